This is an optimization exercise on Yosys and OpenROAD, whose aim is small area, not a production implementation. RTL that was checked went through simulation tests only; none was proved equivalent to the original. The runs stand in the order in which they began. Some may have run side by side, so a run need not build on the results above it, and the first need not be the original design. Some runs may be left out. An edit can pass the tests and still lose a function that they never use. No functional check of the RTL was part of runs 2 to 15, 18, 19, 24, 28 and 33. The clock cells of runs 18 to 41 come from the design's own scripts or RTL, not from TritonCTS. The flow treats the clock pin as an ideal source. Dropping or thinning the clock tree relies on that and would not hold on a real chip.

===== flow/design.v =====
`timescale 1ns / 1ps
module BCD_SEG(
    input wire [3:0] BCD, 
    output reg [7:0] s
);
    always @(*) begin
        case(BCD)
            0: s = 8'b0000_0011; 
            1: s = 8'b1001_1111;
            2: s = 8'b0010_0101;
            3: s = 8'b0000_1101;
            4: s = 8'b1001_1001;
            5: s = 8'b0100_1001;
            6: s = 8'b0100_0001;
            7: s = 8'b0001_1111;
            8: s = 8'b0000_0001;
            9: s = 8'b0000_1001;
            default s = 8'b0000_0000;
        endcase
end
endmodule
`timescale 1ns / 1ps
`default_nettype none
module Multi_Driver(
    input wire clk, 
    input wire reset, 
    input wire [15:0] sw,
    output reg [3:0] an,
    output reg [7:0] seg
    );
    wire [7:0] segValues [3:0]; 
    genvar i;
    generate 
        for(i = 0; i < 4; i = i + 1) begin
            BCD_SEG x(sw[3 + 4 * i:4 * i], segValues[i]); 
        end
    endgenerate
    parameter DELAY = 4095; 
    reg [11:0] count;  
    always @(posedge clk) begin
        if(count < (DELAY / 4)) begin
            an <= 4'b1110;
            seg <= segValues[0];
        end
        else if (count < (DELAY / 2)) begin
            an <= 4'b1101;
            seg <= segValues[1];
        end
        else if (count < ((3 * DELAY) / 4)) begin
            an <= 4'b1011;
            seg <= segValues[2];
        end
        else begin
            an <= 4'b0111;
            seg <= segValues[3];
        end
    end
    always @(posedge clk or posedge reset) begin
        if(reset) count <= 0;
        else count <= count + 1;
    end
endmodule
`timescale 1ns / 1ps
module COUNT_BCD(
    input wire clk,  
    input wire reset, 
    input wire en,  
    input wire [15:0] count, 
    output reg [19:0] BCD,
    output reg rdy
    );
    parameter IDLE = 0; 
    parameter SHIFT = 1;
    parameter ADD = 2;
    reg [15:0] count_p;  
    reg [4:0] shift_idx;  
    reg [1:0] state;  
    reg [19:0] BCD_temp;  
    always @(posedge clk or posedge reset) begin
        if(reset) begin
            BCD <= 0;
            rdy <= 0; 
            shift_idx <= 0; 
            count_p <= 0; 
            state <= IDLE;
        end
        else begin
            case(state)
                IDLE : begin  
                    if((count_p != count) && en) begin  
                        rdy <= 0;
                        BCD <= 0;  
                        count_p <= count;  
                        shift_idx <= 0;  
                        state <= SHIFT;  
                    end 
                    else state <= IDLE;  
                    rdy <= 0;  
                end
                SHIFT : begin  
                    BCD <= {BCD[18:0], count_p[15 - shift_idx]};  
                    shift_idx <= shift_idx + 1;  
                    state <= ADD;  
                    rdy <= 0;  
                end
                ADD : begin  
                    if(shift_idx == 16) begin
                        rdy <= 1;     
                        state <= IDLE;   
                    end
                    else begin  
                        BCD <= {(BCD[15:12] >= 5) ? BCD[15:12] + 4'd3 : BCD[15:12], 
                            (BCD[11:8] >= 5) ? BCD[11:8] + 4'd3 : BCD[11:8],
                            (BCD[7:4] >= 5) ? BCD[7:4] + 4'd3 : BCD[7:4],
                            (BCD[3:0] >= 5) ? BCD[3:0] + 4'd3 : BCD[3:0]}; 
                        state <= SHIFT;  
                        rdy <= 0;  
                    end
                end
            endcase             
        end
    end
endmodule
`timescale 1ns / 1ps
module Seq_Mult(
        input wire [7:0] A,
        input wire [7:0] B,
        input wire clk,
        input wire rst,
        input wire enable,
        output reg [15:0] res,
        output reg ready
    );
    parameter idle = 2'b00;
    parameter multiplying = 2'b01;
    parameter done = 2'b10;
    reg [1:0] state;
    reg [2:0] ns;
    reg [2:0] count;
    reg [15:0] temp_output;
    reg [15:0] Multiplier;
    reg [7:0] Multiplicand;
    always@(posedge clk) begin
        if(rst == 1) begin
            count <= 0;
            temp_output <= 0;
            res <= 0;
            ready <= 0;
            ns <= 0;
            Multiplier <= 0;
            Multiplicand <= 0;
        end
        else begin
        case(state)
            idle: begin
                count <= 0;
                temp_output <= 0;
                if(!enable)
                    ns <= idle;
                else 
                    ns <= multiplying;
                Multiplier[7:0] <= A;
                Multiplicand <= B;
                res <= res; 
                end
            multiplying: begin
                ready <= 0;
                if(Multiplicand[0])
                    temp_output = temp_output + Multiplier;
                Multiplier <= Multiplier << 1;
                Multiplicand <= {1'b0, Multiplicand[7:1]};
                if(count == 3'b111)
                    ns<=done;
                else begin
                    count <= count + 1;
                    ns <= multiplying;
                end
                end
            done: begin
                res <= temp_output;
                ready <= 1;
                count <= 0;
                temp_output <= 0;
                ns <= idle;
                Multiplier <= 0;
                Multiplicand <= 0;
                end
            default begin
                count <= 0;
                temp_output <= 0;
                res <= 0;
                ready <= 0;
                ns <= 0;
                Multiplier <= 0;
                Multiplicand <= 0;
            end
        endcase
        end
    end
    always@(negedge clk) begin
        if(rst) state <= 0; 
        else state <= ns;
    end
endmodule
`timescale 1ns / 1ps
module MultTop_seq(input wire clk, input wire reset, input wire m_enable, input wire [7:0] a, input wire [7:0] b, 
               output wire [3:0] an, output wire [7:0] seg);
    wire rdy;
    reg [15:0] latched_BCD;  
    wire [15:0] mult_out; 
    wire convert_en; 
    Seq_Mult SeqMultiplier(.A(a), .B(b), .rst(reset), .clk(clk), .enable(m_enable), .res(mult_out), .ready(convert_en));
    wire [19:0] BCD_out; 
    COUNT_BCD converter(.clk(clk), .en(convert_en), .reset(reset), .count(mult_out), .BCD(BCD_out), .rdy(rdy));
    always @(posedge clk or posedge reset) begin
        if(reset) begin
            latched_BCD <= 0;
        end
        else if(rdy) begin
            latched_BCD <= BCD_out[15:0]; 
        end
    end
    wire [3:0] md_an; wire [7:0] md_seg; 
    Multi_Driver MD(.clk(clk), .reset(reset), .sw(latched_BCD), .an(md_an), .seg(md_seg));
    assign an = md_an;
    assign seg = md_seg;
endmodule

===== flow/run.sh =====
#!/bin/bash
# synth_recipe.tcl (not shown) runs the flow's synth.tcl, then flattens the netlist and writes it again
# the make line also repeats each setting of config.mk as NAME=value (left out here)
make -C /OpenROAD-flow-scripts/flow DESIGN_CONFIG=/design/flow/config.mk WORK_HOME=/design/flow/orfs CLKGATE_MAP_FILE= SYNTH_SCRIPT=/design/flow/synth_recipe.tcl finish

===== flow/config.mk =====
export PLATFORM = sky130hd
export DESIGN_NAME = MultTop_seq
export DESIGN_NICKNAME = MultTop_seq
export VERILOG_FILES = /design/flow/design.v
export SDC_FILE = /design/flow/constraint.sdc
export NUM_CORES = 4
export LEC_CHECK = 0
export CAP_MARGIN = 20
export CORE_MARGIN = 2
export CORE_UTILIZATION = 40
export SLEW_MARGIN = 20

===== flow/constraint.sdc =====
create_clock -name core_clock -period 10.0 [get_ports {clk}]
set_input_delay 2.0000 -clock core_clock [delete_from_list [all_inputs] [get_ports {clk}]]
set_output_delay 2.0000 -clock core_clock [all_outputs]
set_load 0.01 [all_outputs]

==> results of run 1 <==
state kept, by name (all words and copies together), names as in the netlist, 12 cells and up:
name and flops:
MD.count 12, SeqMultiplier.Multiplier 16, latched_BCD 16, converter.count_p 16
SeqMultiplier.res 16, SeqMultiplier.temp_output 16, converter.BCD 16
metal layers:
metal | vias up | wire length (um)
met4 | 0 | 169
met2 | 83 | 6690
met5 | - | 0
met3 | 12 | 406
li1 | 2879 | -
met1 | 2695 | 7620
cells in the final DEF, fill, tap and decap left out, types with 7 or more instances in the layout:
cell | netlist | routed
sky130_fd_sc_hd__nand3b_1 | 19 | 19
sky130_fd_sc_hd__dfrtp_1 | 68 | 68
sky130_fd_sc_hd__clkdlybuf4s50_1 | 0 | 30
sky130_fd_sc_hd__a22oi_1 | 8 | 8
sky130_fd_sc_hd__mux2i_1 | 18 | 18
sky130_fd_sc_hd__or3_1 | 7 | 7
sky130_fd_sc_hd__clkbuf_16 | 0 | 19
sky130_fd_sc_hd__xnor2_1 | 18 | 18
sky130_fd_sc_hd__o21ai_0 | 57 | 57
sky130_fd_sc_hd__nor2_1 | 39 | 39
sky130_fd_sc_hd__nor3_1 | 8 | 7
sky130_fd_sc_hd__ha_1 | 52 | 52
sky130_fd_sc_hd__o22ai_1 | 7 | 7
sky130_fd_sc_hd__xor2_1 | 25 | 25
sky130_fd_sc_hd__dfxtp_1 | 76 | 76
sky130_fd_sc_hd__nand2b_1 | 18 | 18
sky130_fd_sc_hd__a21oi_1 | 49 | 49
sky130_fd_sc_hd__a22o_1 | 25 | 25
sky130_fd_sc_hd__nand3_1 | 23 | 23
sky130_fd_sc_hd__a31oi_1 | 8 | 8
sky130_fd_sc_hd__nand2_1 | 69 | 69
sky130_fd_sc_hd__inv_1 | 38 | 38
sky130_fd_sc_hd__mux2_2 | 26 | 26
cells by family after synthesis:
group	count (synthesis)	share of synthesized area, %
simple gates	230	16.2
compound gates	202	17.2
xor+xnor	43	4.88
mux	48	7.19
fa+ha+maj	53	8.69
flops	144	41.7
buf+inv	75	4.05
layout make-up:
type / count / area [um^2] / share of cell area, %
well taps: 260 / 325 / 3.69
repair buffers: 33 / 323 / 3.66
clock inverters: 14 / 141 / 1.60
clock buffers: 20 / 479 / 5.43
inverters: 37 / 139 / 1.57
flip-flops and latches: 144 / 3220 / 36.5
multi-input cells: 576 / 4190 / 47.5
worst max path at each step:
stage                             end  slack, ns  depth (start not counted)
6_report       SeqMultiplier.state[1]       2.23                          2
5_1_grt        SeqMultiplier.state[0]       2.17                          2
4_1_cts        SeqMultiplier.state[0]       2.23                          2
3_5_place_dp   SeqMultiplier.state[1]       1.76                          2
3_3_place_gp   SeqMultiplier.state[0]       1.76                          2
2_1_floorplan  SeqMultiplier.state[0]       2.56                          2
per-stage QoR:
stage               setup WS, ns  std cells  cell area (um^2)  hold slack, ns
CTS                         2.23       1084              8820           0.452
finish                      2.23       1084              8820           0.449
global route                2.17       1084              8820           0.466
global placement            1.76       1051              8200           0.430
detailed placement          1.76       1051              8200           0.435
floorplan                   2.56        795              7720           0.426
==> impl_metrics.csv, run 1 <==
group,metric,value,unit
status,status,"no timing/DRC/antenna violations",
detailed_routing,first_pass_iters,4,
floorplanning,initial_utilization,41.0,%
sta,setup-tns-final,0,ns
cells_and_area,final_core_occ,46.8,%
flow_run,cap_violations,0,
yosys,ys.warnings.count,5,
sta,finalSetupViolations,0,
placed_design,globalplace.congestion,0.818,
grt,first_pass_grt_wire_length,25.6,mm
clocking,cts_buffer_depth,2,
yosys,syn-cell-area,7720,um^2
sta,timing.max_slew.rel_slack,36.3,%
clocking,cts.root.buffer_cell,"sky130_fd_sc_hd__clkbuf_16",
detailed_routing,route.detailed.vias_per_inst,5.23,
detailed_routing,drt_iter0_drc,260,
detailed_routing,avgRoutedWirePerCell,13.7,um
grt,grt_pass1_vias,5267,
floorplanning,floorplan.die_area,20400,um^2
yosys,synthTopCellsByCount,"sky130_fd_sc_hd__dfxtp_1 (76), sky130_fd_sc_hd__nand2_1 (69), sky130_fd_sc_hd__dfrtp_1 (68), sky130_fd_sc_hd__o21ai_0 (57), sky130_fd_sc_hd__ha_1 (52)",
clocking,holdBufCountCts,0,
yosys,synth.top_cell.area_share,22.0,%
min_path,whs_path_depth,1,
yosys,postSynthNetCount,867,
floorplanning,fp.dieH,143,um
yosys,post_synth.cell_area_avg,9.71,um^2
min_path,hold_path_end,"SeqMultiplier.Multiplicand[0]",
worst_setup_path,critPathMaxFanout,22,
grt,globalRouteTotalUtil,15.6,%
worst_setup_path,start_point_of_the_critical_path,"reset",
grt,grt_antenna_before_repair,0,
floorplanning,placeableCoreArea,18800,um^2
floorplanning,io_pins,31,
cells_and_area,area_growth,14.2,%
clocking,clkTransAtPathRegs,0.07,ns
worst_setup_path,worst_r2r_endpoint,"SeqMultiplier.temp_output[15]",
grt,gr-max-usage-layer,"met2",
worst_setup_path,startpoint_to_endpoint_class_of_the_critical_path,"input port to register",
floorplanning,floorplan.die.width,143,um
yosys,synthArstFlopShare,47.2,%
worst_setup_path,critPathBufInv,1,
yosys,synthDistinctLibCells,71,
cells_and_area,antenna_cells_inserted,0,
placed_design,dp_hpwl,10.3,mm
grt,gr-usage-met3,3.72,%
sta,hold_violations,0,
cells_and_area,fin_nets,883,
clocking,count_of_buffers_added_by_post_cts_timing_repair_for_setup,0,
yosys,yosys.cell_count.top_type,"sky130_fd_sc_hd__dfxtp_1",
worst_setup_path,timing.critical_path.max_delay_family,"buffers and inverters",
placed_design,port_buffers,30,
grt,maximum_number_of_pins_on_one_net_before_global_route_repair,69,
clocking,cts_htree_levels,4,
grt,globalRouteMet1Util,21.4,%
clocking,clock_sinks,144,
clocking,cts_tree,"yes",
worst_setup_path,data_required_time_of_the_critical_path,5.31,ns
yosys,postSynthCellCount,795,
clocking,cts_inserted_buffers,17,
worst_setup_path,worst_setup_path_end_kind,"register",
min_path,hold_class,"register to register",
clocking,cts_repair_resize_count,0,
cells_and_area,layout.filler_cells,1778,
detailed_routing,dr_total_vias,5669,
worst_setup_path,reg2reg_slack,2.70,ns
grt,global_route_congestion_overflow_total,0,
yosys,synth.ff_latch_count,144,
sta,timing_worst_slew_pin_value,0.955,ns
yosys,ys_seq_area_share,41.7,%
clocking,clk_latency,0.45,ns
detailed_routing,drc,0,
yosys,yosys-top-cells-area,"sky130_fd_sc_hd__dfrtp_1 (22%), sky130_fd_sc_hd__dfxtp_1 (20%), sky130_fd_sc_hd__ha_1 (8.4%)",
worst_setup_path,slowest_delay,0.98,ns
worst_setup_path,critical_path.slowest_cell,"sky130_fd_sc_hd__clkdlybuf4s50_1",
worst_setup_path,worst-endpoint-arrival,3.08,ns
detailed_routing,drt.antenna.violating_nets,0,
yosys,number_of_enable_type_register_cells_in_the_synthesized_netlist,0,
sta,worst_clock_skew,0.0297,ns
worst_setup_path,critical_path_cell_sequence,"clkdlybuf4s50_1, nor2b_1",
min_path,hp-start,"SeqMultiplier.Multiplicand[1]",
yosys,ys_dominant_reg_cell,"sky130_fd_sc_hd__dfxtp_1",
worst_setup_path,reg2reg_from,"SeqMultiplier.state[1]",
detailed_routing,drt_wl_total,14.9,mm
worst_setup_path,start_kind,"input port",
worst_setup_path,worst-r2r-cell-count,5,
sta,maxSlewViolCount,0,
sta,setup_repair_after_global_routing_missed_its_margin,"false",
cells_and_area,share_of_layout_cells_above_drive_strength_1,11.7,%
yosys,synth_top_area_cell,"sky130_fd_sc_hd__dfrtp_1",
floorplanning,std_cell_rows,50,
grt,use_met2,24.0,%
Power of run 1 is not shown: the default activity estimate is doubtful for this run.
==> run 2: changes to the inputs <==
==> flow/design.v (replaced) <==
`timescale 1ns / 1ps
module MultTop_seq(input wire clk, input wire reset, input wire m_enable,
                   input wire [7:0] a, input wire [7:0] b,
                   output wire [3:0] an, output wire [7:0] seg);
    reg  [3:0]  mc;
    reg         rv;       
    reg  [7:0]  ar;       
    reg  [15:0] p;        
    wire m_idle = (mc == 4'd0);
    wire m_done = (mc == 4'd9);
    wire m_first = (mc == 4'd1);
    wire [8:0] sum = {1'b0, p[15:8]} + (p[0] ? ar : 8'd0);
    reg  [5:0]  cnt;
    reg  [15:0] cp;       
    reg  [15:0] w;        
    reg         pl;       
    reg  [15:0] ld;       
    wire c_idle = (cnt == 6'd0) | (cnt == 6'd33);
    wire diff = (p != cp);
    wire cp_load = m_idle & rv & diff & (c_idle | (m_enable & (cnt == 6'd32)));
    wire start = c_idle & rv & (m_first | diff);
    wire step = (cnt[5:4] == 2'b01);
    wire first_step = step & (cnt[3:0] == 4'd0);
    wire sbit = cp[~cnt[3:0]];
    wire [15:0] wi = first_step ? 16'd0 : w;
    function [3:0] add3(input [3:0] d);
        add3 = (d >= 4'd5) ? d + 4'd3 : d;
    endfunction
    wire [15:0] wa = {add3(wi[15:12]), add3(wi[11:8]), add3(wi[7:4]), add3(wi[3:0])};
    always @(posedge clk) begin
        if (reset) mc <= 4'd0;
        else if (m_idle) mc <= {3'd0, m_enable};
        else if (m_done) mc <= 4'd0;
        else mc <= mc + 4'd1;
    end
    always @(posedge clk) begin
        if (reset) rv <= 1'b0;
        else if (m_done) rv <= 1'b1;
        else if (m_first) rv <= 1'b0;
        else if (m_idle & m_enable) rv <= rv & diff & (cnt == 6'd32);
    end
    always @(posedge clk) begin
        if (m_idle) begin
            ar <= a;
            if (m_enable) p <= {8'd0, b};
        end else if (!m_done) begin
            p <= {sum, p[7:1]};
        end
    end
    always @(posedge clk or posedge reset) begin
        if (reset) cnt <= 6'd0;
        else if (c_idle) cnt <= {5'd0, start};
        else cnt <= cnt + 6'd1;
    end
    always @(posedge clk or posedge reset) begin
        if (reset) cp <= 16'd0;
        else if (cp_load) cp <= p;
    end
    always @(posedge clk) begin
        if (step) w <= {wa[14:0], sbit};
    end
    always @(posedge clk) begin
        if (reset) pl <= 1'b0;
        else pl <= (cnt == 6'd33);
    end
    always @(posedge clk) begin
        if (reset) ld <= 16'd0;
        else if (pl) ld <= w;
    end
    reg [11:0] dc;        
    reg [1:0]  sel;       
    always @(posedge clk or posedge reset) begin
        if (reset) dc <= 12'd0;
        else dc <= dc + 12'd1;
    end
    wire wrap = &dc[9:0];
    always @(posedge clk) begin
        sel <= dc[11:10] + {1'b0, wrap & ~(&dc[11:10])};
    end
    reg [3:0] digit;
    always @(*) begin
        case (sel)
            2'd0: digit = ld[3:0];
            2'd1: digit = ld[7:4];
            2'd2: digit = ld[11:8];
            default: digit = ld[15:12];
        endcase
    end
    reg [7:0] s;
    always @(*) begin
        case (digit)
            4'd0: s = 8'b0000_0011;
            4'd1: s = 8'b1001_1111;
            4'd2: s = 8'b0010_0101;
            4'd3: s = 8'b0000_1101;
            4'd4: s = 8'b1001_1001;
            4'd5: s = 8'b0100_1001;
            4'd6: s = 8'b0100_0001;
            4'd7: s = 8'b0001_1111;
            4'd8: s = 8'b0000_0001;
            4'd9: s = 8'b0000_1001;
            default: s = 8'b0000_0000;
        endcase
    end
    assign seg = s;
    assign an = ~(4'd1 << sel);
endmodule
==> impl_metrics.csv, run 2 <==
group,metric,value,unit
status,status,"no timing/DRC/antenna violations",
floorplanning,std_cell_rows,42,
worst_setup_path,startpoint_to_endpoint_class_of_the_critical_path,"register to primary output",
detailed_routing,dr_total_vias,3431,
clocking,clkTransAtPathRegs,0.07,ns
sta,maxSlewViolCount,0,
detailed_routing,drc,0,
placed_design,globalplace.congestion,0.764,
cells_and_area,area_growth,13.7,%
detailed_routing,drt.antenna.violating_nets,0,
yosys,post_synth.cell_area_avg,11.3,um^2
grt,first_pass_grt_wire_length,16.0,mm
yosys,number_of_enable_type_register_cells_in_the_synthesized_netlist,40,
sta,finalSetupViolations,0,
sta,worst_clock_skew,0.00474,ns
sta,tcrit_tclk_final,46.8,%
floorplanning,floorplan.die_area,14200,um^2
grt,global_route_congestion_overflow_total,0,
flow_run,cap_violations,0,
yosys,synthTopCellsByCount,"sky130_fd_sc_hd__nor2_1 (47), sky130_fd_sc_hd__edfxtp_1 (40), sky130_fd_sc_hd__dfrtp_1 (34), sky130_fd_sc_hd__nand2_1 (34), sky130_fd_sc_hd__a21oi_1 (28)",
grt,grt_pass1_vias,3298,
worst_setup_path,worst_setup_path_end_kind,"primary output",
yosys,synth.top_cell.area_share,22.7,%
yosys,synthArstFlopShare,34.7,%
cells_and_area,antenna_cells_inserted,0,
yosys,postSynthNetCount,513,
clocking,cts_inserted_buffers,9,
placed_design,post-place-cells,659,
sta,clock.fmax,214,MHz
sta,timing.max_slew.rel_slack,37.4,%
floorplanning,placeableCoreArea,13100,um^2
sta,timing.hold.ws,0.470,ns
yosys,postSynthCellCount,469,
cells_and_area,share_of_layout_cells_above_drive_strength_1,13.2,%
yosys,synth_top_area_cell,"sky130_fd_sc_hd__edfxtp_1",
cells_and_area,final-instance-count-excl-fill,675,
worst_setup_path,worst-endpoint-arrival,2.68,ns
floorplanning,initial_utilization,40.4,%
detailed_routing,drt_wl_total,9.49,mm
cells_and_area,fin_nets,538,
cells_and_area,layout.cells.most_common,"sky130_fd_sc_hd__nor2_1",
clocking,cts_repair_resize_count,0,
placed_design,port_buffers,30,
yosys,yosys-top-cells-area,"sky130_fd_sc_hd__edfxtp_1 (23%), sky130_fd_sc_hd__dfrtp_1 (16%), sky130_fd_sc_hd__dfxtp_1 (9.1%)",
clocking,cts_tree,"yes",
detailed_routing,route.detailed.vias_per_inst,5.08,
yosys,ys_dominant_reg_cell,"sky130_fd_sc_hd__edfxtp_1",
grt,maximum_number_of_pins_on_one_net_before_global_route_repair,36,
floorplanning,floorplan.die.width,119,um
sta,period_minus_slack,4.68,ns
sta,timing_worst_slew_pin_value,0.938,ns
yosys,synth.ff_latch_count,98,
clocking,cts_buffer_depth,2,
yosys,synthDistinctLibCells,51,
sta,setup_repair_after_global_routing_missed_its_margin,"false",
cells_and_area,layout_common_cells,"sky130_fd_sc_hd__nor2_1 (47), sky130_fd_sc_hd__edfxtp_1 (40), sky130_fd_sc_hd__nand2_1 (34), sky130_fd_sc_hd__dfrtp_1 (34), sky130_fd_sc_hd__clkdlybuf4s50_1 (30)",
yosys,syn-cell-area,5290,um^2
clocking,clock_sinks,98,
worst_setup_path,start_kind,"register",
clocking,cts_htree_levels,3,
yosys,yosys.cell_count.top_type,"sky130_fd_sc_hd__nor2_1",
yosys,ys.warnings.count,1,
detailed_routing,avgRoutedWirePerCell,14.1,um
min_path,hold_class,"register to register",
placed_design,dp_hpwl,6.84,mm
detailed_routing,drt_iter0_drc,213,
yosys,ys_seq_area_share,47.9,%
grt,globalRouteTotalUtil,14.1,%
floorplanning,fp.dieH,119,um
clocking,cts.root.buffer_cell,"sky130_fd_sc_hd__clkbuf_16",
clocking,count_of_buffers_added_by_post_cts_timing_repair_for_setup,0,
detailed_routing,first_pass_iters,4,
clocking,clk_latency,0.35,ns
sta,setup-tns-final,0,ns
clocking,holdBufCountCts,0,
sta,hold_violations,0,
floorplanning,io_pins,31,
worst_setup_path,critPathMaxFanout,9,
grt,grt_antenna_before_repair,0,
cells_and_area,final_core_occ,45.9,%
worst_setup_path,data_required_time_of_the_critical_path,8.00,ns
-- run 2: cell types whose count changed in the layout (fill, tap and decap cells not counted), moves of 25 or more --
| cell | before | now |
|---|---|---|
| sky130_fd_sc_hd__a22o_1 | 25 | 0 |
| sky130_fd_sc_hd__dfrtp_1 | 68 | 34 |
| sky130_fd_sc_hd__dfxtp_1 | 76 | 24 |
| sky130_fd_sc_hd__edfxtp_1 | 0 | 40 |
| sky130_fd_sc_hd__ha_1 | 52 | 24 |
| sky130_fd_sc_hd__nand2_1 | 69 | 34 |
| sky130_fd_sc_hd__o21ai_0 | 57 | 14 |
-- run 2: final cells by class --
cell class	instances	area [um^2]
Clock inverter	5	62.6
Inverter	15	56.3
Tap cell	176	220
Multi-Input combinational cell	337	2580
Timing Repair Buffer	33	323
Sequential cell	98	2530
Clock buffer	11	233
Fill cell	1197	7070
-- run 2: critical path: stages, from the launching register on --
cell and delay [ns]:
sky130_fd_sc_hd__dfxtp_1 0.56, sky130_fd_sc_hd__mux4_2 0.62, sky130_fd_sc_hd__ha_1 0.31, sky130_fd_sc_hd__nand2b_1 0.14
sky130_fd_sc_hd__a21oi_1 0.15, sky130_fd_sc_hd__clkdlybuf4s50_1 0.55
-- run 2: path summary, 6_finish.rpt --
| check | from | to | slack [ns] | cells after the start |
|---|---|---|---|---|
| worst max-delay path | sel[0] | seg[4] | 5.32 | 5 |
| worst min-delay path | dc[7] | dc[7] | 0.47 | 1 |
| worst max register to register | cnt[0] | w[6] | 7.45 | 9 |
| worst min register to register | dc[7] | dc[7] | 0.47 | 1 |
| max in group asynchronous | reset | cp[6] | 7.37 | 4 |
| min in group asynchronous | reset | cp[14] | 2.31 | 4 |
-- run 2: cell families (layout without fill, tap and decap cells) --
| kind of cell | Yosys count | count (layout) | share of synthesized area, % |
|---|---|---|---|
| AND/OR/NAND/NOR | 154 | 154 | 15.1 |
| flip-flops | 98 | 98 | 47.9 |
| AO/OA/AOI/OAI | 69 | 69 | 8.00 |
| multiplexers | 54 | 54 | 13.9 |
| XOR/XNOR | 35 | 35 | 5.80 |
| buffers and inverters | 34 | 64 | 3.22 |
| adder cells (fa/ha/maj) | 25 | 25 | 6.06 |
-- run 2: metrics by stage --
step                      cell area, um^2  worst slack [ns]
after floorplan                      5290              6.31
after global routing                 6010              5.14
final                                6010              5.32
after detailed placement             5720              5.66
after CTS                            6010              5.28
after global placement               5720              5.72
-- run 2: per-layer routing --
layer  part of all wire [%]  vias to the layer above  track usage [%]
met5                      0                        -                0
met4                    2.2                        0             5.65
met3                    2.7                       18             3.16
met2                     45                       53             21.8
met1                     50                     1644             19.2
li1                       -                     1716                -
Power of run 2 is not shown: the default activity estimate is doubtful for this run.
==> run 3: changes to the inputs <==
--- a/flow/config.mk
+++ b/flow/config.mk
@@ -6,4 +6,5 @@
 export NUM_CORES = 4
 export LEC_CHECK = 0
+export ABC_AREA = 1
 export CAP_MARGIN = 20
 export CORE_MARGIN = 2
==> impl_metrics.csv, run 3 <==
group,metric,value,unit
yosys,synth-xor-area-share,2.79,%
grt,global_route_congestion_overflow_total,0,
sta,hold_violations,0,
cells_and_area,layout.filler_cells,1285,
placed_design,post-place-cells,814,
floorplanning,floorplan.die_area,14300,um^2
min_path,hold_class,"register to register",
worst_setup_path,critical_path_cell_sequence,"inv_1, nand2_1, o22ai_1, a21oi_1, nand2_1, inv_1, ha_1, a21oi_1, a211oi_1, clkdlybuf4s50_1",
clocking,count_of_buffers_added_by_post_cts_timing_repair_for_setup,0,
yosys,synth.top_cell.area_share,22.5,%
worst_setup_path,start_kind,"register",
yosys,synth.ff_latch_count,98,
yosys,synthTopCellsByCount,"sky130_fd_sc_hd__nand2_1 (137), sky130_fd_sc_hd__inv_1 (92), sky130_fd_sc_hd__nor2_1 (54), sky130_fd_sc_hd__o21ai_0 (41), sky130_fd_sc_hd__edfxtp_1 (40)",
worst_setup_path,logic_depth_of_the_worst_path_buffers_included,10,
clocking,cts_repair_resize_count,0,
cells_and_area,fin_nets,693,
clocking,cts_inserted_buffers,9,
worst_setup_path,worst_r2r_endpoint,"w[14]",
worst_setup_path,critPathMaxFanout,6,
yosys,postSynthCellCount,623,
detailed_routing,drt_wl_total,10.1,mm
worst_setup_path,slowest_delay,0.56,ns
sta,setup-tns-final,0,ns
cells_and_area,layout_common_cells,"sky130_fd_sc_hd__nand2_1 (137), sky130_fd_sc_hd__inv_1 (92), sky130_fd_sc_hd__nor2_1 (54), sky130_fd_sc_hd__o21ai_0 (40), sky130_fd_sc_hd__edfxtp_1 (40)",
min_path,hold_path_end,"dc[0]",
cells_and_area,share_of_layout_cells_above_drive_strength_1,8.87,%
cells_and_area,final-instance-count-excl-fill,830,
sta,finalSetupViolations,0,
worst_setup_path,worst_setup_path_end_kind,"primary output",
detailed_routing,drt.antenna.violating_nets,0,
grt,maximum_number_of_pins_on_one_net_before_global_route_repair,52,
cells_and_area,layout.cells.most_common,"sky130_fd_sc_hd__nand2_1",
floorplanning,std_cell_rows,42,
worst_setup_path,reg2reg_from,"cnt[0]",
yosys,synth_top_area_cell,"sky130_fd_sc_hd__edfxtp_1",
yosys,yosys.cell_count.top_type,"sky130_fd_sc_hd__nand2_1",
clocking,cts_buffer_depth,2,
clocking,clkTransAtPathRegs,0.07,ns
worst_setup_path,timing.critical_path.max_delay_family,"buffers and inverters",
yosys,synth_compound_area_share,14.1,%
sta,clock.fmax,224,MHz
sta,tcrit_tclk_final,44.7,%
placed_design,globalplace.congestion,0.827,
clocking,clock_sinks,98,
clocking,cts_htree_levels,3,
worst_setup_path,critical_path.slowest_cell,"sky130_fd_sc_hd__clkdlybuf4s50_1",
clocking,cts.root.buffer_cell,"sky130_fd_sc_hd__clkbuf_16",
sta,worst_slack,5.53,ns
sta,worst_clock_skew,0.00782,ns
worst_setup_path,data_required_time_of_the_critical_path,8.00,ns
yosys,number_of_enable_type_register_cells_in_the_synthesized_netlist,40,
yosys,synthDistinctLibCells,46,
yosys,ys_seq_area_share,47.4,%
status,status,"no timing/DRC/antenna violations",
grt,grt_pass1_vias,3912,
floorplanning,floorplan.die.width,120,um
sta,period_minus_slack,4.47,ns
yosys,muxShareOfSynthArea,0,%
sta,timing.hold.ws,0.460,ns
yosys,yosys-top-cells-area,"sky130_fd_sc_hd__edfxtp_1 (22%), sky130_fd_sc_hd__dfrtp_1 (16%), sky130_fd_sc_hd__nand2_1 (9.6%)",
sta,timing.max_slew.rel_slack,35.8,%
grt,first_pass_grt_wire_length,17.5,mm
clocking,holdBufCountCts,0,
detailed_routing,drt_iter0_drc,276,
yosys,synth_simple_gate_area_share,20.5,%
floorplanning,placeableCoreArea,13100,um^2
placed_design,dp_hpwl,7.20,mm
yosys,postSynthNetCount,667,
worst_setup_path,critPathBufInv,3,
yosys,ys.warnings.count,1,
yosys,main_combinational_cell_family_by_area_after_synthesis,"simple AND/OR/NAND/NOR gates",
yosys,syn-cell-area,5340,um^2
min_path,hp-start,"dc[0]",
min_path,whs_path_depth,1,
sta,setup_repair_after_global_routing_missed_its_margin,"false",
floorplanning,fp.dieH,120,um
worst_setup_path,reg2reg_slack,7.10,ns
yosys,synthAdderAreaFrac,5.99,%
detailed_routing,route.detailed.vias_per_inst,4.87,
sta,maxSlewViolCount,0,
cells_and_area,antenna_cells_inserted,0,
placed_design,pre_cts_ws,5.91,ns
grt,globalRouteTotalUtil,15.2,%
clocking,clk_latency,0.35,ns
floorplanning,io_pins,31,
placed_design,port_buffers,30,
worst_setup_path,worst-r2r-cell-count,11,
detailed_routing,drc,0,
worst_setup_path,startpoint_to_endpoint_class_of_the_critical_path,"register to primary output",
grt,grt_antenna_before_repair,0,
yosys,ys_dominant_reg_cell,"sky130_fd_sc_hd__edfxtp_1",
worst_setup_path,worst-endpoint-arrival,2.47,ns
cells_and_area,area_growth,12.9,%
detailed_routing,avgRoutedWirePerCell,12.2,um
detailed_routing,dr_total_vias,4043,
flow_run,cap_violations,0,
clocking,cts_tree,"yes",
yosys,synthArstFlopShare,34.7,%
detailed_routing,first_pass_iters,6,
sta,timing_worst_slew_pin_value,0.962,ns
floorplanning,initial_utilization,40.7,%
yosys,post_synth.cell_area_avg,8.58,um^2
==> run 3: cell count changes after synthesis, moves of 14 or more <==
cell,delta
sky130_fd_sc_hd__o21ai_0,+27
sky130_fd_sc_hd__inv_1,+78
sky130_fd_sc_hd__nand2_1,+103
sky130_fd_sc_hd__nand2b_1,-16
sky130_fd_sc_hd__mux2i_1,-20
sky130_fd_sc_hd__mux2_2,-14
sky130_fd_sc_hd__o21ai_2,+18
==> run 3: worst max path at each step <==
stage	start	end	slack, ns
2_1_floorplan	reset	ld[10]	6.29
3_3_place_gp	sel[0]	seg[3]	5.99
3_5_place_dp	sel[1]	seg[3]	5.91
4_1_cts	sel[1]	seg[3]	5.53
6_report	sel[1]	seg[3]	5.53
5_1_grt	sel[0]	seg[6]	5.36
==> run 3: cells by family after synthesis <==
logic type | count (synthesis)
AO/OA/AOI/OAI | 127
AND/OR/NAND/NOR | 244
buffers and inverters | 112
adder cells (fa/ha/maj) | 25
flip-flops | 98
XOR/XNOR | 17
==> run 3: cell type report <==
cell class	count	area, um^2	share of cell area [%]
sequential	98	2530	42.0
multi-input combinational	413	2320	38.4
timing repair buffer	31	308	5.10
clock inverter	5	37.5	0.622
clock buffer	11	254	4.21
tap	176	220	3.65
inverter	96	362	5.99
==> run 3: worst register-to-register path, cell delays in order (launching register included) <==
cell	delay, ns
sky130_fd_sc_hd__dfrtp_1	0.74
sky130_fd_sc_hd__inv_1	0.16
sky130_fd_sc_hd__ha_1	0.27
sky130_fd_sc_hd__nand3_2	0.47
sky130_fd_sc_hd__nand2_1	0.22
sky130_fd_sc_hd__ha_1	0.27
sky130_fd_sc_hd__o21ai_1	0.08
sky130_fd_sc_hd__nand2_1	0.06
sky130_fd_sc_hd__nand2_1	0.07
sky130_fd_sc_hd__nand2_1	0.08
sky130_fd_sc_hd__nand3_1	0.11
sky130_fd_sc_hd__o21ai_0	0.11
==> run 3: metal layers <==
| layer | global-route usage, % | vias up | wire length (um) |
|---|---|---|---|
| met2 | 25.6 | 71 | 4890 |
| li1 | - | 2091 | - |
| met5 | 0 | - | 0 |
| met4 | 6.25 | 0 | 152 |
| met3 | 3.80 | 10 | 345 |
| met1 | 18.6 | 1871 | 4720 |
==> run 3: stage by stage <==
stage	area, um^2	util (%)
6_report	6030	45.9
5_1_grt	6030	45.9
4_1_cts	6030	45.9
3_5_place_dp	5740	43.7
3_3_place_gp	5740	43.7
2_1_floorplan	5340	-
Power of run 3 is not shown: the default activity estimate is doubtful for this run.
==> run 4: changes to the inputs <==
--- a/flow/config.mk
+++ b/flow/config.mk
@@ -6,7 +6,8 @@
 export NUM_CORES = 4
 export LEC_CHECK = 0
-export ABC_AREA = 1
 export CAP_MARGIN = 20
 export CORE_MARGIN = 2
 export CORE_UTILIZATION = 40
+export CTS_BUF_LIST = sky130_fd_sc_hd__clkbuf_4 sky130_fd_sc_hd__clkbuf_8
+export CTS_CLUSTER_SIZE = 10
 export SLEW_MARGIN = 20
==> impl_metrics.csv, run 4 <==
group,metric,value,unit
status,status,"no timing/DRC/antenna violations",
worst_setup_path,timing.critical_path.max_delay_family,"multiplexers",
floorplanning,placeableCoreArea,13100,um^2
flow_run,cap_violations,0,
clocking,cts.root.buffer_cell,"sky130_fd_sc_hd__clkbuf_8",
worst_setup_path,data_required_time_of_the_critical_path,8.00,ns
sta,finalSetupViolations,0,
yosys,ys_dominant_reg_cell,"sky130_fd_sc_hd__edfxtp_1",
worst_setup_path,critical_path_cell_sequence,"mux4_2, ha_1, nand2b_1, a21oi_1, clkdlybuf4s50_1",
worst_setup_path,reg2reg_slack,7.45,ns
yosys,synth_top_area_cell,"sky130_fd_sc_hd__edfxtp_1",
yosys,postSynthCellCount,469,
placed_design,dp_hpwl,6.84,mm
worst_setup_path,worst-endpoint-arrival,2.71,ns
cells_and_area,layout_common_cells,"sky130_fd_sc_hd__nor2_1 (47), sky130_fd_sc_hd__edfxtp_1 (40), sky130_fd_sc_hd__nand2_1 (34), sky130_fd_sc_hd__dfrtp_1 (34), sky130_fd_sc_hd__clkdlybuf4s50_1 (30)",
min_path,hold_class,"register to register",
detailed_routing,drc,0,
yosys,postSynthNetCount,513,
worst_setup_path,logic_depth_of_the_worst_path_buffers_included,5,
worst_setup_path,critical_path.slowest_cell,"sky130_fd_sc_hd__mux4_2",
detailed_routing,drt_wl_total,9.43,mm
yosys,synthArstFlopShare,34.7,%
detailed_routing,met3RoutedLength,247,um
sta,hold_violations,0,
grt,grt_pass1_vias,3282,
grt,grt_antenna_before_repair,0,
sta,maxSlewViolCount,0,
floorplanning,floorplan.die.width,119,um
clocking,holdBufCountCts,0,
detailed_routing,first_pass_iters,4,
sta,tcrit_tclk_final,47.1,%
yosys,ys_seq_area_share,47.9,%
yosys,post_synth.cell_area_avg,11.3,um^2
clocking,cts_tree,"yes",
worst_setup_path,worst_r2r_endpoint,"w[6]",
cells_and_area,layout.filler_cells,1208,
clocking,clk_latency,0.37,ns
cells_and_area,multi_input_area,2580,um^2
sta,timing_worst_slew_pin_value,0.937,ns
detailed_routing,dr_total_vias,3418,
clocking,count_of_buffers_added_by_post_cts_timing_repair_for_setup,0,
floorplanning,floorplan.die_area,14200,um^2
floorplanning,io_pins,31,
yosys,syn-cell-area,5290,um^2
clocking,cts_inserted_buffers,9,
clocking,clock_sinks,98,
yosys,yosys.cell_count.top_type,"sky130_fd_sc_hd__nor2_1",
grt,globalRouteTotalUtil,14.0,%
sta,period_minus_slack,4.71,ns
cells_and_area,final_core_occ,45.2,%
detailed_routing,route.detailed.vias_per_inst,5.06,
yosys,synth.ff_latch_count,98,
detailed_routing,avgRoutedWirePerCell,14.0,um
grt,maximum_number_of_pins_on_one_net_before_global_route_repair,36,
yosys,synth.top_cell.area_share,22.7,%
placed_design,globalplace.congestion,0.764,
worst_setup_path,slowest_delay,0.62,ns
sta,clock.fmax,212,MHz
detailed_routing,drt_iter0_drc,143,
floorplanning,fp.dieH,119,um
cells_and_area,layout.cells.most_common,"sky130_fd_sc_hd__nor2_1",
sta,timing.max_slew.rel_slack,37.4,%
grt,first_pass_grt_wire_length,15.9,mm
cells_and_area,antenna_cells_inserted,0,
worst_setup_path,start_kind,"register",
clocking,cts_buffer_depth,2,
worst_setup_path,critPathMaxFanout,9,
cells_and_area,area.sequential,2530,um^2
detailed_routing,wl_met2,4.32,mm
clocking,cts_htree_levels,3,
yosys,yosys-top-cells-area,"sky130_fd_sc_hd__edfxtp_1 (23%), sky130_fd_sc_hd__dfrtp_1 (16%), sky130_fd_sc_hd__dfxtp_1 (9.1%)",
worst_setup_path,worst_setup_path_end_kind,"primary output",
sta,setup_repair_after_global_routing_missed_its_margin,"false",
yosys,number_of_enable_type_register_cells_in_the_synthesized_netlist,40,
worst_setup_path,setup.worst_path.end,"seg[4]",
floorplanning,std_cell_rows,42,
cells_and_area,area_growth,11.9,%
detailed_routing,routedLengthMet1,4.68,mm
placed_design,port_buffers,30,
worst_setup_path,startpoint_to_endpoint_class_of_the_critical_path,"register to primary output",
cells_and_area,share_of_layout_cells_above_drive_strength_1,13.6,%
worst_setup_path,critPathBufInv,1,
sta,setup-tns-final,0,ns
sta,worst_clock_skew,0.00740,ns
yosys,synthTopCellsByCount,"sky130_fd_sc_hd__nor2_1 (47), sky130_fd_sc_hd__edfxtp_1 (40), sky130_fd_sc_hd__dfrtp_1 (34), sky130_fd_sc_hd__nand2_1 (34), sky130_fd_sc_hd__a21oi_1 (28)",
detailed_routing,topRoutingLayerUsed,"met4",
yosys,ys.warnings.count,1,
worst_setup_path,worst-r2r-cell-count,9,
detailed_routing,drt.antenna.violating_nets,0,
worst_setup_path,reg2reg_from,"cnt[0]",
grt,global_route_congestion_overflow_total,0,
floorplanning,initial_utilization,40.4,%
worst_setup_path,start_point_of_the_critical_path,"sel[0]",
clocking,cts_repair_resize_count,0,
yosys,synthDistinctLibCells,51,
clocking,clkTransAtPathRegs,0.10,ns
cells_and_area,fin_nets,538,
-- run 4: changes by cell type after synthesis, moves of 14 or more --
cell / before / now
sky130_fd_sc_hd__o21ai_2: 18 / 0
sky130_fd_sc_hd__nand2_1: 137 / 34
sky130_fd_sc_hd__mux2_2: 0 / 14
sky130_fd_sc_hd__nand2b_1: 0 / 16
sky130_fd_sc_hd__mux2i_1: 0 / 20
sky130_fd_sc_hd__o21ai_0: 41 / 14
sky130_fd_sc_hd__inv_1: 92 / 14
-- run 4: logic make-up after synthesis --
group,after synthesis,synth area share [%]
buffers and inverters,34,3.22
AO/OA/AOI/OAI,69,8.00
XOR/XNOR,35,5.80
AND/OR/NAND/NOR,154,15.1
flip-flops,98,47.9
multiplexers,54,13.9
adder cells (fa/ha/maj),25,6.06
-- run 4: worst min path at each step --
stage	from	to	slack, ns	cells after the start
3_5_place_dp	dc[7]	dc[7]	0.46	1
3_3_place_gp	dc[7]	dc[7]	0.46	1
5_1_grt	dc[7]	dc[7]	0.48	1
2_1_floorplan	dc[7]	dc[7]	0.44	1
6_report	dc[7]	dc[7]	0.47	1
4_1_cts	dc[7]	dc[7]	0.48	1
-- run 4: layout make-up --
cell class | instances | share of cell area, %
Timing Repair Buffer | 33 | 5.46
Inverter | 15 | 0.952
Clock inverter | 5 | 1.06
Multi-Input combinational cell | 337 | 43.7
Tap cell | 176 | 3.72
Sequential cell | 98 | 42.8
Clock buffer | 11 | 2.35
-- run 4: stage by stage --
step / cells / setup WS (ns) / area [um^2] / hold WS, ns
6_report: 675 / 5.29 / 5920 / 0.473
5_1_grt: 675 / 5.09 / 5920 / 0.481
4_1_cts: 675 / 5.23 / 5920 / 0.475
3_5_place_dp: 659 / 5.66 / 5720 / 0.461
3_3_place_gp: 659 / 5.72 / 5720 / 0.460
2_1_floorplan: 469 / 6.31 / 5290 / 0.441
-- run 4: per-layer routing --
| metal | global-route usage, % | up-vias |
|---|---|---|
| met5 | 0 | - |
| met2 | 22.2 | 47 |
| met1 | 18.9 | 1641 |
| met4 | 6.03 | 0 |
| met3 | 2.44 | 14 |
| li1 | - | 1716 |
Power of run 4 is not shown: the default activity estimate is doubtful for this run.
==> run 5: changes to the inputs <==
--- a/flow/config.mk
+++ b/flow/config.mk
@@ -9,5 +9,4 @@
 export CORE_MARGIN = 2
 export CORE_UTILIZATION = 40
-export CTS_BUF_LIST = sky130_fd_sc_hd__clkbuf_4 sky130_fd_sc_hd__clkbuf_8
-export CTS_CLUSTER_SIZE = 10
+export CTS_BUF_LIST = sky130_fd_sc_hd__clkbuf_8
 export SLEW_MARGIN = 20
==> impl_metrics.csv, run 5 <==
group,metric,value,unit
worst_setup_path,worst-endpoint-arrival,2.71,ns
clocking,cts_tree,"yes",
yosys,syn-cell-area,5290,um^2
clocking,count_of_buffers_added_by_post_cts_timing_repair_for_setup,0,
worst_setup_path,reg2reg_slack,7.45,ns
worst_setup_path,data_required_time_of_the_critical_path,8.00,ns
sta,worst_slack,5.29,ns
clocking,clock_sinks,98,
cells_and_area,layout.cells.most_common,"sky130_fd_sc_hd__nor2_1",
placed_design,pre_cts_ws,5.66,ns
detailed_routing,drc,0,
clocking,holdBufCountCts,0,
detailed_routing,drt_iter0_drc,146,
flow_run,cap_violations,0,
grt,maximum_number_of_pins_on_one_net_before_global_route_repair,36,
clocking,clk_latency,0.37,ns
placed_design,dp_hpwl,6.84,mm
worst_setup_path,startpoint_to_endpoint_class_of_the_critical_path,"register to primary output",
yosys,post_synth.cell_area_avg,11.3,um^2
min_path,hp-start,"dc[7]",
worst_setup_path,reg2reg_from,"cnt[0]",
yosys,synthDistinctLibCells,51,
sta,clock.fmax,212,MHz
yosys,postSynthNetCount,513,
floorplanning,initial_utilization,40.4,%
clocking,cts_repair_resize_count,0,
detailed_routing,drt.antenna.violating_nets,0,
grt,globalRouteTotalUtil,14.0,%
floorplanning,floorplan.die.width,119,um
yosys,postSynthCellCount,469,
cells_and_area,layout.filler_cells,1213,
grt,grt_pass1_vias,3279,
clocking,cts.root.buffer_cell,"sky130_fd_sc_hd__clkbuf_8",
cells_and_area,share_of_layout_cells_above_drive_strength_1,13.2,%
floorplanning,std_cell_rows,42,
sta,hold_violations,0,
floorplanning,fp.dieH,119,um
clocking,cts_inserted_buffers,9,
yosys,synthTopCellsByCount,"sky130_fd_sc_hd__nor2_1 (47), sky130_fd_sc_hd__edfxtp_1 (40), sky130_fd_sc_hd__dfrtp_1 (34), sky130_fd_sc_hd__nand2_1 (34), sky130_fd_sc_hd__a21oi_1 (28)",
sta,setup-tns-final,0,ns
sta,tcrit_tclk_final,47.1,%
min_path,whs_path_depth,1,
worst_setup_path,worst_r2r_endpoint,"w[6]",
placed_design,globalplace.congestion,0.764,
placed_design,port_buffers,30,
yosys,synth.top_cell.area_share,22.7,%
yosys,synth_top_area_cell,"sky130_fd_sc_hd__edfxtp_1",
yosys,ys_dominant_reg_cell,"sky130_fd_sc_hd__edfxtp_1",
worst_setup_path,critPathBufInv,1,
worst_setup_path,start_kind,"register",
worst_setup_path,timing.critical_path.max_delay_family,"multiplexers",
detailed_routing,route.detailed.vias_per_inst,5.08,
cells_and_area,fin_nets,538,
grt,global_route_congestion_overflow_total,0,
grt,grt_antenna_before_repair,0,
clocking,cts_htree_levels,3,
cells_and_area,antenna_cells_inserted,0,
sta,finalSetupViolations,0,
sta,period_minus_slack,4.71,ns
detailed_routing,avgRoutedWirePerCell,14.0,um
worst_setup_path,worst_setup_path_end_kind,"primary output",
detailed_routing,first_pass_iters,4,
clocking,clkTransAtPathRegs,0.10,ns
yosys,synth.ff_latch_count,98,
clocking,cts_buffer_depth,2,
cells_and_area,area_growth,11.8,%
grt,first_pass_grt_wire_length,15.9,mm
cells_and_area,postLayoutCellArea,5910,um^2
sta,maxSlewViolCount,0,
floorplanning,floorplan.die_area,14200,um^2
sta,timing_worst_slew_pin_value,0.938,ns
min_path,hold_path_end,"dc[7]",
yosys,synthArstFlopShare,34.7,%
sta,setup_repair_after_global_routing_missed_its_margin,"false",
status,status,"no timing/DRC/antenna violations",
sta,worst_clock_skew,0.00844,ns
sta,timing.max_slew.rel_slack,37.4,%
yosys,yosys.cell_count.top_type,"sky130_fd_sc_hd__nor2_1",
worst_setup_path,critPathMaxFanout,9,
detailed_routing,drt_wl_total,9.44,mm
yosys,ys_seq_area_share,47.9,%
worst_setup_path,critical_path.slowest_cell,"sky130_fd_sc_hd__mux4_2",
yosys,ys.warnings.count,1,
floorplanning,placeableCoreArea,13100,um^2
worst_setup_path,worst-r2r-cell-count,9,
floorplanning,io_pins,31,
placed_design,dpl_cell_area,5720,um^2
worst_setup_path,slowest_delay,0.62,ns
sta,timing.hold.ws,0.472,ns
min_path,hold_class,"register to register",
worst_setup_path,critical_path_cell_sequence,"mux4_2, ha_1, nand2b_1, a21oi_1, clkdlybuf4s50_1",
detailed_routing,dr_total_vias,3426,
yosys,yosys-top-cells-area,"sky130_fd_sc_hd__edfxtp_1 (23%), sky130_fd_sc_hd__dfrtp_1 (16%), sky130_fd_sc_hd__dfxtp_1 (9.1%)",
yosys,number_of_enable_type_register_cells_in_the_synthesized_netlist,40,
cells_and_area,layout_common_cells,"sky130_fd_sc_hd__nor2_1 (47), sky130_fd_sc_hd__edfxtp_1 (40), sky130_fd_sc_hd__nand2_1 (34), sky130_fd_sc_hd__dfrtp_1 (34), sky130_fd_sc_hd__clkdlybuf4s50_1 (30)",
[run 5: layout make-up]
class	count	area, um^2	share of cell area, %
multi-input combinational	337	2580	43.7
sequential	98	2530	42.9
timing repair buffer	33	323	5.46
tap	176	220	3.73
clock buffer	9	124	2.10
clock inverter	7	70.1	1.19
inverter	15	56.3	0.953
[run 5: how the worst max path moves through the flow]
stage	startpoint	endpoint	depth (start not counted)
after floorplan	sel[0]	seg[4]	5
after global placement	sel[0]	seg[4]	5
after detailed placement	sel[0]	seg[4]	5
after CTS	sel[0]	seg[4]	5
after global routing	sel[0]	seg[4]	5
final	sel[0]	seg[4]	5
[run 5: cell families (layout without fill, tap and decap cells)]
kind of cell    Yosys count  after routing  share of synthesized area [%]
fa+ha+maj                25             25                           6.06
flops                    98             98                           47.9
simple gates            154            154                           15.1
mux                      54             54                           13.9
xor+xnor                 35             35                           5.80
buf+inv                  34             64                           3.22
compound gates           69             69                           8.00
[run 5: through the flow]
step	utilization [%]	std cells
after floorplan	-	469
after global placement	43.7	659
after detailed placement	43.7	659
after CTS	45.2	675
after global routing	45.2	675
final	45.2	675
[run 5: routing by layer]
| layer | track usage [%] | routed length, um | vias to the layer above | share of wire [%] |
|---|---|---|---|---|
| met1 | 18.9 | 4700 | 1648 | 50 |
| met4 | 6.03 | 145 | 0 | 1.5 |
| met2 | 22.2 | 4320 | 48 | 46 |
| met3 | 2.44 | 279 | 11 | 3.0 |
| li1 | - | - | 1719 | - |
| met5 | 0 | 0 | - | 0 |
Power of run 5 is not shown: the default activity estimate is doubtful for this run.
==> run 6: changes to the inputs <==
--- a/flow/config.mk
+++ b/flow/config.mk
@@ -10,3 +10,5 @@
 export CORE_UTILIZATION = 40
 export CTS_BUF_LIST = sky130_fd_sc_hd__clkbuf_8
+export CTS_CLUSTER_DIAMETER = 200
+export CTS_CLUSTER_SIZE = 50
 export SLEW_MARGIN = 20
==> impl_metrics.csv, run 6 <==
group,metric,value,unit
worst_setup_path,reg2reg_slack,7.45,ns
clocking,cts_htree_levels,3,
clocking,holdBufCountCts,0,
worst_setup_path,critPathMaxFanout,9,
cells_and_area,antenna_cells_inserted,0,
worst_setup_path,worst_r2r_endpoint,"w[6]",
clocking,count_of_buffers_added_by_post_cts_timing_repair_for_setup,0,
yosys,ys.warnings.count,1,
min_path,hold_path_end,"dc[7]",
worst_setup_path,slowest_delay,0.62,ns
detailed_routing,first_pass_iters,4,
cells_and_area,area_growth,11.8,%
grt,globalRouteTotalUtil,14.0,%
yosys,yosys.cell_count.top_type,"sky130_fd_sc_hd__nor2_1",
worst_setup_path,data_required_time_of_the_critical_path,8.00,ns
yosys,synthArstFlopShare,34.7,%
yosys,synth.top_cell.area_share,22.7,%
cells_and_area,layout.cells.most_common,"sky130_fd_sc_hd__nor2_1",
sta,maxSlewViolCount,0,
grt,global_route_congestion_overflow_total,0,
worst_setup_path,critical_path_cell_sequence,"mux4_2, ha_1, nand2b_1, a21oi_1, clkdlybuf4s50_1",
worst_setup_path,critPathBufInv,1,
detailed_routing,drt_iter0_drc,146,
yosys,post_synth.cell_area_avg,11.3,um^2
yosys,yosys-top-cells-area,"sky130_fd_sc_hd__edfxtp_1 (23%), sky130_fd_sc_hd__dfrtp_1 (16%), sky130_fd_sc_hd__dfxtp_1 (9.1%)",
worst_setup_path,reg2reg_from,"cnt[0]",
detailed_routing,drt.antenna.violating_nets,0,
min_path,hold_class,"register to register",
yosys,postSynthNetCount,513,
floorplanning,fp.dieH,119,um
placed_design,dp_hpwl,6.84,mm
placed_design,dpl_cell_area,5720,um^2
detailed_routing,route.detailed.vias_per_inst,5.08,
grt,grt_pass1_vias,3279,
placed_design,globalplace.congestion,0.764,
sta,hold_violations,0,
sta,tcrit_tclk_final,47.1,%
floorplanning,floorplan.die_area,14200,um^2
clocking,cts_inserted_buffers,9,
sta,period_minus_slack,4.71,ns
yosys,synth_top_area_cell,"sky130_fd_sc_hd__edfxtp_1",
min_path,hp-start,"dc[7]",
worst_setup_path,logic_depth_of_the_worst_path_buffers_included,5,
worst_setup_path,worst-endpoint-arrival,2.71,ns
detailed_routing,dr_total_vias,3426,
detailed_routing,drc,0,
floorplanning,std_cell_rows,42,
worst_setup_path,start_kind,"register",
sta,finalSetupViolations,0,
sta,timing.max_slew.rel_slack,37.4,%
yosys,postSynthCellCount,469,
clocking,cts_repair_resize_count,0,
yosys,ys_dominant_reg_cell,"sky130_fd_sc_hd__edfxtp_1",
floorplanning,placeableCoreArea,13100,um^2
flow_run,cap_violations,0,
sta,worst_clock_skew,0.00844,ns
sta,clock.fmax,212,MHz
clocking,cts_tree,"yes",
clocking,clock_sinks,98,
clocking,cts.root.buffer_cell,"sky130_fd_sc_hd__clkbuf_8",
cells_and_area,fin_nets,538,
grt,first_pass_grt_wire_length,15.9,mm
cells_and_area,share_of_layout_cells_above_drive_strength_1,13.2,%
yosys,synth.ff_latch_count,98,
sta,timing_worst_slew_pin_value,0.938,ns
grt,maximum_number_of_pins_on_one_net_before_global_route_repair,36,
yosys,number_of_enable_type_register_cells_in_the_synthesized_netlist,40,
clocking,clk_latency,0.37,ns
yosys,synthTopCellsByCount,"sky130_fd_sc_hd__nor2_1 (47), sky130_fd_sc_hd__edfxtp_1 (40), sky130_fd_sc_hd__dfrtp_1 (34), sky130_fd_sc_hd__nand2_1 (34), sky130_fd_sc_hd__a21oi_1 (28)",
worst_setup_path,critical_path.slowest_cell,"sky130_fd_sc_hd__mux4_2",
detailed_routing,avgRoutedWirePerCell,14.0,um
yosys,syn-cell-area,5290,um^2
detailed_routing,drt_wl_total,9.44,mm
placed_design,port_buffers,30,
yosys,synthDistinctLibCells,51,
worst_setup_path,timing.critical_path.max_delay_family,"multiplexers",
sta,setup_repair_after_global_routing_missed_its_margin,"false",
sta,setup-tns-final,0,ns
cells_and_area,postLayoutCellArea,5910,um^2
yosys,ys_seq_area_share,47.9,%
cells_and_area,layout_common_cells,"sky130_fd_sc_hd__nor2_1 (47), sky130_fd_sc_hd__edfxtp_1 (40), sky130_fd_sc_hd__nand2_1 (34), sky130_fd_sc_hd__dfrtp_1 (34), sky130_fd_sc_hd__clkdlybuf4s50_1 (30)",
worst_setup_path,startpoint_to_endpoint_class_of_the_critical_path,"register to primary output",
floorplanning,io_pins,31,
worst_setup_path,worst-r2r-cell-count,9,
clocking,cts_buffer_depth,2,
status,status,"no timing/DRC/antenna violations",
grt,grt_antenna_before_repair,0,
min_path,whs_path_depth,1,
clocking,clkTransAtPathRegs,0.10,ns
floorplanning,floorplan.die.width,119,um
floorplanning,initial_utilization,40.4,%
worst_setup_path,worst_setup_path_end_kind,"primary output",
[run 6: cell counts in the layout (fill, tap and decap cells not counted)]
No cell type changed its count.
[run 6: how the worst max path moves through the flow]
stage,to,slack (ns),from
final,seg[4],5.29,sel[0]
after CTS,seg[4],5.23,sel[0]
after global routing,seg[4],5.09,sel[0]
after detailed placement,seg[4],5.66,sel[0]
after floorplan,seg[4],6.31,sel[0]
after global placement,seg[4],5.72,sel[0]
[run 6: cell type report]
cell class	instances	area (um^2)
fill	1213	7180
multi-input combinational	337	2580
sequential	98	2530
timing repair buffer	33	323
tap	176	220
clock buffer	9	124
clock inverter	7	70.1
inverter	15	56.3
[run 6: worst reg2reg max path, cell delays in order (launching register included)]
cell	delay, ns
sky130_fd_sc_hd__dfrtp_1	0.54
sky130_fd_sc_hd__inv_1	0.11
sky130_fd_sc_hd__ha_1	0.25
sky130_fd_sc_hd__nand3_1	0.44
sky130_fd_sc_hd__nand2_1	0.21
sky130_fd_sc_hd__ha_1	0.25
sky130_fd_sc_hd__nand2b_1	0.08
sky130_fd_sc_hd__a21oi_1	0.16
sky130_fd_sc_hd__nor2_1	0.07
sky130_fd_sc_hd__o211a_1	0.21
[run 6: routing by layer]
metal,global-route usage (%),routed length (um)
met3,2.44,279
met1,18.9,4700
met2,22.2,4320
met4,6.03,145
met5,0,0
[run 6: logic make-up (layout without fill, tap and decap cells)]
logic type      after synthesis  in the layout  share of synthesized area, %
compound gates               69             69                          8.00
xor+xnor                     35             35                          5.80
fa+ha+maj                    25             25                          6.06
buf+inv                      34             64                          3.22
flops                        98             98                          47.9
mux                          54             54                          13.9
simple gates                154            154                          15.1
[run 6: per-stage QoR]
step	hold WS, ns	utilization, %	cells	setup WS [ns]
after floorplan	0.441	-	469	6.31
final	0.472	45.2	675	5.29
after CTS	0.475	45.2	675	5.23
after global placement	0.460	43.7	659	5.72
after detailed placement	0.461	43.7	659	5.66
after global routing	0.481	45.2	675	5.09
Power of run 6 is not shown: the default activity estimate is doubtful for this run.
==> run 7: changes to the inputs <==
--- a/flow/config.mk
+++ b/flow/config.mk
@@ -9,6 +9,6 @@
 export CORE_MARGIN = 2
 export CORE_UTILIZATION = 40
-export CTS_BUF_LIST = sky130_fd_sc_hd__clkbuf_8
-export CTS_CLUSTER_DIAMETER = 200
-export CTS_CLUSTER_SIZE = 50
+export CTS_BUF_LIST = sky130_fd_sc_hd__clkbuf_16
+export CTS_CLUSTER_DIAMETER = 300
+export CTS_CLUSTER_SIZE = 100
 export SLEW_MARGIN = 20
==> impl_metrics.csv, run 7 <==
group,metric,value,unit
sta,finalSetupViolations,0,
clocking,cts.root.buffer_cell,"sky130_fd_sc_hd__clkbuf_16",
yosys,yosys-top-cells-area,"sky130_fd_sc_hd__edfxtp_1 (23%), sky130_fd_sc_hd__dfrtp_1 (16%), sky130_fd_sc_hd__dfxtp_1 (9.1%)",
yosys,synthTopCellsByCount,"sky130_fd_sc_hd__nor2_1 (47), sky130_fd_sc_hd__edfxtp_1 (40), sky130_fd_sc_hd__dfrtp_1 (34), sky130_fd_sc_hd__nand2_1 (34), sky130_fd_sc_hd__a21oi_1 (28)",
placed_design,dpl_cell_area,5720,um^2
yosys,post_synth.cell_area_avg,11.3,um^2
grt,maximum_number_of_pins_on_one_net_before_global_route_repair,36,
flow_run,cap_violations,0,
detailed_routing,drt_iter0_drc,221,
yosys,ys.warnings.count,1,
yosys,synthDistinctLibCells,51,
min_path,hold_class,"register to register",
clocking,clk_latency,0.35,ns
yosys,synth_top_area_cell,"sky130_fd_sc_hd__edfxtp_1",
clocking,cts_htree_levels,3,
sta,period_minus_slack,4.68,ns
yosys,synthArstFlopShare,34.7,%
clocking,cts_inserted_buffers,9,
detailed_routing,drt.antenna.violating_nets,0,
grt,global_route_congestion_overflow_total,0,
sta,hold_violations,0,
grt,grt_antenna_before_repair,0,
sta,worst_clock_skew,0.00491,ns
worst_setup_path,critPathMaxFanout,9,
cells_and_area,multi_input_area,2580,um^2
yosys,synth.top_cell.area_share,22.7,%
yosys,number_of_enable_type_register_cells_in_the_synthesized_netlist,40,
clocking,cts_buffer_depth,2,
detailed_routing,route.detailed.vias_per_inst,5.08,
placed_design,dp_hpwl,6.84,mm
yosys,yosys.cell_count.top_type,"sky130_fd_sc_hd__nor2_1",
floorplanning,initial_utilization,40.4,%
grt,first_pass_grt_wire_length,16.0,mm
placed_design,globalplace.congestion,0.764,
worst_setup_path,startpoint_to_endpoint_class_of_the_critical_path,"register to primary output",
yosys,synth.ff_latch_count,98,
floorplanning,floorplan.die.width,119,um
worst_setup_path,start_kind,"register",
grt,grt_pass1_vias,3298,
sta,clock.fmax,214,MHz
grt,globalRouteTotalUtil,14.1,%
detailed_routing,dr_total_vias,3429,
worst_setup_path,data_required_time_of_the_critical_path,8.00,ns
detailed_routing,avgRoutedWirePerCell,14.0,um
cells_and_area,area_growth,13.7,%
floorplanning,std_cell_rows,42,
sta,timing.max_slew.rel_slack,37.4,%
cells_and_area,area.sequential,2530,um^2
yosys,postSynthCellCount,469,
sta,timing.hold.ws,0.470,ns
yosys,ys_seq_area_share,47.9,%
floorplanning,io_pins,31,
detailed_routing,first_pass_iters,4,
sta,setup-tns-final,0,ns
sta,timing_worst_slew_pin_value,0.938,ns
sta,setup_repair_after_global_routing_missed_its_margin,"false",
sta,maxSlewViolCount,0,
worst_setup_path,worst_setup_path_end_kind,"primary output",
yosys,ys_dominant_reg_cell,"sky130_fd_sc_hd__edfxtp_1",
floorplanning,floorplan.die_area,14200,um^2
floorplanning,fp.dieH,119,um
cells_and_area,share_of_layout_cells_above_drive_strength_1,13.2,%
cells_and_area,postLayoutCellArea,6010,um^2
cells_and_area,layout.filler_cells,1197,
yosys,syn-cell-area,5290,um^2
cells_and_area,layout_common_cells,"sky130_fd_sc_hd__nor2_1 (47), sky130_fd_sc_hd__edfxtp_1 (40), sky130_fd_sc_hd__nand2_1 (34), sky130_fd_sc_hd__dfrtp_1 (34), sky130_fd_sc_hd__clkdlybuf4s50_1 (30)",
cells_and_area,antenna_cells_inserted,0,
placed_design,port_buffers,30,
detailed_routing,drc,0,
clocking,cts_repair_resize_count,0,
worst_setup_path,worst-endpoint-arrival,2.68,ns
cells_and_area,layout.cells.most_common,"sky130_fd_sc_hd__nor2_1",
clocking,holdBufCountCts,0,
clocking,count_of_buffers_added_by_post_cts_timing_repair_for_setup,0,
clocking,clkTransAtPathRegs,0.07,ns
sta,tcrit_tclk_final,46.8,%
yosys,postSynthNetCount,513,
clocking,clock_sinks,98,
status,status,"no timing/DRC/antenna violations",
detailed_routing,drt_wl_total,9.47,mm
floorplanning,placeableCoreArea,13100,um^2
cells_and_area,fin_nets,538,
clocking,cts_tree,"yes",
run 7: cell counts after synthesis:
Identical to the previous run, type by type.
run 7: logic make-up (layout without fill, tap and decap cells):
family                     after synthesis  in the layout  synth area share, %
AOI/OAI and AO/OA                       69             69                 8.00
xor gates and xnor gates                35             35                 5.80
adders and majority gates               25             25                 6.06
buffers and inverters                   34             64                 3.22
DFF                                     98             98                 47.9
muxes                                   54             54                 13.9
and+or+nand+nor                        154            154                 15.1
run 7: path summary, 6_finish.rpt:
kind	start	endpoint	slack (ns)	cells after the start
max in group asynchronous	reset	cp[6]	7.37	4
hold reg to reg	dc[7]	dc[7]	0.47	1
setup reg to reg	cnt[0]	w[6]	7.45	9
hold / removal	dc[7]	dc[7]	0.47	1
min in group asynchronous	reset	cp[14]	2.31	4
setup / recovery	sel[0]	seg[4]	5.32	5
run 7: routing by layer:
metal | up-vias | routed length (um) | track usage [%]
li1 | 1716 | - | -
met1 | 1640 | 4720 | 19.2
met2 | 55 | 4280 | 21.8
met3 | 18 | 266 | 3.16
met4 | 0 | 201 | 5.65
met5 | - | 0 | 0
run 7: metrics by stage:
stage	setup WS, ns	instances	util [%]
finish	5.32	675	45.9
global route	5.14	675	45.9
CTS	5.28	675	45.9
detailed placement	5.66	659	43.7
global placement	5.72	659	43.7
floorplan	6.31	469	-
run 7: layout make-up:
class | count | area share (%)
multi-input combinational | 337 | 43.0
sequential | 98 | 42.1
timing repair buffer | 33 | 5.37
clock buffer | 9 | 3.75
tap | 176 | 3.66
clock inverter | 7 | 1.17
inverter | 15 | 0.937
run 7: critical path, stage by stage, from the launching register on:
cell,delay [ns]
sky130_fd_sc_hd__dfxtp_1,0.56
sky130_fd_sc_hd__mux4_2,0.62
sky130_fd_sc_hd__ha_1,0.31
sky130_fd_sc_hd__nand2b_1,0.14
sky130_fd_sc_hd__a21oi_1,0.15
sky130_fd_sc_hd__clkdlybuf4s50_1,0.55
Power of run 7 is not shown: the default activity estimate is doubtful for this run.
==> run 8: changes to the inputs <==
--- a/flow/design.v
+++ b/flow/design.v
@@ -13,7 +13,5 @@
     reg  [5:0]  cnt;
     reg  [15:0] cp;       
-    reg  [15:0] w;        
-    reg         pl;       
-    reg  [15:0] ld;       
+    reg  [15:0] l;        
     wire c_idle = (cnt == 6'd0) | (cnt == 6'd33);
     wire diff = (p != cp);
@@ -21,11 +19,11 @@
     wire start = c_idle & rv & (m_first | diff);
     wire step = (cnt[5:4] == 2'b01);
-    wire first_step = step & (cnt[3:0] == 4'd0);
-    wire sbit = cp[~cnt[3:0]];
-    wire [15:0] wi = first_step ? 16'd0 : w;
+    wire clr = reset | (step & (cnt[3:0] == 4'd0));
+    wire sbit = cp[~cnt[3:0]] & ~reset;
+    wire [15:0] li = clr ? 16'd0 : l;
     function [3:0] add3(input [3:0] d);
         add3 = (d >= 4'd5) ? d + 4'd3 : d;
     endfunction
-    wire [15:0] wa = {add3(wi[15:12]), add3(wi[11:8]), add3(wi[7:4]), add3(wi[3:0])};
+    wire [15:0] la = {add3(li[15:12]), add3(li[11:8]), add3(li[7:4]), add3(li[3:0])};
     always @(posedge clk) begin
         if (reset) mc <= 4'd0;
@@ -58,36 +56,45 @@
     end
     always @(posedge clk) begin
-        if (step) w <= {wa[14:0], sbit};
+        if (step | reset) l <= {la[14:0], sbit};
+    end
+    reg [9:0] lo;
+    reg [1:0] sel;
+    reg       q;
+    wire z9 = ~|lo[8:0];
+    wire lend = lo[9] & z9;
+    always @(posedge clk or posedge reset) begin
+        if (reset) lo <= 10'd0;
+        else lo <= {lo[8:0], lo[9] ^ lo[6] ^ z9};
+    end
+    wire sw = q | (lend & ~(&sel));
+    wire [1:0] sel_n = reset ? 2'd0 : sel + {1'b0, sw};
+    always @(posedge clk) begin
+        sel <= sel_n;
+        q <= lend & (&sel);
+    end
+    reg [3:0] d;
+    reg [3:0] sv;
+    wire capm = (cnt >= 6'd2) & (cnt <= 6'd15);
+    wire holdm = (cnt >= 6'd16);
+    wire [1:0] idx = sel + {1'b0, sw | capm};
+    reg [3:0] mx;
+    always @(*) begin
+        case (idx)
+            2'd0: mx = l[3:0];
+            2'd1: mx = l[7:4];
+            2'd2: mx = l[11:8];
+            default: mx = l[15:12];
+        endcase
     end
     always @(posedge clk) begin
-        if (reset) pl <= 1'b0;
-        else pl <= (cnt == 6'd33);
-    end
-    always @(posedge clk) begin
-        if (reset) ld <= 16'd0;
-        else if (pl) ld <= w;
-    end
-    reg [11:0] dc;        
-    reg [1:0]  sel;       
-    always @(posedge clk or posedge reset) begin
-        if (reset) dc <= 12'd0;
-        else dc <= dc + 12'd1;
-    end
-    wire wrap = &dc[9:0];
-    always @(posedge clk) begin
-        sel <= dc[11:10] + {1'b0, wrap & ~(&dc[11:10])};
-    end
-    reg [3:0] digit;
-    always @(*) begin
-        case (sel)
-            2'd0: digit = ld[3:0];
-            2'd1: digit = ld[7:4];
-            2'd2: digit = ld[11:8];
-            default: digit = ld[15:12];
-        endcase
+        if (capm) sv <= mx;
+        if (reset) d <= 4'd0;
+        else if (holdm) begin
+            if (sw) d <= sv;
+        end else if (sw | ~capm) d <= mx;
     end
     reg [7:0] s;
     always @(*) begin
-        case (digit)
+        case (d)
             4'd0: s = 8'b0000_0011;
             4'd1: s = 8'b1001_1111;
--- a/flow/config.mk
+++ b/flow/config.mk
@@ -9,6 +9,3 @@
 export CORE_MARGIN = 2
 export CORE_UTILIZATION = 40
-export CTS_BUF_LIST = sky130_fd_sc_hd__clkbuf_16
-export CTS_CLUSTER_DIAMETER = 300
-export CTS_CLUSTER_SIZE = 100
 export SLEW_MARGIN = 20
==> impl_metrics.csv, run 8 <==
group,metric,value,unit
yosys,synthTopCellsByCount,"sky130_fd_sc_hd__edfxtp_1 (44), sky130_fd_sc_hd__nor2_1 (36), sky130_fd_sc_hd__dfrtp_1 (32), sky130_fd_sc_hd__ha_1 (30), sky130_fd_sc_hd__nand2_1 (30)",
clocking,clkTransAtPathRegs,0.07,ns
placed_design,globalplace.congestion,0.818,
worst_setup_path,critPathMaxFanout,11,
yosys,synth.ff_latch_count,96,
yosys,postSynthCellCount,423,
yosys,number_of_enable_type_register_cells_in_the_synthesized_netlist,44,
sta,timing.max_slew.rel_slack,42.1,%
yosys,syn-cell-area,4900,um^2
detailed_routing,first_pass_iters,6,
worst_setup_path,critical_path.slowest_cell,"sky130_fd_sc_hd__a311oi_1",
yosys,synthDistinctLibCells,53,
detailed_routing,drt.antenna.violating_nets,0,
flow_run,cap_violations,0,
sta,finalSetupViolations,0,
sta,clock.fmax,225,MHz
min_path,whs_path_depth,0,
yosys,synth_top_area_cell,"sky130_fd_sc_hd__edfxtp_1",
worst_setup_path,worst_setup_path_end_kind,"register",
yosys,post_synth.cell_area_avg,11.6,um^2
clocking,clock_sinks,96,
grt,gr-usage-met3,2.95,%
floorplanning,fp.dieH,115,um
worst_setup_path,start_kind,"register",
cells_and_area,layout_common_cells,"sky130_fd_sc_hd__edfxtp_1 (44), sky130_fd_sc_hd__nor2_1 (35), sky130_fd_sc_hd__dfrtp_1 (32)",
grt,globalRouteTotalUtil,15.0,%
detailed_routing,dr_total_vias,3196,
worst_setup_path,critical-path-top-cell-by-count,"sky130_fd_sc_hd__ha_1",
sta,worst_clock_skew,0.00866,ns
worst_setup_path,worst-endpoint-arrival,4.75,ns
grt,grt_antenna_before_repair,0,
placed_design,dp_hpwl,6.45,mm
sta,setup_repair_after_global_routing_missed_its_margin,"false",
worst_setup_path,reg2reg_slack,5.55,ns
grt,global_route_congestion_overflow_total,0,
worst_setup_path,slowest_delay,0.69,ns
grt,maximum_number_of_pins_on_one_net_before_global_route_repair,26,
yosys,ys.warnings.count,1,
clocking,holdBufCountCts,0,
worst_setup_path,critPathBufInv,2,
clocking,count_of_buffers_added_by_post_cts_timing_repair_for_setup,0,
sta,timing_worst_slew_pin_value,0.846,ns
grt,first_pass_grt_wire_length,15.3,mm
yosys,synthArstFlopShare,33.3,%
floorplanning,placeableCoreArea,12000,um^2
cells_and_area,final-instance-count-excl-fill,608,
floorplanning,initial_utilization,40.8,%
cells_and_area,antenna_cells_inserted,0,
yosys,synth.top_cell.area_share,26.9,%
floorplanning,floorplan.die.width,115,um
detailed_routing,avgRoutedWirePerCell,15.1,um
grt,globalRouteMet1Util,19.5,%
worst_setup_path,worst-r2r-cell-count,14,
clocking,cts_inserted_buffers,9,
detailed_routing,route.detailed.vias_per_inst,5.26,
yosys,yosys-top-cells-area,"sky130_fd_sc_hd__edfxtp_1 (27%), sky130_fd_sc_hd__dfrtp_1 (16%), sky130_fd_sc_hd__dfxtp_1 (8.2%)",
clocking,cts_htree_levels,3,
worst_setup_path,data_required_time_of_the_critical_path,10.30,ns
sta,hold_violations,0,
grt,gr-max-usage-layer,"met2",
cells_and_area,largest_registers,"cp: 16 flops, l: 16 flops, p: 16 flops",
clocking,clk_latency,0.36,ns
clocking,cts_tree,"yes",
cells_and_area,fin_nets,506,
placed_design,port_buffers,30,
placed_design,post-place-cells,592,
cells_and_area,layout.cells.most_common,"sky130_fd_sc_hd__edfxtp_1",
floorplanning,std_cell_rows,40,
cells_and_area,layout.filler_cells,1150,
clocking,cts_repair_resize_count,0,
grt,use_met2,23.9,%
cells_and_area,multi_input_area,2260,um^2
sta,tcrit_tclk_final,44.5,%
yosys,ys_seq_area_share,51.4,%
cells_and_area,area.sequential,2520,um^2
worst_setup_path,timing.critical_path.max_delay_family,"simple AND/OR/NAND/NOR gates",
worst_setup_path,logic_depth_of_the_worst_path_buffers_included,14,
floorplanning,io_pins,31,
sta,period_minus_slack,4.45,ns
cells_and_area,share_of_layout_cells_above_drive_strength_1,12.8,%
cells_and_area,area_growth,15.7,%
status,status,"no timing/DRC/antenna violations",
sta,setup-tns-final,0,ns
yosys,yosys.cell_count.top_type,"sky130_fd_sc_hd__edfxtp_1",
yosys,ys_dominant_reg_cell,"sky130_fd_sc_hd__edfxtp_1",
yosys,postSynthNetCount,473,
detailed_routing,drc,0,
clocking,cts_buffer_depth,2,
min_path,hold_class,"register to register",
clocking,cts.root.buffer_cell,"sky130_fd_sc_hd__clkbuf_16",
sta,maxSlewViolCount,0,
detailed_routing,drt_iter0_drc,138,
worst_setup_path,critical_path_cell_sequence,"inv_1, ha_1, nor2_1, a21boi_0, or3_1, ha_1, xnor2_2, mux4_1, nand2_1, a311oi_1, inv_1, ha_1, or4b_1, nand3_1",
floorplanning,floorplan.die_area,13200,um^2
grt,grt_pass1_vias,3100,
worst_setup_path,startpoint_to_endpoint_class_of_the_critical_path,"register to register",
detailed_routing,drt_wl_total,9.15,mm
-- run 8: path summary, 6_finish.rpt --
path                        start  endpoint
max                        cnt[0]    seg[3]
min                         lo[7]     lo[8]
max reg2reg                cnt[0]    seg[3]
min reg2reg                 lo[7]     lo[8]
max in group asynchronous   reset     cp[4]
min in group asynchronous   reset     lo[3]
-- run 8: per-layer routing --
layer | routed length, um | vias up
met5 | 0 | -
met4 | 211 | 0
met3 | 313 | 11
met2 | 4370 | 52
met1 | 4250 | 1550
li1 | - | 1583
-- run 8: logic make-up after synthesis --
kind of cell               Yosys count  share of synthesized area (%)
and+or+nand+nor                    132                           13.6
DFF                                 96                           51.4
AOI/OAI and AO/OA                   62                           7.83
muxes                               39                           10.8
xor gates and xnor gates            32                           5.87
buffers and inverters               31                           2.45
adders and majority gates           31                           8.06
-- run 8: metrics by stage --
step	instance area [um^2]	setup WS (ns)	utilization, %	hold slack (ns)
after floorplan	4900	5.87	-	0.346
after global placement	5370	5.51	44.7	0.358
after detailed placement	5370	5.43	44.7	0.359
after CTS	5670	5.55	47.2	0.380
after global routing	5670	5.21	47.2	0.391
final	5670	5.55	47.2	0.379
-- run 8: area by class of cell --
| class | instances | area share (%) |
|---|---|---|
| Timing Repair Buffer | 34 | 5.82 |
| Clock inverter | 3 | 0.331 |
| Multi-Input combinational cell | 296 | 39.9 |
| Clock buffer | 13 | 4.96 |
| Tap cell | 147 | 3.24 |
| Sequential cell | 96 | 44.5 |
| Inverter | 19 | 1.26 |
Power of run 8 is not shown: the default activity estimate is doubtful for this run.
==> run 9: changes to the inputs <==
--- a/flow/design.v
+++ b/flow/design.v
@@ -94,20 +94,13 @@
         end else if (sw | ~capm) d <= mx;
     end
-    reg [7:0] s;
-    always @(*) begin
-        case (d)
-            4'd0: s = 8'b0000_0011;
-            4'd1: s = 8'b1001_1111;
-            4'd2: s = 8'b0010_0101;
-            4'd3: s = 8'b0000_1101;
-            4'd4: s = 8'b1001_1001;
-            4'd5: s = 8'b0100_1001;
-            4'd6: s = 8'b0100_0001;
-            4'd7: s = 8'b0001_1111;
-            4'd8: s = 8'b0000_0001;
-            4'd9: s = 8'b0000_1001;
-            default: s = 8'b0000_0000;
-        endcase
-    end
+    wire [3:0] d_ = d;
+    wire b7 = ~d_[1] & ~d_[3] & (d_[2] ^ d_[0]);
+    wire b6 = d_[2] & (d_[1] ^ d_[0]);
+    wire b5 = d_[1] & ~d_[2] & ~d_[0];
+    wire b4 = b7 | (d_[2] & d_[1] & d_[0]);
+    wire b3 = d_[0] | (d_[2] & ~d_[1]);
+    wire b2 = ~d_[3] & ((d_[1] & d_[0]) | (~d_[2] & (d_[1] | d_[0])));
+    wire b1 = ~d_[3] & (d_[2] ? (d_[1] & d_[0]) : ~d_[1]);
+    wire [7:0] s = {b7, b6, b5, b4, b3, b2, b1, 1'b1};
     assign seg = s;
     assign an = ~(4'd1 << sel);
==> impl_metrics.csv, run 9 <==
group,metric,value,unit
placed_design,pre_cts_ws,5.37,ns
yosys,ys.warnings.count,1,
floorplanning,floorplan.die_area,12700,um^2
yosys,postSynthNetCount,451,
sta,setup-tns-final,0,ns
floorplanning,floorplan.die.width,113,um
yosys,muxShareOfSynthArea,11.1,%
yosys,synth_simple_gate_area_share,13.1,%
status,status,"no timing/DRC/antenna violations",
grt,grt_pass1_vias,2903,
sta,timing_worst_slew_pin_value,0.822,ns
yosys,postSynthCellCount,404,
detailed_routing,avgRoutedWirePerCell,14.0,um
worst_setup_path,worst_setup_path_end_kind,"register",
detailed_routing,first_pass_iters,4,
worst_setup_path,data_required_time_of_the_critical_path,10.08,ns
yosys,ys_seq_area_share,50.1,%
sta,period_minus_slack,4.24,ns
worst_setup_path,startpoint_to_endpoint_class_of_the_critical_path,"input port to register",
clocking,cts_htree_levels,3,
clocking,count_of_buffers_added_by_post_cts_timing_repair_for_setup,0,
yosys,synth.top_cell.area_share,28.0,%
sta,setup_repair_after_global_routing_missed_its_margin,"false",
yosys,yosys-top-cells-area,"sky130_fd_sc_hd__edfxtp_1 (28%), sky130_fd_sc_hd__dfrtp_1 (17%), sky130_fd_sc_hd__ha_1 (7.2%)",
cells_and_area,share_of_layout_cells_above_drive_strength_1,13.0,%
clocking,holdBufCountCts,0,
clocking,clock_sinks,88,
cells_and_area,final_core_occ,46.7,%
sta,worst_slack,5.76,ns
grt,gr-usage-met3,4.10,%
cells_and_area,layout.cells.most_common,"sky130_fd_sc_hd__edfxtp_1",
cells_and_area,layout_common_cells,"sky130_fd_sc_hd__edfxtp_1 (44), sky130_fd_sc_hd__nor2_1 (40), sky130_fd_sc_hd__dfrtp_1 (32), sky130_fd_sc_hd__nand2_1 (29), sky130_fd_sc_hd__clkdlybuf4s50_1 (29)",
yosys,main_combinational_cell_family_by_area_after_synthesis,"simple AND/OR/NAND/NOR gates",
placed_design,dp_hpwl,5.73,mm
detailed_routing,dr_total_vias,2952,
cells_and_area,antenna_cells_inserted,0,
detailed_routing,drt.antenna.violating_nets,0,
yosys,ys_dominant_reg_cell,"sky130_fd_sc_hd__edfxtp_1",
placed_design,globalplace.congestion,0.754,
cells_and_area,area_growth,13.6,%
sta,maxSlewViolCount,0,
worst_setup_path,start_kind,"input port",
clocking,cts.root.buffer_cell,"sky130_fd_sc_hd__clkbuf_16",
grt,maximum_number_of_pins_on_one_net_before_global_route_repair,39,
worst_setup_path,worst-endpoint-arrival,4.32,ns
yosys,synth_compound_area_share,7.43,%
yosys,synth_top_area_cell,"sky130_fd_sc_hd__edfxtp_1",
grt,gr-max-usage-layer,"met2",
clocking,cts_inserted_buffers,9,
detailed_routing,drt_wl_total,8.08,mm
detailed_routing,route.detailed.vias_per_inst,5.13,
worst_setup_path,critPathMaxFanout,8,
flow_run,cap_violations,0,
grt,globalRouteTotalUtil,13.9,%
sta,tcrit_tclk_final,42.4,%
placed_design,port_buffers,29,
yosys,synth.ff_latch_count,88,
clocking,cts_tree,"yes",
detailed_routing,drc,0,
yosys,yosys.cell_count.top_type,"sky130_fd_sc_hd__edfxtp_1",
sta,timing.max_slew.rel_slack,45.2,%
cells_and_area,fin_nets,474,
sta,hold_violations,0,
yosys,synthAdderAreaFrac,7.59,%
yosys,synthArstFlopShare,36.4,%
floorplanning,placeableCoreArea,11500,um^2
yosys,synthDistinctLibCells,54,
detailed_routing,drt_iter0_drc,142,
clocking,clk_latency,0.34,ns
yosys,post_synth.cell_area_avg,11.7,um^2
grt,use_met2,22.9,%
min_path,hold_class,"register to register",
grt,global_route_congestion_overflow_total,0,
sta,clock.fmax,236,MHz
sta,finalSetupViolations,0,
grt,first_pass_grt_wire_length,14.0,mm
clocking,cts_repair_resize_count,0,
sta,timing.hold.ws,0.373,ns
yosys,number_of_enable_type_register_cells_in_the_synthesized_netlist,44,
cells_and_area,largest_registers,"cp: 16 flops, l: 16 flops, p: 16 flops",
floorplanning,std_cell_rows,39,
yosys,synthTopCellsByCount,"sky130_fd_sc_hd__edfxtp_1 (44), sky130_fd_sc_hd__nor2_1 (40), sky130_fd_sc_hd__dfrtp_1 (32), sky130_fd_sc_hd__nand2_1 (29), sky130_fd_sc_hd__ha_1 (27)",
grt,grt_antenna_before_repair,0,
clocking,cts_buffer_depth,2,
floorplanning,fp.dieH,113,um
yosys,synth-xor-area-share,6.31,%
floorplanning,io_pins,31,
clocking,clkTransAtPathRegs,0.06,ns
grt,globalRouteMet1Util,17.4,%
floorplanning,initial_utilization,41.1,%
yosys,syn-cell-area,4720,um^2
sta,worst_clock_skew,0.00975,ns
[run 9: per-layer routing]
metal,routed length (um),share of wire [%]
met5,0,0
met4,112,1.4
met3,292,3.6
met2,3940,49
met1,3730,46
[run 9: logic make-up (layout without fill, tap and decap cells)]
family / after synthesis / after routing
flip-flops: 88 / 88
buffers and inverters: 37 / 65
AND/OR/NAND/NOR: 124 / 124
AO/OA/AOI/OAI: 55 / 55
XOR/XNOR: 34 / 34
adder cells (fa/ha/maj): 28 / 28
multiplexers: 37 / 37
other: 1 / 1
[run 9: area by class of cell]
type	instances	area, um^2
Timing Repair Buffer	31	305
Sequential cell	88	2360
Multi-Input combinational cell	279	2150
Fill cell	1026	6110
Tap cell	143	179
Clock buffer	16	292
Inverter	18	67.6
[run 9: worst paths after layout]
path | to | cells past startpoint | start | slack, ns
max | l[10] | 9 | reset | 5.76
min | lo[2] | 0 | lo[1] | 0.37
max reg2reg | d[0] | 10 | cnt[0] | 6.55
min reg2reg | lo[2] | 0 | lo[1] | 0.37
max in group asynchronous | lo[0] | 3 | reset | 7.35
min in group asynchronous | cnt[3] | 3 | reset | 2.31
[run 9: per-stage QoR]
| stage | cells | area (um^2) |
|---|---|---|
| after floorplan | 404 | 4720 |
| after global placement | 559 | 5060 |
| after detailed placement | 559 | 5060 |
| after CTS | 575 | 5360 |
| after global routing | 575 | 5360 |
| final | 575 | 5360 |
[run 9: critical path, cell delays in order]
cell	delay, ns
sky130_fd_sc_hd__clkdlybuf4s50_1	0.55
sky130_fd_sc_hd__a31oi_1	0.64
sky130_fd_sc_hd__nand2_1	0.18
sky130_fd_sc_hd__ha_1	0.23
sky130_fd_sc_hd__nand2b_1	0.14
sky130_fd_sc_hd__a21oi_1	0.29
sky130_fd_sc_hd__nor2_1	0.08
sky130_fd_sc_hd__a21oi_1	0.14
sky130_fd_sc_hd__nor2_1	0.06
Power of run 9 is not shown: the default activity estimate is doubtful for this run.
==> run 10: changes to the inputs <==
==> flow/flow/run.sh (new file) <==
#!/bin/bash
export BUFFER_PORTS_ARGS="-buffer_cell sky130_fd_sc_hd__buf_1"
export CTS_ARGS="-sink_clustering_enable -repair_clock_nets -buf_list sky130_fd_sc_hd__clkbuf_8 -dont_use_dummy_load"
bash standard.sh > standard.log 2>&1
==> flow/standard.sh (new file) <==
#!/bin/bash
# synth_recipe.tcl (not shown) runs the flow's synth.tcl, then flattens the netlist and writes it again
# the make line also repeats each setting of config.mk as NAME=value (left out here)
make -C /OpenROAD-flow-scripts/flow DESIGN_CONFIG=/design/flow/config.mk WORK_HOME=/design/flow/orfs CLKGATE_MAP_FILE= SYNTH_SCRIPT=/design/flow/synth_recipe.tcl "${@:-finish}"
removed: flow/run.sh
==> impl_metrics.csv, run 10 <==
group,metric,value,unit
status,status,"no timing/DRC/antenna violations",
floorplanning,floorplan.die_area,12700,um^2
cells_and_area,layout.filler_cells,1081,
floorplanning,io_pins,31,
floorplanning,fp.dieH,113,um
worst_setup_path,startpoint_to_endpoint_class_of_the_critical_path,"input port to register",
yosys,synth.ff_latch_count,88,
cells_and_area,layout_common_cells,"sky130_fd_sc_hd__edfxtp_1 (44), sky130_fd_sc_hd__nor2_1 (40), sky130_fd_sc_hd__dfrtp_1 (32), sky130_fd_sc_hd__nand2_1 (29), sky130_fd_sc_hd__buf_1 (29)",
placed_design,post-place-cells,559,
clocking,cts_repair_resize_count,0,
detailed_routing,drt_wl_total,8.04,mm
grt,grt_antenna_before_repair,0,
grt,global_route_congestion_overflow_total,0,
yosys,ys_seq_area_share,50.1,%
detailed_routing,drc,0,
yosys,synthArstFlopShare,36.4,%
placed_design,dp_hpwl,5.76,mm
clocking,cts_htree_levels,3,
floorplanning,initial_utilization,41.1,%
yosys,yosys.cell_count.top_type,"sky130_fd_sc_hd__edfxtp_1",
clocking,count_of_buffers_added_by_post_cts_timing_repair_for_setup,0,
worst_setup_path,critPathMaxFanout,8,
cells_and_area,share_of_layout_cells_above_drive_strength_1,12.2,%
grt,maximum_number_of_pins_on_one_net_before_global_route_repair,39,
worst_setup_path,data_required_time_of_the_critical_path,10.10,ns
cells_and_area,area_growth,6.18,%
worst_setup_path,worst-endpoint-arrival,3.90,ns
yosys,syn-cell-area,4720,um^2
floorplanning,placeableCoreArea,11500,um^2
yosys,postSynthNetCount,451,
sta,period_minus_slack,3.79,ns
sta,setup-tns-final,0,ns
cells_and_area,layout.cells.most_common,"sky130_fd_sc_hd__edfxtp_1",
sta,timing_worst_slew_pin_value,0.810,ns
grt,grt_pass1_vias,2979,
worst_setup_path,reg2reg_slack,6.53,ns
clocking,clock_sinks,88,
cells_and_area,largest_registers,"cp: 16 flops, l: 16 flops, p: 16 flops",
sta,clock.fmax,264,MHz
yosys,ys.warnings.count,1,
sta,maxSlewViolCount,0,
detailed_routing,route.detailed.vias_per_inst,5.15,
sta,timing.hold.ws,0.374,ns
sta,hold_violations,0,
clocking,clk_latency,0.37,ns
flow_run,cap_violations,0,
sta,finalSetupViolations,0,
yosys,synthTopCellsByCount,"sky130_fd_sc_hd__edfxtp_1 (44), sky130_fd_sc_hd__nor2_1 (40), sky130_fd_sc_hd__dfrtp_1 (32), sky130_fd_sc_hd__nand2_1 (29), sky130_fd_sc_hd__ha_1 (27)",
yosys,post_synth.cell_area_avg,11.7,um^2
grt,first_pass_grt_wire_length,14.1,mm
cells_and_area,final-instance-count-excl-fill,568,
placed_design,globalplace.congestion,0.742,
placed_design,port_buffers,29,
sta,worst_clock_skew,0.0210,ns
worst_setup_path,critical_path.slowest_cell,"sky130_fd_sc_hd__a31oi_1",
clocking,cts.root.buffer_cell,"sky130_fd_sc_hd__clkbuf_8",
cells_and_area,antenna_cells_inserted,0,
yosys,ys_dominant_reg_cell,"sky130_fd_sc_hd__edfxtp_1",
min_path,hold_class,"register to register",
clocking,cts_buffer_depth,2,
detailed_routing,avgRoutedWirePerCell,14.2,um
yosys,number_of_enable_type_register_cells_in_the_synthesized_netlist,44,
yosys,postSynthCellCount,404,
clocking,clkTransAtPathRegs,0.08,ns
sta,timing.max_slew.rel_slack,45.5,%
detailed_routing,dr_total_vias,2928,
worst_setup_path,worst_setup_path_end_kind,"register",
sta,setup_repair_after_global_routing_missed_its_margin,"false",
cells_and_area,fin_nets,474,
worst_setup_path,start_kind,"input port",
worst_setup_path,slowest_delay,0.57,ns
yosys,yosys-top-cells-area,"sky130_fd_sc_hd__edfxtp_1 (28%), sky130_fd_sc_hd__dfrtp_1 (17%), sky130_fd_sc_hd__ha_1 (7.2%)",
detailed_routing,drt.antenna.violating_nets,0,
yosys,synthDistinctLibCells,54,
clocking,cts_tree,"yes",
clocking,holdBufCountCts,0,
grt,globalRouteTotalUtil,14.0,%
yosys,synth_top_area_cell,"sky130_fd_sc_hd__edfxtp_1",
clocking,cts_inserted_buffers,9,
yosys,synth.top_cell.area_share,28.0,%
detailed_routing,drt_iter0_drc,82,
sta,tcrit_tclk_final,37.9,%
floorplanning,std_cell_rows,39,
detailed_routing,first_pass_iters,4,
worst_setup_path,critical_path_cell_sequence,"buf_1, a31oi_1, nand2_1, ha_1, nand2b_1, a21oi_1, nor2_1, a21oi_1, nor2_1",
floorplanning,floorplan.die.width,113,um
run 10: cell families (layout without fill, tap and decap cells):
logic type      after synthesis  in the layout  synth area share [%]
buf+inv                      37             58                  4.30
xor+xnor                     34             34                  6.31
other cells                   1              1                0.0795
mux                          37             37                  11.1
flops                        88             88                  50.1
fa+ha+maj                    28             28                  7.59
simple gates                124            124                  13.1
compound gates               55             55                  7.43
run 10: critical path, delay by kind of cell:
kind	cells	cell delay (ns)
buffers and inverters	1	0.18
AND/OR/NAND/NOR	4	0.46
AO/OA/AOI/OAI	3	1.03
adder cells (fa/ha/maj)	1	0.22
run 10: area by class of cell:
cell class                      instances  area (um^2)  area share, %
Clock buffer                            9          124           2.47
Inverter                               18         67.6           1.35
Multi-Input combinational cell        279         2150           43.0
Sequential cell                        88         2360           47.2
Tap cell                              143          179           3.57
Timing Repair Buffer                   31          124           2.47
run 10: path summary, 6_finish.rpt:
path,start,to,depth (start not counted)
min in group asynchronous,reset,cp[0],3
min,lo[0],lo[1],0
max in group asynchronous,reset,cp[5],3
max reg2reg,cnt[0],d[0],10
min reg2reg,lo[0],lo[1],0
max,reset,l[2],9
run 10: through the flow:
step                      cell area, um^2  setup WS, ns  util [%]
after detailed placement             4880          5.83      42.6
after global placement               4880          5.93      42.6
after global routing                 5010          5.96      43.7
after CTS                            5010          6.22      43.7
after floorplan                      4720          6.40         -
final                                5010          6.21      43.7
run 10: routing by layer:
layer | GRT usage, % | vias up | part of all wire [%]
met1 | 18.3 | 1412 | 48
li1 | - | 1463 | -
met4 | 6.42 | 0 | 2.3
met5 | 0 | - | 0
met2 | 22.2 | 40 | 46
met3 | 3.29 | 13 | 3.0
Power of run 10 is not shown: the default activity estimate is doubtful for this run.
==> run 11: changes to the inputs <==
==> flow/flow/run.sh (replaced) <==
#!/bin/bash
export BUFFER_PORTS_ARGS="-buffer_cell sky130_fd_sc_hd__buf_1"
export CTS_ARGS="-sink_clustering_enable -repair_clock_nets -buf_list sky130_fd_sc_hd__clkbuf_16 -dont_use_dummy_load -sink_clustering_size 100 -sink_clustering_max_diameter 1000"
bash standard.sh > standard.log 2>&1
==> impl_metrics.csv, run 11 <==
group,metric,value,unit
sta,hold_violations,0,
sta,finalSetupViolations,0,
cells_and_area,layout.filler_cells,1071,
cells_and_area,largest_registers,"cp: 16 flops, l: 16 flops, p: 16 flops",
floorplanning,placeableCoreArea,11500,um^2
sta,setup-tns-final,0,ns
detailed_routing,avgRoutedWirePerCell,14.2,um
floorplanning,io_pins,31,
worst_setup_path,critPathMaxFanout,8,
yosys,ys.warnings.count,1,
floorplanning,floorplan.die.width,113,um
detailed_routing,dr_total_vias,2951,
clocking,cts_tree,"yes",
detailed_routing,drt_wl_total,8.09,mm
clocking,cts_buffer_depth,2,
yosys,synthDistinctLibCells,54,
sta,period_minus_slack,3.85,ns
flow_run,cap_violations,0,
sta,clock.fmax,260,MHz
placed_design,dp_hpwl,5.76,mm
yosys,ys_dominant_reg_cell,"sky130_fd_sc_hd__edfxtp_1",
min_path,hold_class,"register to register",
yosys,synth.ff_latch_count,88,
floorplanning,floorplan.die_area,12700,um^2
worst_setup_path,start_kind,"input port",
yosys,yosys-top-cells-area,"sky130_fd_sc_hd__edfxtp_1 (28%), sky130_fd_sc_hd__dfrtp_1 (17%), sky130_fd_sc_hd__ha_1 (7.2%)",
sta,tcrit_tclk_final,38.5,%
cells_and_area,area_growth,8.33,%
grt,maximum_number_of_pins_on_one_net_before_global_route_repair,39,
yosys,number_of_enable_type_register_cells_in_the_synthesized_netlist,44,
detailed_routing,drt.antenna.violating_nets,0,
clocking,clk_latency,0.34,ns
detailed_routing,drc,0,
worst_setup_path,data_required_time_of_the_critical_path,10.07,ns
cells_and_area,postLayoutCellArea,5110,um^2
clocking,holdBufCountCts,0,
yosys,synth.top_cell.area_share,28.0,%
sta,timing_worst_slew_pin_value,0.809,ns
floorplanning,std_cell_rows,39,
cells_and_area,multi_input_area,2150,um^2
worst_setup_path,worst-endpoint-arrival,3.93,ns
yosys,yosys.cell_count.top_type,"sky130_fd_sc_hd__edfxtp_1",
grt,grt_antenna_before_repair,0,
yosys,postSynthNetCount,451,
grt,global_route_congestion_overflow_total,0,
yosys,synth_top_area_cell,"sky130_fd_sc_hd__edfxtp_1",
sta,maxSlewViolCount,0,
sta,worst_clock_skew,0.0116,ns
clocking,clock_sinks,88,
yosys,synthTopCellsByCount,"sky130_fd_sc_hd__edfxtp_1 (44), sky130_fd_sc_hd__nor2_1 (40), sky130_fd_sc_hd__dfrtp_1 (32), sky130_fd_sc_hd__nand2_1 (29), sky130_fd_sc_hd__ha_1 (27)",
detailed_routing,route.detailed.vias_per_inst,5.20,
sta,timing.hold.ws,0.368,ns
detailed_routing,drt_iter0_drc,87,
cells_and_area,area.sequential,2360,um^2
clocking,cts_htree_levels,3,
cells_and_area,share_of_layout_cells_above_drive_strength_1,12.2,%
placed_design,dpl_cell_area,4880,um^2
clocking,cts_inserted_buffers,9,
cells_and_area,fin_nets,474,
clocking,clkTransAtPathRegs,0.06,ns
clocking,count_of_buffers_added_by_post_cts_timing_repair_for_setup,0,
yosys,postSynthCellCount,404,
grt,grt_pass1_vias,3009,
placed_design,pre_cts_ws,5.83,ns
status,status,"no timing/DRC/antenna violations",
clocking,cts.root.buffer_cell,"sky130_fd_sc_hd__clkbuf_16",
worst_setup_path,startpoint_to_endpoint_class_of_the_critical_path,"input port to register",
sta,worst_slack,6.15,ns
floorplanning,fp.dieH,113,um
yosys,ys_seq_area_share,50.1,%
detailed_routing,first_pass_iters,4,
placed_design,port_buffers,29,
floorplanning,initial_utilization,41.1,%
yosys,syn-cell-area,4720,um^2
grt,first_pass_grt_wire_length,14.3,mm
yosys,post_synth.cell_area_avg,11.7,um^2
cells_and_area,antenna_cells_inserted,0,
yosys,synthArstFlopShare,36.4,%
worst_setup_path,worst_setup_path_end_kind,"register",
cells_and_area,layout_common_cells,"sky130_fd_sc_hd__edfxtp_1 (44), sky130_fd_sc_hd__nor2_1 (40), sky130_fd_sc_hd__dfrtp_1 (32), sky130_fd_sc_hd__nand2_1 (29), sky130_fd_sc_hd__buf_1 (29)",
placed_design,globalplace.congestion,0.742,
clocking,cts_repair_resize_count,0,
cells_and_area,layout.cells.most_common,"sky130_fd_sc_hd__edfxtp_1",
sta,timing.max_slew.rel_slack,45.5,%
grt,globalRouteTotalUtil,14.2,%
sta,setup_repair_after_global_routing_missed_its_margin,"false",
==> run 11: cell families after synthesis <==
group,count (synthesis),share of synthesized area (%)
muxes,37,11.1
xor gates and xnor gates,34,6.31
DFF,88,50.1
adders and majority gates,28,7.59
other,1,0.0795
AOI/OAI and AO/OA,55,7.43
and+or+nand+nor,124,13.1
buffers and inverters,37,4.30
==> run 11: critical path: stages <==
cell	delay [ns]
sky130_fd_sc_hd__buf_1	0.19
sky130_fd_sc_hd__a31oi_1	0.58
sky130_fd_sc_hd__nand2_1	0.18
sky130_fd_sc_hd__ha_1	0.22
sky130_fd_sc_hd__nand2b_1	0.14
sky130_fd_sc_hd__a21oi_1	0.35
sky130_fd_sc_hd__nor2_1	0.09
sky130_fd_sc_hd__a21oi_1	0.13
sky130_fd_sc_hd__nor2_1	0.05
==> run 11: cell type report <==
type,count,area share (%)
Multi-Input combinational cell,279,42.1
Inverter,18,1.32
Sequential cell,88,46.2
Timing Repair Buffer,31,2.42
Tap cell,143,3.50
Clock buffer,9,4.41
==> run 11: through the flow <==
step	std cells	util, %
floorplan	404	-
global placement	559	42.6
detailed placement	559	42.6
CTS	568	44.5
global route	568	44.5
finish	568	44.5
==> run 11: final timing paths <==
check / startpoint / endpoint / slack (ns) / depth (start not counted)
worst min-delay path: lo[0] / lo[1] / 0.37 / 0
worst max-delay path: reset / l[2] / 6.15 / 9
min in group asynchronous: reset / cp[0] / 1.94 / 3
worst max register to register: cnt[0] / d[0] / 6.53 / 10
worst min register to register: lo[0] / lo[1] / 0.37 / 0
max in group asynchronous: reset / cp[4] / 7.73 / 3
==> run 11: per-layer routing <==
metal,GRT usage (%),routed length [um]
met3,3.24,265
met2,22.6,3800
met4,6.34,159
met5,0,0
met1,18.7,3870
Power of run 11 is not shown: the default activity estimate is doubtful for this run.
==> run 12: changes to the inputs <==
==> flow/flow/run.sh (replaced) <==
#!/bin/bash
export BUFFER_PORTS_ARGS="-buffer_cell sky130_fd_sc_hd__buf_1"
export CTS_ARGS="-sink_clustering_enable -repair_clock_nets -buf_list sky130_fd_sc_hd__clkbuf_8 -dont_use_dummy_load -sink_clustering_size 30 -sink_clustering_max_diameter 400"
bash standard.sh > standard.log 2>&1
==> impl_metrics.csv, run 12 <==
group,metric,value,unit
floorplanning,fp.dieH,113,um
clocking,clock_sinks,88,
detailed_routing,avgRoutedWirePerCell,14.2,um
cells_and_area,largest_registers,"cp: 16 flops, l: 16 flops, p: 16 flops",
sta,tcrit_tclk_final,37.9,%
worst_setup_path,worst-r2r-cell-count,10,
yosys,syn-cell-area,4720,um^2
grt,globalRouteTotalUtil,14.0,%
placed_design,globalplace.congestion,0.742,
yosys,ys_dominant_reg_cell,"sky130_fd_sc_hd__edfxtp_1",
grt,global_route_congestion_overflow_total,0,
yosys,postSynthCellCount,404,
detailed_routing,drc,0,
yosys,yosys.cell_count.top_type,"sky130_fd_sc_hd__edfxtp_1",
cells_and_area,layout.cells.most_common,"sky130_fd_sc_hd__edfxtp_1",
placed_design,pre_cts_ws,5.83,ns
yosys,synthArstFlopShare,36.4,%
clocking,clk_latency,0.37,ns
yosys,synthTopCellsByCount,"sky130_fd_sc_hd__edfxtp_1 (44), sky130_fd_sc_hd__nor2_1 (40), sky130_fd_sc_hd__dfrtp_1 (32), sky130_fd_sc_hd__nand2_1 (29), sky130_fd_sc_hd__ha_1 (27)",
sta,timing.hold.ws,0.374,ns
worst_setup_path,worst_r2r_endpoint,"d[0]",
detailed_routing,topRoutingLayerUsed,"met4",
sta,worst_slack,6.21,ns
min_path,hp-start,"lo[0]",
floorplanning,floorplan.die_area,12700,um^2
grt,first_pass_grt_wire_length,14.1,mm
grt,grt_pass1_vias,2979,
cells_and_area,fin_nets,474,
status,status,"no timing/DRC/antenna violations",
yosys,ys_seq_area_share,50.1,%
yosys,postSynthNetCount,451,
sta,clock.fmax,264,MHz
worst_setup_path,worst_setup_path_end_kind,"register",
yosys,number_of_enable_type_register_cells_in_the_synthesized_netlist,44,
sta,period_minus_slack,3.79,ns
cells_and_area,layout_common_cells,"sky130_fd_sc_hd__edfxtp_1 (44), sky130_fd_sc_hd__nor2_1 (40), sky130_fd_sc_hd__dfrtp_1 (32), sky130_fd_sc_hd__nand2_1 (29), sky130_fd_sc_hd__buf_1 (29)",
floorplanning,io_pins,31,
clocking,cts_repair_resize_count,0,
grt,grt_antenna_before_repair,0,
cells_and_area,area_growth,6.18,%
floorplanning,std_cell_rows,39,
sta,setup-tns-final,0,ns
worst_setup_path,reg2reg_from,"cnt[0]",
clocking,clkTransAtPathRegs,0.08,ns
min_path,hold_path_end,"lo[1]",
floorplanning,initial_utilization,41.1,%
detailed_routing,drt.antenna.violating_nets,0,
detailed_routing,first_pass_iters,4,
flow_run,cap_violations,0,
sta,maxSlewViolCount,0,
detailed_routing,met3RoutedLength,241,um
clocking,cts_buffer_depth,2,
clocking,holdBufCountCts,0,
detailed_routing,route.detailed.vias_per_inst,5.15,
clocking,cts_inserted_buffers,9,
min_path,hold_class,"register to register",
sta,worst_clock_skew,0.0210,ns
worst_setup_path,reg2reg_slack,6.53,ns
detailed_routing,drt_wl_total,8.04,mm
detailed_routing,wl_met2,3.72,mm
detailed_routing,routedLengthMet1,3.90,mm
sta,timing_worst_slew_pin_value,0.810,ns
placed_design,port_buffers,29,
min_path,whs_path_depth,0,
cells_and_area,final_core_occ,43.7,%
grt,maximum_number_of_pins_on_one_net_before_global_route_repair,39,
sta,timing.max_slew.rel_slack,45.5,%
yosys,synth_top_area_cell,"sky130_fd_sc_hd__edfxtp_1",
worst_setup_path,startpoint_to_endpoint_class_of_the_critical_path,"input port to register",
worst_setup_path,critPathMaxFanout,8,
worst_setup_path,start_kind,"input port",
worst_setup_path,data_required_time_of_the_critical_path,10.10,ns
yosys,ys.warnings.count,1,
worst_setup_path,worst-endpoint-arrival,3.90,ns
yosys,synthDistinctLibCells,54,
yosys,yosys-top-cells-area,"sky130_fd_sc_hd__edfxtp_1 (28%), sky130_fd_sc_hd__dfrtp_1 (17%), sky130_fd_sc_hd__ha_1 (7.2%)",
sta,setup_repair_after_global_routing_missed_its_margin,"false",
cells_and_area,antenna_cells_inserted,0,
floorplanning,floorplan.die.width,113,um
cells_and_area,share_of_layout_cells_above_drive_strength_1,12.2,%
yosys,post_synth.cell_area_avg,11.7,um^2
clocking,cts_tree,"yes",
yosys,synth.top_cell.area_share,28.0,%
detailed_routing,dr_total_vias,2928,
placed_design,dp_hpwl,5.76,mm
clocking,count_of_buffers_added_by_post_cts_timing_repair_for_setup,0,
yosys,synth.ff_latch_count,88,
sta,hold_violations,0,
detailed_routing,drt_iter0_drc,82,
worst_setup_path,start_point_of_the_critical_path,"reset",
clocking,cts.root.buffer_cell,"sky130_fd_sc_hd__clkbuf_8",
sta,finalSetupViolations,0,
floorplanning,placeableCoreArea,11500,um^2
clocking,cts_htree_levels,3,
## run 12: layout make-up
cell class                      count  area, um^2
Fill cell                        1081        6460
Sequential cell                    88        2360
Multi-Input combinational cell    279        2150
Tap cell                          143         179
Clock buffer                        9         124
Timing Repair Buffer               31         124
Inverter                           18        67.6
## run 12: worst max path at each step
stage	endpoint	slack, ns	cells after the start
2_1_floorplan	l[6]	6.40	4
3_3_place_gp	l[2]	5.93	9
3_5_place_dp	l[2]	5.83	9
4_1_cts	l[2]	6.22	9
5_1_grt	l[2]	5.96	9
6_report	l[2]	6.21	9
## run 12: kinds of logic (layout without fill, tap and decap cells)
family | Yosys count | after routing | share of synthesized area [%]
xor+xnor | 34 | 34 | 6.31
buf+inv | 37 | 58 | 4.30
simple gates | 124 | 124 | 13.1
fa+ha+maj | 28 | 28 | 7.59
flops | 88 | 88 | 50.1
mux | 37 | 37 | 11.1
compound gates | 55 | 55 | 7.43
other cells | 1 | 1 | 0.0795
## run 12: metal layers
layer / GRT usage [%] / vias to the layer above
li1: - / 1463
met1: 18.3 / 1412
met2: 22.2 / 40
met3: 3.29 / 13
met4: 6.42 / 0
met5: 0 / -
## run 12: metrics by stage
| step | cells | instance area, um^2 |
|---|---|---|
| after floorplan | 404 | 4720 |
| after global placement | 559 | 4880 |
| after detailed placement | 559 | 4880 |
| after CTS | 568 | 5010 |
| after global routing | 568 | 5010 |
| final | 568 | 5010 |
## run 12: critical path, stage by stage
cell,delay [ns]
sky130_fd_sc_hd__buf_1,0.18
sky130_fd_sc_hd__a31oi_1,0.57
sky130_fd_sc_hd__nand2_1,0.18
sky130_fd_sc_hd__ha_1,0.22
sky130_fd_sc_hd__nand2b_1,0.14
sky130_fd_sc_hd__a21oi_1,0.33
sky130_fd_sc_hd__nor2_1,0.09
sky130_fd_sc_hd__a21oi_1,0.13
sky130_fd_sc_hd__nor2_1,0.05
Power of run 12 is not shown: the default activity estimate is doubtful for this run.
==> run 13: changes to the inputs <==
==> flow/flow/run.sh (replaced) <==
#!/bin/bash
export BUFFER_PORTS_ARGS="-buffer_cell sky130_fd_sc_hd__buf_1"
export CTS_ARGS="-sink_clustering_enable -sink_clustering_levels 1 -repair_clock_nets -buf_list sky130_fd_sc_hd__clkbuf_8 -dont_use_dummy_load -sink_clustering_size 30 -sink_clustering_max_diameter 400"
bash standard.sh > standard.log 2>&1
==> impl_metrics.csv, run 13 <==
group,metric,value,unit
yosys,synth_top_area_cell,"sky130_fd_sc_hd__edfxtp_1",
sta,finalSetupViolations,0,
yosys,synth-xor-area-share,6.31,%
cells_and_area,antenna_cells_inserted,0,
cells_and_area,fin_nets,474,
yosys,ys.warnings.count,1,
yosys,synthAdderAreaFrac,7.59,%
grt,globalRouteTotalUtil,14.0,%
sta,worst_clock_skew,0.0210,ns
sta,tcrit_tclk_final,37.9,%
worst_setup_path,slowest_delay,0.57,ns
sta,setup_repair_after_global_routing_missed_its_margin,"false",
yosys,yosys-top-cells-area,"sky130_fd_sc_hd__edfxtp_1 (28%), sky130_fd_sc_hd__dfrtp_1 (17%), sky130_fd_sc_hd__ha_1 (7.2%)",
detailed_routing,drc,0,
clocking,cts.root.buffer_cell,"sky130_fd_sc_hd__clkbuf_8",
floorplanning,placeableCoreArea,11500,um^2
sta,timing_worst_slew_pin_value,0.810,ns
worst_setup_path,worst_setup_path_end_kind,"register",
flow_run,cap_violations,0,
clocking,count_of_buffers_added_by_post_cts_timing_repair_for_setup,0,
sta,worst_slack,6.21,ns
worst_setup_path,critical_path.slowest_cell,"sky130_fd_sc_hd__a31oi_1",
detailed_routing,drt_wl_total,8.04,mm
grt,grt_pass1_vias,2979,
yosys,synth.top_cell.area_share,28.0,%
yosys,postSynthNetCount,451,
clocking,cts_htree_levels,3,
clocking,clk_latency,0.37,ns
sta,maxSlewViolCount,0,
yosys,postSynthCellCount,404,
detailed_routing,drt_iter0_drc,82,
yosys,muxShareOfSynthArea,11.1,%
grt,maximum_number_of_pins_on_one_net_before_global_route_repair,39,
yosys,synth.ff_latch_count,88,
yosys,synth_simple_gate_area_share,13.1,%
yosys,ys_dominant_reg_cell,"sky130_fd_sc_hd__edfxtp_1",
cells_and_area,area.sequential,2360,um^2
sta,clock.fmax,264,MHz
sta,hold_violations,0,
floorplanning,std_cell_rows,39,
clocking,clock_sinks,88,
worst_setup_path,data_required_time_of_the_critical_path,10.10,ns
cells_and_area,layout.cells.most_common,"sky130_fd_sc_hd__edfxtp_1",
clocking,cts_repair_resize_count,0,
grt,first_pass_grt_wire_length,14.1,mm
worst_setup_path,critPathMaxFanout,8,
cells_and_area,final_core_occ,43.7,%
status,status,"no timing/DRC/antenna violations",
worst_setup_path,start_kind,"input port",
grt,global_route_congestion_overflow_total,0,
placed_design,dp_hpwl,5.76,mm
floorplanning,io_pins,31,
placed_design,pre_cts_ws,5.83,ns
cells_and_area,layout_common_cells,"sky130_fd_sc_hd__edfxtp_1 (44), sky130_fd_sc_hd__nor2_1 (40), sky130_fd_sc_hd__dfrtp_1 (32), sky130_fd_sc_hd__nand2_1 (29), sky130_fd_sc_hd__buf_1 (29)",
detailed_routing,dr_total_vias,2928,
worst_setup_path,worst-endpoint-arrival,3.90,ns
detailed_routing,drt.antenna.violating_nets,0,
yosys,number_of_enable_type_register_cells_in_the_synthesized_netlist,44,
clocking,holdBufCountCts,0,
clocking,cts_inserted_buffers,9,
placed_design,port_buffers,29,
placed_design,globalplace.congestion,0.742,
worst_setup_path,startpoint_to_endpoint_class_of_the_critical_path,"input port to register",
min_path,hold_class,"register to register",
cells_and_area,area_growth,6.18,%
clocking,cts_tree,"yes",
sta,period_minus_slack,3.79,ns
yosys,syn-cell-area,4720,um^2
floorplanning,initial_utilization,41.1,%
sta,setup-tns-final,0,ns
floorplanning,floorplan.die_area,12700,um^2
detailed_routing,avgRoutedWirePerCell,14.2,um
yosys,yosys.cell_count.top_type,"sky130_fd_sc_hd__edfxtp_1",
floorplanning,fp.dieH,113,um
sta,timing.max_slew.rel_slack,45.5,%
clocking,cts_buffer_depth,2,
yosys,post_synth.cell_area_avg,11.7,um^2
detailed_routing,first_pass_iters,4,
cells_and_area,largest_registers,"cp: 16 flops, l: 16 flops, p: 16 flops",
yosys,ys_seq_area_share,50.1,%
cells_and_area,share_of_layout_cells_above_drive_strength_1,12.2,%
floorplanning,floorplan.die.width,113,um
clocking,clkTransAtPathRegs,0.08,ns
cells_and_area,layout.filler_cells,1081,
detailed_routing,route.detailed.vias_per_inst,5.15,
yosys,synthTopCellsByCount,"sky130_fd_sc_hd__edfxtp_1 (44), sky130_fd_sc_hd__nor2_1 (40), sky130_fd_sc_hd__dfrtp_1 (32), sky130_fd_sc_hd__nand2_1 (29), sky130_fd_sc_hd__ha_1 (27)",
yosys,synthDistinctLibCells,54,
cells_and_area,multi_input_area,2150,um^2
yosys,synthArstFlopShare,36.4,%
yosys,synth_compound_area_share,7.43,%
yosys,main_combinational_cell_family_by_area_after_synthesis,"simple AND/OR/NAND/NOR gates",
grt,grt_antenna_before_repair,0,
worst_setup_path,critical_path_cell_sequence,"buf_1, a31oi_1, nand2_1, ha_1, nand2b_1, a21oi_1, nor2_1, a21oi_1, nor2_1",
run 13: cell counts in the layout (fill, tap and decap cells not counted):
Identical to the previous run, type by type.
run 13: worst paths after layout:
path / start / to / slack (ns) / depth (start not counted)
max reg2reg: cnt[0] / d[0] / 6.53 / 10
min reg2reg: lo[0] / lo[1] / 0.37 / 0
min in group asynchronous: reset / cp[0] / 1.91 / 3
max: reset / l[2] / 6.21 / 9
max in group asynchronous: reset / cp[5] / 7.75 / 3
min: lo[0] / lo[1] / 0.37 / 0
run 13: routing by layer:
metal / track usage (%) / share of wire (%) / routed length (um)
met5: 0 / 0 / 0
met4: 6.42 / 2.3 / 182
met3: 3.29 / 3.0 / 241
met2: 22.2 / 46 / 3720
met1: 18.3 / 48 / 3900
run 13: layout make-up:
class | count | share of cell area (%)
multi-input combinational | 279 | 43.0
timing repair buffer | 31 | 2.47
inverter | 18 | 1.35
tap | 143 | 3.57
sequential | 88 | 47.2
clock buffer | 9 | 2.47
run 13: cell families (layout without fill, tap and decap cells):
logic type	count (synthesis)	after routing
DFF	88	88
AOI/OAI and AO/OA	55	55
and+or+nand+nor	124	124
other	1	1
xor gates and xnor gates	34	34
adders and majority gates	28	28
buffers and inverters	37	58
muxes	37	37
run 13: stage by stage:
| stage | instance area (um^2) | hold WS [ns] | instances |
|---|---|---|---|
| floorplan | 4720 | 0.346 | 404 |
| global placement | 4880 | 0.356 | 559 |
| detailed placement | 4880 | 0.358 | 559 |
| CTS | 5010 | 0.376 | 568 |
| global route | 5010 | 0.393 | 568 |
| finish | 5010 | 0.374 | 568 |
run 13: critical path, delay by kind of cell:
family	cells	cell delay, ns
AND/OR/NAND/NOR	4	0.46
buffers and inverters	1	0.18
adder cells (fa/ha/maj)	1	0.22
AO/OA/AOI/OAI	3	1.03
Power of run 13 is not shown: the default activity estimate is doubtful for this run.
==> run 14: changes to the inputs <==
==> flow/flow/run.sh (replaced) <==
#!/bin/bash
export BUFFER_PORTS_ARGS="-buffer_cell sky130_fd_sc_hd__buf_1"
export CTS_ARGS="-repair_clock_nets -buf_list sky130_fd_sc_hd__clkbuf_16 -dont_use_dummy_load"
bash standard.sh > standard.log 2>&1
==> impl_metrics.csv, run 14 <==
group,metric,value,unit
sta,timing_worst_slew_pin_value,0.809,ns
worst_setup_path,critical_path.slowest_cell,"sky130_fd_sc_hd__a31oi_1",
clocking,clk_latency,0.34,ns
sta,period_minus_slack,3.85,ns
floorplanning,floorplan.die.width,113,um
worst_setup_path,timing.critical_path.max_delay_family,"compound AO/OA/AOI/OAI gates",
yosys,yosys-top-cells-area,"sky130_fd_sc_hd__edfxtp_1 (28%), sky130_fd_sc_hd__dfrtp_1 (17%), sky130_fd_sc_hd__ha_1 (7.2%)",
sta,maxSlewViolCount,0,
detailed_routing,avgRoutedWirePerCell,14.2,um
cells_and_area,layout.filler_cells,1071,
min_path,hold_class,"register to register",
cells_and_area,share_of_layout_cells_above_drive_strength_1,12.2,%
floorplanning,placeableCoreArea,11500,um^2
cells_and_area,layout_common_cells,"sky130_fd_sc_hd__edfxtp_1 (44), sky130_fd_sc_hd__nor2_1 (40), sky130_fd_sc_hd__dfrtp_1 (32), sky130_fd_sc_hd__nand2_1 (29), sky130_fd_sc_hd__buf_1 (29)",
cells_and_area,largest_registers,"cp: 16 flops, l: 16 flops, p: 16 flops",
yosys,synthDistinctLibCells,54,
grt,grt_pass1_vias,3009,
worst_setup_path,worst_setup_path_end_kind,"register",
clocking,clock_sinks,88,
placed_design,globalplace.congestion,0.742,
yosys,synth_top_area_cell,"sky130_fd_sc_hd__edfxtp_1",
placed_design,port_buffers,29,
cells_and_area,layout.cells.most_common,"sky130_fd_sc_hd__edfxtp_1",
sta,setup-tns-final,0,ns
clocking,cts_repair_resize_count,0,
yosys,synth.ff_latch_count,88,
cells_and_area,area.sequential,2360,um^2
worst_setup_path,critical_path_cell_sequence,"buf_1, a31oi_1, nand2_1, ha_1, nand2b_1, a21oi_1, nor2_1, a21oi_1, nor2_1",
placed_design,post-place-cells,559,
clocking,count_of_buffers_added_by_post_cts_timing_repair_for_setup,0,
grt,first_pass_grt_wire_length,14.3,mm
worst_setup_path,data_required_time_of_the_critical_path,10.07,ns
yosys,syn-cell-area,4720,um^2
grt,grt_antenna_before_repair,0,
clocking,cts_tree,"yes",
grt,maximum_number_of_pins_on_one_net_before_global_route_repair,39,
worst_setup_path,critPathBufInv,1,
clocking,cts.root.buffer_cell,"sky130_fd_sc_hd__clkbuf_16",
floorplanning,io_pins,31,
worst_setup_path,worst-endpoint-arrival,3.93,ns
clocking,clkTransAtPathRegs,0.06,ns
sta,worst_clock_skew,0.0116,ns
yosys,synthTopCellsByCount,"sky130_fd_sc_hd__edfxtp_1 (44), sky130_fd_sc_hd__nor2_1 (40), sky130_fd_sc_hd__dfrtp_1 (32), sky130_fd_sc_hd__nand2_1 (29), sky130_fd_sc_hd__ha_1 (27)",
yosys,synth-xor-area-share,6.31,%
clocking,cts_inserted_buffers,9,
sta,timing.max_slew.rel_slack,45.5,%
placed_design,dp_hpwl,5.76,mm
floorplanning,initial_utilization,41.1,%
yosys,synthAdderAreaFrac,7.59,%
yosys,synth_simple_gate_area_share,13.1,%
cells_and_area,multi_input_area,2150,um^2
sta,clock.fmax,260,MHz
sta,hold_violations,0,
cells_and_area,fin_nets,474,
yosys,ys.warnings.count,1,
yosys,main_combinational_cell_family_by_area_after_synthesis,"simple AND/OR/NAND/NOR gates",
sta,tcrit_tclk_final,38.5,%
status,status,"no timing/DRC/antenna violations",
flow_run,cap_violations,0,
detailed_routing,dr_total_vias,2951,
worst_setup_path,slowest_delay,0.58,ns
yosys,ys_seq_area_share,50.1,%
cells_and_area,antenna_cells_inserted,0,
grt,global_route_congestion_overflow_total,0,
floorplanning,fp.dieH,113,um
detailed_routing,drt_wl_total,8.09,mm
worst_setup_path,start_kind,"input port",
detailed_routing,drt.antenna.violating_nets,0,
detailed_routing,drc,0,
floorplanning,std_cell_rows,39,
detailed_routing,route.detailed.vias_per_inst,5.20,
yosys,number_of_enable_type_register_cells_in_the_synthesized_netlist,44,
yosys,muxShareOfSynthArea,11.1,%
grt,globalRouteTotalUtil,14.2,%
yosys,postSynthCellCount,404,
clocking,cts_buffer_depth,2,
sta,finalSetupViolations,0,
yosys,ys_dominant_reg_cell,"sky130_fd_sc_hd__edfxtp_1",
placed_design,pre_cts_ws,5.83,ns
sta,timing.hold.ws,0.368,ns
sta,setup_repair_after_global_routing_missed_its_margin,"false",
worst_setup_path,startpoint_to_endpoint_class_of_the_critical_path,"input port to register",
detailed_routing,drt_iter0_drc,87,
worst_setup_path,critPathMaxFanout,8,
yosys,yosys.cell_count.top_type,"sky130_fd_sc_hd__edfxtp_1",
yosys,synth_compound_area_share,7.43,%
clocking,holdBufCountCts,0,
clocking,cts_htree_levels,3,
cells_and_area,final-instance-count-excl-fill,568,
yosys,postSynthNetCount,451,
yosys,synthArstFlopShare,36.4,%
cells_and_area,area_growth,8.33,%
yosys,synth.top_cell.area_share,28.0,%
yosys,post_synth.cell_area_avg,11.7,um^2
floorplanning,floorplan.die_area,12700,um^2
detailed_routing,first_pass_iters,4,
sta,worst_slack,6.15,ns
[run 14: cell families after synthesis]
logic type                 count (synthesis)
xor gates and xnor gates                  34
and+or+nand+nor                          124
AOI/OAI and AO/OA                         55
adders and majority gates                 28
buffers and inverters                     37
DFF                                       88
muxes                                     37
other                                      1
[run 14: final timing paths]
kind | end | slack, ns | from | cells after the start
min reg2reg | lo[1] | 0.37 | lo[0] | 0
max reg2reg | d[0] | 6.53 | cnt[0] | 10
max in group asynchronous | cp[4] | 7.73 | reset | 3
min in group asynchronous | cp[0] | 1.94 | reset | 3
min | lo[1] | 0.37 | lo[0] | 0
max | l[2] | 6.15 | reset | 9
[run 14: through the flow]
step	utilization (%)	cell area [um^2]
6_report	44.5	5110
5_1_grt	44.5	5110
4_1_cts	44.5	5110
3_5_place_dp	42.6	4880
3_3_place_gp	42.6	4880
2_1_floorplan	-	4720
[run 14: area by class of cell]
cell class                 instances  share of cell area (%)
sequential                        88                    46.2
multi-input combinational        279                    42.1
clock buffer                       9                    4.41
tap                              143                    3.50
timing repair buffer              31                    2.42
inverter                          18                    1.32
[run 14: worst register-to-register path, delay by kind of cell (launching register included)]
family                     cells  cell delay, ns
and+or+nand+nor                4            1.03
muxes                          1            0.68
AOI/OAI and AO/OA              1            0.08
buffers and inverters          1            0.12
DFF                            1            0.58
xor gates and xnor gates       1            0.47
adders and majority gates      2            0.40
[run 14: routing by layer]
| layer | vias to the layer above | global-route usage (%) | wire length [um] |
|---|---|---|---|
| met3 | 12 | 3.24 | 265 |
| met1 | 1433 | 18.7 | 3870 |
| li1 | 1462 | - | - |
| met2 | 44 | 22.6 | 3800 |
| met5 | - | 0 | 0 |
| met4 | 0 | 6.34 | 159 |
Power of run 14 is not shown: the default activity estimate is doubtful for this run.
==> run 15: changes to the inputs <==
--- a/flow/design.v
+++ b/flow/design.v
@@ -10,10 +10,20 @@
     wire m_done = (mc == 4'd9);
     wire m_first = (mc == 4'd1);
-    wire [8:0] sum = {1'b0, p[15:8]} + (p[0] ? ar : 8'd0);
+    wire [7:0] addend = ar & {8{p[0]}};
+    wire [8:0] cy;
+    wire [7:0] sm;
+    assign cy[0] = 1'b0;
+    genvar gi;
+    generate for (gi = 0; gi < 8; gi = gi + 1) begin : rca
+        assign sm[gi] = p[8+gi] ^ addend[gi] ^ cy[gi];
+        assign cy[gi+1] = (p[8+gi] & addend[gi]) | (cy[gi] & (p[8+gi] ^ addend[gi]));
+    end endgenerate
+    wire [8:0] sum = {cy[8], sm};
     reg  [5:0]  cnt;
     reg  [15:0] cp;       
     reg  [15:0] l;        
     wire c_idle = (cnt == 6'd0) | (cnt == 6'd33);
-    wire diff = (p != cp);
+    reg         cz;       
+    wire diff = cz ? (p != 16'd0) : (p != cp);
     wire cp_load = m_idle & rv & diff & (c_idle | (m_enable & (cnt == 6'd32)));
     wire start = c_idle & rv & (m_first | diff);
@@ -23,5 +33,8 @@
     wire [15:0] li = clr ? 16'd0 : l;
     function [3:0] add3(input [3:0] d);
-        add3 = (d >= 4'd5) ? d + 4'd3 : d;
+        add3 = {d[3] | (d[2] & (d[1] | d[0])),
+                (d[3] & d[0]) | (d[2] & ~d[1] & ~d[0]),
+                (d[3] & ~d[0]) | (~d[2] & d[1]) | (d[1] & d[0]),
+                (d[3] & ~d[0]) | (~d[3] & ~d[2] & d[0]) | (d[2] & d[1] & ~d[0])};
     endfunction
     wire [15:0] la = {add3(li[15:12]), add3(li[11:8]), add3(li[7:4]), add3(li[3:0])};
@@ -51,7 +64,8 @@
         else cnt <= cnt + 6'd1;
     end
-    always @(posedge clk or posedge reset) begin
-        if (reset) cp <= 16'd0;
-        else if (cp_load) cp <= p;
+    always @(posedge clk) begin
+        if (cp_load) cp <= p;
+        if (reset) cz <= 1'b1;
+        else if (cp_load) cz <= 1'b0;
     end
     always @(posedge clk) begin
==> flow/flow/run.sh (replaced) <==
#!/bin/bash
export BUFFER_PORTS_ARGS="-buffer_cell sky130_fd_sc_hd__buf_1"
export CTS_ARGS="-sink_clustering_enable -sink_clustering_size 44 -sink_clustering_max_diameter 400 -sink_buffer_max_cap_derate 1.0 -buf_list sky130_fd_sc_hd__clkbuf_8 -dont_use_dummy_load -repair_clock_nets"
bash standard.sh > standard.log 2>&1
==> impl_metrics.csv, run 15 <==
group,metric,value,unit
status,status,"no timing/DRC/antenna violations",
sta,maxSlewViolCount,0,
yosys,yosys-top-cells-area,"sky130_fd_sc_hd__edfxtp_1 (40%), sky130_fd_sc_hd__dfrtp_1 (9.0%), sky130_fd_sc_hd__dfxtp_1 (5.8%)",
floorplanning,floorplan.die_area,12000,um^2
worst_setup_path,reg2reg_from,"p[0]",
min_path,hp-start,"lo[3]",
worst_setup_path,reg2reg_slack,6.49,ns
detailed_routing,drt_iter0_drc,114,
yosys,syn-cell-area,4460,um^2
yosys,number_of_enable_type_register_cells_in_the_synthesized_netlist,60,
yosys,ys_dominant_reg_cell,"sky130_fd_sc_hd__edfxtp_1",
clocking,clock_sinks,89,
placed_design,dp_hpwl,5.50,mm
cells_and_area,fin_nets,431,
worst_setup_path,critical_path.slowest_cell,"sky130_fd_sc_hd__dfxtp_1",
worst_setup_path,startpoint_to_endpoint_class_of_the_critical_path,"register to primary output",
worst_setup_path,worst_r2r_endpoint,"p[14]",
worst_setup_path,worst-r2r-cell-count,15,
placed_design,port_buffers,29,
sta,timing.max_slew.rel_slack,44.3,%
clocking,cts_inserted_buffers,9,
worst_setup_path,slowest_delay,0.50,ns
cells_and_area,antenna_cells_inserted,0,
sta,setup-tns-final,0,ns
yosys,ys.warnings.count,1,
sta,period_minus_slack,3.61,ns
detailed_routing,route.detailed.vias_per_inst,5.11,
yosys,synth_top_area_cell,"sky130_fd_sc_hd__edfxtp_1",
detailed_routing,dr_total_vias,2716,
clocking,holdBufCountCts,0,
detailed_routing,drt.antenna.violating_nets,0,
floorplanning,std_cell_rows,38,
grt,maximum_number_of_pins_on_one_net_before_global_route_repair,26,
sta,worst_clock_skew,0.0244,ns
floorplanning,fp.dieH,110,um
yosys,yosys.cell_count.top_type,"sky130_fd_sc_hd__edfxtp_1",
sta,timing_worst_slew_pin_value,0.825,ns
detailed_routing,avgRoutedWirePerCell,14.2,um
yosys,synth.top_cell.area_share,40.4,%
clocking,cts_buffer_depth,2,
floorplanning,initial_utilization,41.2,%
floorplanning,placeableCoreArea,10800,um^2
grt,grt_antenna_before_repair,0,
cells_and_area,largest_registers,"cp: 16 flops, l: 16 flops, p: 16 flops",
sta,finalSetupViolations,0,
yosys,synthDistinctLibCells,51,
cells_and_area,area_growth,6.37,%
sta,clock.fmax,277,MHz
yosys,synthTopCellsByCount,"sky130_fd_sc_hd__edfxtp_1 (60), sky130_fd_sc_hd__nor2_1 (39), sky130_fd_sc_hd__inv_1 (25), sky130_fd_sc_hd__a21oi_1 (23), sky130_fd_sc_hd__nand2_1 (18)",
min_path,hold_class,"register to register",
placed_design,globalplace.congestion,0.832,
detailed_routing,first_pass_iters,4,
clocking,cts.root.buffer_cell,"sky130_fd_sc_hd__clkbuf_8",
clocking,count_of_buffers_added_by_post_cts_timing_repair_for_setup,0,
worst_setup_path,data_required_time_of_the_critical_path,8.00,ns
min_path,whs_path_depth,0,
yosys,postSynthCellCount,373,
floorplanning,floorplan.die.width,110,um
sta,hold_violations,0,
worst_setup_path,worst-endpoint-arrival,1.61,ns
clocking,cts_repair_resize_count,0,
worst_setup_path,critical_path_cell_sequence,"inv_1, or3_1, mux2i_1, buf_1",
worst_setup_path,timing.critical_path.max_delay_family,"flip-flops",
grt,grt_pass1_vias,2677,
cells_and_area,layout_common_cells,"sky130_fd_sc_hd__edfxtp_1 (60), sky130_fd_sc_hd__nor2_1 (37), sky130_fd_sc_hd__buf_1 (29), sky130_fd_sc_hd__inv_1 (25), sky130_fd_sc_hd__a21oi_1 (23)",
yosys,synth.ff_latch_count,89,
sta,tcrit_tclk_final,36.1,%
sta,setup_repair_after_global_routing_missed_its_margin,"false",
grt,first_pass_grt_wire_length,12.8,mm
min_path,hold_path_end,"lo[4]",
worst_setup_path,worst_setup_path_end_kind,"primary output",
yosys,synthArstFlopShare,18.0,%
grt,globalRouteTotalUtil,13.9,%
detailed_routing,drt_wl_total,7.53,mm
worst_setup_path,start_kind,"register",
floorplanning,io_pins,31,
grt,global_route_congestion_overflow_total,0,
cells_and_area,layout.cells.most_common,"sky130_fd_sc_hd__edfxtp_1",
clocking,clkTransAtPathRegs,0.09,ns
detailed_routing,drc,0,
yosys,post_synth.cell_area_avg,12.0,um^2
clocking,cts_tree,"yes",
cells_and_area,share_of_layout_cells_above_drive_strength_1,8.70,%
clocking,cts_htree_levels,3,
clocking,clk_latency,0.36,ns
worst_setup_path,critPathBufInv,2,
flow_run,cap_violations,0,
yosys,postSynthNetCount,411,
worst_setup_path,critPathMaxFanout,8,
yosys,ys_seq_area_share,55.2,%
run 15: cell types whose count changed in the layout (fill, tap and decap cells not counted), sizes merged, moves of 6 or more:
cell | previous run | this run
edfxtp | 44 | 60
xor2 | 21 | 13
mux2 | 24 | 8
ha | 27 | 12
inv | 18 | 25
nand2 | 29 | 18
dfrtp | 32 | 16
fa | 1 | 7
run 15: worst max-delay path by stage:
stage	slack [ns]	cells after the start	end	startpoint
6_report	6.39	4	seg[4]	d[0]
5_1_grt	6.09	10	d[2]	cnt[0]
4_1_cts	6.38	4	seg[4]	d[0]
3_5_place_dp	6.26	5	rv	reset
3_3_place_gp	6.18	5	cp[12]	m_enable
2_1_floorplan	6.58	16	p[14]	p[0]
run 15: cell families (layout without fill, tap and decap cells):
| group | count (synthesis) | after routing | synth area share [%] |
|---|---|---|---|
| buffers and inverters | 45 | 63 | 5.10 |
| AO/OA/AOI/OAI | 58 | 58 | 8.38 |
| AND/OR/NAND/NOR | 113 | 113 | 12.7 |
| XOR/XNOR | 27 | 27 | 5.30 |
| other | 1 | 1 | 0.0840 |
| multiplexers | 21 | 21 | 6.70 |
| flip-flops | 89 | 89 | 55.2 |
| adder cells (fa/ha/maj) | 19 | 19 | 6.51 |
run 15: layer usage:
| layer | up-vias | routed length, um | track usage (%) |
|---|---|---|---|
| met5 | - | 0 | 0 |
| met4 | 0 | 89 | 4.07 |
| met3 | 8 | 372 | 4.62 |
| met2 | 52 | 3670 | 23.4 |
| met1 | 1309 | 3400 | 17.0 |
| li1 | 1347 | - | - |
run 15: cell type report:
type | count | area (um^2)
clock buffer | 9 | 124
sequential | 89 | 2460
multi-input combinational | 239 | 1780
timing repair buffer | 29 | 109
inverter | 25 | 93.8
fill | 1034 | 6090
tap | 140 | 175
run 15: per-stage QoR:
step	util (%)	instances	hold slack, ns	setup slack, ns	instance area (um^2)
finish	43.8	531	0.350	6.39	4750
global route	43.8	531	0.355	6.09	4750
CTS	43.7	531	0.357	6.38	4740
detailed placement	42.6	522	0.363	6.26	4620
global placement	42.6	522	0.353	6.18	4610
floorplan	-	373	0.346	6.58	4460
Power of run 15 is not shown: the default activity estimate is doubtful for this run.
==> run 16: changes to the inputs <==
--- a/flow/design.v
+++ b/flow/design.v
@@ -59,5 +59,5 @@
         end
     end
-    always @(posedge clk or posedge reset) begin
+    always @(posedge clk) begin
         if (reset) cnt <= 6'd0;
         else if (c_idle) cnt <= {5'd0, start};
==> flow/flow/run.sh (replaced) <==
#!/bin/bash
export BUFFER_PORTS_ARGS="-buffer_cell sky130_fd_sc_hd__buf_1"
export CTS_ARGS="-sink_clustering_enable -repair_clock_nets -buf_list sky130_fd_sc_hd__clkbuf_8 -dont_use_dummy_load"
export PRE_CTS_TCL=$PWD/flow/pre_cts.tcl
export MY_NBUF=2
export MY_BUFCELL=sky130_fd_sc_hd__clkbuf_8
bash standard.sh > standard.log 2>&1
==> flow/flow/pre_cts.tcl (new file) <==
# Clock tree by hand: the clock port drives NBUF clock buffers, each driving
# the flip-flops of one vertical slice of the placement.
set nbuf $::env(MY_NBUF)
set bufcell $::env(MY_BUFCELL)
set block [ord::get_db_block]
set db [ord::get_db]
set clk_net [$block findNet clk]
set master [$db findMaster $bufcell]
set sinks {}
foreach it [$clk_net getITerms] {
  lappend sinks $it
}
# sort sinks by x
set keyed {}
foreach it $sinks {
  set inst [$it getInst]
  set loc [$inst getLocation]
  lappend keyed [list [lindex $loc 0] [lindex $loc 1] $it]
}
set keyed [lsort -integer -index 0 $keyed]
set n [llength $keyed]
set per [expr {int(ceil(double($n) / $nbuf))}]
for {set b 0} {$b < $nbuf} {incr b} {
  set grp [lrange $keyed [expr {$b * $per}] [expr {($b + 1) * $per - 1}]]
  if {[llength $grp] == 0} { continue }
  set inst [odb::dbInst_create $block $master "clkbuf_man_$b"]
  set net [odb::dbNet_create $block "clknet_man_$b"]
  $net setSigType CLOCK
  set sx 0; set sy 0
  foreach e $grp {
    set it [lindex $e 2]
    $it disconnect
    $it connect $net
    set sx [expr {$sx + [lindex $e 0]}]
    set sy [expr {$sy + [lindex $e 1]}]
  }
  set cx [expr {$sx / [llength $grp]}]
  set cy [expr {$sy / [llength $grp]}]
  [$inst findITerm A] connect $clk_net
  [$inst findITerm X] connect $net
  $inst setLocation $cx $cy
  $inst setPlacementStatus PLACED
  puts "manual clock buffer $b: [llength $grp] sinks at $cx $cy"
}
detailed_placement
==> impl_metrics.csv, run 16 <==
group,metric,value,unit
yosys,number_of_enable_type_register_cells_in_the_synthesized_netlist,60,
placed_design,port_buffers,29,
floorplanning,io_pins,31,
detailed_routing,avgRoutedWirePerCell,14.1,um
cells_and_area,layout_common_cells,"sky130_fd_sc_hd__edfxtp_1 (60), sky130_fd_sc_hd__nor2_1 (40), sky130_fd_sc_hd__buf_1 (29), sky130_fd_sc_hd__a21oi_1 (27), sky130_fd_sc_hd__inv_1 (26)",
clocking,holdBufCountCts,0,
sta,finalSetupViolations,0,
grt,globalRouteTotalUtil,13.8,%
worst_setup_path,worst-endpoint-arrival,1.75,ns
worst_setup_path,worst_setup_path_end_kind,"primary output",
clocking,count_of_buffers_added_by_post_cts_timing_repair_for_setup,0,
detailed_routing,drt_iter0_drc,218,
yosys,ys.warnings.count,1,
yosys,ys_seq_area_share,55.1,%
sta,setup-tns-final,0,ns
worst_setup_path,critical_path.slowest_cell,"sky130_fd_sc_hd__dfxtp_1",
worst_setup_path,data_required_time_of_the_critical_path,8.00,ns
grt,global_route_congestion_overflow_total,0,
floorplanning,fp.dieH,109,um
clocking,clkTransAtPathRegs,0.08,ns
worst_setup_path,startpoint_to_endpoint_class_of_the_critical_path,"register to primary output",
cells_and_area,antenna_cells_inserted,0,
min_path,hold_class,"register to register",
detailed_routing,drt.antenna.violating_nets,0,
worst_setup_path,reg2reg_slack,6.47,ns
clocking,cts_tree,"yes",
flow_run,cap_violations,0,
grt,first_pass_grt_wire_length,12.9,mm
sta,worst_clock_skew,0.0247,ns
grt,maximum_number_of_pins_on_one_net_before_global_route_repair,27,
status,status,"no timing/DRC/antenna violations",
floorplanning,floorplan.die_area,11900,um^2
sta,period_minus_slack,3.75,ns
detailed_routing,dr_total_vias,2745,
worst_setup_path,start_kind,"register",
placed_design,globalplace.congestion,0.772,
clocking,clk_latency,0.63,ns
worst_setup_path,critical_path_cell_sequence,"inv_1, ha_1, and2_1, buf_1",
yosys,synth.top_cell.area_share,40.8,%
detailed_routing,drt_wl_total,7.60,mm
sta,hold_violations,0,
detailed_routing,drc,0,
sta,timing_worst_slew_pin_value,0.717,ns
yosys,synthArstFlopShare,11.2,%
worst_setup_path,critPathMaxFanout,6,
yosys,postSynthCellCount,371,
cells_and_area,fin_nets,437,
yosys,synth.ff_latch_count,89,
sta,setup_repair_after_global_routing_missed_its_margin,"false",
yosys,yosys.cell_count.top_type,"sky130_fd_sc_hd__edfxtp_1",
sta,maxSlewViolCount,0,
grt,grt_pass1_vias,2624,
worst_setup_path,slowest_delay,0.44,ns
yosys,synthDistinctLibCells,46,
yosys,synthTopCellsByCount,"sky130_fd_sc_hd__edfxtp_1 (60), sky130_fd_sc_hd__nor2_1 (40), sky130_fd_sc_hd__a21oi_1 (27), sky130_fd_sc_hd__inv_1 (26), sky130_fd_sc_hd__dfxtp_1 (19)",
yosys,ys_dominant_reg_cell,"sky130_fd_sc_hd__edfxtp_1",
yosys,syn-cell-area,4410,um^2
floorplanning,floorplan.die.width,109,um
cells_and_area,area.sequential,2430,um^2
cells_and_area,multi_input_area,1780,um^2
cells_and_area,largest_registers,"cp: 16 flops, l: 16 flops, p: 16 flops",
detailed_routing,route.detailed.vias_per_inst,5.11,
sta,timing.max_slew.rel_slack,52.1,%
cells_and_area,layout.cells.most_common,"sky130_fd_sc_hd__edfxtp_1",
yosys,post_synth.cell_area_avg,11.9,um^2
yosys,yosys-top-cells-area,"sky130_fd_sc_hd__edfxtp_1 (41%), sky130_fd_sc_hd__dfxtp_1 (8.6%), sky130_fd_sc_hd__dfrtp_1 (5.7%)",
placed_design,dp_hpwl,5.41,mm
cells_and_area,area_growth,9.07,%
detailed_routing,first_pass_iters,4,
clocking,cts_repair_resize_count,0,
floorplanning,initial_utilization,40.9,%
floorplanning,std_cell_rows,38,
cells_and_area,layout.filler_cells,1029,
sta,tcrit_tclk_final,37.5,%
floorplanning,placeableCoreArea,10800,um^2
yosys,postSynthNetCount,409,
yosys,synth_top_area_cell,"sky130_fd_sc_hd__edfxtp_1",
sta,clock.fmax,266,MHz
cells_and_area,share_of_layout_cells_above_drive_strength_1,11.1,%
grt,grt_antenna_before_repair,0,
run 16: critical path: cells and delay by family (launching register included):
| kind | cells | cell delay, ns |
|---|---|---|
| AND/OR/NAND/NOR | 1 | 0.15 |
| flip-flops | 1 | 0.44 |
| buffers and inverters | 2 | 0.23 |
| adder cells (fa/ha/maj) | 1 | 0.30 |
run 16: cell type report, without the clock buffers:
class	instances	share of cell area (%)
Buffer	2	0.572
Inverter	26	2.03
Multi-Input combinational cell	236	36.9
Sequential cell	89	50.5
Tap cell	140	3.64
Timing Repair Buffer	31	2.57
run 16: final timing paths:
check / from / end / cells after the start
max in group asynchronous: reset / lo[5] / 2
min reg2reg: lo[1] / lo[2] / 0
min: lo[1] / lo[2] / 0
min in group asynchronous: reset / lo[9] / 2
max: d[0] / seg[6] / 4
max reg2reg: p[0] / p[14] / 15
run 16: cells by family after synthesis:
logic type               after synthesis  share of synthesized area [%]
flip-flops                            89                           55.1
XOR/XNOR                              26                           5.33
adder cells (fa/ha/maj)               19                           6.58
other                                  1                         0.0850
AND/OR/NAND/NOR                      110                           12.7
buffers and inverters                 46                           4.73
multiplexers                          22                           7.77
AO/OA/AOI/OAI                         58                           7.68
run 16: routing by layer:
layer  track usage (%)  vias to the layer above  wire, um
met1              19.5                     1319      3770
li1                  -                     1366         -
met5                 0                        -         0
met3              3.29                        6       287
met2              21.3                       54      3440
met4              4.12                        0        91
run 16: stage by stage:
step                      hold WS (ns)  cells  area, um^2  utilization (%)  worst slack (ns)
after floorplan                  0.346    371        4410                -              5.57
after global placement           0.348    522        4610             42.7              6.58
after detailed placement         0.353    522        4610             42.7              6.47
after CTS                        0.371    537        4810             44.6              6.22
after global routing             0.386    537        4810             44.6              6.09
final                            0.370    537        4810             44.6              6.25
Power of run 16 is not shown: the default activity estimate is doubtful for this run.
==> run 17: changes to the inputs <==
==> flow/flow/run.sh (replaced) <==
#!/bin/bash
export BUFFER_PORTS_ARGS="-buffer_cell sky130_fd_sc_hd__buf_1"
export CTS_ARGS="-sink_clustering_enable -repair_clock_nets -buf_list sky130_fd_sc_hd__clkbuf_8 -dont_use_dummy_load"
bash standard.sh > standard.log 2>&1
removed: flow/flow/pre_cts.tcl
==> impl_metrics.csv, run 17 <==
group,metric,value,unit
cells_and_area,layout_common_cells,"sky130_fd_sc_hd__edfxtp_1 (60), sky130_fd_sc_hd__nor2_1 (40), sky130_fd_sc_hd__buf_1 (29), sky130_fd_sc_hd__a21oi_1 (27), sky130_fd_sc_hd__inv_1 (26)",
detailed_routing,drc,0,
worst_setup_path,worst-endpoint-arrival,3.66,ns
grt,globalRouteTotalUtil,14.4,%
floorplanning,io_pins,31,
sta,hold_violations,0,
sta,timing.max_slew.rel_slack,52.3,%
yosys,synth_compound_area_share,7.68,%
floorplanning,initial_utilization,40.9,%
worst_setup_path,data_required_time_of_the_critical_path,10.12,ns
worst_setup_path,critPathBufInv,5,
yosys,postSynthNetCount,409,
detailed_routing,avgRoutedWirePerCell,14.3,um
detailed_routing,met3RoutedLength,302,um
cells_and_area,share_of_layout_cells_above_drive_strength_1,9.72,%
sta,worst_slack,6.46,ns
clocking,clk_latency,0.38,ns
detailed_routing,drt_wl_total,7.59,mm
yosys,yosys-top-cells-area,"sky130_fd_sc_hd__edfxtp_1 (41%), sky130_fd_sc_hd__dfxtp_1 (8.6%), sky130_fd_sc_hd__dfrtp_1 (5.7%)",
yosys,post_synth.cell_area_avg,11.9,um^2
cells_and_area,antenna_cells_inserted,0,
clocking,cts_repair_resize_count,0,
flow_run,cap_violations,0,
cells_and_area,final_core_occ,43.8,%
yosys,muxShareOfSynthArea,7.77,%
worst_setup_path,start_point_of_the_critical_path,"p[0]",
yosys,synth_simple_gate_area_share,12.7,%
grt,grt_antenna_before_repair,0,
detailed_routing,drt_iter0_drc,228,
detailed_routing,drt.antenna.violating_nets,0,
floorplanning,std_cell_rows,38,
grt,first_pass_grt_wire_length,12.9,mm
detailed_routing,route.detailed.vias_per_inst,5.15,
yosys,postSynthCellCount,371,
sta,setup-tns-final,0,ns
clocking,cts_htree_levels,3,
detailed_routing,wl_met2,3.39,mm
grt,global_route_congestion_overflow_total,0,
worst_setup_path,critical_path_cell_sequence,"and2_1, ha_1, inv_1, fa_1, fa_1, inv_1, fa_1, fa_1, inv_1, fa_1, inv_1, fa_1, inv_1, fa_1, nor2_1",
floorplanning,floorplan.die.width,109,um
worst_setup_path,critPathMaxFanout,11,
clocking,cts.root.buffer_cell,"sky130_fd_sc_hd__clkbuf_8",
worst_setup_path,slowest_delay,0.55,ns
status,status,"no timing/DRC/antenna violations",
detailed_routing,topRoutingLayerUsed,"met4",
yosys,ys_dominant_reg_cell,"sky130_fd_sc_hd__edfxtp_1",
worst_setup_path,critical-path-top-cell-by-count,"sky130_fd_sc_hd__fa_1",
clocking,cts_inserted_buffers,9,
sta,finalSetupViolations,0,
sta,tcrit_tclk_final,35.4,%
detailed_routing,routedLengthMet1,3.77,mm
yosys,synth.top_cell.area_share,40.8,%
sta,period_minus_slack,3.54,ns
yosys,synthDistinctLibCells,46,
yosys,ys_seq_area_share,55.1,%
sta,worst_clock_skew,0.0340,ns
yosys,ys.warnings.count,1,
grt,maximum_number_of_pins_on_one_net_before_global_route_repair,27,
yosys,synth-xor-area-share,5.33,%
yosys,yosys.cell_count.top_type,"sky130_fd_sc_hd__edfxtp_1",
clocking,count_of_buffers_added_by_post_cts_timing_repair_for_setup,0,
floorplanning,floorplan.die_area,11900,um^2
yosys,synthTopCellsByCount,"sky130_fd_sc_hd__edfxtp_1 (60), sky130_fd_sc_hd__nor2_1 (40), sky130_fd_sc_hd__a21oi_1 (27), sky130_fd_sc_hd__inv_1 (26), sky130_fd_sc_hd__dfxtp_1 (19)",
yosys,synthArstFlopShare,11.2,%
cells_and_area,largest_registers,"cp: 16 flops, l: 16 flops, p: 16 flops",
yosys,synth_top_area_cell,"sky130_fd_sc_hd__edfxtp_1",
sta,maxSlewViolCount,0,
clocking,holdBufCountCts,0,
yosys,synthAdderAreaFrac,6.58,%
floorplanning,placeableCoreArea,10800,um^2
floorplanning,fp.dieH,109,um
sta,timing_worst_slew_pin_value,0.715,ns
cells_and_area,layout.cells.most_common,"sky130_fd_sc_hd__edfxtp_1",
clocking,cts_buffer_depth,2,
worst_setup_path,startpoint_to_endpoint_class_of_the_critical_path,"register to register",
clocking,clock_sinks,89,
detailed_routing,dr_total_vias,2732,
worst_setup_path,start_kind,"register",
yosys,number_of_enable_type_register_cells_in_the_synthesized_netlist,60,
placed_design,dp_hpwl,5.41,mm
worst_setup_path,timing.critical_path.max_delay_family,"adder cells",
worst_setup_path,worst_setup_path_end_kind,"register",
clocking,clkTransAtPathRegs,0.10,ns
placed_design,pre_cts_ws,6.47,ns
worst_setup_path,critical_path.slowest_cell,"sky130_fd_sc_hd__edfxtp_1",
min_path,hold_class,"register to register",
placed_design,globalplace.congestion,0.772,
yosys,main_combinational_cell_family_by_area_after_synthesis,"simple AND/OR/NAND/NOR gates",
placed_design,port_buffers,29,
worst_setup_path,reg2reg_from,"p[0]",
cells_and_area,area_growth,7.20,%
clocking,cts_tree,"yes",
min_path,hp-start,"lo[1]",
sta,setup_repair_after_global_routing_missed_its_margin,"false",
grt,grt_pass1_vias,2571,
detailed_routing,first_pass_iters,4,
sta,clock.fmax,283,MHz
yosys,synth.ff_latch_count,89,
cells_and_area,fin_nets,431,
yosys,syn-cell-area,4410,um^2
[run 17: layout make-up]
class                   instances  area (um^2)
inverters                      26         97.6
clock buffers                   9          124
fillers                      1025         6060
repair buffers                 31          124
multi-input cells             236         1780
flip-flops and latches         89         2430
well taps                     140          175
[run 17: stage by stage]
| step | hold WS, ns | instances | instance area [um^2] |
|---|---|---|---|
| 4_1_cts | 0.371 | 531 | 4730 |
| 3_3_place_gp | 0.348 | 522 | 4610 |
| 6_report | 0.371 | 531 | 4730 |
| 3_5_place_dp | 0.353 | 522 | 4610 |
| 2_1_floorplan | 0.346 | 371 | 4410 |
| 5_1_grt | 0.382 | 531 | 4730 |
[run 17: worst register-to-register path, stage by stage, from the launching register on]
cell and delay (ns):
sky130_fd_sc_hd__edfxtp_1 0.55, sky130_fd_sc_hd__and2_1 0.18, sky130_fd_sc_hd__ha_1 0.13, sky130_fd_sc_hd__inv_1 0.05
sky130_fd_sc_hd__fa_1 0.39, sky130_fd_sc_hd__fa_1 0.37, sky130_fd_sc_hd__inv_1 0.07, sky130_fd_sc_hd__fa_1 0.18
sky130_fd_sc_hd__fa_1 0.16, sky130_fd_sc_hd__inv_1 0.05, sky130_fd_sc_hd__fa_1 0.35, sky130_fd_sc_hd__inv_1 0.08
sky130_fd_sc_hd__fa_1 0.16, sky130_fd_sc_hd__inv_1 0.05, sky130_fd_sc_hd__fa_1 0.47, sky130_fd_sc_hd__nor2_1 0.04
[run 17: cells by family (layout without fill, tap and decap cells)]
kind of cell / count (synthesis) / after routing
simple gates: 110 / 110
flops: 89 / 89
compound gates: 58 / 58
buf+inv: 46 / 66
xor+xnor: 26 / 26
mux: 22 / 22
fa+ha+maj: 19 / 19
other cells: 1 / 1
[run 17: worst paths after layout]
path / cells after the start / slack (ns) / to
max: 15 / 6.46 / p[14]
min: 0 / 0.37 / lo[2]
max reg2reg: 15 / 6.46 / p[14]
min reg2reg: 0 / 0.37 / lo[2]
max in group asynchronous: 2 / 7.68 / lo[5]
min in group asynchronous: 2 / 1.87 / lo[3]
[run 17: routing by layer]
| metal | track usage, % | up-vias |
|---|---|---|
| li1 | - | 1348 |
| met1 | 19.8 | 1323 |
| met2 | 21.5 | 51 |
| met3 | 4.48 | 10 |
| met4 | 5.49 | 0 |
| met5 | 0 | - |
Power of run 17 is not shown: the default activity estimate is doubtful for this run.
==> run 18: changes to the inputs <==
--- a/flow/design.v
+++ b/flow/design.v
@@ -20,15 +20,20 @@
     end endgenerate
     wire [8:0] sum = {cy[8], sm};
-    reg  [5:0]  cnt;
+    reg  [1:0]  ph;
+    reg  [3:0]  ix;
+    wire ph_a = (ph == 2'd1);
+    wire ph_s = (ph == 2'd3);
+    wire ix0 = (ix == 4'd0);
+    wire ix15 = (ix == 4'd15);
     reg  [15:0] cp;       
     reg  [15:0] l;        
-    wire c_idle = (cnt == 6'd0) | (cnt == 6'd33);
+    wire c_idle = ~ph[0];
     reg         cz;       
     wire diff = cz ? (p != 16'd0) : (p != cp);
-    wire cp_load = m_idle & rv & diff & (c_idle | (m_enable & (cnt == 6'd32)));
+    wire cp_load = m_idle & rv & diff & (c_idle | (m_enable & ph_s & ix15));
     wire start = c_idle & rv & (m_first | diff);
-    wire step = (cnt[5:4] == 2'b01);
-    wire clr = reset | (step & (cnt[3:0] == 4'd0));
-    wire sbit = cp[~cnt[3:0]] & ~reset;
+    wire step = ph_s;
+    wire clr = reset | (ph_s & ix0);
+    wire sbit = cp[~ix] & ~reset;
     wire [15:0] li = clr ? 16'd0 : l;
     function [3:0] add3(input [3:0] d);
@@ -49,5 +54,5 @@
         else if (m_done) rv <= 1'b1;
         else if (m_first) rv <= 1'b0;
-        else if (m_idle & m_enable) rv <= rv & diff & (cnt == 6'd32);
+        else if (m_idle & m_enable) rv <= rv & diff & ph_s & ix15;
     end
     always @(posedge clk) begin
@@ -60,7 +65,12 @@
     end
     always @(posedge clk) begin
-        if (reset) cnt <= 6'd0;
-        else if (c_idle) cnt <= {5'd0, start};
-        else cnt <= cnt + 6'd1;
+        if (reset) begin
+            ph <= 2'd0;
+            ix <= 4'd0;
+        end else begin
+            if (c_idle) ph <= {1'b0, start};
+            else if (ix15) ph <= {1'b1, ~ph[1]};
+            if (ph[0]) ix <= ix + 4'd1;
+        end
     end
     always @(posedge clk) begin
@@ -89,6 +99,6 @@
     reg [3:0] d;
     reg [3:0] sv;
-    wire capm = (cnt >= 6'd2) & (cnt <= 6'd15);
-    wire holdm = (cnt >= 6'd16);
+    wire capm = ph_a & ~ix0;
+    wire holdm = ph[1];
     wire [1:0] idx = sel + {1'b0, sw | capm};
     reg [3:0] mx;
@@ -108,14 +118,19 @@
         end else if (sw | ~capm) d <= mx;
     end
-    wire [3:0] d_ = d;
-    wire b7 = ~d_[1] & ~d_[3] & (d_[2] ^ d_[0]);
-    wire b6 = d_[2] & (d_[1] ^ d_[0]);
-    wire b5 = d_[1] & ~d_[2] & ~d_[0];
-    wire b4 = b7 | (d_[2] & d_[1] & d_[0]);
-    wire b3 = d_[0] | (d_[2] & ~d_[1]);
-    wire b2 = ~d_[3] & ((d_[1] & d_[0]) | (~d_[2] & (d_[1] | d_[0])));
-    wire b1 = ~d_[3] & (d_[2] ? (d_[1] & d_[0]) : ~d_[1]);
-    wire [7:0] s = {b7, b6, b5, b4, b3, b2, b1, 1'b1};
-    assign seg = s;
+    function [7:0] segdec(input [3:0] v);
+        reg p7;
+        begin
+            p7 = ~v[1] & ~v[3] & (v[2] ^ v[0]);
+            segdec = {p7,
+                      v[2] & (v[1] ^ v[0]),
+                      v[1] & ~v[2] & ~v[0],
+                      p7 | (v[2] & v[1] & v[0]),
+                      v[0] | (v[2] & ~v[1]),
+                      ~v[3] & ((v[1] & v[0]) | (~v[2] & (v[1] | v[0]))),
+                      ~v[3] & (v[2] ? (v[1] & v[0]) : ~v[1]),
+                      1'b1};
+        end
+    endfunction
+    assign seg = segdec(d);
     assign an = ~(4'd1 << sel);
 endmodule
==> flow/flow/run.sh (replaced) <==
#!/bin/bash
export BUFFER_PORTS_ARGS="-buffer_cell sky130_fd_sc_hd__buf_1"
export PRE_CTS_TCL=$PWD/flow/pre_cts.tcl
export MY_NBUF=4
export MY_BUFCELL=sky130_fd_sc_hd__clkbuf_16
bash standard.sh > standard.log 2>&1
==> flow/flow/pre_cts.tcl (new file) <==
# Clock tree by hand: the clock port drives MY_NBUF clock buffers (a power
# of two), each driving the flip-flops of one region of the placement,
# regions found by recursive bisection at the median.
set nbuf $::env(MY_NBUF)
set bufcell $::env(MY_BUFCELL)
set block [ord::get_db_block]
set db [ord::get_db]
set clk_net [$block findNet clk]
set master [$db findMaster $bufcell]
set items {}
foreach it [$clk_net getITerms] {
  set loc [[$it getInst] getLocation]
  lappend items [list [lindex $loc 0] [lindex $loc 1] $it]
}
proc bisect {items n} {
  if {$n <= 1} { return [list $items] }
  set xs [lsort -integer [lmap e $items {lindex $e 0}]]
  set ys [lsort -integer [lmap e $items {lindex $e 1}]]
  set dx [expr {[lindex $xs end] - [lindex $xs 0]}]
  set dy [expr {[lindex $ys end] - [lindex $ys 0]}]
  set idx [expr {$dx >= $dy ? 0 : 1}]
  set sorted [lsort -integer -index $idx $items]
  set half [expr {[llength $sorted] / 2}]
  set a [lrange $sorted 0 [expr {$half - 1}]]
  set b [lrange $sorted $half end]
  set m [expr {$n / 2}]
  return [concat [bisect $a $m] [bisect $b $m]]
}
set groups [bisect $items $nbuf]
set b 0
foreach grp $groups {
  set inst [odb::dbInst_create $block $master "clkbuf_man_$b"]
  set net [odb::dbNet_create $block "clknet_man_$b"]
  $net setSigType CLOCK
  set sx 0; set sy 0
  foreach e $grp {
    set it [lindex $e 2]
    $it disconnect
    $it connect $net
    set sx [expr {$sx + [lindex $e 0]}]
    set sy [expr {$sy + [lindex $e 1]}]
  }
  set cx [expr {$sx / [llength $grp]}]
  set cy [expr {$sy / [llength $grp]}]
  [$inst findITerm A] connect $clk_net
  [$inst findITerm X] connect $net
  $inst setLocation $cx $cy
  $inst setPlacementStatus PLACED
  puts "manual clock buffer $b: [llength $grp] sinks at $cx $cy"
  incr b
}
detailed_placement
# the tree is complete: make clock_tree_synthesis only propagate the clock
rename clock_tree_synthesis orig_clock_tree_synthesis
proc clock_tree_synthesis {args} {
  puts "clock tree built by hand"
  set_propagated_clock [all_clocks]
}
--- a/flow/config.mk
+++ b/flow/config.mk
@@ -8,4 +8,5 @@
 export CAP_MARGIN = 20
 export CORE_MARGIN = 2
-export CORE_UTILIZATION = 40
+export CORE_UTILIZATION = 70
+export PLACE_DENSITY = 0.85
 export SLEW_MARGIN = 20
==> impl_metrics.csv, run 18 <==
group,metric,value,unit
clocking,clk_latency,0.15,ns
cells_and_area,layout_common_cells,"sky130_fd_sc_hd__edfxtp_1 (60), sky130_fd_sc_hd__nor2_1 (37), sky130_fd_sc_hd__buf_1 (29), sky130_fd_sc_hd__inv_1 (27), sky130_fd_sc_hd__a21oi_1 (26)",
cells_and_area,area_growth,6.34,%
cells_and_area,layout.filler_cells,412,
yosys,number_of_enable_type_register_cells_in_the_synthesized_netlist,60,
min_path,hold_class,"register to register",
yosys,ys_dominant_reg_cell,"sky130_fd_sc_hd__edfxtp_1",
cells_and_area,fin_nets,413,
yosys,synth_top_area_cell,"sky130_fd_sc_hd__edfxtp_1",
floorplanning,floorplan.die_area,6760,um^2
placed_design,globalplace.congestion,0.840,
floorplanning,std_cell_rows,28,
detailed_routing,avgRoutedWirePerCell,17.0,um
grt,first_pass_grt_wire_length,12.4,mm
yosys,synthArstFlopShare,11.2,%
yosys,syn-cell-area,4280,um^2
floorplanning,fp.dieH,82.2,um
cells_and_area,layout.cells.most_common,"sky130_fd_sc_hd__edfxtp_1",
yosys,ys_seq_area_share,56.8,%
detailed_routing,dr_total_vias,2677,
detailed_routing,drt.antenna.violating_nets,0,
grt,global_route_congestion_overflow_total,0,
sta,maxSlewViolCount,0,
worst_setup_path,worst-endpoint-arrival,3.71,ns
yosys,yosys-top-cells-area,"sky130_fd_sc_hd__edfxtp_1 (42%), sky130_fd_sc_hd__dfxtp_1 (8.9%), sky130_fd_sc_hd__dfrtp_1 (5.8%)",
status,status,"no timing/DRC/antenna violations",
sta,worst_slack,6.17,ns
detailed_routing,first_pass_iters,4,
sta,worst_clock_skew,0.00617,ns
sta,setup_repair_after_global_routing_missed_its_margin,"false",
worst_setup_path,startpoint_to_endpoint_class_of_the_critical_path,"input port to register",
yosys,postSynthNetCount,387,
clocking,cts_repair_resize_count,0,
sta,timing.max_slew.rel_slack,31.3,%
sta,hold_violations,0,
cells_and_area,share_of_layout_cells_above_drive_strength_1,8.27,%
yosys,yosys.cell_count.top_type,"sky130_fd_sc_hd__edfxtp_1",
yosys,ys.warnings.count,1,
clocking,count_of_buffers_added_by_post_cts_timing_repair_for_setup,0,
worst_setup_path,worst_setup_path_end_kind,"register",
cells_and_area,antenna_cells_inserted,0,
clocking,holdBufCountCts,0,
sta,finalSetupViolations,0,
yosys,synthTopCellsByCount,"sky130_fd_sc_hd__edfxtp_1 (60), sky130_fd_sc_hd__nor2_1 (38), sky130_fd_sc_hd__inv_1 (27), sky130_fd_sc_hd__a21oi_1 (26)",
yosys,synth.ff_latch_count,89,
yosys,synth.top_cell.area_share,42.1,%
placed_design,pre_cts_ws,5.99,ns
floorplanning,floorplan.die.width,82.2,um
worst_setup_path,critPathMaxFanout,16,
placed_design,port_buffers,29,
grt,maximum_number_of_pins_on_one_net_before_global_route_repair,26,
sta,timing_worst_slew_pin_value,1.03,ns
sta,clock.fmax,261,MHz
clocking,clkTransAtPathRegs,0.09,ns
sta,period_minus_slack,3.83,ns
cells_and_area,largest_registers,"cp: 16 flops, l: 16 flops, p: 16 flops",
floorplanning,initial_utilization,72.3,%
flow_run,cap_violations,0,
sta,tcrit_tclk_final,38.3,%
detailed_routing,drt_wl_total,7.63,mm
grt,grt_pass1_vias,2564,
yosys,post_synth.cell_area_avg,12.2,um^2
worst_setup_path,start_kind,"input port",
floorplanning,placeableCoreArea,5920,um^2
detailed_routing,drt_iter0_drc,132,
yosys,postSynthCellCount,351,
detailed_routing,route.detailed.vias_per_inst,5.95,
worst_setup_path,data_required_time_of_the_critical_path,9.87,ns
grt,globalRouteTotalUtil,23.8,%
placed_design,dp_hpwl,5.48,mm
sta,setup-tns-final,0,ns
floorplanning,io_pins,31,
grt,grt_antenna_before_repair,0,
sta,timing.hold.ws,0.395,ns
detailed_routing,drc,0,
yosys,synthDistinctLibCells,45,
## run 18: cell types whose count changed in the layout (fill, tap and decap cells not counted), moves of 3 or more
cell                        previous run  this run
sky130_fd_sc_hd__nand2b_1              6        10
sky130_fd_sc_hd__clkbuf_8              9         0
sky130_fd_sc_hd__clkbuf_16             0         4
sky130_fd_sc_hd__a221oi_1              0         4
sky130_fd_sc_hd__a21o_1                3         0
sky130_fd_sc_hd__mux2i_1               5         1
sky130_fd_sc_hd__nor2_1               40        37
sky130_fd_sc_hd__nor3_1               12         8
## run 18: through the flow
step | instances | cell area (um^2) | util [%]
2_1_floorplan | 351 | 4280 | -
3_3_place_gp | 446 | 4450 | 75.1
3_5_place_dp | 446 | 4450 | 75.2
4_1_cts | 450 | 4550 | 76.9
5_1_grt | 450 | 4550 | 76.9
6_report | 450 | 4550 | 76.9
## run 18: cells by family (layout without fill, tap and decap cells)
logic type / Yosys count / in the layout / synth area share (%)
flops: 89 / 89 / 56.8
fa+ha+maj: 17 / 17 / 6.20
compound gates: 56 / 56 / 8.01
mux: 18 / 18 / 7.16
simple gates: 108 / 108 / 13.1
xor+xnor: 25 / 25 / 5.29
buf+inv: 37 / 61 / 3.33
other cells: 1 / 1 / 0.0876
## run 18: critical path, stage by stage
cell and delay [ns]:
sky130_fd_sc_hd__buf_1 0.48, sky130_fd_sc_hd__inv_1 0.45, sky130_fd_sc_hd__o21ai_1 0.65, sky130_fd_sc_hd__nor2_1 0.12
## run 18: area by class of cell
type	count	area [um^2]	share of cell area, %
Sequential cell	89	2430	53.4
Buffer	4	100	2.20
Timing Repair Buffer	30	116	2.56
Tap cell	75	93.8	2.06
Multi-Input combinational cell	225	1710	37.5
Inverter	27	101	2.23
## run 18: routing by layer
metal,global-route usage [%],part of all wire [%],vias up
li1,-,-,1296
met1,30.3,41,1304
met2,45.2,53,66
met3,1.20,3.8,11
met4,4.83,1.6,0
met5,0,0,-
## run 18: worst paths after layout
check                      slack, ns  cells past startpoint     to  start
hold reg to reg                 0.39                      0  lo[8]  lo[7]
min in group asynchronous       2.16                      2  lo[8]  reset
setup / recovery                6.17                      4  l[13]  reset
max in group asynchronous       7.50                      2  lo[3]  reset
setup reg to reg                6.33                     15  p[14]   p[0]
hold / removal                  0.39                      0  lo[8]  lo[7]
Power of run 18 is not shown: the default activity estimate is doubtful for this run.
==> run 19: changes to the inputs <==
==> flow/flow/run.sh (replaced) <==
#!/bin/bash
export BUFFER_PORTS_ARGS="-buffer_cell sky130_fd_sc_hd__buf_1"
export PRE_CTS_TCL=$PWD/flow/pre_cts.tcl
export MY_NBUF=8
export MY_BUFCELL=sky130_fd_sc_hd__clkbuf_4

export MY_ROOT=sky130_fd_sc_hd__clkbuf_8
bash standard.sh > standard.log 2>&1
--- a/flow/flow/pre_cts.tcl
+++ b/flow/flow/pre_cts.tcl
@@ -28,4 +28,17 @@
 }
 set groups [bisect $items $nbuf]
+# optional root buffer between the clock port and the leaf buffers
+set root_net $clk_net
+if {[info exists ::env(MY_ROOT)] && $::env(MY_ROOT) ne ""} {
+  set rinst [odb::dbInst_create $block [$db findMaster $::env(MY_ROOT)] "clkbuf_man_root"]
+  set root_net [odb::dbNet_create $block "clknet_man_root"]
+  $root_net setSigType CLOCK
+  [$rinst findITerm A] connect $clk_net
+  [$rinst findITerm X] connect $root_net
+  set rx 0; set ry 0
+  foreach e $items { set rx [expr {$rx + [lindex $e 0]}]; set ry [expr {$ry + [lindex $e 1]}] }
+  $rinst setLocation [expr {$rx / [llength $items]}] [expr {$ry / [llength $items]}]
+  $rinst setPlacementStatus PLACED
+}
 set b 0
 foreach grp $groups {
@@ -43,5 +56,5 @@
   set cx [expr {$sx / [llength $grp]}]
   set cy [expr {$sy / [llength $grp]}]
-  [$inst findITerm A] connect $clk_net
+  [$inst findITerm A] connect $root_net
   [$inst findITerm X] connect $net
   $inst setLocation $cx $cy
==> impl_metrics.csv, run 19 <==
group,metric,value,unit
sta,finalSetupViolations,0,
worst_setup_path,data_required_time_of_the_critical_path,10.09,ns
yosys,ys.warnings.count,1,
worst_setup_path,critPathMaxFanout,16,
yosys,postSynthNetCount,387,
placed_design,port_buffers,29,
placed_design,dp_hpwl,5.48,mm
detailed_routing,drt_iter0_drc,140,
floorplanning,std_cell_rows,28,
detailed_routing,drc,0,
yosys,synth.top_cell.area_share,42.1,%
worst_setup_path,startpoint_to_endpoint_class_of_the_critical_path,"input port to register",
sta,timing_worst_slew_pin_value,1.02,ns
clocking,clk_latency,0.36,ns
grt,globalRouteTotalUtil,23.2,%
yosys,synthTopCellsByCount,"sky130_fd_sc_hd__edfxtp_1 (60), sky130_fd_sc_hd__nor2_1 (38), sky130_fd_sc_hd__inv_1 (27), sky130_fd_sc_hd__a21oi_1 (26)",
yosys,synth_top_area_cell,"sky130_fd_sc_hd__edfxtp_1",
sta,worst_clock_skew,0.0109,ns
floorplanning,floorplan.die.width,82.2,um
yosys,synthDistinctLibCells,45,
cells_and_area,fin_nets,418,
sta,clock.fmax,276,MHz
sta,hold_violations,0,
cells_and_area,area_growth,5.73,%
sta,timing.max_slew.rel_slack,32.0,%
floorplanning,floorplan.die_area,6760,um^2
worst_setup_path,worst_setup_path_end_kind,"register",
yosys,yosys.cell_count.top_type,"sky130_fd_sc_hd__edfxtp_1",
cells_and_area,share_of_layout_cells_above_drive_strength_1,9.47,%
sta,timing.hold.ws,0.400,ns
cells_and_area,layout.filler_cells,417,
grt,maximum_number_of_pins_on_one_net_before_global_route_repair,26,
floorplanning,placeableCoreArea,5920,um^2
grt,first_pass_grt_wire_length,12.2,mm
clocking,clkTransAtPathRegs,0.11,ns
detailed_routing,first_pass_iters,4,
yosys,number_of_enable_type_register_cells_in_the_synthesized_netlist,60,
placed_design,pre_cts_ws,5.99,ns
clocking,holdBufCountCts,0,
floorplanning,initial_utilization,72.3,%
grt,grt_antenna_before_repair,0,
placed_design,globalplace.congestion,0.840,
grt,grt_pass1_vias,2569,
detailed_routing,dr_total_vias,2704,
yosys,syn-cell-area,4280,um^2
cells_and_area,largest_registers,"cp: 16 flops, l: 16 flops, p: 16 flops",
worst_setup_path,start_kind,"input port",
clocking,cts_repair_resize_count,0,
yosys,ys_dominant_reg_cell,"sky130_fd_sc_hd__edfxtp_1",
yosys,synthArstFlopShare,11.2,%
sta,period_minus_slack,3.62,ns
yosys,ys_seq_area_share,56.8,%
flow_run,cap_violations,0,
detailed_routing,route.detailed.vias_per_inst,5.94,
clocking,count_of_buffers_added_by_post_cts_timing_repair_for_setup,0,
detailed_routing,drt.antenna.violating_nets,0,
detailed_routing,drt_wl_total,7.49,mm
floorplanning,io_pins,31,
cells_and_area,final-instance-count-excl-fill,455,
min_path,hold_class,"register to register",
cells_and_area,layout_common_cells,"sky130_fd_sc_hd__edfxtp_1 (60), sky130_fd_sc_hd__nor2_1 (37), sky130_fd_sc_hd__buf_1 (29), sky130_fd_sc_hd__inv_1 (27), sky130_fd_sc_hd__a21oi_1 (26)",
status,status,"no timing/DRC/antenna violations",
floorplanning,fp.dieH,82.2,um
yosys,postSynthCellCount,351,
worst_setup_path,worst-endpoint-arrival,3.70,ns
placed_design,post-place-cells,446,
detailed_routing,avgRoutedWirePerCell,16.5,um
cells_and_area,layout.cells.most_common,"sky130_fd_sc_hd__edfxtp_1",
yosys,post_synth.cell_area_avg,12.2,um^2
sta,setup-tns-final,0,ns
yosys,synth.ff_latch_count,89,
grt,global_route_congestion_overflow_total,0,
yosys,yosys-top-cells-area,"sky130_fd_sc_hd__edfxtp_1 (42%), sky130_fd_sc_hd__dfxtp_1 (8.9%), sky130_fd_sc_hd__dfrtp_1 (5.8%)",
sta,worst_slack,6.38,ns
sta,maxSlewViolCount,0,
cells_and_area,antenna_cells_inserted,0,
sta,setup_repair_after_global_routing_missed_its_margin,"false",
sta,tcrit_tclk_final,36.2,%
-- run 19: cell counts after synthesis --
No cell type changed its count.
-- run 19: path summary, 6_finish.rpt --
check | startpoint | endpoint | slack, ns | cells after the start
min reg2reg | lo[7] | lo[8] | 0.40 | 0
max | reset | l[13] | 6.38 | 4
min | lo[7] | lo[8] | 0.40 | 0
max reg2reg | p[0] | p[14] | 6.40 | 15
min in group asynchronous | reset | lo[9] | 1.95 | 2
max in group asynchronous | reset | lo[2] | 7.70 | 2
-- run 19: routing by layer --
layer / up-vias / routed length [um] / GRT usage, %
met5: - / 0 / 0
met4: 0 / 146 / 5.83
met3: 16 / 256 / 2.39
met2: 60 / 3880 / 42.3
met1: 1320 / 3210 / 29.8
li1: 1308 / - / -
-- run 19: cell type report --
| type | count | area (um^2) | area share [%] |
|---|---|---|---|
| Tap cell | 75 | 93.8 | 2.07 |
| Timing Repair Buffer | 30 | 116 | 2.57 |
| Multi-Input combinational cell | 225 | 1710 | 37.7 |
| Buffer | 9 | 73.8 | 1.63 |
| Sequential cell | 89 | 2430 | 53.7 |
| Inverter | 27 | 101 | 2.24 |
-- run 19: cell families after synthesis --
group                      share of synthesized area, %
and+or+nand+nor                                    13.1
DFF                                                56.8
AOI/OAI and AO/OA                                  8.01
buffers and inverters                              3.33
xor gates and xnor gates                           5.29
muxes                                              7.16
adders and majority gates                          6.20
other                                            0.0876
-- run 19: metrics by stage --
stage	util, %	instance area [um^2]
2_1_floorplan	-	4280
3_3_place_gp	75.1	4450
3_5_place_dp	75.2	4450
4_1_cts	76.4	4530
5_1_grt	76.4	4530
6_report	76.4	4530
-- run 19: worst max-delay path, stage by stage --
cell and delay, ns:
sky130_fd_sc_hd__buf_1 0.48, sky130_fd_sc_hd__inv_1 0.45, sky130_fd_sc_hd__o21ai_1 0.64, sky130_fd_sc_hd__nor2_1 0.12
Power of run 19 is not shown: the default activity estimate is doubtful for this run.
==> run 20: changes to the inputs <==
--- a/flow/design.v
+++ b/flow/design.v
@@ -129,5 +129,5 @@
                       ~v[3] & ((v[1] & v[0]) | (~v[2] & (v[1] | v[0]))),
                       ~v[3] & (v[2] ? (v[1] & v[0]) : ~v[1]),
-                      1'b1};
+                      ~(v[3] & (v[2] | v[1]))};
         end
     endfunction
==> flow/flow/run.sh (replaced) <==
#!/bin/bash
set -euo pipefail
W=$PWD
{ head -n 1 synth_recipe.tcl; cat flow/abc_override.tcl; tail -n +2 synth_recipe.tcl; } > my_synth.tcl
sed "s#SYNTH_SCRIPT=[^ ]*#SYNTH_SCRIPT=$W/my_synth.tcl#" standard.sh > my_standard.sh
grep -q "SYNTH_SCRIPT=$W/my_synth.tcl" my_standard.sh
export MY_ABC_SCRIPT=$W/flow/area.abc
export BUFFER_PORTS_ARGS="-buffer_cell sky130_fd_sc_hd__buf_1"
export PRE_CTS_TCL=$W/flow/pre_cts.tcl
export MY_NBUF=8
export MY_BUFCELL=sky130_fd_sc_hd__clkbuf_4
export MY_ROOT=sky130_fd_sc_hd__clkbuf_8
bash my_standard.sh > standard.log 2>&1
==> flow/flow/abc_override.tcl (new file) <==
# Map the combinational logic with an area-oriented ABC script (flow/area.abc)
# instead of ORFS's speed script; the flip-flops are mapped before ABC runs
# and are not touched by it.
proc abc {args} {
  set i [lsearch -exact $args -script]
  if {$i >= 0} {
    set args [lreplace $args [expr {$i + 1}] [expr {$i + 1}] $::env(MY_ABC_SCRIPT)]
  }
  puts "abc with script $::env(MY_ABC_SCRIPT)"
  yosys abc {*}$args
}
==> flow/flow/area.abc (new file) <==
&get -n
&st
&dch -f
&nf -R 1000 -F 8 -A 4
&put
==> impl_metrics.csv, run 20 <==
group,metric,value,unit
status,status,"no timing/DRC/antenna violations",
sta,finalSetupViolations,0,
yosys,yosys.cell_count.top_type,"sky130_fd_sc_hd__nor2_1",
yosys,postSynthCellCount,360,
grt,global_route_congestion_overflow_total,0,
detailed_routing,drc,0,
min_path,hold_class,"register to register",
detailed_routing,dr_total_vias,2772,
yosys,ys_dominant_reg_cell,"sky130_fd_sc_hd__edfxtp_1",
min_path,whs_path_depth,0,
cells_and_area,layout.filler_cells,362,
yosys,number_of_enable_type_register_cells_in_the_synthesized_netlist,60,
yosys,ys.warnings.count,1,
worst_setup_path,critPathMaxFanout,20,
floorplanning,std_cell_rows,27,
grt,first_pass_grt_wire_length,12.2,mm
detailed_routing,avgRoutedWirePerCell,15.7,um
clocking,clk_latency,0.37,ns
worst_setup_path,critical-path-top-cell-by-count,"sky130_fd_sc_hd__nand2_1",
detailed_routing,route.detailed.vias_per_inst,5.87,
floorplanning,io_pins,31,
detailed_routing,first_pass_iters,4,
floorplanning,initial_utilization,73.6,%
yosys,syn-cell-area,4130,um^2
sta,worst_clock_skew,0.0104,ns
grt,grt_antenna_before_repair,0,
placed_design,globalplace.congestion,0.760,
detailed_routing,drt_wl_total,7.42,mm
yosys,synthTopCellsByCount,"sky130_fd_sc_hd__nor2_1 (64), sky130_fd_sc_hd__edfxtp_1 (60), sky130_fd_sc_hd__nand2_1 (41), sky130_fd_sc_hd__clkinv_1 (21)",
cells_and_area,multi_input_area,1620,um^2
worst_setup_path,reg2reg_from,"p[0]",
cells_and_area,antenna_cells_inserted,0,
clocking,clkTransAtPathRegs,0.11,ns
cells_and_area,area_growth,7.00,%
cells_and_area,area.sequential,2430,um^2
worst_setup_path,worst-endpoint-arrival,4.07,ns
yosys,synth_top_area_cell,"sky130_fd_sc_hd__edfxtp_1",
sta,timing_worst_slew_pin_value,0.739,ns
placed_design,dp_hpwl,5.42,mm
yosys,ys_seq_area_share,58.9,%
floorplanning,placeableCoreArea,5610,um^2
worst_setup_path,start_kind,"input port",
cells_and_area,layout_common_cells,"sky130_fd_sc_hd__nor2_1 (64), sky130_fd_sc_hd__edfxtp_1 (60), sky130_fd_sc_hd__nand2_1 (41), sky130_fd_sc_hd__buf_1 (30), sky130_fd_sc_hd__clkinv_1 (21)",
floorplanning,floorplan.die_area,6530,um^2
sta,setup_repair_after_global_routing_missed_its_margin,"false",
grt,grt_pass1_vias,2647,
yosys,postSynthNetCount,396,
grt,maximum_number_of_pins_on_one_net_before_global_route_repair,25,
cells_and_area,largest_registers,"cp: 16 flops, l: 16 flops, p: 16 flops",
min_path,hp-start,"lo[7]",
sta,period_minus_slack,3.96,ns
yosys,synthArstFlopShare,11.2,%
worst_setup_path,slowest_delay,0.62,ns
yosys,synthDistinctLibCells,34,
worst_setup_path,worst-r2r-cell-count,15,
detailed_routing,drt.antenna.violating_nets,0,
worst_setup_path,critical_path.slowest_cell,"sky130_fd_sc_hd__clkinv_1",
sta,timing.max_slew.rel_slack,50.2,%
worst_setup_path,startpoint_to_endpoint_class_of_the_critical_path,"input port to register",
sta,setup-tns-final,0,ns
worst_setup_path,worst_r2r_endpoint,"p[14]",
sta,tcrit_tclk_final,39.6,%
cells_and_area,layout.cells.most_common,"sky130_fd_sc_hd__nor2_1",
clocking,count_of_buffers_added_by_post_cts_timing_repair_for_setup,0,
flow_run,cap_violations,0,
clocking,cts_repair_resize_count,0,
cells_and_area,fin_nets,438,
sta,hold_violations,0,
floorplanning,fp.dieH,80.8,um
min_path,hold_path_end,"lo[8]",
cells_and_area,share_of_layout_cells_above_drive_strength_1,4.00,%
floorplanning,floorplan.die.width,80.8,um
worst_setup_path,reg2reg_slack,6.21,ns
worst_setup_path,worst_setup_path_end_kind,"register",
detailed_routing,drt_iter0_drc,167,
sta,clock.fmax,252,MHz
clocking,holdBufCountCts,0,
worst_setup_path,critical_path_cell_sequence,"buf_1, clkinv_1, o21a_1, nand2_1, nor2_1, nand2_1, o211ai_1",
yosys,synth.ff_latch_count,89,
yosys,post_synth.cell_area_avg,11.5,um^2
worst_setup_path,data_required_time_of_the_critical_path,10.11,ns
grt,globalRouteTotalUtil,23.6,%
yosys,synth.top_cell.area_share,43.6,%
placed_design,port_buffers,30,
sta,maxSlewViolCount,0,
yosys,yosys-top-cells-area,"sky130_fd_sc_hd__edfxtp_1 (44%), sky130_fd_sc_hd__dfxtp_1 (9.2%), sky130_fd_sc_hd__dfrtp_1 (6.1%)",
run 20: changes by cell type after synthesis, moves of 8 or more:
cell	delta
sky130_fd_sc_hd__nor2_1	+26
sky130_fd_sc_hd__mux2_2	-8
sky130_fd_sc_hd__a21oi_1	-18
sky130_fd_sc_hd__nand2b_1	-8
sky130_fd_sc_hd__clkinv_1	+21
sky130_fd_sc_hd__inv_1	-27
sky130_fd_sc_hd__and2_0	+11
sky130_fd_sc_hd__and2_1	-8
sky130_fd_sc_hd__nand2_1	+27
sky130_fd_sc_hd__clkbuf_1	-9
run 20: cell type report:
| type | count | share of cell area [%] |
|---|---|---|
| sequential | 89 | 55.1 |
| multi-input combinational | 250 | 36.7 |
| timing repair buffer | 31 | 2.72 |
| tap | 72 | 2.04 |
| buffer | 9 | 1.67 |
| inverter | 21 | 1.78 |
run 20: cells by family (layout without fill, tap and decap cells):
| kind of cell | Yosys count | count (layout) | share of synthesized area, % |
|---|---|---|---|
| flip-flops | 89 | 89 | 58.9 |
| AO/OA/AOI/OAI | 45 | 45 | 6.94 |
| buffers and inverters | 21 | 61 | 1.91 |
| multiplexers | 11 | 11 | 4.21 |
| XOR/XNOR | 25 | 25 | 5.30 |
| adder cells (fa/ha/maj) | 17 | 17 | 6.42 |
| AND/OR/NAND/NOR | 152 | 152 | 16.3 |
run 20: worst max-delay path, delay by kind of cell:
family | cells | cell delay, ns
buffers and inverters | 2 | 1.06
and+or+nand+nor | 3 | 0.40
AOI/OAI and AO/OA | 2 | 0.60
run 20: worst max-delay path by stage:
stage / startpoint / to / slack [ns]
after global routing: reset / l[1] / 5.82
after detailed placement: reset / l[5] / 5.68
after global placement: reset / l[1] / 5.83
final: reset / l[5] / 6.04
after floorplan: m_enable / cp[0] / 6.34
after CTS: reset / l[1] / 6.07
run 20: per-layer routing:
layer | track usage (%) | wire (um)
met3 | 1.56 | 309
met5 | 0 | 0
met4 | 4.24 | 144
met1 | 30.7 | 3130
met2 | 44.2 | 3840
run 20: metrics by stage:
stage / cells / util, % / hold slack [ns] / worst slack (ns) / cell area [um^2]
2_1_floorplan: 360 / - / 0.354 / 6.34 / 4130
3_3_place_gp: 463 / 77.5 / 0.359 / 5.83 / 4340
3_5_place_dp: 463 / 77.5 / 0.368 / 5.68 / 4340
4_1_cts: 472 / 78.8 / 0.393 / 6.07 / 4420
5_1_grt: 472 / 78.8 / 0.404 / 5.82 / 4420
6_report: 472 / 78.8 / 0.390 / 6.04 / 4420
Power of run 20 is not shown: the default activity estimate is doubtful for this run.
==> run 21: changes to the inputs <==
--- a/flow/design.v
+++ b/flow/design.v
@@ -8,5 +8,5 @@
     reg  [15:0] p;        
     wire m_idle = (mc == 4'd0);
-    wire m_done = (mc == 4'd9);
+    wire m_done = (mc == 4'd5);
     wire m_first = (mc == 4'd1);
     wire [7:0] addend = ar & {8{p[0]}};
@@ -48,5 +48,5 @@
         else if (m_idle) mc <= {3'd0, m_enable};
         else if (m_done) mc <= 4'd0;
-        else mc <= mc + 4'd1;
+        else mc <= {mc[2:0], mc[3] ^ mc[2] ^ ~|mc[2:0]};
     end
     always @(posedge clk) begin
==> impl_metrics.csv, run 21 <==
group,metric,value,unit
status,status,"no timing/DRC/antenna violations",
detailed_routing,route.detailed.vias_per_inst,5.88,
yosys,synth.ff_latch_count,89,
cells_and_area,layout.cells.most_common,"sky130_fd_sc_hd__nor2_1",
detailed_routing,dr_total_vias,2751,
detailed_routing,first_pass_iters,4,
yosys,synth.top_cell.area_share,44.0,%
sta,maxSlewViolCount,0,
worst_setup_path,reg2reg_from,"p[0]",
sta,finalSetupViolations,0,
sta,tcrit_tclk_final,40.0,%
worst_setup_path,critical-path-top-cell-by-count,"sky130_fd_sc_hd__nand2_1",
cells_and_area,antenna_cells_inserted,0,
worst_setup_path,critical_path_cell_sequence,"buf_1, clkinv_1, o21a_1, nand2_1, nor2_1, nand2_1, o211ai_1",
clocking,holdBufCountCts,0,
yosys,ys_seq_area_share,59.4,%
floorplanning,floorplan.die.width,80.5,um
placed_design,port_buffers,30,
yosys,main_combinational_cell_family_by_area_after_synthesis,"simple AND/OR/NAND/NOR gates",
floorplanning,floorplan.die_area,6480,um^2
yosys,postSynthNetCount,391,
clocking,clk_latency,0.35,ns
cells_and_area,layout_common_cells,"sky130_fd_sc_hd__nor2_1 (62), sky130_fd_sc_hd__edfxtp_1 (60), sky130_fd_sc_hd__nand2_1 (40), sky130_fd_sc_hd__buf_1 (30), sky130_fd_sc_hd__clkinv_1 (21)",
placed_design,dp_hpwl,5.14,mm
min_path,hold_class,"register to register",
yosys,synth-xor-area-share,4.70,%
floorplanning,placeableCoreArea,5570,um^2
detailed_routing,drt.antenna.violating_nets,0,
worst_setup_path,data_required_time_of_the_critical_path,10.10,ns
min_path,whs_path_depth,0,
floorplanning,std_cell_rows,27,
clocking,cts_repair_resize_count,0,
yosys,ys_dominant_reg_cell,"sky130_fd_sc_hd__edfxtp_1",
worst_setup_path,timing.critical_path.max_delay_family,"buffers and inverters",
worst_setup_path,start_kind,"input port",
clocking,clkTransAtPathRegs,0.11,ns
worst_setup_path,worst_r2r_endpoint,"p[14]",
yosys,post_synth.cell_area_avg,11.5,um^2
detailed_routing,avgRoutedWirePerCell,15.0,um
worst_setup_path,worst-r2r-cell-count,15,
sta,timing.hold.ws,0.388,ns
floorplanning,fp.dieH,80.5,um
grt,maximum_number_of_pins_on_one_net_before_global_route_repair,24,
grt,grt_pass1_vias,2625,
clocking,count_of_buffers_added_by_post_cts_timing_repair_for_setup,0,
cells_and_area,share_of_layout_cells_above_drive_strength_1,4.04,%
worst_setup_path,slowest_delay,0.62,ns
min_path,hp-start,"lo[4]",
worst_setup_path,worst-endpoint-arrival,4.10,ns
floorplanning,io_pins,31,
sta,clock.fmax,250,MHz
min_path,hold_path_end,"lo[5]",
cells_and_area,fin_nets,433,
placed_design,globalplace.congestion,0.801,
sta,setup_repair_after_global_routing_missed_its_margin,"false",
grt,globalRouteTotalUtil,22.9,%
yosys,synthAdderAreaFrac,6.17,%
grt,first_pass_grt_wire_length,11.7,mm
yosys,number_of_enable_type_register_cells_in_the_synthesized_netlist,60,
yosys,postSynthCellCount,356,
detailed_routing,drt_wl_total,7.00,mm
cells_and_area,largest_registers,"cp: 16 flops, l: 16 flops, p: 16 flops",
worst_setup_path,critPathBufInv,2,
sta,setup-tns-final,0,ns
yosys,muxShareOfSynthArea,4.00,%
yosys,syn-cell-area,4100,um^2
yosys,yosys.cell_count.top_type,"sky130_fd_sc_hd__nor2_1",
cells_and_area,area_growth,7.06,%
placed_design,dpl_cell_area,4310,um^2
grt,global_route_congestion_overflow_total,0,
worst_setup_path,critical_path.slowest_cell,"sky130_fd_sc_hd__clkinv_1",
sta,worst_clock_skew,0.0122,ns
cells_and_area,postLayoutCellArea,4390,um^2
flow_run,cap_violations,0,
yosys,yosys-top-cells-area,"sky130_fd_sc_hd__edfxtp_1 (44%), sky130_fd_sc_hd__dfxtp_1 (9.3%), sky130_fd_sc_hd__dfrtp_1 (6.1%)",
yosys,synthArstFlopShare,11.2,%
yosys,ys.warnings.count,1,
yosys,synth_compound_area_share,6.99,%
worst_setup_path,startpoint_to_endpoint_class_of_the_critical_path,"input port to register",
worst_setup_path,critPathMaxFanout,20,
sta,hold_violations,0,
sta,timing_worst_slew_pin_value,0.744,ns
sta,timing.max_slew.rel_slack,49.9,%
cells_and_area,layout.filler_cells,353,
yosys,synthTopCellsByCount,"sky130_fd_sc_hd__nor2_1 (62), sky130_fd_sc_hd__edfxtp_1 (60), sky130_fd_sc_hd__nand2_1 (40), sky130_fd_sc_hd__clkinv_1 (21)",
worst_setup_path,reg2reg_slack,6.36,ns
detailed_routing,drc,0,
floorplanning,initial_utilization,73.5,%
detailed_routing,drt_iter0_drc,249,
grt,grt_antenna_before_repair,0,
yosys,synth_top_area_cell,"sky130_fd_sc_hd__edfxtp_1",
sta,period_minus_slack,4.00,ns
worst_setup_path,worst_setup_path_end_kind,"register",
yosys,synth_simple_gate_area_share,16.8,%
yosys,synthDistinctLibCells,35,
## run 21: cell count changes after synthesis, moves of 2 or more
cell,previous run,this run
sky130_fd_sc_hd__nor2_1,64,62
sky130_fd_sc_hd__nor3_1,5,7
sky130_fd_sc_hd__xnor2_1,6,3
sky130_fd_sc_hd__a311oi_1,0,2
sky130_fd_sc_hd__a21oi_1,8,6
## run 21: area by class of cell
| type | instances | area (um^2) | area share [%] |
|---|---|---|---|
| repair buffers | 31 | 120 | 2.74 |
| well taps | 72 | 90.1 | 2.05 |
| plain buffers | 9 | 73.8 | 1.68 |
| multi-input cells | 246 | 1590 | 36.3 |
| inverters | 21 | 78.8 | 1.80 |
| flip-flops and latches | 89 | 2430 | 55.5 |
## run 21: worst max-delay path by stage
stage,startpoint,end,cells past startpoint
after floorplan,m_enable,cp[0],2
after global placement,reset,l[1],7
after detailed placement,reset,l[5],7
after CTS,reset,l[1],7
after global routing,reset,l[5],7
final,reset,l[5],7
## run 21: per-stage QoR
step           util (%)  setup slack (ns)  instances
4_1_cts            78.7              6.04        468
5_1_grt            78.7              5.72        468
3_3_place_gp       77.4              5.73        459
3_5_place_dp       77.4              5.65        459
2_1_floorplan         -              6.34        356
6_report           78.7              6.00        468
## run 21: logic make-up after synthesis
logic type,after synthesis
and+or+nand+nor,154
muxes,10
adders and majority gates,16
buffers and inverters,21
AOI/OAI and AO/OA,44
DFF,89
xor gates and xnor gates,22
## run 21: layer usage
layer / track usage [%] / wire [um] / up-vias
li1: - / - / 1360
met4: 5.25 / 128 / 0
met1: 29.3 / 3070 / 1305
met5: 0 / 0 / -
met2: 42.4 / 3540 / 75
met3: 2.02 / 256 / 11
## run 21: worst reg2reg max path, cell delays in order (launching register included)
cell                       delay (ns)
sky130_fd_sc_hd__edfxtp_1        0.57
sky130_fd_sc_hd__and2_0          0.19
sky130_fd_sc_hd__ha_1            0.14
sky130_fd_sc_hd__clkinv_1        0.08
sky130_fd_sc_hd__fa_1            0.39
sky130_fd_sc_hd__fa_1            0.37
sky130_fd_sc_hd__clkinv_1        0.06
sky130_fd_sc_hd__fa_1            0.16
sky130_fd_sc_hd__fa_1            0.16
sky130_fd_sc_hd__clkinv_1        0.07
sky130_fd_sc_hd__fa_1            0.36
sky130_fd_sc_hd__clkinv_1        0.06
sky130_fd_sc_hd__fa_1            0.16
sky130_fd_sc_hd__clkinv_1        0.07
sky130_fd_sc_hd__fa_1            0.49
sky130_fd_sc_hd__nor2_1          0.05
Power of run 21 is not shown: the default activity estimate is doubtful for this run.
==> run 22: changes to the inputs <==
--- a/flow/config.mk
+++ b/flow/config.mk
@@ -6,7 +6,7 @@
 export NUM_CORES = 4
 export LEC_CHECK = 0
-export CAP_MARGIN = 20
+export CAP_MARGIN = 0
 export CORE_MARGIN = 2
 export CORE_UTILIZATION = 70
 export PLACE_DENSITY = 0.85
-export SLEW_MARGIN = 20
+export SLEW_MARGIN = 0
==> impl_metrics.csv, run 22 <==
group,metric,value,unit
sta,hold_violations,0,
min_path,hold_class,"register to register",
clocking,holdBufCountCts,0,
floorplanning,initial_utilization,73.5,%
cells_and_area,layout.cells.most_common,"sky130_fd_sc_hd__nor2_1",
yosys,synthAdderAreaFrac,6.17,%
sta,tcrit_tclk_final,40.0,%
clocking,clk_latency,0.35,ns
yosys,postSynthCellCount,356,
yosys,yosys-top-cells-area,"sky130_fd_sc_hd__edfxtp_1 (44%), sky130_fd_sc_hd__dfxtp_1 (9.3%), sky130_fd_sc_hd__dfrtp_1 (6.1%)",
detailed_routing,drc,0,
placed_design,port_buffers,30,
worst_setup_path,critPathMaxFanout,20,
sta,setup-tns-final,0,ns
worst_setup_path,critical-path-top-cell-by-count,"sky130_fd_sc_hd__nand2_1",
cells_and_area,largest_registers,"cp: 16 flops, l: 16 flops, p: 16 flops",
cells_and_area,layout_common_cells,"sky130_fd_sc_hd__nor2_1 (62), sky130_fd_sc_hd__edfxtp_1 (60), sky130_fd_sc_hd__nand2_1 (40), sky130_fd_sc_hd__buf_1 (30), sky130_fd_sc_hd__clkinv_1 (21)",
clocking,clkTransAtPathRegs,0.11,ns
yosys,post_synth.cell_area_avg,11.5,um^2
yosys,main_combinational_cell_family_by_area_after_synthesis,"simple AND/OR/NAND/NOR gates",
detailed_routing,route.detailed.vias_per_inst,5.88,
grt,maximum_number_of_pins_on_one_net_before_global_route_repair,24,
placed_design,globalplace.congestion,0.801,
yosys,postSynthNetCount,391,
floorplanning,floorplan.die.width,80.5,um
sta,period_minus_slack,4.00,ns
floorplanning,placeableCoreArea,5570,um^2
yosys,synth-xor-area-share,4.70,%
worst_setup_path,start_kind,"input port",
sta,timing.max_slew.rel_slack,49.9,%
floorplanning,floorplan.die_area,6480,um^2
sta,timing_worst_slew_pin_value,0.744,ns
yosys,synth.ff_latch_count,89,
yosys,number_of_enable_type_register_cells_in_the_synthesized_netlist,60,
detailed_routing,drt_iter0_drc,249,
grt,grt_pass1_vias,2625,
worst_setup_path,slowest_delay,0.62,ns
yosys,synthDistinctLibCells,35,
floorplanning,std_cell_rows,27,
yosys,ys.warnings.count,1,
detailed_routing,first_pass_iters,4,
flow_run,cap_violations,0,
yosys,synthTopCellsByCount,"sky130_fd_sc_hd__nor2_1 (62), sky130_fd_sc_hd__edfxtp_1 (60), sky130_fd_sc_hd__nand2_1 (40), sky130_fd_sc_hd__clkinv_1 (21)",
cells_and_area,area_growth,7.06,%
worst_setup_path,critical_path.slowest_cell,"sky130_fd_sc_hd__clkinv_1",
grt,first_pass_grt_wire_length,11.7,mm
detailed_routing,drt_wl_total,7.00,mm
yosys,synth_top_area_cell,"sky130_fd_sc_hd__edfxtp_1",
worst_setup_path,critical_path_cell_sequence,"buf_1, clkinv_1, o21a_1, nand2_1, nor2_1, nand2_1, o211ai_1",
worst_setup_path,worst_setup_path_end_kind,"register",
worst_setup_path,timing.critical_path.max_delay_family,"buffers and inverters",
yosys,syn-cell-area,4100,um^2
yosys,ys_dominant_reg_cell,"sky130_fd_sc_hd__edfxtp_1",
clocking,cts_repair_resize_count,0,
grt,globalRouteTotalUtil,22.9,%
yosys,ys_seq_area_share,59.4,%
detailed_routing,dr_total_vias,2751,
yosys,synth.top_cell.area_share,44.0,%
cells_and_area,antenna_cells_inserted,0,
grt,grt_antenna_before_repair,0,
yosys,synthArstFlopShare,11.2,%
grt,global_route_congestion_overflow_total,0,
clocking,count_of_buffers_added_by_post_cts_timing_repair_for_setup,0,
sta,clock.fmax,250,MHz
yosys,synth_simple_gate_area_share,16.8,%
sta,finalSetupViolations,0,
worst_setup_path,startpoint_to_endpoint_class_of_the_critical_path,"input port to register",
worst_setup_path,critPathBufInv,2,
sta,maxSlewViolCount,0,
worst_setup_path,data_required_time_of_the_critical_path,10.10,ns
cells_and_area,fin_nets,433,
detailed_routing,drt.antenna.violating_nets,0,
placed_design,dp_hpwl,5.14,mm
yosys,yosys.cell_count.top_type,"sky130_fd_sc_hd__nor2_1",
sta,setup_repair_after_global_routing_missed_its_margin,"false",
cells_and_area,share_of_layout_cells_above_drive_strength_1,4.04,%
yosys,synth_compound_area_share,6.99,%
floorplanning,io_pins,31,
floorplanning,fp.dieH,80.5,um
status,status,"no timing/DRC/antenna violations",
detailed_routing,avgRoutedWirePerCell,15.0,um
yosys,muxShareOfSynthArea,4.00,%
sta,worst_clock_skew,0.0122,ns
worst_setup_path,worst-endpoint-arrival,4.10,ns
## run 22: area by class of cell
type,count,area (um^2)
tap,72,90.1
multi-input combinational,246,1590
fill,353,1190
buffer,9,73.8
timing repair buffer,31,120
sequential,89,2430
inverter,21,78.8
## run 22: worst paths after layout
kind	slack, ns	end	cells after the start	from
hold reg to reg	0.39	lo[5]	0	lo[4]
setup reg to reg	6.36	p[14]	15	p[0]
min in group asynchronous	1.90	lo[8]	2	reset
max in group asynchronous	7.84	lo[3]	2	reset
hold / removal	0.39	lo[5]	0	lo[4]
setup / recovery	6.00	l[5]	7	reset
## run 22: metal layers
| metal | wire, um | global-route usage (%) | part of all wire, % | vias up |
|---|---|---|---|---|
| li1 | - | - | - | 1360 |
| met1 | 3070 | 29.3 | 44 | 1305 |
| met4 | 128 | 5.25 | 1.8 | 0 |
| met3 | 256 | 2.02 | 3.7 | 11 |
| met2 | 3540 | 42.4 | 51 | 75 |
| met5 | 0 | 0 | 0 | - |
## run 22: per-stage QoR
step	cell area, um^2	cells	utilization [%]	worst slack (ns)	hold WS, ns
2_1_floorplan	4100	356	-	6.34	0.354
3_3_place_gp	4310	459	77.4	5.73	0.360
3_5_place_dp	4310	459	77.4	5.65	0.360
4_1_cts	4390	468	78.7	6.04	0.388
5_1_grt	4390	468	78.7	5.72	0.398
6_report	4390	468	78.7	6.00	0.388
## run 22: kinds of logic after synthesis
family | count (synthesis)
AO/OA/AOI/OAI | 44
XOR/XNOR | 22
adder cells (fa/ha/maj) | 16
buffers and inverters | 21
flip-flops | 89
multiplexers | 10
AND/OR/NAND/NOR | 154
Power of run 22 is not shown: the default activity estimate is doubtful for this run.
==> run 23: changes to the inputs <==
--- a/flow/flow/run.sh
+++ b/flow/flow/run.sh
@@ -10,4 +10,4 @@
 export MY_NBUF=8
 export MY_BUFCELL=sky130_fd_sc_hd__clkbuf_4
-export MY_ROOT=sky130_fd_sc_hd__clkbuf_8
+export MY_ROOT=sky130_fd_sc_hd__clkbuf_4
 bash my_standard.sh > standard.log 2>&1
==> impl_metrics.csv, run 23 <==
group,metric,value,unit
cells_and_area,share_of_layout_cells_above_drive_strength_1,4.04,%
placed_design,port_buffers,30,
worst_setup_path,data_required_time_of_the_critical_path,10.16,ns
floorplanning,fp.dieH,80.5,um
yosys,synthTopCellsByCount,"sky130_fd_sc_hd__nor2_1 (62), sky130_fd_sc_hd__edfxtp_1 (60), sky130_fd_sc_hd__nand2_1 (40), sky130_fd_sc_hd__clkinv_1 (21)",
grt,global_route_congestion_overflow_total,0,
worst_setup_path,slowest_delay,0.62,ns
status,status,"no timing/DRC/antenna violations",
cells_and_area,antenna_cells_inserted,0,
sta,finalSetupViolations,0,
cells_and_area,layout_common_cells,"sky130_fd_sc_hd__nor2_1 (62), sky130_fd_sc_hd__edfxtp_1 (60), sky130_fd_sc_hd__nand2_1 (40), sky130_fd_sc_hd__buf_1 (30), sky130_fd_sc_hd__clkinv_1 (21)",
flow_run,cap_violations,0,
detailed_routing,first_pass_iters,4,
cells_and_area,fin_nets,433,
worst_setup_path,start_kind,"input port",
placed_design,globalplace.congestion,0.801,
worst_setup_path,reg2reg_slack,6.37,ns
worst_setup_path,start_point_of_the_critical_path,"reset",
worst_setup_path,critical_path.slowest_cell,"sky130_fd_sc_hd__clkinv_1",
sta,setup_repair_after_global_routing_missed_its_margin,"false",
worst_setup_path,critPathBufInv,2,
worst_setup_path,worst-r2r-cell-count,15,
detailed_routing,drc,0,
yosys,ys_dominant_reg_cell,"sky130_fd_sc_hd__edfxtp_1",
sta,tcrit_tclk_final,39.3,%
sta,worst_clock_skew,0.0102,ns
grt,grt_pass1_vias,2612,
worst_setup_path,worst-endpoint-arrival,4.09,ns
grt,globalRouteTotalUtil,22.7,%
sta,setup-tns-final,0,ns
detailed_routing,drt.antenna.violating_nets,0,
cells_and_area,area_growth,6.90,%
detailed_routing,drt_wl_total,6.95,mm
cells_and_area,postLayoutCellArea,4380,um^2
worst_setup_path,logic_depth_of_the_worst_path_buffers_included,7,
yosys,synth.top_cell.area_share,44.0,%
yosys,yosys.cell_count.top_type,"sky130_fd_sc_hd__nor2_1",
floorplanning,floorplan.die.width,80.5,um
worst_setup_path,reg2reg_from,"p[0]",
yosys,postSynthCellCount,356,
placed_design,dp_hpwl,5.14,mm
worst_setup_path,worst_r2r_endpoint,"p[14]",
min_path,hold_class,"register to register",
yosys,number_of_enable_type_register_cells_in_the_synthesized_netlist,60,
floorplanning,io_pins,31,
yosys,synth.ff_latch_count,89,
sta,period_minus_slack,3.93,ns
detailed_routing,drt_iter0_drc,238,
grt,maximum_number_of_pins_on_one_net_before_global_route_repair,24,
cells_and_area,layout.cells.most_common,"sky130_fd_sc_hd__nor2_1",
clocking,count_of_buffers_added_by_post_cts_timing_repair_for_setup,0,
yosys,synthDistinctLibCells,35,
worst_setup_path,setup.worst_path.end,"l[5]",
yosys,synth_top_area_cell,"sky130_fd_sc_hd__edfxtp_1",
worst_setup_path,critPathMaxFanout,20,
yosys,syn-cell-area,4100,um^2
clocking,clkTransAtPathRegs,0.10,ns
worst_setup_path,worst_setup_path_end_kind,"register",
worst_setup_path,critical-path-top-cell-by-count,"sky130_fd_sc_hd__nand2_1",
grt,grt_antenna_before_repair,0,
sta,timing_worst_slew_pin_value,0.744,ns
worst_setup_path,critical_path_cell_sequence,"buf_1, clkinv_1, o21a_1, nand2_1, nor2_1, nand2_1, o211ai_1",
yosys,post_synth.cell_area_avg,11.5,um^2
worst_setup_path,startpoint_to_endpoint_class_of_the_critical_path,"input port to register",
sta,clock.fmax,254,MHz
floorplanning,std_cell_rows,27,
floorplanning,placeableCoreArea,5570,um^2
detailed_routing,route.detailed.vias_per_inst,5.85,
worst_setup_path,timing.critical_path.max_delay_family,"buffers and inverters",
clocking,cts_repair_resize_count,0,
clocking,holdBufCountCts,0,
detailed_routing,avgRoutedWirePerCell,14.9,um
cells_and_area,largest_registers,"cp: 16 flops, l: 16 flops, p: 16 flops",
yosys,yosys-top-cells-area,"sky130_fd_sc_hd__edfxtp_1 (44%), sky130_fd_sc_hd__dfxtp_1 (9.3%), sky130_fd_sc_hd__dfrtp_1 (6.1%)",
placed_design,pre_cts_ws,5.65,ns
sta,timing.max_slew.rel_slack,49.9,%
sta,worst_slack,6.07,ns
yosys,postSynthNetCount,391,
floorplanning,initial_utilization,73.5,%
yosys,ys_seq_area_share,59.4,%
detailed_routing,dr_total_vias,2739,
yosys,synthArstFlopShare,11.2,%
sta,maxSlewViolCount,0,
cells_and_area,layout.filler_cells,357,
floorplanning,floorplan.die_area,6480,um^2
grt,first_pass_grt_wire_length,11.6,mm
sta,hold_violations,0,
placed_design,dpl_cell_area,4310,um^2
clocking,clk_latency,0.41,ns
yosys,ys.warnings.count,1,
-- run 23: final cells by class --
cell class | instances | area (um^2) | share of cell area, %
flip-flops and latches | 89 | 2430 | 55.5
multi-input cells | 246 | 1590 | 36.3
repair buffers | 31 | 120 | 2.74
well taps | 72 | 90.1 | 2.06
inverters | 21 | 78.8 | 1.80
plain buffers | 9 | 67.6 | 1.54
-- run 23: kinds of logic after synthesis --
| family | after synthesis | share of synthesized area (%) |
|---|---|---|
| AND/OR/NAND/NOR | 154 | 16.8 |
| buffers and inverters | 21 | 1.92 |
| flip-flops | 89 | 59.4 |
| adder cells (fa/ha/maj) | 16 | 6.17 |
| XOR/XNOR | 22 | 4.70 |
| AO/OA/AOI/OAI | 44 | 6.99 |
| multiplexers | 10 | 4.00 |
-- run 23: stage by stage --
step | std cells | hold slack (ns) | utilization (%)
after floorplan | 356 | 0.354 | -
after global placement | 459 | 0.360 | 77.4
after detailed placement | 459 | 0.360 | 77.4
after CTS | 468 | 0.388 | 78.6
after global routing | 468 | 0.398 | 78.6
final | 468 | 0.388 | 78.6
-- run 23: how the worst min path moves through the flow --
stage | slack [ns] | depth (start not counted) | from | end
after floorplan | 0.35 | 0 | lo[5] | lo[6]
after global placement | 0.36 | 0 | lo[3] | lo[4]
after detailed placement | 0.36 | 0 | lo[5] | lo[6]
after CTS | 0.39 | 0 | lo[4] | lo[5]
after global routing | 0.40 | 0 | lo[5] | lo[6]
final | 0.39 | 0 | lo[4] | lo[5]
-- run 23: layer usage --
layer,track usage (%),vias to the layer above,share of wire (%)
li1,-,1360,-
met5,0,-,0
met1,29.2,1307,44
met2,42.2,61,51
met3,1.80,11,3.1
met4,4.92,0,2.0
Power of run 23 is not shown: the default activity estimate is doubtful for this run.
==> run 24: changes to the inputs <==
--- a/flow/design.v
+++ b/flow/design.v
@@ -31,5 +31,5 @@
     reg         cz;       
     wire diff = cz ? (p != 16'd0) : (p != cp);
-    wire cp_load = m_idle & rv & diff & (c_idle | (m_enable & ph_s & ix15));
+    wire cp_load = m_idle & rv & (c_idle | (m_enable & ph_s & ix15));
     wire start = c_idle & rv & (m_first | diff);
     wire step = ph_s;
==> impl_metrics.csv, run 24 <==
group,metric,value,unit
yosys,synth.top_cell.area_share,43.8,%
cells_and_area,share_of_layout_cells_above_drive_strength_1,4.75,%
detailed_routing,avgRoutedWirePerCell,16.7,um
detailed_routing,first_pass_iters,5,
grt,globalRouteTotalUtil,24.2,%
cells_and_area,area.sequential,2430,um^2
sta,maxSlewViolCount,0,
grt,maximum_number_of_pins_on_one_net_before_global_route_repair,28,
cells_and_area,postLayoutCellArea,4410,um^2
yosys,synthTopCellsByCount,"sky130_fd_sc_hd__edfxtp_1 (60), sky130_fd_sc_hd__nand2_1 (37), sky130_fd_sc_hd__nor2_1 (37), sky130_fd_sc_hd__clkinv_1 (19), sky130_fd_sc_hd__dfxtp_1 (19)",
yosys,postSynthCellCount,338,
sta,worst_clock_skew,0.0121,ns
yosys,ys_seq_area_share,59.1,%
sta,clock.fmax,250,MHz
grt,grt_pass1_vias,2678,
placed_design,globalplace.congestion,0.818,
sta,timing.hold.ws,0.391,ns
worst_setup_path,startpoint_to_endpoint_class_of_the_critical_path,"input port to register",
worst_setup_path,critPathMaxFanout,20,
sta,tcrit_tclk_final,40.0,%
cells_and_area,layout_common_cells,"sky130_fd_sc_hd__edfxtp_1 (60), sky130_fd_sc_hd__nand2_1 (37), sky130_fd_sc_hd__nor2_1 (37), sky130_fd_sc_hd__buf_1 (30)",
detailed_routing,drt.antenna.violating_nets,0,
yosys,postSynthNetCount,373,
placed_design,port_buffers,30,
floorplanning,std_cell_rows,27,
cells_and_area,layout.cells.most_common,"sky130_fd_sc_hd__edfxtp_1",
worst_setup_path,start_kind,"input port",
clocking,clk_latency,0.43,ns
yosys,yosys.cell_count.top_type,"sky130_fd_sc_hd__edfxtp_1",
worst_setup_path,critical_path.slowest_cell,"sky130_fd_sc_hd__clkinv_1",
floorplanning,initial_utilization,73.8,%
worst_setup_path,worst_setup_path_end_kind,"register",
clocking,cts_repair_resize_count,0,
min_path,hold_class,"register to register",
clocking,clkTransAtPathRegs,0.12,ns
sta,setup-tns-final,0,ns
placed_design,dpl_cell_area,4340,um^2
yosys,synthArstFlopShare,11.2,%
yosys,synth.ff_latch_count,89,
sta,setup_repair_after_global_routing_missed_its_margin,"false",
cells_and_area,largest_registers,"cp: 16 flops, l: 16 flops, p: 16 flops",
sta,finalSetupViolations,0,
placed_design,dp_hpwl,5.52,mm
sta,timing_worst_slew_pin_value,0.758,ns
cells_and_area,area_growth,7.18,%
clocking,count_of_buffers_added_by_post_cts_timing_repair_for_setup,0,
floorplanning,floorplan.die_area,6500,um^2
worst_setup_path,critical_path_cell_sequence,"buf_1, clkinv_1, o21a_1, nand2_1, nor2_1, nand2_1, o211ai_1",
sta,hold_violations,0,
clocking,holdBufCountCts,0,
yosys,synth_top_area_cell,"sky130_fd_sc_hd__edfxtp_1",
worst_setup_path,data_required_time_of_the_critical_path,10.17,ns
sta,period_minus_slack,4.00,ns
floorplanning,floorplan.die.width,80.7,um
detailed_routing,drc,0,
cells_and_area,multi_input_area,1620,um^2
detailed_routing,drt_wl_total,7.52,mm
yosys,ys_dominant_reg_cell,"sky130_fd_sc_hd__edfxtp_1",
grt,global_route_congestion_overflow_total,0,
floorplanning,placeableCoreArea,5570,um^2
yosys,number_of_enable_type_register_cells_in_the_synthesized_netlist,60,
worst_setup_path,slowest_delay,0.63,ns
worst_setup_path,critical-path-top-cell-by-count,"sky130_fd_sc_hd__nand2_1",
cells_and_area,layout.filler_cells,347,
grt,grt_antenna_before_repair,0,
yosys,post_synth.cell_area_avg,12.2,um^2
status,status,"no timing/DRC/antenna violations",
flow_run,cap_violations,0,
detailed_routing,route.detailed.vias_per_inst,6.17,
cells_and_area,antenna_cells_inserted,0,
yosys,ys.warnings.count,1,
floorplanning,io_pins,31,
floorplanning,fp.dieH,80.7,um
cells_and_area,final_core_occ,79.1,%
sta,timing.max_slew.rel_slack,48.9,%
yosys,synthDistinctLibCells,40,
grt,first_pass_grt_wire_length,12.3,mm
detailed_routing,drt_iter0_drc,123,
detailed_routing,dr_total_vias,2784,
yosys,yosys-top-cells-area,"sky130_fd_sc_hd__edfxtp_1 (44%), sky130_fd_sc_hd__dfxtp_1 (9.2%), sky130_fd_sc_hd__dfrtp_1 (6.1%)",
cells_and_area,fin_nets,416,
worst_setup_path,worst-endpoint-arrival,4.17,ns
yosys,syn-cell-area,4110,um^2
==> run 24: cell types whose count changed in the layout (fill, tap and decap cells not counted), moves of 3 or more <==
| cell | delta |
|---|---|
| sky130_fd_sc_hd__and2_0 | -3 |
| sky130_fd_sc_hd__mux2_1 | +8 |
| sky130_fd_sc_hd__nand2_1 | -3 |
| sky130_fd_sc_hd__nor2_1 | -25 |
==> run 24: worst max-delay path, delay by kind of cell <==
| kind | cells | cell delay [ns] |
|---|---|---|
| simple gates | 3 | 0.41 |
| buf+inv | 2 | 1.13 |
| compound gates | 2 | 0.61 |
==> run 24: cells by family after synthesis <==
kind of cell / share of synthesized area (%)
AOI/OAI and AO/OA: 7.06
DFF: 59.1
xor gates and xnor gates: 4.90
muxes: 5.93
and+or+nand+nor: 15.1
buffers and inverters: 1.73
adders and majority gates: 6.15
==> run 24: layout make-up <==
cell class	instances	share of cell area (%)
multi-input combinational	230	36.7
timing repair buffer	32	2.90
inverter	19	1.62
buffer	9	1.53
tap	72	2.04
sequential	89	55.2
==> run 24: worst paths after layout <==
kind                       start    end  slack (ns)  cells after the start
min                        lo[0]  lo[1]        0.39                      0
min in group asynchronous  reset  lo[2]        1.83                      2
min reg2reg                lo[0]  lo[1]        0.39                      0
max in group asynchronous  reset  lo[0]        7.92                      2
max                        reset   l[5]        6.00                      7
max reg2reg                 p[0]  p[14]        6.27                     15
==> run 24: metrics by stage <==
stage	instances	worst slack, ns
4_1_cts	451	6.02
3_5_place_dp	442	5.59
2_1_floorplan	338	5.86
5_1_grt	451	5.76
6_report	451	6.00
3_3_place_gp	442	5.74
==> run 24: routing by layer <==
layer	track usage [%]	wire, um	up-vias
met5	0	0	-
met4	6.27	197	0
met3	2.47	431	23
met2	41.8	3650	127
met1	33.3	3240	1316
li1	-	-	1318
Power of run 24 is not shown: the default activity estimate is doubtful for this run.
==> run 25: changes to the inputs <==
--- a/flow/design.v
+++ b/flow/design.v
@@ -31,5 +31,5 @@
     reg         cz;       
     wire diff = cz ? (p != 16'd0) : (p != cp);
-    wire cp_load = m_idle & rv & (c_idle | (m_enable & ph_s & ix15));
+    wire cp_load = m_idle & rv & diff & (c_idle | (m_enable & ph_s & ix15));
     wire start = c_idle & rv & (m_first | diff);
     wire step = ph_s;
==> impl_metrics.csv, run 25 <==
group,metric,value,unit
detailed_routing,topRoutingLayerUsed,"met4",
clocking,holdBufCountCts,0,
sta,setup_repair_after_global_routing_missed_its_margin,"false",
placed_design,dpl_cell_area,4310,um^2
cells_and_area,fin_nets,433,
clocking,clk_latency,0.41,ns
clocking,clkTransAtPathRegs,0.10,ns
grt,maximum_number_of_pins_on_one_net_before_global_route_repair,24,
cells_and_area,largest_registers,"cp: 16 flops, l: 16 flops, p: 16 flops",
clocking,count_of_buffers_added_by_post_cts_timing_repair_for_setup,0,
detailed_routing,dr_total_vias,2739,
worst_setup_path,worst_setup_path_end_kind,"register",
sta,tcrit_tclk_final,39.3,%
yosys,synth_top_area_cell,"sky130_fd_sc_hd__edfxtp_1",
yosys,synthDistinctLibCells,35,
worst_setup_path,reg2reg_slack,6.37,ns
detailed_routing,wl_met2,3.53,mm
detailed_routing,first_pass_iters,4,
floorplanning,fp.dieH,80.5,um
placed_design,dp_hpwl,5.14,mm
placed_design,globalplace.congestion,0.801,
sta,setup-tns-final,0,ns
yosys,ys.warnings.count,1,
min_path,hold_path_end,"lo[5]",
grt,global_route_congestion_overflow_total,0,
grt,grt_antenna_before_repair,0,
sta,worst_clock_skew,0.0102,ns
sta,clock.fmax,254,MHz
sta,timing_worst_slew_pin_value,0.744,ns
status,status,"no timing/DRC/antenna violations",
sta,maxSlewViolCount,0,
yosys,number_of_enable_type_register_cells_in_the_synthesized_netlist,60,
yosys,syn-cell-area,4100,um^2
clocking,cts_repair_resize_count,0,
floorplanning,placeableCoreArea,5570,um^2
detailed_routing,drt_iter0_drc,238,
yosys,postSynthCellCount,356,
cells_and_area,layout.filler_cells,357,
cells_and_area,layout.cells.most_common,"sky130_fd_sc_hd__nor2_1",
yosys,synthTopCellsByCount,"sky130_fd_sc_hd__nor2_1 (62), sky130_fd_sc_hd__edfxtp_1 (60), sky130_fd_sc_hd__nand2_1 (40), sky130_fd_sc_hd__clkinv_1 (21)",
floorplanning,floorplan.die.width,80.5,um
placed_design,port_buffers,30,
floorplanning,floorplan.die_area,6480,um^2
yosys,ys_seq_area_share,59.4,%
yosys,synth.top_cell.area_share,44.0,%
floorplanning,std_cell_rows,27,
grt,globalRouteTotalUtil,22.7,%
worst_setup_path,critPathMaxFanout,20,
detailed_routing,drc,0,
cells_and_area,antenna_cells_inserted,0,
detailed_routing,drt.antenna.violating_nets,0,
detailed_routing,avgRoutedWirePerCell,14.9,um
floorplanning,initial_utilization,73.5,%
cells_and_area,final_core_occ,78.6,%
sta,timing.max_slew.rel_slack,49.9,%
min_path,hold_class,"register to register",
yosys,yosys-top-cells-area,"sky130_fd_sc_hd__edfxtp_1 (44%), sky130_fd_sc_hd__dfxtp_1 (9.3%), sky130_fd_sc_hd__dfrtp_1 (6.1%)",
yosys,synthArstFlopShare,11.2,%
cells_and_area,postLayoutCellArea,4380,um^2
flow_run,cap_violations,0,
grt,first_pass_grt_wire_length,11.6,mm
worst_setup_path,start_kind,"input port",
worst_setup_path,startpoint_to_endpoint_class_of_the_critical_path,"input port to register",
sta,period_minus_slack,3.93,ns
yosys,ys_dominant_reg_cell,"sky130_fd_sc_hd__edfxtp_1",
detailed_routing,drt_wl_total,6.95,mm
detailed_routing,met3RoutedLength,215,um
min_path,whs_path_depth,0,
yosys,synth.ff_latch_count,89,
cells_and_area,layout_common_cells,"sky130_fd_sc_hd__nor2_1 (62), sky130_fd_sc_hd__edfxtp_1 (60), sky130_fd_sc_hd__nand2_1 (40), sky130_fd_sc_hd__buf_1 (30), sky130_fd_sc_hd__clkinv_1 (21)",
detailed_routing,route.detailed.vias_per_inst,5.85,
sta,hold_violations,0,
worst_setup_path,worst-r2r-cell-count,15,
sta,finalSetupViolations,0,
worst_setup_path,worst-endpoint-arrival,4.09,ns
worst_setup_path,start_point_of_the_critical_path,"reset",
placed_design,pre_cts_ws,5.65,ns
yosys,postSynthNetCount,391,
sta,worst_slack,6.07,ns
yosys,yosys.cell_count.top_type,"sky130_fd_sc_hd__nor2_1",
worst_setup_path,data_required_time_of_the_critical_path,10.16,ns
detailed_routing,routedLengthMet1,3.06,mm
min_path,hp-start,"lo[4]",
worst_setup_path,reg2reg_from,"p[0]",
worst_setup_path,worst_r2r_endpoint,"p[14]",
grt,grt_pass1_vias,2612,
yosys,post_synth.cell_area_avg,11.5,um^2
cells_and_area,area_growth,6.90,%
floorplanning,io_pins,31,
cells_and_area,share_of_layout_cells_above_drive_strength_1,4.04,%
## run 25: final cells by class
class                           count  area (um^2)  share of cell area [%]
Inverter                           21         78.8                    1.80
Buffer                              9         67.6                    1.54
Tap cell                           72         90.1                    2.06
Sequential cell                    89         2430                    55.5
Multi-Input combinational cell    246         1590                    36.3
Timing Repair Buffer               31          120                    2.74
## run 25: critical path: stages
cell	delay, ns
sky130_fd_sc_hd__buf_1	0.50
sky130_fd_sc_hd__clkinv_1	0.62
sky130_fd_sc_hd__o21a_1	0.49
sky130_fd_sc_hd__nand2_1	0.24
sky130_fd_sc_hd__nor2_1	0.07
sky130_fd_sc_hd__nand2_1	0.08
sky130_fd_sc_hd__o211ai_1	0.09
## run 25: worst max path at each step
stage,to
2_1_floorplan,cp[0]
3_3_place_gp,l[1]
3_5_place_dp,l[5]
4_1_cts,l[1]
5_1_grt,l[5]
6_report,l[5]
## run 25: kinds of logic (layout without fill, tap and decap cells)
family	Yosys count	count (layout)	share of synthesized area (%)
compound gates	44	44	6.99
fa+ha+maj	16	16	6.17
buf+inv	21	61	1.92
flops	89	89	59.4
xor+xnor	22	22	4.70
mux	10	10	4.00
simple gates	154	154	16.8
## run 25: through the flow
step | hold WS, ns | instances
floorplan | 0.354 | 356
global placement | 0.360 | 459
detailed placement | 0.360 | 459
CTS | 0.388 | 468
global route | 0.398 | 468
finish | 0.388 | 468
## run 25: layer usage
layer  up-vias  global-route usage (%)
met1      1307                    29.2
li1       1360                       -
met3        11                    1.80
met2        61                    42.2
met4         0                    4.92
met5         -                       0
Power of run 25 is not shown: the default activity estimate is doubtful for this run.
==> run 26: changes to the inputs <==
--- a/flow/config.mk
+++ b/flow/config.mk
@@ -6,7 +6,8 @@
 export NUM_CORES = 4
 export LEC_CHECK = 0
-export CAP_MARGIN = 0
+export CAP_MARGIN = 20
 export CORE_MARGIN = 2
 export CORE_UTILIZATION = 70
+export GPL_TIMING_DRIVEN = 0
 export PLACE_DENSITY = 0.85
-export SLEW_MARGIN = 0
+export SLEW_MARGIN = 20
==> impl_metrics.csv, run 26 <==
group,metric,value,unit
status,status,"no timing/DRC/antenna violations",
placed_design,port_buffers,30,
detailed_routing,route.detailed.vias_per_inst,5.88,
grt,maximum_number_of_pins_on_one_net_before_global_route_repair,24,
grt,global_route_congestion_overflow_total,0,
detailed_routing,first_pass_iters,4,
worst_setup_path,startpoint_to_endpoint_class_of_the_critical_path,"input port to register",
yosys,post_synth.cell_area_avg,11.5,um^2
worst_setup_path,critPathMaxFanout,20,
sta,maxSlewViolCount,0,
floorplanning,floorplan.die.width,80.5,um
yosys,number_of_enable_type_register_cells_in_the_synthesized_netlist,60,
clocking,cts_repair_resize_count,0,
detailed_routing,drt.antenna.violating_nets,0,
cells_and_area,final_core_occ,78.6,%
clocking,clk_latency,0.43,ns
detailed_routing,drt_wl_total,6.94,mm
yosys,synthTopCellsByCount,"sky130_fd_sc_hd__nor2_1 (62), sky130_fd_sc_hd__edfxtp_1 (60), sky130_fd_sc_hd__nand2_1 (40), sky130_fd_sc_hd__clkinv_1 (21)",
grt,first_pass_grt_wire_length,11.8,mm
sta,timing.max_slew.rel_slack,50.6,%
yosys,ys_seq_area_share,59.4,%
placed_design,globalplace.congestion,0.782,
grt,globalRouteTotalUtil,22.8,%
cells_and_area,layout.cells.most_common,"sky130_fd_sc_hd__nor2_1",
grt,grt_antenna_before_repair,0,
yosys,synth.ff_latch_count,89,
detailed_routing,drt_iter0_drc,164,
yosys,synth_top_area_cell,"sky130_fd_sc_hd__edfxtp_1",
cells_and_area,largest_registers,"cp: 16 flops, l: 16 flops, p: 16 flops",
yosys,postSynthCellCount,356,
floorplanning,fp.dieH,80.5,um
worst_setup_path,setup.worst_path.end,"l[5]",
yosys,synthArstFlopShare,11.2,%
floorplanning,placeableCoreArea,5570,um^2
clocking,clkTransAtPathRegs,0.12,ns
sta,timing_worst_slew_pin_value,0.733,ns
sta,worst_clock_skew,0.0165,ns
grt,grt_pass1_vias,2683,
floorplanning,std_cell_rows,27,
yosys,ys.warnings.count,1,
worst_setup_path,start_point_of_the_critical_path,"reset",
sta,hold_violations,0,
cells_and_area,share_of_layout_cells_above_drive_strength_1,4.04,%
worst_setup_path,worst-r2r-cell-count,15,
yosys,yosys.cell_count.top_type,"sky130_fd_sc_hd__nor2_1",
min_path,hold_class,"register to register",
cells_and_area,fin_nets,433,
worst_setup_path,worst-endpoint-arrival,4.21,ns
detailed_routing,avgRoutedWirePerCell,14.8,um
floorplanning,initial_utilization,73.5,%
sta,tcrit_tclk_final,40.4,%
detailed_routing,dr_total_vias,2752,
yosys,ys_dominant_reg_cell,"sky130_fd_sc_hd__edfxtp_1",
clocking,holdBufCountCts,0,
yosys,postSynthNetCount,391,
cells_and_area,antenna_cells_inserted,0,
cells_and_area,layout_common_cells,"sky130_fd_sc_hd__nor2_1 (62), sky130_fd_sc_hd__edfxtp_1 (60), sky130_fd_sc_hd__nand2_1 (40), sky130_fd_sc_hd__buf_1 (30), sky130_fd_sc_hd__clkinv_1 (21)",
worst_setup_path,start_kind,"input port",
sta,finalSetupViolations,0,
worst_setup_path,data_required_time_of_the_critical_path,10.17,ns
worst_setup_path,reg2reg_slack,6.25,ns
sta,period_minus_slack,4.04,ns
clocking,count_of_buffers_added_by_post_cts_timing_repair_for_setup,0,
sta,setup-tns-final,0,ns
yosys,syn-cell-area,4100,um^2
floorplanning,io_pins,31,
worst_setup_path,worst_r2r_endpoint,"p[14]",
placed_design,dp_hpwl,5.03,mm
flow_run,cap_violations,0,
detailed_routing,drc,0,
yosys,synthDistinctLibCells,35,
floorplanning,floorplan.die_area,6480,um^2
sta,setup_repair_after_global_routing_missed_its_margin,"false",
worst_setup_path,worst_setup_path_end_kind,"register",
sta,clock.fmax,248,MHz
yosys,yosys-top-cells-area,"sky130_fd_sc_hd__edfxtp_1 (44%), sky130_fd_sc_hd__dfxtp_1 (9.3%), sky130_fd_sc_hd__dfrtp_1 (6.1%)",
cells_and_area,area_growth,6.99,%
worst_setup_path,reg2reg_from,"p[0]",
yosys,synth.top_cell.area_share,44.0,%
## run 26: cell types whose count changed in the layout (fill, tap and decap cells not counted)
cell / previous run / this run
sky130_fd_sc_hd__buf_4: 1 / 0
sky130_fd_sc_hd__buf_6: 0 / 1
## run 26: metrics by stage
| step | setup WS [ns] | instance area, um^2 | hold WS (ns) | instances |
|---|---|---|---|---|
| after floorplan | 6.34 | 4100 | 0.354 | 356 |
| after global routing | 5.69 | 4380 | 0.388 | 468 |
| final | 5.96 | 4380 | 0.377 | 468 |
| after global placement | 5.55 | 4300 | 0.359 | 458 |
| after detailed placement | 5.43 | 4320 | 0.363 | 459 |
| after CTS | 5.88 | 4380 | 0.381 | 468 |
## run 26: layout make-up
class                   count  area (um^2)
fillers                   338         1190
multi-input cells         246         1590
plain buffers               9         67.6
well taps                  72         90.1
flip-flops and latches     89         2430
repair buffers             31          124
inverters                  21         78.8
## run 26: worst min-delay path by stage
stage           from     to  slack (ns)  cells past startpoint
6_report       lo[5]  lo[6]        0.38                      0
5_1_grt        lo[5]  lo[6]        0.39                      0
4_1_cts        lo[5]  lo[6]        0.38                      0
3_5_place_dp   lo[7]  lo[8]        0.36                      0
3_3_place_gp   lo[5]  lo[6]        0.36                      0
2_1_floorplan  lo[5]  lo[6]        0.35                      0
## run 26: critical path, stage by stage
cell and delay (ns):
sky130_fd_sc_hd__buf_1 0.54, sky130_fd_sc_hd__clkinv_1 0.63, sky130_fd_sc_hd__o21a_1 0.51, sky130_fd_sc_hd__nand2_1 0.24, sky130_fd_sc_hd__nor2_1 0.08, sky130_fd_sc_hd__nand2_1 0.09, sky130_fd_sc_hd__o211ai_1 0.12
## run 26: kinds of logic after synthesis
group / after synthesis / synth area share (%)
xor gates and xnor gates: 22 / 4.70
adders and majority gates: 16 / 6.17
DFF: 89 / 59.4
muxes: 10 / 4.00
buffers and inverters: 21 / 1.92
and+or+nand+nor: 154 / 16.8
AOI/OAI and AO/OA: 44 / 6.99
## run 26: layer usage
| layer | vias up | GRT usage, % | part of all wire, % |
|---|---|---|---|
| met3 | 11 | 1.80 | 4.1 |
| met5 | - | 0 | 0 |
| met4 | 0 | 4.75 | 1.7 |
| met1 | 1310 | 29.8 | 43 |
| li1 | 1355 | - | - |
| met2 | 76 | 41.8 | 51 |
Power of run 26 is not shown: the default activity estimate is doubtful for this run.
==> run 27: changes to the inputs <==
--- a/flow/config.mk
+++ b/flow/config.mk
@@ -8,6 +8,5 @@
 export CAP_MARGIN = 20
 export CORE_MARGIN = 2
-export CORE_UTILIZATION = 70
-export GPL_TIMING_DRIVEN = 0
-export PLACE_DENSITY = 0.85
+export CORE_UTILIZATION = 60
+export PLACE_DENSITY = 0.75
 export SLEW_MARGIN = 20
==> impl_metrics.csv, run 27 <==
group,metric,value,unit
sta,setup-tns-final,0,ns
sta,setup_repair_after_global_routing_missed_its_margin,"false",
clocking,holdBufCountCts,0,
yosys,synthDistinctLibCells,35,
grt,maximum_number_of_pins_on_one_net_before_global_route_repair,24,
worst_setup_path,worst_setup_path_end_kind,"register",
detailed_routing,dr_total_vias,2725,
clocking,count_of_buffers_added_by_post_cts_timing_repair_for_setup,0,
sta,worst_clock_skew,0.0184,ns
cells_and_area,final_core_occ,65.7,%
yosys,post_synth.cell_area_avg,11.5,um^2
sta,timing.max_slew.rel_slack,49.8,%
cells_and_area,layout_common_cells,"sky130_fd_sc_hd__nor2_1 (62), sky130_fd_sc_hd__edfxtp_1 (60), sky130_fd_sc_hd__nand2_1 (40), sky130_fd_sc_hd__buf_1 (30), sky130_fd_sc_hd__clkinv_1 (21)",
floorplanning,initial_utilization,61.3,%
grt,globalRouteMet1Util,24.9,%
cells_and_area,layout.cells.most_common,"sky130_fd_sc_hd__nor2_1",
cells_and_area,layout.filler_cells,522,
worst_setup_path,start_kind,"input port",
floorplanning,floorplan.die.width,86.6,um
detailed_routing,drt_iter0_drc,127,
placed_design,port_buffers,30,
yosys,synthTopCellsByCount,"sky130_fd_sc_hd__nor2_1 (62), sky130_fd_sc_hd__edfxtp_1 (60), sky130_fd_sc_hd__nand2_1 (40), sky130_fd_sc_hd__clkinv_1 (21)",
cells_and_area,largest_registers,"cp: 16 flops, l: 16 flops, p: 16 flops",
worst_setup_path,critical_path_cell_sequence,"buf_1, clkinv_1, o21a_1, nand2_1, nor2_1, nand2_1, o211ai_1",
detailed_routing,drc,0,
yosys,ys_dominant_reg_cell,"sky130_fd_sc_hd__edfxtp_1",
floorplanning,floorplan.die_area,7500,um^2
sta,period_minus_slack,4.04,ns
clocking,cts_repair_resize_count,0,
grt,gr-usage-met3,1.71,%
sta,finalSetupViolations,0,
grt,grt_pass1_vias,2528,
worst_setup_path,startpoint_to_endpoint_class_of_the_critical_path,"input port to register",
grt,globalRouteTotalUtil,19.5,%
yosys,yosys-top-cells-area,"sky130_fd_sc_hd__edfxtp_1 (44%), sky130_fd_sc_hd__dfxtp_1 (9.3%), sky130_fd_sc_hd__dfrtp_1 (6.1%)",
worst_setup_path,data_required_time_of_the_critical_path,10.15,ns
cells_and_area,area.sequential,2430,um^2
detailed_routing,route.detailed.vias_per_inst,5.72,
clocking,clk_latency,0.43,ns
grt,global_route_congestion_overflow_total,0,
sta,clock.fmax,247,MHz
placed_design,dp_hpwl,5.20,mm
sta,tcrit_tclk_final,40.4,%
sta,hold_violations,0,
grt,use_met2,36.5,%
placed_design,globalplace.congestion,0.783,
worst_setup_path,critical-path-top-cell-by-count,"sky130_fd_sc_hd__nand2_1",
yosys,yosys.cell_count.top_type,"sky130_fd_sc_hd__nor2_1",
cells_and_area,antenna_cells_inserted,0,
cells_and_area,multi_input_area,1590,um^2
clocking,clkTransAtPathRegs,0.12,ns
flow_run,cap_violations,0,
yosys,synth.top_cell.area_share,44.0,%
floorplanning,std_cell_rows,30,
yosys,ys.warnings.count,1,
grt,first_pass_grt_wire_length,11.8,mm
yosys,syn-cell-area,4100,um^2
cells_and_area,fin_nets,433,
worst_setup_path,slowest_delay,0.64,ns
detailed_routing,drt.antenna.violating_nets,0,
cells_and_area,area_growth,7.15,%
yosys,number_of_enable_type_register_cells_in_the_synthesized_netlist,60,
sta,timing_worst_slew_pin_value,0.745,ns
yosys,synth.ff_latch_count,89,
min_path,hp-start,"lo[5]",
detailed_routing,avgRoutedWirePerCell,15.0,um
grt,gr-max-usage-layer,"met2",
floorplanning,io_pins,31,
min_path,hold_class,"register to register",
floorplanning,fp.dieH,86.6,um
worst_setup_path,critical_path.slowest_cell,"sky130_fd_sc_hd__clkinv_1",
yosys,synthArstFlopShare,11.2,%
worst_setup_path,start_point_of_the_critical_path,"reset",
detailed_routing,drt_wl_total,7.12,mm
worst_setup_path,worst-endpoint-arrival,4.20,ns
grt,grt_antenna_before_repair,0,
yosys,ys_seq_area_share,59.4,%
floorplanning,placeableCoreArea,6680,um^2
worst_setup_path,reg2reg_from,"p[0]",
status,status,"no timing/DRC/antenna violations",
sta,maxSlewViolCount,0,
yosys,postSynthCellCount,356,
yosys,postSynthNetCount,391,
yosys,synth_top_area_cell,"sky130_fd_sc_hd__edfxtp_1",
worst_setup_path,critPathMaxFanout,20,
cells_and_area,share_of_layout_cells_above_drive_strength_1,4.04,%
detailed_routing,first_pass_iters,6,
[run 27: kinds of logic after synthesis]
kind of cell               share of synthesized area (%)
muxes                                               4.00
adders and majority gates                           6.17
buffers and inverters                               1.92
xor gates and xnor gates                            4.70
AOI/OAI and AO/OA                                   6.99
and+or+nand+nor                                     16.8
DFF                                                 59.4
[run 27: worst max-delay path: cells and delay by family]
| family | cells | cell delay [ns] |
|---|---|---|
| AND/OR/NAND/NOR | 3 | 0.40 |
| buffers and inverters | 2 | 1.18 |
| AO/OA/AOI/OAI | 2 | 0.60 |
[run 27: area by class of cell]
| cell class | instances | share of cell area, % |
|---|---|---|
| tap | 80 | 2.28 |
| inverter | 21 | 1.80 |
| buffer | 9 | 1.54 |
| sequential | 89 | 55.4 |
| timing repair buffer | 31 | 2.74 |
| multi-input combinational | 246 | 36.2 |
[run 27: per-layer routing]
metal / share of wire, % / vias to the layer above
li1: - / 1366
met1: 44 / 1292
met2: 51 / 60
met3: 3.9 / 7
met4: 1.3 / 0
met5: 0 / -
[run 27: worst paths after layout]
check,to,slack [ns],cells past startpoint
setup / recovery,l[1],5.96,7
hold / removal,lo[6],0.38,0
setup reg to reg,p[14],6.29,15
hold reg to reg,lo[6],0.38,0
max in group asynchronous,lo[9],7.86,2
min in group asynchronous,lo[7],1.87,2
[run 27: through the flow]
stage	cells	hold slack, ns	instance area [um^2]	setup slack, ns
after floorplan	356	0.354	4100	6.34
after global placement	467	0.361	4320	5.64
after detailed placement	467	0.363	4320	5.51
after CTS	476	0.385	4390	5.97
after global routing	476	0.394	4390	5.83
final	476	0.379	4390	5.96
Power of run 27 is not shown: the default activity estimate is doubtful for this run.
==> run 28: changes to the inputs <==
--- a/flow/design.v
+++ b/flow/design.v
@@ -16,6 +16,5 @@
     genvar gi;
     generate for (gi = 0; gi < 8; gi = gi + 1) begin : rca
-        assign sm[gi] = p[8+gi] ^ addend[gi] ^ cy[gi];
-        assign cy[gi+1] = (p[8+gi] & addend[gi]) | (cy[gi] & (p[8+gi] ^ addend[gi]));
+        assign {cy[gi+1], sm[gi]} = p[8+gi] + addend[gi] + cy[gi];
     end endgenerate
     wire [8:0] sum = {cy[8], sm};
--- a/flow/config.mk
+++ b/flow/config.mk
@@ -8,5 +8,5 @@
 export CAP_MARGIN = 20
 export CORE_MARGIN = 2
-export CORE_UTILIZATION = 60
-export PLACE_DENSITY = 0.75
+export CORE_UTILIZATION = 70
+export PLACE_DENSITY = 0.85
 export SLEW_MARGIN = 20
==> impl_metrics.csv, run 28 <==
group,metric,value,unit
status,status,"no timing/DRC/antenna violations",
floorplanning,initial_utilization,73.6,%
cells_and_area,layout_common_cells,"sky130_fd_sc_hd__edfxtp_1 (60), sky130_fd_sc_hd__nor2_1 (59), sky130_fd_sc_hd__nand2_1 (35), sky130_fd_sc_hd__buf_1 (30), sky130_fd_sc_hd__xor2_1 (20)",
worst_setup_path,worst_setup_path_end_kind,"register",
worst_setup_path,critPathMaxFanout,11,
cells_and_area,area_growth,6.90,%
sta,clock.fmax,234,MHz
sta,finalSetupViolations,0,
detailed_routing,drt.antenna.violating_nets,0,
grt,grt_pass1_vias,2614,
sta,setup-tns-final,0,ns
yosys,ys_dominant_reg_cell,"sky130_fd_sc_hd__edfxtp_1",
detailed_routing,avgRoutedWirePerCell,15.7,um
detailed_routing,first_pass_iters,5,
detailed_routing,route.detailed.vias_per_inst,5.95,
placed_design,globalplace.congestion,0.817,
sta,hold_violations,0,
worst_setup_path,worst-endpoint-arrival,4.54,ns
yosys,post_synth.cell_area_avg,11.7,um^2
sta,timing.max_slew.rel_slack,48.7,%
cells_and_area,postLayoutCellArea,4380,um^2
cells_and_area,fin_nets,427,
worst_setup_path,start_kind,"register",
placed_design,port_buffers,30,
yosys,synthTopCellsByCount,"sky130_fd_sc_hd__edfxtp_1 (60), sky130_fd_sc_hd__nor2_1 (59), sky130_fd_sc_hd__nand2_1 (35), sky130_fd_sc_hd__xor2_1 (20), sky130_fd_sc_hd__dfxtp_1 (19)",
placed_design,dpl_cell_area,4320,um^2
yosys,synthArstFlopShare,11.2,%
sta,setup_repair_after_global_routing_missed_its_margin,"false",
yosys,ys.warnings.count,1,
grt,grt_antenna_before_repair,0,
detailed_routing,drt_wl_total,7.25,mm
detailed_routing,dr_total_vias,2747,
yosys,yosys-top-cells-area,"sky130_fd_sc_hd__edfxtp_1 (44%), sky130_fd_sc_hd__dfxtp_1 (9.3%), sky130_fd_sc_hd__dfrtp_1 (6.1%)",
flow_run,cap_violations,0,
yosys,postSynthNetCount,385,
yosys,synth.top_cell.area_share,43.9,%
worst_setup_path,data_required_time_of_the_critical_path,10.26,ns
clocking,cts_repair_resize_count,0,
yosys,synth.ff_latch_count,89,
clocking,holdBufCountCts,0,
yosys,yosys.cell_count.top_type,"sky130_fd_sc_hd__edfxtp_1",
floorplanning,fp.dieH,80.5,um
grt,global_route_congestion_overflow_total,0,
sta,maxSlewViolCount,0,
cells_and_area,largest_registers,"cp: 16 flops, l: 16 flops, p: 16 flops",
grt,globalRouteTotalUtil,22.8,%
detailed_routing,drc,0,
min_path,hold_class,"register to register",
yosys,postSynthCellCount,350,
floorplanning,floorplan.die_area,6490,um^2
cells_and_area,share_of_layout_cells_above_drive_strength_1,4.10,%
cells_and_area,layout.cells.most_common,"sky130_fd_sc_hd__edfxtp_1",
yosys,number_of_enable_type_register_cells_in_the_synthesized_netlist,60,
yosys,ys_seq_area_share,59.3,%
sta,tcrit_tclk_final,42.8,%
clocking,clkTransAtPathRegs,0.11,ns
placed_design,dp_hpwl,5.18,mm
floorplanning,std_cell_rows,27,
sta,period_minus_slack,4.28,ns
floorplanning,placeableCoreArea,5570,um^2
worst_setup_path,startpoint_to_endpoint_class_of_the_critical_path,"register to register",
yosys,synth_top_area_cell,"sky130_fd_sc_hd__edfxtp_1",
yosys,syn-cell-area,4100,um^2
sta,worst_clock_skew,0.0119,ns
clocking,clk_latency,0.43,ns
cells_and_area,antenna_cells_inserted,0,
yosys,synthDistinctLibCells,34,
floorplanning,io_pins,31,
grt,first_pass_grt_wire_length,11.7,mm
floorplanning,floorplan.die.width,80.5,um
sta,timing_worst_slew_pin_value,0.762,ns
detailed_routing,drt_iter0_drc,201,
clocking,count_of_buffers_added_by_post_cts_timing_repair_for_setup,0,
grt,maximum_number_of_pins_on_one_net_before_global_route_repair,21,
## run 28: cell types whose count changed in the layout (fill, tap and decap cells not counted), moves of 3 or more
cell	previous run	this run
sky130_fd_sc_hd__and2_0	11	17
sky130_fd_sc_hd__clkinv_1	21	14
sky130_fd_sc_hd__nor2_1	62	59
sky130_fd_sc_hd__nand2_1	40	35
## run 28: metal layers
metal	up-vias	GRT usage, %	share of wire [%]
met5	-	0	0
met4	0	5.08	1.7
met3	12	1.91	4.2
met2	70	41.9	51
met1	1326	29.5	43
li1	1339	-	-
## run 28: final timing paths
path | from | slack, ns | cells after the start | to
max | p[0] | 5.72 | 11 | p[14]
min | lo[1] | 0.39 | 0 | lo[2]
max reg2reg | p[0] | 5.72 | 11 | p[14]
min reg2reg | lo[1] | 0.39 | 0 | lo[2]
max in group asynchronous | reset | 7.87 | 2 | lo[3]
min in group asynchronous | reset | 1.87 | 2 | lo[7]
## run 28: critical path: stages, from the launching register on
cell and delay, ns:
sky130_fd_sc_hd__edfxtp_1 0.55, sky130_fd_sc_hd__and2_0 0.22, sky130_fd_sc_hd__ha_1 0.20, sky130_fd_sc_hd__fa_1 0.41
sky130_fd_sc_hd__fa_1 0.42, sky130_fd_sc_hd__fa_1 0.43, sky130_fd_sc_hd__fa_1 0.43, sky130_fd_sc_hd__fa_1 0.42
sky130_fd_sc_hd__fa_1 0.42, sky130_fd_sc_hd__clkinv_1 0.08, sky130_fd_sc_hd__fa_1 0.41, sky130_fd_sc_hd__nor2_1 0.12
## run 28: final cells by class
class | instances | area [um^2]
plain buffers | 9 | 67.6
well taps | 72 | 90.1
repair buffers | 31 | 120
inverters | 14 | 52.6
flip-flops and latches | 89 | 2430
multi-input cells | 247 | 1620
fillers | 362 | 1190
## run 28: metrics by stage
step / setup WS [ns] / hold slack [ns] / instances / utilization, %
final: 5.72 / 0.389 / 462 / 78.6
after global routing: 5.53 / 0.399 / 462 / 78.6
after CTS: 5.68 / 0.390 / 462 / 78.6
after detailed placement: 5.49 / 0.366 / 453 / 77.4
after global placement: 5.64 / 0.357 / 453 / 77.4
after floorplan: 5.96 / 0.354 / 350 / -
## run 28: cell families (layout without fill, tap and decap cells)
group / Yosys count / count (layout) / share of synthesized area (%)
compound gates: 44 / 44 / 6.96
xor+xnor: 24 / 24 / 5.13
fa+ha+maj: 16 / 16 / 6.16
buf+inv: 14 / 54 / 1.28
flops: 89 / 89 / 59.3
mux: 10 / 10 / 4.00
simple gates: 153 / 153 / 17.1
Power of run 28 is not shown: the default activity estimate is doubtful for this run.
==> run 29: changes to the inputs <==
--- a/flow/design.v
+++ b/flow/design.v
@@ -16,5 +16,6 @@
     genvar gi;
     generate for (gi = 0; gi < 8; gi = gi + 1) begin : rca
-        assign {cy[gi+1], sm[gi]} = p[8+gi] + addend[gi] + cy[gi];
+        assign sm[gi] = p[8+gi] ^ addend[gi] ^ cy[gi];
+        assign cy[gi+1] = (p[8+gi] & addend[gi]) | (cy[gi] & (p[8+gi] ^ addend[gi]));
     end endgenerate
     wire [8:0] sum = {cy[8], sm};
==> flow/flow/area.abc (replaced) <==
&get -n
&st
&dch -f
&nf -R 1000 -F 20 -A 20 -C 32
&put
==> impl_metrics.csv, run 29 <==
group,metric,value,unit
yosys,synth_top_area_cell,"sky130_fd_sc_hd__edfxtp_1",
grt,grt_antenna_before_repair,0,
detailed_routing,dr_total_vias,2692,
detailed_routing,first_pass_iters,4,
grt,maximum_number_of_pins_on_one_net_before_global_route_repair,24,
worst_setup_path,reg2reg_slack,6.24,ns
detailed_routing,drt.antenna.violating_nets,0,
yosys,synthArstFlopShare,11.2,%
grt,grt_pass1_vias,2641,
status,status,"no timing/DRC/antenna violations",
cells_and_area,layout.filler_cells,354,
min_path,hp-start,"lo[5]",
sta,setup-tns-final,0,ns
sta,maxSlewViolCount,0,
yosys,syn-cell-area,4090,um^2
detailed_routing,avgRoutedWirePerCell,15.8,um
detailed_routing,routedLengthMet1,3.03,mm
sta,hold_violations,0,
flow_run,cap_violations,0,
clocking,cts_repair_resize_count,0,
worst_setup_path,worst-endpoint-arrival,4.15,ns
cells_and_area,area_growth,6.91,%
yosys,post_synth.cell_area_avg,12.0,um^2
min_path,hold_class,"register to register",
detailed_routing,topRoutingLayerUsed,"met4",
floorplanning,fp.dieH,80.5,um
min_path,whs_path_depth,0,
yosys,synth.top_cell.area_share,44.0,%
placed_design,port_buffers,30,
yosys,ys_seq_area_share,59.4,%
yosys,synth.ff_latch_count,89,
cells_and_area,fin_nets,419,
sta,period_minus_slack,3.96,ns
sta,tcrit_tclk_final,39.6,%
detailed_routing,route.detailed.vias_per_inst,5.93,
floorplanning,placeableCoreArea,5570,um^2
placed_design,globalplace.congestion,0.797,
worst_setup_path,start_kind,"input port",
sta,timing.max_slew.rel_slack,52.3,%
cells_and_area,antenna_cells_inserted,0,
grt,first_pass_grt_wire_length,11.8,mm
worst_setup_path,reg2reg_from,"p[0]",
worst_setup_path,data_required_time_of_the_critical_path,10.19,ns
worst_setup_path,worst_setup_path_end_kind,"register",
cells_and_area,share_of_layout_cells_above_drive_strength_1,5.24,%
cells_and_area,largest_registers,"cp: 16 flops, l: 16 flops, p: 16 flops",
yosys,synthTopCellsByCount,"sky130_fd_sc_hd__edfxtp_1 (60), sky130_fd_sc_hd__nor2_1 (60), sky130_fd_sc_hd__nand2_1 (34), sky130_fd_sc_hd__clkinv_1 (20)",
min_path,hold_path_end,"lo[6]",
detailed_routing,wl_met2,3.65,mm
worst_setup_path,worst-r2r-cell-count,15,
detailed_routing,drc,0,
detailed_routing,drt_wl_total,7.19,mm
yosys,number_of_enable_type_register_cells_in_the_synthesized_netlist,60,
detailed_routing,met3RoutedLength,301,um
yosys,yosys-top-cells-area,"sky130_fd_sc_hd__edfxtp_1 (44%), sky130_fd_sc_hd__dfxtp_1 (9.3%), sky130_fd_sc_hd__dfrtp_1 (6.1%)",
floorplanning,floorplan.die.width,80.5,um
clocking,count_of_buffers_added_by_post_cts_timing_repair_for_setup,0,
sta,worst_clock_skew,0.0104,ns
detailed_routing,drt_iter0_drc,224,
clocking,clkTransAtPathRegs,0.12,ns
sta,finalSetupViolations,0,
yosys,synthDistinctLibCells,36,
yosys,postSynthCellCount,342,
yosys,postSynthNetCount,377,
floorplanning,io_pins,31,
placed_design,dp_hpwl,5.31,mm
yosys,ys.warnings.count,1,
clocking,clk_latency,0.43,ns
floorplanning,std_cell_rows,27,
floorplanning,floorplan.die_area,6470,um^2
cells_and_area,layout_common_cells,"sky130_fd_sc_hd__nor2_1 (60), sky130_fd_sc_hd__edfxtp_1 (60), sky130_fd_sc_hd__nand2_1 (34), sky130_fd_sc_hd__buf_1 (30), sky130_fd_sc_hd__clkinv_1 (20)",
grt,global_route_congestion_overflow_total,0,
grt,globalRouteTotalUtil,23.5,%
sta,clock.fmax,253,MHz
floorplanning,initial_utilization,73.4,%
sta,setup_repair_after_global_routing_missed_its_margin,"false",
clocking,holdBufCountCts,0,
worst_setup_path,worst_r2r_endpoint,"p[14]",
worst_setup_path,startpoint_to_endpoint_class_of_the_critical_path,"input port to register",
sta,timing_worst_slew_pin_value,0.709,ns
yosys,ys_dominant_reg_cell,"sky130_fd_sc_hd__edfxtp_1",
worst_setup_path,critPathMaxFanout,17,
[run 29: cell count changes after synthesis, sizes merged, moves of 4 or more]
cell    previous run  this run
o211ai             4         0
xnor2              4        19
a222oi             4         0
mux4               5         9
xor2              20         3
clkinv            14        20
and2              17        10
nand3              8         4
[run 29: stage by stage]
step / worst slack (ns) / instance area (um^2) / cells / util (%) / hold WS (ns)
floorplan: 6.34 / 4090 / 342 / - / 0.354
global placement: 5.69 / 4310 / 445 / 77.3 / 0.361
detailed placement: 5.58 / 4310 / 445 / 77.3 / 0.361
CTS: 6.04 / 4380 / 454 / 78.5 / 0.390
global route: 5.76 / 4380 / 454 / 78.5 / 0.402
finish: 6.04 / 4380 / 454 / 78.5 / 0.390
[run 29: cell type report]
cell class              instances  area (um^2)  area share, %
flip-flops and latches         89         2430           55.6
multi-input cells             233         1590           36.3
repair buffers                 31          120           2.75
well taps                      72         90.1           2.06
inverters                      20         75.1           1.72
plain buffers                   9         67.6           1.54
[run 29: cell families (layout without fill, tap and decap cells)]
logic type | count (synthesis) | after routing | synth area share [%]
flip-flops | 89 | 89 | 59.4
AND/OR/NAND/NOR | 142 | 142 | 15.5
multiplexers | 14 | 14 | 6.21
adder cells (fa/ha/maj) | 16 | 16 | 6.18
buffers and inverters | 20 | 60 | 1.83
XOR/XNOR | 22 | 22 | 4.71
AO/OA/AOI/OAI | 39 | 39 | 6.11
[run 29: worst max-delay path by stage]
stage	startpoint	end	slack, ns	depth (start not counted)
5_1_grt	reset	l[1]	5.76	6
3_5_place_dp	reset	l[1]	5.58	6
4_1_cts	reset	l[1]	6.04	6
6_report	reset	l[1]	6.04	6
2_1_floorplan	m_enable	cp[0]	6.34	2
3_3_place_gp	reset	l[9]	5.69	6
[run 29: worst max-delay path: stages]
cell                       delay [ns]
sky130_fd_sc_hd__buf_1           0.50
sky130_fd_sc_hd__clkinv_1        0.62
sky130_fd_sc_hd__o21a_1          0.45
sky130_fd_sc_hd__nand2_1         0.20
sky130_fd_sc_hd__nor2_1          0.08
sky130_fd_sc_hd__a211o_1         0.29
[run 29: per-layer routing]
| metal | vias to the layer above | track usage [%] |
|---|---|---|
| met5 | - | 0 |
| met4 | 0 | 5.59 |
| met3 | 18 | 1.80 |
| met2 | 76 | 43.3 |
| met1 | 1286 | 30.3 |
| li1 | 1312 | - |
Power of run 29 is not shown: the default activity estimate is doubtful for this run.
==> run 30: changes to the inputs <==
--- a/flow/design.v
+++ b/flow/design.v
@@ -65,12 +65,8 @@
     end
     always @(posedge clk) begin
-        if (reset) begin
-            ph <= 2'd0;
-            ix <= 4'd0;
-        end else begin
-            if (c_idle) ph <= {1'b0, start};
-            else if (ix15) ph <= {1'b1, ~ph[1]};
-            if (ph[0]) ix <= ix + 4'd1;
-        end
+        if (reset) ph <= 2'd0;
+        else if (c_idle) ph <= {1'b0, start};
+        else if (ix15) ph <= {1'b1, ~ph[1]};
+        ix <= ph[0] ? ix + 4'd1 : 4'd0;
     end
     always @(posedge clk) begin
==> flow/flow/area.abc (replaced) <==
&get -n
&st
&dch -f
&nf -R 1000 -F 8 -A 4
&put
==> impl_metrics.csv, run 30 <==
group,metric,value,unit
floorplanning,io_pins,31,
sta,worst_slack,6.25,ns
min_path,hold_path_end,"lo[6]",
cells_and_area,layout_common_cells,"sky130_fd_sc_hd__nor2_1 (62), sky130_fd_sc_hd__edfxtp_1 (60), sky130_fd_sc_hd__nand2_1 (41), sky130_fd_sc_hd__buf_1 (30), sky130_fd_sc_hd__clkinv_1 (21)",
detailed_routing,avgRoutedWirePerCell,15.0,um
floorplanning,std_cell_rows,27,
grt,global_route_congestion_overflow_total,0,
grt,first_pass_grt_wire_length,11.5,mm
worst_setup_path,worst-endpoint-arrival,1.75,ns
detailed_routing,dr_total_vias,2720,
grt,grt_antenna_before_repair,0,
yosys,yosys.cell_count.top_type,"sky130_fd_sc_hd__nor2_1",
detailed_routing,first_pass_iters,4,
placed_design,port_buffers,30,
floorplanning,placeableCoreArea,5570,um^2
grt,globalRouteTotalUtil,22.6,%
worst_setup_path,slowest_delay,0.51,ns
cells_and_area,final-instance-count-excl-fill,466,
yosys,yosys-top-cells-area,"sky130_fd_sc_hd__edfxtp_1 (44%), sky130_fd_sc_hd__dfxtp_1 (9.3%), sky130_fd_sc_hd__dfrtp_1 (6.1%)",
sta,worst_clock_skew,0.0111,ns
worst_setup_path,timing.critical_path.max_delay_family,"flip-flops",
yosys,synthDistinctLibCells,35,
status,status,"no timing/DRC/antenna violations",
worst_setup_path,critPathMaxFanout,9,
detailed_routing,route.detailed.vias_per_inst,5.84,
sta,maxSlewViolCount,0,
min_path,whs_path_depth,0,
grt,maximum_number_of_pins_on_one_net_before_global_route_repair,24,
worst_setup_path,data_required_time_of_the_critical_path,8.00,ns
cells_and_area,share_of_layout_cells_above_drive_strength_1,4.06,%
detailed_routing,drt.antenna.violating_nets,0,
worst_setup_path,startpoint_to_endpoint_class_of_the_critical_path,"register to primary output",
worst_setup_path,worst_r2r_endpoint,"p[14]",
placed_design,pre_cts_ws,5.81,ns
worst_setup_path,critPathBufInv,1,
yosys,synthTopCellsByCount,"sky130_fd_sc_hd__nor2_1 (62), sky130_fd_sc_hd__edfxtp_1 (60), sky130_fd_sc_hd__nand2_1 (41), sky130_fd_sc_hd__clkinv_1 (21), sky130_fd_sc_hd__dfxtp_1 (19)",
cells_and_area,area_growth,6.93,%
yosys,ys.warnings.count,1,
cells_and_area,largest_registers,"cp: 16 flops, l: 16 flops, p: 16 flops",
sta,timing.max_slew.rel_slack,52.3,%
min_path,hp-start,"lo[5]",
floorplanning,floorplan.die.width,80.3,um
yosys,synth.top_cell.area_share,44.2,%
clocking,cts_repair_resize_count,0,
yosys,postSynthNetCount,389,
yosys,ys_seq_area_share,59.6,%
worst_setup_path,start_kind,"register",
sta,setup-tns-final,0,ns
placed_design,post-place-cells,457,
yosys,synthArstFlopShare,11.2,%
floorplanning,floorplan.die_area,6450,um^2
placed_design,dp_hpwl,5.22,mm
worst_setup_path,critical_path_cell_sequence,"nor2_1, or3_1, a21oi_1, a31o_1, buf_1",
floorplanning,fp.dieH,80.3,um
clocking,clk_latency,0.42,ns
yosys,synth.ff_latch_count,89,
clocking,count_of_buffers_added_by_post_cts_timing_repair_for_setup,0,
cells_and_area,fin_nets,431,
worst_setup_path,critical_path.slowest_cell,"sky130_fd_sc_hd__dfxtp_1",
flow_run,cap_violations,0,
detailed_routing,drt_wl_total,6.98,mm
placed_design,globalplace.congestion,0.818,
sta,tcrit_tclk_final,37.5,%
worst_setup_path,worst-r2r-cell-count,15,
sta,hold_violations,0,
worst_setup_path,reg2reg_from,"p[0]",
sta,finalSetupViolations,0,
floorplanning,initial_utilization,73.2,%
sta,clock.fmax,266,MHz
clocking,holdBufCountCts,0,
cells_and_area,layout.cells.most_common,"sky130_fd_sc_hd__nor2_1",
detailed_routing,drc,0,
worst_setup_path,reg2reg_slack,6.33,ns
yosys,number_of_enable_type_register_cells_in_the_synthesized_netlist,60,
yosys,synth_top_area_cell,"sky130_fd_sc_hd__edfxtp_1",
worst_setup_path,worst_setup_path_end_kind,"primary output",
cells_and_area,antenna_cells_inserted,0,
detailed_routing,drt_iter0_drc,113,
grt,grt_pass1_vias,2644,
sta,setup_repair_after_global_routing_missed_its_margin,"false",
clocking,clkTransAtPathRegs,0.12,ns
yosys,syn-cell-area,4080,um^2
yosys,postSynthCellCount,354,
yosys,ys_dominant_reg_cell,"sky130_fd_sc_hd__edfxtp_1",
sta,period_minus_slack,3.75,ns
yosys,post_synth.cell_area_avg,11.5,um^2
sta,timing_worst_slew_pin_value,0.708,ns
min_path,hold_class,"register to register",
sta,timing.hold.ws,0.386,ns
run 30: changes by cell type in the layout (fill, tap and decap cells not counted), moves of 4 or more:
cell / previous run / this run
sky130_fd_sc_hd__nand3_1: 4 / 8
sky130_fd_sc_hd__mux4_2: 9 / 5
sky130_fd_sc_hd__nand2_1: 34 / 41
sky130_fd_sc_hd__xor2_1: 3 / 18
sky130_fd_sc_hd__a222oi_1: 0 / 4
sky130_fd_sc_hd__nor3_1: 9 / 5
sky130_fd_sc_hd__xnor2_1: 19 / 3
run 30: cells by family after synthesis:
logic type,Yosys count,synth area share (%)
buffers and inverters,21,1.93
XOR/XNOR,21,4.51
flip-flops,89,59.6
AO/OA/AOI/OAI,43,6.93
AND/OR/NAND/NOR,155,17.0
multiplexers,9,3.77
adder cells (fa/ha/maj),16,6.20
run 30: worst reg2reg max path, cell delays in order (launching register included):
cell	delay, ns
sky130_fd_sc_hd__edfxtp_1	0.58
sky130_fd_sc_hd__and2_0	0.19
sky130_fd_sc_hd__ha_1	0.14
sky130_fd_sc_hd__clkinv_1	0.08
sky130_fd_sc_hd__fa_1	0.39
sky130_fd_sc_hd__fa_1	0.38
sky130_fd_sc_hd__clkinv_1	0.07
sky130_fd_sc_hd__fa_1	0.17
sky130_fd_sc_hd__fa_1	0.17
sky130_fd_sc_hd__clkinv_1	0.07
sky130_fd_sc_hd__fa_1	0.36
sky130_fd_sc_hd__clkinv_1	0.06
sky130_fd_sc_hd__fa_1	0.15
sky130_fd_sc_hd__clkinv_1	0.07
sky130_fd_sc_hd__fa_1	0.48
sky130_fd_sc_hd__nor2_1	0.05
run 30: per-layer routing:
| metal | part of all wire (%) | wire (um) | track usage (%) |
|---|---|---|---|
| met1 | 42 | 2920 | 27.5 |
| met2 | 53 | 3680 | 43.2 |
| met3 | 3.4 | 237 | 1.57 |
| met4 | 2.1 | 149 | 6.10 |
| met5 | 0 | 0 | 0 |
run 30: through the flow:
step                      instance area, um^2  util (%)
after global routing                     4360      78.2
final                                    4360      78.2
after global placement                   4290      77.0
after floorplan                          4080         -
after CTS                                4360      78.2
after detailed placement                 4290      77.0
run 30: worst max-delay path by stage:
stage,startpoint,endpoint,cells past startpoint
after floorplan,m_enable,cp[0],2
after global placement,reset,l[1],7
final,d[2],seg[4],5
after CTS,d[2],seg[4],5
after detailed placement,reset,l[1],7
after global routing,reset,l[5],7
run 30: final cells by class:
cell class / count / area (um^2)
flip-flops and latches: 89 / 2430
multi-input cells: 244 / 1570
fillers: 351 / 1210
plain buffers: 9 / 67.6
well taps: 72 / 90.1
repair buffers: 31 / 120
inverters: 21 / 78.8
Power of run 30 is not shown: the default activity estimate is doubtful for this run.
==> run 31: changes to the inputs <==
--- a/flow/flow/run.sh
+++ b/flow/flow/run.sh
@@ -9,5 +9,5 @@
 export PRE_CTS_TCL=$W/flow/pre_cts.tcl
 export MY_NBUF=8
-export MY_BUFCELL=sky130_fd_sc_hd__clkbuf_4
-export MY_ROOT=sky130_fd_sc_hd__clkbuf_4
+export MY_BUFCELL=sky130_fd_sc_hd__inv_4
+export MY_ROOT=sky130_fd_sc_hd__inv_2
 bash my_standard.sh > standard.log 2>&1
--- a/flow/flow/pre_cts.tcl
+++ b/flow/flow/pre_cts.tcl
@@ -8,4 +8,10 @@
 set clk_net [$block findNet clk]
 set master [$db findMaster $bufcell]
+# the output pin of a buffer or inverter cell
+proc out_pin {m} {
+  foreach mt [$m getMTerms] {
+    if {[$mt getIoType] eq "OUTPUT"} { return [$mt getName] }
+  }
+}
 set items {}
 foreach it [$clk_net getITerms] {
@@ -35,5 +41,5 @@
   $root_net setSigType CLOCK
   [$rinst findITerm A] connect $clk_net
-  [$rinst findITerm X] connect $root_net
+  [$rinst findITerm [out_pin [$db findMaster $::env(MY_ROOT)]]] connect $root_net
   set rx 0; set ry 0
   foreach e $items { set rx [expr {$rx + [lindex $e 0]}]; set ry [expr {$ry + [lindex $e 1]}] }
@@ -57,5 +63,5 @@
   set cy [expr {$sy / [llength $grp]}]
   [$inst findITerm A] connect $root_net
-  [$inst findITerm X] connect $net
+  [$inst findITerm [out_pin $master]] connect $net
   $inst setLocation $cx $cy
   $inst setPlacementStatus PLACED
@@ -70,2 +76,7 @@
   set_propagated_clock [all_clocks]
 }
+# the hand-built tree may use inverter pairs; keep them as built
+rename repair_clock_inverters orig_repair_clock_inverters
+proc repair_clock_inverters {args} {
+  puts "clock inverters kept as built"
+}
==> impl_metrics.csv, run 31 <==
group,metric,value,unit
grt,globalRouteTotalUtil,22.7,%
worst_setup_path,critPathMaxFanout,20,
yosys,ys.warnings.count,1,
yosys,synth_simple_gate_area_share,17.0,%
worst_setup_path,start_kind,"input port",
clocking,clkTransAtPathRegs,0.12,ns
yosys,yosys.cell_count.top_type,"sky130_fd_sc_hd__nor2_1",
yosys,synth.top_cell.area_share,44.2,%
yosys,yosys-top-cells-area,"sky130_fd_sc_hd__edfxtp_1 (44%), sky130_fd_sc_hd__dfxtp_1 (9.3%), sky130_fd_sc_hd__dfrtp_1 (6.1%)",
status,status,"no timing/DRC/antenna violations",
yosys,postSynthNetCount,389,
min_path,hold_class,"register to register",
placed_design,post-place-cells,457,
worst_setup_path,worst-r2r-cell-count,15,
sta,timing.max_slew.rel_slack,52.4,%
sta,setup_repair_after_global_routing_missed_its_margin,"false",
sta,timing_worst_slew_pin_value,0.707,ns
yosys,syn-cell-area,4080,um^2
cells_and_area,layout_common_cells,"sky130_fd_sc_hd__nor2_1 (62), sky130_fd_sc_hd__edfxtp_1 (60), sky130_fd_sc_hd__nand2_1 (41), sky130_fd_sc_hd__buf_1 (30), sky130_fd_sc_hd__clkinv_1 (21)",
yosys,ys_seq_area_share,59.6,%
grt,maximum_number_of_pins_on_one_net_before_global_route_repair,24,
sta,clock.fmax,262,MHz
placed_design,pre_cts_ws,5.81,ns
grt,grt_antenna_before_repair,0,
yosys,synth-xor-area-share,4.51,%
grt,first_pass_grt_wire_length,11.6,mm
floorplanning,placeableCoreArea,5570,um^2
worst_setup_path,worst-endpoint-arrival,3.92,ns
yosys,synth_compound_area_share,6.93,%
yosys,synth_top_area_cell,"sky130_fd_sc_hd__edfxtp_1",
grt,global_route_congestion_overflow_total,0,
worst_setup_path,setup.worst_path.end,"l[1]",
flow_run,cap_violations,0,
cells_and_area,final-instance-count-excl-fill,466,
worst_setup_path,reg2reg_slack,6.35,ns
sta,tcrit_tclk_final,38.2,%
yosys,number_of_enable_type_register_cells_in_the_synthesized_netlist,60,
worst_setup_path,worst_r2r_endpoint,"p[14]",
placed_design,globalplace.congestion,0.818,
yosys,synthAdderAreaFrac,6.20,%
floorplanning,floorplan.die_area,6450,um^2
worst_setup_path,reg2reg_from,"p[0]",
cells_and_area,multi_input_area,1570,um^2
cells_and_area,layout.cells.most_common,"sky130_fd_sc_hd__nor2_1",
sta,worst_clock_skew,0.00950,ns
worst_setup_path,worst_setup_path_end_kind,"register",
sta,timing.hold.ws,0.394,ns
grt,grt_pass1_vias,2656,
floorplanning,initial_utilization,73.2,%
placed_design,dp_hpwl,5.22,mm
cells_and_area,largest_registers,"cp: 16 flops, l: 16 flops, p: 16 flops",
cells_and_area,share_of_layout_cells_above_drive_strength_1,4.06,%
clocking,holdBufCountCts,0,
detailed_routing,drt_iter0_drc,137,
yosys,synth.ff_latch_count,89,
yosys,main_combinational_cell_family_by_area_after_synthesis,"simple AND/OR/NAND/NOR gates",
yosys,muxShareOfSynthArea,3.77,%
cells_and_area,fin_nets,431,
detailed_routing,avgRoutedWirePerCell,15.0,um
worst_setup_path,start_point_of_the_critical_path,"reset",
worst_setup_path,data_required_time_of_the_critical_path,10.09,ns
detailed_routing,drc,0,
floorplanning,std_cell_rows,27,
sta,maxSlewViolCount,0,
detailed_routing,dr_total_vias,2735,
detailed_routing,route.detailed.vias_per_inst,5.87,
floorplanning,floorplan.die.width,80.3,um
sta,setup-tns-final,0,ns
yosys,synthArstFlopShare,11.2,%
yosys,postSynthCellCount,354,
detailed_routing,first_pass_iters,4,
yosys,synthDistinctLibCells,35,
yosys,synthTopCellsByCount,"sky130_fd_sc_hd__nor2_1 (62), sky130_fd_sc_hd__edfxtp_1 (60), sky130_fd_sc_hd__nand2_1 (41), sky130_fd_sc_hd__clkinv_1 (21), sky130_fd_sc_hd__dfxtp_1 (19)",
yosys,ys_dominant_reg_cell,"sky130_fd_sc_hd__edfxtp_1",
detailed_routing,drt.antenna.violating_nets,0,
cells_and_area,area_growth,6.60,%
clocking,count_of_buffers_added_by_post_cts_timing_repair_for_setup,0,
cells_and_area,area.sequential,2430,um^2
sta,worst_slack,6.18,ns
sta,finalSetupViolations,0,
sta,hold_violations,0,
sta,period_minus_slack,3.82,ns
detailed_routing,drt_wl_total,7.01,mm
yosys,post_synth.cell_area_avg,11.5,um^2
cells_and_area,layout.filler_cells,360,
floorplanning,io_pins,31,
placed_design,port_buffers,30,
worst_setup_path,startpoint_to_endpoint_class_of_the_critical_path,"input port to register",
cells_and_area,antenna_cells_inserted,0,
clocking,cts_repair_resize_count,0,
floorplanning,fp.dieH,80.3,um
clocking,clk_latency,0.35,ns
[run 31: cell count changes in the layout (fill, tap and decap cells not counted)]
cell and delta:
sky130_fd_sc_hd__inv_2 +1, sky130_fd_sc_hd__clkbuf_4 -9, sky130_fd_sc_hd__inv_4 +8
[run 31: routing by layer]
metal / vias up / routed length (um) / track usage (%)
met3: 14 / 218 / 1.57
met1: 1316 / 2940 / 27.6
met2: 56 / 3670 / 43.3
met5: - / 0 / 0
li1: 1349 / - / -
met4: 0 / 182 / 6.44
[run 31: stage by stage]
step,utilization (%),instance area [um^2]
final,78.0,4350
after global routing,78.0,4350
after CTS,78.0,4350
after detailed placement,77.0,4290
after global placement,77.0,4290
after floorplan,-,4080
[run 31: critical path: stages]
cell                       delay [ns]
sky130_fd_sc_hd__buf_1           0.42
sky130_fd_sc_hd__clkinv_1        0.54
sky130_fd_sc_hd__o21a_1          0.47
sky130_fd_sc_hd__nand2_1         0.24
sky130_fd_sc_hd__nor2_1          0.08
sky130_fd_sc_hd__nand2_1         0.08
sky130_fd_sc_hd__o211ai_1        0.09
[run 31: final cells by class]
cell class / instances / share of cell area [%]
inverters: 30 / 3.05
repair buffers: 31 / 2.76
multi-input cells: 244 / 36.2
flip-flops and latches: 89 / 55.9
well taps: 72 / 2.07
[run 31: worst min-delay path by stage]
| stage | endpoint | slack (ns) | start | cells past startpoint |
|---|---|---|---|---|
| 2_1_floorplan | lo[6] | 0.35 | lo[5] | 0 |
| 5_1_grt | lo[2] | 0.40 | lo[1] | 0 |
| 3_5_place_dp | lo[6] | 0.37 | lo[5] | 0 |
| 3_3_place_gp | lo[4] | 0.36 | lo[3] | 0 |
| 6_report | lo[8] | 0.39 | lo[7] | 0 |
| 4_1_cts | lo[8] | 0.40 | lo[7] | 0 |
[run 31: cell families after synthesis]
kind of cell,after synthesis
fa+ha+maj,16
buf+inv,21
xor+xnor,21
mux,9
compound gates,43
flops,89
simple gates,155
Power of run 31 is not shown: the default activity estimate is doubtful for this run.
==> run 32: changes to the inputs <==
--- a/flow/flow/run.sh
+++ b/flow/flow/run.sh
@@ -8,6 +8,6 @@
 export BUFFER_PORTS_ARGS="-buffer_cell sky130_fd_sc_hd__buf_1"
 export PRE_CTS_TCL=$W/flow/pre_cts.tcl
-export MY_NBUF=8
-export MY_BUFCELL=sky130_fd_sc_hd__inv_4
+export MY_NBUF=4
+export MY_BUFCELL=sky130_fd_sc_hd__inv_8
 export MY_ROOT=sky130_fd_sc_hd__inv_2
 bash my_standard.sh > standard.log 2>&1
==> impl_metrics.csv, run 32 <==
group,metric,value,unit
sta,tcrit_tclk_final,38.4,%
worst_setup_path,slowest_delay,0.53,ns
yosys,postSynthNetCount,389,
sta,timing_worst_slew_pin_value,0.729,ns
yosys,synthTopCellsByCount,"sky130_fd_sc_hd__nor2_1 (62), sky130_fd_sc_hd__edfxtp_1 (60), sky130_fd_sc_hd__nand2_1 (41), sky130_fd_sc_hd__clkinv_1 (21), sky130_fd_sc_hd__dfxtp_1 (19)",
detailed_routing,drt.antenna.violating_nets,0,
placed_design,post-place-cells,457,
worst_setup_path,data_required_time_of_the_critical_path,10.07,ns
worst_setup_path,startpoint_to_endpoint_class_of_the_critical_path,"input port to register",
grt,first_pass_grt_wire_length,11.4,mm
worst_setup_path,critical_path.slowest_cell,"sky130_fd_sc_hd__clkinv_1",
grt,maximum_number_of_pins_on_one_net_before_global_route_repair,24,
sta,worst_slack,6.16,ns
sta,period_minus_slack,3.84,ns
cells_and_area,layout.filler_cells,368,
sta,worst_clock_skew,0.0141,ns
clocking,count_of_buffers_added_by_post_cts_timing_repair_for_setup,0,
floorplanning,fp.dieH,80.3,um
floorplanning,std_cell_rows,27,
yosys,synthDistinctLibCells,35,
yosys,synth_top_area_cell,"sky130_fd_sc_hd__edfxtp_1",
cells_and_area,fin_nets,427,
cells_and_area,layout_common_cells,"sky130_fd_sc_hd__nor2_1 (62), sky130_fd_sc_hd__edfxtp_1 (60), sky130_fd_sc_hd__nand2_1 (41), sky130_fd_sc_hd__buf_1 (30), sky130_fd_sc_hd__clkinv_1 (21)",
yosys,yosys.cell_count.top_type,"sky130_fd_sc_hd__nor2_1",
placed_design,port_buffers,30,
sta,setup-tns-final,0,ns
yosys,post_synth.cell_area_avg,11.5,um^2
worst_setup_path,critical_path_cell_sequence,"buf_1, clkinv_1, o21a_1, nand2_1, nor2_1, nand2_1, o211ai_1",
worst_setup_path,worst-endpoint-arrival,3.91,ns
detailed_routing,drc,0,
cells_and_area,area_growth,6.47,%
cells_and_area,largest_registers,"cp: 16 flops, l: 16 flops, p: 16 flops",
floorplanning,floorplan.die_area,6450,um^2
yosys,synth.top_cell.area_share,44.2,%
worst_setup_path,critPathMaxFanout,20,
floorplanning,io_pins,31,
yosys,synth.ff_latch_count,89,
worst_setup_path,critical-path-top-cell-by-count,"sky130_fd_sc_hd__nand2_1",
cells_and_area,share_of_layout_cells_above_drive_strength_1,3.08,%
yosys,syn-cell-area,4080,um^2
yosys,ys.warnings.count,1,
yosys,yosys-top-cells-area,"sky130_fd_sc_hd__edfxtp_1 (44%), sky130_fd_sc_hd__dfxtp_1 (9.3%), sky130_fd_sc_hd__dfrtp_1 (6.1%)",
sta,hold_violations,0,
yosys,ys_dominant_reg_cell,"sky130_fd_sc_hd__edfxtp_1",
floorplanning,floorplan.die.width,80.3,um
flow_run,cap_violations,0,
grt,grt_pass1_vias,2603,
sta,timing.max_slew.rel_slack,50.9,%
sta,setup_repair_after_global_routing_missed_its_margin,"false",
yosys,postSynthCellCount,354,
worst_setup_path,start_kind,"input port",
detailed_routing,drt_wl_total,6.94,mm
worst_setup_path,worst_setup_path_end_kind,"register",
floorplanning,placeableCoreArea,5570,um^2
cells_and_area,final-instance-count-excl-fill,462,
placed_design,pre_cts_ws,5.81,ns
detailed_routing,drt_iter0_drc,160,
detailed_routing,first_pass_iters,4,
grt,globalRouteTotalUtil,22.5,%
grt,grt_antenna_before_repair,0,
cells_and_area,antenna_cells_inserted,0,
sta,finalSetupViolations,0,
floorplanning,initial_utilization,73.2,%
sta,clock.fmax,261,MHz
cells_and_area,layout.cells.most_common,"sky130_fd_sc_hd__nor2_1",
placed_design,globalplace.congestion,0.818,
clocking,clk_latency,0.32,ns
clocking,holdBufCountCts,0,
yosys,number_of_enable_type_register_cells_in_the_synthesized_netlist,60,
sta,maxSlewViolCount,0,
detailed_routing,dr_total_vias,2740,
yosys,ys_seq_area_share,59.6,%
min_path,hold_class,"register to register",
detailed_routing,route.detailed.vias_per_inst,5.93,
placed_design,dp_hpwl,5.22,mm
detailed_routing,avgRoutedWirePerCell,15.0,um
yosys,synthArstFlopShare,11.2,%
grt,global_route_congestion_overflow_total,0,
clocking,clkTransAtPathRegs,0.12,ns
status,status,"no timing/DRC/antenna violations",
clocking,cts_repair_resize_count,0,
==> run 32: changes by cell type in the layout (fill, tap and decap cells not counted) <==
cell	before	now
sky130_fd_sc_hd__inv_4	8	0
sky130_fd_sc_hd__inv_8	0	4
==> run 32: layer usage <==
layer	share of wire (%)	vias to the layer above	GRT usage, %
met2	53	58	43.1
li1	-	1337	-
met3	2.9	14	1.24
met4	2.4	0	5.76
met1	41	1331	27.5
met5	0	-	0
==> run 32: final timing paths <==
check,from,to,slack [ns],cells past startpoint
worst max-delay path,reset,l[1],6.16,7
worst min-delay path,lo[5],lo[6],0.39,0
worst max register to register,p[0],p[14],6.34,15
worst min register to register,lo[5],lo[6],0.39,0
max in group asynchronous,reset,lo[4],7.92,2
min in group asynchronous,reset,lo[7],1.84,2
==> run 32: area by class of cell <==
| cell class | count | area (um^2) | share of cell area [%] |
|---|---|---|---|
| flip-flops and latches | 89 | 2430 | 56.0 |
| multi-input cells | 244 | 1570 | 36.2 |
| well taps | 72 | 90.1 | 2.07 |
| repair buffers | 31 | 120 | 2.77 |
| inverters | 26 | 128 | 2.94 |
==> run 32: stage by stage <==
stage	hold WS, ns	area, um^2	util, %
floorplan	0.354	4080	-
global placement	0.361	4290	77.0
detailed placement	0.367	4290	77.0
CTS	0.398	4340	77.9
global route	0.407	4340	77.9
finish	0.392	4340	77.9
==> run 32: cell families (layout without fill, tap and decap cells) <==
| logic type | count (synthesis) | after routing | synth area share (%) |
|---|---|---|---|
| compound gates | 43 | 43 | 6.93 |
| buf+inv | 21 | 57 | 1.93 |
| mux | 9 | 9 | 3.77 |
| xor+xnor | 21 | 21 | 4.51 |
| simple gates | 155 | 155 | 17.0 |
| flops | 89 | 89 | 59.6 |
| fa+ha+maj | 16 | 16 | 6.20 |
==> run 32: worst max-delay path, delay by kind of cell <==
family | cells | cell delay, ns
AOI/OAI and AO/OA | 2 | 0.56
buffers and inverters | 2 | 0.95
and+or+nand+nor | 3 | 0.40
Power of run 32 is not shown: the default activity estimate is doubtful for this run.
==> run 33: changes to the inputs <==
--- a/flow/design.v
+++ b/flow/design.v
@@ -31,5 +31,6 @@
     reg         cz;       
     wire diff = cz ? (p != 16'd0) : (p != cp);
-    wire cp_load = m_idle & rv & diff & (c_idle | (m_enable & ph_s & ix15));
+    wire cp_take = m_idle & rv & (c_idle | (m_enable & ph_s & ix15));
+    wire cp_load = cp_take & diff;
     wire start = c_idle & rv & (m_first | diff);
     wire step = ph_s;
@@ -71,5 +72,6 @@
     end
     always @(posedge clk) begin
-        if (cp_load) cp <= p;
+        if (cp_load) cp[15:8] <= p[15:8];
+        if (cp_take) cp[7:0] <= p[7:0];
         if (reset) cz <= 1'b1;
         else if (cp_load) cz <= 1'b0;
--- a/flow/flow/run.sh
+++ b/flow/flow/run.sh
@@ -8,6 +8,6 @@
 export BUFFER_PORTS_ARGS="-buffer_cell sky130_fd_sc_hd__buf_1"
 export PRE_CTS_TCL=$W/flow/pre_cts.tcl
-export MY_NBUF=4
-export MY_BUFCELL=sky130_fd_sc_hd__inv_8
+export MY_NBUF=8
+export MY_BUFCELL=sky130_fd_sc_hd__inv_4
 export MY_ROOT=sky130_fd_sc_hd__inv_2
 bash my_standard.sh > standard.log 2>&1
==> impl_metrics.csv, run 33 <==
group,metric,value,unit
grt,maximum_number_of_pins_on_one_net_before_global_route_repair,28,
worst_setup_path,reg2reg_slack,6.31,ns
floorplanning,initial_utilization,73.5,%
yosys,syn-cell-area,4100,um^2
min_path,hold_class,"register to register",
cells_and_area,layout.cells.most_common,"sky130_fd_sc_hd__edfxtp_1",
cells_and_area,postLayoutCellArea,4360,um^2
worst_setup_path,start_point_of_the_critical_path,"reset",
placed_design,post-place-cells,442,
cells_and_area,share_of_layout_cells_above_drive_strength_1,4.22,%
floorplanning,floorplan.die_area,6480,um^2
yosys,postSynthCellCount,339,
sta,tcrit_tclk_final,38.3,%
worst_setup_path,startpoint_to_endpoint_class_of_the_critical_path,"input port to register",
yosys,yosys.cell_count.top_type,"sky130_fd_sc_hd__edfxtp_1",
clocking,clk_latency,0.35,ns
worst_setup_path,critPathMaxFanout,20,
worst_setup_path,logic_depth_of_the_worst_path_buffers_included,7,
floorplanning,placeableCoreArea,5570,um^2
floorplanning,fp.dieH,80.5,um
yosys,yosys-top-cells-area,"sky130_fd_sc_hd__edfxtp_1 (44%), sky130_fd_sc_hd__dfxtp_1 (9.3%), sky130_fd_sc_hd__dfrtp_1 (6.1%)",
grt,grt_pass1_vias,2594,
yosys,postSynthNetCount,374,
placed_design,dpl_cell_area,4310,um^2
sta,period_minus_slack,3.83,ns
floorplanning,io_pins,31,
sta,timing_worst_slew_pin_value,0.892,ns
worst_setup_path,setup.worst_path.end,"l[5]",
clocking,cts_repair_resize_count,0,
flow_run,cap_violations,0,
sta,maxSlewViolCount,0,
yosys,synthDistinctLibCells,36,
sta,timing.hold.ws,0.392,ns
cells_and_area,largest_registers,"cp: 16 flops, l: 16 flops, p: 16 flops",
detailed_routing,dr_total_vias,2681,
clocking,count_of_buffers_added_by_post_cts_timing_repair_for_setup,0,
detailed_routing,drt.antenna.violating_nets,0,
yosys,synthTopCellsByCount,"sky130_fd_sc_hd__edfxtp_1 (60), sky130_fd_sc_hd__nand2_1 (43), sky130_fd_sc_hd__nor2_1 (36), sky130_fd_sc_hd__clkinv_1 (19), sky130_fd_sc_hd__dfxtp_1 (19)",
detailed_routing,drt_iter0_drc,145,
worst_setup_path,critPathBufInv,2,
grt,global_route_congestion_overflow_total,0,
grt,grt_antenna_before_repair,0,
sta,hold_violations,0,
worst_setup_path,critical_path_cell_sequence,"buf_1, clkinv_1, o21a_1, nand2_1, nor2_1, nand2_1, o211ai_1",
yosys,synth.top_cell.area_share,44.0,%
yosys,synthArstFlopShare,11.2,%
placed_design,dp_hpwl,5.05,mm
floorplanning,floorplan.die.width,80.5,um
worst_setup_path,critical_path.slowest_cell,"sky130_fd_sc_hd__clkinv_1",
grt,first_pass_grt_wire_length,11.4,mm
detailed_routing,first_pass_iters,4,
detailed_routing,avgRoutedWirePerCell,15.4,um
placed_design,globalplace.congestion,0.863,
worst_setup_path,start_kind,"input port",
worst_setup_path,reg2reg_from,"p[0]",
detailed_routing,route.detailed.vias_per_inst,5.94,
yosys,post_synth.cell_area_avg,12.1,um^2
cells_and_area,area_growth,6.57,%
cells_and_area,fin_nets,416,
status,status,"no timing/DRC/antenna violations",
sta,clock.fmax,261,MHz
worst_setup_path,data_required_time_of_the_critical_path,10.10,ns
worst_setup_path,worst_r2r_endpoint,"p[14]",
worst_setup_path,worst_setup_path_end_kind,"register",
sta,setup_repair_after_global_routing_missed_its_margin,"false",
placed_design,port_buffers,30,
worst_setup_path,slowest_delay,0.55,ns
yosys,synth.ff_latch_count,89,
clocking,holdBufCountCts,0,
yosys,ys_seq_area_share,59.4,%
sta,worst_clock_skew,0.0114,ns
yosys,ys_dominant_reg_cell,"sky130_fd_sc_hd__edfxtp_1",
cells_and_area,layout_common_cells,"sky130_fd_sc_hd__edfxtp_1 (60), sky130_fd_sc_hd__nand2_1 (43), sky130_fd_sc_hd__nor2_1 (36), sky130_fd_sc_hd__buf_1 (30)",
cells_and_area,antenna_cells_inserted,0,
yosys,synth_top_area_cell,"sky130_fd_sc_hd__edfxtp_1",
sta,timing.max_slew.rel_slack,40.5,%
cells_and_area,final-instance-count-excl-fill,451,
detailed_routing,drc,0,
worst_setup_path,timing.critical_path.max_delay_family,"buffers and inverters",
yosys,ys.warnings.count,1,
worst_setup_path,worst-r2r-cell-count,15,
sta,finalSetupViolations,0,
floorplanning,std_cell_rows,27,
clocking,clkTransAtPathRegs,0.11,ns
sta,setup-tns-final,0,ns
worst_setup_path,worst-endpoint-arrival,3.93,ns
worst_setup_path,critical-path-top-cell-by-count,"sky130_fd_sc_hd__nand2_1",
detailed_routing,drt_wl_total,6.93,mm
grt,globalRouteTotalUtil,22.3,%
yosys,number_of_enable_type_register_cells_in_the_synthesized_netlist,60,
[run 33: worst reg2reg max path, stage by stage, from the launching register on]
cell and delay (ns):
sky130_fd_sc_hd__edfxtp_1 0.56, sky130_fd_sc_hd__and2_0 0.22, sky130_fd_sc_hd__ha_1 0.17, sky130_fd_sc_hd__clkinv_1 0.07, sky130_fd_sc_hd__fa_1 0.38, sky130_fd_sc_hd__fa_1 0.37, sky130_fd_sc_hd__clkinv_1 0.07, sky130_fd_sc_hd__fa_1 0.17
sky130_fd_sc_hd__fa_1 0.17, sky130_fd_sc_hd__clkinv_1 0.07, sky130_fd_sc_hd__fa_1 0.36, sky130_fd_sc_hd__clkinv_1 0.07, sky130_fd_sc_hd__fa_1 0.16, sky130_fd_sc_hd__clkinv_1 0.08, sky130_fd_sc_hd__fa_1 0.48, sky130_fd_sc_hd__nor2_1 0.05
[run 33: routing by layer]
| layer | routed length, um | share of wire [%] | vias up | GRT usage [%] |
|---|---|---|---|---|
| li1 | - | - | 1315 | - |
| met4 | 227 | 3.3 | 0 | 6.95 |
| met3 | 257 | 3.7 | 16 | 1.46 |
| met5 | 0 | 0 | - | 0 |
| met1 | 2830 | 41 | 1282 | 27.1 |
| met2 | 3620 | 52 | 68 | 42.3 |
[run 33: logic make-up after synthesis]
kind of cell / synth area share [%]
AND/OR/NAND/NOR: 15.8
AO/OA/AOI/OAI: 6.63
XOR/XNOR: 4.28
multiplexers: 5.96
buffers and inverters: 1.74
adder cells (fa/ha/maj): 6.17
flip-flops: 59.4
[run 33: through the flow]
stage | setup slack, ns | utilization [%]
final | 6.17 | 78.3
after floorplan | 6.18 | -
after global routing | 5.92 | 78.3
after global placement | 5.90 | 77.3
after detailed placement | 5.80 | 77.3
after CTS | 6.17 | 78.3
[run 33: cell type report]
class,instances,area (um^2)
fillers,380,1210
inverters,28,125
multi-input cells,231,1600
flip-flops and latches,89,2430
well taps,72,90.1
repair buffers,31,120
[run 33: worst min path at each step]
stage | startpoint | endpoint | slack, ns | depth (start not counted)
after floorplan | lo[5] | lo[6] | 0.35 | 0
after global placement | lo[5] | lo[6] | 0.36 | 0
after detailed placement | lo[7] | lo[8] | 0.36 | 0
after CTS | lo[7] | lo[8] | 0.39 | 0
after global routing | lo[7] | lo[8] | 0.40 | 0
final | lo[5] | lo[6] | 0.39 | 0
Power of run 33 is not shown: the default activity estimate is doubtful for this run.
==> run 34: changes to the inputs <==
--- a/flow/design.v
+++ b/flow/design.v
@@ -20,21 +20,19 @@
     end endgenerate
     wire [8:0] sum = {cy[8], sm};
-    reg  [1:0]  ph;
-    reg  [3:0]  ix;
-    wire ph_a = (ph == 2'd1);
-    wire ph_s = (ph == 2'd3);
-    wire ix0 = (ix == 4'd0);
-    wire ix15 = (ix == 4'd15);
+    reg  [5:0]  cn;
+    wire busy = cn[5];
+    wire c_idle = ~busy;
+    wire lastc = busy & (&cn[4:0]);
+    wire cn_b = ~busy & cn[0];           
+    wire cn_b2 = ~busy & cn[1];          
+    wire cn_0 = ~busy & ~cn[1] & ~cn[0];
     reg  [15:0] cp;       
     reg  [15:0] l;        
-    wire c_idle = ~ph[0];
     reg         cz;       
     wire diff = cz ? (p != 16'd0) : (p != cp);
-    wire cp_take = m_idle & rv & (c_idle | (m_enable & ph_s & ix15));
-    wire cp_load = cp_take & diff;
+    wire cp_load = m_idle & rv & diff & (c_idle | (m_enable & lastc));
     wire start = c_idle & rv & (m_first | diff);
-    wire step = ph_s;
-    wire clr = reset | (ph_s & ix0);
-    wire sbit = cp[~ix] & ~reset;
+    wire clr = reset | (busy & ~|cn[4:0]);
+    wire sbit = cp[~cn[4:1]] & ~reset;
     wire [15:0] li = clr ? 16'd0 : l;
     function [3:0] add3(input [3:0] d);
@@ -44,5 +42,9 @@
                 (d[3] & ~d[0]) | (~d[3] & ~d[2] & d[0]) | (d[2] & d[1] & ~d[0])};
     endfunction
-    wire [15:0] la = {add3(li[15:12]), add3(li[11:8]), add3(li[7:4]), add3(li[3:0])};
+    wire [3:0] a_hi = add3(li[15:12]);
+    wire [3:0] a_lo = add3(li[11:8]);
+    wire [3:0] a_3 = add3(li[7:4]);
+    wire cin = cn[0] ? sbit : a_3[3];
+    wire [15:0] ln = {li[7:0], a_hi[2:0], a_lo[3], a_lo[2:0], cin};
     always @(posedge clk) begin
         if (reset) mc <= 4'd0;
@@ -55,5 +57,5 @@
         else if (m_done) rv <= 1'b1;
         else if (m_first) rv <= 1'b0;
-        else if (m_idle & m_enable) rv <= rv & diff & ph_s & ix15;
+        else if (m_idle & m_enable) rv <= rv & diff & lastc;
     end
     always @(posedge clk) begin
@@ -66,17 +68,16 @@
     end
     always @(posedge clk) begin
-        if (reset) ph <= 2'd0;
-        else if (c_idle) ph <= {1'b0, start};
-        else if (ix15) ph <= {1'b1, ~ph[1]};
-        ix <= ph[0] ? ix + 4'd1 : 4'd0;
+        if (reset) cn <= 6'd0;
+        else if (c_idle) cn <= start ? 6'd32 : {4'd0, cn[0], 1'b0};
+        else if (lastc) cn <= 6'd1;
+        else cn <= cn + 6'd1;
     end
     always @(posedge clk) begin
-        if (cp_load) cp[15:8] <= p[15:8];
-        if (cp_take) cp[7:0] <= p[7:0];
+        if (cp_load) cp <= p;
         if (reset) cz <= 1'b1;
         else if (cp_load) cz <= 1'b0;
     end
     always @(posedge clk) begin
-        if (step | reset) l <= {la[14:0], sbit};
+        if (busy | reset) l <= ln;
     end
     reg [9:0] lo;
@@ -97,6 +98,7 @@
     reg [3:0] d;
     reg [3:0] sv;
-    wire capm = ph_a & ~ix0;
-    wire holdm = ph[1];
+    wire cap0 = cn_0 & start;
+    wire capm = cn_b | cap0;
+    wire holdm = cn_b | (busy & (|cn[4:0]));
     wire [1:0] idx = sel + {1'b0, sw | capm};
     reg [3:0] mx;
@@ -114,5 +116,5 @@
         else if (holdm) begin
             if (sw) d <= sv;
-        end else if (sw | ~capm) d <= mx;
+        end else if (sw | ~cap0) d <= mx;
     end
     function [7:0] segdec(input [3:0] v);
==> impl_metrics.csv, run 34 <==
group,metric,value,unit
status,status,"no timing/DRC/antenna violations",
yosys,synthDistinctLibCells,40,
cells_and_area,layout_common_cells,"sky130_fd_sc_hd__edfxtp_1 (60), sky130_fd_sc_hd__nor2_1 (53), sky130_fd_sc_hd__nand2_1 (31), sky130_fd_sc_hd__buf_1 (30), sky130_fd_sc_hd__xnor2_1 (21)",
detailed_routing,avgRoutedWirePerCell,15.4,um
sta,timing.max_slew.rel_slack,51.4,%
cells_and_area,share_of_layout_cells_above_drive_strength_1,4.50,%
placed_design,globalplace.congestion,0.853,
cells_and_area,postLayoutCellArea,4340,um^2
yosys,post_synth.cell_area_avg,12.0,um^2
clocking,cts_repair_resize_count,0,
yosys,number_of_enable_type_register_cells_in_the_synthesized_netlist,60,
sta,setup-tns-final,0,ns
sta,maxSlewViolCount,0,
cells_and_area,antenna_cells_inserted,0,
yosys,synthArstFlopShare,11.2,%
yosys,syn-cell-area,4070,um^2
worst_setup_path,critical-path-top-cell-by-count,"sky130_fd_sc_hd__o21ai_0",
min_path,hold_path_end,"lo[2]",
worst_setup_path,start_point_of_the_critical_path,"p[0]",
detailed_routing,dr_total_vias,2658,
cells_and_area,final_core_occ,77.9,%
worst_setup_path,critical_path_cell_sequence,"xnor2_1, nand4_1, nor4_1, o21ai_0, o21ai_0, or3_1, o21ai_0, or2_0, ha_1, xnor2_1, and2_0, a222oi_1, nand2_1, mux2_1, nor2_1, a211oi_1",
yosys,yosys-top-cells-area,"sky130_fd_sc_hd__edfxtp_1 (44%), sky130_fd_sc_hd__dfxtp_1 (9.3%), sky130_fd_sc_hd__dfrtp_1 (6.1%)",
sta,timing_worst_slew_pin_value,0.721,ns
worst_setup_path,critical_path.slowest_cell,"sky130_fd_sc_hd__edfxtp_1",
grt,first_pass_grt_wire_length,11.4,mm
detailed_routing,drt_wl_total,6.91,mm
detailed_routing,drt.antenna.violating_nets,0,
cells_and_area,layout.filler_cells,356,
worst_setup_path,start_kind,"register",
yosys,yosys.cell_count.top_type,"sky130_fd_sc_hd__edfxtp_1",
yosys,ys_dominant_reg_cell,"sky130_fd_sc_hd__edfxtp_1",
detailed_routing,route.detailed.vias_per_inst,5.91,
yosys,postSynthNetCount,374,
sta,worst_clock_skew,0.0151,ns
yosys,ys_seq_area_share,59.8,%
worst_setup_path,critPathMaxFanout,11,
placed_design,dp_hpwl,5.11,mm
clocking,clk_latency,0.35,ns
sta,finalSetupViolations,0,
floorplanning,initial_utilization,73.0,%
floorplanning,floorplan.die_area,6440,um^2
yosys,synth.top_cell.area_share,44.3,%
grt,globalRouteTotalUtil,22.4,%
sta,period_minus_slack,4.05,ns
floorplanning,fp.dieH,80.3,um
yosys,synth_top_area_cell,"sky130_fd_sc_hd__edfxtp_1",
detailed_routing,drt_iter0_drc,193,
worst_setup_path,worst_r2r_endpoint,"d[0]",
cells_and_area,fin_nets,416,
worst_setup_path,data_required_time_of_the_critical_path,10.21,ns
cells_and_area,area_growth,6.70,%
cells_and_area,largest_registers,"cp: 16 flops, l: 16 flops, p: 16 flops",
placed_design,port_buffers,30,
placed_design,dpl_cell_area,4290,um^2
min_path,hold_class,"register to register",
grt,grt_pass1_vias,2577,
min_path,whs_path_depth,0,
worst_setup_path,startpoint_to_endpoint_class_of_the_critical_path,"register to register",
min_path,hp-start,"lo[1]",
yosys,synth.ff_latch_count,89,
sta,timing.hold.ws,0.385,ns
yosys,postSynthCellCount,338,
detailed_routing,first_pass_iters,6,
yosys,synthTopCellsByCount,"sky130_fd_sc_hd__edfxtp_1 (60), sky130_fd_sc_hd__nor2_1 (53), sky130_fd_sc_hd__nand2_1 (31), sky130_fd_sc_hd__xnor2_1 (21), sky130_fd_sc_hd__and2_0 (20)",
floorplanning,io_pins,31,
grt,global_route_congestion_overflow_total,0,
worst_setup_path,worst-r2r-cell-count,16,
flow_run,cap_violations,0,
worst_setup_path,reg2reg_from,"p[0]",
worst_setup_path,worst-endpoint-arrival,4.26,ns
sta,clock.fmax,247,MHz
sta,hold_violations,0,
clocking,clkTransAtPathRegs,0.12,ns
floorplanning,placeableCoreArea,5570,um^2
floorplanning,std_cell_rows,27,
grt,grt_antenna_before_repair,0,
sta,tcrit_tclk_final,40.5,%
floorplanning,floorplan.die.width,80.3,um
yosys,ys.warnings.count,1,
clocking,holdBufCountCts,0,
worst_setup_path,slowest_delay,0.55,ns
clocking,count_of_buffers_added_by_post_cts_timing_repair_for_setup,0,
detailed_routing,drc,0,
worst_setup_path,worst_setup_path_end_kind,"register",
sta,setup_repair_after_global_routing_missed_its_margin,"false",
worst_setup_path,reg2reg_slack,5.95,ns
cells_and_area,layout.cells.most_common,"sky130_fd_sc_hd__edfxtp_1",
grt,maximum_number_of_pins_on_one_net_before_global_route_repair,22,
==> run 34: cell types whose count changed after synthesis, sizes merged, moves of 3 or more <==
cell	previous run	this run
nor2b	7	3
xor2	17	3
and3	5	2
and2	10	20
xnor2	3	21
a311oi	3	0
clkinv	19	16
nor2	36	53
nand2b	5	2
nor4	9	6
mux2	9	2
nand2	43	31
==> run 34: cells by family (layout without fill, tap and decap cells) <==
| group | after synthesis | count (layout) | synth area share, % |
|---|---|---|---|
| xor gates and xnor gates | 24 | 24 | 5.16 |
| adders and majority gates | 17 | 17 | 6.52 |
| and+or+nand+nor | 144 | 144 | 16.8 |
| muxes | 10 | 10 | 4.06 |
| DFF | 89 | 89 | 59.8 |
| buffers and inverters | 16 | 56 | 1.48 |
| AOI/OAI and AO/OA | 38 | 38 | 6.18 |
==> run 34: worst max-delay path by stage <==
stage | to | slack, ns
4_1_cts | d[0] | 5.96
5_1_grt | d[1] | 5.56
6_report | d[0] | 5.95
3_5_place_dp | l[2] | 5.98
3_3_place_gp | l[2] | 6.11
2_1_floorplan | cp[0] | 6.20
==> run 34: per-stage QoR <==
step	setup WS (ns)	std cells
final	5.95	450
after global routing	5.56	450
after CTS	5.96	450
after detailed placement	5.98	441
after global placement	6.11	441
after floorplan	6.20	338
==> run 34: final cells by class <==
type | count | area [um^2] | area share (%)
Tap cell | 72 | 90.1 | 2.07
Sequential cell | 89 | 2430 | 56.0
Inverter | 25 | 114 | 2.62
Multi-Input combinational cell | 233 | 1590 | 36.5
Timing Repair Buffer | 31 | 120 | 2.77
==> run 34: worst max-delay path: cells and delay by family, from the launching register on <==
kind            cells  cell delay [ns]
compound gates      5             1.12
fa+ha+maj           1             0.23
simple gates        7             1.35
xor+xnor            2             0.36
mux                 1             0.31
flops               1             0.55
==> run 34: metal layers <==
metal  part of all wire (%)  wire length [um]  global-route usage (%)  vias to the layer above
met3                    5.1               352                    1.69                       16
met2                     49              3410                    39.8                       77
met1                     43              2970                    30.2                     1268
met5                      0                 0                       0                        -
met4                    2.6               182                    5.42                        0
li1                       -                 -                       -                     1297
Power of run 34 is not shown: the default activity estimate is doubtful for this run.
==> run 35: changes to the inputs <==
--- a/flow/design.v
+++ b/flow/design.v
@@ -25,5 +25,4 @@
     wire lastc = busy & (&cn[4:0]);
     wire cn_b = ~busy & cn[0];           
-    wire cn_b2 = ~busy & cn[1];          
     wire cn_0 = ~busy & ~cn[1] & ~cn[0];
     reg  [15:0] cp;       
==> flow/flow/area.abc (replaced) <==
&get -n
&st
&dch -f
&nf -R 1000 -F 20 -A 20 -C 32
&put
==> impl_metrics.csv, run 35 <==
group,metric,value,unit
sta,maxSlewViolCount,0,
worst_setup_path,critical_path_cell_sequence,"nor4_1, a41o_1, o21ai_0, o21ai_0, or3_1, o21ai_0, or2_0, ha_1, xor2_1, mux4_2, mux2_1, nor2_1, a211oi_1",
floorplanning,std_cell_rows,27,
clocking,count_of_buffers_added_by_post_cts_timing_repair_for_setup,0,
yosys,postSynthCellCount,324,
grt,grt_antenna_before_repair,0,
grt,global_route_congestion_overflow_total,0,
yosys,yosys.cell_count.top_type,"sky130_fd_sc_hd__edfxtp_1",
detailed_routing,route.detailed.vias_per_inst,6.01,
cells_and_area,fin_nets,401,
yosys,synthAdderAreaFrac,6.53,%
cells_and_area,area_growth,6.69,%
sta,clock.fmax,239,MHz
grt,maximum_number_of_pins_on_one_net_before_global_route_repair,22,
sta,setup_repair_after_global_routing_missed_its_margin,"false",
sta,period_minus_slack,4.19,ns
yosys,main_combinational_cell_family_by_area_after_synthesis,"simple AND/OR/NAND/NOR gates",
sta,tcrit_tclk_final,41.9,%
sta,worst_clock_skew,0.00884,ns
floorplanning,floorplan.die_area,6430,um^2
worst_setup_path,worst_setup_path_end_kind,"register",
cells_and_area,share_of_layout_cells_above_drive_strength_1,5.51,%
cells_and_area,antenna_cells_inserted,0,
grt,grt_pass1_vias,2568,
floorplanning,initial_utilization,73.3,%
yosys,synth-xor-area-share,4.96,%
yosys,ys_seq_area_share,59.9,%
detailed_routing,drt_wl_total,7.16,mm
yosys,synth_simple_gate_area_share,15.6,%
floorplanning,io_pins,31,
yosys,ys.warnings.count,1,
clocking,clk_latency,0.34,ns
yosys,number_of_enable_type_register_cells_in_the_synthesized_netlist,60,
flow_run,cap_violations,0,
placed_design,post-place-cells,426,
yosys,postSynthNetCount,360,
sta,setup-tns-final,0,ns
detailed_routing,first_pass_iters,4,
status,status,"no timing/DRC/antenna violations",
clocking,cts_repair_resize_count,0,
sta,timing_worst_slew_pin_value,0.778,ns
detailed_routing,avgRoutedWirePerCell,16.5,um
worst_setup_path,startpoint_to_endpoint_class_of_the_critical_path,"register to register",
placed_design,dp_hpwl,5.24,mm
floorplanning,fp.dieH,80.2,um
detailed_routing,drt_iter0_drc,155,
clocking,holdBufCountCts,0,
floorplanning,floorplan.die.width,80.2,um
cells_and_area,final-instance-count-excl-fill,435,
placed_design,globalplace.congestion,0.840,
yosys,synth.ff_latch_count,89,
detailed_routing,dr_total_vias,2616,
sta,finalSetupViolations,0,
worst_setup_path,data_required_time_of_the_critical_path,10.20,ns
floorplanning,placeableCoreArea,5540,um^2
sta,timing.max_slew.rel_slack,48.0,%
yosys,synth_compound_area_share,5.27,%
yosys,yosys-top-cells-area,"sky130_fd_sc_hd__edfxtp_1 (44%), sky130_fd_sc_hd__dfxtp_1 (9.4%), sky130_fd_sc_hd__dfrtp_1 (6.2%)",
min_path,hold_class,"register to register",
cells_and_area,layout_common_cells,"sky130_fd_sc_hd__edfxtp_1 (60), sky130_fd_sc_hd__nor2_1 (52), sky130_fd_sc_hd__buf_1 (30), sky130_fd_sc_hd__nand2_1 (23), sky130_fd_sc_hd__xnor2_1 (20)",
yosys,syn-cell-area,4060,um^2
worst_setup_path,critical_path.slowest_cell,"sky130_fd_sc_hd__mux4_2",
cells_and_area,largest_registers,"cp: 16 flops, l: 16 flops, p: 16 flops",
worst_setup_path,slowest_delay,0.59,ns
yosys,synth.top_cell.area_share,44.4,%
cells_and_area,layout.cells.most_common,"sky130_fd_sc_hd__edfxtp_1",
grt,first_pass_grt_wire_length,11.8,mm
grt,globalRouteTotalUtil,23.3,%
detailed_routing,drt.antenna.violating_nets,0,
yosys,synthDistinctLibCells,42,
yosys,muxShareOfSynthArea,6.29,%
worst_setup_path,critical-path-top-cell-by-count,"sky130_fd_sc_hd__o21ai_0",
detailed_routing,drc,0,
yosys,ys_dominant_reg_cell,"sky130_fd_sc_hd__edfxtp_1",
clocking,clkTransAtPathRegs,0.12,ns
yosys,synthArstFlopShare,11.2,%
sta,hold_violations,0,
placed_design,port_buffers,30,
yosys,synthTopCellsByCount,"sky130_fd_sc_hd__edfxtp_1 (60), sky130_fd_sc_hd__nor2_1 (52), sky130_fd_sc_hd__nand2_1 (23), sky130_fd_sc_hd__xnor2_1 (20), sky130_fd_sc_hd__dfxtp_1 (19)",
yosys,synth_top_area_cell,"sky130_fd_sc_hd__edfxtp_1",
worst_setup_path,worst-endpoint-arrival,4.39,ns
worst_setup_path,critPathMaxFanout,11,
worst_setup_path,start_kind,"register",
yosys,post_synth.cell_area_avg,12.5,um^2
==> run 35: cells by family after synthesis <==
logic type               after synthesis
AO/OA/AOI/OAI                         33
buffers and inverters                 16
XOR/XNOR                              23
flip-flops                            89
multiplexers                          14
adder cells (fa/ha/maj)               17
AND/OR/NAND/NOR                      132
==> run 35: final cells by class <==
type,instances,area [um^2]
Timing Repair Buffer,30,113
Sequential cell,89,2430
Tap cell,72,90.1
Fill cell,351,1210
Multi-Input combinational cell,219,1580
Inverter,25,114
==> run 35: worst paths after layout <==
| path | startpoint | end | slack [ns] | depth (start not counted) |
|---|---|---|---|---|
| max reg2reg | p[0] | d[1] | 5.81 | 13 |
| max | p[0] | d[1] | 5.81 | 13 |
| min reg2reg | lo[1] | lo[2] | 0.39 | 0 |
| max in group asynchronous | reset | lo[8] | 7.79 | 2 |
| min | lo[1] | lo[2] | 0.39 | 0 |
| min in group asynchronous | reset | lo[0] | 1.95 | 2 |
==> run 35: critical path: cells and delay by family (launching register included) <==
kind	cells	cell delay [ns]
AND/OR/NAND/NOR	4	1.00
AO/OA/AOI/OAI	5	0.93
multiplexers	2	0.90
flip-flops	1	0.56
XOR/XNOR	1	0.45
adder cells (fa/ha/maj)	1	0.19
==> run 35: metal layers <==
layer | vias up | track usage (%) | wire length (um)
met5 | - | 0 | 0
met1 | 1256 | 30.6 | 2970
met2 | 92 | 42.2 | 3650
met3 | 23 | 2.13 | 367
met4 | 0 | 5.93 | 179
li1 | 1245 | - | -
==> run 35: per-stage QoR <==
step / area (um^2) / hold slack, ns / setup slack [ns] / utilization [%]
after floorplan: 4060 / 0.354 / 6.32 / -
after global placement: 4270 / 0.360 / 6.04 / 77.0
after detailed placement: 4270 / 0.365 / 5.85 / 77.1
after CTS: 4330 / 0.394 / 5.83 / 78.1
after global routing: 4330 / 0.412 / 5.47 / 78.2
final: 4330 / 0.391 / 5.81 / 78.2
Power of run 35 is not shown: the default activity estimate is doubtful for this run.
==> run 36: changes to the inputs <==
--- a/flow/design.v
+++ b/flow/design.v
@@ -28,4 +28,5 @@
     reg  [15:0] cp;       
     reg  [15:0] l;        
+    reg         lt;
     reg         cz;       
     wire diff = cz ? (p != 16'd0) : (p != cp);
@@ -78,5 +79,7 @@
     end
     always @(posedge clk) begin
-        if (busy | reset) l <= ln;
+        l[15:8] <= ln[15:8];
+        l[7:0] <= (busy | reset) ? ln[7:0] : l[15:8];
+        lt <= busy ? ~cn[0] : ~lt;
     end
     reg [9:0] lo;
@@ -100,5 +103,5 @@
     wire capm = cn_b | cap0;
     wire holdm = cn_b | (busy & (|cn[4:0]));
-    wire [1:0] idx = sel + {1'b0, sw | capm};
+    wire [1:0] idx = sel + {lt, sw | capm};
     reg [3:0] mx;
     always @(*) begin
==> impl_metrics.csv, run 36 <==
group,metric,value,unit
floorplanning,placeableCoreArea,5510,um^2
worst_setup_path,reg2reg_slack,5.74,ns
yosys,synth.top_cell.area_share,33.0,%
floorplanning,initial_utilization,72.7,%
yosys,syn-cell-area,4000,um^2
cells_and_area,layout_common_cells,"sky130_fd_sc_hd__nor2_1 (52), sky130_fd_sc_hd__edfxtp_1 (44), sky130_fd_sc_hd__dfxtp_1 (36), sky130_fd_sc_hd__nand2_1 (35), sky130_fd_sc_hd__buf_1 (30)",
sta,finalSetupViolations,0,
detailed_routing,route.detailed.vias_per_inst,5.91,
yosys,number_of_enable_type_register_cells_in_the_synthesized_netlist,44,
sta,tcrit_tclk_final,42.6,%
sta,maxSlewViolCount,0,
clocking,clk_latency,0.35,ns
cells_and_area,antenna_cells_inserted,0,
grt,grt_pass1_vias,2655,
cells_and_area,final_core_occ,77.6,%
detailed_routing,dr_total_vias,2749,
yosys,ys.warnings.count,1,
status,status,"no timing/DRC/antenna violations",
grt,global_route_congestion_overflow_total,0,
floorplanning,floorplan.die.width,79.6,um
flow_run,cap_violations,0,
yosys,synth_top_area_cell,"sky130_fd_sc_hd__edfxtp_1",
worst_setup_path,worst_r2r_endpoint,"d[1]",
cells_and_area,area_growth,6.82,%
floorplanning,io_pins,31,
yosys,post_synth.cell_area_avg,11.3,um^2
detailed_routing,drt_iter0_drc,134,
worst_setup_path,critPathMaxFanout,11,
yosys,ys_seq_area_share,57.3,%
placed_design,dp_hpwl,5.25,mm
yosys,yosys-top-cells-area,"sky130_fd_sc_hd__edfxtp_1 (33%), sky130_fd_sc_hd__dfxtp_1 (18%), sky130_fd_sc_hd__dfrtp_1 (6.3%)",
sta,setup_repair_after_global_routing_missed_its_margin,"false",
floorplanning,floorplan.die_area,6340,um^2
detailed_routing,avgRoutedWirePerCell,15.4,um
clocking,count_of_buffers_added_by_post_cts_timing_repair_for_setup,0,
grt,first_pass_grt_wire_length,12.1,mm
yosys,yosys.cell_count.top_type,"sky130_fd_sc_hd__nor2_1",
worst_setup_path,setup.worst_path.end,"d[1]",
yosys,ys_dominant_reg_cell,"sky130_fd_sc_hd__edfxtp_1",
cells_and_area,fin_nets,431,
worst_setup_path,start_point_of_the_critical_path,"p[0]",
worst_setup_path,worst-r2r-cell-count,17,
grt,grt_antenna_before_repair,0,
yosys,synth.ff_latch_count,90,
placed_design,globalplace.congestion,0.802,
floorplanning,fp.dieH,79.6,um
cells_and_area,share_of_layout_cells_above_drive_strength_1,4.07,%
worst_setup_path,reg2reg_from,"p[0]",
clocking,cts_repair_resize_count,0,
sta,timing_worst_slew_pin_value,0.768,ns
yosys,postSynthCellCount,353,
sta,setup-tns-final,0,ns
yosys,synthTopCellsByCount,"sky130_fd_sc_hd__nor2_1 (52), sky130_fd_sc_hd__edfxtp_1 (44), sky130_fd_sc_hd__dfxtp_1 (36), sky130_fd_sc_hd__nand2_1 (35), sky130_fd_sc_hd__xnor2_1 (22)",
yosys,synthDistinctLibCells,39,
worst_setup_path,start_kind,"register",
yosys,postSynthNetCount,389,
grt,globalRouteTotalUtil,24.0,%
worst_setup_path,worst-endpoint-arrival,4.46,ns
floorplanning,std_cell_rows,27,
min_path,hold_class,"register to register",
detailed_routing,first_pass_iters,5,
worst_setup_path,worst_setup_path_end_kind,"register",
sta,period_minus_slack,4.26,ns
detailed_routing,drc,0,
detailed_routing,drt.antenna.violating_nets,0,
sta,timing.max_slew.rel_slack,48.3,%
worst_setup_path,data_required_time_of_the_critical_path,10.21,ns
sta,hold_violations,0,
clocking,holdBufCountCts,0,
yosys,synthArstFlopShare,11.1,%
grt,maximum_number_of_pins_on_one_net_before_global_route_repair,22,
placed_design,port_buffers,30,
sta,clock.fmax,235,MHz
worst_setup_path,startpoint_to_endpoint_class_of_the_critical_path,"register to register",
cells_and_area,largest_registers,"cp: 16 flops, l: 16 flops, p: 16 flops",
cells_and_area,layout.cells.most_common,"sky130_fd_sc_hd__nor2_1",
min_path,hp-start,"lo[0]",
detailed_routing,drt_wl_total,7.15,mm
clocking,clkTransAtPathRegs,0.12,ns
sta,worst_clock_skew,0.0160,ns
run 36: logic make-up (layout without fill, tap and decap cells):
family / after synthesis / count (layout) / synth area share (%)
muxes: 12 / 12 / 4.35
adders and majority gates: 17 / 17 / 6.63
and+or+nand+nor: 151 / 151 / 17.9
xor gates and xnor gates: 23 / 23 / 5.03
buffers and inverters: 16 / 56 / 1.50
DFF: 90 / 90 / 57.3
AOI/OAI and AO/OA: 44 / 44 / 7.32
run 36: worst min path at each step:
stage | endpoint | slack [ns] | cells after the start
finish | lo[1] | 0.40 | 0
global route | lo[2] | 0.41 | 0
CTS | lo[9] | 0.40 | 0
detailed placement | lo[9] | 0.37 | 0
global placement | lo[2] | 0.36 | 0
floorplan | lo[2] | 0.35 | 0
run 36: per-stage QoR:
stage	setup WS (ns)	hold slack (ns)	std cells	cell area, um^2
2_1_floorplan	6.20	0.354	353	4000
3_3_place_gp	6.03	0.356	456	4220
3_5_place_dp	5.81	0.371	456	4220
4_1_cts	5.77	0.401	465	4270
5_1_grt	5.38	0.406	465	4270
6_report	5.74	0.397	465	4270
run 36: cell type report:
class	count	area (um^2)
Tap cell	72	90.1
Sequential cell	90	2290
Inverter	25	114
Timing Repair Buffer	31	120
Fill cell	375	1230
Multi-Input combinational cell	247	1660
run 36: layer usage:
| layer | up-vias | global-route usage (%) | part of all wire (%) |
|---|---|---|---|
| met5 | - | 0 | 0 |
| met4 | 0 | 5.86 | 2.2 |
| met3 | 19 | 2.83 | 4.9 |
| met2 | 78 | 43.6 | 51 |
| met1 | 1313 | 30.7 | 42 |
| li1 | 1339 | - | - |
run 36: critical path, cell delays in order, from the launching register on:
cell	delay, ns
sky130_fd_sc_hd__edfxtp_1	0.56
sky130_fd_sc_hd__xnor2_1	0.21
sky130_fd_sc_hd__nand4_1	0.11
sky130_fd_sc_hd__nor4_1	0.28
sky130_fd_sc_hd__o21ai_0	0.13
sky130_fd_sc_hd__o21ai_0	0.31
sky130_fd_sc_hd__or3_1	0.17
sky130_fd_sc_hd__o21ai_0	0.24
sky130_fd_sc_hd__or2_0	0.30
sky130_fd_sc_hd__ha_1	0.19
sky130_fd_sc_hd__xnor2_1	0.13
sky130_fd_sc_hd__xnor2_1	0.41
sky130_fd_sc_hd__nor2b_1	0.17
sky130_fd_sc_hd__a222oi_1	0.33
sky130_fd_sc_hd__nand2_1	0.11
sky130_fd_sc_hd__mux2_1	0.30
sky130_fd_sc_hd__nor2_1	0.09
sky130_fd_sc_hd__a211oi_1	0.06
Power of run 36 is not shown: the default activity estimate is doubtful for this run.
==> run 37: changes to the inputs <==
--- a/flow/flow/run.sh
+++ b/flow/flow/run.sh
@@ -9,5 +9,5 @@
 export PRE_CTS_TCL=$W/flow/pre_cts.tcl
 export MY_NBUF=8
-export MY_BUFCELL=sky130_fd_sc_hd__inv_4
-export MY_ROOT=sky130_fd_sc_hd__inv_2
+export MY_BUFCELL=sky130_fd_sc_hd__clkbuf_4
+export MY_ROOT=sky130_fd_sc_hd__clkbuf_4
 bash my_standard.sh > standard.log 2>&1
==> impl_metrics.csv, run 37 <==
group,metric,value,unit
cells_and_area,share_of_layout_cells_above_drive_strength_1,4.07,%
detailed_routing,drt.antenna.violating_nets,0,
floorplanning,fp.dieH,79.6,um
grt,first_pass_grt_wire_length,12.2,mm
worst_setup_path,startpoint_to_endpoint_class_of_the_critical_path,"register to register",
sta,setup-tns-final,0,ns
detailed_routing,drt_wl_total,7.29,mm
yosys,synthDistinctLibCells,39,
cells_and_area,layout.cells.most_common,"sky130_fd_sc_hd__nor2_1",
floorplanning,std_cell_rows,27,
cells_and_area,final-instance-count-excl-fill,465,
worst_setup_path,start_point_of_the_critical_path,"p[0]",
placed_design,dp_hpwl,5.25,mm
worst_setup_path,worst_r2r_endpoint,"d[0]",
yosys,synthTopCellsByCount,"sky130_fd_sc_hd__nor2_1 (52), sky130_fd_sc_hd__edfxtp_1 (44), sky130_fd_sc_hd__dfxtp_1 (36), sky130_fd_sc_hd__nand2_1 (35), sky130_fd_sc_hd__xnor2_1 (22)",
worst_setup_path,reg2reg_slack,5.76,ns
detailed_routing,route.detailed.vias_per_inst,5.94,
clocking,clk_latency,0.44,ns
grt,maximum_number_of_pins_on_one_net_before_global_route_repair,22,
clocking,holdBufCountCts,0,
yosys,ys_seq_area_share,57.3,%
floorplanning,floorplan.die_area,6340,um^2
worst_setup_path,critical_path_cell_sequence,"xnor2_1, nand4_1, nor4_1, o21ai_0, o21ai_0, or3_1, o21ai_0, or2_0, ha_1, xnor2_1, xnor2_1, nor2b_1, a222oi_1, nand2_1, mux2_1, nor2_1, a211oi_1",
sta,timing.hold.ws,0.397,ns
worst_setup_path,setup.worst_path.end,"d[0]",
yosys,ys_dominant_reg_cell,"sky130_fd_sc_hd__edfxtp_1",
detailed_routing,drc,0,
worst_setup_path,logic_depth_of_the_worst_path_buffers_included,17,
floorplanning,placeableCoreArea,5510,um^2
worst_setup_path,slowest_delay,0.55,ns
yosys,yosys-top-cells-area,"sky130_fd_sc_hd__edfxtp_1 (33%), sky130_fd_sc_hd__dfxtp_1 (18%), sky130_fd_sc_hd__dfrtp_1 (6.3%)",
yosys,synth.top_cell.area_share,33.0,%
worst_setup_path,data_required_time_of_the_critical_path,10.29,ns
sta,clock.fmax,236,MHz
sta,timing.max_slew.rel_slack,46.4,%
yosys,synth.ff_latch_count,90,
sta,setup_repair_after_global_routing_missed_its_margin,"false",
yosys,ys.warnings.count,1,
floorplanning,initial_utilization,72.7,%
detailed_routing,dr_total_vias,2764,
cells_and_area,multi_input_area,1660,um^2
worst_setup_path,worst_setup_path_end_kind,"register",
cells_and_area,final_core_occ,77.9,%
sta,tcrit_tclk_final,42.4,%
grt,global_route_congestion_overflow_total,0,
yosys,number_of_enable_type_register_cells_in_the_synthesized_netlist,44,
yosys,post_synth.cell_area_avg,11.3,um^2
clocking,count_of_buffers_added_by_post_cts_timing_repair_for_setup,0,
cells_and_area,area_growth,7.16,%
yosys,postSynthNetCount,389,
detailed_routing,first_pass_iters,5,
yosys,synthArstFlopShare,11.1,%
placed_design,post-place-cells,456,
sta,period_minus_slack,4.24,ns
worst_setup_path,worst-r2r-cell-count,17,
cells_and_area,area.sequential,2290,um^2
min_path,hold_class,"register to register",
sta,maxSlewViolCount,0,
sta,timing_worst_slew_pin_value,0.805,ns
worst_setup_path,critPathBufInv,0,
yosys,synth_top_area_cell,"sky130_fd_sc_hd__edfxtp_1",
detailed_routing,avgRoutedWirePerCell,15.7,um
cells_and_area,fin_nets,431,
sta,hold_violations,0,
worst_setup_path,critPathMaxFanout,11,
sta,worst_clock_skew,0.0139,ns
floorplanning,floorplan.die.width,79.6,um
detailed_routing,drt_iter0_drc,139,
yosys,syn-cell-area,4000,um^2
cells_and_area,layout_common_cells,"sky130_fd_sc_hd__nor2_1 (52), sky130_fd_sc_hd__edfxtp_1 (44), sky130_fd_sc_hd__dfxtp_1 (36), sky130_fd_sc_hd__nand2_1 (35), sky130_fd_sc_hd__buf_1 (30)",
worst_setup_path,start_kind,"register",
grt,grt_pass1_vias,2663,
yosys,yosys.cell_count.top_type,"sky130_fd_sc_hd__nor2_1",
cells_and_area,largest_registers,"cp: 16 flops, l: 16 flops, p: 16 flops",
worst_setup_path,critical_path.slowest_cell,"sky130_fd_sc_hd__edfxtp_1",
sta,finalSetupViolations,0,
worst_setup_path,worst-endpoint-arrival,4.53,ns
clocking,cts_repair_resize_count,0,
yosys,postSynthCellCount,353,
grt,grt_antenna_before_repair,0,
cells_and_area,layout.filler_cells,368,
status,status,"no timing/DRC/antenna violations",
grt,globalRouteTotalUtil,24.3,%
worst_setup_path,reg2reg_from,"p[0]",
worst_setup_path,timing.critical_path.max_delay_family,"simple AND/OR/NAND/NOR gates",
flow_run,cap_violations,0,
floorplanning,io_pins,31,
clocking,clkTransAtPathRegs,0.11,ns
cells_and_area,antenna_cells_inserted,0,
placed_design,globalplace.congestion,0.802,
placed_design,port_buffers,30,
## run 37: logic make-up after synthesis
kind of cell / share of synthesized area [%]
AOI/OAI and AO/OA: 7.32
adders and majority gates: 6.63
and+or+nand+nor: 17.9
xor gates and xnor gates: 5.03
muxes: 4.35
buffers and inverters: 1.50
DFF: 57.3
## run 37: metal layers
layer	vias to the layer above	track usage [%]	wire [um]
li1	1337	-	-
met1	1337	31.0	3060
met2	75	44.6	3740
met3	15	2.83	357
met4	0	5.52	136
met5	-	0	0
## run 37: worst reg2reg max path, delay by kind of cell, from the launching register on
family / cells / cell delay [ns]
muxes: 1 / 0.30
adders and majority gates: 1 / 0.19
xor gates and xnor gates: 3 / 0.76
DFF: 1 / 0.55
and+or+nand+nor: 7 / 1.23
AOI/OAI and AO/OA: 5 / 1.07
## run 37: worst min path at each step
stage | start | to | slack (ns) | depth (start not counted)
after floorplan | lo[1] | lo[2] | 0.35 | 0
after global placement | lo[1] | lo[2] | 0.36 | 0
after detailed placement | lo[8] | lo[9] | 0.37 | 0
after CTS | lo[8] | lo[9] | 0.40 | 0
after global routing | lo[1] | lo[2] | 0.40 | 0
final | lo[0] | lo[1] | 0.40 | 0
## run 37: cell type report
cell class / count / share of cell area (%)
inverters: 16 / 1.40
repair buffers: 31 / 2.80
flip-flops and latches: 90 / 53.5
plain buffers: 9 / 1.58
well taps: 72 / 2.10
multi-input cells: 247 / 38.7
## run 37: per-stage QoR
step,setup slack (ns),cell area [um^2]
after CTS,5.77,4280
after detailed placement,5.81,4220
after floorplan,6.20,4000
final,5.76,4290
after global placement,6.03,4220
after global routing,5.38,4290
Power of run 37 is not shown: the default activity estimate is doubtful for this run.
==> run 38: changes to the inputs <==
--- a/flow/flow/run.sh
+++ b/flow/flow/run.sh
@@ -9,5 +9,5 @@
 export PRE_CTS_TCL=$W/flow/pre_cts.tcl
 export MY_NBUF=8
-export MY_BUFCELL=sky130_fd_sc_hd__clkbuf_4
-export MY_ROOT=sky130_fd_sc_hd__clkbuf_4
+export MY_BUFCELL=sky130_fd_sc_hd__inv_4
+export MY_ROOT=sky130_fd_sc_hd__inv_2
 bash my_standard.sh > standard.log 2>&1
--- a/flow/config.mk
+++ b/flow/config.mk
@@ -8,5 +8,5 @@
 export CAP_MARGIN = 20
 export CORE_MARGIN = 2
-export CORE_UTILIZATION = 70
-export PLACE_DENSITY = 0.85
+export CORE_UTILIZATION = 80
+export PLACE_DENSITY = 0.9
 export SLEW_MARGIN = 20
==> impl_metrics.csv, run 38 <==
group,metric,value,unit
sta,setup_repair_after_global_routing_missed_its_margin,"false",
detailed_routing,drt_wl_total,8.00,mm
sta,finalSetupViolations,0,
detailed_routing,first_pass_iters,6,
grt,first_pass_grt_wire_length,12.7,mm
yosys,yosys-top-cells-area,"sky130_fd_sc_hd__edfxtp_1 (33%), sky130_fd_sc_hd__dfxtp_1 (18%), sky130_fd_sc_hd__dfrtp_1 (6.3%)",
cells_and_area,layout.cells.most_common,"sky130_fd_sc_hd__nor2_1",
yosys,synth_top_area_cell,"sky130_fd_sc_hd__edfxtp_1",
worst_setup_path,reg2reg_from,"p[0]",
detailed_routing,avgRoutedWirePerCell,17.4,um
worst_setup_path,critPathMaxFanout,11,
worst_setup_path,critical_path.slowest_cell,"sky130_fd_sc_hd__edfxtp_1",
yosys,ys.warnings.count,1,
placed_design,pre_cts_ws,5.70,ns
clocking,count_of_buffers_added_by_post_cts_timing_repair_for_setup,0,
clocking,cts_repair_resize_count,0,
detailed_routing,drc,0,
grt,globalRouteTotalUtil,30.1,%
clocking,clk_latency,0.34,ns
detailed_routing,drt.antenna.violating_nets,0,
yosys,synthTopCellsByCount,"sky130_fd_sc_hd__nor2_1 (52), sky130_fd_sc_hd__edfxtp_1 (44), sky130_fd_sc_hd__dfxtp_1 (36), sky130_fd_sc_hd__nand2_1 (35), sky130_fd_sc_hd__xnor2_1 (22)",
yosys,number_of_enable_type_register_cells_in_the_synthesized_netlist,44,
cells_and_area,area_growth,6.66,%
yosys,synthArstFlopShare,11.1,%
yosys,yosys.cell_count.top_type,"sky130_fd_sc_hd__nor2_1",
cells_and_area,multi_input_area,1660,um^2
clocking,holdBufCountCts,0,
cells_and_area,layout.filler_cells,211,
sta,timing.max_slew.rel_slack,47.2,%
yosys,postSynthNetCount,389,
placed_design,globalplace.congestion,0.893,
worst_setup_path,critical_path_cell_sequence,"xnor2_1, nand4_1, nor4_1, o21ai_0, o21ai_0, or3_1, o21ai_0, or2_0, ha_1, xnor2_1, xnor2_1, nor2b_1, a222oi_1, nand2_1, mux2_1, nor2_1, a211oi_1",
sta,tcrit_tclk_final,44.6,%
cells_and_area,layout_common_cells,"sky130_fd_sc_hd__nor2_1 (52), sky130_fd_sc_hd__edfxtp_1 (44), sky130_fd_sc_hd__dfxtp_1 (36), sky130_fd_sc_hd__nand2_1 (35), sky130_fd_sc_hd__buf_1 (30)",
sta,clock.fmax,224,MHz
sta,setup-tns-final,0,ns
yosys,ys_seq_area_share,57.3,%
min_path,hp-start,"lo[3]",
floorplanning,placeableCoreArea,4790,um^2
floorplanning,fp.dieH,74.7,um
floorplanning,io_pins,31,
sta,maxSlewViolCount,0,
flow_run,cap_violations,0,
worst_setup_path,data_required_time_of_the_critical_path,10.20,ns
worst_setup_path,worst-r2r-cell-count,17,
cells_and_area,fin_nets,431,
clocking,clkTransAtPathRegs,0.12,ns
detailed_routing,drt_iter0_drc,241,
cells_and_area,share_of_layout_cells_above_drive_strength_1,4.07,%
yosys,postSynthCellCount,353,
yosys,post_synth.cell_area_avg,11.3,um^2
placed_design,dp_hpwl,6.00,mm
worst_setup_path,slowest_delay,0.56,ns
worst_setup_path,startpoint_to_endpoint_class_of_the_critical_path,"register to register",
min_path,whs_path_depth,0,
yosys,synthDistinctLibCells,39,
grt,maximum_number_of_pins_on_one_net_before_global_route_repair,22,
grt,global_route_congestion_overflow_total,0,
grt,grt_pass1_vias,2838,
grt,grt_antenna_before_repair,0,
yosys,ys_dominant_reg_cell,"sky130_fd_sc_hd__edfxtp_1",
status,status,"no timing/DRC/antenna violations",
sta,hold_violations,0,
worst_setup_path,start_point_of_the_critical_path,"p[0]",
cells_and_area,area.sequential,2290,um^2
min_path,hold_class,"register to register",
worst_setup_path,worst-endpoint-arrival,4.66,ns
yosys,synth.top_cell.area_share,33.0,%
floorplanning,initial_utilization,83.6,%
yosys,synth.ff_latch_count,90,
yosys,syn-cell-area,4000,um^2
floorplanning,floorplan.die_area,5580,um^2
sta,worst_clock_skew,0.00941,ns
floorplanning,std_cell_rows,25,
worst_setup_path,worst_setup_path_end_kind,"register",
floorplanning,floorplan.die.width,74.7,um
sta,timing_worst_slew_pin_value,0.784,ns
cells_and_area,largest_registers,"cp: 16 flops, l: 16 flops, p: 16 flops",
detailed_routing,route.detailed.vias_per_inst,6.23,
cells_and_area,antenna_cells_inserted,0,
placed_design,port_buffers,30,
worst_setup_path,start_kind,"register",
sta,period_minus_slack,4.46,ns
detailed_routing,dr_total_vias,2867,
sta,worst_slack,5.54,ns
-- run 38: cell counts after synthesis --
No cell type changed its count.
-- run 38: cells by family (layout without fill, tap and decap cells) --
logic type	count (synthesis)	after routing	share of synthesized area (%)
buf+inv	16	56	1.50
fa+ha+maj	17	17	6.63
flops	90	90	57.3
compound gates	44	44	7.32
simple gates	151	151	17.9
mux	12	12	4.35
xor+xnor	23	23	5.03
-- run 38: area by class of cell --
type,instances,share of cell area (%)
multi-input cells,247,38.8
well taps,67,1.96
inverters,25,2.67
flip-flops and latches,90,53.7
repair buffers,31,2.81
-- run 38: metrics by stage --
stage	area (um^2)	hold slack (ns)	instances	utilization, %
2_1_floorplan	4000	0.354	353	-
3_3_place_gp	4210	0.359	451	88.0
3_5_place_dp	4210	0.365	451	88.0
4_1_cts	4260	0.391	460	89.1
5_1_grt	4270	0.405	460	89.2
6_report	4270	0.393	460	89.2
-- run 38: worst max-delay path, delay by kind of cell (launching register included) --
| family | cells | cell delay, ns |
|---|---|---|
| xor gates and xnor gates | 3 | 0.80 |
| adders and majority gates | 1 | 0.20 |
| muxes | 1 | 0.32 |
| and+or+nand+nor | 7 | 1.33 |
| AOI/OAI and AO/OA | 5 | 1.12 |
| DFF | 1 | 0.56 |
-- run 38: per-layer routing --
metal  GRT usage [%]  routed length [um]  vias to the layer above
met5               0                   0                        -
met4            11.5                 289                        0
met3            3.35                 492                       31
met2            56.9                4190                      139
met1            35.1                3020                     1362
li1                -                   -                     1335
-- run 38: final timing paths --
| path | slack, ns | endpoint |
|---|---|---|
| min reg2reg | 0.39 | lo[4] |
| min in group asynchronous | 1.96 | lo[3] |
| max in group asynchronous | 7.80 | lo[1] |
| max | 5.54 | d[1] |
| max reg2reg | 5.54 | d[1] |
| min | 0.39 | lo[4] |
Power of run 38 is not shown: the default activity estimate is doubtful for this run.
==> run 39: changes to the inputs <==
--- a/flow/design.v
+++ b/flow/design.v
@@ -81,5 +81,5 @@
         l[15:8] <= ln[15:8];
         l[7:0] <= (busy | reset) ? ln[7:0] : l[15:8];
-        lt <= busy ? ~cn[0] : ~lt;
+        lt <= reset ? 1'b0 : busy ? ~cn[0] : ~lt;
     end
     reg [9:0] lo;
==> impl_metrics.csv, run 39 <==
group,metric,value,unit
status,status,"no timing/DRC/antenna violations",
sta,timing_worst_slew_pin_value,0.739,ns
yosys,number_of_enable_type_register_cells_in_the_synthesized_netlist,44,
detailed_routing,drt_wl_total,8.40,mm
clocking,cts_repair_resize_count,0,
worst_setup_path,start_kind,"register",
yosys,post_synth.cell_area_avg,11.3,um^2
yosys,ys.warnings.count,1,
sta,setup_repair_after_global_routing_missed_its_margin,"false",
worst_setup_path,startpoint_to_endpoint_class_of_the_critical_path,"register to register",
yosys,ys_dominant_reg_cell,"sky130_fd_sc_hd__edfxtp_1",
detailed_routing,dr_total_vias,2906,
cells_and_area,antenna_cells_inserted,0,
yosys,synth_top_area_cell,"sky130_fd_sc_hd__edfxtp_1",
floorplanning,placeableCoreArea,4790,um^2
grt,globalRouteMet1Util,37.7,%
grt,grt_antenna_before_repair,0,
floorplanning,floorplan.die_area,5580,um^2
yosys,yosys.cell_count.top_type,"sky130_fd_sc_hd__nor2_1",
cells_and_area,share_of_layout_cells_above_drive_strength_1,4.06,%
cells_and_area,layout_common_cells,"sky130_fd_sc_hd__nor2_1 (52), sky130_fd_sc_hd__edfxtp_1 (44), sky130_fd_sc_hd__dfxtp_1 (36), sky130_fd_sc_hd__nand2_1 (35), sky130_fd_sc_hd__buf_1 (30)",
clocking,clk_latency,0.36,ns
sta,clock.fmax,225,MHz
cells_and_area,multi_input_area,1650,um^2
floorplanning,initial_utilization,83.5,%
detailed_routing,route.detailed.vias_per_inst,6.30,
sta,maxSlewViolCount,0,
yosys,synth.ff_latch_count,90,
worst_setup_path,critical_path.slowest_cell,"sky130_fd_sc_hd__edfxtp_1",
yosys,synthTopCellsByCount,"sky130_fd_sc_hd__nor2_1 (52), sky130_fd_sc_hd__edfxtp_1 (44), sky130_fd_sc_hd__dfxtp_1 (36), sky130_fd_sc_hd__nand2_1 (35), sky130_fd_sc_hd__xnor2_1 (22)",
worst_setup_path,worst-r2r-cell-count,17,
worst_setup_path,logic_depth_of_the_worst_path_buffers_included,17,
sta,timing.max_slew.rel_slack,50.2,%
sta,setup-tns-final,0,ns
grt,globalRouteTotalUtil,31.5,%
detailed_routing,avgRoutedWirePerCell,18.2,um
grt,global_route_congestion_overflow_total,0,
cells_and_area,area.sequential,2290,um^2
worst_setup_path,slowest_delay,0.57,ns
yosys,postSynthNetCount,389,
clocking,clkTransAtPathRegs,0.12,ns
worst_setup_path,critPathBufInv,0,
floorplanning,std_cell_rows,25,
detailed_routing,drc,0,
flow_run,cap_violations,0,
sta,hold_violations,0,
yosys,ys_seq_area_share,57.3,%
sta,period_minus_slack,4.45,ns
worst_setup_path,worst_setup_path_end_kind,"register",
clocking,holdBufCountCts,0,
cells_and_area,area_growth,6.76,%
yosys,yosys-top-cells-area,"sky130_fd_sc_hd__edfxtp_1 (33%), sky130_fd_sc_hd__dfxtp_1 (18%), sky130_fd_sc_hd__dfrtp_1 (6.3%)",
worst_setup_path,timing.critical_path.max_delay_family,"simple AND/OR/NAND/NOR gates",
yosys,syn-cell-area,4000,um^2
detailed_routing,drt.antenna.violating_nets,0,
yosys,postSynthCellCount,353,
sta,tcrit_tclk_final,44.5,%
cells_and_area,fin_nets,432,
sta,worst_clock_skew,0.0155,ns
cells_and_area,layout.filler_cells,224,
yosys,main_combinational_cell_family_by_area_after_synthesis,"simple AND/OR/NAND/NOR gates",
detailed_routing,first_pass_iters,5,
sta,finalSetupViolations,0,
grt,first_pass_grt_wire_length,13.2,mm
yosys,synthAdderAreaFrac,6.64,%
placed_design,globalplace.congestion,0.817,
floorplanning,fp.dieH,74.7,um
grt,gr-max-usage-layer,"met2",
yosys,muxShareOfSynthArea,4.10,%
grt,use_met2,58.7,%
placed_design,dp_hpwl,5.84,mm
worst_setup_path,data_required_time_of_the_critical_path,10.23,ns
placed_design,post-place-cells,452,
yosys,synth_simple_gate_area_share,17.9,%
cells_and_area,layout.cells.most_common,"sky130_fd_sc_hd__nor2_1",
detailed_routing,drt_iter0_drc,208,
placed_design,port_buffers,30,
floorplanning,floorplan.die.width,74.7,um
grt,gr-usage-met3,4.02,%
min_path,hold_class,"register to register",
cells_and_area,largest_registers,"cp: 16 flops, l: 16 flops, p: 16 flops",
yosys,synthDistinctLibCells,39,
worst_setup_path,critical_path_cell_sequence,"xnor2_1, nand4_1, nor4_1, o21ai_0, o21ai_0, or3_1, o21ai_0, or2_0, ha_1, xnor2_1, xnor2_1, nor2b_1, a222oi_1, nand2_1, mux2_1, nor2_1, a211oi_1",
grt,grt_pass1_vias,2806,
yosys,synth.top_cell.area_share,33.1,%
floorplanning,io_pins,31,
min_path,whs_path_depth,0,
grt,maximum_number_of_pins_on_one_net_before_global_route_repair,22,
clocking,count_of_buffers_added_by_post_cts_timing_repair_for_setup,0,
yosys,synthArstFlopShare,11.1,%
worst_setup_path,critPathMaxFanout,11,
yosys,synth-xor-area-share,5.04,%
worst_setup_path,worst-endpoint-arrival,4.68,ns
cells_and_area,final-instance-count-excl-fill,461,
yosys,synth_compound_area_share,7.48,%
## run 39: cell count changes after synthesis
cell and delta:
sky130_fd_sc_hd__o22ai_1 +1, sky130_fd_sc_hd__mux2i_1 -1, sky130_fd_sc_hd__o21ai_0 +1, sky130_fd_sc_hd__a21oi_1 -1
## run 39: stage by stage
stage	instance area (um^2)	setup slack (ns)	util, %	hold slack, ns
after floorplan	4000	6.20	-	0.354
after global placement	4210	5.78	88.1	0.358
after detailed placement	4210	5.70	88.1	0.366
after CTS	4270	5.64	89.2	0.399
after global routing	4270	5.12	89.2	0.401
final	4270	5.55	89.2	0.394
## run 39: layout make-up
type	instances	area share, %
inverter	25	2.67
sequential	90	53.7
multi-input combinational	247	38.7
timing repair buffer	32	2.99
tap	67	1.96
## run 39: path summary, 6_finish.rpt
| kind | slack, ns | to | from |
|---|---|---|---|
| setup / recovery | 5.55 | d[0] | p[0] |
| hold reg to reg | 0.39 | lo[8] | lo[7] |
| setup reg to reg | 5.55 | d[0] | p[0] |
| max in group asynchronous | 7.85 | lo[3] | reset |
| hold / removal | 0.39 | lo[8] | lo[7] |
| min in group asynchronous | 1.90 | lo[9] | reset |
## run 39: layer usage
layer | wire length, um | vias up
li1 | - | 1337
met1 | 3170 | 1399
met2 | 4410 | 142
met3 | 522 | 28
met4 | 299 | 0
met5 | 0 | -
## run 39: logic make-up after synthesis
family          Yosys count
buf+inv                  16
compound gates           45
simple gates            151
xor+xnor                 23
flops                    90
fa+ha+maj                17
mux                      11
Power of run 39 is not shown: the default activity estimate is doubtful for this run.
==> run 40: changes to the inputs <==
--- a/flow/flow/run.sh
+++ b/flow/flow/run.sh
@@ -9,5 +9,5 @@
 export PRE_CTS_TCL=$W/flow/pre_cts.tcl
 export MY_NBUF=8
-export MY_BUFCELL=sky130_fd_sc_hd__inv_4
+export MY_BUFCELL=sky130_fd_sc_hd__inv_6
 export MY_ROOT=sky130_fd_sc_hd__inv_2
 bash my_standard.sh > standard.log 2>&1
==> impl_metrics.csv, run 40 <==
group,metric,value,unit
detailed_routing,drt.antenna.violating_nets,0,
worst_setup_path,critical_path_cell_sequence,"xnor2_1, nand4_1, nor4_1, o21ai_0, o21ai_0, or3_1, o21ai_0, or2_0, ha_1, xnor2_1, xnor2_1, nor2b_1, a222oi_1, nand2_1, mux2_1, nor2_1, a211oi_1",
yosys,postSynthCellCount,353,
worst_setup_path,reg2reg_slack,5.65,ns
grt,global_route_congestion_overflow_total,0,
detailed_routing,drt_wl_total,8.80,mm
sta,timing.hold.ws,0.385,ns
yosys,yosys-top-cells-area,"sky130_fd_sc_hd__edfxtp_1 (33%), sky130_fd_sc_hd__dfxtp_1 (18%), sky130_fd_sc_hd__dfrtp_1 (6.3%)",
placed_design,pre_cts_ws,5.70,ns
clocking,holdBufCountCts,0,
grt,maximum_number_of_pins_on_one_net_before_global_route_repair,22,
cells_and_area,largest_registers,"cp: 16 flops, l: 16 flops, p: 16 flops",
detailed_routing,avgRoutedWirePerCell,19.1,um
yosys,number_of_enable_type_register_cells_in_the_synthesized_netlist,44,
worst_setup_path,data_required_time_of_the_critical_path,10.27,ns
sta,clock.fmax,230,MHz
floorplanning,fp.dieH,74.7,um
clocking,cts_repair_resize_count,0,
sta,finalSetupViolations,0,
clocking,clkTransAtPathRegs,0.11,ns
worst_setup_path,worst_r2r_endpoint,"d[0]",
yosys,synthTopCellsByCount,"sky130_fd_sc_hd__nor2_1 (52), sky130_fd_sc_hd__edfxtp_1 (44), sky130_fd_sc_hd__dfxtp_1 (36), sky130_fd_sc_hd__nand2_1 (35), sky130_fd_sc_hd__xnor2_1 (22)",
placed_design,globalplace.congestion,0.817,
sta,timing.max_slew.rel_slack,50.0,%
worst_setup_path,startpoint_to_endpoint_class_of_the_critical_path,"register to register",
grt,grt_antenna_before_repair,0,
worst_setup_path,worst_setup_path_end_kind,"register",
yosys,post_synth.cell_area_avg,11.3,um^2
min_path,hp-start,"lo[7]",
grt,grt_pass1_vias,2830,
cells_and_area,layout_common_cells,"sky130_fd_sc_hd__nor2_1 (52), sky130_fd_sc_hd__edfxtp_1 (44), sky130_fd_sc_hd__dfxtp_1 (36), sky130_fd_sc_hd__nand2_1 (35), sky130_fd_sc_hd__buf_1 (30)",
floorplanning,floorplan.die.width,74.7,um
cells_and_area,multi_input_area,1650,um^2
min_path,hold_path_end,"lo[8]",
cells_and_area,area_growth,7.26,%
sta,timing_worst_slew_pin_value,0.742,ns
clocking,count_of_buffers_added_by_post_cts_timing_repair_for_setup,0,
worst_setup_path,worst-endpoint-arrival,4.63,ns
worst_setup_path,critPathMaxFanout,11,
cells_and_area,area.sequential,2290,um^2
placed_design,post-place-cells,452,
yosys,postSynthNetCount,389,
cells_and_area,share_of_layout_cells_above_drive_strength_1,4.06,%
yosys,synth_top_area_cell,"sky130_fd_sc_hd__edfxtp_1",
floorplanning,std_cell_rows,25,
detailed_routing,drc,0,
yosys,synth.top_cell.area_share,33.1,%
min_path,hold_class,"register to register",
cells_and_area,antenna_cells_inserted,0,
worst_setup_path,worst-r2r-cell-count,17,
grt,globalRouteTotalUtil,33.4,%
placed_design,dp_hpwl,5.84,mm
sta,tcrit_tclk_final,43.5,%
yosys,ys.warnings.count,1,
cells_and_area,final-instance-count-excl-fill,461,
cells_and_area,layout.filler_cells,212,
flow_run,cap_violations,0,
sta,setup-tns-final,0,ns
detailed_routing,first_pass_iters,5,
yosys,yosys.cell_count.top_type,"sky130_fd_sc_hd__nor2_1",
sta,worst_slack,5.65,ns
cells_and_area,layout.cells.most_common,"sky130_fd_sc_hd__nor2_1",
min_path,whs_path_depth,0,
yosys,syn-cell-area,4000,um^2
yosys,synth.ff_latch_count,90,
detailed_routing,dr_total_vias,2951,
placed_design,port_buffers,30,
yosys,ys_seq_area_share,57.3,%
sta,maxSlewViolCount,0,
floorplanning,initial_utilization,83.5,%
worst_setup_path,start_kind,"register",
worst_setup_path,critical_path.slowest_cell,"sky130_fd_sc_hd__edfxtp_1",
detailed_routing,drt_iter0_drc,232,
clocking,clk_latency,0.41,ns
worst_setup_path,slowest_delay,0.58,ns
yosys,ys_dominant_reg_cell,"sky130_fd_sc_hd__edfxtp_1",
grt,first_pass_grt_wire_length,13.9,mm
cells_and_area,fin_nets,432,
yosys,synthDistinctLibCells,39,
worst_setup_path,reg2reg_from,"p[0]",
sta,hold_violations,0,
status,status,"no timing/DRC/antenna violations",
floorplanning,placeableCoreArea,4790,um^2
floorplanning,floorplan.die_area,5580,um^2
yosys,synthArstFlopShare,11.1,%
floorplanning,io_pins,31,
sta,setup_repair_after_global_routing_missed_its_margin,"false",
detailed_routing,route.detailed.vias_per_inst,6.40,
sta,period_minus_slack,4.35,ns
sta,worst_clock_skew,0.0173,ns
==> run 40: cell count changes in the layout (fill, tap and decap cells not counted) <==
cell	previous run	this run
sky130_fd_sc_hd__inv_4	8	0
sky130_fd_sc_hd__inv_6	0	8
==> run 40: cell families after synthesis <==
kind of cell / synth area share (%)
buf+inv: 1.50
simple gates: 17.9
xor+xnor: 5.04
fa+ha+maj: 6.64
mux: 4.10
flops: 57.3
compound gates: 7.48
==> run 40: final cells by class <==
| cell class | instances | area share, % |
|---|---|---|
| inverter | 25 | 3.12 |
| tap | 67 | 1.96 |
| sequential | 90 | 53.5 |
| timing repair buffer | 32 | 2.98 |
| multi-input combinational | 247 | 38.5 |
==> run 40: worst max path at each step <==
stage	start	end	slack [ns]	depth (start not counted)
global placement	reset	l[0]	5.78	8
detailed placement	p[0]	d[0]	5.70	17
CTS	p[0]	d[0]	5.69	17
floorplan	m_enable	cp[0]	6.20	2
finish	p[0]	d[0]	5.65	17
global route	p[0]	d[0]	5.17	17
==> run 40: worst max-delay path: cells and delay by family, from the launching register on <==
kind                     cells  cell delay [ns]
adder cells (fa/ha/maj)      1             0.19
AO/OA/AOI/OAI                5             1.06
XOR/XNOR                     3             0.85
flip-flops                   1             0.58
multiplexers                 1             0.30
AND/OR/NAND/NOR              7             1.27
==> run 40: stage by stage <==
step	area, um^2	utilization, %
after floorplan	4000	-
after global placement	4210	88.1
after detailed placement	4210	88.1
after CTS	4290	89.6
after global routing	4290	89.6
final	4290	89.6
==> run 40: routing by layer <==
layer,track usage [%],share of wire [%],vias up
met3,4.69,7.3,34
met1,41.5,37,1404
met4,9.33,3.7,0
met5,0,0,-
li1,-,-,1334
met2,61.5,52,179
Power of run 40 is not shown: the default activity estimate is doubtful for this run.
==> run 41: changes to the inputs <==
--- a/flow/flow/run.sh
+++ b/flow/flow/run.sh
@@ -9,5 +9,5 @@
 export PRE_CTS_TCL=$W/flow/pre_cts.tcl
 export MY_NBUF=8
-export MY_BUFCELL=sky130_fd_sc_hd__inv_6
-export MY_ROOT=sky130_fd_sc_hd__inv_2
+export MY_BUFCELL=sky130_fd_sc_hd__inv_4
+export MY_ROOT=sky130_fd_sc_hd__inv_4
 bash my_standard.sh > standard.log 2>&1
==> impl_metrics.csv, run 41 <==
group,metric,value,unit
status,status,"no timing/DRC/antenna violations",
worst_setup_path,worst-endpoint-arrival,4.54,ns
grt,global_route_congestion_overflow_total,0,
clocking,holdBufCountCts,0,
worst_setup_path,data_required_time_of_the_critical_path,10.10,ns
detailed_routing,avgRoutedWirePerCell,17.8,um
worst_setup_path,startpoint_to_endpoint_class_of_the_critical_path,"register to register",
flow_run,cap_violations,0,
sta,tcrit_tclk_final,44.4,%
cells_and_area,largest_registers,"cp: 16 flops, l: 16 flops, p: 16 flops",
sta,finalSetupViolations,0,
yosys,yosys.cell_count.top_type,"sky130_fd_sc_hd__nor2_1",
yosys,syn-cell-area,4000,um^2
sta,clock.fmax,225,MHz
worst_setup_path,reg2reg_slack,5.56,ns
detailed_routing,drt_iter0_drc,165,
worst_setup_path,reg2reg_from,"p[0]",
floorplanning,fp.dieH,74.7,um
clocking,clk_latency,0.24,ns
sta,timing.max_slew.rel_slack,49.8,%
worst_setup_path,setup.worst_path.end,"d[0]",
yosys,synthDistinctLibCells,39,
clocking,count_of_buffers_added_by_post_cts_timing_repair_for_setup,0,
floorplanning,placeableCoreArea,4790,um^2
sta,maxSlewViolCount,0,
yosys,ys_dominant_reg_cell,"sky130_fd_sc_hd__edfxtp_1",
cells_and_area,share_of_layout_cells_above_drive_strength_1,4.06,%
yosys,synth_top_area_cell,"sky130_fd_sc_hd__edfxtp_1",
grt,maximum_number_of_pins_on_one_net_before_global_route_repair,22,
grt,globalRouteTotalUtil,30.6,%
grt,grt_antenna_before_repair,0,
yosys,yosys-top-cells-area,"sky130_fd_sc_hd__edfxtp_1 (33%), sky130_fd_sc_hd__dfxtp_1 (18%), sky130_fd_sc_hd__dfrtp_1 (6.3%)",
yosys,synthArstFlopShare,11.1,%
clocking,clkTransAtPathRegs,0.11,ns
cells_and_area,area_growth,6.82,%
yosys,synthTopCellsByCount,"sky130_fd_sc_hd__nor2_1 (52), sky130_fd_sc_hd__edfxtp_1 (44), sky130_fd_sc_hd__dfxtp_1 (36), sky130_fd_sc_hd__nand2_1 (35), sky130_fd_sc_hd__xnor2_1 (22)",
cells_and_area,layout.cells.most_common,"sky130_fd_sc_hd__nor2_1",
worst_setup_path,critical_path.slowest_cell,"sky130_fd_sc_hd__edfxtp_1",
worst_setup_path,critical_path_cell_sequence,"xnor2_1, nand4_1, nor4_1, o21ai_0, o21ai_0, or3_1, o21ai_0, or2_0, ha_1, xnor2_1, xnor2_1, nor2b_1, a222oi_1, nand2_1, mux2_1, nor2_1, a211oi_1",
cells_and_area,layout.filler_cells,224,
sta,timing_worst_slew_pin_value,0.752,ns
worst_setup_path,critPathBufInv,0,
worst_setup_path,slowest_delay,0.56,ns
worst_setup_path,timing.critical_path.max_delay_family,"simple AND/OR/NAND/NOR gates",
worst_setup_path,start_point_of_the_critical_path,"p[0]",
sta,period_minus_slack,4.44,ns
sta,setup_repair_after_global_routing_missed_its_margin,"false",
min_path,hold_class,"register to register",
clocking,cts_repair_resize_count,0,
grt,first_pass_grt_wire_length,12.8,mm
placed_design,globalplace.congestion,0.817,
placed_design,port_buffers,30,
worst_setup_path,worst_setup_path_end_kind,"register",
yosys,postSynthCellCount,353,
detailed_routing,first_pass_iters,6,
yosys,synth.top_cell.area_share,33.1,%
sta,timing.hold.ws,0.382,ns
cells_and_area,layout_common_cells,"sky130_fd_sc_hd__nor2_1 (52), sky130_fd_sc_hd__edfxtp_1 (44), sky130_fd_sc_hd__dfxtp_1 (36), sky130_fd_sc_hd__nand2_1 (35), sky130_fd_sc_hd__buf_1 (30)",
detailed_routing,drc,0,
detailed_routing,drt_wl_total,8.20,mm
sta,worst_clock_skew,0.0105,ns
floorplanning,floorplan.die_area,5580,um^2
floorplanning,io_pins,31,
worst_setup_path,worst-r2r-cell-count,17,
yosys,ys_seq_area_share,57.3,%
placed_design,dp_hpwl,5.84,mm
detailed_routing,drt.antenna.violating_nets,0,
cells_and_area,fin_nets,432,
yosys,post_synth.cell_area_avg,11.3,um^2
worst_setup_path,critPathMaxFanout,11,
detailed_routing,route.detailed.vias_per_inst,6.19,
cells_and_area,multi_input_area,1650,um^2
yosys,synth.ff_latch_count,90,
worst_setup_path,logic_depth_of_the_worst_path_buffers_included,17,
detailed_routing,dr_total_vias,2853,
cells_and_area,area.sequential,2290,um^2
sta,setup-tns-final,0,ns
sta,hold_violations,0,
yosys,postSynthNetCount,389,
floorplanning,std_cell_rows,25,
yosys,ys.warnings.count,1,
floorplanning,floorplan.die.width,74.7,um
floorplanning,initial_utilization,83.5,%
yosys,number_of_enable_type_register_cells_in_the_synthesized_netlist,44,
worst_setup_path,start_kind,"register",
grt,grt_pass1_vias,2767,
cells_and_area,antenna_cells_inserted,0,
worst_setup_path,worst_r2r_endpoint,"d[0]",
-- run 41: cell count changes in the layout (fill, tap and decap cells not counted) --
cell                    previous run  this run
sky130_fd_sc_hd__inv_6             8         0
sky130_fd_sc_hd__inv_4             0         9
sky130_fd_sc_hd__inv_2             1         0
-- run 41: how the worst min path moves through the flow --
stage                     startpoint    end  slack [ns]  cells after the start
after floorplan                lo[1]  lo[2]        0.35                      0
after global placement         lo[4]  lo[5]        0.36                      0
final                          lo[7]  lo[8]        0.38                      0
after global routing           lo[7]  lo[8]        0.37                      0
after CTS                      lo[7]  lo[8]        0.38                      0
after detailed placement       lo[2]  lo[3]        0.37                      0
-- run 41: layout make-up --
type	count	area share [%]
Sequential cell	90	53.7
Multi-Input combinational cell	247	38.6
Timing Repair Buffer	32	2.99
Inverter	25	2.72
Tap cell	67	1.96
-- run 41: kinds of logic (layout without fill, tap and decap cells) --
logic type,after synthesis,after routing,synth area share [%]
simple gates,151,151,17.9
flops,90,90,57.3
compound gates,45,45,7.48
xor+xnor,23,23,5.04
fa+ha+maj,17,17,6.64
buf+inv,16,57,1.50
mux,11,11,4.10
-- run 41: worst reg2reg max path, delay by kind of cell, from the launching register on --
| family | cells | cell delay, ns |
|---|---|---|
| AND/OR/NAND/NOR | 7 | 1.28 |
| flip-flops | 1 | 0.56 |
| adder cells (fa/ha/maj) | 1 | 0.19 |
| multiplexers | 1 | 0.30 |
| XOR/XNOR | 3 | 0.92 |
| AO/OA/AOI/OAI | 5 | 1.06 |
-- run 41: metal layers --
layer | up-vias | global-route usage [%] | routed length [um]
met5 | - | 0 | 0
met4 | 0 | 10.9 | 264
met3 | 28 | 3.75 | 379
met2 | 110 | 57.6 | 4360
met1 | 1383 | 36.2 | 3200
li1 | 1332 | - | -
-- run 41: metrics by stage --
step / util (%) / cells / instance area, um^2 / setup WS, ns
3_5_place_dp: 88.1 / 452 / 4210 / 5.70
5_1_grt: 89.2 / 461 / 4270 / 5.12
6_report: 89.2 / 461 / 4270 / 5.56
4_1_cts: 89.2 / 461 / 4270 / 5.65
3_3_place_gp: 88.1 / 452 / 4210 / 5.78
2_1_floorplan: - / 353 / 4000 / 6.20
Power of run 41 is not shown: the default activity estimate is doubtful for this run.

## re-timing with driven ports
How much do the figures lean on ideal ports? The routed layouts below were timed once more, with nothing changed but the port constraints.
Step 1 (the two cells are an assumption about what drives the block):
set clk [get_ports {clk}]
set_driving_cell -lib_cell sky130_fd_sc_hd__clkbuf_16 $clk
set_driving_cell -lib_cell sky130_fd_sc_hd__buf_2 [delete_from_list [all_inputs] $clk]
Step 2 moves the port delays by t, midway between the first and last clock arrival at a register: inputs arrive t later, outputs are due t later. That takes back most of the time a late clock gives input paths.
Three values: ideal ports, drivers, drivers and shift; two values: the first two.
run | shift t [ns] | setup slack, ns | worst setup path at the end | worst register clock-pin slew, ns | worst data-port slew with drivers (ns)
run 2 | 0.381 | 5.322 / 5.287 / 5.667 | register to output | 0.07 / 0.07 | 0.03
run 3 | 0.387 | 5.532 / 5.492 / 5.878 | register to output | 0.07 / 0.07 | 0.03
run 4 | 0.403 | 5.285 / 5.253 / 5.655 | register to output | 0.10 / 0.10 | 0.03
run 5 | 0.402 | 5.285 / 5.253 / 5.655 | register to output | 0.10 / 0.10 | 0.03
run 6 | 0.402 | 5.285 / 5.253 / 5.655 | register to output | 0.10 / 0.10 | 0.03
run 7 | 0.380 | 5.322 / 5.287 / 5.667 | register to output | 0.07 / 0.07 | 0.03
run 8 | 0.389 | 5.552 / 5.552 / 5.390 | input to register | 0.07 / 0.07 | 0.03
run 9 | 0.373 | 5.758 / 5.765 / 5.392 | input to register | 0.06 / 0.06 | 0.04
run 10 | 0.391 | 6.205 / 6.212 / 5.822 | input to register | 0.09 / 0.09 | 0.04
run 11 | 0.372 | 6.149 / 6.161 / 5.789 | input to register | 0.06 / 0.06 | 0.04
run 12 | 0.391 | 6.205 / 6.212 / 5.822 | input to register | 0.09 / 0.09 | 0.04
run 13 | 0.391 | 6.205 / 6.212 / 5.822 | input to register | 0.09 / 0.09 | 0.04
run 14 | 0.372 | 6.149 / 6.161 / 5.789 | input to register | 0.06 / 0.06 | 0.04
run 15 | 0.383 | 6.393 / 6.362 / 6.329 | input to register | 0.09 / 0.09 | 0.03
run 16 | 0.655 | 6.246 / 6.213 / 6.469 | register to register | 0.09 / 0.09 | 0.03
run 17 | 0.396 | 6.464 / 6.464 / 6.464 | register to register | 0.10 / 0.10 | 0.03
run 18 | 0.224 | 6.166 / 6.217 / 5.993 | input to register | 0.09 / 0.09 | 0.03
run 19 | 0.378 | 6.383 / 6.384 / 6.007 | input to register | 0.11 / 0.11 | 0.03
run 20 | 0.388 | 6.038 / 6.041 / 5.653 | input to register | 0.11 / 0.11 | 0.03
run 21 | 0.372 | 5.997 / 5.995 / 5.623 | input to register | 0.12 / 0.12 | 0.03
run 22 | 0.372 | 5.997 / 5.995 / 5.623 | input to register | 0.12 / 0.12 | 0.03
run 23 | 0.434 | 6.069 / 6.065 / 5.631 | input to register | 0.11 / 0.11 | 0.03
run 24 | 0.451 | 5.997 / 5.994 / 5.543 | input to register | 0.12 / 0.12 | 0.07
run 25 | 0.434 | 6.069 / 6.065 / 5.631 | input to register | 0.11 / 0.11 | 0.03
run 26 | 0.447 | 5.965 / 5.963 / 5.516 | input to register | 0.12 / 0.12 | 0.03
run 27 | 0.443 | 5.957 / 5.956 / 5.514 | input to register | 0.12 / 0.12 | 0.03
run 28 | 0.449 | 5.717 / 5.717 / 5.496 | input to register | 0.12 / 0.12 | 0.03
run 29 | 0.446 | 6.045 / 6.043 / 5.597 | input to register | 0.12 / 0.12 | 0.04
run 30 | 0.445 | 6.245 / 6.218 / 5.807 | input to register | 0.12 / 0.12 | 0.03
run 31 | 0.372 | 6.176 / 6.182 / 5.810 | input to register | 0.12 / 0.12 | 0.03
run 32 | 0.348 | 6.162 / 6.168 / 5.820 | input to register | 0.12 / 0.12 | 0.03
run 33 | 0.372 | 6.168 / 6.171 / 5.799 | input to register | 0.12 / 0.12 | 0.03
run 34 | 0.373 | 5.952 / 5.952 / 5.952 | register to register | 0.12 / 0.12 | 0.03
run 35 | 0.367 | 5.812 / 5.812 / 5.812 | register to register | 0.12 / 0.12 | 0.03
run 36 | 0.373 | 5.743 / 5.743 / 5.743 | register to register | 0.13 / 0.13 | 0.03
run 37 | 0.457 | 5.758 / 5.758 / 5.758 | register to register | 0.12 / 0.12 | 0.03
run 38 | 0.364 | 5.543 / 5.542 / 5.542 | register to register | 0.12 / 0.12 | 0.04
run 39 | 0.384 | 5.549 / 5.549 / 5.549 | register to register | 0.12 / 0.12 | 0.04
run 40 | 0.434 | 5.645 / 5.645 / 5.645 | register to register | 0.12 / 0.12 | 0.04
run 41 | 0.269 | 5.563 / 5.563 / 5.563 | register to register | 0.11 / 0.11 | 0.04
After both steps every run listed still meets setup and hold. The setup slack of run 24, which loses most, moves by -0.003 ns with the drivers and by -0.454 ns with both steps.
